This design comes from an exercise in tuning for small area and a short achievable clock period on the open sky130 flow, not from production work.
Where RTL was checked, it was by simulation tests only, not by an equivalence proof against the original.
The runs stand in the order in which they began. Some may have run side by side, so a run need not build on the results above it, and the first need not be the original design.
The series may have gaps, and a smaller design here may also do less where the tests do not look.
For runs 2 to 11, 13, 15, 17, 19 to 22, 25, 26, 28 to 31, 33, 42, 43, 46, 47 and 50 to 52, only the layout was checked, not whether the RTL still works.
Power figures rest on the tool's default switching activity, not on a simulated workload.

File: flow/config.mk
export PLATFORM = sky130hd
export DESIGN_NAME = MAC
export DESIGN_NICKNAME = MAC
export VERILOG_FILES = /design/flow/design.v
export SDC_FILE = /design/flow/constraint.sdc
export NUM_CORES = 4
export LEC_CHECK = 0
export CAP_MARGIN = 20
export CORE_MARGIN = 2
export CORE_UTILIZATION = 40
export SLEW_MARGIN = 20
File: flow/constraint.sdc
create_clock -name core_clock -period 5.5 [get_ports {clk}]
set_input_delay 1.1000 -clock core_clock [delete_from_list [all_inputs] [get_ports {clk}]]
set_output_delay 1.1000 -clock core_clock [all_outputs]
set_load 0.01 [all_outputs]
File: flow/design.v
module halfAdder ( a ,b ,sum ,carry );
output sum ;
output carry ;
input a ;
input b ;
assign  sum = a ^ b ;  
assign  carry = a & b;
endmodule
module fullAdder (input a ,b ,cin ,
output sum ,carry );
assign  sum = a ^ b ^ cin;  
assign  carry = (a&b) | (b&cin) | (cin&a);
endmodule
module adder4( a ,b ,cin, sum ,carry );
output [3:0] sum ;
output carry ;
input [3:0] a ;
input [3:0] b ;
input cin;
wire [2:0]s;
fullAdder u0 (a[0],b[0],1'b0,sum[0],s[0]);
fullAdder u1 (a[1],b[1],s[0],sum[1],s[1]);
fullAdder u2 (a[2],b[2],s[1],sum[2],s[2]);
fullAdder u3 (a[3],b[3],s[2],sum[3],carry);
endmodule
module alpha_adder16(a,b,cin,sum,carry );
output [15:0] sum ;
output carry ;
input [15:0] a ;
input [15:0] b ;
input cin;
wire [2:0]c;
adder4 a0 (a[3:0],b[3:0],0,sum[3:0],c[0]);
adder4 a1 (a[7:4],b[7:4],c[0],sum[7:4],c[1]);
adder4 a2 (a[11:8],b[11:8],c[1],sum[11:8],c[2]);
adder4 a3 (a[15:12],b[15:12],c[2],sum[15:12],carry);
endmodule
`timescale 1ns / 1ps
module reg_in(clk,in,out);
input clk;
input [7:0]in;
output reg [7:0]out;
always@(posedge clk)
begin
	out<=in;
end
endmodule
module PPG(X,Y,p00,p01,p02,p03,p04,p05,p06,p07,p10,p11,p12,p13,p14,p15,p16,p17,p20,p21,p22,p23,p24,p25,
          p26,p27,p30,p31,p32,p33,p34,p35,p36,p37,p40,p41,p42,p43,p44,p45,p46,p47,p50,p51,p52,p53,
          p54,p55,p56,p57,p60,p61,p62,p63,p64,p65,p66,p67,p70,p71,p72,p73,p74,p75,p76,p77);
      input [7:0] X;
      input [7:0] Y;
		output p00,p01,p02,p03,p04,p05,p06,p07,p10,p11,p12,p13,p14,p15,p16,p17,p20,p21,p22,p23,p24,p25,
           p26,p27,p30,p31,p32,p33,p34,p35,p36,p37,p40,p41,p42,p43,p44,p45,p46,p47,p50,p51,p52,p53,
           p54,p55,p56,p57,p60,p61,p62,p63,p64,p65,p66,p67,p70,p71,p72,p73,p74,p75,p76,p77;
	 assign     p10 = X[1] & Y[0];
    assign     p20 = X[2] & Y[0];
    assign     p30 = X[3] & Y[0];
    assign     p40 = X[4] & Y[0];
    assign     p50 = X[5] & Y[0];
    assign     p60 = X[6] & Y[0];
    assign     p70 = X[7] & Y[0];
    assign     p01 = X[0] & Y[1];
    assign     p11 = X[1] & Y[1];
    assign     p21 = X[2] & Y[1];
    assign     p31 = X[3] & Y[1];
    assign     p41 = X[4] & Y[1];
    assign     p51 = X[5] & Y[1];
    assign     p61 = X[6] & Y[1];
    assign     p71 = X[7] & Y[1];
    assign     p00 = X[0] & Y[0];
    assign     p02 = X[0] & Y[2];
    assign     p12 = X[1] & Y[2];
    assign     p22 = X[2] & Y[2];
    assign     p32 = X[3] & Y[2];
    assign     p42 = X[4] & Y[2];
    assign     p52 = X[5] & Y[2];
    assign     p62 = X[6] & Y[2];
    assign     p72 = X[7] & Y[2];
    assign     p03 = X[0] & Y[3];
    assign     p13 = X[1] & Y[3];
    assign     p23 = X[2] & Y[3];
    assign     p33 = X[3] & Y[3];
    assign     p43 = X[4] & Y[3];
    assign     p53 = X[5] & Y[3];
    assign     p63 = X[6] & Y[3];
    assign     p73 = X[7] & Y[3];
    assign     p04 = X[0] & Y[4];
    assign     p14 = X[1] & Y[4];
    assign     p24 = X[2] & Y[4];
    assign     p34 = X[3] & Y[4];
    assign     p44 = X[4] & Y[4];
    assign     p54 = X[5] & Y[4];
    assign     p64 = X[6] & Y[4];
    assign     p74 = X[7] & Y[4];
    assign     p05 = X[0] & Y[5];
    assign     p15 = X[1] & Y[5];
    assign     p25 = X[2] & Y[5];
    assign     p35 = X[3] & Y[5];
    assign     p45 = X[4] & Y[5];
    assign     p55 = X[5] & Y[5];
    assign     p65 = X[6] & Y[5];
    assign     p75 = X[7] & Y[5];
    assign     p06 = X[0] & Y[6];
    assign     p16 = X[1] & Y[6];
    assign     p26 = X[2] & Y[6];
    assign     p36 = X[3] & Y[6];
    assign     p46 = X[4] & Y[6];
    assign     p56 = X[5] & Y[6];
    assign     p66 = X[6] & Y[6];
    assign     p76 = X[7] & Y[6];
    assign     p07 = X[0] & Y[7];
    assign     p17 = X[1] & Y[7];
    assign     p27 = X[2] & Y[7];
    assign     p37 = X[3] & Y[7];
    assign     p47 = X[4] & Y[7];
    assign     p57 = X[5] & Y[7];
    assign     p67 = X[6] & Y[7];
    assign     p77 = X[7] & Y[7];
endmodule
module PPR(p00,p01,p02,p03,p04,p05,p06,p07,p10,p11,p12,p13,p14,p15,p16,p17,p20,p21,p22,p23,p24,p25,
          p26,p27,p30,p31,p32,p33,p34,p35,p36,p37,p40,p41,p42,p43,p44,p45,p46,p47,p50,p51,p52,p53,
          p54,p55,p56,p57,p60,p61,p62,p63,p64,p65,p66,p67,p70,p71,p72,p73,p74,p75,p76,p77,row1,row2);
input     p00,p01,p02,p03,p04,p05,p06,p07,p10,p11,p12,p13,p14,p15,p16,p17,p20,p21,p22,p23,p24,p25,
          p26,p27,p30,p31,p32,p33,p34,p35,p36,p37,p40,p41,p42,p43,p44,p45,p46,p47,p50,p51,p52,p53,
          p54,p55,p56,p57,p60,p61,p62,p63,p64,p65,p66,p67,p70,p71,p72,p73,p74,p75,p76,p77;
	 output [15:0] row1;
    output [15:0] row2;	 
     wire  [42:1] s;
     wire  [42:1] c;
 	  halfAdder  h1(p60,p51,s[1],c[1]);
     fullAdder  h2(p70,p61,p52,s[2],c[2]);
     halfAdder  h3(p43,p34,s[3],c[3]);
     fullAdder  h4(p62,p53,p44,s[4],c[4]);
     halfAdder  h5(p26,p35,s[5],c[5]);
     fullAdder  h6(p36,p45,p54,s[6],c[6]);
    halfAdder  h7(p31,p40,s[7],c[7]);
    halfAdder  h8(p14,p23,s[8],c[8]);
    fullAdder  h9(p32,p50,p41,s[9],c[9]);
    fullAdder  h10(p06,p15,p24,s[10],c[10]);
    fullAdder  h11(p33,p42,s[1],s[11],c[11]);
    fullAdder  h12(p07,p16,p25,s[12],c[12]);    
    fullAdder  h13(s[2],s[3],c[1],s[13],c[13]);
    fullAdder  h14(p71,p17,s[5],s[14],c[14]);
    fullAdder  h15(c[2],s[4],c[3],s[15],c[15]);
    fullAdder  h16(p63,p27,p72 ,s[16],c[16]);
    fullAdder  h17(s[6],c[4], c[5],s[17],c[17]);
    fullAdder  h18(p55,p64,p73,s[18],c[18]);
    fullAdder  h19(p37,p46,c[6],s[19],c[19]);
    fullAdder  h20(p56,p65,p74,s[20],c[20]);
    halfAdder  h21(p21,p30,s[21],c[21]);
    fullAdder  h22(p13,p22,s[7],s[22],c[22]);
    fullAdder  h23(s[8],s[9],c[7],s[23],c[23]);
    fullAdder  h24(s[11],c[8],c[9],s[24],c[24]);
    fullAdder  h25(s[13],c[10],c[11],s[25],c[25]);
    fullAdder  h26(s[15],c[12],c[13],s[26],c[26]);
    fullAdder  h27(s[17],c[14],c[15],s[27],c[27]);
    fullAdder  h28(s[19],c[16],c[17],s[28],c[28]);
    fullAdder  h29(c[18],c[19],p47,s[29],c[29]);
    fullAdder  h30(p66,p75,c[20],s[30],c[30]);
    halfAdder  h31(p11,p20,s[31],c[31]);
    fullAdder  h32(p03,p12,s[21],s[32],c[32]);
    fullAdder  h33(p04,c[21],s[22],s[33],c[33]);
    fullAdder  h34(p05,s[23],c[22],s[34],c[34]);
    fullAdder  h35(s[10],s[24],c[23],s[35],c[35]);
    fullAdder  h36(s[12],s[25],c[24],s[36],c[36]);
    fullAdder  h37(s[14],s[26],c[25],s[37],c[37]);
    fullAdder  h38(s[16],s[27],c[26],s[38],c[38]);
    fullAdder  h40(s[18],s[28],c[27],s[39],c[39]);
    fullAdder  h41(s[20],s[29],c[28],s[40],c[40]);
    fullAdder  h42(p57,s[30],c[29],s[41],c[41]);
    fullAdder  h43(p67,p76,c[30],s[42],c[42]);
    assign row1[0] = p00;
    assign row1[1] = p01;
    assign row1[2] = p02;
    assign row1[3] = s[32];
    assign row1[4] = s[33];
    assign row1[5] = s[34];
    assign row1[6] = s[35];
    assign row1[7] = s[36];
    assign row1[8] = s[37];
    assign row1[9] = s[38];
    assign row1[10]= s[39];
    assign row1[11]= s[40];
    assign row1[12]= s[41];
    assign row1[13]= s[42];
    assign row1[14]= p77;
    assign row1[15]= 0;
    assign row2[0] = 0;
    assign row2[1] = p10;
    assign row2[2] = s[31];
    assign row2[3] = c[31];
    assign row2[4] = c[32];
    assign row2[5] = c[33];
    assign row2[6] = c[34];
    assign row2[7] = c[35];
    assign row2[8] = c[36];
    assign row2[9] = c[37];
    assign row2[10]= c[38];
    assign row2[11]= c[39];
    assign row2[12]= c[40];
    assign row2[13]= c[41];
    assign row2[14]= c[42];
    assign row2[15]= 0;
endmodule
`timescale 1ns / 1ps
module MAC( clk,reset,X,Y,reg_Pro );
        input clk,reset;
		  input [7:0] X;
        input [7:0] Y;
  wire [7:0] reg_X;
  wire [7:0] reg_Y;
  wire [15:0] row1;
  wire [15:0] row2;
  wire [15:0] Pro;
  output reg  [15:0] reg_Pro;
  reg_in R1(clk,X,reg_X);
  reg_in R2(clk,Y,reg_Y);
  PPG PP1(reg_X,reg_Y,p00,p01,p02,p03,p04,p05,p06,p07,p10,p11,p12,p13,p14,p15,p16,p17,p20,p21,p22,p23,p24,p25,
          p26,p27,p30,p31,p32,p33,p34,p35,p36,p37,p40,p41,p42,p43,p44,p45,p46,p47,p50,p51,p52,p53,
          p54,p55,p56,p57,p60,p61,p62,p63,p64,p65,p66,p67,p70,p71,p72,p73,p74,p75,p76,p77);
  PPR PP2(p00,p01,p02,p03,p04,p05,p06,p07,p10,p11,p12,p13,p14,p15,p16,p17,p20,p21,p22,p23,p24,p25,
          p26,p27,p30,p31,p32,p33,p34,p35,p36,p37,p40,p41,p42,p43,p44,p45,p46,p47,p50,p51,p52,p53,
          p54,p55,p56,p57,p60,p61,p62,p63,p64,p65,p66,p67,p70,p71,p72,p73,p74,p75,p76,p77,row1,row2);
  alpha_adder16 a(row1,row2,1'b0,Pro,carry);
always@(posedge clk)
begin
if (reset)
	reg_Pro<=0;
else
	reg_Pro<=Pro+reg_Pro;
end
endmodule
File: flow/run.sh
#!/bin/bash
# synth_recipe.tcl (not shown) runs the flow's synth.tcl, then flattens the netlist and writes it again
# the make line also repeats each setting of config.mk as NAME=value (left out here)
make -C /OpenROAD-flow-scripts/flow DESIGN_CONFIG=/design/flow/config.mk WORK_HOME=/design/flow/orfs CLKGATE_MAP_FILE= SYNTH_SCRIPT=/design/flow/synth_recipe.tcl finish
==> results of run 1 <==
==> registers in the layout, summed over array words and instances, names as in the netlist <==
signal,flops
R1.out,8
reg_Pro,16
R2.out,8
==> metrics by stage <==
step	hold WS [ps]	total power, uW	cell area (sq um)	util
after floorplan	629	1260	2990	-
after global routing	676	2020	3650	0.503
after CTS	613	1820	3620	0.499
after detailed placement	593	1560	3500	0.482
final	605	1830	3650	0.503
after global placement	593	1550	3500	0.482
==> where the power goes <==
group | switching [uW] | internal (uW) | total (uW)
combinational | 652 | 598 | 1250
clock | 92.7 | 160 | 253
sequential | 37.8 | 290 | 328
total | 783 | 1050 | 1830
==> cell usage in the layout, fill, tap and decap left out, drive strengths merged <==
master         instances
and4                   2
mux2                   2
a221oi                 1
bufinv                 1
nor2                  15
o21ai                  6
a21oi                 12
a211oi                 3
fa                    43
ha                    26
nand2                 34
o211ai                 2
o211a                  1
o22ai                  1
buf                    8
xnor2                 11
clkbuf                 7
nor2b                  6
and2                  40
inv                   56
nand3                  2
dfxtp                 32
a31oi                  2
o21bai                 2
clkdlybuf4s50         33
a21o                   4
nand4                  1
xor2                   8
==> final cells by class <==
cell class / instances / area, sq um / share of cell area
Multi-Input combinational cell: 224 / 2150 / 0.588
Sequential cell: 32 / 651 / 0.178
Clock buffer: 7 / 96.3 / 0.0264
Timing Repair Buffer: 41 / 390 / 0.107
Clock inverter: 1 / 30.0 / 0.00823
Tap cell: 99 / 124 / 0.0340
Inverter: 56 / 210 / 0.0576
==> worst register-to-register path: cells and delay by family (launching register included) <==
family	cells	cell delay (ps)
DFF	1	390
adders and majority gates	8	3440
muxes	1	320
and+or+nand+nor	3	380
buffers and inverters	3	140
AOI/OAI and AO/OA	3	470
==> routing by layer <==
| metal | up-vias | track usage |
|---|---|---|
| met1 | 1030 | 0.211 |
| met4 | 0 | 0.0321 |
| met3 | 8 | 0.0426 |
| met5 | - | 0 |
| met2 | 43 | 0.249 |
| li1 | 1063 | - |
==> final timing paths <==
check        startpoint          end  slack (ps)  depth (start not counted)
min          reg_Pro[0]   reg_Pro[0]         610                          2
max           R2.out[2]  reg_Pro[14]         260                         18
min reg2reg  reg_Pro[0]   reg_Pro[0]         610                          2
max reg2reg   R2.out[2]  reg_Pro[14]         260                         18
==> cells by family (layout without fill, tap and decap cells) <==
family / after synthesis / after routing / share of synthesized area
muxes: 2 / 2 / 0.00879
buffers and inverters: 58 / 105 / 0.0728
DFF: 32 / 32 / 0.214
adders and majority gates: 69 / 69 / 0.397
xor gates and xnor gates: 19 / 19 / 0.0557
AOI/OAI and AO/OA: 34 / 34 / 0.0825
and+or+nand+nor: 100 / 100 / 0.169
==> timing repair <==
action | CTS | global route
buffers inserted | 0 | 0
resized for setup | 0 | 9
hold buffers | 0 | 0
endpoints found under the setup margin | 0 | 4
==> impl_metrics.json, run 1 <==
{
  "p_leak_uw": 0.00173,
  "coreArea_sq_mm": 0.00725,
  "fillers": 700,
  "placedCellCount": 452,
  "worstSetupPathType": "flop to flop",
  "ys_ff_latch": 32,
  "worst_slack_ps": 263,
  "die_y_um": 90.4,
  "critical-path-top-delay-family": "adder cells",
  "synth.avg_cell_area_sq_um": 9.52,
  "finalSetupTns_ps": 0,
  "area.growth.synth_to_final_pct": 22.1,
  "top_layer": "met4",
  "vias": 2144,
  "ys_top_cells_by_count": "inv_1, fa_1, and2_1, nand2_1, dfxtp_1",
  "pre_cts_ws_ps": 55.9,
  "met2_length_um": 2700,
  "wire_per_inst_um": 12.7,
  "path_buf_inv": 3,
  "finalHoldViolations": 0,
  "grt_max_degree": 19,
  "setup.worst_path.end_class": "flop",
  "critPathMaxFanout": 8,
  "cp-start-kind": "flop",
  "syn_inst": 314,
  "worstMarginPinSlew_ps": 665,
  "relSlewSlack": 0.555,
  "wl_met3_um": 248,
  "synthFlopType": "dfxtp_1",
  "vias_per_cell": 4.66,
  "fin_crit_ps": 5240,
  "ys_types": 32,
  "grt_pass1_wl_um": 10200,
  "status": "timing/DRC/antenna clean",
  "cts_buffers": 5,
  "start_util": 0.412,
  "synthArstFlopShare": 0,
  "dieArea_sq_mm": 0.00818,
  "netlist_area_sq_mm": 0.00299,
  "clkTransAtPathRegs_ps": 80,
  "h-tree-depth": 2,
  "overflow": 0,
  "pin_count": 34,
  "num-nets-final": 447,
  "cp_slowest_cell": "fa_1",
  "synth.area.top_cells": "fa_1, dfxtp_1, ha_1, and2_1, inv_1",
  "drtIter0Drc": 73,
  "ys_seq_area_frac": 0.214,
  "hold_class": "flop to flop",
  "cp.arrival_ps": 5420,
  "antenna_left": 0,
  "rsz0062_at_grt": "false",
  "fp.dieW_um": 90.4,
  "max_freq_ghz": 0.191,
  "grt_antenna_before_repair": 0,
  "finalSetupViolCount": 0,
  "synth_top_area_share": 0.288,
  "cts.sink_count": 32,
  "yosysTopAreaCell": "fa_1",
  "routabilityCongestion": 0.790,
  "worstPathCellList": "nand2_1, fa_1, inv_1, fa_1, fa_1, inv_1, fa_1, inv_1, ha_1, fa_1, fa_1, ha_4, and4_1, o211a_1, nand2_1, a21oi_2, a31oi_1, mux2_1",
  "finalNonFillerCells": 460,
  "cpMostUsedCell": "fa_1",
  "drive_gt1_frac": 0.0803,
  "io_buffer_count": 33,
  "slew_violations": 0,
  "routed_wl_um": 5840,
  "post-route-period-util": 0.952,
  "yosysMostFrequentCell": "inv_1",
  "drcViolationCount": 0,
  "cts_max_path_buffers": 2,
  "maxCapViolations": 0,
  "wl_met1_um": 2800,
  "required_ps": 5680,
  "cts_tree": "built",
  "fin_worst_skew_ps": 11.8,
  "max-vdd-ir-drop_mv": 0.285,
  "yosysWarnings": 68,
  "powerDensity_mw_per_mm2": 502,
  "track_usage": 0.155,
  "cpPeakStageDelay_ps": 540,
  "grt_pass1_vias": 2246,
  "antenna_cells": 0,
  "synth_edf_count": 0,
  "num_rows": 31,
  "drt-pass1-iter-count": 4,
  "root_buffer": "clkbuf_8",
  "clk_latency_ps": 290,
  "dp_hpwl_um": 4750
}
==> run 2, diff against run 1 <==
--- a/flow/design.v
+++ b/flow/design.v
@@ -206,15 +206,13 @@
 `timescale 1ns / 1ps
 module MAC( clk,reset,X,Y,reg_Pro );
-        input clk,reset;
-		  input [7:0] X;
-        input [7:0] Y;
-  wire [7:0] reg_X;
-  wire [7:0] reg_Y;
+  input clk,reset;
+  input [7:0] X;
+  input [7:0] Y;
+  output reg [15:0] reg_Pro;
   wire [15:0] row1;
   wire [15:0] row2;
   wire [15:0] Pro;
-  output reg  [15:0] reg_Pro;
-  reg_in R1(clk,X,reg_X);
-  reg_in R2(clk,Y,reg_Y);
+  wire [7:0] reg_X = X;
+  wire [7:0] reg_Y = Y;
   PPG PP1(reg_X,reg_Y,p00,p01,p02,p03,p04,p05,p06,p07,p10,p11,p12,p13,p14,p15,p16,p17,p20,p21,p22,p23,p24,p25,
           p26,p27,p30,p31,p32,p33,p34,p35,p36,p37,p40,p41,p42,p43,p44,p45,p46,p47,p50,p51,p52,p53,
@@ -224,10 +222,9 @@
           p54,p55,p56,p57,p60,p61,p62,p63,p64,p65,p66,p67,p70,p71,p72,p73,p74,p75,p76,p77,row1,row2);
   alpha_adder16 a(row1,row2,1'b0,Pro,carry);
-always@(posedge clk)
-begin
-if (reset)
-	reg_Pro<=0;
-else
-	reg_Pro<=Pro+reg_Pro;
-end
-endmodule
+  reg [15:0] reg_A;
+  always @(posedge clk) begin
+    reg_A <= Pro;
+    if (reset) reg_Pro <= 0;
+    else reg_Pro <= reg_Pro + reg_A;
+  end
+endmodule
==> run 2 against run 1 <==
  * Synthesized area increased by 0.88%
  * Global-route usage fell by 0.24 points
  * Non-clock buffer count down 2
  * Worst hold slack got worse by 47 ps
  * Register-to-register slack improved by 2900 ps
  * Die area rose by 0.84%
  * Synthesized cell count rose by 1.3%
  * Largest cell class unchanged
==> impl_metrics.json, run 2 <==
{
  "hold_class": "flop to flop",
  "final-seq-area_sq_um": 641,
  "io_buffer_count": 33,
  "cts_max_path_buffers": 2,
  "routed_wl_um": 5780,
  "synth.avg_cell_area_sq_um": 9.48,
  "fin_total_pwr_uw": 1460,
  "switchingPower_uw": 623,
  "ys_types": 41,
  "routabilityCongestion": 0.822,
  "fillers": 738,
  "h-tree-depth": 2,
  "grt_pass1_wl_um": 10300,
  "p_leak_uw": 0.00167,
  "die_y_um": 90.8,
  "reg2reg_to": "reg_Pro[12]",
  "fin_worst_skew_ps": 2.90,
  "critPathMaxFanout": 8,
  "cts.sink_count": 32,
  "final_area_sq_mm": 0.00357,
  "status": "timing/DRC/antenna clean",
  "worst_slack_ps": 669,
  "worstSetupPathType": "input pin to flop",
  "max_freq_ghz": 0.207,
  "max-vdd-ir-drop_mv": 0.141,
  "overflow": 0,
  "powerDensity_mw_per_mm2": 410,
  "ys_ff_latch": 32,
  "pre_cts_ws_ps": 320,
  "yosysMostFrequentCell": "inv_1",
  "clk_latency_ps": 280,
  "cts_buffers": 5,
  "num_rows": 31,
  "syn_inst": 318,
  "cp-start-kind": "input pin",
  "dpl_cell_area_sq_mm": 0.00349,
  "cp_slowest_cell": "fa_1",
  "placedCellCount": 451,
  "worstPathCellList": "clkdlybuf4s50_1, and2_1, fa_1, inv_1, fa_1, fa_1, fa_1, inv_1, ha_1, inv_1, fa_1, inv_1, fa_1",
  "synthFlopType": "dfxtp_1",
  "mostFrequentLayoutCells": "inv_1, fa_1, and2_1",
  "start_util": 0.414,
  "yosysTopAreaCell": "fa_1",
  "cts_hold_buf": 0,
  "yosysWarnings": 67,
  "critical-path-top-delay-family": "adder cells",
  "hold_end": "reg_Pro[0]",
  "rsz0062_at_grt": "false",
  "synth.area.top_cells": "fa_1, dfxtp_1, ha_1, and2_1, inv_1",
  "drive_gt1_frac": 0.0362,
  "hp-start": "reg_A[0]",
  "cp.arrival_ps": 4990,
  "grt_max_degree": 22,
  "r2r_slack_ps": 3160,
  "coreArea_sq_mm": 0.00729,
  "r2r_start": "reg_Pro[0]",
  "multi_input_area_sq_mm": 0.00217,
  "whs_path_depth": 2,
  "setup.worst_path.end_class": "flop",
  "vias_per_cell": 4.76,
  "reg2regPathDepth": 8,
  "cts_tree": "built",
  "finalSetupTns_ps": 0,
  "pwr-share-clk": 0.114,
  "combPwrFrac": 0.633,
  "netlist_area_sq_mm": 0.00302,
  "swShare": 0.426,
  "dieArea_sq_mm": 0.00825,
  "fp.dieW_um": 90.8,
  "maxCapViolations": 0,
  "track_usage": 0.153,
  "vias": 2178,
  "area.growth.synth_to_final_pct": 18.4,
  "cts_resized": 0,
  "cts_setup_buffers": 0,
  "layout_commonest_cell": "inv_1",
  "required_ps": 5660,
  "num-nets-final": 446,
  "cpPeakStageDelay_ps": 580,
  "slew_violations": 0,
  "largestRegisters": "reg_A (16), reg_Pro (16)",
  "antenna_left": 0,
  "cpMostUsedCell": "fa_1",
  "internal-power_uw": 841,
  "grt_pass1_vias": 2240,
  "ys_seq_area_frac": 0.212,
  "synth_edf_count": 0,
  "grt_antenna_before_repair": 0,
  "relSlewSlack": 0.491,
  "dp_hpwl_um": 4860,
  "synthArstFlopShare": 0,
  "post-route-period-util": 0.878,
  "root_buffer": "clkbuf_8",
  "wire_per_inst_um": 12.6,
  "finalHoldViolations": 0,
  "pin_count": 34,
  "clkTransAtPathRegs_ps": 60,
  "ys_top_cells_by_count": "inv_1, fa_1, and2_1, nand2_1, dfxtp_1",
  "antenna_cells": 0,
  "drtIter0Drc": 61,
  "pwr-share-seq": 0.253,
  "path_buf_inv": 5,
  "fin_crit_ps": 4830,
  "drt-pass1-iter-count": 5,
  "finalSetupViolCount": 0,
  "synth_top_area_share": 0.285,
  "finalNonFillerCells": 458,
  "drcViolationCount": 0,
  "worstMarginPinSlew_ps": 761
}
run 2: cell types whose count changed after synthesis, moves of 3 or more:
cell	delta
xnor2_1	-4
o21ai_1	-3
xor2_1	-3
nor3_1	+6
o21ai_0	+3
buf_2	+3
o21a_1	+3
inv_1	-8
run 2: stage by stage:
stage          utilization  hold slack [ps]
2_1_floorplan            -              524
3_5_place_dp         0.479              549
3_3_place_gp         0.479              541
5_1_grt              0.490              628
4_1_cts              0.490              566
6_report             0.490              558
run 2: worst max-delay path by stage:
stage	startpoint	to	slack, ps	depth (start not counted)
after global routing	Y[2]	reg_A[10]	480	13
after floorplan	X[6]	reg_A[10]	1070	12
after global placement	X[6]	reg_A[10]	400	13
after detailed placement	X[6]	reg_A[10]	320	13
final	X[6]	reg_A[10]	670	13
after CTS	X[6]	reg_A[10]	640	13
run 2: logic make-up (layout without fill, tap and decap cells):
logic type	count (synthesis)	in the layout	synth area share
xor+xnor	12	12	0.0349
flops	32	32	0.212
fa+ha+maj	69	69	0.393
simple gates	108	108	0.183
compound gates	41	41	0.0983
buf+inv	53	94	0.0672
mux	3	3	0.0112
run 2: layer usage:
| metal | GRT usage | share of wire | wire length (um) |
|---|---|---|---|
| met5 | 0 | 0 | 0 |
| met4 | 0.0505 | 0.015 | 84 |
| met3 | 0.0192 | 0.040 | 233 |
| met2 | 0.249 | 0.45 | 2610 |
| met1 | 0.211 | 0.49 | 2850 |
run 2: final cells by class:
type | count | share of cell area
multi-input cells | 233 | 0.608
clock buffers | 6 | 0.0203
clock inverters | 1 | 0.00140
inverters | 48 | 0.0505
well taps | 99 | 0.0347
repair buffers | 39 | 0.105
flip-flops and latches | 32 | 0.179
run 2: power groups by stage:
stage / Sequential [uW] / Combinational [uW] / Clock (uW)
floorplan: 385 / 666 / 0
CTS: 371 / 931 / 173
global route: 380 / 1060 / 184
global placement: 375 / 910 / 0
detailed placement: 376 / 924 / 0
finish: 370 / 927 / 167
run 2: worst reg2reg max path: stages (launching register included):
cell,delay [ps]
dfxtp_1,330
ha_1,190
inv_1,60
fa_1,370
and2b_1,240
o2111ai_1,170
a21oi_1,380
a31oi_1,150
mux2_1,330
==> run 3, diff against run 2 <==
--- a/flow/design.v
+++ b/flow/design.v
@@ -213,4 +213,5 @@
   wire [15:0] row2;
   wire [15:0] Pro;
+  wire [15:0] t1, t2;
   wire [7:0] reg_X = X;
   wire [7:0] reg_Y = Y;
@@ -220,11 +221,14 @@
   PPR PP2(p00,p01,p02,p03,p04,p05,p06,p07,p10,p11,p12,p13,p14,p15,p16,p17,p20,p21,p22,p23,p24,p25,
           p26,p27,p30,p31,p32,p33,p34,p35,p36,p37,p40,p41,p42,p43,p44,p45,p46,p47,p50,p51,p52,p53,
-          p54,p55,p56,p57,p60,p61,p62,p63,p64,p65,p66,p67,p70,p71,p72,p73,p74,p75,p76,p77,row1,row2);
+          p54,p55,p56,p57,p60,p61,p62,p63,p64,p65,p66,p67,p70,p71,p72,p73,p74,p75,p76,p77,t1,t2);
+  reg [15:0] reg_r1, reg_r2;
+  assign row1 = reg_r1;
+  assign row2 = reg_r2;
   alpha_adder16 a(row1,row2,1'b0,Pro,carry);
-  reg [15:0] reg_A;
   always @(posedge clk) begin
-    reg_A <= Pro;
+    reg_r1 <= t1;
+    reg_r2 <= t2;
     if (reset) reg_Pro <= 0;
-    else reg_Pro <= reg_Pro + reg_A;
+    else reg_Pro <= reg_Pro + Pro;
   end
 endmodule
==> run 3 against run 2 <==
  * Still clean
  * Sequential cell count is 13 higher
  * Combinational power is 26% higher
  * Count of clock-buffer cells in the layout is 1 lower
  * Die area is 11% higher
  * Synthesized area is 11% higher
  * Via count is 4.6% higher
  * Non-clock buffer count is 6 lower
  * Sequential power is 28% higher
  * Global-route usage is 0.74 points lower
  * Fmax is 26% higher
  * Critical endpoint is now reg_r1[9]
  * Highest routed layer unchanged
==> impl_metrics.json, run 3 <==
{
  "switchingPower_uw": 792,
  "cts_hold_buf": 0,
  "hold_class": "flop to flop",
  "largestRegisters": "reg_Pro (16), reg_r1 (15)",
  "grt_antenna_before_repair": 0,
  "yosysWarnings": 67,
  "clk_latency_ps": 300,
  "dieArea_sq_mm": 0.00914,
  "root_buffer": "clkbuf_8",
  "synth_edf_count": 0,
  "cts_resized": 0,
  "dp_hpwl_um": 4900,
  "synthFlopType": "dfxtp_1",
  "pwr-share-clk": 0.137,
  "drive_gt1_frac": 0.0395,
  "synthArstFlopShare": 0,
  "required_ps": 5680,
  "r2r_start": "a.a1.b[0]",
  "ys_types": 40,
  "internal-power_uw": 1110,
  "num-nets-final": 467,
  "max-vdd-ir-drop_mv": 0.158,
  "reg2reg_to": "reg_Pro[12]",
  "finalSetupTns_ps": 0,
  "h-tree-depth": 2,
  "r2r_slack_ps": 2290,
  "pwr-share-seq": 0.249,
  "cts_max_path_buffers": 2,
  "timing.hold.ws_ps": 566,
  "critPathCapture": "reg_r1[9]",
  "grt_pass1_vias": 2264,
  "largest_reg_flops": 16,
  "die_y_um": 95.6,
  "worst_slack_ps": 1670,
  "post-route-period-util": 0.697,
  "drtIter0Drc": 48,
  "netlist_area_sq_mm": 0.00336,
  "pin_count": 34,
  "worstSetupPathType": "input pin to flop",
  "yosysMostFrequentCell": "inv_1",
  "layout_commonest_cell": "inv_1",
  "rsz0062_at_grt": "false",
  "ys_seq_area_frac": 0.268,
  "vias_per_cell": 4.70,
  "track_usage": 0.145,
  "reg2regPathDepth": 11,
  "finalSetupViolCount": 0,
  "fin_crit_ps": 3830,
  "fp.dieW_um": 95.6,
  "grt_max_degree": 19,
  "critPathMaxFanout": 8,
  "crit_start": "Y[5]",
  "cts_tree": "built",
  "pre_cts_ws_ps": 1330,
  "cp-start-kind": "input pin",
  "ys_ff_latch": 45,
  "wire_per_inst_um": 12.1,
  "yosysTopAreaCell": "dfxtp_1",
  "powerDensity_mw_per_mm2": 487,
  "drt-pass1-iter-count": 4,
  "swShare": 0.417,
  "grt_pass1_wl_um": 10400,
  "largest_register": "reg_Pro",
  "cp.arrival_ps": 4010,
  "slew_violations": 0,
  "status": "timing/DRC/antenna clean",
  "worstMarginPinSlew_ps": 721,
  "antenna_cells": 0,
  "vias": 2278,
  "routed_wl_um": 5890,
  "finalHoldViolations": 0,
  "clkTransAtPathRegs_ps": 90,
  "drcViolationCount": 0,
  "num_rows": 33,
  "cts.sink_count": 45,
  "overflow": 0,
  "cts_setup_buffers": 0,
  "setup.worst_path.end_class": "flop",
  "ys_top_cells_by_count": "inv_1, dfxtp_1, fa_1, and2_1, nand2_1",
  "area.growth.synth_to_final_pct": 16.2,
  "io_buffer_count": 33,
  "antenna_left": 0,
  "synth.avg_cell_area_sq_um": 9.82,
  "synth_top_area_share": 0.268,
  "p_leak_uw": 0.00177,
  "combPwrFrac": 0.614,
  "routabilityCongestion": 0.837,
  "relSlewSlack": 0.518,
  "cts_buffers": 5,
  "mostFrequentLayoutCells": "inv_1, dfxtp_1, fa_1",
  "start_util": 0.411,
  "maxCapViolations": 0,
  "synth.area.top_cells": "dfxtp_1, fa_1, ha_1, and2_1, inv_1",
  "final_util": 0.477,
  "max_freq_ghz": 0.261,
  "fin_worst_skew_ps": 5.54,
  "coreArea_sq_mm": 0.00818,
  "syn_inst": 342
}
==> run 3: worst min path at each step <==
stage / cells past startpoint / start / end / slack (ps)
after global placement: 2 / reg_r1[0] / reg_Pro[0] / 540
after CTS: 2 / reg_r1[0] / reg_Pro[0] / 570
after floorplan: 2 / reg_r1[0] / reg_Pro[0] / 520
final: 2 / reg_r1[0] / reg_Pro[0] / 570
after detailed placement: 2 / reg_r1[0] / reg_Pro[0] / 550
after global routing: 2 / reg_r1[0] / reg_Pro[0] / 620
==> run 3: power groups by stage <==
stage / combinational [uW] / sequential (uW) / clock (uW)
floorplan: 876 / 496 / 0
global placement: 1150 / 481 / 0
detailed placement: 1170 / 482 / 0
CTS: 1170 / 474 / 269
global route: 1320 / 483 / 281
finish: 1170 / 472 / 260
==> run 3: metal layers <==
layer	global-route usage	up-vias	wire, um
met5	0	-	0
met4	0.0429	0	63
met3	0.0166	4	174
met2	0.237	37	2730
met1	0.204	1081	2930
li1	-	1156	-
==> run 3: worst max-delay path: stages <==
cell and delay, ps:
clkdlybuf4s50_1 560, and2_1 250, fa_1 480, fa_1 540, inv_1 50, fa_1 520
inv_1 50, fa_1 450
==> run 3: final cells by class <==
cell class / count / area, sq um
Clock buffer: 5 / 68.8
Clock inverter: 3 / 47.5
Fill cell: 796 / 4270
Inverter: 60 / 225
Multi-Input combinational cell: 234 / 2200
Sequential cell: 45 / 901
Tap cell: 105 / 131
Timing Repair Buffer: 33 / 330
==> run 3: cells by family (layout without fill, tap and decap cells) <==
group	Yosys count	after routing	share of synthesized area
AO/OA/AOI/OAI	40	40	0.0876
multiplexers	2	2	0.00671
XOR/XNOR	15	15	0.0391
AND/OR/NAND/NOR	107	107	0.164
adder cells (fa/ha/maj)	70	70	0.357
flip-flops	45	45	0.268
buffers and inverters	63	101	0.0772
==> run 3: metrics by stage <==
stage	power, uW	instances	cell area (sq um)
floorplan	1370	342	3360
global placement	1630	477	3780
detailed placement	1650	477	3780
CTS	1910	485	3900
global route	2090	485	3900
finish	1900	485	3900
==> run 4, diff against run 3 <==
--- a/flow/config.mk
+++ b/flow/config.mk
@@ -9,3 +9,4 @@
 export CORE_MARGIN = 2
 export CORE_UTILIZATION = 40
+export SETUP_SLACK_MARGIN = 2.0
 export SLEW_MARGIN = 20
==> run 4 against run 3 <==
  * Clock skew rose by 2.3 ps
  * Worst setup slack improved by 400 ps
  * Die area did not move
  * Core utilization fell by 0.34 points
  * Wire length rose by 0.87%
  * First-iteration DRC count fell by 6.3%
  * Cell area fell by 0.71%
  * Critical endpoint is now reg_r1[7]
  * Cell count did not move
  * Largest power group unchanged
  * Largest cell class unchanged
  * Critical path depth did not move
  * Worst hold slack improved by 0.59 ps
  * Sequential cell count did not move
  * Global-route usage barely moved
  * Still clean
==> impl_metrics.json, run 4 <==
{
  "status": "timing/DRC/antenna clean",
  "relSlewSlack": 0.519,
  "yosysTopAreaCell": "dfxtp_1",
  "fin_worst_skew_ps": 7.87,
  "synth_top_area_share": 0.268,
  "synth.avg_cell_area_sq_um": 9.82,
  "synthArstFlopShare": 0,
  "yosysMostFrequentCell": "inv_1",
  "placedCellCount": 477,
  "cp_slowest_cell": "fa_1",
  "cts.sink_count": 45,
  "worstMarginPinSlew_ps": 720,
  "clkTransAtPathRegs_ps": 90,
  "cp.arrival_ps": 3620,
  "synthFlopType": "dfxtp_1",
  "drcViolationCount": 0,
  "vias_per_cell": 4.71,
  "powerDensity_mw_per_mm2": 490,
  "h-tree-depth": 2,
  "vias": 2286,
  "fp.dieW_um": 95.6,
  "maxCapViolations": 0,
  "num-nets-final": 467,
  "clk_latency_ps": 300,
  "reg2regPathDepth": 11,
  "dieArea_sq_mm": 0.00914,
  "io_buffer_count": 33,
  "coreArea_sq_mm": 0.00818,
  "die_y_um": 95.6,
  "routabilityCongestion": 0.837,
  "p_leak_uw": 0.00179,
  "max-vdd-ir-drop_mv": 0.157,
  "area.growth.synth_to_final_pct": 15.4,
  "worst_slack_ps": 2070,
  "grt_antenna_before_repair": 0,
  "cts_max_path_buffers": 2,
  "cts_tree": "built",
  "grt_max_degree": 19,
  "whs_path_depth": 2,
  "finalSetupViolCount": 0,
  "timing.hold.ws_ps": 567,
  "largest_reg_flops": 16,
  "wire_per_inst_um": 12.3,
  "pin_count": 34,
  "hold_class": "flop to flop",
  "drive_gt1_frac": 0.0763,
  "layout_commonest_cell": "inv_1",
  "largest_register": "reg_Pro",
  "grt_pass1_wl_um": 10400,
  "start_util": 0.411,
  "worstPathCellList": "clkdlybuf4s15_2, and2_4, fa_1, fa_1, inv_1, fa_1, inv_1, fa_1",
  "root_buffer": "clkbuf_8",
  "antenna_cells": 0,
  "cp-start-kind": "input pin",
  "cts_hold_buf": 0,
  "ys_types": 40,
  "cts_buffers": 5,
  "ys_top_cells_by_count": "inv_1, dfxtp_1, fa_1, and2_1, nand2_1",
  "num_rows": 33,
  "finalNonFillerCells": 485,
  "synth_edf_count": 0,
  "fin_crit_ps": 3430,
  "slew_violations": 0,
  "setup.worst_path.end_class": "flop",
  "grt_pass1_vias": 2257,
  "mostFrequentLayoutCells": "inv_1, dfxtp_1, fa_1",
  "syn_inst": 342,
  "worstSetupPathType": "input pin to flop",
  "synth.area.top_cells": "dfxtp_1, fa_1, ha_1, and2_1, inv_1",
  "drtIter0Drc": 45,
  "yosysWarnings": 67,
  "max_freq_ghz": 0.292,
  "largestRegisters": "reg_Pro (16), reg_r1 (15)",
  "cts_setup_buffers": 0,
  "finalSetupTns_ps": 0,
  "dp_hpwl_um": 4900,
  "cpMostUsedCell": "fa_1",
  "pre_cts_ws_ps": 1330,
  "overflow": 0,
  "netlist_area_sq_mm": 0.00336,
  "critPathMaxFanout": 8,
  "required_ps": 5690,
  "cpPeakStageDelay_ps": 540,
  "fin_total_pwr_uw": 1900,
  "post-route-period-util": 0.624,
  "routed_wl_um": 5940,
  "track_usage": 0.146,
  "ys_seq_area_frac": 0.268,
  "drt-pass1-iter-count": 4,
  "ys_ff_latch": 45,
  "finalHoldViolations": 0,
  "rsz0062_at_grt": "false",
  "antenna_left": 0
}
[run 4: cell type report]
class / count / area, sq um
clock inverter: 3 / 47.5
clock buffer: 5 / 68.8
inverter: 60 / 225
tap: 105 / 131
multi-input combinational: 234 / 2200
fill: 801 / 4300
timing repair buffer: 33 / 298
sequential: 45 / 901
[run 4: path summary, 6_finish.rpt]
kind	end	slack, ps	startpoint
worst max-delay path	reg_r1[7]	2070	Y[2]
worst min-delay path	reg_Pro[0]	570	reg_r1[0]
worst max register to register	reg_Pro[12]	2290	a.a1.b[0]
worst min register to register	reg_Pro[0]	570	reg_r1[0]
[run 4: where the power goes]
group	leakage (uW)	switching [uW]	internal, uW
sequential	0.000376	42.3	430
clock	0.0000591	123	139
combinational	0.00135	629	535
total	0.00179	794	1100
[run 4: what timing repair did]
| item | CTS | global route |
|---|---|---|
| pin swaps | 0 | 2 |
| endpoints found under the setup margin | 10 | 7 |
| resized for setup | 30 | 17 |
[run 4: kinds of logic after synthesis]
kind of cell	count (synthesis)	synth area share
AOI/OAI and AO/OA	40	0.0876
and+or+nand+nor	107	0.164
adders and majority gates	70	0.357
xor gates and xnor gates	15	0.0391
buffers and inverters	63	0.0772
muxes	2	0.00671
DFF	45	0.268
[run 4: through the flow]
stage               cell area [sq um]   util
CTS                              3910  0.478
floorplan                        3360      -
global placement                 3780  0.463
detailed placement               3780  0.463
finish                           3870  0.474
global route                     3870  0.474
[run 4: worst max-delay path: cells and delay by family]
kind | cells | cell delay (ps)
adder cells (fa/ha/maj) | 4 | 2000
AND/OR/NAND/NOR | 1 | 160
buffers and inverters | 3 | 350
[run 4: routing by layer]
layer  GRT usage  wire length, um
met1       0.204             2990
met3      0.0166              153
met5           0                0
met2       0.237             2740
met4      0.0429               60
==> run 5, diff against run 4 <==
--- a/flow/config.mk
+++ b/flow/config.mk
@@ -6,7 +6,8 @@
 export NUM_CORES = 4
 export LEC_CHECK = 0
+export ABC_CLOCK_PERIOD_IN_PS = 3000
 export CAP_MARGIN = 20
 export CORE_MARGIN = 2
 export CORE_UTILIZATION = 40
-export SETUP_SLACK_MARGIN = 2.0
+export SETUP_SLACK_MARGIN = 2.5
 export SLEW_MARGIN = 20
==> run 5 against run 4 <==
  * Via count grew 3.0%
  * Core utilization grew 4.1 points
  * Clock skew shrank 0.71 ps
  * Cell count grew 3.3%
  * First-iteration DRC count grew 22%
  * Sequential cell count is the same
  * Synthesized cell count is the same
  * Fmax grew 8.8%
  * Wire length grew 11%
  * Critical path depth is the same
  * Critical endpoint is now reg_r1[9]
==> impl_metrics.json, run 5 <==
{
  "status": "timing/DRC/antenna clean",
  "maxCapViolations": 0,
  "num-nets-final": 483,
  "fp.dieW_um": 95.6,
  "io_buffer_count": 33,
  "grt_pass1_wl_um": 11300,
  "reg2regPathDepth": 11,
  "h-tree-depth": 2,
  "yosysWarnings": 67,
  "crit_start": "Y[6]",
  "finalSetupViolCount": 0,
  "netlist_area_sq_mm": 0.00336,
  "worstPathCellList": "buf_4, and2_4, fa_2, fa_1, inv_1, fa_1, inv_1, fa_2",
  "wl_met3_um": 195,
  "powerDensity_mw_per_mm2": 517,
  "vias_per_cell": 4.70,
  "clkTransAtPathRegs_ps": 80,
  "synth.avg_cell_area_sq_um": 9.82,
  "cp.arrival_ps": 3400,
  "yosysTopAreaCell": "dfxtp_1",
  "worstMarginPinSlew_ps": 734,
  "ys_ff_latch": 45,
  "cts_max_path_buffers": 2,
  "vias": 2355,
  "largest_reg_flops": 16,
  "max-vdd-ir-drop_mv": 0.185,
  "drive_gt1_frac": 0.215,
  "cts_buffers": 5,
  "pin_count": 34,
  "start_util": 0.411,
  "ys_types": 40,
  "grt_antenna_before_repair": 0,
  "max_freq_ghz": 0.317,
  "largestRegisters": "reg_Pro (16), reg_r1 (15)",
  "antenna_cells": 0,
  "top_layer": "met4",
  "synth.area.top_cells": "dfxtp_1, fa_1, ha_1, and2_1, inv_1",
  "r2r_start": "a.a1.b[0]",
  "rsz0062_at_grt": "true",
  "dp_hpwl_um": 5020,
  "critPathMaxFanout": 8,
  "cts.sink_count": 45,
  "synthFlopType": "dfxtp_1",
  "grt_max_degree": 19,
  "track_usage": 0.160,
  "overflow": 0,
  "grt_pass1_vias": 2426,
  "ys_top_cells_by_count": "inv_1, dfxtp_1, fa_1, and2_1, nand2_1",
  "fin_total_pwr_uw": 2180,
  "fin_crit_ps": 3150,
  "antenna_left": 0,
  "layout_commonest_cell": "inv_1",
  "finalHoldViolations": 0,
  "post-route-period-util": 0.573,
  "whs_path_depth": 2,
  "syn_inst": 342,
  "required_ps": 5750,
  "clk_latency_ps": 300,
  "drtIter0Drc": 55,
  "fin_worst_skew_ps": 7.16,
  "largest_register": "reg_Pro",
  "relSlewSlack": 0.509,
  "synthArstFlopShare": 0,
  "dieArea_sq_mm": 0.00914,
  "synth_edf_count": 0,
  "worstSetupPathType": "input pin to flop",
  "finalSetupTns_ps": 0,
  "routabilityCongestion": 0.818,
  "wl_met1_um": 3100,
  "cts_hold_buf": 0,
  "num_rows": 33,
  "root_buffer": "clkbuf_8",
  "area.growth.synth_to_final_pct": 25.4,
  "cp_slowest_cell": "fa_2",
  "cts_tree": "built",
  "ys_seq_area_frac": 0.268,
  "cpPeakStageDelay_ps": 500,
  "coreArea_sq_mm": 0.00818,
  "met2_length_um": 3190,
  "slew_violations": 0,
  "multi_input_area_sq_mm": 0.00235,
  "setup.worst_path.end_class": "flop",
  "synth_top_area_share": 0.268,
  "hold_class": "flop to flop",
  "drcViolationCount": 0,
  "cp-start-kind": "input pin",
  "fillers": 751,
  "drt-pass1-iter-count": 4,
  "yosysMostFrequentCell": "inv_1",
  "mostFrequentLayoutCells": "inv_1, dfxtp_1, nand2_1",
  "final-seq-area_sq_um": 902,
  "die_y_um": 95.6,
  "hp-start": "reg_r1[0]",
  "wire_per_inst_um": 13.1,
  "routed_wl_um": 6570,
  "p_leak_uw": 0.00190
}
-- run 5: cell types whose count changed in the layout (fill, tap and decap cells not counted), sizes merged, moves of 2 or more --
cell,change
clkdlybuf4s15,-3
buf,+24
clkdlybuf4s50,-3
clkbuf,-3
inv,-2
-- run 5: critical path: cells and delay by family --
kind | cells | cell delay, ps
adders and majority gates | 4 | 1880
and+or+nand+nor | 1 | 160
buffers and inverters | 3 | 250
-- run 5: power by group --
group	leakage, uW	internal (uW)	switching, uW	total (uW)
sequential	0.000376	430	44.8	475
clock	0.0000554	136	117	253
combinational	0.00147	705	745	1450
-- run 5: final timing paths --
check           endpoint  slack (ps)
max reg2reg  reg_Pro[12]        2630
min reg2reg   reg_Pro[0]         570
max            reg_r1[9]        2350
min           reg_Pro[0]         570
-- run 5: logic make-up after synthesis --
group,Yosys count,synth area share
compound gates,40,0.0876
simple gates,107,0.164
buf+inv,63,0.0772
flops,45,0.268
mux,2,0.00671
xor+xnor,15,0.0391
fa+ha+maj,70,0.357
-- run 5: final cells by class --
| cell class | count | share of cell area |
|---|---|---|
| tap | 105 | 0.0312 |
| timing repair buffer | 49 | 0.116 |
| multi-input combinational | 234 | 0.559 |
| clock inverter | 2 | 0.00922 |
| clock buffer | 6 | 0.0172 |
| sequential | 45 | 0.214 |
| inverter | 60 | 0.0535 |
-- run 5: metrics by stage --
stage           util  cells  hold slack [ps]  worst slack, ps  instance area, sq um
3_3_place_gp   0.466    477              541             1510                  3810
5_1_grt        0.515    501              588             2290                  4210
6_report       0.515    501              571             2350                  4210
4_1_cts        0.501    495              580             2350                  4090
2_1_floorplan      -    342              524             2210                  3380
3_5_place_dp   0.466    477              553             1450                  3810
-- run 5: routing by layer --
metal | track usage | vias up
met5 | 0 | -
met4 | 0.0524 | 0
met3 | 0.0229 | 6
met2 | 0.277 | 42
met1 | 0.205 | 1124
li1 | - | 1183
-- run 5: what timing repair did --
action / CTS / global route
gates cloned: 0 / 0
setup buffers: 10 / 6
endpoints found under the setup margin: 20 / 14
gates resized for setup: 102 / 24
pin swaps: 15 / 19
==> run 6, diff against run 5 <==
==> flow/flow/run.sh (new file) <==
#!/bin/bash
# Standard ORFS layout, but synthesis keeps full adders as plain gates
# (no mapping to the library's fa/ha cells), so abc can map them for speed.
set -euo pipefail
bash standard.sh ADDER_MAP_FILE= finish > flow_make.log 2>&1
==> flow/standard.sh (new file) <==
#!/bin/bash
# synth_recipe.tcl (not shown) runs the flow's synth.tcl, then flattens the netlist and writes it again
# the make line also repeats each setting of config.mk as NAME=value (left out here)
make -C /OpenROAD-flow-scripts/flow DESIGN_CONFIG=/design/flow/config.mk WORK_HOME=/design/flow/orfs CLKGATE_MAP_FILE= SYNTH_SCRIPT=/design/flow/synth_recipe.tcl "${@:-finish}"
--- a/flow/config.mk
+++ b/flow/config.mk
@@ -6,8 +6,7 @@
 export NUM_CORES = 4
 export LEC_CHECK = 0
-export ABC_CLOCK_PERIOD_IN_PS = 3000
 export CAP_MARGIN = 20
 export CORE_MARGIN = 2
 export CORE_UTILIZATION = 40
-export SETUP_SLACK_MARGIN = 2.5
+export SETUP_SLACK_MARGIN = 2.0
 export SLEW_MARGIN = 20
removed: flow/run.sh
==> run 6 against run 5 <==
  * Core utilization is 5.6 points lower
  * Synthesized area is 27% higher
  * Fmax is 3.6% lower
  * Cell area is 13% higher
  * Cell count is 44% higher
  * Worst setup slack worse by 120 ps
  * Combinational power is 13% lower
  * Critical path type unchanged
==> impl_metrics.json, run 6 <==
{
  "synth_top_area_share": 0.212,
  "antenna_cells": 0,
  "critical-path-top-delay-family": "buffers and inverters",
  "required_ps": 5680,
  "p_leak_uw": 0.00177,
  "finalSetupTns_ps": 0,
  "fin_total_pwr_uw": 2080,
  "coreArea_sq_mm": 0.0103,
  "worst_slack_ps": 2230,
  "drtIter0Drc": 92,
  "cts_setup_buffers": 0,
  "synth.area.top_cells": "dfxtp_1, xnor2_1, xor2_1, nand2_1, maj3_1",
  "powerDensity_mw_per_mm2": 439,
  "max-vdd-ir-drop_mv": 0.158,
  "setup.worst_path.end_class": "flop",
  "netlist_area_sq_mm": 0.00425,
  "cts_resized": 2,
  "path_buf_inv": 1,
  "fp.dieW_um": 107,
  "num_rows": 37,
  "drive_gt1_frac": 0.0513,
  "area.growth.synth_to_final_pct": 11.5,
  "mostFrequentLayoutCells": "nand2_1, xnor2_1, nor2_1",
  "layout_commonest_cell": "nand2_1",
  "start_util": 0.411,
  "cts_buffers": 5,
  "yosysTopAreaCell": "dfxtp_1",
  "syn_inst": 579,
  "synth_edf_count": 0,
  "cts_max_path_buffers": 2,
  "ys_seq_area_frac": 0.212,
  "die_y_um": 107,
  "synth.avg_cell_area_sq_um": 7.33,
  "vias_per_cell": 5.20,
  "cpMostUsedCell": "nor2_1",
  "final_util": 0.459,
  "ys_types": 62,
  "grt_antenna_before_repair": 0,
  "worstPathCellList": "clkdlybuf4s50_1, a21oi_1, nor2_1, xnor3_1, nor2_1, nand2b_1, xnor2_1, maj3_1",
  "slew_violations": 0,
  "wire_per_inst_um": 12.2,
  "h-tree-depth": 2,
  "ys_ff_latch": 45,
  "cts_hold_buf": 0,
  "placedCellCount": 713,
  "dieArea_sq_mm": 0.0115,
  "max_freq_ghz": 0.306,
  "status": "timing/DRC/antenna clean",
  "relSlewSlack": 0.543,
  "fin_worst_skew_ps": 13.2,
  "root_buffer": "clkbuf_8",
  "routed_wl_um": 8830,
  "synthFlopType": "dfxtp_1",
  "grt_pass1_vias": 3453,
  "ys_top_cells_by_count": "nand2_1, xnor2_1, nor2_1, dfxtp_1, xor2_1",
  "pre_cts_ws_ps": 1570,
  "yosysWarnings": 67,
  "cp-start-kind": "input pin",
  "synthArstFlopShare": 0,
  "clk_latency_ps": 300,
  "io_buffer_count": 33,
  "hold_class": "flop to flop",
  "cts.sink_count": 45,
  "largest_reg_flops": 16,
  "fin_crit_ps": 3270,
  "worstSetupPathType": "input pin to flop",
  "overflow": 0,
  "dp_hpwl_um": 6620,
  "drcViolationCount": 0,
  "clkTransAtPathRegs_ps": 80,
  "cp.arrival_ps": 3450,
  "cts_tree": "built",
  "rsz0062_at_grt": "false",
  "largestRegisters": "reg_Pro (16), reg_r1 (15)",
  "critPathMaxFanout": 16,
  "num-nets-final": 602,
  "finalNonFillerCells": 721,
  "post-route-period-util": 0.594,
  "yosysMostFrequentCell": "nand2_1",
  "routabilityCongestion": 0.817,
  "grt_max_degree": 21,
  "worstMarginPinSlew_ps": 684,
  "maxCapViolations": 0,
  "track_usage": 0.159,
  "vias": 3748,
  "finalHoldViolations": 0,
  "fillers": 1042,
  "finalSetupViolCount": 0,
  "pin_count": 34,
  "grt_pass1_wl_um": 15200,
  "drt-pass1-iter-count": 4,
  "cpPeakStageDelay_ps": 880,
  "cp_slowest_cell": "clkdlybuf4s50_1",
  "largest_register": "reg_Pro",
  "antenna_left": 0
}
[run 6: area by class of cell]
type	instances	area, sq um	share of cell area
timing repair buffer	33	344	0.0727
tap	136	170	0.0359
inverter	13	48.8	0.0103
sequential	45	901	0.190
clock buffer	6	82.6	0.0174
multi-input combinational	486	3150	0.666
clock inverter	2	37.5	0.00793
[run 6: routing by layer]
metal	GRT usage	wire [um]	vias up	share of wire
met1	0.218	4510	1716	0.51
li1	-	-	1974	-
met5	0	0	-	0
met2	0.261	3970	52	0.45
met3	0.0195	244	6	0.028
met4	0.0482	97	0	0.011
[run 6: cell families after synthesis]
| group | after synthesis | share of synthesized area |
|---|---|---|
| flip-flops | 45 | 0.212 |
| XOR/XNOR | 120 | 0.253 |
| multiplexers | 3 | 0.00825 |
| AO/OA/AOI/OAI | 124 | 0.186 |
| adder cells (fa/ha/maj) | 26 | 0.0625 |
| AND/OR/NAND/NOR | 213 | 0.233 |
| buffers and inverters | 48 | 0.0457 |
[run 6: worst reg2reg max path: cells and delay by family, from the launching register on]
| kind | cells | cell delay [ps] |
|---|---|---|
| mux | 1 | 290 |
| fa+ha+maj | 1 | 250 |
| xor+xnor | 1 | 520 |
| compound gates | 4 | 830 |
| flops | 1 | 400 |
| simple gates | 3 | 680 |
[run 6: final timing paths]
kind / start / end / slack, ps / cells past startpoint
hold / removal: reg_Pro[0] / reg_Pro[0] / 600 / 2
setup / recovery: X[7] / a.a2.b[1] / 2230 / 8
hold reg to reg: reg_Pro[0] / reg_Pro[0] / 600 / 2
setup reg to reg: a.a1.b[1] / reg_Pro[15] / 2420 / 10
[run 6: power by group]
part | internal, uW | switching, uW | total [uW]
Combinational | 618 | 642 | 1260
Clock | 148 | 113 | 260
Sequential | 427 | 133 | 560
Total | 1190 | 888 | 2080
[run 6: through the flow]
| stage | instance area (sq um) | hold slack (ps) |
|---|---|---|
| global route | 4740 | 692 |
| global placement | 4600 | 587 |
| finish | 4740 | 601 |
| CTS | 4720 | 608 |
| detailed placement | 4600 | 595 |
| floorplan | 4250 | 554 |
==> run 7: too many edits to list; what changed since run 6 <==
flow/design.v: 234 -> 435 lines; modules unchanged: 7
  MAC: edited, 28 -> 229 lines, not shown
removed: flow/flow/run.sh
removed: flow/standard.sh
==> flow/run.sh (new file) <==
#!/bin/bash
# synth_recipe.tcl (not shown) runs the flow's synth.tcl, then flattens the netlist and writes it again
# the make line also repeats each setting of config.mk as NAME=value (left out here)
make -C /OpenROAD-flow-scripts/flow DESIGN_CONFIG=/design/flow/config.mk WORK_HOME=/design/flow/orfs CLKGATE_MAP_FILE= SYNTH_SCRIPT=/design/flow/synth_recipe.tcl finish
--- a/flow/config.mk
+++ b/flow/config.mk
@@ -9,4 +9,4 @@
 export CORE_MARGIN = 2
 export CORE_UTILIZATION = 40
-export SETUP_SLACK_MARGIN = 2.0
+export SETUP_SLACK_MARGIN = 2.5
 export SLEW_MARGIN = 20
==> run 7 against run 6 <==
  * Register-to-register slack improved by 90 ps
  * First-iteration DRC count fell by 64%
  * Synthesized cell count fell by 39%
  * Non-clock buffer count rose by 10
  * Clock power fell by 12%
  * Clock skew fell by 4.2 ps
  * Wire length fell by 26%
  * Die area fell by 16%
  * Synthesized area fell by 17%
  * Global-route usage fell by 1.4 points
  * Via count fell by 36%
  * Largest cell class unchanged
  * Highest routed layer unchanged
==> impl_metrics.json, run 7 <==
{
  "status": "timing/DRC/antenna clean",
  "ys_ff_latch": 49,
  "top_layer": "met4",
  "drive_gt1_frac": 0.172,
  "timing.hold.ws_ps": 572,
  "synth_edf_count": 0,
  "largestRegisters": "reg_Pro (16), a0_q (4)",
  "cts.sink_count": 49,
  "routed_wl_um": 6500,
  "whs_path_depth": 2,
  "fin_crit_ps": 2990,
  "pre_cts_ws_ps": 1830,
  "finalHoldViolations": 0,
  "cts_max_path_buffers": 2,
  "grt_pass1_wl_um": 11500,
  "synthFlopType": "dfxtp_1",
  "grt_pass1_vias": 2502,
  "routabilityCongestion": 0.856,
  "wire_per_inst_um": 12.8,
  "num-nets-final": 490,
  "synth.area.top_cells": "dfxtp_1, fa_1, ha_1, and2_1, inv_1",
  "yosysWarnings": 1,
  "antenna_left": 0,
  "mostFrequentLayoutCells": "and2_1, inv_1, dfxtp_1",
  "dieArea_sq_mm": 0.00959,
  "fin_worst_skew_ps": 9.03,
  "finalSetupTns_ps": 0,
  "wl_met1_um": 3280,
  "p_leak_uw": 0.00198,
  "slew_violations": 0,
  "relSlewSlack": 0.418,
  "hold_end": "reg_Pro[0]",
  "pin_count": 34,
  "layout_commonest_cell": "and2_1",
  "reg2reg_to": "reg_Pro[15]",
  "synth_top_area_share": 0.278,
  "synthArstFlopShare": 0,
  "rsz0062_at_grt": "true",
  "required_ps": 5700,
  "finalSetupViolCount": 0,
  "area.growth.synth_to_final_pct": 20.6,
  "num_rows": 34,
  "vias_per_cell": 4.73,
  "drtIter0Drc": 33,
  "clk_latency_ps": 300,
  "worstMarginPinSlew_ps": 870,
  "fp.dieW_um": 97.9,
  "cts_buffers": 5,
  "largest_reg_flops": 16,
  "r2r_start": "c29_q",
  "yosysMostFrequentCell": "and2_1",
  "cts_hold_buf": 0,
  "setup.worst_path.end_class": "flop",
  "vias": 2407,
  "hp-start": "a0_q[0]",
  "start_util": 0.409,
  "reg2regPathDepth": 11,
  "cp-start-kind": "flop",
  "hold_class": "flop to flop",
  "worstSetupPathType": "flop to flop",
  "largest_register": "reg_Pro",
  "die_y_um": 97.9,
  "synth.avg_cell_area_sq_um": 10.0,
  "clkTransAtPathRegs_ps": 100,
  "fillers": 820,
  "maxCapViolations": 0,
  "root_buffer": "clkbuf_8",
  "ys_seq_area_frac": 0.278,
  "powerDensity_mw_per_mm2": 533,
  "overflow": 0,
  "r2r_slack_ps": 2510,
  "post-route-period-util": 0.544,
  "netlist_area_sq_mm": 0.00353,
  "ys_types": 39,
  "coreArea_sq_mm": 0.00864,
  "cp.arrival_ps": 3200,
  "ys_top_cells_by_count": "and2_1, inv_1, dfxtp_1, fa_1, ha_1",
  "grt_antenna_before_repair": 0,
  "max_freq_ghz": 0.334,
  "wl_met3_um": 189,
  "io_buffer_count": 33,
  "grt_max_degree": 23,
  "critPathMaxFanout": 2,
  "met2_length_um": 2940,
  "yosysTopAreaCell": "dfxtp_1",
  "h-tree-depth": 2,
  "worst_slack_ps": 2510,
  "dp_hpwl_um": 5170,
  "track_usage": 0.145,
  "drt-pass1-iter-count": 4,
  "fin_total_pwr_uw": 2270,
  "syn_inst": 353,
  "cts_tree": "built",
  "drcViolationCount": 0,
  "max-vdd-ir-drop_mv": 0.198,
  "antenna_cells": 0
}
## run 7: area by class of cell
| type | instances | area, sq um | area share |
|---|---|---|---|
| clock inverter | 2 | 17.5 | 0.00412 |
| timing repair buffer | 43 | 382 | 0.0897 |
| multi-input combinational | 250 | 2460 | 0.578 |
| tap | 108 | 135 | 0.0317 |
| inverter | 51 | 191 | 0.0450 |
| sequential | 49 | 986 | 0.232 |
| clock buffer | 6 | 82.6 | 0.0194 |
## run 7: worst max-delay path by stage
stage / start / slack, ps / end / cells after the start
after detailed placement: X[7] / 1830 / s25_q / 7
after CTS: c29_q / 2480 / reg_Pro[15] / 11
final: c29_q / 2510 / reg_Pro[15] / 11
after global routing: c29_q / 2350 / reg_Pro[15] / 11
after global placement: Y[5] / 1870 / s27_q / 7
after floorplan: c26_q / 2500 / reg_Pro[15] / 11
## run 7: logic make-up (layout without fill, tap and decap cells)
| family | Yosys count | in the layout | synth area share |
|---|---|---|---|
| AO/OA/AOI/OAI | 53 | 53 | 0.106 |
| buffers and inverters | 54 | 102 | 0.0578 |
| adder cells (fa/ha/maj) | 72 | 72 | 0.340 |
| XOR/XNOR | 13 | 13 | 0.0323 |
| flip-flops | 49 | 49 | 0.278 |
| AND/OR/NAND/NOR | 106 | 106 | 0.166 |
| multiplexers | 6 | 6 | 0.0202 |
## run 7: power by group
group / internal (uW) / switching [uW]
logic: 765 / 779
registers: 450 / 47.2
clock network: 105 / 124
## run 7: per-layer routing
metal,GRT usage,vias to the layer above
met5,0,-
li1,-,1226
met3,0.0215,7
met1,0.194,1135
met2,0.244,39
met4,0.0459,0
## run 7: timing repair
item | in CTS | in global routing
setup endpoints to repair | 14 | 12
gates resized for setup | 47 | 30
pin swaps | 8 | 14
buffers inserted | 8 | 2
## run 7: stage by stage
stage,std cells,instance area (sq um),util
global placement,491,3980,0.461
global route,509,4260,0.493
CTS,507,4210,0.487
finish,509,4260,0.493
floorplan,353,3530,-
detailed placement,491,3980,0.461
## run 7: worst max-delay path: stages (launching register included)
cell     delay, ps
dfxtp_2        330
fa_1           540
ha_2           170
inv_1           50
fa_2           350
xnor2_2        150
ha_1           300
a21o_1         160
a31oi_1        120
a21bo_2        240
a41oi_2        180
mux2_4         320
==> run 8, diff against run 7 <==
--- a/flow/design.v
+++ b/flow/design.v
@@ -342,8 +342,22 @@
   wire s34_d = p05_d ^ s23_d ^ c22_d;
   wire c34_d = (p05_d & s23_d) | (s23_d & c22_d) | (c22_d & p05_d);
+  wire s35_d = s10_d ^ s24_d ^ c23_d;
+  wire c35_d = (s10_d & s24_d) | (s24_d & c23_d) | (c23_d & s10_d);
+  wire s36_d = s12_d ^ s25_d ^ c24_d;
+  wire c36_d = (s12_d & s25_d) | (s25_d & c24_d) | (c24_d & s12_d);
+  wire s37_d = s14_d ^ s26_d ^ c25_d;
+  wire c37_d = (s14_d & s26_d) | (s26_d & c25_d) | (c25_d & s14_d);
+  wire s38_d = s16_d ^ s27_d ^ c26_d;
+  wire c38_d = (s16_d & s27_d) | (s27_d & c26_d) | (c26_d & s16_d);
+  wire s39_d = s18_d ^ s28_d ^ c27_d;
+  wire c39_d = (s18_d & s28_d) | (s28_d & c27_d) | (c27_d & s18_d);
+  wire s40_d = s20_d ^ s29_d ^ c28_d;
+  wire c40_d = (s20_d & s29_d) | (s29_d & c28_d) | (c28_d & s20_d);
+  wire s41_d = p57_d ^ s30_d ^ c29_d;
+  wire c41_d = (p57_d & s30_d) | (s30_d & c29_d) | (c29_d & p57_d);
   wire s42_d = p67_d ^ p76_d ^ c30_d;
   wire c42_d = (p67_d & p76_d) | (p76_d & c30_d) | (c30_d & p67_d);
   wire [3:0] a0_d = {s32_d,p02_d,p01_d,p00_d} + {c31_d,s31_d,p10_d,1'b0};
-  reg c32_q, s33_q, c33_q, s34_q, c23_q, c34_q, s10_q, s24_q, c24_q, s12_q, s25_q, c25_q, s14_q, s26_q, c26_q, s16_q, s27_q, c27_q, s18_q, s28_q, c28_q, s20_q, s29_q, c29_q, p57_q, s30_q, s42_q, c42_q, p77_q;
+  reg c32_q, s33_q, c33_q, s34_q, c34_q, s35_q, c35_q, s36_q, c36_q, s37_q, c37_q, s38_q, c38_q, s39_q, c39_q, s40_q, c40_q, s41_q, c41_q, s42_q, c42_q, p77_q;
   reg [3:0] a0_q;
   always @(posedge clk) begin
@@ -352,26 +366,19 @@
     c33_q <= c33_d;
     s34_q <= s34_d;
-    c23_q <= c23_d;
     c34_q <= c34_d;
-    s10_q <= s10_d;
-    s24_q <= s24_d;
-    c24_q <= c24_d;
-    s12_q <= s12_d;
-    s25_q <= s25_d;
-    c25_q <= c25_d;
-    s14_q <= s14_d;
-    s26_q <= s26_d;
-    c26_q <= c26_d;
-    s16_q <= s16_d;
-    s27_q <= s27_d;
-    c27_q <= c27_d;
-    s18_q <= s18_d;
-    s28_q <= s28_d;
-    c28_q <= c28_d;
-    s20_q <= s20_d;
-    s29_q <= s29_d;
-    c29_q <= c29_d;
-    p57_q <= p57_d;
-    s30_q <= s30_d;
+    s35_q <= s35_d;
+    c35_q <= c35_d;
+    s36_q <= s36_d;
+    c36_q <= c36_d;
+    s37_q <= s37_d;
+    c37_q <= c37_d;
+    s38_q <= s38_d;
+    c38_q <= c38_d;
+    s39_q <= s39_d;
+    c39_q <= c39_d;
+    s40_q <= s40_d;
+    c40_q <= c40_d;
+    s41_q <= s41_d;
+    c41_q <= c41_d;
     s42_q <= s42_d;
     c42_q <= c42_d;
@@ -383,43 +390,22 @@
   wire c33 = c33_q;
   wire s34 = s34_q;
-  wire c23 = c23_q;
   wire c34 = c34_q;
-  wire s10 = s10_q;
-  wire s24 = s24_q;
-  wire c24 = c24_q;
-  wire s12 = s12_q;
-  wire s25 = s25_q;
-  wire c25 = c25_q;
-  wire s14 = s14_q;
-  wire s26 = s26_q;
-  wire c26 = c26_q;
-  wire s16 = s16_q;
-  wire s27 = s27_q;
-  wire c27 = c27_q;
-  wire s18 = s18_q;
-  wire s28 = s28_q;
-  wire c28 = c28_q;
-  wire s20 = s20_q;
-  wire s29 = s29_q;
-  wire c29 = c29_q;
-  wire p57 = p57_q;
-  wire s30 = s30_q;
+  wire s35 = s35_q;
+  wire c35 = c35_q;
+  wire s36 = s36_q;
+  wire c36 = c36_q;
+  wire s37 = s37_q;
+  wire c37 = c37_q;
+  wire s38 = s38_q;
+  wire c38 = c38_q;
+  wire s39 = s39_q;
+  wire c39 = c39_q;
+  wire s40 = s40_q;
+  wire c40 = c40_q;
+  wire s41 = s41_q;
+  wire c41 = c41_q;
   wire s42 = s42_q;
   wire c42 = c42_q;
   wire p77 = p77_q;
-  wire s35 = s10 ^ s24 ^ c23;
-  wire c35 = (s10 & s24) | (s24 & c23) | (c23 & s10);
-  wire s36 = s12 ^ s25 ^ c24;
-  wire c36 = (s12 & s25) | (s25 & c24) | (c24 & s12);
-  wire s37 = s14 ^ s26 ^ c25;
-  wire c37 = (s14 & s26) | (s26 & c25) | (c25 & s14);
-  wire s38 = s16 ^ s27 ^ c26;
-  wire c38 = (s16 & s27) | (s27 & c26) | (c26 & s16);
-  wire s39 = s18 ^ s28 ^ c27;
-  wire c39 = (s18 & s28) | (s28 & c27) | (c27 & s18);
-  wire s40 = s20 ^ s29 ^ c28;
-  wire c40 = (s20 & s29) | (s29 & c28) | (c28 & s20);
-  wire s41 = p57 ^ s30 ^ c29;
-  wire c41 = (p57 & s30) | (s30 & c29) | (c29 & p57);
   wire [15:4] row1 = {1'b0,p77,s42,s41,s40,s39,s38,s37,s36,s35,s34,s33};
   wire [15:4] row2 = {1'b0,c42,c41,c40,c39,c38,c37,c36,c35,c34,c33,c32};
==> run 8 against run 7 <==
  * Cell area fell by 7.7%
  * Sequential power fell by 8.2%
  * Fmax fell by 5.0%
  * Critical endpoint is now s36_q
  * Cell count fell by 6.1%
  * Critical path depth fell by 3
  * Clock power rose by 4%
==> impl_metrics.json, run 8 <==
{
  "fp.dieW_um": 94.2,
  "h-tree-depth": 2,
  "fillers": 750,
  "num_rows": 32,
  "synthArstFlopShare": 0,
  "final_util": 0.503,
  "drtIter0Drc": 46,
  "synth.avg_cell_area_sq_um": 9.80,
  "start_util": 0.417,
  "io_buffer_count": 33,
  "fin_crit_ps": 3150,
  "largest_register": "reg_Pro",
  "finalHoldViolations": 0,
  "p_leak_uw": 0.00184,
  "grt_pass1_wl_um": 10600,
  "layout_commonest_cell": "dfxtp_1",
  "synth_edf_count": 0,
  "grt_antenna_before_repair": 0,
  "root_buffer": "clkbuf_8",
  "ys_seq_area_frac": 0.258,
  "area.growth.synth_to_final_pct": 20.7,
  "clkTransAtPathRegs_ps": 80,
  "hold_class": "flop to flop",
  "wire_per_inst_um": 12.6,
  "worstMarginPinSlew_ps": 865,
  "ys_types": 36,
  "drt-pass1-iter-count": 4,
  "drcViolationCount": 0,
  "cts.sink_count": 42,
  "rsz0062_at_grt": "true",
  "vias": 2260,
  "dieArea_sq_mm": 0.00887,
  "cp.arrival_ps": 3390,
  "cts_tree": "built",
  "mostFrequentLayoutCells": "dfxtp_1, inv_1, nand2_1",
  "overflow": 0,
  "dp_hpwl_um": 4980,
  "ys_ff_latch": 42,
  "clk_latency_ps": 290,
  "synthFlopType": "dfxtp_1",
  "netlist_area_sq_mm": 0.00325,
  "routed_wl_um": 6040,
  "status": "timing/DRC/antenna clean",
  "critPathMaxFanout": 6,
  "antenna_cells": 0,
  "dpl_cell_area_sq_mm": 0.00374,
  "worstSetupPathType": "input pin to flop",
  "yosysTopAreaCell": "dfxtp_1",
  "setup.worst_path.end_class": "flop",
  "max_freq_ghz": 0.317,
  "die_y_um": 94.2,
  "relSlewSlack": 0.422,
  "vias_per_cell": 4.73,
  "grt_max_degree": 24,
  "pin_count": 34,
  "finalSetupTns_ps": 0,
  "largestRegisters": "reg_Pro (16), a0_q (4)",
  "fin_worst_skew_ps": 6.10,
  "cp-start-kind": "input pin",
  "maxCapViolations": 0,
  "largest_reg_flops": 16,
  "post-route-period-util": 0.573,
  "final_area_sq_mm": 0.00393,
  "num-nets-final": 465,
  "synth.area.top_cells": "dfxtp_1, fa_1, ha_1, and2_1, inv_1",
  "syn_inst": 332,
  "synth_top_area_share": 0.258,
  "grt_pass1_vias": 2297,
  "routabilityCongestion": 0.815,
  "antenna_left": 0,
  "yosysMostFrequentCell": "dfxtp_1",
  "max-vdd-ir-drop_mv": 0.175,
  "track_usage": 0.152,
  "powerDensity_mw_per_mm2": 450,
  "ys_top_cells_by_count": "dfxtp_1, and2_1, fa_1, inv_1, nand2_1",
  "slew_violations": 0,
  "cts_buffers": 5,
  "yosysWarnings": 1,
  "finalSetupViolCount": 0,
  "drive_gt1_frac": 0.146,
  "cts_max_path_buffers": 2,
  "fin_total_pwr_uw": 1770,
  "required_ps": 5740,
  "coreArea_sq_mm": 0.00781
}
run 8: changes by cell type after synthesis, moves of 3 or more:
cell,delta
o21a_1,-5
and2_1,-15
nand2_1,+20
o211ai_1,-3
dfxtp_1,-7
nor3_1,-5
inv_1,-11
run 8: path summary, 6_finish.rpt:
path / depth (start not counted) / slack [ps] / start / endpoint
max: 8 / 2350 / Y[2] / s36_q
min: 2 / 570 / a0_q[0] / reg_Pro[0]
max reg2reg: 10 / 2730 / c33_q / reg_Pro[13]
min reg2reg: 2 / 570 / a0_q[0] / reg_Pro[0]
run 8: area by class of cell:
cell class / instances / area [sq um] / share of cell area
Clock buffer: 6 / 72.6 / 0.0185
Clock inverter: 2 / 37.5 / 0.00955
Inverter: 40 / 150 / 0.0382
Multi-Input combinational cell: 248 / 2310 / 0.588
Sequential cell: 42 / 841 / 0.214
Tap cell: 102 / 128 / 0.0325
Timing Repair Buffer: 38 / 392 / 0.0997
run 8: power by group:
part,internal (uW),switching [uW]
Clock,135,104
Combinational,512,558
Sequential,407,50.5
Total,1050,712
run 8: worst max-delay path, stage by stage:
cell	delay, ps
buf_12	110
and2_4	150
fa_2	470
fa_1	490
inv_1	50
fa_1	470
inv_1	50
fa_2	500
run 8: logic make-up after synthesis:
kind of cell,synth area share
buffers and inverters,0.0484
adder cells (fa/ha/maj),0.369
AND/OR/NAND/NOR,0.181
AO/OA/AOI/OAI,0.0823
XOR/XNOR,0.0350
multiplexers,0.0254
flip-flops,0.258
run 8: stage by stage:
step                      hold WS [ps]  std cells  setup slack (ps)
after floorplan                    524        332              2210
after global placement             544        465              1470
after detailed placement           557        465              1450
final                              567        478              2350
after global routing               597        478              2290
after CTS                          579        475              2360
run 8: routing by layer:
| layer | global-route usage | share of wire | up-vias |
|---|---|---|---|
| met5 | 0 | 0 | - |
| met4 | 0.0507 | 0.013 | 0 |
| met3 | 0.0193 | 0.033 | 6 |
| met1 | 0.212 | 0.50 | 1058 |
| li1 | - | - | 1150 |
| met2 | 0.246 | 0.45 | 46 |
run 8: timing repair:
item                       in CTS  in global routing
hold buffers                    0                  0
setup endpoints to repair      17                  9
buffers inserted                2                  3
pin swaps                       4                  2
resized for setup              90                  8
gates cloned                    0                  0
==> run 9, diff against run 8 <==
--- a/flow/design.v
+++ b/flow/design.v
@@ -410,12 +410,20 @@
   wire [15:4] row1 = {1'b0,p77,s42,s41,s40,s39,s38,s37,s36,s35,s34,s33};
   wire [15:4] row2 = {1'b0,c42,c41,c40,c39,c38,c37,c36,c35,c34,c33,c32};
-  wire [3:0] a3 = row1[15:12] + row2[15:12];
-  wire [3:0] a2 = row1[11:8] + row2[11:8];
-  wire [3:0] a1 = row1[7:4] + row2[7:4];
-  wire [3:0] a0 = a0_q;
-  wire [15:0] approx = {a3, a2, a1, a0};
+  wire [15:4] cs_s = reg_Pro[15:4] ^ row1[15:4] ^ row2[15:4];
+  wire [15:4] cs_c = (reg_Pro[15:4] & row1[15:4]) | (row1[15:4] & row2[15:4]) | (row2[15:4] & reg_Pro[15:4]);
+  wire [4:0] n0 = {1'b0, reg_Pro[3:0]} + {1'b0, a0_q};
+  wire d1 = ({1'b0, row1[7:4]} + {1'b0, row2[7:4]}) > 5'd15;
+  wire ci1 = n0[4];
+  wire [4:0] n1 = {1'b0, cs_s[7:4]} + {1'b0, cs_c[6:4], 1'b0} + {4'd0, ci1};
+  wire d2 = ({1'b0, row1[11:8]} + {1'b0, row2[11:8]}) > 5'd15;
+  wire ci2 = (cs_c[7] & ~d1) | ((cs_c[7] | ~d1) & n1[4]);
+  wire [4:0] n2 = {1'b0, cs_s[11:8]} + {1'b0, cs_c[10:8], 1'b0} + {4'd0, ci2};
+  wire d3 = ({1'b0, row1[15:12]} + {1'b0, row2[15:12]}) > 5'd15;
+  wire ci3 = (cs_c[11] & ~d2) | ((cs_c[11] | ~d2) & n2[4]);
+  wire [4:0] n3 = {1'b0, cs_s[15:12]} + {1'b0, cs_c[14:12], 1'b0} + {4'd0, ci3};
+  wire [15:0] nxt = {n3[3:0], n2[3:0], n1[3:0], n0[3:0]};
   always @(posedge clk) begin
     if (reset) reg_Pro <= 16'd0;
-    else reg_Pro <= reg_Pro + approx;
+    else reg_Pro <= nxt;
   end
 endmodule
==> run 9 against run 8 <==
  * Cell count decreased by 7.9%
  * Combinational power decreased by 6%
  * Cell area increased by 1.1%
  * Worst setup slack got worse by 730 ps
  * Sequential power increased by 6.3%
  * Clock power increased by 26%
  * Count of clock-buffer cells in the layout unchanged
  * Critical path type is now flop to flop
  * Wire length decreased by 7.7%
  * Worst hold slack improved by 30 ps
==> impl_metrics.json, run 9 <==
{
  "ys_ff_latch": 42,
  "ys_seq_area_frac": 0.269,
  "synth.area.top_cells": "fa_1, dfxtp_1, ha_1, and2_1, inv_1",
  "clk_latency_ps": 290,
  "max-vdd-ir-drop_mv": 0.189,
  "layout_commonest_cell": "dfxtp_1",
  "status": "timing/DRC/antenna clean",
  "overflow": 0,
  "slew_violations": 0,
  "placedCellCount": 420,
  "cts.sink_count": 42,
  "grt_pass1_wl_um": 10200,
  "antenna_cells": 0,
  "whs_path_depth": 2,
  "pwr-share-clk": 0.167,
  "coreArea_sq_mm": 0.00765,
  "routed_wl_um": 5570,
  "grt_busiest_layer": "met2",
  "internal-power_uw": 1150,
  "synthArstFlopShare": 0,
  "synthAdderAreaFrac": 0.463,
  "yosysTopAreaCell": "fa_1",
  "finalNonFillerCells": 440,
  "post-route-period-util": 0.706,
  "grt_max_degree": 21,
  "reg2regPathDepth": 20,
  "finalSetupTns_ps": 0,
  "vias": 2008,
  "cts_max_path_buffers": 2,
  "synth_edf_count": 0,
  "rsz0062_at_grt": "true",
  "relSlewSlack": 0.456,
  "final_util": 0.519,
  "setup.worst_path.end_class": "flop",
  "synth.avg_cell_area_sq_um": 10.9,
  "synth_compound_area_frac": 0.0373,
  "powerDensity_mw_per_mm2": 452,
  "hp-start": "a0_q[0]",
  "yosysMostFrequentCell": "fa_1",
  "routabilityCongestion": 0.805,
  "dieArea_sq_mm": 0.00852,
  "hold_class": "flop to flop",
  "fin_worst_skew_ps": 12.0,
  "synthMuxAreaShare": 0.0108,
  "antenna_left": 0,
  "combPwrFrac": 0.562,
  "drtIter0Drc": 23,
  "ys_top_cells_by_count": "fa_1, dfxtp_1, inv_1, and2_1, ha_1",
  "fin_crit_ps": 3880,
  "die_y_um": 92.3,
  "cts_buffers": 5,
  "max_freq_ghz": 0.257,
  "fp.dieW_um": 92.3,
  "worstPathCellList": "ha_4, fa_2, a21o_1, a21o_1, ha_2, inv_2, fa_2, nand2b_4, a21oi_2, maj3_2, ha_4, inv_2, fa_2, nand2b_4, a21oi_2, maj3_2, ha_4, a21o_1, a2111o_1, o21ai_1",
  "switchingPower_uw": 644,
  "drt-pass1-iter-count": 4,
  "drive_gt1_frac": 0.234,
  "pwr-share-seq": 0.271,
  "netlist_area_sq_mm": 0.00312,
  "drcViolationCount": 0,
  "synth_xor_area_frac": 0.0196,
  "cts_tree": "built",
  "grt_pass1_vias": 2218,
  "use_met2": 0.248,
  "met1_usage": 0.208,
  "synthFlopType": "dfxtp_1",
  "worstSetupPathType": "flop to flop",
  "area.growth.synth_to_final_pct": 27.2,
  "p_leak_uw": 0.00187,
  "finalHoldViolations": 0,
  "ys_types": 18,
  "r2r_slack_ps": 1620,
  "num_rows": 32,
  "synth_top_family_by_area": "adder cells",
  "cp.arrival_ps": 4100,
  "dp_hpwl_um": 4480,
  "cp-start-kind": "flop",
  "root_buffer": "clkbuf_8",
  "vias_per_cell": 4.56,
  "clkTransAtPathRegs_ps": 80,
  "maxCapViolations": 0,
  "pin_count": 34,
  "largestRegisters": "reg_Pro (16), a0_q (4)",
  "track_usage": 0.151,
  "num-nets-final": 437,
  "yosys.area_share.simple": 0.146,
  "hold_end": "reg_Pro[0]",
  "largest_reg_flops": 16,
  "largest_register": "reg_Pro",
  "critPathMaxFanout": 2,
  "critical-path-top-delay-family": "adder cells",
  "cpPeakStageDelay_ps": 360,
  "grt_util_met3": 0.0212,
  "start_util": 0.408,
  "swShare": 0.359,
  "r2r_start": "reg_Pro[0]",
  "syn_inst": 287,
  "yosysWarnings": 1,
  "cp_slowest_cell": "a2111o_1",
  "h-tree-depth": 2,
  "worstMarginPinSlew_ps": 814,
  "finalSetupViolCount": 0,
  "io_buffer_count": 33,
  "path_buf_inv": 2,
  "synth_top_area_share": 0.340,
  "grt_antenna_before_repair": 0,
  "mostFrequentLayoutCells": "dfxtp_1, fa_1, inv_1",
  "reg2reg_to": "reg_Pro[15]",
  "required_ps": 5720,
  "wire_per_inst_um": 12.7
}
run 9: changes by cell type after synthesis, sizes merged, moves of 3 or more:
cell | previous run | this run
fa | 40 | 53
nand2 | 36 | 26
a21oi | 15 | 8
o21ai | 8 | 1
a211oi | 4 | 0
mux2 | 7 | 3
nand3 | 4 | 0
xnor2 | 8 | 4
ha | 32 | 29
nor3 | 3 | 0
run 9: cell type report:
type | instances | area (sq um)
Sequential cell | 42 | 843
Inverter | 42 | 158
Timing Repair Buffer | 45 | 452
Clock inverter | 2 | 60.1
Fill cell | 692 | 3680
Clock buffer | 6 | 82.6
Multi-Input combinational cell | 201 | 2250
Tap cell | 102 | 128
run 9: power by group through the flow:
| stage | clock network [uW] | registers (uW) | logic, uW |
|---|---|---|---|
| 6_report | 300 | 486 | 1010 |
| 4_1_cts | 312 | 488 | 999 |
| 2_1_floorplan | 0 | 500 | 674 |
| 5_1_grt | 320 | 504 | 1180 |
| 3_3_place_gp | 0 | 494 | 911 |
| 3_5_place_dp | 0 | 494 | 942 |
run 9: through the flow:
| step | power (uW) | hold slack, ps | area, sq um | setup WS (ps) |
|---|---|---|---|---|
| detailed placement | 1440 | 593 | 3660 | 1430 |
| global route | 2000 | 638 | 3970 | 1400 |
| global placement | 1410 | 586 | 3660 | 1440 |
| floorplan | 1170 | 592 | 3220 | 1740 |
| CTS | 1800 | 607 | 3930 | 1600 |
| finish | 1790 | 597 | 3970 | 1620 |
run 9: worst max-delay path by stage:
| stage | from | to | slack (ps) | cells after the start |
|---|---|---|---|---|
| after floorplan | reg_Pro[0] | reg_Pro[15] | 1740 | 20 |
| after global placement | Y[4] | s38_q | 1440 | 8 |
| after detailed placement | Y[3] | s37_q | 1430 | 8 |
| after CTS | reg_Pro[0] | reg_Pro[13] | 1600 | 20 |
| after global routing | reg_Pro[0] | reg_Pro[15] | 1400 | 20 |
| final | reg_Pro[0] | reg_Pro[15] | 1620 | 20 |
run 9: timing repair:
item | in CTS | in global routing
resized for setup | 94 | 8
hold buffers | 0 | 0
setup buffers | 10 | 2
pin swaps | 13 | 4
endpoints found under the setup margin | 23 | 17
run 9: layer usage:
layer / part of all wire / wire length (um)
met3: 0.025 / 141
met2: 0.47 / 2610
met5: 0 / 0
met1: 0.49 / 2750
met4: 0.011 / 64
==> run 10, diff against run 9 <==
--- a/flow/design.v
+++ b/flow/design.v
@@ -342,22 +342,8 @@
   wire s34_d = p05_d ^ s23_d ^ c22_d;
   wire c34_d = (p05_d & s23_d) | (s23_d & c22_d) | (c22_d & p05_d);
-  wire s35_d = s10_d ^ s24_d ^ c23_d;
-  wire c35_d = (s10_d & s24_d) | (s24_d & c23_d) | (c23_d & s10_d);
-  wire s36_d = s12_d ^ s25_d ^ c24_d;
-  wire c36_d = (s12_d & s25_d) | (s25_d & c24_d) | (c24_d & s12_d);
-  wire s37_d = s14_d ^ s26_d ^ c25_d;
-  wire c37_d = (s14_d & s26_d) | (s26_d & c25_d) | (c25_d & s14_d);
-  wire s38_d = s16_d ^ s27_d ^ c26_d;
-  wire c38_d = (s16_d & s27_d) | (s27_d & c26_d) | (c26_d & s16_d);
-  wire s39_d = s18_d ^ s28_d ^ c27_d;
-  wire c39_d = (s18_d & s28_d) | (s28_d & c27_d) | (c27_d & s18_d);
-  wire s40_d = s20_d ^ s29_d ^ c28_d;
-  wire c40_d = (s20_d & s29_d) | (s29_d & c28_d) | (c28_d & s20_d);
-  wire s41_d = p57_d ^ s30_d ^ c29_d;
-  wire c41_d = (p57_d & s30_d) | (s30_d & c29_d) | (c29_d & p57_d);
   wire s42_d = p67_d ^ p76_d ^ c30_d;
   wire c42_d = (p67_d & p76_d) | (p76_d & c30_d) | (c30_d & p67_d);
   wire [3:0] a0_d = {s32_d,p02_d,p01_d,p00_d} + {c31_d,s31_d,p10_d,1'b0};
-  reg c32_q, s33_q, c33_q, s34_q, c34_q, s35_q, c35_q, s36_q, c36_q, s37_q, c37_q, s38_q, c38_q, s39_q, c39_q, s40_q, c40_q, s41_q, c41_q, s42_q, c42_q, p77_q;
+  reg c32_q, s33_q, c33_q, s34_q, c23_q, c34_q, s10_q, s24_q, c24_q, s12_q, s25_q, c25_q, s14_q, s26_q, c26_q, s16_q, s27_q, c27_q, s18_q, s28_q, c28_q, s20_q, s29_q, c29_q, p57_q, s30_q, s42_q, c42_q, p77_q;
   reg [3:0] a0_q;
   always @(posedge clk) begin
@@ -366,19 +352,26 @@
     c33_q <= c33_d;
     s34_q <= s34_d;
+    c23_q <= c23_d;
     c34_q <= c34_d;
-    s35_q <= s35_d;
-    c35_q <= c35_d;
-    s36_q <= s36_d;
-    c36_q <= c36_d;
-    s37_q <= s37_d;
-    c37_q <= c37_d;
-    s38_q <= s38_d;
-    c38_q <= c38_d;
-    s39_q <= s39_d;
-    c39_q <= c39_d;
-    s40_q <= s40_d;
-    c40_q <= c40_d;
-    s41_q <= s41_d;
-    c41_q <= c41_d;
+    s10_q <= s10_d;
+    s24_q <= s24_d;
+    c24_q <= c24_d;
+    s12_q <= s12_d;
+    s25_q <= s25_d;
+    c25_q <= c25_d;
+    s14_q <= s14_d;
+    s26_q <= s26_d;
+    c26_q <= c26_d;
+    s16_q <= s16_d;
+    s27_q <= s27_d;
+    c27_q <= c27_d;
+    s18_q <= s18_d;
+    s28_q <= s28_d;
+    c28_q <= c28_d;
+    s20_q <= s20_d;
+    s29_q <= s29_d;
+    c29_q <= c29_d;
+    p57_q <= p57_d;
+    s30_q <= s30_d;
     s42_q <= s42_d;
     c42_q <= c42_d;
@@ -390,22 +383,43 @@
   wire c33 = c33_q;
   wire s34 = s34_q;
+  wire c23 = c23_q;
   wire c34 = c34_q;
-  wire s35 = s35_q;
-  wire c35 = c35_q;
-  wire s36 = s36_q;
-  wire c36 = c36_q;
-  wire s37 = s37_q;
-  wire c37 = c37_q;
-  wire s38 = s38_q;
-  wire c38 = c38_q;
-  wire s39 = s39_q;
-  wire c39 = c39_q;
-  wire s40 = s40_q;
-  wire c40 = c40_q;
-  wire s41 = s41_q;
-  wire c41 = c41_q;
+  wire s10 = s10_q;
+  wire s24 = s24_q;
+  wire c24 = c24_q;
+  wire s12 = s12_q;
+  wire s25 = s25_q;
+  wire c25 = c25_q;
+  wire s14 = s14_q;
+  wire s26 = s26_q;
+  wire c26 = c26_q;
+  wire s16 = s16_q;
+  wire s27 = s27_q;
+  wire c27 = c27_q;
+  wire s18 = s18_q;
+  wire s28 = s28_q;
+  wire c28 = c28_q;
+  wire s20 = s20_q;
+  wire s29 = s29_q;
+  wire c29 = c29_q;
+  wire p57 = p57_q;
+  wire s30 = s30_q;
   wire s42 = s42_q;
   wire c42 = c42_q;
   wire p77 = p77_q;
+  wire s35 = s10 ^ s24 ^ c23;
+  wire c35 = (s10 & s24) | (s24 & c23) | (c23 & s10);
+  wire s36 = s12 ^ s25 ^ c24;
+  wire c36 = (s12 & s25) | (s25 & c24) | (c24 & s12);
+  wire s37 = s14 ^ s26 ^ c25;
+  wire c37 = (s14 & s26) | (s26 & c25) | (c25 & s14);
+  wire s38 = s16 ^ s27 ^ c26;
+  wire c38 = (s16 & s27) | (s27 & c26) | (c26 & s16);
+  wire s39 = s18 ^ s28 ^ c27;
+  wire c39 = (s18 & s28) | (s28 & c27) | (c27 & s18);
+  wire s40 = s20 ^ s29 ^ c28;
+  wire c40 = (s20 & s29) | (s29 & c28) | (c28 & s20);
+  wire s41 = p57 ^ s30 ^ c29;
+  wire c41 = (p57 & s30) | (s30 & c29) | (c29 & p57);
   wire [15:4] row1 = {1'b0,p77,s42,s41,s40,s39,s38,s37,s36,s35,s34,s33};
   wire [15:4] row2 = {1'b0,c42,c41,c40,c39,c38,c37,c36,c35,c34,c33,c32};
==> run 10 against run 9 <==
  * Clock power grew 1%
  * Sequential cell count rose by 7
  * Sequential power up 5.1%
  * Clock skew decreased by 6.9 ps
  * Combinational power rose by 12%
  * Global-route usage about the same
  * Sequential share of layout area increased by 3.2 points
  * Die area is 6.0% higher
  * Critical path type unchanged
  * Critical endpoint is now reg_Pro[13]
  * Largest power group unchanged
  * Highest routed layer unchanged
==> impl_metrics.json, run 10 <==
{
  "rsz0062_at_grt": "true",
  "drcViolationCount": 0,
  "synth.avg_cell_area_sq_um": 11.1,
  "worstMarginPinSlew_ps": 728,
  "post-route-period-util": 0.718,
  "ys_ff_latch": 49,
  "die_y_um": 95.0,
  "powerDensity_mw_per_mm2": 484,
  "fp.dieW_um": 95.0,
  "layout_commonest_cell": "and2_1",
  "cts.sink_count": 49,
  "synth_edf_count": 0,
  "fillers": 770,
  "finalHoldViolations": 0,
  "drtIter0Drc": 38,
  "clk_latency_ps": 300,
  "cp.arrival_ps": 4120,
  "cts_max_path_buffers": 2,
  "synthFlopType": "dfxtp_1",
  "largestRegisters": "reg_Pro (16), a0_q (4)",
  "pin_count": 34,
  "h-tree-depth": 2,
  "final_area_sq_mm": 0.00402,
  "root_buffer": "clkbuf_8",
  "largest_reg_flops": 16,
  "drive_gt1_frac": 0.158,
  "num-nets-final": 441,
  "timing.hold.ws_ps": 597,
  "grt_max_degree": 21,
  "synth.area.top_cells": "fa_1, dfxtp_1, ha_1, and2_1, inv_1",
  "coreArea_sq_mm": 0.00813,
  "grt_pass1_wl_um": 10400,
  "track_usage": 0.150,
  "antenna_cells": 0,
  "fin_worst_skew_ps": 5.14,
  "p_leak_uw": 0.00190,
  "setup.worst_path.end_class": "flop",
  "ys_top_cells_by_count": "and2_1, fa_1, dfxtp_1, inv_1, ha_1",
  "worst_slack_ps": 1550,
  "yosysTopAreaCell": "fa_1",
  "synth_top_area_share": 0.320,
  "routed_wl_um": 5900,
  "dp_hpwl_um": 4780,
  "antenna_left": 0,
  "finalNonFillerCells": 447,
  "status": "timing/DRC/antenna clean",
  "vias": 1984,
  "dieArea_sq_mm": 0.00903,
  "grt_pass1_vias": 2230,
  "drt-pass1-iter-count": 3,
  "cts_tree": "built",
  "max-vdd-ir-drop_mv": 0.202,
  "num_rows": 33,
  "area.growth.synth_to_final_pct": 21.3,
  "worstSetupPathType": "flop to flop",
  "maxCapViolations": 0,
  "grt_antenna_before_repair": 0,
  "ys_types": 18,
  "finalSetupTns_ps": 0,
  "slew_violations": 0,
  "fin_total_pwr_uw": 1950,
  "hold_class": "flop to flop",
  "fin_crit_ps": 3950,
  "netlist_area_sq_mm": 0.00332,
  "routabilityCongestion": 0.763,
  "dpl_cell_area_sq_mm": 0.00383,
  "io_buffer_count": 33,
  "wire_per_inst_um": 13.2,
  "critPathMaxFanout": 2,
  "mostFrequentLayoutCells": "and2_1, fa_1, dfxtp_1",
  "max_freq_ghz": 0.253,
  "largest_register": "reg_Pro",
  "placedCellCount": 434,
  "finalSetupViolCount": 0,
  "final_util": 0.495,
  "synthArstFlopShare": 0,
  "pre_cts_ws_ps": 1490,
  "yosysMostFrequentCell": "and2_1",
  "required_ps": 5670,
  "overflow": 0,
  "vias_per_cell": 4.44,
  "cts_buffers": 5,
  "cp-start-kind": "flop",
  "yosysWarnings": 1,
  "clkTransAtPathRegs_ps": 90,
  "start_util": 0.408,
  "syn_inst": 298,
  "relSlewSlack": 0.513,
  "ys_seq_area_frac": 0.296
}
## run 10: cell count changes after synthesis, sizes merged
cell	delta
and2	+16
dfxtp	+7
nand2	-16
inv	+4
## run 10: per-layer routing
metal	up-vias	global-route usage	wire (um)	part of all wire
met2	31	0.241	2630	0.44
li1	984	-	-	-
met3	6	0.0221	154	0.026
met1	963	0.214	3060	0.52
met4	0	0.0399	68	0.012
met5	-	0	0	0
## run 10: power by group
group | internal [uW] | switching (uW)
clock network | 183 | 121
registers | 451 | 59.9
logic | 607 | 527
total | 1240 | 708
## run 10: logic make-up after synthesis
| kind of cell | Yosys count | synth area share |
|---|---|---|
| and+or+nand+nor | 89 | 0.150 |
| adders and majority gates | 84 | 0.435 |
| DFF | 49 | 0.296 |
| buffers and inverters | 48 | 0.0551 |
| AOI/OAI and AO/OA | 18 | 0.0351 |
| xor gates and xnor gates | 7 | 0.0185 |
| muxes | 3 | 0.0102 |
## run 10: final timing paths
| kind | from | to | slack (ps) | depth (start not counted) |
|---|---|---|---|---|
| hold / removal | a0_q[0] | reg_Pro[0] | 600 | 2 |
| setup reg to reg | c23_q | reg_Pro[13] | 1550 | 18 |
| hold reg to reg | a0_q[0] | reg_Pro[0] | 600 | 2 |
| setup / recovery | c23_q | reg_Pro[13] | 1550 | 18 |
## run 10: cell type report
type / count / area [sq um] / share of cell area
clock inverters: 3 / 68.8 / 0.0171
repair buffers: 38 / 324 / 0.0806
flip-flops and latches: 49 / 985 / 0.245
inverters: 46 / 173 / 0.0429
clock buffers: 5 / 68.8 / 0.0171
multi-input cells: 201 / 2270 / 0.565
well taps: 105 / 131 / 0.0327
## run 10: worst max-delay path, stage by stage, from the launching register on
cell and delay (ps):
dfxtp_2 330, fa_1 550, inv_1 50, fa_1 500, inv_2 50, ha_4 280, nand2b_4 60, a21oi_4 110
maj3_2 220, ha_4 130, inv_2 30, fa_2 340, nand2b_4 150, a21oi_2 120, maj3_2 210, ha_4 130
inv_2 30, fa_2 510, nor2_1 40
## run 10: what timing repair did
item                                    4_1_cts  5_1_grt
endpoints found under the setup margin       21       11
buffers inserted                              4        1
hold buffers                                  0        0
gates resized for setup                      48       21
pin swaps                                    10        3
==> run 11, diff against run 10 <==
--- a/flow/design.v
+++ b/flow/design.v
@@ -426,18 +426,73 @@
   wire [15:4] cs_s = reg_Pro[15:4] ^ row1[15:4] ^ row2[15:4];
   wire [15:4] cs_c = (reg_Pro[15:4] & row1[15:4]) | (row1[15:4] & row2[15:4]) | (row2[15:4] & reg_Pro[15:4]);
-  wire [4:0] n0 = {1'b0, reg_Pro[3:0]} + {1'b0, a0_q};
-  wire d1 = ({1'b0, row1[7:4]} + {1'b0, row2[7:4]}) > 5'd15;
-  wire ci1 = n0[4];
-  wire [4:0] n1 = {1'b0, cs_s[7:4]} + {1'b0, cs_c[6:4], 1'b0} + {4'd0, ci1};
-  wire d2 = ({1'b0, row1[11:8]} + {1'b0, row2[11:8]}) > 5'd15;
-  wire ci2 = (cs_c[7] & ~d1) | ((cs_c[7] | ~d1) & n1[4]);
-  wire [4:0] n2 = {1'b0, cs_s[11:8]} + {1'b0, cs_c[10:8], 1'b0} + {4'd0, ci2};
-  wire d3 = ({1'b0, row1[15:12]} + {1'b0, row2[15:12]}) > 5'd15;
-  wire ci3 = (cs_c[11] & ~d2) | ((cs_c[11] | ~d2) & n2[4]);
-  wire [4:0] n3 = {1'b0, cs_s[15:12]} + {1'b0, cs_c[14:12], 1'b0} + {4'd0, ci3};
-  wire [15:0] nxt = {n3[3:0], n2[3:0], n1[3:0], n0[3:0]};
+  wire [15:0] opa = {cs_s[15:4], reg_Pro[3:0]};
+  wire [15:0] opb = {cs_c[14:12], 1'b0, cs_c[10:8], 1'b0, cs_c[6:4], 1'b0, a0_q};
+  wire [15:0] g = opa & opb;
+  wire [15:0] p = opa ^ opb;
+  wire [3:0] dg1 = row1[7:4] & row2[7:4];
+  wire [3:0] dp1 = row1[7:4] | row2[7:4];
+  wire d1 = dg1[3] | (dp1[3] & dg1[2]) | (dp1[3] & dp1[2] & dg1[1]) | (dp1[3] & dp1[2] & dp1[1] & dg1[0]);
+  wire [3:0] dg2 = row1[11:8] & row2[11:8];
+  wire [3:0] dp2 = row1[11:8] | row2[11:8];
+  wire d2 = dg2[3] | (dp2[3] & dg2[2]) | (dp2[3] & dp2[2] & dg2[1]) | (dp2[3] & dp2[2] & dp2[1] & dg2[0]);
+  wire [3:0] dg3 = row1[15:12] & row2[15:12];
+  wire [3:0] dp3 = row1[15:12] | row2[15:12];
+  wire d3 = dg3[3] | (dp3[3] & dg3[2]) | (dp3[3] & dp3[2] & dg3[1]) | (dp3[3] & dp3[2] & dp3[1] & dg3[0]);
+  wire G0_1 = g[1] | (p[1] & g[0]);
+  wire P0_1 = p[1] & p[0];
+  wire G0_2 = g[2] | (p[2] & G0_1);
+  wire P0_2 = p[2] & P0_1;
+  wire G0_3 = g[3] | (p[3] & g[2]) | (p[3] & p[2] & G0_1);
+  wire P0_3 = p[3] & p[2] & P0_1;
+  wire G1_1 = g[5] | (p[5] & g[4]);
+  wire P1_1 = p[5] & p[4];
+  wire G1_2 = g[6] | (p[6] & G1_1);
+  wire P1_2 = p[6] & P1_1;
+  wire G1_3 = g[7] | (p[7] & g[6]) | (p[7] & p[6] & G1_1);
+  wire P1_3 = p[7] & p[6] & P1_1;
+  wire G2_1 = g[9] | (p[9] & g[8]);
+  wire P2_1 = p[9] & p[8];
+  wire G2_2 = g[10] | (p[10] & G2_1);
+  wire P2_2 = p[10] & P2_1;
+  wire G2_3 = g[11] | (p[11] & g[10]) | (p[11] & p[10] & G2_1);
+  wire P2_3 = p[11] & p[10] & P2_1;
+  wire G3_1 = g[13] | (p[13] & g[12]);
+  wire P3_1 = p[13] & p[12];
+  wire G3_2 = g[14] | (p[14] & G3_1);
+  wire P3_2 = p[14] & P3_1;
+  wire G3_3 = g[15] | (p[15] & g[14]) | (p[15] & p[14] & G3_1);
+  wire P3_3 = p[15] & p[14] & P3_1;
+  wire k1 = cs_c[7] | ~d1;
+  wire Gm1 = (cs_c[7] & ~d1) | (k1 & G1_3);
+  wire Pm1 = k1 & P1_3;
+  wire k2 = cs_c[11] | ~d2;
+  wire Gm2 = (cs_c[11] & ~d2) | (k2 & G2_3);
+  wire Pm2 = k2 & P2_3;
+  wire k3 = cs_c[15] | ~d3;
+  wire Gm3 = (cs_c[15] & ~d3) | (k3 & G3_3);
+  wire Pm3 = k3 & P3_3;
+  wire ci1 = G0_3;
+  wire ci2 = Gm1 | (Pm1 & G0_3);
+  wire ci3 = Gm2 | (Pm2 & Gm1) | (Pm2 & Pm1 & G0_3);
+  wire [15:0] cy;
+  assign cy[0] = 1'b0;
+  assign cy[1] = g[0] | (p[0] & 1'b0);
+  assign cy[2] = G0_1 | (P0_1 & 1'b0);
+  assign cy[3] = G0_2 | (P0_2 & 1'b0);
+  assign cy[4] = ci1;
+  assign cy[5] = g[4] | (p[4] & ci1);
+  assign cy[6] = G1_1 | (P1_1 & ci1);
+  assign cy[7] = G1_2 | (P1_2 & ci1);
+  assign cy[8] = ci2;
+  assign cy[9] = g[8] | (p[8] & ci2);
+  assign cy[10] = G2_1 | (P2_1 & ci2);
+  assign cy[11] = G2_2 | (P2_2 & ci2);
+  assign cy[12] = ci3;
+  assign cy[13] = g[12] | (p[12] & ci3);
+  assign cy[14] = G3_1 | (P3_1 & ci3);
+  assign cy[15] = G3_2 | (P3_2 & ci3);
+  wire [15:0] nxt = p ^ cy;
   always @(posedge clk) begin
-    if (reset) reg_Pro <= 16'd0;
-    else reg_Pro <= nxt;
+    reg_Pro <= nxt & {16{~reset}};
   end
 endmodule
==> run 11 against run 10 <==
  * Global-route usage is 0.55 points lower
  * Clock power is 24% lower
  * First-iteration DRC count is 37% higher
  * Largest cell class unchanged
==> impl_metrics.json, run 11 <==
{
  "netlist_area_sq_mm": 0.00345,
  "internal-power_uw": 1340,
  "cts.sink_count": 49,
  "worst_slack_ps": 2340,
  "mostFrequentLayoutCells": "and2_1, inv_1, dfxtp_1",
  "synth.avg_cell_area_sq_um": 10.4,
  "coreArea_sq_mm": 0.00830,
  "routed_wl_um": 6440,
  "swShare": 0.412,
  "cpPeakStageDelay_ps": 570,
  "syn_inst": 332,
  "drcViolationCount": 0,
  "rsz0062_at_grt": "true",
  "num_rows": 33,
  "yosysTopAreaCell": "dfxtp_1",
  "cp-start-kind": "flop",
  "worstMarginPinSlew_ps": 407,
  "grt_antenna_before_repair": 0,
  "finalSetupViolCount": 0,
  "finalSetupTns_ps": 0,
  "root_buffer": "clkbuf_8",
  "clk_latency_ps": 300,
  "cts_max_path_buffers": 2,
  "fp.dieW_um": 96.9,
  "largest_register": "reg_Pro",
  "die_y_um": 96.9,
  "yosysWarnings": 1,
  "vias": 2279,
  "layout_commonest_cell": "and2_1",
  "final_util": 0.503,
  "drtIter0Drc": 52,
  "yosysMostFrequentCell": "and2_1",
  "post-route-period-util": 0.575,
  "h-tree-depth": 2,
  "powerDensity_mw_per_mm2": 545,
  "ys_top_cells_by_count": "and2_1, inv_1, dfxtp_1, fa_1, ha_1",
  "critPathMaxFanout": 3,
  "drt-pass1-iter-count": 4,
  "finalNonFillerCells": 489,
  "synth.area.top_cells": "dfxtp_1, fa_1, and2_1, ha_1, inv_1",
  "area.growth.synth_to_final_pct": 21.1,
  "required_ps": 5690,
  "largest_reg_flops": 16,
  "dieArea_sq_mm": 0.00938,
  "clkTransAtPathRegs_ps": 100,
  "worstPathCellList": "fa_1, inv_2, fa_1, inv_2, ha_4, o21a_1, nor2_4, o41ai_4, a31oi_4, a21bo_2, a21oi_2, ha_1, nor2b_1",
  "switchingPower_uw": 938,
  "fin_crit_ps": 3160,
  "placedCellCount": 470,
  "setup.worst_path.end_class": "flop",
  "vias_per_cell": 4.66,
  "combPwrFrac": 0.675,
  "slew_violations": 0,
  "dpl_cell_area_sq_mm": 0.00394,
  "pwr-share-clk": 0.102,
  "cp_slowest_cell": "fa_1",
  "ys_seq_area_frac": 0.284,
  "synthFlopType": "dfxtp_1",
  "synth_top_area_share": 0.284,
  "pin_count": 34,
  "final-seq-area_sq_um": 982,
  "drive_gt1_frac": 0.159,
  "hold_class": "flop to flop",
  "max_freq_ghz": 0.316,
  "finalHoldViolations": 0,
  "antenna_cells": 0,
  "fillers": 787,
  "grt_pass1_wl_um": 11300,
  "fin_worst_skew_ps": 11.6,
  "dp_hpwl_um": 5020,
  "wire_per_inst_um": 13.2,
  "grt_pass1_vias": 2361,
  "pwr-share-seq": 0.224,
  "worstSetupPathType": "flop to flop",
  "cts_buffers": 5,
  "ys_ff_latch": 49,
  "multi_input_area_sq_mm": 0.00240,
  "start_util": 0.415,
  "max-vdd-ir-drop_mv": 0.204,
  "cts_tree": "built",
  "final_area_sq_mm": 0.00418,
  "largestRegisters": "reg_Pro (16), a0_q (4)",
  "p_leak_uw": 0.00190,
  "antenna_left": 0,
  "num-nets-final": 472,
  "relSlewSlack": 0.727,
  "routabilityCongestion": 0.816,
  "io_buffer_count": 33,
  "track_usage": 0.145,
  "synthArstFlopShare": 0,
  "ys_types": 43,
  "synth_edf_count": 0,
  "maxCapViolations": 0,
  "status": "timing/DRC/antenna clean",
  "pre_cts_ws_ps": 1880,
  "cp.arrival_ps": 3360,
  "overflow": 0,
  "grt_max_degree": 19
}
[run 11: cell types whose count changed after synthesis, moves of 5 or more]
cell | previous run | this run
ha_1 | 29 | 23
nand2_1 | 10 | 17
nand3_1 | 0 | 6
fa_1 | 53 | 48
inv_1 | 46 | 51
a21o_1 | 8 | 3
[run 11: power by group through the flow]
stage	sequential, uW	clock [uW]	combinational (uW)
floorplan	527	0	913
global placement	516	0	1190
detailed placement	518	0	1210
CTS	510	241	1330
global route	524	256	1720
finish	510	232	1540
[run 11: cell type report]
class	count	area share
Clock inverter	2	0.00419
Tap cell	105	0.0315
Sequential cell	49	0.235
Timing Repair Buffer	45	0.0893
Clock buffer	6	0.0198
Inverter	51	0.0458
Multi-Input combinational cell	231	0.574
[run 11: through the flow]
step / hold WS (ps) / total power [uW]
after floorplan: 524 / 1440
after global placement: 538 / 1710
after detailed placement: 546 / 1730
after CTS: 570 / 2080
after global routing: 582 / 2500
final: 557 / 2280
[run 11: metal layers]
layer  up-vias  track usage  share of wire
li1       1156            -              -
met3         7       0.0130          0.017
met2        28        0.228           0.45
met1      1088        0.214           0.52
met5         -            0              0
met4         0       0.0412          0.011
[run 11: worst paths after layout]
check / slack [ps] / cells past startpoint / startpoint / to
setup / recovery: 2340 / 13 / s24_q / reg_Pro[12]
hold / removal: 560 / 2 / a0_q[0] / reg_Pro[0]
setup reg to reg: 2340 / 13 / s24_q / reg_Pro[12]
hold reg to reg: 560 / 2 / a0_q[0] / reg_Pro[0]
[run 11: critical path, delay by kind of cell (launching register included)]
family                     cells  cell delay, ps
buffers and inverters          2             100
AOI/OAI and AO/OA              5             880
adders and majority gates      4            1550
and+or+nand+nor                2             200
DFF                            1             330
[run 11: cell families after synthesis]
kind of cell / count (synthesis) / synth area share
muxes: 1 / 0.00435
AOI/OAI and AO/OA: 41 / 0.0940
buffers and inverters: 52 / 0.0566
DFF: 49 / 0.284
adders and majority gates: 72 / 0.365
xor gates and xnor gates: 10 / 0.0254
and+or+nand+nor: 107 / 0.170
[run 11: repair_timing]
item / in CTS / in global routing
endpoints found under the setup margin: 14 / 14
buffers inserted: 4 / 7
pin swaps: 1 / 11
resized for setup: 29 / 35
hold buffers: 0 / 0
==> run 12, diff against run 11 <==
--- a/flow/design.v
+++ b/flow/design.v
@@ -342,8 +342,22 @@
   wire s34_d = p05_d ^ s23_d ^ c22_d;
   wire c34_d = (p05_d & s23_d) | (s23_d & c22_d) | (c22_d & p05_d);
+  wire s35_d = s10_d ^ s24_d ^ c23_d;
+  wire c35_d = (s10_d & s24_d) | (s24_d & c23_d) | (c23_d & s10_d);
+  wire s36_d = s12_d ^ s25_d ^ c24_d;
+  wire c36_d = (s12_d & s25_d) | (s25_d & c24_d) | (c24_d & s12_d);
+  wire s37_d = s14_d ^ s26_d ^ c25_d;
+  wire c37_d = (s14_d & s26_d) | (s26_d & c25_d) | (c25_d & s14_d);
+  wire s38_d = s16_d ^ s27_d ^ c26_d;
+  wire c38_d = (s16_d & s27_d) | (s27_d & c26_d) | (c26_d & s16_d);
+  wire s39_d = s18_d ^ s28_d ^ c27_d;
+  wire c39_d = (s18_d & s28_d) | (s28_d & c27_d) | (c27_d & s18_d);
+  wire s40_d = s20_d ^ s29_d ^ c28_d;
+  wire c40_d = (s20_d & s29_d) | (s29_d & c28_d) | (c28_d & s20_d);
+  wire s41_d = p57_d ^ s30_d ^ c29_d;
+  wire c41_d = (p57_d & s30_d) | (s30_d & c29_d) | (c29_d & p57_d);
   wire s42_d = p67_d ^ p76_d ^ c30_d;
   wire c42_d = (p67_d & p76_d) | (p76_d & c30_d) | (c30_d & p67_d);
   wire [3:0] a0_d = {s32_d,p02_d,p01_d,p00_d} + {c31_d,s31_d,p10_d,1'b0};
-  reg c32_q, s33_q, c33_q, s34_q, c23_q, c34_q, s10_q, s24_q, c24_q, s12_q, s25_q, c25_q, s14_q, s26_q, c26_q, s16_q, s27_q, c27_q, s18_q, s28_q, c28_q, s20_q, s29_q, c29_q, p57_q, s30_q, s42_q, c42_q, p77_q;
+  reg c32_q, s33_q, c33_q, s34_q, c34_q, s35_q, c35_q, s36_q, c36_q, s37_q, c37_q, s38_q, c38_q, s39_q, c39_q, s40_q, c40_q, s41_q, c41_q, s42_q, c42_q, p77_q;
   reg [3:0] a0_q;
   always @(posedge clk) begin
@@ -352,26 +366,19 @@
     c33_q <= c33_d;
     s34_q <= s34_d;
-    c23_q <= c23_d;
     c34_q <= c34_d;
-    s10_q <= s10_d;
-    s24_q <= s24_d;
-    c24_q <= c24_d;
-    s12_q <= s12_d;
-    s25_q <= s25_d;
-    c25_q <= c25_d;
-    s14_q <= s14_d;
-    s26_q <= s26_d;
-    c26_q <= c26_d;
-    s16_q <= s16_d;
-    s27_q <= s27_d;
-    c27_q <= c27_d;
-    s18_q <= s18_d;
-    s28_q <= s28_d;
-    c28_q <= c28_d;
-    s20_q <= s20_d;
-    s29_q <= s29_d;
-    c29_q <= c29_d;
-    p57_q <= p57_d;
-    s30_q <= s30_d;
+    s35_q <= s35_d;
+    c35_q <= c35_d;
+    s36_q <= s36_d;
+    c36_q <= c36_d;
+    s37_q <= s37_d;
+    c37_q <= c37_d;
+    s38_q <= s38_d;
+    c38_q <= c38_d;
+    s39_q <= s39_d;
+    c39_q <= c39_d;
+    s40_q <= s40_d;
+    c40_q <= c40_d;
+    s41_q <= s41_d;
+    c41_q <= c41_d;
     s42_q <= s42_d;
     c42_q <= c42_d;
@@ -383,43 +390,22 @@
   wire c33 = c33_q;
   wire s34 = s34_q;
-  wire c23 = c23_q;
   wire c34 = c34_q;
-  wire s10 = s10_q;
-  wire s24 = s24_q;
-  wire c24 = c24_q;
-  wire s12 = s12_q;
-  wire s25 = s25_q;
-  wire c25 = c25_q;
-  wire s14 = s14_q;
-  wire s26 = s26_q;
-  wire c26 = c26_q;
-  wire s16 = s16_q;
-  wire s27 = s27_q;
-  wire c27 = c27_q;
-  wire s18 = s18_q;
-  wire s28 = s28_q;
-  wire c28 = c28_q;
-  wire s20 = s20_q;
-  wire s29 = s29_q;
-  wire c29 = c29_q;
-  wire p57 = p57_q;
-  wire s30 = s30_q;
+  wire s35 = s35_q;
+  wire c35 = c35_q;
+  wire s36 = s36_q;
+  wire c36 = c36_q;
+  wire s37 = s37_q;
+  wire c37 = c37_q;
+  wire s38 = s38_q;
+  wire c38 = c38_q;
+  wire s39 = s39_q;
+  wire c39 = c39_q;
+  wire s40 = s40_q;
+  wire c40 = c40_q;
+  wire s41 = s41_q;
+  wire c41 = c41_q;
   wire s42 = s42_q;
   wire c42 = c42_q;
   wire p77 = p77_q;
-  wire s35 = s10 ^ s24 ^ c23;
-  wire c35 = (s10 & s24) | (s24 & c23) | (c23 & s10);
-  wire s36 = s12 ^ s25 ^ c24;
-  wire c36 = (s12 & s25) | (s25 & c24) | (c24 & s12);
-  wire s37 = s14 ^ s26 ^ c25;
-  wire c37 = (s14 & s26) | (s26 & c25) | (c25 & s14);
-  wire s38 = s16 ^ s27 ^ c26;
-  wire c38 = (s16 & s27) | (s27 & c26) | (c26 & s16);
-  wire s39 = s18 ^ s28 ^ c27;
-  wire c39 = (s18 & s28) | (s28 & c27) | (c27 & s18);
-  wire s40 = s20 ^ s29 ^ c28;
-  wire c40 = (s20 & s29) | (s29 & c28) | (c28 & s20);
-  wire s41 = p57 ^ s30 ^ c29;
-  wire c41 = (p57 & s30) | (s30 & c29) | (c29 & p57);
   wire [15:4] row1 = {1'b0,p77,s42,s41,s40,s39,s38,s37,s36,s35,s34,s33};
   wire [15:4] row2 = {1'b0,c42,c41,c40,c39,c38,c37,c36,c35,c34,c33,c32};
--- a/flow/config.mk
+++ b/flow/config.mk
@@ -9,4 +9,4 @@
 export CORE_MARGIN = 2
 export CORE_UTILIZATION = 40
-export SETUP_SLACK_MARGIN = 2.5
+export SETUP_SLACK_MARGIN = 3.2
 export SLEW_MARGIN = 20
==> run 12 against run 11 <==
  * Cell count decreased by 6.3%
  * Cell area shrank 0.84%
  * Combinational power is 22% lower
  * Power decreased by 18%
  * Register-to-register slack improved by 510 ps
  * Synthesized cell count decreased by 8.7%
  * Clock skew decreased by 6.0 ps
  * Critical path depth is 5 lower
  * Synthesized area down 9.7%
  * First-iteration DRC count decreased by 58%
  * Wire length shrank 13%
  * Die area is 9.3% lower
==> impl_metrics.json, run 12 <==
{
  "synth_top_family_by_area": "adder cells",
  "rsz0062_at_grt": "true",
  "fillers": 673,
  "max_freq_ghz": 0.312,
  "finalSetupTns_ps": 0,
  "finalNonFillerCells": 458,
  "coreArea_sq_mm": 0.00765,
  "dieArea_sq_mm": 0.00851,
  "synthMuxAreaShare": 0,
  "powerDensity_mw_per_mm2": 453,
  "largestRegisters": "reg_Pro (16), a0_q (4)",
  "drcViolationCount": 0,
  "crit_start": "X[4]",
  "fin_crit_ps": 3200,
  "routabilityCongestion": 0.783,
  "synth.avg_cell_area_sq_um": 10.3,
  "hold_class": "flop to flop",
  "drtIter0Drc": 22,
  "antenna_left": 0,
  "synthArstFlopShare": 0,
  "vias_per_cell": 4.55,
  "finalSetupViolCount": 0,
  "num-nets-final": 445,
  "largest_register": "reg_Pro",
  "cts.sink_count": 42,
  "cp-start-kind": "input pin",
  "critical-path-top-delay-family": "adder cells",
  "layout_commonest_cell": "dfxtp_1",
  "area.growth.synth_to_final_pct": 33.0,
  "root_buffer": "clkbuf_8",
  "cp.arrival_ps": 3370,
  "clkTransAtPathRegs_ps": 80,
  "vias": 2084,
  "overflow": 0,
  "p_leak_uw": 0.00197,
  "yosysMostFrequentCell": "fa_1",
  "yosys.area_share.simple": 0.155,
  "pre_cts_ws_ps": 1380,
  "num_rows": 32,
  "synth_compound_area_frac": 0.0747,
  "fp.dieW_um": 92.2,
  "cts_max_path_buffers": 2,
  "io_buffer_count": 33,
  "reg2reg_to": "reg_Pro[13]",
  "cts_tree": "built",
  "antenna_cells": 0,
  "worstMarginPinSlew_ps": 650,
  "synth_xor_area_frac": 0.0337,
  "placedCellCount": 435,
  "timing.hold.ws_ps": 566,
  "critPathMaxFanout": 5,
  "ys_types": 37,
  "max-vdd-ir-drop_mv": 0.173,
  "synthFlopType": "dfxtp_1",
  "largest_reg_flops": 16,
  "wire_per_inst_um": 12.2,
  "grt_pass1_vias": 2220,
  "cts_hold_buf": 0,
  "r2r_slack_ps": 2850,
  "synthAdderAreaFrac": 0.407,
  "synth_edf_count": 0,
  "synth_top_area_share": 0.315,
  "finalHoldViolations": 0,
  "cpMostUsedCell": "fa_2",
  "drt-pass1-iter-count": 4,
  "yosysWarnings": 1,
  "r2r_start": "s34_q",
  "cp_slowest_cell": "fa_2",
  "relSlewSlack": 0.565,
  "synth.area.top_cells": "fa_1, dfxtp_1, ha_1, and2_1, inv_1",
  "maxCapViolations": 0,
  "drive_gt1_frac": 0.301,
  "pin_count": 34,
  "reg2regPathDepth": 11,
  "yosysTopAreaCell": "fa_1",
  "crit_cells": 8,
  "ys_top_cells_by_count": "fa_1, inv_1, dfxtp_1, nand2_1, and2_1",
  "worstSetupPathType": "input pin to flop",
  "post-route-period-util": 0.582,
  "cpPeakStageDelay_ps": 560,
  "slew_violations": 0,
  "netlist_area_sq_mm": 0.00311,
  "die_y_um": 92.2,
  "grt_pass1_wl_um": 10400,
  "mostFrequentLayoutCells": "dfxtp_1, inv_1, fa_1",
  "ys_seq_area_frac": 0.270,
  "setup.worst_path.end_class": "flop",
  "status": "timing/DRC/antenna clean",
  "grt_antenna_before_repair": 0,
  "fin_total_pwr_uw": 1870,
  "ys_ff_latch": 42,
  "critPathCapture": "s37_q",
  "syn_inst": 303,
  "cts_buffers": 5,
  "track_usage": 0.151,
  "fin_worst_skew_ps": 5.61,
  "worstPathCellList": "buf_12, and2_4, fa_2, inv_2, fa_2, fa_1, inv_1, fa_2",
  "worst_slack_ps": 2300,
  "grt_max_degree": 19,
  "required_ps": 5670,
  "start_util": 0.407,
  "clk_latency_ps": 290,
  "path_buf_inv": 3,
  "dp_hpwl_um": 4500,
  "routed_wl_um": 5600,
  "h-tree-depth": 2
}
## run 12: cell count changes after synthesis, moves of 3 or more
cell,change
and2_1,-22
dfxtp_1,-7
nand2_1,+19
nand2b_1,-3
nand3_1,-5
inv_1,-5
o22ai_1,-3
## run 12: kinds of logic (layout without fill, tap and decap cells)
kind of cell,after synthesis,in the layout
AO/OA/AOI/OAI,30,30
XOR/XNOR,12,12
adder cells (fa/ha/maj),72,72
buffers and inverters,49,102
flip-flops,42,42
AND/OR/NAND/NOR,98,98
## run 12: area by class of cell
type                       count  area [sq um]  area share
multi-input combinational    212          2340       0.566
sequential                    42           843       0.204
inverter                      46           173      0.0417
clock buffer                   5          68.8      0.0166
tap                          102           128      0.0308
clock inverter                 2          15.0     0.00363
timing repair buffer          49           572       0.138
## run 12: worst min path at each step
stage          cells after the start  slack, ps    endpoint     from
2_1_floorplan                      2        520  reg_Pro[0]  a0_q[0]
3_3_place_gp                       2        550  reg_Pro[0]  a0_q[0]
3_5_place_dp                       2        560  reg_Pro[0]  a0_q[0]
4_1_cts                            2        570  reg_Pro[0]  a0_q[0]
5_1_grt                            2        610  reg_Pro[0]  a0_q[0]
6_report                           2        570  reg_Pro[0]  a0_q[0]
## run 12: worst register-to-register path, cell delays in order (launching register included)
cell and delay [ps]:
dfxtp_2 340, fa_1 570, ha_4 210, o211a_1 110, o21a_1 130, a311oi_2 320
o211ai_2 150, a311oi_2 230, a21oi_1 70, ha_2 180, xnor2_1 140, nor2_1 60
## run 12: repair_timing
action,in CTS,in global routing
pin swaps,26,12
buffers inserted,10,6
resized for setup,147,27
endpoints found under the setup margin,41,33
endpoints found under the hold margin,0,0
## run 12: through the flow
stage / cell area [sq um] / util
after detailed placement: 3690 / 0.483
after global routing: 4140 / 0.542
after floorplan: 3270 / -
after CTS: 4030 / 0.527
after global placement: 3690 / 0.483
final: 4140 / 0.542
## run 12: layer usage
layer	wire (um)	track usage	up-vias
li1	-	-	1051
met1	2860	0.221	994
met2	2500	0.232	31
met3	136	0.0197	8
met4	99	0.0498	0
met5	0	0	-
## run 12: power breakdown
| group | switching [uW] | total [uW] | internal, uW |
|---|---|---|---|
| combinational | 566 | 1200 | 634 |
| sequential | 76.2 | 487 | 410 |
| clock | 103 | 189 | 86.6 |
| total | 744 | 1870 | 1130 |
--- run 13: outline of the changes from run 12 ---
flow/design.v: 484 -> 516 lines; modules unchanged: 7
  MAC: edited, 278 -> 310 lines, not shown
--- a/flow/config.mk
+++ b/flow/config.mk
@@ -9,4 +9,4 @@
 export CORE_MARGIN = 2
 export CORE_UTILIZATION = 40
-export SETUP_SLACK_MARGIN = 3.2
+export SETUP_SLACK_MARGIN = 3.0
 export SLEW_MARGIN = 20
==> run 13 against run 12 <==
  * Cell area grew 7.6%
  * Power grew 35%
  * Still clean
  * Critical path depth grew 5
  * Non-clock buffer count shrank 3
  * Worst hold slack lost 2.2 ps
  * Core utilization shrank 2.8 points
  * Combinational power grew 27%
  * Synthesized cell count grew 13%
  * Highest routed layer unchanged
  * Sequential cell count grew 16
==> impl_metrics.json, run 13 <==
{
  "slew_violations": 0,
  "ys_seq_area_frac": 0.325,
  "finalNonFillerCells": 510,
  "grt_busiest_layer": "met2",
  "dpl_cell_area_sq_mm": 0.00408,
  "cts.sink_count": 58,
  "num_rows": 34,
  "swShare": 0.369,
  "pwr-share-clk": 0.176,
  "fin_worst_skew_ps": 13.8,
  "num-nets-final": 486,
  "cp-start-kind": "flop",
  "grt_antenna_before_repair": 0,
  "mostFrequentLayoutCells": "inv_1, dfxtp_1, fa_1",
  "synthArstFlopShare": 0,
  "required_ps": 5730,
  "cts_max_path_buffers": 2,
  "clkTransAtPathRegs_ps": 80,
  "cts_buffers": 9,
  "worstMarginPinSlew_ps": 462,
  "antenna_cells": 0,
  "area.growth.synth_to_final_pct": 24.7,
  "drive_gt1_frac": 0.152,
  "fin_crit_ps": 3580,
  "synth.avg_cell_area_sq_um": 10.5,
  "whs_path_depth": 2,
  "vias": 2334,
  "pwr-share-seq": 0.221,
  "grt_max_degree": 19,
  "synth.area.top_cells": "dfxtp_1, fa_1, ha_1, inv_1, and2_1",
  "vias_per_cell": 4.58,
  "worst_slack_ps": 1920,
  "cp_slowest_cell": "fa_1",
  "met1_usage": 0.220,
  "antenna_left": 0,
  "synth_edf_count": 0,
  "track_usage": 0.153,
  "root_buffer": "clkbuf_8",
  "largest_reg_flops": 16,
  "powerDensity_mw_per_mm2": 567,
  "cts_tree": "built",
  "synth_top_area_share": 0.325,
  "fp.dieW_um": 98.5,
  "placedCellCount": 482,
  "h-tree-depth": 3,
  "die_y_um": 98.5,
  "grt_pass1_vias": 2495,
  "netlist_area_sq_mm": 0.00357,
  "finalSetupViolCount": 0,
  "pre_cts_ws_ps": 1790,
  "routed_wl_um": 6600,
  "max_freq_ghz": 0.279,
  "met2_length_um": 2890,
  "start_util": 0.412,
  "cp.arrival_ps": 3810,
  "worstSetupPathType": "flop to flop",
  "dp_hpwl_um": 5160,
  "routabilityCongestion": 0.787,
  "grt_util_met3": 0.0277,
  "wl_met3_um": 209,
  "combPwrFrac": 0.603,
  "wl_met1_um": 3360,
  "setup.worst_path.end_class": "flop",
  "maxCapViolations": 0,
  "p_leak_uw": 0.00210,
  "final_area_sq_mm": 0.00446,
  "worstPathCellList": "inv_1, fa_1, fa_1, inv_2, fa_1, ha_4, and3_2, nand2_1, o31a_1, a31oi_4, and2_4, ha_4, nor2b_1",
  "hold_class": "flop to flop",
  "use_met2": 0.230,
  "yosysWarnings": 1,
  "coreArea_sq_mm": 0.00868,
  "drcViolationCount": 0,
  "final_util": 0.514,
  "syn_inst": 341,
  "finalSetupTns_ps": 0,
  "post-route-period-util": 0.651,
  "yosysMostFrequentCell": "inv_1",
  "largestRegisters": "reg_Pro (16), a0_q (4)",
  "dieArea_sq_mm": 0.00971,
  "io_buffer_count": 33,
  "relSlewSlack": 0.692,
  "drt-pass1-iter-count": 4,
  "status": "timing/DRC/antenna clean",
  "pin_count": 34,
  "internal-power_uw": 1600,
  "largest_register": "reg_Pro",
  "synthFlopType": "dfxtp_1",
  "drtIter0Drc": 40,
  "ys_ff_latch": 58,
  "layout_commonest_cell": "inv_1",
  "reg2regPathDepth": 13,
  "top_layer": "met4",
  "clk_latency_ps": 340,
  "cpPeakStageDelay_ps": 540,
  "rsz0062_at_grt": "true",
  "grt_pass1_wl_um": 11800,
  "yosysTopAreaCell": "dfxtp_1",
  "finalHoldViolations": 0,
  "ys_top_cells_by_count": "inv_1, dfxtp_1, fa_1, and2_1, nand2_1",
  "overflow": 0,
  "switchingPower_uw": 933,
  "cpMostUsedCell": "fa_1",
  "critPathMaxFanout": 3,
  "wire_per_inst_um": 12.9,
  "max-vdd-ir-drop_mv": 0.190,
  "ys_types": 39
}
==> run 13: cell count changes after synthesis, moves of 3 or more <==
| cell | delta |
|---|---|
| and2_1 | +5 |
| or2_2 | +3 |
| inv_1 | +16 |
| dfxtp_1 | +16 |
| nor2_1 | -3 |
==> run 13: what timing repair did <==
action / 4_1_cts / 5_1_grt
pin swaps: 10 / 1
buffers inserted: 8 / 4
setup endpoints to repair: 22 / 15
hold buffers: 0 / 0
gates resized for setup: 24 / 12
==> run 13: final timing paths <==
kind / from / to / slack, ps
max reg2reg: c14_q / reg_Pro[12] / 1920
max: c14_q / reg_Pro[12] / 1920
min reg2reg: a0_q[0] / reg_Pro[0] / 560
min: a0_q[0] / reg_Pro[0] / 560
==> run 13: layout make-up <==
class / count / area (sq um)
clock buffer: 10 / 138
clock inverter: 6 / 90.1
fill: 823 / 4220
inverter: 62 / 233
multi-input combinational: 220 / 2290
sequential: 58 / 1160
tap: 108 / 135
timing repair buffer: 46 / 410
==> run 13: worst max-delay path, delay by kind of cell, from the launching register on <==
| kind | cells | cell delay [ps] |
|---|---|---|
| compound gates | 2 | 510 |
| fa+ha+maj | 5 | 2010 |
| buf+inv | 2 | 100 |
| flops | 1 | 310 |
| simple gates | 4 | 540 |
==> run 13: power groups by stage <==
stage | sequential, uW | combinational (uW) | clock (uW)
after floorplan | 581 | 936 | 0
after global placement | 570 | 1200 | 0
after detailed placement | 571 | 1230 | 0
after CTS | 563 | 1440 | 458
after global routing | 575 | 1720 | 477
final | 559 | 1520 | 445
==> run 13: cell families (layout without fill, tap and decap cells) <==
group | count (synthesis) | in the layout | synth area share
XOR/XNOR | 11 | 11 | 0.0270
buffers and inverters | 63 | 124 | 0.0662
adder cells (fa/ha/maj) | 71 | 71 | 0.351
AND/OR/NAND/NOR | 107 | 107 | 0.155
multiplexers | 1 | 1 | 0.00280
flip-flops | 58 | 58 | 0.325
AO/OA/AOI/OAI | 30 | 30 | 0.0728
==> run 13: metrics by stage <==
step           hold WS, ps  power, uW
6_report               564       2530
3_3_place_gp           542       1770
4_1_cts                582       2470
2_1_floorplan          524       1520
5_1_grt                610       2770
3_5_place_dp           563       1800
==> run 14, diff against run 13 <==
==> flow/design.v: back to that of run 12 <==
--- a/flow/config.mk
+++ b/flow/config.mk
@@ -9,4 +9,4 @@
 export CORE_MARGIN = 2
 export CORE_UTILIZATION = 40
-export SETUP_SLACK_MARGIN = 3.0
+export SETUP_SLACK_MARGIN = 2.5
 export SLEW_MARGIN = 20
==> run 14 against run 13 <==
  * Combinational power is 33% lower
  * Global-route usage is 0.24 points higher
  * Sequential cell count shrank 16
  * Register-to-register slack better by 770 ps
  * Worst hold slack lost 1.0 ps
  * Largest cell class unchanged
  * Largest power group unchanged
  * Highest routed layer unchanged
==> impl_metrics.json, run 14 <==
{
  "finalHoldViolations": 0,
  "synth_edf_count": 0,
  "status": "timing/DRC/antenna clean",
  "worstMarginPinSlew_ps": 669,
  "vias_per_cell": 4.65,
  "overflow": 0,
  "fin_worst_skew_ps": 6.20,
  "fin_crit_ps": 3190,
  "antenna_cells": 0,
  "largest_register": "reg_Pro",
  "drcViolationCount": 0,
  "worstSetupPathType": "input pin to flop",
  "yosysTopAreaCell": "fa_1",
  "max-vdd-ir-drop_mv": 0.152,
  "h-tree-depth": 2,
  "drt-pass1-iter-count": 6,
  "yosysMostFrequentCell": "fa_1",
  "pwr-share-seq": 0.279,
  "slew_violations": 0,
  "wire_per_inst_um": 12.7,
  "finalSetupTns_ps": 0,
  "synth.area.top_cells": "fa_1, dfxtp_1, ha_1, and2_1, inv_1",
  "syn_inst": 303,
  "antenna_left": 0,
  "coreArea_sq_mm": 0.00765,
  "cts_tree": "built",
  "ys_ff_latch": 42,
  "mostFrequentLayoutCells": "fa_1, dfxtp_1, inv_1",
  "cts_max_path_buffers": 2,
  "dp_hpwl_um": 4650,
  "num-nets-final": 437,
  "grt_pass1_vias": 2241,
  "relSlewSlack": 0.553,
  "finalNonFillerCells": 451,
  "internal-power_uw": 1080,
  "dieArea_sq_mm": 0.00851,
  "start_util": 0.407,
  "yosysWarnings": 1,
  "area.growth.synth_to_final_pct": 24.9,
  "io_buffer_count": 33,
  "track_usage": 0.155,
  "cts_hold_buf": 0,
  "rsz0062_at_grt": "true",
  "largestRegisters": "reg_Pro (16), a0_q (4)",
  "routabilityCongestion": 0.817,
  "netlist_area_sq_mm": 0.00311,
  "vias": 2096,
  "cp-start-kind": "input pin",
  "combPwrFrac": 0.582,
  "clkTransAtPathRegs_ps": 80,
  "grt_max_degree": 19,
  "cts.sink_count": 42,
  "p_leak_uw": 0.00178,
  "synthFlopType": "dfxtp_1",
  "max_freq_ghz": 0.314,
  "ys_types": 37,
  "powerDensity_mw_per_mm2": 451,
  "drtIter0Drc": 31,
  "synth.avg_cell_area_sq_um": 10.3,
  "required_ps": 5680,
  "largest_reg_flops": 16,
  "post-route-period-util": 0.580,
  "synth_top_area_share": 0.315,
  "pin_count": 34,
  "cp.arrival_ps": 3370,
  "drive_gt1_frac": 0.175,
  "grt_antenna_before_repair": 0,
  "timing.hold.ws_ps": 563,
  "hold_class": "flop to flop",
  "placedCellCount": 435,
  "fp.dieW_um": 92.2,
  "die_y_um": 92.2,
  "routed_wl_um": 5750,
  "ys_top_cells_by_count": "fa_1, inv_1, dfxtp_1, nand2_1, and2_1",
  "ys_seq_area_frac": 0.270,
  "synthArstFlopShare": 0,
  "clk_latency_ps": 300,
  "root_buffer": "clkbuf_8",
  "critPathMaxFanout": 4,
  "grt_pass1_wl_um": 10400,
  "swShare": 0.386,
  "setup.worst_path.end_class": "flop",
  "num_rows": 32,
  "finalSetupViolCount": 0,
  "maxCapViolations": 0,
  "switchingPower_uw": 677,
  "cts_buffers": 5,
  "pwr-share-clk": 0.138
}
[run 14: power groups by stage]
stage	logic (uW)	registers, uW	clock network [uW]
floorplan	722	500	0
global placement	958	495	0
detailed placement	979	497	0
CTS	999	490	252
global route	1170	507	262
finish	1020	489	243
[run 14: repair_timing]
action | in CTS | in global routing
setup buffers | 5 | 3
resized for setup | 109 | 8
pin swaps | 6 | 6
setup endpoints to repair | 19 | 10
[run 14: per-stage QoR]
| step | power, uW | worst slack [ps] | utilization | area, sq um |
|---|---|---|---|---|
| finish | 1750 | 2310 | 0.509 | 3890 |
| global route | 1940 | 2260 | 0.509 | 3890 |
| CTS | 1740 | 2320 | 0.504 | 3850 |
| detailed placement | 1480 | 1370 | 0.472 | 3610 |
| global placement | 1450 | 1440 | 0.472 | 3610 |
| floorplan | 1220 | 2150 | - | 3180 |
[run 14: routing by layer]
layer / vias up / global-route usage / wire (um)
li1: 1035 / - / -
met1: 1010 / 0.216 / 2850
met2: 39 / 0.241 / 2590
met3: 12 / 0.0255 / 161
met4: 0 / 0.0634 / 147
met5: - / 0 / 0
[run 14: kinds of logic after synthesis]
kind of cell,synth area share
XOR/XNOR,0.0337
buffers and inverters,0.0591
flip-flops,0.270
adder cells (fa/ha/maj),0.407
AND/OR/NAND/NOR,0.155
AO/OA/AOI/OAI,0.0747
[run 14: area by class of cell]
type	instances	area, sq um
tap	102	128
timing repair buffer	41	468
fill	710	3760
sequential	42	841
clock inverter	2	37.5
multi-input combinational	212	2170
clock buffer	6	72.6
inverter	46	173
[run 14: path summary, 6_finish.rpt]
kind         startpoint           to  slack (ps)  depth (start not counted)
max                Y[4]        s37_q        2310                          8
max reg2reg       c33_q  reg_Pro[13]        2690                         11
min reg2reg     a0_q[0]   reg_Pro[0]         560                          2
min             a0_q[0]   reg_Pro[0]         560                          2
[run 14: critical path, cell delays in order]
cell and delay (ps):
buf_8 100, and2_4 150, fa_2 560, inv_2 40, fa_2 520, fa_1 400, inv_1 80, fa_2 420
==> run 15, diff against run 14 <==
==> flow/design.v: back to that of run 11 <==
--- a/flow/config.mk
+++ b/flow/config.mk
@@ -6,7 +6,8 @@
 export NUM_CORES = 4
 export LEC_CHECK = 0
+export ABC_CLOCK_PERIOD_IN_PS = 2000
 export CAP_MARGIN = 20
 export CORE_MARGIN = 2
 export CORE_UTILIZATION = 40
-export SETUP_SLACK_MARGIN = 2.5
+export SETUP_SLACK_MARGIN = 2.9
 export SLEW_MARGIN = 20
==> run 15 against run 14 <==
  * Fmax rose by 1.6%
  * Register-to-register slack lost 330 ps
  * Largest cell class unchanged
  * Count of clock-buffer cells in the layout unchanged
  * Worst setup slack gained 51 ps
  * Power increased by 31%
  * Non-clock buffer count increased by 9
  * Via count rose by 9.3%
==> impl_metrics.json, run 15 <==
{
  "status": "timing/DRC/antenna clean",
  "final-seq-area_sq_um": 983,
  "layout_commonest_cell": "dfxtp_1",
  "largest_register": "reg_Pro",
  "synth.avg_cell_area_sq_um": 10.4,
  "setup.worst_path.end_class": "flop",
  "pin_count": 34,
  "fin_worst_skew_ps": 9.10,
  "synth.area.top_cells": "dfxtp_1, fa_1, and2_1, ha_1, inv_1",
  "hold_class": "flop to flop",
  "drive_gt1_frac": 0.249,
  "fp.dieW_um": 96.9,
  "critPathMaxFanout": 5,
  "crit_start": "s24_q",
  "clkTransAtPathRegs_ps": 90,
  "finalNonFillerCells": 494,
  "max-vdd-ir-drop_mv": 0.213,
  "synth_top_area_share": 0.284,
  "io_buffer_count": 33,
  "post-route-period-util": 0.570,
  "num-nets-final": 477,
  "grt_pass1_vias": 2310,
  "cp.arrival_ps": 3330,
  "clk_latency_ps": 300,
  "wire_per_inst_um": 12.6,
  "finalHoldViolations": 0,
  "yosysTopAreaCell": "dfxtp_1",
  "die_y_um": 96.9,
  "rsz0062_at_grt": "true",
  "worstMarginPinSlew_ps": 368,
  "ys_ff_latch": 49,
  "drtIter0Drc": 69,
  "netlist_area_sq_mm": 0.00345,
  "relSlewSlack": 0.755,
  "dieArea_sq_mm": 0.00938,
  "num_rows": 33,
  "grt_max_degree": 19,
  "max_freq_ghz": 0.319,
  "h-tree-depth": 2,
  "area.growth.synth_to_final_pct": 26.5,
  "cts_tree": "built",
  "slew_violations": 0,
  "hold_end": "reg_Pro[0]",
  "powerDensity_mw_per_mm2": 527,
  "start_util": 0.415,
  "fin_crit_ps": 3140,
  "maxCapViolations": 0,
  "dp_hpwl_um": 5050,
  "drt-pass1-iter-count": 4,
  "synthArstFlopShare": 0,
  "worstSetupPathType": "flop to flop",
  "ys_top_cells_by_count": "and2_1, inv_1, dfxtp_1, fa_1, ha_1",
  "vias_per_cell": 4.64,
  "p_leak_uw": 0.00195,
  "ys_types": 43,
  "track_usage": 0.141,
  "vias": 2290,
  "placedCellCount": 470,
  "r2r_slack_ps": 2360,
  "final_util": 0.525,
  "ys_seq_area_frac": 0.284,
  "yosysWarnings": 1,
  "largestRegisters": "reg_Pro (16), a0_q (4)",
  "routed_wl_um": 6250,
  "multi_input_area_sq_mm": 0.00247,
  "cts.sink_count": 49,
  "whs_path_depth": 2,
  "finalSetupViolCount": 0,
  "largest_reg_flops": 16,
  "required_ps": 5700,
  "drcViolationCount": 0,
  "fillers": 750,
  "grt_antenna_before_repair": 0,
  "cts_buffers": 5,
  "cp-start-kind": "flop",
  "reg2regPathDepth": 13,
  "root_buffer": "clkbuf_8",
  "hp-start": "a0_q[0]",
  "syn_inst": 332,
  "overflow": 0,
  "antenna_left": 0,
  "reg2reg_to": "reg_Pro[14]",
  "cts_max_path_buffers": 2,
  "synth_edf_count": 0,
  "mostFrequentLayoutCells": "dfxtp_1, and2_1, inv_1",
  "grt_pass1_wl_um": 11000,
  "synthFlopType": "dfxtp_1",
  "yosysMostFrequentCell": "and2_1",
  "cts_hold_buf": 0,
  "finalSetupTns_ps": 0,
  "routabilityCongestion": 0.839,
  "antenna_cells": 0,
  "r2r_start": "s24_q",
  "coreArea_sq_mm": 0.00830
}
## run 15: layout make-up
class / instances / area share
inverters: 51 / 0.0439
clock buffers: 6 / 0.0189
flip-flops and latches: 49 / 0.226
clock inverters: 2 / 0.00402
multi-input cells: 231 / 0.566
well taps: 105 / 0.0301
repair buffers: 50 / 0.112
## run 15: kinds of logic (layout without fill, tap and decap cells)
family | Yosys count | in the layout | synth area share
xor gates and xnor gates | 10 | 10 | 0.0254
adders and majority gates | 72 | 72 | 0.365
DFF | 49 | 49 | 0.284
AOI/OAI and AO/OA | 41 | 41 | 0.0940
and+or+nand+nor | 107 | 107 | 0.170
buffers and inverters | 52 | 109 | 0.0566
muxes | 1 | 1 | 0.00435
## run 15: layer usage
layer | GRT usage | wire length (um) | vias up
met5 | 0 | 0 | -
met4 | 0.0390 | 71 | 0
met3 | 0.0173 | 124 | 5
met2 | 0.220 | 2830 | 31
met1 | 0.207 | 3220 | 1090
li1 | - | - | 1164
## run 15: critical path: stages (launching register included)
cell	delay, ps
dfxtp_2	330
fa_1	570
inv_2	50
fa_1	520
inv_2	50
ha_4	260
o21a_1	160
nor2_4	60
o41ai_4	250
a31oi_4	60
buf_4	160
buf_6	120
o21ai_4	140
mux2_4	310
## run 15: worst max path at each step
| stage | cells past startpoint | slack [ps] | end |
|---|---|---|---|
| 3_5_place_dp | 7 | 1930 | s25_q |
| 3_3_place_gp | 7 | 1970 | s27_q |
| 6_report | 13 | 2360 | reg_Pro[14] |
| 2_1_floorplan | 13 | 2460 | reg_Pro[12] |
| 4_1_cts | 13 | 2320 | reg_Pro[12] |
| 5_1_grt | 14 | 2250 | reg_Pro[13] |
## run 15: repair_timing
action / in CTS / in global routing
pin swaps: 7 / 26
setup buffers: 7 / 9
resized for setup: 88 / 30
setup endpoints to repair: 27 / 17
## run 15: where the power goes
group,internal [uW],leakage [uW],switching (uW)
clock network,105,0.0000518,124
registers,451,0.000409,59.2
logic,822,0.00148,737
## run 15: stage by stage
step	power, uW	hold slack [ps]	area (sq um)	setup slack, ps
2_1_floorplan	1450	524	3510	2460
3_3_place_gp	1720	537	3980	1970
3_5_place_dp	1740	549	3980	1930
4_1_cts	2060	570	4160	2320
5_1_grt	2510	604	4360	2250
6_report	2300	559	4360	2360
==> run 16, diff against run 15 <==
==> flow/design.v: back to that of run 12 <==
--- a/flow/config.mk
+++ b/flow/config.mk
@@ -6,8 +6,7 @@
 export NUM_CORES = 4
 export LEC_CHECK = 0
-export ABC_CLOCK_PERIOD_IN_PS = 2000
 export CAP_MARGIN = 20
 export CORE_MARGIN = 2
 export CORE_UTILIZATION = 40
-export SETUP_SLACK_MARGIN = 2.9
+export SETUP_SLACK_MARGIN = 2.2
 export SLEW_MARGIN = 20
==> run 16 against run 15 <==
  * First-iteration DRC count fell by 54%
  * Sequential cell count fell by 7
  * Register-to-register slack better by 260 ps
  * Cell count is 10% lower
  * Critical path depth shrank 5
  * Via count down 13%
  * Critical path type is now input pin to flop
  * Sequential power shrank 4.5%
  * Power down 27%
  * Fmax down 2.5%
  * Cell area is 17% lower
==> impl_metrics.json, run 16 <==
{
  "cts_buffers": 5,
  "cts_setup_buffers": 0,
  "critPathMaxFanout": 8,
  "status": "timing/DRC/antenna clean",
  "num_rows": 32,
  "netlist_area_sq_mm": 0.00311,
  "rsz0062_at_grt": "true",
  "num-nets-final": 429,
  "cts_tree": "built",
  "largestRegisters": "reg_Pro (16), a0_q (4)",
  "synth.avg_cell_area_sq_um": 10.3,
  "start_util": 0.407,
  "reg2regPathDepth": 10,
  "fin_worst_skew_ps": 5.76,
  "io_buffer_count": 33,
  "relSlewSlack": 0.544,
  "ys_ff_latch": 42,
  "vias_per_cell": 4.51,
  "synthArstFlopShare": 0,
  "drive_gt1_frac": 0.0880,
  "syn_inst": 303,
  "synthFlopType": "dfxtp_1",
  "post-route-period-util": 0.585,
  "dieArea_sq_mm": 0.00851,
  "finalSetupViolCount": 0,
  "wire_per_inst_um": 11.9,
  "p_leak_uw": 0.00171,
  "r2r_slack_ps": 2620,
  "whs_path_depth": 2,
  "dp_hpwl_um": 4390,
  "h-tree-depth": 2,
  "powerDensity_mw_per_mm2": 463,
  "timing.hold.ws_ps": 555,
  "antenna_cells": 0,
  "synth_top_area_share": 0.315,
  "die_y_um": 92.2,
  "fin_crit_ps": 3220,
  "cts_max_path_buffers": 2,
  "clkTransAtPathRegs_ps": 80,
  "slew_violations": 0,
  "clk_latency_ps": 290,
  "mostFrequentLayoutCells": "fa_1, inv_1, dfxtp_1",
  "grt_pass1_wl_um": 9440,
  "cp.arrival_ps": 3390,
  "yosysWarnings": 1,
  "ys_seq_area_frac": 0.270,
  "ys_top_cells_by_count": "fa_1, inv_1, dfxtp_1, nand2_1, and2_1",
  "cts.sink_count": 42,
  "synth_edf_count": 0,
  "dpl_cell_area_sq_mm": 0.00357,
  "yosysMostFrequentCell": "fa_1",
  "largest_reg_flops": 16,
  "coreArea_sq_mm": 0.00765,
  "maxCapViolations": 0,
  "layout_commonest_cell": "fa_1",
  "antenna_left": 0,
  "final_area_sq_mm": 0.00364,
  "grt_antenna_before_repair": 0,
  "cp-start-kind": "input pin",
  "worstSetupPathType": "input pin to flop",
  "area.growth.synth_to_final_pct": 16.9,
  "yosysTopAreaCell": "fa_1",
  "pin_count": 34,
  "ys_types": 37,
  "worstMarginPinSlew_ps": 681,
  "drcViolationCount": 0,
  "drtIter0Drc": 32,
  "routed_wl_um": 5250,
  "hold_class": "flop to flop",
  "root_buffer": "clkbuf_8",
  "finalHoldViolations": 0,
  "routabilityCongestion": 0.800,
  "setup.worst_path.end_class": "flop",
  "max-vdd-ir-drop_mv": 0.144,
  "finalSetupTns_ps": 0,
  "max_freq_ghz": 0.311,
  "overflow": 0,
  "synth.area.top_cells": "fa_1, dfxtp_1, ha_1, and2_1, inv_1",
  "track_usage": 0.140,
  "required_ps": 5670,
  "largest_register": "reg_Pro",
  "fp.dieW_um": 92.2,
  "grt_max_degree": 19,
  "vias": 1999,
  "drt-pass1-iter-count": 4,
  "grt_pass1_vias": 1993
}
run 16: cell count changes after synthesis, sizes merged, moves of 4 or more:
cell,previous run,this run
dfxtp,49,42
inv,51,46
nand2,17,36
o21ai,6,2
and2,54,33
nand3,6,1
run 16: cell type report:
| class | count | area (sq um) |
|---|---|---|
| fillers | 722 | 4010 |
| multi-input cells | 212 | 2100 |
| flip-flops and latches | 42 | 841 |
| repair buffers | 33 | 284 |
| inverters | 46 | 173 |
| well taps | 102 | 128 |
| clock buffers | 6 | 72.6 |
| clock inverters | 2 | 37.5 |
run 16: per-layer routing:
metal | GRT usage | part of all wire | up-vias | wire, um
li1 | - | - | 1020 | -
met1 | 0.208 | 0.54 | 941 | 2820
met2 | 0.210 | 0.42 | 30 | 2220
met3 | 0.0214 | 0.023 | 8 | 123
met4 | 0.0435 | 0.017 | 0 | 87
met5 | 0 | 0 | - | 0
run 16: report_power, final:
group          internal, uW  switching (uW)
registers               409            78.3
clock network           135             107
logic                   495             460
total                  1040             645
run 16: what timing repair did:
action / 4_1_cts / 5_1_grt
hold buffers: 0 / 0
endpoints found under the setup margin: 12 / 7
resized for setup: 49 / 19
run 16: per-stage QoR:
stage / worst slack, ps / cells / total power, uW / utilization
after floorplan: 2150 / 303 / 1220 / -
after global placement: 1470 / 435 / 1450 / 0.467
after detailed placement: 1430 / 435 / 1460 / 0.467
after CTS: 2200 / 443 / 1710 / 0.478
after global routing: 2170 / 443 / 1870 / 0.476
final: 2280 / 443 / 1680 / 0.476
run 16: critical path, cell delays in order:
cell	delay [ps]
clkbuf_4	150
and2_4	160
fa_1	520
inv_1	50
fa_1	450
fa_1	490
inv_1	50
fa_1	430
run 16: worst paths after layout:
path | startpoint | to
min reg2reg | a0_q[0] | reg_Pro[0]
max reg2reg | c33_q | reg_Pro[12]
min | a0_q[0] | reg_Pro[0]
max | X[4] | s37_q
run 16: logic make-up (layout without fill, tap and decap cells):
group | Yosys count | count (layout) | synth area share
simple gates | 98 | 98 | 0.155
fa+ha+maj | 72 | 72 | 0.407
buf+inv | 49 | 87 | 0.0591
flops | 42 | 42 | 0.270
compound gates | 30 | 30 | 0.0747
xor+xnor | 12 | 12 | 0.0337
==> run 17: too many edits to list; what changed since run 16 <==
flow/design.v: 484 -> 495 lines; modules unchanged: 7
  MAC: edited, 278 -> 289 lines, not shown
--- a/flow/config.mk
+++ b/flow/config.mk
@@ -9,4 +9,6 @@
 export CORE_MARGIN = 2
 export CORE_UTILIZATION = 40
-export SETUP_SLACK_MARGIN = 2.2
+export SETUP_SLACK_MARGIN = 2.5
 export SLEW_MARGIN = 20
+export SYNTH_HIERARCHICAL = 1
+export SYNTH_MINIMUM_KEEP_SIZE = 0
==> run 17 against run 16 <==
  * Critical path depth is 2 lower
  * Cell area increased by 3.9%
  * Non-clock buffer count grew 3
  * Critical path type unchanged
  * Global-route usage rose by 1.1 points
  * Core utilization is 1.8 points higher
  * Still clean on timing, DRC and antenna
  * Largest cell class unchanged
  * First-iteration DRC count up 9.4%
  * Register-to-register slack gained 30 ps
  * Worst setup slack improved by 75 ps
  * Clock skew rose by 0.89 ps
==> impl_metrics.json, run 17 <==
{
  "relSlewSlack": 0.531,
  "required_ps": 5670,
  "post-route-period-util": 0.572,
  "pin_count": 34,
  "synth_top_area_share": 0.320,
  "largest_reg_flops": 16,
  "cp.arrival_ps": 3310,
  "num-nets-final": 412,
  "worstMarginPinSlew_ps": 701,
  "slew_violations": 0,
  "hold_class": "flop to flop",
  "finalSetupViolCount": 0,
  "setup.worst_path.end_class": "flop",
  "yosysTopAreaCell": "fa_1",
  "status": "timing/DRC/antenna clean",
  "root_buffer": "clkbuf_8",
  "powerDensity_mw_per_mm2": 461,
  "max-vdd-ir-drop_mv": 0.179,
  "coreArea_sq_mm": 0.00765,
  "fin_worst_skew_ps": 6.64,
  "finalSetupTns_ps": 0,
  "die_y_um": 92.4,
  "overflow": 0,
  "layout_commonest_cell": "and2_1",
  "largestRegisters": "reg_Pro (16), a0_q (4)",
  "rsz0062_at_grt": "true",
  "dieArea_sq_mm": 0.00854,
  "cp-start-kind": "input pin",
  "antenna_cells": 0,
  "clk_latency_ps": 290,
  "drcViolationCount": 0,
  "ys_ff_latch": 42,
  "final_util": 0.494,
  "cts_max_path_buffers": 2,
  "grt_pass1_wl_um": 10300,
  "wire_per_inst_um": 13.4,
  "synth.avg_cell_area_sq_um": 11.2,
  "yosysMostFrequentCell": "and2_1",
  "synth.area.top_cells": "fa_1, dfxtp_1, and2_1, ha_1, nor2_1",
  "synthArstFlopShare": 0,
  "worst_slack_ps": 2360,
  "drt-pass1-iter-count": 4,
  "ys_seq_area_frac": 0.269,
  "h-tree-depth": 2,
  "fin_crit_ps": 3140,
  "finalHoldViolations": 0,
  "pre_cts_ws_ps": 1560,
  "routed_wl_um": 5710,
  "fin_total_pwr_uw": 1740,
  "synthFlopType": "dfxtp_1",
  "grt_max_degree": 20,
  "cts_tree": "built",
  "cts.sink_count": 42,
  "grt_antenna_before_repair": 0,
  "netlist_area_sq_mm": 0.00313,
  "fp.dieW_um": 92.4,
  "p_leak_uw": 0.00164,
  "ys_types": 42,
  "drive_gt1_frac": 0.155,
  "mostFrequentLayoutCells": "and2_1, dfxtp_1, fa_1",
  "routabilityCongestion": 0.794,
  "maxCapViolations": 0,
  "antenna_left": 0,
  "ys_top_cells_by_count": "and2_1, fa_1, dfxtp_1, ha_1, nor2_1",
  "num_rows": 32,
  "track_usage": 0.151,
  "max_freq_ghz": 0.318,
  "drtIter0Drc": 35,
  "worstSetupPathType": "input pin to flop",
  "io_buffer_count": 33,
  "timing.hold.ws_ps": 567,
  "syn_inst": 280,
  "cts_buffers": 5,
  "critPathMaxFanout": 8,
  "dp_hpwl_um": 4700,
  "area.growth.synth_to_final_pct": 20.8,
  "yosysWarnings": 7,
  "clkTransAtPathRegs_ps": 80,
  "grt_pass1_vias": 2175,
  "start_util": 0.409,
  "vias_per_cell": 4.70,
  "vias": 1997,
  "synth_edf_count": 0,
  "largest_register": "reg_Pro"
}
## run 17: changes by cell type after synthesis, moves of 4 or more
cell,change
nand3_1,+4
and2_1,+32
inv_1,-35
nand2b_1,+4
nand2_1,-28
## run 17: layout make-up
cell class,instances,area [sq um]
inverters,12,45.0
clock inverters,2,16.3
flip-flops and latches,42,841
well taps,102,128
clock buffers,6,82.6
repair buffers,36,358
fillers,690,3870
multi-input cells,225,2310
## run 17: critical path, cell delays in order
cell and delay (ps):
buf_8 110, and2_4 150, fa_2 570, fa_2 450, fa_1 510, fa_2 420
## run 17: per-layer routing
| metal | routed length, um | up-vias | track usage | share of wire |
|---|---|---|---|---|
| met1 | 2920 | 961 | 0.221 | 0.51 |
| met2 | 2630 | 31 | 0.245 | 0.46 |
| met5 | 0 | - | 0 | 0 |
| li1 | - | 1003 | - | - |
| met3 | 120 | 2 | 0.0146 | 0.021 |
| met4 | 36 | 0 | 0.0336 | 0.0063 |
## run 17: report_power, final
part,total [uW],switching (uW),internal [uW]
registers,500,87.6,412
clock network,214,110,103
logic,1030,503,527
total,1740,700,1040
## run 17: modules after synthesis, one instance, submodules excluded
module / copies in the design / cells inside
fullAdder: 47 / 1
halfAdder: 7 / 1
MAC: 1 / 226
## run 17: per-stage QoR
| step | cells | cell area, sq um |
|---|---|---|
| final | 425 | 3780 |
| after global routing | 425 | 3780 |
| after CTS | 424 | 3720 |
| after detailed placement | 414 | 3610 |
| after global placement | 414 | 3610 |
| after floorplan | 281 | 3160 |
## run 17: path summary, 6_finish.rpt
kind	cells after the start	start	slack, ps	end
setup reg to reg	9	reg_Pro[7]	2650	reg_Pro[12]
hold / removal	2	a0_q[0]	570	reg_Pro[0]
setup / recovery	6	X[4]	2360	s37_q
hold reg to reg	2	a0_q[0]	570	reg_Pro[0]
## run 17: cells by family after synthesis
kind of cell | Yosys count | share of synthesized area
adder cells (fa/ha/maj) | 74 | 0.416
AND/OR/NAND/NOR | 111 | 0.204
XOR/XNOR | 9 | 0.0252
other | 1 | 0.00120
buffers and inverters | 14 | 0.0168
AO/OA/AOI/OAI | 28 | 0.0644
multiplexers | 1 | 0.00360
flip-flops | 42 | 0.269
## run 17: timing repair
action                     4_1_cts  5_1_grt
setup endpoints to repair       16       10
pin swaps                        3        2
resized for setup               75       25
hold buffers                     0        0
buffers inserted                 2        1
==> run 18, diff against run 17 <==
==> flow/design.v: back to that of run 12 <==
--- a/flow/config.mk
+++ b/flow/config.mk
@@ -9,6 +9,4 @@
 export CORE_MARGIN = 2
 export CORE_UTILIZATION = 40
-export SETUP_SLACK_MARGIN = 2.5
+export SETUP_SLACK_MARGIN = 2.0
 export SLEW_MARGIN = 20
-export SYNTH_HIERARCHICAL = 1
-export SYNTH_MINIMUM_KEEP_SIZE = 0
==> run 18 against run 17 <==
  * Still clean
  * Global-route usage is 0.83 points lower
  * Sequential cell count unchanged
  * Worst setup slack worse by 280 ps
  * Core utilization fell by 1.9 points
  * Synthesized cell count increased by 8.2%
  * Count of clock-buffer cells in the layout unchanged
  * Worst hold slack got worse by 15 ps
  * Critical path type unchanged
  * Critical endpoint is now s38_q
  * Highest routed layer unchanged
==> impl_metrics.json, run 18 <==
{
  "status": "timing/DRC/antenna clean",
  "slew_violations": 0,
  "required_ps": 5680,
  "cts.sink_count": 42,
  "drt-pass1-iter-count": 4,
  "io_buffer_count": 33,
  "root_buffer": "clkbuf_8",
  "fin_worst_skew_ps": 6.43,
  "wire_per_inst_um": 12.1,
  "cp_slowest_cell": "fa_1",
  "cts_resized": 24,
  "rsz0062_at_grt": "true",
  "powerDensity_mw_per_mm2": 465,
  "netlist_area_sq_mm": 0.00311,
  "ys_types": 37,
  "fillers": 723,
  "grt_max_degree": 19,
  "pre_cts_ws_ps": 1340,
  "mostFrequentLayoutCells": "fa_1, inv_1, dfxtp_1",
  "setup.worst_path.end_class": "flop",
  "finalSetupViolCount": 0,
  "cpMostUsedCell": "fa_1",
  "reg2regPathDepth": 10,
  "overflow": 0,
  "grt_antenna_before_repair": 0,
  "maxCapViolations": 0,
  "r2r_start": "c34_q",
  "coreArea_sq_mm": 0.00765,
  "die_y_um": 92.2,
  "vias": 2038,
  "relSlewSlack": 0.566,
  "cp.arrival_ps": 3600,
  "cts_buffers": 5,
  "critPathMaxFanout": 8,
  "largest_reg_flops": 16,
  "num-nets-final": 429,
  "layout_commonest_cell": "fa_1",
  "pin_count": 34,
  "hp-start": "a0_q[0]",
  "whs_path_depth": 2,
  "finalHoldViolations": 0,
  "max_freq_ghz": 0.292,
  "antenna_left": 0,
  "max-vdd-ir-drop_mv": 0.183,
  "grt_pass1_vias": 2148,
  "ys_ff_latch": 42,
  "worstSetupPathType": "input pin to flop",
  "synth_edf_count": 0,
  "clkTransAtPathRegs_ps": 80,
  "r2r_slack_ps": 2610,
  "synth.area.top_cells": "fa_1, dfxtp_1, ha_1, and2_1, inv_1",
  "track_usage": 0.143,
  "finalNonFillerCells": 443,
  "synthFlopType": "dfxtp_1",
  "synth.avg_cell_area_sq_um": 10.3,
  "ys_seq_area_frac": 0.270,
  "cp-start-kind": "input pin",
  "h-tree-depth": 2,
  "syn_inst": 303,
  "antenna_cells": 0,
  "yosysTopAreaCell": "fa_1",
  "worstMarginPinSlew_ps": 650,
  "placedCellCount": 435,
  "cpPeakStageDelay_ps": 530,
  "num_rows": 32,
  "area.growth.synth_to_final_pct": 16.6,
  "p_leak_uw": 0.00170,
  "largestRegisters": "reg_Pro (16), a0_q (4)",
  "vias_per_cell": 4.60,
  "yosysMostFrequentCell": "fa_1",
  "routabilityCongestion": 0.813,
  "dp_hpwl_um": 4450,
  "cts_hold_buf": 0,
  "grt_pass1_wl_um": 9760,
  "routed_wl_um": 5350,
  "ys_top_cells_by_count": "fa_1, inv_1, dfxtp_1, nand2_1, and2_1",
  "synth_top_area_share": 0.315,
  "start_util": 0.407,
  "cts_setup_buffers": 0,
  "worst_slack_ps": 2080,
  "largest_register": "reg_Pro",
  "drtIter0Drc": 46,
  "clk_latency_ps": 290,
  "hold_end": "reg_Pro[0]",
  "synthArstFlopShare": 0,
  "reg2reg_to": "reg_Pro[12]",
  "drive_gt1_frac": 0.0792,
  "drcViolationCount": 0,
  "hold_class": "flop to flop",
  "finalSetupTns_ps": 0,
  "cts_max_path_buffers": 2,
  "worstPathCellList": "clkdlybuf4s15_2, nand2_4, fa_1, inv_1, fa_1, inv_1, fa_1, inv_1, fa_1",
  "yosysWarnings": 1,
  "cts_tree": "built",
  "fp.dieW_um": 92.2,
  "post-route-period-util": 0.623,
  "fin_crit_ps": 3420,
  "dieArea_sq_mm": 0.00851
}
run 18: cell count changes after synthesis, moves of 2 or more:
cell	previous run	this run
nor2b_1	6	8
nand2_1	8	36
nor3_1	0	2
and4_1	2	0
xor2_1	3	5
nand3_1	5	1
o211a_1	0	2
inv_1	11	46
o2111ai_1	4	2
and3_1	2	0
and2_1	64	32
clkbuf_1	1	3
nand2b_1	4	0
run 18: per-stage QoR:
step | util | hold WS [ps] | cell area (sq um) | total power, uW
floorplan | - | 524 | 3140 | 1220
global placement | 0.467 | 534 | 3570 | 1450
detailed placement | 0.467 | 544 | 3570 | 1460
CTS | 0.481 | 565 | 3680 | 1710
global route | 0.475 | 572 | 3630 | 1880
finish | 0.475 | 553 | 3630 | 1690
run 18: per-layer routing:
layer,GRT usage,vias to the layer above,wire [um]
met3,0.0230,9,190
li1,-,1016,-
met1,0.202,972,2780
met4,0.0510,0,104
met2,0.222,41,2280
met5,0,-,0
run 18: worst max-delay path by stage:
stage | to | slack (ps) | startpoint
6_report | s38_q | 2080 | Y[6]
5_1_grt | s38_q | 2000 | Y[5]
4_1_cts | s37_q | 1990 | Y[3]
3_5_place_dp | s38_q | 1340 | Y[6]
3_3_place_gp | s38_q | 1380 | Y[5]
2_1_floorplan | s38_q | 2010 | Y[6]
run 18: layout make-up:
type / instances / area [sq um] / share of cell area
clock inverter: 2 / 37.5 / 0.0103
multi-input combinational: 212 / 2100 / 0.578
inverter: 46 / 173 / 0.0476
clock buffer: 6 / 72.6 / 0.0200
timing repair buffer: 33 / 283 / 0.0779
sequential: 42 / 841 / 0.232
tap: 102 / 128 / 0.0351
run 18: cells by family (layout without fill, tap and decap cells):
logic type | Yosys count | count (layout) | synth area share
adder cells (fa/ha/maj) | 72 | 72 | 0.407
buffers and inverters | 49 | 87 | 0.0591
AND/OR/NAND/NOR | 98 | 98 | 0.155
XOR/XNOR | 12 | 12 | 0.0337
flip-flops | 42 | 42 | 0.270
AO/OA/AOI/OAI | 30 | 30 | 0.0747
run 18: critical path, delay by kind of cell:
kind / cells / cell delay, ps
adders and majority gates: 4 / 1990
buffers and inverters: 4 / 440
and+or+nand+nor: 1 / 70
run 18: power by group:
group          switching (uW)  internal (uW)  total (uW)
Clock                     107            135         242
Sequential               79.1            409         488
Combinational             462            495         957
Total                     647           1040        1690
==> run 19, diff against run 18 <==
==> flow/design.v: back to that of run 17 <==
--- a/flow/config.mk
+++ b/flow/config.mk
@@ -9,4 +9,6 @@
 export CORE_MARGIN = 2
 export CORE_UTILIZATION = 40
-export SETUP_SLACK_MARGIN = 2.0
+export SETUP_SLACK_MARGIN = 2.2
 export SLEW_MARGIN = 20
+export SYNTH_HIERARCHICAL = 1
+export SYNTH_MINIMUM_KEEP_SIZE = 0
==> run 19 against run 18 <==
  * Power decreased by 1.1%
  * Wire length grew 6.7%
  * Still clean on timing, DRC and antenna
  * Core utilization increased by 0.13 points
==> impl_metrics.json, run 19 <==
{
  "pin_count": 34,
  "cts_max_path_buffers": 2,
  "reg2reg_to": "reg_Pro[12]",
  "antenna_left": 0,
  "finalSetupTns_ps": 0,
  "placedCellCount": 414,
  "synth_top_area_share": 0.320,
  "status": "timing/DRC/antenna clean",
  "mostFrequentLayoutCells": "and2_1, fa_1, dfxtp_1",
  "timing.hold.ws_ps": 552,
  "yosys.area_share.simple": 0.204,
  "finalHoldViolations": 0,
  "maxCapViolations": 0,
  "layout_commonest_cell": "and2_1",
  "synth.area.top_cells": "fa_1, dfxtp_1, and2_1, ha_1, nor2_1",
  "crit_start": "Y[2]",
  "syn_inst": 280,
  "cts_tree": "built",
  "setup.worst_path.end_class": "flop",
  "routed_wl_um": 5710,
  "r2r_start": "s34_q",
  "drtIter0Drc": 66,
  "critPathMaxFanout": 8,
  "worstMarginPinSlew_ps": 710,
  "clk_latency_ps": 290,
  "cp-start-kind": "input pin",
  "cp_slowest_cell": "fa_1",
  "grt_pass1_wl_um": 9960,
  "vias_per_cell": 4.73,
  "slew_violations": 0,
  "h-tree-depth": 2,
  "powerDensity_mw_per_mm2": 458,
  "fin_crit_ps": 3250,
  "synthAdderAreaFrac": 0.416,
  "area.growth.synth_to_final_pct": 16.4,
  "grt_antenna_before_repair": 0,
  "max_freq_ghz": 0.308,
  "fillers": 712,
  "dp_hpwl_um": 4700,
  "coreArea_sq_mm": 0.00765,
  "io_buffer_count": 33,
  "dieArea_sq_mm": 0.00854,
  "start_util": 0.409,
  "synth.avg_cell_area_sq_um": 11.2,
  "yosysMostFrequentCell": "and2_1",
  "ys_top_cells_by_count": "and2_1, fa_1, dfxtp_1, ha_1, nor2_1",
  "ys_types": 42,
  "ys_seq_area_frac": 0.269,
  "finalSetupViolCount": 0,
  "overflow": 0,
  "yosysTopAreaCell": "fa_1",
  "r2r_slack_ps": 2630,
  "relSlewSlack": 0.525,
  "grt_pass1_vias": 2092,
  "synthMuxAreaShare": 0.00360,
  "drt-pass1-iter-count": 4,
  "drive_gt1_frac": 0.0972,
  "yosysWarnings": 7,
  "track_usage": 0.147,
  "cts.sink_count": 42,
  "antenna_cells": 0,
  "grt_max_degree": 20,
  "post-route-period-util": 0.591,
  "vias": 1990,
  "dpl_cell_area_sq_mm": 0.00358,
  "largest_register": "reg_Pro",
  "synth_xor_area_frac": 0.0252,
  "required_ps": 5670,
  "hold_class": "flop to flop",
  "p_leak_uw": 0.00159,
  "synthFlopType": "dfxtp_1",
  "max-vdd-ir-drop_mv": 0.159,
  "synth_edf_count": 0,
  "synthArstFlopShare": 0,
  "drcViolationCount": 0,
  "fin_worst_skew_ps": 5.71,
  "largest_reg_flops": 16,
  "clkTransAtPathRegs_ps": 80,
  "root_buffer": "clkbuf_8",
  "cpMostUsedCell": "fa_1",
  "final_area_sq_mm": 0.00364,
  "reg2regPathDepth": 10,
  "fp.dieW_um": 92.4,
  "rsz0062_at_grt": "false",
  "num_rows": 32,
  "netlist_area_sq_mm": 0.00313,
  "cp.arrival_ps": 3420,
  "largestRegisters": "reg_Pro (16), a0_q (4)",
  "routabilityCongestion": 0.846,
  "synth_top_family_by_area": "adder cells",
  "synth_compound_area_frac": 0.0644,
  "worstPathCellList": "clkdlybuf4s15_2, and2_4, fa_1, fa_2, fa_1, fa_1",
  "finalNonFillerCells": 421,
  "worstSetupPathType": "input pin to flop",
  "cpPeakStageDelay_ps": 550,
  "ys_ff_latch": 42,
  "wire_per_inst_um": 13.6,
  "critPathCapture": "s37_q",
  "die_y_um": 92.4,
  "cts_buffers": 5,
  "num-nets-final": 409
}
## run 19: cell type report
type	instances	area [sq um]	share of cell area
multi-input cells	225	2260	0.620
flip-flops and latches	42	841	0.231
repair buffers	33	288	0.0790
well taps	102	128	0.0351
clock buffers	5	68.8	0.0189
inverters	12	45.0	0.0124
clock inverters	2	15.0	0.00412
## run 19: metrics by stage
step	utilization	total power [uW]	worst slack (ps)
floorplan	-	1220	2240
global placement	0.468	1470	1590
detailed placement	0.468	1490	1550
CTS	0.482	1690	2210
global route	0.476	1840	2210
finish	0.476	1670	2250
## run 19: Yosys stat by module (local to each module, per instance)
module / flops+latches / area [sq um] / cells inside / times used
MAC: 42 / 2100 / 226 / 1
fullAdder: 0 / 20.0 / 1 / 47
halfAdder: 0 / 12.5 / 1 / 7
## run 19: how the worst min path moves through the flow
stage	cells past startpoint	slack (ps)	endpoint	from
2_1_floorplan	2	520	reg_Pro[0]	a0_q[0]
3_3_place_gp	2	530	reg_Pro[0]	a0_q[0]
3_5_place_dp	2	550	reg_Pro[0]	a0_q[0]
4_1_cts	2	570	reg_Pro[0]	a0_q[0]
5_1_grt	2	580	reg_Pro[0]	a0_q[0]
6_report	2	550	reg_Pro[0]	a0_q[0]
## run 19: power breakdown
part	internal, uW	total [uW]	switching [uW]
Sequential	412	500	87.6
Clock	86.7	192	105
Combinational	499	976	477
## run 19: worst max-delay path, delay by kind of cell
| family | cells | cell delay [ps] |
|---|---|---|
| adders and majority gates | 4 | 1910 |
| and+or+nand+nor | 1 | 160 |
| buffers and inverters | 1 | 240 |
## run 19: logic make-up (layout without fill, tap and decap cells)
| family | Yosys count | in the layout |
|---|---|---|
| multiplexers | 1 | 1 |
| AO/OA/AOI/OAI | 28 | 28 |
| XOR/XNOR | 9 | 9 |
| flip-flops | 42 | 42 |
| AND/OR/NAND/NOR | 111 | 111 |
| buffers and inverters | 14 | 52 |
| adder cells (fa/ha/maj) | 74 | 74 |
| other | 1 | 2 |
## run 19: what timing repair did
action,CTS,global route
gates resized for setup,38,24
pin swaps,0,1
endpoints found under the setup margin,14,5
hold buffers,0,0
setup buffers,0,0
## run 19: layer usage
metal,up-vias,share of wire,track usage
met5,-,0,0
met3,4,0.030,0.0195
met1,951,0.51,0.216
met4,0,0.011,0.0485
met2,38,0.45,0.226
li1,997,-,-
==> run 20, diff against run 19 <==
--- a/flow/config.mk
+++ b/flow/config.mk
@@ -9,5 +9,5 @@
 export CORE_MARGIN = 2
 export CORE_UTILIZATION = 40
-export SETUP_SLACK_MARGIN = 2.2
+export SETUP_SLACK_MARGIN = 2.35
 export SLEW_MARGIN = 20
 export SYNTH_HIERARCHICAL = 1
==> run 20 against run 19 <==
  * Still clean on timing, DRC and antenna
  * Worst setup slack improved by 120 ps
  * Core utilization rose by 0.97 points
  * Wire length fell by 2.5%
  * Critical endpoint unchanged
  * Largest power group unchanged
==> impl_metrics.json, run 20 <==
{
  "hp-start": "a0_q[0]",
  "critPathMaxFanout": 4,
  "ys_types": 42,
  "powerDensity_mw_per_mm2": 462,
  "ys_top_cells_by_count": "and2_1, fa_1, dfxtp_1, ha_1, nor2_1",
  "antenna_left": 0,
  "worstMarginPinSlew_ps": 737,
  "largest_register": "reg_Pro",
  "clkTransAtPathRegs_ps": 80,
  "critical-path-top-delay-family": "adder cells",
  "dieArea_sq_mm": 0.00854,
  "start_util": 0.409,
  "drcViolationCount": 0,
  "reg2reg_to": "reg_Pro[12]",
  "ys_ff_latch": 42,
  "finalSetupTns_ps": 0,
  "drt-pass1-iter-count": 4,
  "fillers": 711,
  "worst_slack_ps": 2370,
  "cpMostUsedCell": "fa_1",
  "combPwrFrac": 0.568,
  "fin_crit_ps": 3130,
  "h-tree-depth": 2,
  "placedCellCount": 414,
  "wire_per_inst_um": 13.2,
  "grt_pass1_wl_um": 9690,
  "hold_end": "reg_Pro[0]",
  "overflow": 0,
  "yosysWarnings": 7,
  "fin_total_pwr_uw": 1720,
  "synth.avg_cell_area_sq_um": 11.2,
  "reg2regPathDepth": 9,
  "finalSetupViolCount": 0,
  "r2r_slack_ps": 2650,
  "switchingPower_uw": 668,
  "cts_tree": "built",
  "multi_input_area_sq_mm": 0.00226,
  "mostFrequentLayoutCells": "and2_1, fa_1, dfxtp_1",
  "swShare": 0.389,
  "routed_wl_um": 5570,
  "r2r_start": "reg_Pro[7]",
  "track_usage": 0.144,
  "cts_buffers": 5,
  "drive_gt1_frac": 0.103,
  "worstSetupPathType": "input pin to flop",
  "finalHoldViolations": 0,
  "yosysMostFrequentCell": "and2_1",
  "hold_class": "flop to flop",
  "antenna_cells": 0,
  "relSlewSlack": 0.507,
  "cpPeakStageDelay_ps": 560,
  "routabilityCongestion": 0.826,
  "layout_commonest_cell": "and2_1",
  "pin_count": 34,
  "synth_edf_count": 0,
  "setup.worst_path.end_class": "flop",
  "synth.area.top_cells": "fa_1, dfxtp_1, and2_1, ha_1, nor2_1",
  "cp.arrival_ps": 3300,
  "area.growth.synth_to_final_pct": 18.8,
  "ys_seq_area_frac": 0.269,
  "dp_hpwl_um": 4580,
  "yosysTopAreaCell": "fa_1",
  "crit_cells": 6,
  "die_y_um": 92.4,
  "syn_inst": 280,
  "whs_path_depth": 2,
  "maxCapViolations": 0,
  "slew_violations": 0,
  "max-vdd-ir-drop_mv": 0.151,
  "required_ps": 5670,
  "grt_antenna_before_repair": 0,
  "coreArea_sq_mm": 0.00765,
  "vias": 2010,
  "largest_reg_flops": 16,
  "status": "timing/DRC/antenna clean",
  "largestRegisters": "reg_Pro (16), a0_q (4)",
  "synth_top_area_share": 0.320,
  "netlist_area_sq_mm": 0.00313,
  "cts.sink_count": 42,
  "drtIter0Drc": 54,
  "path_buf_inv": 1,
  "pre_cts_ws_ps": 1560,
  "synthArstFlopShare": 0,
  "cp-start-kind": "input pin",
  "clk_latency_ps": 290,
  "fin_worst_skew_ps": 8.39,
  "root_buffer": "clkbuf_8",
  "grt_pass1_vias": 2021,
  "post-route-period-util": 0.569,
  "max_freq_ghz": 0.320,
  "finalNonFillerCells": 423,
  "synthFlopType": "dfxtp_1",
  "num-nets-final": 410,
  "pwr-share-seq": 0.291,
  "cts_max_path_buffers": 2,
  "cp_slowest_cell": "fa_1",
  "internal-power_uw": 1050,
  "num_rows": 32,
  "grt_max_degree": 20,
  "p_leak_uw": 0.00165,
  "pwr-share-clk": 0.141,
  "final-seq-area_sq_um": 841,
  "worstPathCellList": "buf_8, and2_4, fa_1, fa_1, fa_1, fa_1",
  "cts_hold_buf": 0,
  "io_buffer_count": 33,
  "rsz0062_at_grt": "true",
  "fp.dieW_um": 92.4,
  "vias_per_cell": 4.75
}
## run 20: cell counts after synthesis
No cell type changed its count.
## run 20: power by group through the flow
stage / combinational (uW) / clock, uW / sequential [uW]
finish: 975 / 242 / 500
global route: 1120 / 262 / 518
CTS: 978 / 251 / 503
detailed placement: 974 / 0 / 510
global placement: 964 / 0 / 508
floorplan: 705 / 0 / 513
## run 20: modules after synthesis (local to each module, per instance)
module / times used / cells / cell area (sq um)
MAC: 1 / 226 / 2100
fullAdder: 47 / 1 / 20.0
halfAdder: 7 / 1 / 12.5
## run 20: area by class of cell
| cell class | instances | share of cell area |
|---|---|---|
| multi-input combinational | 225 | 0.608 |
| sequential | 42 | 0.226 |
| timing repair buffer | 34 | 0.0896 |
| tap | 102 | 0.0344 |
| clock buffer | 6 | 0.0195 |
| inverter | 12 | 0.0121 |
| clock inverter | 2 | 0.0101 |
## run 20: worst reg2reg max path, stage by stage (launching register included)
cell and delay, ps:
dfxtp_1 340, fa_1 480, ha_1 220, or3_1 380, o22ai_2 180, maj3_4 250
o21ai_0 90, maj3_1 380, ha_1 270, nor2b_1 120
## run 20: cell families after synthesis
family / share of synthesized area
buffers and inverters: 0.0168
xor gates and xnor gates: 0.0252
and+or+nand+nor: 0.204
AOI/OAI and AO/OA: 0.0644
other: 0.00120
DFF: 0.269
adders and majority gates: 0.416
muxes: 0.00360
## run 20: routing by layer
layer	up-vias	global-route usage	routed length [um]
met3	4	0.0195	130
met4	0	0.0498	62
met5	-	0	0
met2	32	0.220	2480
met1	970	0.211	2900
li1	1004	-	-
## run 20: timing repair
item,in CTS,in global routing
gates resized for setup,51,33
buffers inserted,0,1
pin swaps,0,6
endpoints found under the setup margin,16,6
## run 20: worst max-delay path by stage
stage / start / end
after floorplan: X[5] / s38_q
after global placement: Y[5] / s39_q
after detailed placement: Y[5] / s39_q
after CTS: Y[7] / s39_q
after global routing: Y[2] / s36_q
final: Y[2] / s37_q
## run 20: per-stage QoR
step	hold WS (ps)	cell area, sq um	utilization
after floorplan	524	3140	-
after global placement	536	3590	0.469
after detailed placement	546	3590	0.469
after CTS	566	3650	0.477
after global routing	577	3710	0.486
final	554	3710	0.486
==> run 21, diff against run 20 <==
--- a/flow/design.v
+++ b/flow/design.v
@@ -342,22 +342,8 @@
   wire s34_d, c34_d;
   fullAdder u_s34_d(p05_d, s23_d, c22_d, s34_d, c34_d);
-  wire s35_d, c35_d;
-  fullAdder u_s35_d(s10_d, s24_d, c23_d, s35_d, c35_d);
-  wire s36_d, c36_d;
-  fullAdder u_s36_d(s12_d, s25_d, c24_d, s36_d, c36_d);
-  wire s37_d, c37_d;
-  fullAdder u_s37_d(s14_d, s26_d, c25_d, s37_d, c37_d);
-  wire s38_d, c38_d;
-  fullAdder u_s38_d(s16_d, s27_d, c26_d, s38_d, c38_d);
-  wire s39_d, c39_d;
-  fullAdder u_s39_d(s18_d, s28_d, c27_d, s39_d, c39_d);
-  wire s40_d, c40_d;
-  fullAdder u_s40_d(s20_d, s29_d, c28_d, s40_d, c40_d);
-  wire s41_d, c41_d;
-  fullAdder u_s41_d(p57_d, s30_d, c29_d, s41_d, c41_d);
   wire s42_d, c42_d;
   fullAdder u_s42_d(p67_d, p76_d, c30_d, s42_d, c42_d);
   wire [3:0] a0_d = {s32_d,p02_d,p01_d,p00_d} + {c31_d,s31_d,p10_d,1'b0};
-  reg c32_q, s33_q, c33_q, s34_q, c34_q, s35_q, c35_q, s36_q, c36_q, s37_q, c37_q, s38_q, c38_q, s39_q, c39_q, s40_q, c40_q, s41_q, c41_q, s42_q, c42_q, p77_q;
+  reg c32_q, s33_q, c33_q, s34_q, c23_q, c34_q, s10_q, s24_q, c24_q, s12_q, s25_q, c25_q, s14_q, s26_q, c26_q, s16_q, s27_q, c27_q, s18_q, s28_q, c28_q, s20_q, s29_q, c29_q, p57_q, s30_q, s42_q, c42_q, p77_q;
   reg [3:0] a0_q;
   always @(posedge clk) begin
@@ -366,19 +352,26 @@
     c33_q <= c33_d;
     s34_q <= s34_d;
+    c23_q <= c23_d;
     c34_q <= c34_d;
-    s35_q <= s35_d;
-    c35_q <= c35_d;
-    s36_q <= s36_d;
-    c36_q <= c36_d;
-    s37_q <= s37_d;
-    c37_q <= c37_d;
-    s38_q <= s38_d;
-    c38_q <= c38_d;
-    s39_q <= s39_d;
-    c39_q <= c39_d;
-    s40_q <= s40_d;
-    c40_q <= c40_d;
-    s41_q <= s41_d;
-    c41_q <= c41_d;
+    s10_q <= s10_d;
+    s24_q <= s24_d;
+    c24_q <= c24_d;
+    s12_q <= s12_d;
+    s25_q <= s25_d;
+    c25_q <= c25_d;
+    s14_q <= s14_d;
+    s26_q <= s26_d;
+    c26_q <= c26_d;
+    s16_q <= s16_d;
+    s27_q <= s27_d;
+    c27_q <= c27_d;
+    s18_q <= s18_d;
+    s28_q <= s28_d;
+    c28_q <= c28_d;
+    s20_q <= s20_d;
+    s29_q <= s29_d;
+    c29_q <= c29_d;
+    p57_q <= p57_d;
+    s30_q <= s30_d;
     s42_q <= s42_d;
     c42_q <= c42_d;
@@ -390,22 +383,43 @@
   wire c33 = c33_q;
   wire s34 = s34_q;
+  wire c23 = c23_q;
   wire c34 = c34_q;
-  wire s35 = s35_q;
-  wire c35 = c35_q;
-  wire s36 = s36_q;
-  wire c36 = c36_q;
-  wire s37 = s37_q;
-  wire c37 = c37_q;
-  wire s38 = s38_q;
-  wire c38 = c38_q;
-  wire s39 = s39_q;
-  wire c39 = c39_q;
-  wire s40 = s40_q;
-  wire c40 = c40_q;
-  wire s41 = s41_q;
-  wire c41 = c41_q;
+  wire s10 = s10_q;
+  wire s24 = s24_q;
+  wire c24 = c24_q;
+  wire s12 = s12_q;
+  wire s25 = s25_q;
+  wire c25 = c25_q;
+  wire s14 = s14_q;
+  wire s26 = s26_q;
+  wire c26 = c26_q;
+  wire s16 = s16_q;
+  wire s27 = s27_q;
+  wire c27 = c27_q;
+  wire s18 = s18_q;
+  wire s28 = s28_q;
+  wire c28 = c28_q;
+  wire s20 = s20_q;
+  wire s29 = s29_q;
+  wire c29 = c29_q;
+  wire p57 = p57_q;
+  wire s30 = s30_q;
   wire s42 = s42_q;
   wire c42 = c42_q;
   wire p77 = p77_q;
+  wire s35, c35;
+  fullAdder u_s35(s10, s24, c23, s35, c35);
+  wire s36, c36;
+  fullAdder u_s36(s12, s25, c24, s36, c36);
+  wire s37, c37;
+  fullAdder u_s37(s14, s26, c25, s37, c37);
+  wire s38, c38;
+  fullAdder u_s38(s16, s27, c26, s38, c38);
+  wire s39, c39;
+  fullAdder u_s39(s18, s28, c27, s39, c39);
+  wire s40, c40;
+  fullAdder u_s40(s20, s29, c28, s40, c40);
+  wire s41, c41;
+  fullAdder u_s41(p57, s30, c29, s41, c41);
   wire [15:4] row1 = {1'b0,p77,s42,s41,s40,s39,s38,s37,s36,s35,s34,s33};
   wire [15:4] row2 = {1'b0,c42,c41,c40,c39,c38,c37,c36,c35,c34,c33,c32};
@@ -422,5 +436,6 @@
   fullAdder u_cs13(reg_Pro[13], row1[13], row2[13], cs_s[13], cs_c[13]);
   fullAdder u_cs14(reg_Pro[14], row1[14], row2[14], cs_s[14], cs_c[14]);
-  fullAdder u_cs15(reg_Pro[15], row1[15], row2[15], cs_s[15], cs_c[15]);
+  assign cs_s[15] = reg_Pro[15];
+  assign cs_c[15] = 1'b0;
   wire [15:0] opa = {cs_s[15:4], reg_Pro[3:0]};
   wire [15:0] opb = {cs_c[14:12], 1'b0, cs_c[10:8], 1'b0, cs_c[6:4], 1'b0, a0_q};
--- a/flow/config.mk
+++ b/flow/config.mk
@@ -9,5 +9,5 @@
 export CORE_MARGIN = 2
 export CORE_UTILIZATION = 40
-export SETUP_SLACK_MARGIN = 2.35
+export SETUP_SLACK_MARGIN = 2.5
 export SLEW_MARGIN = 20
 export SYNTH_HIERARCHICAL = 1
==> run 21 against run 20 <==
  * Clock power fell by 5%
  * Non-clock buffer count increased by 9
  * Cell count rose by 3.1%
  * First-iteration DRC count shrank 50%
  * Via count grew 3.6%
  * Fmax shrank 0.12%
  * Power is 21% higher
  * Combinational power grew 36%
  * Critical path type is now flop to flop
  * Critical endpoint is now reg_Pro[13]
==> impl_metrics.json, run 21 <==
{
  "yosysWarnings": 7,
  "ys_top_cells_by_count": "and2_1, dfxtp_1, fa_1, ha_1, nor2_1",
  "dpl_cell_area_sq_mm": 0.00371,
  "p_leak_uw": 0.00171,
  "overflow": 0,
  "area.growth.synth_to_final_pct": 21.7,
  "netlist_area_sq_mm": 0.00325,
  "coreArea_sq_mm": 0.00781,
  "yosysTopAreaCell": "dfxtp_1",
  "routed_wl_um": 5900,
  "cpPeakStageDelay_ps": 590,
  "layout_commonest_cell": "and2_1",
  "die_y_um": 94.2,
  "dp_hpwl_um": 4660,
  "num_rows": 32,
  "timing.hold.ws_ps": 567,
  "cp_slowest_cell": "fa_1",
  "slew_violations": 0,
  "finalSetupViolCount": 0,
  "required_ps": 5670,
  "vias": 2083,
  "critical-path-top-delay-family": "adder cells",
  "start_util": 0.417,
  "dieArea_sq_mm": 0.00887,
  "fin_crit_ps": 3130,
  "ys_types": 42,
  "crit_start": "c23_q",
  "pwr-share-clk": 0.110,
  "max-vdd-ir-drop_mv": 0.187,
  "drive_gt1_frac": 0.108,
  "drtIter0Drc": 27,
  "drt-pass1-iter-count": 4,
  "largestRegisters": "reg_Pro (16), a0_q (4)",
  "synthArstFlopShare": 0,
  "fin_total_pwr_uw": 2080,
  "synth.area.top_cells": "dfxtp_1, fa_1, and2_1, ha_1, nor2_1",
  "pre_cts_ws_ps": 1990,
  "path_buf_inv": 0,
  "syn_inst": 286,
  "vias_per_cell": 4.78,
  "synth_edf_count": 0,
  "r2r_slack_ps": 2370,
  "hp-start": "a0_q[0]",
  "cts_buffers": 5,
  "wire_per_inst_um": 13.5,
  "largest_reg_flops": 16,
  "num-nets-final": 422,
  "ys_ff_latch": 49,
  "max_freq_ghz": 0.319,
  "grt_max_degree": 20,
  "grt_pass1_wl_um": 10100,
  "rsz0062_at_grt": "true",
  "status": "timing/DRC/antenna clean",
  "routabilityCongestion": 0.815,
  "fp.dieW_um": 94.2,
  "root_buffer": "clkbuf_8",
  "track_usage": 0.144,
  "cts_tree": "built",
  "worst_slack_ps": 2370,
  "cts_hold_buf": 0,
  "final_util": 0.507,
  "r2r_start": "c23_q",
  "setup.worst_path.end_class": "flop",
  "cp-start-kind": "flop",
  "combPwrFrac": 0.641,
  "synth_top_area_share": 0.302,
  "antenna_cells": 0,
  "finalSetupTns_ps": 0,
  "critPathMaxFanout": 3,
  "worstSetupPathType": "flop to flop",
  "worstMarginPinSlew_ps": 703,
  "swShare": 0.393,
  "pin_count": 34,
  "io_buffer_count": 33,
  "grt_antenna_before_repair": 0,
  "powerDensity_mw_per_mm2": 526,
  "h-tree-depth": 2,
  "ys_seq_area_frac": 0.302,
  "synth.avg_cell_area_sq_um": 11.4,
  "cp.arrival_ps": 3300,
  "mostFrequentLayoutCells": "and2_1, fa_1, dfxtp_1",
  "fillers": 703,
  "post-route-period-util": 0.569,
  "cts_max_path_buffers": 2,
  "switchingPower_uw": 818,
  "hold_class": "flop to flop",
  "maxCapViolations": 0,
  "worstPathCellList": "fa_1, fa_1, ha_4, or3_4, o22ai_4, maj3_4, o21ai_2, maj3_2, ha_4, xnor2_1, nor2_1",
  "synthFlopType": "dfxtp_1",
  "placedCellCount": 418,
  "drcViolationCount": 0,
  "cts.sink_count": 49,
  "yosysMostFrequentCell": "and2_1",
  "clkTransAtPathRegs_ps": 100,
  "relSlewSlack": 0.530,
  "finalHoldViolations": 0,
  "fin_worst_skew_ps": 11.9,
  "antenna_left": 0,
  "internal-power_uw": 1260,
  "largest_register": "reg_Pro",
  "grt_pass1_vias": 2068,
  "final_area_sq_mm": 0.00396,
  "clk_latency_ps": 310,
  "pwr-share-seq": 0.249,
  "finalNonFillerCells": 436
}
[run 21: changes by cell type after synthesis]
cell	previous run	this run
dfxtp_1	42	49
fa_1	50	49
buf_4	0	1
conb_1	1	0
[run 21: repair_timing]
action                                  in CTS  in global routing
resized for setup                           20                 12
pin swaps                                    8                  6
setup buffers                                6                  4
endpoints found under the setup margin      15                  9
[run 21: power by group through the flow]
stage	registers (uW)	clock network, uW	logic, uW
after detailed placement	529	0	1070
after global placement	530	0	1060
after global routing	535	252	1500
after floorplan	536	0	790
final	519	229	1330
after CTS	522	237	1200
[run 21: path summary, 6_finish.rpt]
check / cells past startpoint / endpoint
worst max-delay path: 11 / reg_Pro[13]
worst min-delay path: 2 / reg_Pro[0]
worst max register to register: 11 / reg_Pro[13]
worst min register to register: 2 / reg_Pro[0]
[run 21: per-module statistics from Yosys, one instance, submodules excluded]
module	cells	flops+latches	copies in the design	cell area, sq um
MAC	233	49	1	2240
halfAdder	1	0	7	12.5
fullAdder	1	0	46	20.0
[run 21: final cells by class]
cell class	instances	area, sq um	area share
multi-input combinational	222	2300	0.580
clock buffer	6	82.6	0.0209
sequential	49	985	0.249
tap	102	128	0.0322
timing repair buffer	43	395	0.0999
inverter	12	52.6	0.0133
clock inverter	2	17.5	0.00443
[run 21: worst reg2reg max path, cell delays in order, from the launching register on]
cell and delay, ps:
dfxtp_2 330, fa_1 590, fa_1 470, ha_4 190
or3_4 370, o22ai_4 130, maj3_4 210, o21ai_2 50
maj3_2 320, ha_4 160, xnor2_1 120, nor2_1 60
[run 21: cell families after synthesis]
kind of cell / count (synthesis) / synth area share
buffers and inverters: 15 / 0.0185
AND/OR/NAND/NOR: 111 / 0.197
AO/OA/AOI/OAI: 28 / 0.0619
multiplexers: 1 / 0.00346
flip-flops: 49 / 0.302
XOR/XNOR: 9 / 0.0242
adder cells (fa/ha/maj): 73 / 0.394
[run 21: layer usage]
layer | global-route usage | wire length (um) | vias to the layer above
met5 | 0 | 0 | -
met4 | 0.0435 | 63 | 0
met3 | 0.0209 | 128 | 4
met2 | 0.217 | 2540 | 32
met1 | 0.215 | 3160 | 1011
li1 | - | - | 1036
==> run 22, diff against run 21 <==
--- a/flow/design.v
+++ b/flow/design.v
@@ -342,8 +342,10 @@
   wire s34_d, c34_d;
   fullAdder u_s34_d(p05_d, s23_d, c22_d, s34_d, c34_d);
+  wire s35_d, c35_d;
+  fullAdder u_s35_d(s10_d, s24_d, c23_d, s35_d, c35_d);
   wire s42_d, c42_d;
   fullAdder u_s42_d(p67_d, p76_d, c30_d, s42_d, c42_d);
   wire [3:0] a0_d = {s32_d,p02_d,p01_d,p00_d} + {c31_d,s31_d,p10_d,1'b0};
-  reg c32_q, s33_q, c33_q, s34_q, c23_q, c34_q, s10_q, s24_q, c24_q, s12_q, s25_q, c25_q, s14_q, s26_q, c26_q, s16_q, s27_q, c27_q, s18_q, s28_q, c28_q, s20_q, s29_q, c29_q, p57_q, s30_q, s42_q, c42_q, p77_q;
+  reg c32_q, s33_q, c33_q, s34_q, c34_q, s35_q, c24_q, c35_q, s12_q, s25_q, c25_q, s14_q, s26_q, c26_q, s16_q, s27_q, c27_q, s18_q, s28_q, c28_q, s20_q, s29_q, c29_q, p57_q, s30_q, s42_q, c42_q, p77_q;
   reg [3:0] a0_q;
   always @(posedge clk) begin
@@ -352,9 +354,8 @@
     c33_q <= c33_d;
     s34_q <= s34_d;
-    c23_q <= c23_d;
     c34_q <= c34_d;
-    s10_q <= s10_d;
-    s24_q <= s24_d;
+    s35_q <= s35_d;
     c24_q <= c24_d;
+    c35_q <= c35_d;
     s12_q <= s12_d;
     s25_q <= s25_d;
@@ -383,9 +384,8 @@
   wire c33 = c33_q;
   wire s34 = s34_q;
-  wire c23 = c23_q;
   wire c34 = c34_q;
-  wire s10 = s10_q;
-  wire s24 = s24_q;
+  wire s35 = s35_q;
   wire c24 = c24_q;
+  wire c35 = c35_q;
   wire s12 = s12_q;
   wire s25 = s25_q;
@@ -408,6 +408,4 @@
   wire c42 = c42_q;
   wire p77 = p77_q;
-  wire s35, c35;
-  fullAdder u_s35(s10, s24, c23, s35, c35);
   wire s36, c36;
   fullAdder u_s36(s12, s25, c24, s36, c36);
==> run 22 against run 21 <==
  * Cell count decreased by 1.6%
  * Worst setup slack better by 38 ps
  * Worst hold slack lost 13 ps
  * Combinational power is 11% lower
  * Synthesized area is 0.62% lower
  * Core utilization shrank 1.2 points
  * Critical path depth unchanged
  * Global-route usage is 0.37 points higher
  * Synthesized cell count down 0.35%
  * Critical endpoint unchanged
  * Sequential cell count down 1
==> impl_metrics.json, run 22 <==
{
  "status": "timing/DRC/antenna clean",
  "synth.area.top_cells": "fa_1, dfxtp_1, and2_1, ha_1, nor2_1",
  "relSlewSlack": 0.538,
  "vias": 2053,
  "routabilityCongestion": 0.799,
  "yosysWarnings": 7,
  "cts_tree": "built",
  "syn_inst": 285,
  "cp.arrival_ps": 3270,
  "pre_cts_ws_ps": 1880,
  "ys_types": 42,
  "max_freq_ghz": 0.323,
  "met2_length_um": 2430,
  "num-nets-final": 415,
  "grt_pass1_vias": 2118,
  "cts_resized": 14,
  "cts_buffers": 5,
  "cts_setup_buffers": 3,
  "drive_gt1_frac": 0.110,
  "largest_register": "reg_Pro",
  "dieArea_sq_mm": 0.00881,
  "top_layer": "met4",
  "powerDensity_mw_per_mm2": 504,
  "finalSetupTns_ps": 0,
  "clk_latency_ps": 310,
  "fin_crit_ps": 3090,
  "ys_seq_area_frac": 0.297,
  "rsz0062_at_grt": "true",
  "wl_met3_um": 196,
  "grt_pass1_wl_um": 10100,
  "post-route-period-util": 0.562,
  "routed_wl_um": 5720,
  "cts_hold_buf": 0,
  "grt_antenna_before_repair": 0,
  "antenna_left": 0,
  "finalHoldViolations": 0,
  "worstMarginPinSlew_ps": 691,
  "fp.dieW_um": 93.9,
  "vias_per_cell": 4.79,
  "required_ps": 5670,
  "synthFlopType": "dfxtp_1",
  "root_buffer": "clkbuf_8",
  "cp-start-kind": "flop",
  "track_usage": 0.148,
  "overflow": 0,
  "dp_hpwl_um": 4710,
  "cpPeakStageDelay_ps": 590,
  "synth_top_area_share": 0.304,
  "setup.worst_path.end_class": "flop",
  "worst_slack_ps": 2410,
  "cts_max_path_buffers": 2,
  "fillers": 710,
  "hold_class": "flop to flop",
  "synthArstFlopShare": 0,
  "fin_worst_skew_ps": 5.91,
  "h-tree-depth": 2,
  "cp_slowest_cell": "fa_2",
  "grt_max_degree": 20,
  "drt-pass1-iter-count": 4,
  "cts.sink_count": 48,
  "wl_met1_um": 3010,
  "yosysMostFrequentCell": "and2_1",
  "coreArea_sq_mm": 0.00777,
  "num_rows": 32,
  "largest_reg_flops": 16,
  "ys_top_cells_by_count": "and2_1, fa_1, dfxtp_1, ha_1, nor2_1",
  "maxCapViolations": 0,
  "slew_violations": 0,
  "finalSetupViolCount": 0,
  "p_leak_uw": 0.00168,
  "die_y_um": 93.9,
  "pin_count": 34,
  "mostFrequentLayoutCells": "and2_1, fa_1, dfxtp_1",
  "ys_ff_latch": 48,
  "worstSetupPathType": "flop to flop",
  "netlist_area_sq_mm": 0.00323,
  "worstPathCellList": "fa_2, fa_1, ha_2, or3_4, o22ai_4, maj3_4, o21ai_2, maj3_2, ha_4, xnor2_2, nor2_1",
  "largestRegisters": "reg_Pro (16), a0_q (4)",
  "clkTransAtPathRegs_ps": 90,
  "critPathMaxFanout": 3,
  "synth_edf_count": 0,
  "wire_per_inst_um": 13.3,
  "max-vdd-ir-drop_mv": 0.205,
  "start_util": 0.416,
  "area.growth.synth_to_final_pct": 18.9,
  "antenna_cells": 0,
  "yosysTopAreaCell": "fa_1",
  "synth.avg_cell_area_sq_um": 11.3,
  "drtIter0Drc": 44,
  "layout_commonest_cell": "and2_1",
  "io_buffer_count": 33,
  "drcViolationCount": 0
}
-- run 22: report_power, final --
group          internal (uW)  switching (uW)
clock network            105             128
registers                448            69.4
logic                    615             572
-- run 22: layer usage --
layer | vias to the layer above | global-route usage
met5 | - | 0
met3 | 4 | 0.0217
met2 | 42 | 0.226
li1 | 1021 | -
met1 | 986 | 0.214
met4 | 0 | 0.0543
-- run 22: through the flow --
step           std cells  cell area (sq um)  power [uW]   util  hold slack, ps
6_report             429               3840        1940  0.495             554
5_1_grt              429               3840        2140  0.495             580
4_1_cts              428               3820        1870  0.491             565
3_5_place_dp         417               3700        1590  0.476             542
3_3_place_gp         417               3700        1570  0.476             538
2_1_floorplan        285               3250        1310      -             524
-- run 22: area by class of cell --
type / instances / area, sq um / share of cell area
multi-input cells: 222 / 2280 / 0.593
flip-flops and latches: 48 / 962 / 0.250
repair buffers: 37 / 328 / 0.0853
well taps: 102 / 128 / 0.0332
clock buffers: 6 / 82.6 / 0.0215
inverters: 12 / 45.0 / 0.0117
clock inverters: 2 / 17.5 / 0.00456
-- run 22: cells by family (layout without fill, tap and decap cells) --
kind of cell | after synthesis | count (layout) | share of synthesized area
and+or+nand+nor | 111 | 111 | 0.198
adders and majority gates | 73 | 73 | 0.396
DFF | 48 | 48 | 0.297
AOI/OAI and AO/OA | 28 | 28 | 0.0623
buffers and inverters | 15 | 57 | 0.0186
xor gates and xnor gates | 9 | 9 | 0.0244
muxes | 1 | 1 | 0.00348
-- run 22: Yosys stat by module (local to each module, per instance) --
module | cell area [sq um] | cells | flops+latches
MAC | 2220 | 232 | 48
fullAdder | 20.0 | 1 | 0
halfAdder | 12.5 | 1 | 0
-- run 22: worst max-delay path, delay by kind of cell (launching register included) --
kind,cells,cell delay [ps]
AO/OA/AOI/OAI,2,210
XOR/XNOR,1,110
adder cells (fa/ha/maj),6,1900
flip-flops,1,330
AND/OR/NAND/NOR,2,390
-- run 22: path summary, 6_finish.rpt --
kind                            slack (ps)    start           to  cells past startpoint
worst max-delay path                  2410    c24_q  reg_Pro[13]                     11
worst min-delay path                   550  a0_q[0]   reg_Pro[0]                      2
worst max register to register        2410    c24_q  reg_Pro[13]                     11
worst min register to register         550  a0_q[0]   reg_Pro[0]                      2
==> run 23, diff against run 22 <==
--- a/flow/design.v
+++ b/flow/design.v
@@ -344,8 +344,20 @@
   wire s35_d, c35_d;
   fullAdder u_s35_d(s10_d, s24_d, c23_d, s35_d, c35_d);
+  wire s36_d, c36_d;
+  fullAdder u_s36_d(s12_d, s25_d, c24_d, s36_d, c36_d);
+  wire s37_d, c37_d;
+  fullAdder u_s37_d(s14_d, s26_d, c25_d, s37_d, c37_d);
+  wire s38_d, c38_d;
+  fullAdder u_s38_d(s16_d, s27_d, c26_d, s38_d, c38_d);
+  wire s39_d, c39_d;
+  fullAdder u_s39_d(s18_d, s28_d, c27_d, s39_d, c39_d);
+  wire s40_d, c40_d;
+  fullAdder u_s40_d(s20_d, s29_d, c28_d, s40_d, c40_d);
+  wire s41_d, c41_d;
+  fullAdder u_s41_d(p57_d, s30_d, c29_d, s41_d, c41_d);
   wire s42_d, c42_d;
   fullAdder u_s42_d(p67_d, p76_d, c30_d, s42_d, c42_d);
   wire [3:0] a0_d = {s32_d,p02_d,p01_d,p00_d} + {c31_d,s31_d,p10_d,1'b0};
-  reg c32_q, s33_q, c33_q, s34_q, c34_q, s35_q, c24_q, c35_q, s12_q, s25_q, c25_q, s14_q, s26_q, c26_q, s16_q, s27_q, c27_q, s18_q, s28_q, c28_q, s20_q, s29_q, c29_q, p57_q, s30_q, s42_q, c42_q, p77_q;
+  reg c32_q, s33_q, c33_q, s34_q, c34_q, s35_q, c35_q, s36_q, c36_q, s37_q, c37_q, s38_q, c38_q, s39_q, c39_q, s40_q, c40_q, s41_q, c41_q, s42_q, c42_q, p77_q;
   reg [3:0] a0_q;
   always @(posedge clk) begin
@@ -356,23 +368,17 @@
     c34_q <= c34_d;
     s35_q <= s35_d;
-    c24_q <= c24_d;
     c35_q <= c35_d;
-    s12_q <= s12_d;
-    s25_q <= s25_d;
-    c25_q <= c25_d;
-    s14_q <= s14_d;
-    s26_q <= s26_d;
-    c26_q <= c26_d;
-    s16_q <= s16_d;
-    s27_q <= s27_d;
-    c27_q <= c27_d;
-    s18_q <= s18_d;
-    s28_q <= s28_d;
-    c28_q <= c28_d;
-    s20_q <= s20_d;
-    s29_q <= s29_d;
-    c29_q <= c29_d;
-    p57_q <= p57_d;
-    s30_q <= s30_d;
+    s36_q <= s36_d;
+    c36_q <= c36_d;
+    s37_q <= s37_d;
+    c37_q <= c37_d;
+    s38_q <= s38_d;
+    c38_q <= c38_d;
+    s39_q <= s39_d;
+    c39_q <= c39_d;
+    s40_q <= s40_d;
+    c40_q <= c40_d;
+    s41_q <= s41_d;
+    c41_q <= c41_d;
     s42_q <= s42_d;
     c42_q <= c42_d;
@@ -386,38 +392,20 @@
   wire c34 = c34_q;
   wire s35 = s35_q;
-  wire c24 = c24_q;
   wire c35 = c35_q;
-  wire s12 = s12_q;
-  wire s25 = s25_q;
-  wire c25 = c25_q;
-  wire s14 = s14_q;
-  wire s26 = s26_q;
-  wire c26 = c26_q;
-  wire s16 = s16_q;
-  wire s27 = s27_q;
-  wire c27 = c27_q;
-  wire s18 = s18_q;
-  wire s28 = s28_q;
-  wire c28 = c28_q;
-  wire s20 = s20_q;
-  wire s29 = s29_q;
-  wire c29 = c29_q;
-  wire p57 = p57_q;
-  wire s30 = s30_q;
+  wire s36 = s36_q;
+  wire c36 = c36_q;
+  wire s37 = s37_q;
+  wire c37 = c37_q;
+  wire s38 = s38_q;
+  wire c38 = c38_q;
+  wire s39 = s39_q;
+  wire c39 = c39_q;
+  wire s40 = s40_q;
+  wire c40 = c40_q;
+  wire s41 = s41_q;
+  wire c41 = c41_q;
   wire s42 = s42_q;
   wire c42 = c42_q;
   wire p77 = p77_q;
-  wire s36, c36;
-  fullAdder u_s36(s12, s25, c24, s36, c36);
-  wire s37, c37;
-  fullAdder u_s37(s14, s26, c25, s37, c37);
-  wire s38, c38;
-  fullAdder u_s38(s16, s27, c26, s38, c38);
-  wire s39, c39;
-  fullAdder u_s39(s18, s28, c27, s39, c39);
-  wire s40, c40;
-  fullAdder u_s40(s20, s29, c28, s40, c40);
-  wire s41, c41;
-  fullAdder u_s41(p57, s30, c29, s41, c41);
   wire [15:4] row1 = {1'b0,p77,s42,s41,s40,s39,s38,s37,s36,s35,s34,s33};
   wire [15:4] row2 = {1'b0,c42,c41,c40,c39,c38,c37,c36,c35,c34,c33,c32};
--- a/flow/config.mk
+++ b/flow/config.mk
@@ -9,5 +9,5 @@
 export CORE_MARGIN = 2
 export CORE_UTILIZATION = 40
-export SETUP_SLACK_MARGIN = 2.5
+export SETUP_SLACK_MARGIN = 2.35
 export SLEW_MARGIN = 20
 export SYNTH_HIERARCHICAL = 1
==> run 23 against run 22 <==
  * Still clean
  * Critical path depth is 5 lower
  * Wire length decreased by 2.1%
  * Sequential share of layout area decreased by 2.2 points
  * Fmax is 2.0% lower
  * Core utilization is 1.3 points lower
  * Count of clock-buffer cells in the layout unchanged
  * Sequential cell count decreased by 6
  * Die area fell by 3.6%
  * Sequential power decreased by 3.9%
  * Global-route usage about the same
  * First-iteration DRC count decreased by 2.3%
==> impl_metrics.json, run 23 <==
{
  "ys_ff_latch": 42,
  "root_buffer": "clkbuf_8",
  "power_clock_uw": 243,
  "grt_max_degree": 20,
  "synth.avg_cell_area_sq_um": 11.2,
  "dp_hpwl_um": 4610,
  "max_freq_ghz": 0.317,
  "worstSetupPathType": "input pin to flop",
  "powerDensity_mw_per_mm2": 465,
  "layout_commonest_cell": "and2_1",
  "start_util": 0.407,
  "swShare": 0.390,
  "pwr-share-clk": 0.142,
  "track_usage": 0.148,
  "clk_latency_ps": 300,
  "switchingPower_uw": 669,
  "cp.arrival_ps": 3330,
  "internal-power_uw": 1050,
  "fin_crit_ps": 3150,
  "antenna_cells": 0,
  "r2r_slack_ps": 2610,
  "die_y_um": 92.2,
  "finalSetupViolCount": 0,
  "pin_count": 34,
  "ys_seq_area_frac": 0.270,
  "setup.worst_path.end_class": "flop",
  "drive_gt1_frac": 0.107,
  "cts_max_path_buffers": 2,
  "largest_register": "reg_Pro",
  "fin_worst_skew_ps": 4.69,
  "relSlewSlack": 0.523,
  "ys_types": 42,
  "finalSetupTns_ps": 0,
  "cp-start-kind": "input pin",
  "synth.area.top_cells": "fa_1, dfxtp_1, and2_1, ha_1, nor2_1",
  "routed_wl_um": 5600,
  "pwr-share-seq": 0.291,
  "finalHoldViolations": 0,
  "maxCapViolations": 0,
  "vias_per_cell": 4.75,
  "synth_top_area_share": 0.315,
  "powerSeq_uw": 498,
  "post-route-period-util": 0.574,
  "cts.sink_count": 42,
  "cts_tree": "built",
  "antenna_left": 0,
  "combPwrFrac": 0.568,
  "area.growth.synth_to_final_pct": 18.4,
  "synth_edf_count": 0,
  "ys_top_cells_by_count": "and2_1, fa_1, dfxtp_1, ha_1, nor2_1",
  "netlist_area_sq_mm": 0.00311,
  "grt_antenna_before_repair": 0,
  "clkTransAtPathRegs_ps": 80,
  "syn_inst": 279,
  "fillers": 712,
  "wire_per_inst_um": 13.3,
  "io_buffer_count": 33,
  "rsz0062_at_grt": "true",
  "largest_reg_flops": 16,
  "critPathMaxFanout": 8,
  "p_leak_uw": 0.00161,
  "synthArstFlopShare": 0,
  "coreArea_sq_mm": 0.00765,
  "h-tree-depth": 2,
  "yosysTopAreaCell": "fa_1",
  "max-vdd-ir-drop_mv": 0.175,
  "hold_class": "flop to flop",
  "dieArea_sq_mm": 0.00850,
  "drtIter0Drc": 43,
  "yosysMostFrequentCell": "and2_1",
  "routabilityCongestion": 0.788,
  "vias": 1998,
  "yosysWarnings": 7,
  "num_rows": 32,
  "fp.dieW_um": 92.2,
  "worstMarginPinSlew_ps": 713,
  "pg_comb_uw": 973,
  "status": "timing/DRC/antenna clean",
  "synthFlopType": "dfxtp_1",
  "top_power_group": "combinational logic",
  "cts_buffers": 5,
  "drcViolationCount": 0,
  "slew_violations": 0,
  "largestRegisters": "reg_Pro (16), a0_q (4)",
  "grt_pass1_wl_um": 9870,
  "final_util": 0.482,
  "num-nets-final": 407,
  "grt_pass1_vias": 1988,
  "required_ps": 5680,
  "mostFrequentLayoutCells": "and2_1, fa_1, dfxtp_1",
  "overflow": 0,
  "drt-pass1-iter-count": 4
}
[run 23: kinds of logic after synthesis]
family	Yosys count	share of synthesized area
DFF	42	0.270
adders and majority gates	73	0.411
buffers and inverters	15	0.0193
and+or+nand+nor	111	0.205
muxes	1	0.00362
AOI/OAI and AO/OA	28	0.0647
xor gates and xnor gates	9	0.0253
[run 23: per-layer routing]
layer / share of wire / wire, um / up-vias / GRT usage
met5: 0 / 0 / - / 0
li1: - / - / 997 / -
met1: 0.50 / 2810 / 962 / 0.216
met3: 0.030 / 168 / 6 / 0.0222
met4: 0.014 / 78 / 0 / 0.0485
met2: 0.45 / 2540 / 33 / 0.229
[run 23: layout make-up]
type / count / area [sq um] / share of cell area
Clock buffer: 6 / 72.6 / 0.0197
Clock inverter: 2 / 37.5 / 0.0102
Inverter: 12 / 45.0 / 0.0122
Multi-Input combinational cell: 222 / 2230 / 0.605
Sequential cell: 42 / 841 / 0.228
Tap cell: 102 / 128 / 0.0346
Timing Repair Buffer: 35 / 330 / 0.0896
[run 23: metrics by stage]
stage / worst slack, ps / cells / instance area, sq um / total power (uW) / hold slack, ps
global route: 2310 / 421 / 3680 / 1900 / 575
CTS: 2350 / 419 / 3640 / 1730 / 567
finish: 2350 / 421 / 3680 / 1710 / 555
detailed placement: 1560 / 411 / 3560 / 1480 / 545
global placement: 1610 / 411 / 3560 / 1460 / 534
floorplan: 2280 / 279 / 3120 / 1210 / 524
[run 23: per-module statistics from Yosys, one instance, submodules excluded]
module	cells inside	copies in the design	flops+latches
MAC	226	1	42
fullAdder	1	46	0
halfAdder	1	7	0
[run 23: path summary, 6_finish.rpt]
| path | to | depth (start not counted) | start |
|---|---|---|---|
| max | s38_q | 6 | X[3] |
| min | reg_Pro[0] | 2 | a0_q[0] |
| max reg2reg | reg_Pro[12] | 9 | reg_Pro[7] |
| min reg2reg | reg_Pro[0] | 2 | a0_q[0] |
[run 23: worst max-delay path, cell delays in order]
cell and delay (ps):
buf_2 140, and2_1 170, fa_1 540, fa_2 450
fa_1 500, fa_1 420
[run 23: what timing repair did]
item,4_1_cts,5_1_grt
hold buffers,0,0
gates resized for setup,63,10
buffers inserted,0,2
pin swaps,9,6
setup endpoints to repair,15,4
==> run 24: too many edits to list; what changed since run 23 <==
flow/design.v: 496 -> 637 lines; modules unchanged: 7
  MAC: edited, 290 -> 410 lines, not shown
  g_inv: new, 3 lines
  g_nand2: new, 3 lines, not shown
  g_nor2: new, 3 lines
  g_xor2: new, 3 lines
  g_xnor2: new, 3 lines, not shown
  g_a21oi: new, 3 lines, not shown
  g_o21ai: new, 3 lines, not shown
==> module g_inv as of run 24 <==
module g_inv (input a, output y);
  assign y = ~a;
endmodule
==> module g_nor2 as of run 24 <==
module g_nor2 (input a, b, output y);
  assign y = ~(a | b);
endmodule
==> module g_xor2 as of run 24 <==
module g_xor2 (input a, b, output y);
  assign y = a ^ b;
endmodule
--- a/flow/config.mk
+++ b/flow/config.mk
@@ -9,5 +9,5 @@
 export CORE_MARGIN = 2
 export CORE_UTILIZATION = 40
-export SETUP_SLACK_MARGIN = 2.35
+export SETUP_SLACK_MARGIN = 2.6
 export SLEW_MARGIN = 20
 export SYNTH_HIERARCHICAL = 1
==> run 24 against run 23 <==
  * Core utilization up 0.85 points
  * Non-clock buffer count down 2
  * Wire length up 0.89%
  * Global-route usage down 0.76 points
  * Worst setup slack better by 330 ps
  * Via count down 1.9%
  * Largest power group unchanged
  * Synthesized area up 3.9%
  * Fmax up 12%
  * Largest cell class unchanged
  * Critical path depth down 1
  * Register-to-register slack better by 70 ps
  * Clock power down 6%
  * Synthesized cell count up 1.1%
==> impl_metrics.json, run 24 <==
{
  "met2_length_um": 2450,
  "fin_worst_skew_ps": 7.86,
  "setup.worst_path.end_class": "flop",
  "layout_commonest_cell": "and2_1",
  "largestRegisters": "reg_Pro (16), a0_q (4)",
  "slew_violations": 0,
  "yosysMostFrequentCell": "and2_1",
  "drcViolationCount": 0,
  "cpMostUsedCell": "fa_1",
  "fin_crit_ps": 2830,
  "ys_types": 16,
  "cts_buffers": 5,
  "finalHoldViolations": 0,
  "coreArea_sq_mm": 0.00777,
  "synth_xor_area_frac": 0.0461,
  "synth_top_family_by_area": "adder cells",
  "switchingPower_uw": 785,
  "critical-path-top-delay-family": "adder cells",
  "dp_hpwl_um": 4610,
  "pwr-share-seq": 0.267,
  "grt_pass1_wl_um": 9580,
  "ys_top_cells_by_count": "and2_1, dfxtp_1, fa_1, ha_1, nor2_1",
  "antenna_cells": 0,
  "fp.dieW_um": 93.9,
  "cts_tree": "built",
  "final_area_sq_mm": 0.00381,
  "cp_slowest_cell": "fa_1",
  "path_buf_inv": 1,
  "hold_class": "flop to flop",
  "pwr-share-clk": 0.119,
  "ys_ff_latch": 49,
  "required_ps": 5680,
  "yosysWarnings": 7,
  "reg2reg_to": "reg_Pro[14]",
  "reg2regPathDepth": 12,
  "internal-power_uw": 1130,
  "clk_latency_ps": 310,
  "maxCapViolations": 0,
  "fin_total_pwr_uw": 1920,
  "swShare": 0.409,
  "r2r_slack_ps": 2680,
  "h-tree-depth": 2,
  "routed_wl_um": 5650,
  "largest_reg_flops": 16,
  "fillers": 742,
  "use_met2": 0.214,
  "r2r_start": "c24_q",
  "synthMuxAreaShare": 0,
  "powerDensity_mw_per_mm2": 504,
  "cts_setup_buffers": 0,
  "top_layer": "met4",
  "rsz0062_at_grt": "true",
  "finalSetupViolCount": 0,
  "drt-pass1-iter-count": 4,
  "synthFlopType": "dfxtp_1",
  "worstPathCellList": "clkdlybuf4s15_2, and2_1, fa_1, fa_1, fa_1",
  "wl_met3_um": 177,
  "worstMarginPinSlew_ps": 595,
  "yosysTopAreaCell": "dfxtp_1",
  "status": "timing/DRC/antenna clean",
  "max_freq_ghz": 0.353,
  "cts_max_path_buffers": 2,
  "synth_edf_count": 0,
  "relSlewSlack": 0.602,
  "syn_inst": 282,
  "worstSetupPathType": "input pin to flop",
  "p_leak_uw": 0.00167,
  "pin_count": 34,
  "multi_input_area_sq_mm": 0.00224,
  "routabilityCongestion": 0.863,
  "wl_met1_um": 2930,
  "final-seq-area_sq_um": 982,
  "grt_max_degree": 17,
  "die_y_um": 93.9,
  "mostFrequentLayoutCells": "and2_1, fa_1, dfxtp_1",
  "cp.arrival_ps": 3010,
  "largest_register": "reg_Pro",
  "cts.sink_count": 49,
  "combPwrFrac": 0.614,
  "max-vdd-ir-drop_mv": 0.161,
  "num-nets-final": 415,
  "vias_per_cell": 4.62,
  "synthAdderAreaFrac": 0.408,
  "netlist_area_sq_mm": 0.00323,
  "met1_usage": 0.206,
  "synth.area.top_cells": "dfxtp_1, fa_1, and2_1, ha_1, a21oi_2",
  "whs_path_depth": 3,
  "drtIter0Drc": 31,
  "critPathMaxFanout": 8,
  "hp-start": "a0_q[0]",
  "cp-start-kind": "input pin",
  "root_buffer": "clkbuf_8",
  "drive_gt1_frac": 0.134,
  "cpPeakStageDelay_ps": 560,
  "clkTransAtPathRegs_ps": 90,
  "cts_hold_buf": 0,
  "grt_pass1_vias": 1995,
  "vias": 1960,
  "grt_busiest_layer": "met2",
  "dieArea_sq_mm": 0.00881,
  "antenna_left": 0,
  "finalSetupTns_ps": 0
}
run 24: changes by cell type after synthesis, sizes merged, moves of 4 or more:
cell     change
a21oi        +9
dfxtp        +7
nand2        +6
nor2b        -6
ha           +5
nor2         +5
o21ai        +5
nand2b       -4
o2111ai      -4
xnor2        +4
xor2         +4
run 24: worst max-delay path by stage:
stage           from  cells past startpoint          end
2_1_floorplan   X[3]                      4        s27_q
3_3_place_gp    Y[1]                      5        s25_q
3_5_place_dp    Y[1]                      5        s25_q
4_1_cts         X[6]                      5        s25_q
5_1_grt        c24_q                     12  reg_Pro[14]
6_report        Y[2]                      5        s34_q
run 24: cell type report:
| class | count | area share |
|---|---|---|
| Clock buffer | 6 | 0.0217 |
| Clock inverter | 2 | 0.00460 |
| Inverter | 14 | 0.0138 |
| Multi-Input combinational cell | 218 | 0.588 |
| Sequential cell | 49 | 0.258 |
| Tap cell | 102 | 0.0335 |
| Timing Repair Buffer | 33 | 0.0802 |
run 24: stage by stage:
stage | utilization | setup slack [ps] | hold WS [ps] | cells
after CTS | 0.487 | 2600 | 565 | 424
after floorplan | - | 2640 | 519 | 282
after detailed placement | 0.474 | 1950 | 541 | 416
after global routing | 0.490 | 2520 | 630 | 424
after global placement | 0.474 | 1950 | 528 | 416
final | 0.490 | 2670 | 560 | 424
run 24: logic make-up after synthesis:
logic type	Yosys count
adder cells (fa/ha/maj)	76
XOR/XNOR	17
AO/OA/AOI/OAI	25
flip-flops	49
AND/OR/NAND/NOR	100
buffers and inverters	15
run 24: timing repair:
item                                    CTS  global route
resized for setup                        26            21
endpoints found under the setup margin   17            14
pin swaps                                 1             9
run 24: per-module statistics from Yosys, one instance, submodules excluded, a selection:
| module | times used | flops+latches | cells |
|---|---|---|---|
| g_nor2 | 19 | 0 | 1 |
| g_nand2 | 13 | 0 | 1 |
| g_a21oi | 14 | 0 | 1 |
| g_xor2 | 6 | 0 | 1 |
| fullAdder | 46 | 0 | 1 |
| g_inv | 11 | 0 | 1 |
| halfAdder | 20 | 0 | 1 |
| MAC | 1 | 49 | 137 |
| g_o21ai | 7 | 0 | 1 |
run 24: power groups by stage:
stage	clock network, uW	logic, uW	registers (uW)
6_report	228	1180	512
5_1_grt	250	1340	525
3_3_place_gp	0	1090	522
4_1_cts	237	1110	516
3_5_place_dp	0	1100	524
2_1_floorplan	0	834	532
==> run 25, diff against run 24 <==
--- a/flow/design.v
+++ b/flow/design.v
@@ -342,8 +342,22 @@
   wire s34_d, c34_d;
   fullAdder u_s34(p05_d, s23_d, c22_d, s34_d, c34_d);
+  wire s35_d, c35_d;
+  fullAdder u_s35(s10_d, s24_d, c23_d, s35_d, c35_d);
+  wire s36_d, c36_d;
+  fullAdder u_s36(s12_d, s25_d, c24_d, s36_d, c36_d);
+  wire s37_d, c37_d;
+  fullAdder u_s37(s14_d, s26_d, c25_d, s37_d, c37_d);
+  wire s38_d, c38_d;
+  fullAdder u_s38(s16_d, s27_d, c26_d, s38_d, c38_d);
+  wire s39_d, c39_d;
+  fullAdder u_s39(s18_d, s28_d, c27_d, s39_d, c39_d);
+  wire s40_d, c40_d;
+  fullAdder u_s40(s20_d, s29_d, c28_d, s40_d, c40_d);
+  wire s41_d, c41_d;
+  fullAdder u_s41(p57_d, s30_d, c29_d, s41_d, c41_d);
   wire s42_d, c42_d;
   fullAdder u_s42(p67_d, p76_d, c30_d, s42_d, c42_d);
   wire [3:0] a0_d = {s32_d,p02_d,p01_d,p00_d} + {c31_d,s31_d,p10_d,1'b0};
-  reg c32_q, s33_q, c33_q, s34_q, c23_q, c34_q, s10_q, s24_q, c24_q, s12_q, s25_q, c25_q, s14_q, s26_q, c26_q, s16_q, s27_q, c27_q, s18_q, s28_q, c28_q, s20_q, s29_q, c29_q, p57_q, s30_q, s42_q, c42_q, p77_q;
+  reg c32_q, s33_q, c33_q, s34_q, c34_q, s35_q, c35_q, s36_q, c36_q, s37_q, c37_q, s38_q, c38_q, s39_q, c39_q, s40_q, c40_q, s41_q, c41_q, s42_q, c42_q, p77_q;
   reg [3:0] a0_q;
   always @(posedge clk) begin
@@ -352,26 +366,19 @@
     c33_q <= c33_d;
     s34_q <= s34_d;
-    c23_q <= c23_d;
     c34_q <= c34_d;
-    s10_q <= s10_d;
-    s24_q <= s24_d;
-    c24_q <= c24_d;
-    s12_q <= s12_d;
-    s25_q <= s25_d;
-    c25_q <= c25_d;
-    s14_q <= s14_d;
-    s26_q <= s26_d;
-    c26_q <= c26_d;
-    s16_q <= s16_d;
-    s27_q <= s27_d;
-    c27_q <= c27_d;
-    s18_q <= s18_d;
-    s28_q <= s28_d;
-    c28_q <= c28_d;
-    s20_q <= s20_d;
-    s29_q <= s29_d;
-    c29_q <= c29_d;
-    p57_q <= p57_d;
-    s30_q <= s30_d;
+    s35_q <= s35_d;
+    c35_q <= c35_d;
+    s36_q <= s36_d;
+    c36_q <= c36_d;
+    s37_q <= s37_d;
+    c37_q <= c37_d;
+    s38_q <= s38_d;
+    c38_q <= c38_d;
+    s39_q <= s39_d;
+    c39_q <= c39_d;
+    s40_q <= s40_d;
+    c40_q <= c40_d;
+    s41_q <= s41_d;
+    c41_q <= c41_d;
     s42_q <= s42_d;
     c42_q <= c42_d;
@@ -383,43 +390,22 @@
   wire c33 = c33_q;
   wire s34 = s34_q;
-  wire c23 = c23_q;
   wire c34 = c34_q;
-  wire s10 = s10_q;
-  wire s24 = s24_q;
-  wire c24 = c24_q;
-  wire s12 = s12_q;
-  wire s25 = s25_q;
-  wire c25 = c25_q;
-  wire s14 = s14_q;
-  wire s26 = s26_q;
-  wire c26 = c26_q;
-  wire s16 = s16_q;
-  wire s27 = s27_q;
-  wire c27 = c27_q;
-  wire s18 = s18_q;
-  wire s28 = s28_q;
-  wire c28 = c28_q;
-  wire s20 = s20_q;
-  wire s29 = s29_q;
-  wire c29 = c29_q;
-  wire p57 = p57_q;
-  wire s30 = s30_q;
+  wire s35 = s35_q;
+  wire c35 = c35_q;
+  wire s36 = s36_q;
+  wire c36 = c36_q;
+  wire s37 = s37_q;
+  wire c37 = c37_q;
+  wire s38 = s38_q;
+  wire c38 = c38_q;
+  wire s39 = s39_q;
+  wire c39 = c39_q;
+  wire s40 = s40_q;
+  wire c40 = c40_q;
+  wire s41 = s41_q;
+  wire c41 = c41_q;
   wire s42 = s42_q;
   wire c42 = c42_q;
   wire p77 = p77_q;
-  wire s35, c35;
-  fullAdder u_s35(s10, s24, c23, s35, c35);
-  wire s36, c36;
-  fullAdder u_s36(s12, s25, c24, s36, c36);
-  wire s37, c37;
-  fullAdder u_s37(s14, s26, c25, s37, c37);
-  wire s38, c38;
-  fullAdder u_s38(s16, s27, c26, s38, c38);
-  wire s39, c39;
-  fullAdder u_s39(s18, s28, c27, s39, c39);
-  wire s40, c40;
-  fullAdder u_s40(s20, s29, c28, s40, c40);
-  wire s41, c41;
-  fullAdder u_s41(p57, s30, c29, s41, c41);
   wire [15:4] row1 = {1'b0,p77,s42,s41,s40,s39,s38,s37,s36,s35,s34,s33};
   wire [15:4] row2 = {1'b0,c42,c41,c40,c39,c38,c37,c36,c35,c34,c33,c32};
==> run 25 against run 24 <==
  * Power down 11%
  * Fmax down 9.6%
  * Clock power down 14%
  * Via count down 0.51%
  * Sequential cell count down 7
  * Clock skew down 1.8 ps
  * Cell area down 1.4%
  * Count of clock-buffer cells in the layout unchanged
  * Non-clock buffer count up 4
  * Worst setup slack worse by 300 ps
  * Die area down 4.2%
  * Cell count down 0.71%
==> impl_metrics.json, run 25 <==
{
  "status": "timing/DRC/antenna clean",
  "pwr-share-seq": 0.283,
  "powerDensity_mw_per_mm2": 456,
  "max_freq_ghz": 0.320,
  "wire_per_inst_um": 13.4,
  "cts.sink_count": 42,
  "antenna_left": 0,
  "fp.dieW_um": 91.9,
  "rsz0062_at_grt": "true",
  "vias": 1950,
  "drt-pass1-iter-count": 4,
  "fin_crit_ps": 3130,
  "synth.avg_cell_area_sq_um": 11.2,
  "drcViolationCount": 0,
  "start_util": 0.406,
  "cp-start-kind": "input pin",
  "placedCellCount": 409,
  "required_ps": 5670,
  "fin_worst_skew_ps": 6.07,
  "crit_start": "Y[4]",
  "max-vdd-ir-drop_mv": 0.144,
  "synthFlopType": "dfxtp_1",
  "pin_count": 34,
  "dpl_cell_area_sq_mm": 0.00357,
  "largestRegisters": "reg_Pro (16), a0_q (4)",
  "finalSetupTns_ps": 0,
  "vias_per_cell": 4.63,
  "syn_inst": 275,
  "critPathMaxFanout": 6,
  "routabilityCongestion": 0.776,
  "worstSetupPathType": "input pin to flop",
  "yosysWarnings": 7,
  "cp.arrival_ps": 3300,
  "synth_edf_count": 0,
  "power_clock_uw": 195,
  "top_power_group": "combinational logic",
  "finalSetupViolCount": 0,
  "yosysTopAreaCell": "fa_1",
  "track_usage": 0.150,
  "cts_buffers": 5,
  "final_util": 0.494,
  "io_buffer_count": 33,
  "hp-start": "a0_q[0]",
  "netlist_area_sq_mm": 0.00309,
  "synth.area.top_cells": "fa_1, dfxtp_1, and2_1, ha_1, a21oi_2",
  "largest_reg_flops": 16,
  "ys_types": 16,
  "num_rows": 32,
  "timing.hold.ws_ps": 550,
  "ys_top_cells_by_count": "and2_1, fa_1, dfxtp_1, ha_1, nor2_1",
  "pwr-share-clk": 0.114,
  "ys_seq_area_frac": 0.272,
  "mostFrequentLayoutCells": "and2_1, dfxtp_1, fa_1",
  "hold_class": "flop to flop",
  "powerSeq_uw": 486,
  "drive_gt1_frac": 0.191,
  "clkTransAtPathRegs_ps": 80,
  "grt_antenna_before_repair": 0,
  "antenna_cells": 0,
  "synth_top_area_share": 0.317,
  "grt_max_degree": 17,
  "fin_total_pwr_uw": 1710,
  "synthArstFlopShare": 0,
  "setup.worst_path.end_class": "flop",
  "maxCapViolations": 0,
  "worstMarginPinSlew_ps": 623,
  "pg_comb_uw": 1030,
  "pre_cts_ws_ps": 1530,
  "worst_slack_ps": 2370,
  "relSlewSlack": 0.583,
  "post-route-period-util": 0.569,
  "slew_violations": 0,
  "switchingPower_uw": 714,
  "num-nets-final": 412,
  "drtIter0Drc": 38,
  "p_leak_uw": 0.00166,
  "h-tree-depth": 2,
  "ys_ff_latch": 42,
  "layout_commonest_cell": "and2_1",
  "dp_hpwl_um": 4770,
  "combPwrFrac": 0.603,
  "cts_max_path_buffers": 2,
  "grt_pass1_wl_um": 10000,
  "final_area_sq_mm": 0.00376,
  "yosysMostFrequentCell": "and2_1",
  "root_buffer": "clkbuf_8",
  "largest_register": "reg_Pro",
  "clk_latency_ps": 290,
  "finalNonFillerCells": 421,
  "dieArea_sq_mm": 0.00845,
  "swShare": 0.416,
  "r2r_start": "reg_Pro[6]",
  "finalHoldViolations": 0,
  "cts_tree": "built",
  "die_y_um": 91.9,
  "area.growth.synth_to_final_pct": 21.5,
  "coreArea_sq_mm": 0.00761,
  "routed_wl_um": 5630,
  "internal-power_uw": 1000,
  "overflow": 0,
  "grt_pass1_vias": 2140
}
==> run 25: worst max-delay path, cell delays in order <==
cell    delay (ps)
buf_12         110
and2_4         150
fa_1           550
fa_2           440
fa_1           520
fa_2           430
==> run 25: what timing repair did <==
action	in CTS	in global routing
endpoints found under the setup margin	18	12
hold buffers	0	0
setup buffers	4	0
pin swaps	7	9
resized for setup	88	14
gates cloned	0	0
==> run 25: final timing paths <==
| check | slack (ps) | endpoint | depth (start not counted) |
|---|---|---|---|
| worst max register to register | 3120 | reg_Pro[11] | 10 |
| worst min-delay path | 550 | reg_Pro[0] | 3 |
| worst max-delay path | 2370 | s37_q | 6 |
| worst min register to register | 550 | reg_Pro[0] | 3 |
==> run 25: logic make-up after synthesis <==
family / synth area share
and+or+nand+nor: 0.175
adders and majority gates: 0.427
DFF: 0.272
AOI/OAI and AO/OA: 0.0591
xor gates and xnor gates: 0.0482
buffers and inverters: 0.0194
==> run 25: routing by layer <==
metal | wire length (um) | share of wire | up-vias | track usage
met3 | 127 | 0.023 | 4 | 0.0173
met1 | 2720 | 0.48 | 964 | 0.206
li1 | - | - | 953 | -
met2 | 2730 | 0.48 | 29 | 0.253
met4 | 53 | 0.0094 | 0 | 0.0373
met5 | 0 | 0 | - | 0
==> run 25: Yosys stat by module (local to each module, per instance) <==
module | area (sq um) | times used | cells
g_xor2 | 8.76 | 6 | 1
g_o21ai | 5.00 | 7 | 1
fullAdder | 20.0 | 46 | 1
MAC | 1470 | 1 | 130
g_inv | 3.75 | 11 | 1
g_a21oi | 8.76 | 14 | 1
g_nand2 | 3.75 | 13 | 1
halfAdder | 12.5 | 20 | 1
g_xnor2 | 8.76 | 9 | 1
g_nor2 | 3.75 | 19 | 1
==> run 25: cell type report <==
| cell class | count | area, sq um |
|---|---|---|
| Fill cell | 720 | 3850 |
| Multi-Input combinational cell | 218 | 2260 |
| Sequential cell | 42 | 841 |
| Timing Repair Buffer | 37 | 390 |
| Tap cell | 102 | 128 |
| Clock buffer | 6 | 72.6 |
| Inverter | 14 | 52.6 |
| Clock inverter | 2 | 13.8 |
==> run 26, diff against run 25 <==
--- a/flow/design.v
+++ b/flow/design.v
@@ -344,20 +344,8 @@
   wire s35_d, c35_d;
   fullAdder u_s35(s10_d, s24_d, c23_d, s35_d, c35_d);
-  wire s36_d, c36_d;
-  fullAdder u_s36(s12_d, s25_d, c24_d, s36_d, c36_d);
-  wire s37_d, c37_d;
-  fullAdder u_s37(s14_d, s26_d, c25_d, s37_d, c37_d);
-  wire s38_d, c38_d;
-  fullAdder u_s38(s16_d, s27_d, c26_d, s38_d, c38_d);
-  wire s39_d, c39_d;
-  fullAdder u_s39(s18_d, s28_d, c27_d, s39_d, c39_d);
-  wire s40_d, c40_d;
-  fullAdder u_s40(s20_d, s29_d, c28_d, s40_d, c40_d);
-  wire s41_d, c41_d;
-  fullAdder u_s41(p57_d, s30_d, c29_d, s41_d, c41_d);
   wire s42_d, c42_d;
   fullAdder u_s42(p67_d, p76_d, c30_d, s42_d, c42_d);
   wire [3:0] a0_d = {s32_d,p02_d,p01_d,p00_d} + {c31_d,s31_d,p10_d,1'b0};
-  reg c32_q, s33_q, c33_q, s34_q, c34_q, s35_q, c35_q, s36_q, c36_q, s37_q, c37_q, s38_q, c38_q, s39_q, c39_q, s40_q, c40_q, s41_q, c41_q, s42_q, c42_q, p77_q;
+  reg c32_q, s33_q, c33_q, s34_q, c34_q, s35_q, c24_q, c35_q, s12_q, s25_q, c25_q, s14_q, s26_q, c26_q, s16_q, s27_q, c27_q, s18_q, s28_q, c28_q, s20_q, s29_q, c29_q, p57_q, s30_q, s42_q, c42_q, p77_q;
   reg [3:0] a0_q;
   always @(posedge clk) begin
@@ -368,17 +356,23 @@
     c34_q <= c34_d;
     s35_q <= s35_d;
+    c24_q <= c24_d;
     c35_q <= c35_d;
-    s36_q <= s36_d;
-    c36_q <= c36_d;
-    s37_q <= s37_d;
-    c37_q <= c37_d;
-    s38_q <= s38_d;
-    c38_q <= c38_d;
-    s39_q <= s39_d;
-    c39_q <= c39_d;
-    s40_q <= s40_d;
-    c40_q <= c40_d;
-    s41_q <= s41_d;
-    c41_q <= c41_d;
+    s12_q <= s12_d;
+    s25_q <= s25_d;
+    c25_q <= c25_d;
+    s14_q <= s14_d;
+    s26_q <= s26_d;
+    c26_q <= c26_d;
+    s16_q <= s16_d;
+    s27_q <= s27_d;
+    c27_q <= c27_d;
+    s18_q <= s18_d;
+    s28_q <= s28_d;
+    c28_q <= c28_d;
+    s20_q <= s20_d;
+    s29_q <= s29_d;
+    c29_q <= c29_d;
+    p57_q <= p57_d;
+    s30_q <= s30_d;
     s42_q <= s42_d;
     c42_q <= c42_d;
@@ -392,20 +386,38 @@
   wire c34 = c34_q;
   wire s35 = s35_q;
+  wire c24 = c24_q;
   wire c35 = c35_q;
-  wire s36 = s36_q;
-  wire c36 = c36_q;
-  wire s37 = s37_q;
-  wire c37 = c37_q;
-  wire s38 = s38_q;
-  wire c38 = c38_q;
-  wire s39 = s39_q;
-  wire c39 = c39_q;
-  wire s40 = s40_q;
-  wire c40 = c40_q;
-  wire s41 = s41_q;
-  wire c41 = c41_q;
+  wire s12 = s12_q;
+  wire s25 = s25_q;
+  wire c25 = c25_q;
+  wire s14 = s14_q;
+  wire s26 = s26_q;
+  wire c26 = c26_q;
+  wire s16 = s16_q;
+  wire s27 = s27_q;
+  wire c27 = c27_q;
+  wire s18 = s18_q;
+  wire s28 = s28_q;
+  wire c28 = c28_q;
+  wire s20 = s20_q;
+  wire s29 = s29_q;
+  wire c29 = c29_q;
+  wire p57 = p57_q;
+  wire s30 = s30_q;
   wire s42 = s42_q;
   wire c42 = c42_q;
   wire p77 = p77_q;
+  wire s36, c36;
+  fullAdder u_s36(s12, s25, c24, s36, c36);
+  wire s37, c37;
+  fullAdder u_s37(s14, s26, c25, s37, c37);
+  wire s38, c38;
+  fullAdder u_s38(s16, s27, c26, s38, c38);
+  wire s39, c39;
+  fullAdder u_s39(s18, s28, c27, s39, c39);
+  wire s40, c40;
+  fullAdder u_s40(s20, s29, c28, s40, c40);
+  wire s41, c41;
+  fullAdder u_s41(p57, s30, c29, s41, c41);
   wire [15:4] row1 = {1'b0,p77,s42,s41,s40,s39,s38,s37,s36,s35,s34,s33};
   wire [15:4] row2 = {1'b0,c42,c41,c40,c39,c38,c37,c36,c35,c34,c33,c32};
--- a/flow/config.mk
+++ b/flow/config.mk
@@ -9,5 +9,5 @@
 export CORE_MARGIN = 2
 export CORE_UTILIZATION = 40
-export SETUP_SLACK_MARGIN = 2.6
+export SETUP_SLACK_MARGIN = 2.7
 export SLEW_MARGIN = 20
 export SYNTH_HIERARCHICAL = 1
==> run 26 against run 25 <==
  * Clock power is 31% higher
  * Fmax is 10% higher
  * Core utilization is 0.96 points higher
  * Cell area is 4.1% higher
  * Largest cell class unchanged
  * Critical path type is now flop to flop
  * Count of clock-buffer cells in the layout is 1 lower
  * Wire length is 5.4% higher
==> impl_metrics.json, run 26 <==
{
  "status": "timing/DRC/antenna clean",
  "finalHoldViolations": 0,
  "synthArstFlopShare": 0,
  "start_util": 0.413,
  "ys_types": 16,
  "drive_gt1_frac": 0.193,
  "synth.avg_cell_area_sq_um": 11.4,
  "required_ps": 5670,
  "h-tree-depth": 2,
  "r2r_slack_ps": 2660,
  "ys_seq_area_frac": 0.299,
  "finalSetupTns_ps": 0,
  "setup.worst_path.end_class": "flop",
  "fp.dieW_um": 93.6,
  "cp.arrival_ps": 3020,
  "whs_path_depth": 3,
  "finalSetupViolCount": 0,
  "p_leak_uw": 0.00170,
  "antenna_left": 0,
  "grt_pass1_vias": 2140,
  "root_buffer": "clkbuf_8",
  "synth_top_area_share": 0.305,
  "drtIter0Drc": 35,
  "drt-pass1-iter-count": 4,
  "largestRegisters": "reg_Pro (16), a0_q (4)",
  "cts_tree": "built",
  "yosysTopAreaCell": "fa_1",
  "clkTransAtPathRegs_ps": 100,
  "grt_pass1_wl_um": 10200,
  "cts_buffers": 5,
  "synthFlopType": "dfxtp_1",
  "worstMarginPinSlew_ps": 701,
  "worst_slack_ps": 2660,
  "yosysMostFrequentCell": "and2_1",
  "critPathMaxFanout": 3,
  "grt_antenna_before_repair": 0,
  "largest_register": "reg_Pro",
  "antenna_cells": 0,
  "critical-path-top-delay-family": "adder cells",
  "wire_per_inst_um": 13.9,
  "path_buf_inv": 1,
  "post-route-period-util": 0.517,
  "crit_cells": 12,
  "r2r_start": "c28_q",
  "cts_max_path_buffers": 2,
  "cpMostUsedCell": "a21oi_2",
  "num-nets-final": 419,
  "timing.hold.ws_ps": 574,
  "ys_ff_latch": 48,
  "ys_top_cells_by_count": "and2_1, fa_1, dfxtp_1, ha_1, nor2_1",
  "cp_slowest_cell": "fa_2",
  "hold_class": "flop to flop",
  "layout_commonest_cell": "and2_1",
  "area.growth.synth_to_final_pct": 21.7,
  "clk_latency_ps": 300,
  "hold_end": "reg_Pro[0]",
  "crit_start": "c28_q",
  "vias": 1971,
  "overflow": 0,
  "cts_hold_buf": 0,
  "vias_per_cell": 4.61,
  "fin_worst_skew_ps": 10.7,
  "pin_count": 34,
  "max-vdd-ir-drop_mv": 0.209,
  "powerDensity_mw_per_mm2": 522,
  "netlist_area_sq_mm": 0.00321,
  "cp-start-kind": "flop",
  "reg2reg_to": "reg_Pro[14]",
  "routed_wl_um": 5930,
  "synth_edf_count": 0,
  "grt_max_degree": 17,
  "worstPathCellList": "fa_2, fa_1, ha_4, a21oi_2, o21ai_1, a21oi_2, o21ai_2, a21oi_2, inv_2, a21oi_2, xor2_1, nor2_1",
  "routabilityCongestion": 0.769,
  "yosysWarnings": 7,
  "cpPeakStageDelay_ps": 600,
  "reg2regPathDepth": 12,
  "syn_inst": 281,
  "max_freq_ghz": 0.352,
  "pre_cts_ws_ps": 1890,
  "hp-start": "a0_q[0]",
  "io_buffer_count": 33,
  "drcViolationCount": 0,
  "synth.area.top_cells": "fa_1, dfxtp_1, and2_1, ha_1, a21oi_2",
  "worstSetupPathType": "flop to flop",
  "largest_reg_flops": 16,
  "mostFrequentLayoutCells": "and2_1, dfxtp_1, fa_1",
  "die_y_um": 93.6,
  "relSlewSlack": 0.531,
  "fin_crit_ps": 2840,
  "maxCapViolations": 0,
  "rsz0062_at_grt": "true",
  "coreArea_sq_mm": 0.00777,
  "dieArea_sq_mm": 0.00876,
  "dp_hpwl_um": 4800,
  "slew_violations": 0,
  "num_rows": 32,
  "track_usage": 0.153,
  "cts.sink_count": 48
}
[run 26: changes by cell type after synthesis]
| cell | change |
|---|---|
| dfxtp_1 | +6 |
[run 26: worst reg2reg max path: stages (launching register included)]
cell	delay, ps
dfxtp_2	340
fa_2	600
fa_1	460
ha_4	240
a21oi_2	100
o21ai_1	80
a21oi_2	190
o21ai_2	80
a21oi_2	190
inv_2	80
a21oi_2	140
xor2_1	150
nor2_1	60
[run 26: worst max path at each step]
stage and to:
2_1_floorplan s35_q, 3_5_place_dp s35_q, 3_3_place_gp s35_q, 4_1_cts reg_Pro[14], 5_1_grt reg_Pro[14], 6_report reg_Pro[14]
[run 26: routing by layer]
layer  track usage  routed length (um)  vias up
met1         0.202                2700      961
met5             0                   0        -
met2         0.256                2970       31
met3        0.0330                 196        6
met4        0.0362                  64        0
li1              -                   -      973
[run 26: where the power goes]
group	switching (uW)	internal (uW)	total [uW]
clock	121	135	256
combinational	641	633	1270
sequential	63.7	446	510
total	826	1210	2040
[run 26: per-stage QoR]
stage | cells | cell area, sq um | total power (uW) | utilization
after global placement | 415 | 3680 | 1610 | 0.474
after floorplan | 281 | 3230 | 1350 | -
after global routing | 428 | 3910 | 2250 | 0.503
after detailed placement | 415 | 3680 | 1640 | 0.474
after CTS | 425 | 3840 | 2030 | 0.494
final | 428 | 3910 | 2040 | 0.503
[run 26: logic make-up after synthesis]
kind of cell    count (synthesis)  share of synthesized area
simple gates                  100                      0.168
xor+xnor                       17                     0.0464
flops                          48                      0.299
buf+inv                        15                     0.0187
compound gates                 25                     0.0569
fa+ha+maj                      76                      0.411
[run 26: repair_timing]
action,4_1_cts,5_1_grt
buffers inserted,2,3
resized for setup,51,28
endpoints found under the setup margin,22,13
pin swaps,12,17
[run 26: per-module statistics from Yosys (local to each module, per instance), excerpt]
module | copies in the design | cell area [sq um]
MAC | 1 | 1590
g_a21oi | 14 | 8.76
g_inv | 11 | 3.75
g_nand2 | 13 | 3.75
g_nor2 | 19 | 3.75
g_xnor2 | 9 | 8.76
halfAdder | 20 | 12.5
[run 26: cell type report]
cell class                 instances  area, sq um
clock buffer                       5         68.8
timing repair buffer              38          365
sequential                        48          963
multi-input combinational        218         2290
tap                              102          128
inverter                          14         52.6
clock inverter                     3         42.5
fill                             744         3860
==> run 27, diff against run 26 <==
--- a/flow/design.v
+++ b/flow/design.v
@@ -342,10 +342,8 @@
   wire s34_d, c34_d;
   fullAdder u_s34(p05_d, s23_d, c22_d, s34_d, c34_d);
-  wire s35_d, c35_d;
-  fullAdder u_s35(s10_d, s24_d, c23_d, s35_d, c35_d);
   wire s42_d, c42_d;
   fullAdder u_s42(p67_d, p76_d, c30_d, s42_d, c42_d);
   wire [3:0] a0_d = {s32_d,p02_d,p01_d,p00_d} + {c31_d,s31_d,p10_d,1'b0};
-  reg c32_q, s33_q, c33_q, s34_q, c34_q, s35_q, c24_q, c35_q, s12_q, s25_q, c25_q, s14_q, s26_q, c26_q, s16_q, s27_q, c27_q, s18_q, s28_q, c28_q, s20_q, s29_q, c29_q, p57_q, s30_q, s42_q, c42_q, p77_q;
+  reg c32_q, s33_q, c33_q, s34_q, c23_q, c34_q, s10_q, s24_q, c24_q, s12_q, s25_q, c25_q, s14_q, s26_q, c26_q, s16_q, s27_q, c27_q, s18_q, s28_q, c28_q, s20_q, s29_q, c29_q, p57_q, s30_q, s42_q, c42_q, p77_q;
   reg [3:0] a0_q;
   always @(posedge clk) begin
@@ -354,8 +352,9 @@
     c33_q <= c33_d;
     s34_q <= s34_d;
+    c23_q <= c23_d;
     c34_q <= c34_d;
-    s35_q <= s35_d;
+    s10_q <= s10_d;
+    s24_q <= s24_d;
     c24_q <= c24_d;
-    c35_q <= c35_d;
     s12_q <= s12_d;
     s25_q <= s25_d;
@@ -384,8 +383,9 @@
   wire c33 = c33_q;
   wire s34 = s34_q;
+  wire c23 = c23_q;
   wire c34 = c34_q;
-  wire s35 = s35_q;
+  wire s10 = s10_q;
+  wire s24 = s24_q;
   wire c24 = c24_q;
-  wire c35 = c35_q;
   wire s12 = s12_q;
   wire s25 = s25_q;
@@ -408,4 +408,6 @@
   wire c42 = c42_q;
   wire p77 = p77_q;
+  wire s35, c35;
+  fullAdder u_s35(s10, s24, c23, s35, c35);
   wire s36, c36;
   fullAdder u_s36(s12, s25, c24, s36, c36);
--- a/flow/config.mk
+++ b/flow/config.mk
@@ -9,5 +9,5 @@
 export CORE_MARGIN = 2
 export CORE_UTILIZATION = 40
-export SETUP_SLACK_MARGIN = 2.7
+export SETUP_SLACK_MARGIN = 2.85
 export SLEW_MARGIN = 20
 export SYNTH_HIERARCHICAL = 1
==> run 27 against run 26 <==
  * Global-route usage grew 0.20 points
  * Critical endpoint is now reg_Pro[15]
  * Sequential power is essentially flat
  * Via count grew 1.5%
  * Fmax shrank 1.8%
  * Synthesized area grew 0.62%
  * First-iteration DRC count shrank 5.7%
  * Highest routed layer unchanged
  * Die area grew 0.60%
  * Clock power grew 17%
  * Sequential share of layout area shrank 0.22 points
  * Still clean
  * Wire length shrank 0.37%
==> impl_metrics.json, run 27 <==
{
  "finalHoldViolations": 0,
  "rsz0062_at_grt": "true",
  "r2r_start": "s12_q",
  "required_ps": 5670,
  "slew_violations": 0,
  "routed_wl_um": 5910,
  "vias": 2000,
  "fin_worst_skew_ps": 5.95,
  "max-vdd-ir-drop_mv": 0.277,
  "worstMarginPinSlew_ps": 692,
  "hold_class": "flop to flop",
  "start_util": 0.416,
  "fin_crit_ps": 2900,
  "routabilityCongestion": 0.830,
  "netlist_area_sq_mm": 0.00323,
  "worst_slack_ps": 2600,
  "synth.avg_cell_area_sq_um": 11.5,
  "synthArstFlopShare": 0,
  "dp_hpwl_um": 4730,
  "ys_seq_area_frac": 0.304,
  "synth_top_area_share": 0.304,
  "wire_per_inst_um": 13.6,
  "whs_path_depth": 3,
  "clkTransAtPathRegs_ps": 90,
  "track_usage": 0.155,
  "dpl_cell_area_sq_mm": 0.00369,
  "h-tree-depth": 2,
  "yosysMostFrequentCell": "and2_1",
  "maxCapViolations": 0,
  "critPathMaxFanout": 3,
  "cts.sink_count": 49,
  "area.growth.synth_to_final_pct": 25.1,
  "status": "timing/DRC/antenna clean",
  "layout_commonest_cell": "and2_1",
  "max_freq_ghz": 0.345,
  "synth.area.top_cells": "dfxtp_1, fa_1, and2_1, ha_1, a21oi_2",
  "cts_tree": "built",
  "pin_count": 34,
  "finalSetupViolCount": 0,
  "syn_inst": 282,
  "num_rows": 32,
  "fillers": 721,
  "synth_edf_count": 0,
  "critPathCapture": "reg_Pro[15]",
  "grt_pass1_wl_um": 10400,
  "powerDensity_mw_per_mm2": 584,
  "drcViolationCount": 0,
  "num-nets-final": 425,
  "cts_max_path_buffers": 2,
  "clk_latency_ps": 300,
  "largest_register": "reg_Pro",
  "fp.dieW_um": 93.9,
  "finalSetupTns_ps": 0,
  "reg2regPathDepth": 13,
  "drt-pass1-iter-count": 4,
  "root_buffer": "clkbuf_8",
  "dieArea_sq_mm": 0.00881,
  "hp-start": "a0_q[0]",
  "antenna_left": 0,
  "cts_buffers": 5,
  "worstSetupPathType": "flop to flop",
  "ys_types": 16,
  "setup.worst_path.end_class": "flop",
  "antenna_cells": 0,
  "ys_ff_latch": 49,
  "vias_per_cell": 4.61,
  "grt_antenna_before_repair": 0,
  "overflow": 0,
  "cp.arrival_ps": 3070,
  "yosysTopAreaCell": "dfxtp_1",
  "coreArea_sq_mm": 0.00777,
  "hold_end": "reg_Pro[0]",
  "drive_gt1_frac": 0.250,
  "io_buffer_count": 33,
  "reg2reg_to": "reg_Pro[15]",
  "grt_max_degree": 17,
  "post-route-period-util": 0.527,
  "largestRegisters": "reg_Pro (16), a0_q (4)",
  "grt_pass1_vias": 2228,
  "relSlewSlack": 0.537,
  "cp-start-kind": "flop",
  "synthFlopType": "dfxtp_1",
  "yosysWarnings": 7,
  "drtIter0Drc": 33,
  "r2r_slack_ps": 2600,
  "final_area_sq_mm": 0.00404,
  "mostFrequentLayoutCells": "and2_1, fa_1, dfxtp_1",
  "ys_top_cells_by_count": "and2_1, dfxtp_1, fa_1, ha_1, nor2_1",
  "largest_reg_flops": 16,
  "crit_start": "s12_q",
  "pre_cts_ws_ps": 2070,
  "die_y_um": 93.9,
  "p_leak_uw": 0.00179,
  "final_util": 0.520
}
[run 27: cell count changes after synthesis]
cell | previous run | this run
dfxtp_1 | 48 | 49
[run 27: cell families after synthesis]
| group | count (synthesis) | share of synthesized area |
|---|---|---|
| DFF | 49 | 0.304 |
| xor gates and xnor gates | 17 | 0.0461 |
| adders and majority gates | 76 | 0.408 |
| and+or+nand+nor | 100 | 0.167 |
| buffers and inverters | 15 | 0.0186 |
| AOI/OAI and AO/OA | 25 | 0.0565 |
[run 27: per-module statistics from Yosys (local to each module, per instance)]
module     flops+latches  cell area, sq um  times used
MAC                   49              1610           1
fullAdder              0              20.0          46
halfAdder              0              12.5          20
g_a21oi                0              8.76          14
g_xnor2                0              8.76           9
g_xor2                 0              8.76           6
g_o21ai                0              5.00           7
g_inv                  0              3.75          11
g_nand2                0              3.75          13
g_nor2                 0              3.75          19
[run 27: power breakdown]
group          switching (uW)  internal (uW)  total (uW)  leakage, uW
Sequential               58.2            452         511     0.000410
Clock                     120            181         300    0.0000681
Combinational             763            786        1550      0.00131
[run 27: timing repair]
action,4_1_cts,5_1_grt
pin swaps,11,20
setup endpoints to repair,27,15
setup buffers,4,6
hold buffers,0,0
gates resized for setup,75,42
[run 27: worst max-delay path, cell delays in order, from the launching register on]
cell and delay, ps:
dfxtp_2 330, fa_1 580, fa_1 460, ha_4 320, nand2_4 50, o21ai_2 140
a21oi_2 80, o21ai_2 150, a21oi_2 50, buf_6 140, buf_4 140, o21ai_4 140
xnor2_1 130, nor2_1 50
[run 27: through the flow]
step	instances	total power, uW	hold slack [ps]
final	434	2360	567
after global routing	434	2580	619
after CTS	428	2150	577
after floorplan	282	1360	519
after global placement	416	1620	538
after detailed placement	416	1640	559
[run 27: final cells by class]
type | instances | area, sq um | area share
repair buffers | 43 | 377 | 0.0932
flip-flops and latches | 49 | 987 | 0.244
inverters | 14 | 57.6 | 0.0142
well taps | 102 | 128 | 0.0316
clock buffers | 5 | 68.8 | 0.0170
clock inverters | 3 | 65.1 | 0.0161
multi-input cells | 218 | 2360 | 0.584
[run 27: metal layers]
metal,routed length [um],vias to the layer above,share of wire,track usage
met2,2960,36,0.50,0.257
met1,2660,969,0.45,0.201
met3,181,12,0.031,0.0337
met5,0,-,0,0
met4,112,0,0.019,0.0507
li1,-,983,-,-
--- run 28: outline of the changes from run 27 ---
flow/design.v: 637 -> 650 lines; modules unchanged: 14
  fullAdderF: new, 7 lines
  MAC: edited, 410 -> 410 lines, not shown
  g_or2: new, 3 lines
  g_maj3: new, 3 lines
==> module fullAdderF as of run 28 <==
module fullAdderF (input a ,b ,cin ,
output sum ,carry );
wire t;
g_xor2 x0 (a, b, t);
g_xor2 x1 (t, cin, sum);
g_maj3 m0 (a, b, cin, carry);
endmodule
==> module g_or2 as of run 28 <==
module g_or2 (input a, b, output y);
  assign y = a | b;
endmodule
==> module g_maj3 as of run 28 <==
module g_maj3 (input a, b, c, output y);
  assign y = (a & b) | (b & c) | (c & a);
endmodule
--- a/flow/config.mk
+++ b/flow/config.mk
@@ -9,5 +9,5 @@
 export CORE_MARGIN = 2
 export CORE_UTILIZATION = 40
-export SETUP_SLACK_MARGIN = 2.85
+export SETUP_SLACK_MARGIN = 2.8
 export SLEW_MARGIN = 20
 export SYNTH_HIERARCHICAL = 1
==> run 28 against run 27 <==
  * Fmax up 11%
  * Combinational power shrank 15%
  * Worst setup slack better by 280 ps
  * Die area rose by 12%
  * Cell count up 21%
  * Power is 11% lower
  * Synthesized area up 12%
  * Count of clock-buffer cells in the layout grew 2
  * Core utilization fell by 2.6 points
  * Non-clock buffer count shrank 5
  * Synthesized cell count grew 33%
  * Via count is 25% higher
  * Critical path type unchanged
  * Largest cell class unchanged
  * Largest power group unchanged
==> impl_metrics.json, run 28 <==
{
  "pwr-share-clk": 0.126,
  "finalHoldViolations": 0,
  "pwr-share-seq": 0.251,
  "cp_slowest_cell": "dfxtp_2",
  "cts.sink_count": 49,
  "routabilityCongestion": 0.790,
  "overflow": 0,
  "combPwrFrac": 0.623,
  "synthFlopType": "dfxtp_1",
  "area.growth.synth_to_final_pct": 19.1,
  "die_y_um": 99.3,
  "grt_pass1_wl_um": 11200,
  "relSlewSlack": 0.562,
  "wire_per_inst_um": 12.3,
  "worstMarginPinSlew_ps": 654,
  "io_buffer_count": 33,
  "grt_antenna_before_repair": 0,
  "max_freq_ghz": 0.382,
  "yosysMostFrequentCell": "xor2_1",
  "cp-start-kind": "flop",
  "fp.dieW_um": 99.3,
  "finalNonFillerCells": 527,
  "critPathMaxFanout": 3,
  "fin_worst_skew_ps": 9.57,
  "swShare": 0.412,
  "cpMostUsedCell": "a21oi_2",
  "drt-pass1-iter-count": 4,
  "netlist_area_sq_mm": 0.00363,
  "setup.worst_path.end_class": "flop",
  "cts_buffers": 5,
  "clk_latency_ps": 300,
  "grt_busiest_layer": "met2",
  "synth_edf_count": 0,
  "worst_slack_ps": 2880,
  "largestRegisters": "reg_Pro (16), a0_q (4)",
  "largest_reg_flops": 16,
  "vias_per_cell": 4.74,
  "root_buffer": "clkbuf_8",
  "internal-power_uw": 1240,
  "whs_path_depth": 3,
  "top_layer": "met4",
  "cpPeakStageDelay_ps": 340,
  "maxCapViolations": 0,
  "wl_met1_um": 3170,
  "mostFrequentLayoutCells": "xor2_1, and2_1, maj3_2",
  "p_leak_uw": 0.00209,
  "yosysTopAreaCell": "dfxtp_1",
  "pin_count": 34,
  "synthArstFlopShare": 0,
  "largest_register": "reg_Pro",
  "track_usage": 0.141,
  "finalSetupViolCount": 0,
  "num_rows": 34,
  "cts_tree": "built",
  "final-seq-area_sq_um": 986,
  "met2_length_um": 3030,
  "drcViolationCount": 0,
  "dp_hpwl_um": 5220,
  "cp.arrival_ps": 2790,
  "switchingPower_uw": 869,
  "vias": 2500,
  "h-tree-depth": 2,
  "reg2regPathDepth": 14,
  "worstSetupPathType": "flop to flop",
  "syn_inst": 374,
  "placedCellCount": 514,
  "antenna_left": 0,
  "fillers": 845,
  "synth_top_area_share": 0.270,
  "ys_types": 17,
  "post-route-period-util": 0.476,
  "final_util": 0.494,
  "layout_commonest_cell": "xor2_1",
  "required_ps": 5670,
  "finalSetupTns_ps": 0,
  "rsz0062_at_grt": "true",
  "ys_ff_latch": 49,
  "fin_crit_ps": 2620,
  "ys_seq_area_frac": 0.270,
  "drive_gt1_frac": 0.212,
  "cts_hold_buf": 0,
  "use_met2": 0.241,
  "synth.area.top_cells": "dfxtp_1, xor2_1, maj3_2, and2_1, ha_1",
  "multi_input_area_sq_mm": 0.00267,
  "drtIter0Drc": 35,
  "powerDensity_mw_per_mm2": 487,
  "dieArea_sq_mm": 0.00987,
  "start_util": 0.415,
  "met1_usage": 0.184,
  "grt_util_met3": 0.0197,
  "num-nets-final": 466,
  "fin_total_pwr_uw": 2110,
  "antenna_cells": 0,
  "slew_violations": 0,
  "r2r_slack_ps": 2880,
  "status": "timing/DRC/antenna clean",
  "routed_wl_um": 6470,
  "worstPathCellList": "xor2_2, xor2_2, xor2_1, xor2_1, ha_1, a21oi_2, o21ai_2, a21oi_2, o21ai_2, a21oi_2, inv_2, a21oi_2, xor2_1, nor2_1",
  "synth.avg_cell_area_sq_um": 9.72,
  "max-vdd-ir-drop_mv": 0.140,
  "yosysWarnings": 7,
  "grt_max_degree": 17,
  "cts_max_path_buffers": 2,
  "coreArea_sq_mm": 0.00876,
  "grt_pass1_vias": 2441,
  "clkTransAtPathRegs_ps": 90,
  "ys_top_cells_by_count": "xor2_1, and2_1, dfxtp_1, maj3_2, ha_1",
  "hold_class": "flop to flop",
  "wl_met3_um": 179,
  "pre_cts_ws_ps": 2400
}
==> run 28: path summary, 6_finish.rpt <==
path              startpoint     endpoint
hold reg to reg      a0_q[0]   reg_Pro[0]
setup / recovery       s20_q  reg_Pro[14]
hold / removal       a0_q[0]   reg_Pro[0]
setup reg to reg       s20_q  reg_Pro[14]
==> run 28: kinds of logic after synthesis <==
kind of cell               after synthesis  share of synthesized area
xor gates and xnor gates               109                      0.263
buffers and inverters                   15                     0.0165
AOI/OAI and AO/OA                       25                     0.0503
DFF                                     49                      0.270
adders and majority gates               76                      0.252
and+or+nand+nor                        100                      0.149
==> run 28: per-stage QoR <==
step | hold WS [ps] | cell area (sq um)
4_1_cts | 579 | 4210
5_1_grt | 621 | 4330
3_3_place_gp | 543 | 4090
2_1_floorplan | 519 | 3630
3_5_place_dp | 557 | 4090
6_report | 560 | 4330
==> run 28: power by group through the flow <==
| stage | combinational [uW] | sequential [uW] | clock [uW] |
|---|---|---|---|
| finish | 1320 | 529 | 265 |
| global placement | 1190 | 530 | 0 |
| global route | 1470 | 546 | 291 |
| detailed placement | 1210 | 535 | 0 |
| floorplan | 945 | 540 | 0 |
| CTS | 1210 | 527 | 278 |
==> run 28: layout make-up <==
type / count / area share
clock buffers: 7 / 0.0199
clock inverters: 1 / 0.00693
inverters: 14 / 0.0121
multi-input cells: 310 / 0.616
flip-flops and latches: 49 / 0.228
well taps: 108 / 0.0312
repair buffers: 38 / 0.0861
==> run 28: per-module statistics from Yosys, one instance, submodules excluded, excerpt <==
module / cells / cell area, sq um / flip-flops and latches
g_maj3: 1 / 11.3 / 0
MAC: 137 / 1610 / 49
g_nand2: 1 / 3.75 / 0
g_inv: 1 / 3.75 / 0
g_xnor2: 1 / 8.76 / 0
g_o21ai: 1 / 5.00 / 0
halfAdder: 1 / 12.5 / 0
g_xor2: 1 / 8.76 / 0
g_nor2: 1 / 3.75 / 0
g_a21oi: 1 / 8.76 / 0
==> run 28: timing repair <==
item / CTS / global route
setup buffers: 1 / 4
endpoints found under the setup margin: 6 / 16
pin swaps: 0 / 17
resized for setup: 9 / 22
==> run 28: worst max-delay path: cells and delay by family (launching register included) <==
kind,cells,cell delay [ps]
xor+xnor,5,940
buf+inv,1,70
simple gates,1,50
compound gates,6,790
fa+ha+maj,1,290
flops,1,340
==> run 29, diff against run 28 <==
--- a/flow/design.v
+++ b/flow/design.v
@@ -349,8 +349,22 @@
   wire s34_d, c34_d;
   fullAdderF u_s34(p05_d, c22_d, s23_d, s34_d, c34_d);
+  wire s35_d, c35_d;
+  fullAdderF u_s35(s10_d, c23_d, s24_d, s35_d, c35_d);
+  wire s36_d, c36_d;
+  fullAdderF u_s36(s12_d, c24_d, s25_d, s36_d, c36_d);
+  wire s37_d, c37_d;
+  fullAdderF u_s37(s14_d, c25_d, s26_d, s37_d, c37_d);
+  wire s38_d, c38_d;
+  fullAdderF u_s38(s16_d, c26_d, s27_d, s38_d, c38_d);
+  wire s39_d, c39_d;
+  fullAdderF u_s39(s18_d, c27_d, s28_d, s39_d, c39_d);
+  wire s40_d, c40_d;
+  fullAdderF u_s40(s20_d, s29_d, c28_d, s40_d, c40_d);
+  wire s41_d, c41_d;
+  fullAdderF u_s41(p57_d, s30_d, c29_d, s41_d, c41_d);
   wire s42_d, c42_d;
   fullAdderF u_s42(p67_d, p76_d, c30_d, s42_d, c42_d);
   wire [3:0] a0_d = {s32_d,p02_d,p01_d,p00_d} + {c31_d,s31_d,p10_d,1'b0};
-  reg c32_q, s33_q, c33_q, s34_q, c23_q, c34_q, s10_q, s24_q, c24_q, s12_q, s25_q, c25_q, s14_q, s26_q, c26_q, s16_q, s27_q, c27_q, s18_q, s28_q, c28_q, s20_q, s29_q, c29_q, p57_q, s30_q, s42_q, c42_q, p77_q;
+  reg c32_q, s33_q, c33_q, s34_q, c34_q, s35_q, c35_q, s36_q, c36_q, s37_q, c37_q, s38_q, c38_q, s39_q, c39_q, s40_q, c40_q, s41_q, c41_q, s42_q, c42_q, p77_q;
   reg [3:0] a0_q;
   always @(posedge clk) begin
@@ -359,26 +373,19 @@
     c33_q <= c33_d;
     s34_q <= s34_d;
-    c23_q <= c23_d;
     c34_q <= c34_d;
-    s10_q <= s10_d;
-    s24_q <= s24_d;
-    c24_q <= c24_d;
-    s12_q <= s12_d;
-    s25_q <= s25_d;
-    c25_q <= c25_d;
-    s14_q <= s14_d;
-    s26_q <= s26_d;
-    c26_q <= c26_d;
-    s16_q <= s16_d;
-    s27_q <= s27_d;
-    c27_q <= c27_d;
-    s18_q <= s18_d;
-    s28_q <= s28_d;
-    c28_q <= c28_d;
-    s20_q <= s20_d;
-    s29_q <= s29_d;
-    c29_q <= c29_d;
-    p57_q <= p57_d;
-    s30_q <= s30_d;
+    s35_q <= s35_d;
+    c35_q <= c35_d;
+    s36_q <= s36_d;
+    c36_q <= c36_d;
+    s37_q <= s37_d;
+    c37_q <= c37_d;
+    s38_q <= s38_d;
+    c38_q <= c38_d;
+    s39_q <= s39_d;
+    c39_q <= c39_d;
+    s40_q <= s40_d;
+    c40_q <= c40_d;
+    s41_q <= s41_d;
+    c41_q <= c41_d;
     s42_q <= s42_d;
     c42_q <= c42_d;
@@ -390,43 +397,22 @@
   wire c33 = c33_q;
   wire s34 = s34_q;
-  wire c23 = c23_q;
   wire c34 = c34_q;
-  wire s10 = s10_q;
-  wire s24 = s24_q;
-  wire c24 = c24_q;
-  wire s12 = s12_q;
-  wire s25 = s25_q;
-  wire c25 = c25_q;
-  wire s14 = s14_q;
-  wire s26 = s26_q;
-  wire c26 = c26_q;
-  wire s16 = s16_q;
-  wire s27 = s27_q;
-  wire c27 = c27_q;
-  wire s18 = s18_q;
-  wire s28 = s28_q;
-  wire c28 = c28_q;
-  wire s20 = s20_q;
-  wire s29 = s29_q;
-  wire c29 = c29_q;
-  wire p57 = p57_q;
-  wire s30 = s30_q;
+  wire s35 = s35_q;
+  wire c35 = c35_q;
+  wire s36 = s36_q;
+  wire c36 = c36_q;
+  wire s37 = s37_q;
+  wire c37 = c37_q;
+  wire s38 = s38_q;
+  wire c38 = c38_q;
+  wire s39 = s39_q;
+  wire c39 = c39_q;
+  wire s40 = s40_q;
+  wire c40 = c40_q;
+  wire s41 = s41_q;
+  wire c41 = c41_q;
   wire s42 = s42_q;
   wire c42 = c42_q;
   wire p77 = p77_q;
-  wire s35, c35;
-  fullAdderF u_s35(s10, c23, s24, s35, c35);
-  wire s36, c36;
-  fullAdderF u_s36(s12, c24, s25, s36, c36);
-  wire s37, c37;
-  fullAdderF u_s37(s14, c25, s26, s37, c37);
-  wire s38, c38;
-  fullAdderF u_s38(s16, c26, s27, s38, c38);
-  wire s39, c39;
-  fullAdderF u_s39(s18, c27, s28, s39, c39);
-  wire s40, c40;
-  fullAdderF u_s40(s20, s29, c28, s40, c40);
-  wire s41, c41;
-  fullAdderF u_s41(p57, s30, c29, s41, c41);
   wire [15:4] row1 = {1'b0,p77,s42,s41,s40,s39,s38,s37,s36,s35,s34,s33};
   wire [15:4] row2 = {1'b0,c42,c41,c40,c39,c38,c37,c36,c35,c34,c33,c32};
==> run 29 against run 28 <==
  * Sequential cell count fell by 7
  * Cell count fell by 2.1%
  * Combinational power fell by 14%
  * Die area fell by 3.7%
  * Wire length fell by 4.8%
  * Clock power fell by 8.3%
  * Largest cell class unchanged
  * Highest routed layer unchanged
  * Still clean on timing, DRC and antenna
  * Largest power group unchanged
  * First-iteration DRC count fell by 2.9%
  * Count of clock-buffer cells in the layout fell by 1
  * Critical path depth fell by 7
  * Critical path type is now input pin to flop
  * Non-clock buffer count fell by 4
==> impl_metrics.json, run 29 <==
{
  "drive_gt1_frac": 0.216,
  "final_util": 0.471,
  "yosysMostFrequentCell": "xor2_1",
  "yosysWarnings": 7,
  "vias": 2403,
  "syn_inst": 367,
  "cts_buffers": 5,
  "critPathMaxFanout": 8,
  "met2_length_um": 2810,
  "final-seq-area_sq_um": 841,
  "maxCapViolations": 0,
  "relSlewSlack": 0.606,
  "pwr-share-seq": 0.268,
  "dieArea_sq_mm": 0.00950,
  "synthArstFlopShare": 0,
  "synth_edf_count": 0,
  "fp.dieW_um": 97.5,
  "fillers": 838,
  "fin_crit_ps": 2630,
  "multi_input_area_sq_mm": 0.00262,
  "reg2reg_to": "reg_Pro[14]",
  "combPwrFrac": 0.603,
  "slew_violations": 0,
  "track_usage": 0.139,
  "fin_worst_skew_ps": 5.26,
  "grt_busiest_layer": "met2",
  "top_layer": "met4",
  "powerDensity_mw_per_mm2": 463,
  "cpPeakStageDelay_ps": 340,
  "grt_pass1_vias": 2376,
  "antenna_left": 0,
  "wl_met3_um": 140,
  "mostFrequentLayoutCells": "xor2_1, and2_1, maj3_2",
  "largest_register": "reg_Pro",
  "grt_max_degree": 17,
  "routabilityCongestion": 0.782,
  "synth.avg_cell_area_sq_um": 9.52,
  "routed_wl_um": 6160,
  "h-tree-depth": 2,
  "netlist_area_sq_mm": 0.00349,
  "use_met2": 0.229,
  "grt_util_met3": 0.0180,
  "hold_end": "reg_Pro[0]",
  "cts_max_path_buffers": 2,
  "coreArea_sq_mm": 0.00859,
  "hp-start": "a0_q[0]",
  "clkTransAtPathRegs_ps": 80,
  "whs_path_depth": 3,
  "grt_antenna_before_repair": 0,
  "overflow": 0,
  "cts_hold_buf": 0,
  "ys_seq_area_frac": 0.241,
  "ys_top_cells_by_count": "xor2_1, and2_1, maj3_2, dfxtp_1, ha_1",
  "yosysTopAreaCell": "xor2_1",
  "finalHoldViolations": 0,
  "wire_per_inst_um": 11.9,
  "worstPathCellList": "clkdlybuf4s15_2, and2_1, ha_1, maj3_2, maj3_2, xor2_1, xor2_1",
  "worst_slack_ps": 2870,
  "grt_pass1_wl_um": 11000,
  "drt-pass1-iter-count": 4,
  "finalNonFillerCells": 516,
  "synthFlopType": "dfxtp_1",
  "post-route-period-util": 0.479,
  "placedCellCount": 507,
  "pwr-share-clk": 0.130,
  "switchingPower_uw": 783,
  "ys_ff_latch": 42,
  "cts.sink_count": 42,
  "num_rows": 34,
  "drcViolationCount": 0,
  "reg2regPathDepth": 12,
  "finalSetupTns_ps": 0,
  "layout_commonest_cell": "xor2_1",
  "finalSetupViolCount": 0,
  "worstSetupPathType": "input pin to flop",
  "r2r_start": "reg_Pro[7]",
  "num-nets-final": 455,
  "worstMarginPinSlew_ps": 589,
  "largest_reg_flops": 16,
  "drtIter0Drc": 34,
  "synth.area.top_cells": "xor2_1, dfxtp_1, maj3_2, and2_1, ha_1",
  "start_util": 0.407,
  "p_leak_uw": 0.00195,
  "dp_hpwl_um": 5020,
  "cp_slowest_cell": "maj3_2",
  "max-vdd-ir-drop_mv": 0.171,
  "io_buffer_count": 33,
  "timing.hold.ws_ps": 553,
  "hold_class": "flop to flop",
  "required_ps": 5680,
  "synth_top_area_share": 0.248,
  "max_freq_ghz": 0.380,
  "met1_usage": 0.190,
  "rsz0062_at_grt": "false",
  "swShare": 0.418,
  "cts_tree": "built",
  "wl_met1_um": 3140,
  "pre_cts_ws_ps": 2080,
  "pin_count": 34,
  "r2r_slack_ps": 3250,
  "status": "timing/DRC/antenna clean",
  "die_y_um": 97.5,
  "root_buffer": "clkbuf_8",
  "cp-start-kind": "input pin",
  "area.growth.synth_to_final_pct": 15.7,
  "cp.arrival_ps": 2810,
  "vias_per_cell": 4.66,
  "ys_types": 17,
  "internal-power_uw": 1090,
  "setup.worst_path.end_class": "flop",
  "largestRegisters": "reg_Pro (16), a0_q (4)",
  "clk_latency_ps": 300,
  "antenna_cells": 0
}
[run 29: cell count changes after synthesis]
cell and delta:
dfxtp_1 -7
[run 29: cells by family (layout without fill, tap and decap cells)]
kind of cell | Yosys count | after routing | share of synthesized area
compound gates | 25 | 25 | 0.0523
xor+xnor | 109 | 109 | 0.273
fa+ha+maj | 76 | 76 | 0.262
buf+inv | 15 | 56 | 0.0172
flops | 42 | 42 | 0.241
simple gates | 100 | 100 | 0.155
[run 29: critical path: cells and delay by family]
kind,cells,cell delay (ps)
buffers and inverters,1,240
and+or+nand+nor,1,160
adders and majority gates,3,980
xor gates and xnor gates,2,330
[run 29: modules after synthesis, one instance, submodules excluded, a selection]
module     flip-flops and latches  cells  cell area (sq um)
MAC                            42    130               1470
halfAdder                       0      1               12.5
g_maj3                          0      1               11.3
g_a21oi                         0      1               8.76
g_xnor2                         0      1               8.76
g_xor2                          0      1               8.76
g_o21ai                         0      1               5.00
g_inv                           0      1               3.75
g_nand2                         0      1               3.75
g_nor2                          0      1               3.75
[run 29: cell type report]
class                           instances  share of cell area
Timing Repair Buffer                   34              0.0702
Clock inverter                          2             0.00928
Multi-Input combinational cell        310               0.648
Sequential cell                        42               0.208
Tap cell                              108              0.0334
Clock buffer                            6              0.0179
Inverter                               14              0.0130
[run 29: worst max-delay path by stage]
stage          start    end  slack [ps]
6_report        Y[6]  s39_q        2870
5_1_grt         Y[6]  c40_q        2800
4_1_cts         Y[4]  s39_q        2800
3_5_place_dp    X[6]  c37_q        2080
3_3_place_gp    X[7]  c37_q        2080
2_1_floorplan   X[5]  s38_q        2820
[run 29: through the flow]
step	total power (uW)	cell area, sq um
2_1_floorplan	1400	3490
3_3_place_gp	1620	3950
5_1_grt	2060	4040
3_5_place_dp	1640	3950
6_report	1870	4040
4_1_cts	1890	4060
[run 29: what timing repair did]
item	CTS	global route
resized for setup	55	20
pin swaps	2	8
setup buffers	0	1
cloned	0	0
endpoints found under the setup margin	17	10
[run 29: power groups by stage]
stage / clock network [uW] / registers (uW) / logic [uW]
2_1_floorplan: 0 / 512 / 884
3_3_place_gp: 0 / 508 / 1110
3_5_place_dp: 0 / 512 / 1130
4_1_cts: 252 / 504 / 1140
5_1_grt: 263 / 523 / 1280
6_report: 243 / 501 / 1130
--- run 30: outline of the changes from run 29 ---
flow/design.v: 636 -> 636 lines; modules unchanged: 17
  MAC: edited, 396 -> 396 lines, not shown
removed: flow/run.sh
==> flow/flow/run.sh (new file) <==
#!/bin/bash
# The standard layout (standard.sh), with the port buffers that placement inserts
# made the smallest buffer; repair_timing upsizes those on critical paths.
set -euo pipefail
bash standard.sh "BUFFER_PORTS_ARGS=-buffer_cell sky130_fd_sc_hd__buf_1" finish > standard_flow.log 2>&1
==> flow/standard.sh (new file) <==
#!/bin/bash
# synth_recipe.tcl (not shown) runs the flow's synth.tcl, then flattens the netlist and writes it again
# the make line also repeats each setting of config.mk as NAME=value (left out here)
make -C /OpenROAD-flow-scripts/flow DESIGN_CONFIG=/design/flow/config.mk WORK_HOME=/design/flow/orfs CLKGATE_MAP_FILE= SYNTH_SCRIPT=/design/flow/synth_recipe.tcl "${@:-finish}"
--- a/flow/config.mk
+++ b/flow/config.mk
@@ -9,5 +9,5 @@
 export CORE_MARGIN = 2
 export CORE_UTILIZATION = 40
-export SETUP_SLACK_MARGIN = 2.8
+export SETUP_SLACK_MARGIN = 2.85
 export SLEW_MARGIN = 20
 export SYNTH_HIERARCHICAL = 1
==> run 30 against run 29 <==
  * Still clean
  * Synthesized area is 5.5% lower
  * Combinational power is 9% lower
  * Sequential power is 4% lower
  * Count of clock-buffer cells in the layout stayed put
==> impl_metrics.json, run 30 <==
{
  "cp_slowest_cell": "maj3_2",
  "slew_violations": 0,
  "h-tree-depth": 2,
  "required_ps": 5680,
  "finalSetupViolCount": 0,
  "yosysMostFrequentCell": "and2_1",
  "r2r_slack_ps": 3120,
  "coreArea_sq_mm": 0.00809,
  "num-nets-final": 435,
  "critical-path-top-delay-family": "adder cells",
  "largest_register": "reg_Pro",
  "max_freq_ghz": 0.384,
  "track_usage": 0.144,
  "vias": 2155,
  "grt_pass1_wl_um": 10100,
  "ys_ff_latch": 42,
  "reg2reg_to": "reg_Pro[14]",
  "cts_max_path_buffers": 2,
  "path_buf_inv": 1,
  "cp.arrival_ps": 2790,
  "wire_per_inst_um": 12.6,
  "grt_pass1_vias": 2161,
  "p_leak_uw": 0.00174,
  "vias_per_cell": 4.58,
  "io_buffer_count": 33,
  "layout_commonest_cell": "and2_1",
  "critPathMaxFanout": 8,
  "whs_path_depth": 3,
  "start_util": 0.408,
  "final_area_sq_mm": 0.00372,
  "synthArstFlopShare": 0,
  "fp.dieW_um": 94.9,
  "pin_count": 34,
  "drcViolationCount": 0,
  "setup.worst_path.end_class": "flop",
  "drt-pass1-iter-count": 4,
  "antenna_left": 0,
  "ys_top_cells_by_count": "and2_1, xor2_1, dfxtp_1, ha_1, fa_1",
  "cts_buffers": 5,
  "antenna_cells": 0,
  "fin_crit_ps": 2610,
  "maxCapViolations": 0,
  "cpPeakStageDelay_ps": 350,
  "hp-start": "a0_q[0]",
  "largest_reg_flops": 16,
  "overflow": 0,
  "cts.sink_count": 42,
  "hold_end": "reg_Pro[0]",
  "grt_max_degree": 17,
  "area.growth.synth_to_final_pct": 12.8,
  "post-route-period-util": 0.474,
  "worstSetupPathType": "input pin to flop",
  "synth_edf_count": 0,
  "drive_gt1_frac": 0.180,
  "synth.area.top_cells": "dfxtp_1, fa_1, xor2_1, and2_1, ha_1",
  "worstPathCellList": "buf_2, and2_1, ha_1, maj3_2, xor2_2, xor2_2, maj3_2",
  "relSlewSlack": 0.515,
  "yosysWarnings": 7,
  "max-vdd-ir-drop_mv": 0.141,
  "die_y_um": 94.9,
  "r2r_start": "reg_Pro[7]",
  "drtIter0Drc": 35,
  "mostFrequentLayoutCells": "and2_1, xor2_1, dfxtp_1",
  "root_buffer": "clkbuf_8",
  "fin_worst_skew_ps": 2.76,
  "yosysTopAreaCell": "dfxtp_1",
  "clkTransAtPathRegs_ps": 80,
  "finalHoldViolations": 0,
  "grt_antenna_before_repair": 0,
  "ys_seq_area_frac": 0.255,
  "synth_top_area_share": 0.255,
  "dp_hpwl_um": 5000,
  "rsz0062_at_grt": "true",
  "powerDensity_mw_per_mm2": 470,
  "synth.avg_cell_area_sq_um": 10.2,
  "synthFlopType": "dfxtp_1",
  "netlist_area_sq_mm": 0.00330,
  "reg2regPathDepth": 11,
  "dpl_cell_area_sq_mm": 0.00355,
  "cp-start-kind": "input pin",
  "cts_tree": "built",
  "dieArea_sq_mm": 0.00900,
  "num_rows": 33,
  "routabilityCongestion": 0.801,
  "ys_types": 17,
  "status": "timing/DRC/antenna clean",
  "routed_wl_um": 5910,
  "clk_latency_ps": 290,
  "largestRegisters": "reg_Pro (16), a0_q (4)",
  "syn_inst": 323,
  "worstMarginPinSlew_ps": 728,
  "hold_class": "flop to flop",
  "finalSetupTns_ps": 0
}
[run 30: cell families (layout without fill, tap and decap cells)]
kind of cell	count (synthesis)	after routing	synth area share
simple gates	100	100	0.164
fa+ha+maj	76	76	0.336
xor+xnor	65	65	0.172
flops	42	42	0.255
compound gates	25	25	0.0553
buf+inv	15	58	0.0182
[run 30: worst max-delay path by stage]
stage | startpoint | to | slack, ps | cells past startpoint
after floorplan | X[4] | c34_q | 2850 | 4
final | X[5] | c36_q | 2890 | 7
after global placement | X[6] | c38_q | 2460 | 8
after global routing | X[7] | c37_q | 2820 | 8
after CTS | Y[1] | c38_q | 2850 | 7
after detailed placement | X[6] | c38_q | 2420 | 8
[run 30: layout make-up]
| class | count | area (sq um) |
|---|---|---|
| multi-input combinational | 266 | 2420 |
| clock buffer | 6 | 72.6 |
| fill | 827 | 4370 |
| inverter | 14 | 52.6 |
| tap | 105 | 131 |
| sequential | 42 | 841 |
| timing repair buffer | 36 | 165 |
| clock inverter | 2 | 37.5 |
[run 30: layer usage]
| layer | vias up | part of all wire | global-route usage |
|---|---|---|---|
| li1 | 1119 | - | - |
| met1 | 996 | 0.49 | 0.194 |
| met2 | 34 | 0.47 | 0.239 |
| met3 | 6 | 0.026 | 0.0160 |
| met4 | 0 | 0.012 | 0.0495 |
| met5 | - | 0 | 0 |
[run 30: where the power goes]
| part | leakage, uW | internal [uW] | switching, uW |
|---|---|---|---|
| clock | 0.0000514 | 135 | 103 |
| sequential | 0.000351 | 410 | 73.6 |
| combinational | 0.00134 | 467 | 563 |
| total | 0.00174 | 1010 | 739 |
[run 30: what timing repair did]
item	CTS	global route
pin swaps	0	8
buffers inserted	0	3
endpoints found under the hold margin	0	0
endpoints found under the setup margin	9	13
gates resized for setup	7	11
hold buffers	0	0
[run 30: per-stage QoR]
step           total power, uW  worst slack (ps)  cells   util  hold slack [ps]
5_1_grt                   1940              2820    471  0.460              645
4_1_cts                   1760              2850    468  0.454              564
2_1_floorplan             1320              2850    323      -              519
3_5_place_dp              1510              2420    460  0.439              546
3_3_place_gp              1490              2460    460  0.439              539
6_report                  1750              2890    471  0.460              552
==> run 31, diff against run 30 <==
--- a/flow/design.v
+++ b/flow/design.v
@@ -284,13 +284,13 @@
   halfAdder u_s1(p60_d, p51_d, s1_d, c1_d);
   wire s2_d, c2_d;
-  fullAdderF h2(p70_d, p61_d, p52_d, s2_d, c2_d);
+  fullAdder h2(p70_d, p61_d, p52_d, s2_d, c2_d);
   wire s3_d, c3_d;
   halfAdder u_s3(p43_d, p34_d, s3_d, c3_d);
   wire s4_d, c4_d;
-  fullAdderF h4(p62_d, p53_d, p44_d, s4_d, c4_d);
+  fullAdder h4(p62_d, p53_d, p44_d, s4_d, c4_d);
   wire s5_d, c5_d;
   halfAdder u_s5(p26_d, p35_d, s5_d, c5_d);
   wire s6_d, c6_d;
-  fullAdderF h6(p36_d, p45_d, p54_d, s6_d, c6_d);
+  fullAdder h6(p36_d, p45_d, p54_d, s6_d, c6_d);
   wire s7_d, c7_d;
   halfAdder u_s7(p31_d, p40_d, s7_d, c7_d);
@@ -302,5 +302,5 @@
   fullAdder h10(p06_d, p15_d, p24_d, s10_d, c10_d);
   wire s11_d, c11_d;
-  fullAdderF h11(p33_d, p42_d, s1_d, s11_d, c11_d);
+  fullAdder h11(p33_d, p42_d, s1_d, s11_d, c11_d);
   wire s12_d, c12_d;
   fullAdder h12(p07_d, p16_d, p25_d, s12_d, c12_d);
@@ -308,5 +308,5 @@
   fullAdderF h13(c1_d, s3_d, s2_d, s13_d, c13_d);
   wire s14_d, c14_d;
-  fullAdderF h14(p71_d, p17_d, s5_d, s14_d, c14_d);
+  fullAdder h14(p71_d, p17_d, s5_d, s14_d, c14_d);
   wire s15_d, c15_d;
   fullAdderF h15(c3_d, c2_d, s4_d, s15_d, c15_d);
@@ -348,5 +348,5 @@
   fullAdder h33(p04_d, c21_d, s22_d, s33_d, c33_d);
   wire s34_d, c34_d;
-  fullAdderF h34(p05_d, c22_d, s23_d, s34_d, c34_d);
+  fullAdder h34(p05_d, s23_d, c22_d, s34_d, c34_d);
   wire s35_d, c35_d;
   fullAdderF h35(s10_d, c23_d, s24_d, s35_d, c35_d);
@@ -364,5 +364,5 @@
   fullAdderF h42(p57_d, s30_d, c29_d, s41_d, c41_d);
   wire s42_d, c42_d;
-  fullAdderF h43(p67_d, p76_d, c30_d, s42_d, c42_d);
+  fullAdder h43(p67_d, p76_d, c30_d, s42_d, c42_d);
   wire [3:0] a0_d = {s32_d,p02_d,p01_d,p00_d} + {c31_d,s31_d,p10_d,1'b0};
   reg c32_q, s33_q, c33_q, s34_q, c34_q, s35_q, c35_q, s36_q, c36_q, s37_q, c37_q, s38_q, c38_q, s39_q, c39_q, s40_q, c40_q, s41_q, c41_q, s42_q, c42_q, p77_q;
==> run 31 against run 30 <==
  * Critical endpoint is now s34_q
  * Clock power hardly changed
  * Count of clock-buffer cells in the layout unchanged
  * Still clean on timing, DRC and antenna
  * Combinational power about the same
  * Via count down 3.9%
  * Cell area increased by 3.1%
  * Non-clock buffer count grew 4
==> impl_metrics.json, run 31 <==
{
  "vias_per_cell": 4.52,
  "cpPeakStageDelay_ps": 560,
  "die_y_um": 94.0,
  "nNonClkBuffers": 40,
  "max-vdd-ir-drop_mv": 0.161,
  "ys_types": 17,
  "final-seq-area_sq_um": 841,
  "nClkBuffers": 6,
  "start_util": 0.415,
  "finalSetupViolCount": 0,
  "max_freq_ghz": 0.375,
  "cts_buffers": 5,
  "fp.dieW_um": 94.0,
  "worst_slack_ps": 2840,
  "wire_per_inst_um": 12.6,
  "top_layer": "met4",
  "status": "timing/DRC/antenna clean",
  "buffer_area_frac": 0.0701,
  "worstSetupPathType": "input pin to flop",
  "timing.hold.ws_ps": 563,
  "seq_share": 0.219,
  "cts_max_path_buffers": 2,
  "post-route-period-util": 0.484,
  "swShare": 0.418,
  "wl_met1_um": 2870,
  "pwr-share-seq": 0.277,
  "largest_reg_flops": 16,
  "vias": 2071,
  "root_buffer": "clkbuf_8",
  "largest_class": "multi-input gates",
  "mostFrequentLayoutCells": "and2_1, dfxtp_1, xor2_1",
  "finalSetupTns_ps": 0,
  "coreArea_sq_mm": 0.00781,
  "drtIter0Drc": 38,
  "io_buffer_count": 33,
  "ys_seq_area_frac": 0.259,
  "ys_top_cells_by_count": "and2_1, dfxtp_1, xor2_1, fa_1, ha_1",
  "cp-start-kind": "input pin",
  "cts_hold_buf": 0,
  "drcViolationCount": 0,
  "fin_worst_skew_ps": 4.27,
  "path_buf_inv": 1,
  "grt_pass1_vias": 2168,
  "dp_hpwl_um": 4820,
  "required_ps": 5730,
  "drive_gt1_frac": 0.228,
  "antenna_left": 0,
  "antenna_cells": 0,
  "synth_top_area_share": 0.259,
  "slew_violations": 0,
  "yosysWarnings": 7,
  "multi_input_area_share": 0.635,
  "num_tap_cells": 102,
  "grt_antenna_before_repair": 0,
  "inv_count": 14,
  "netlist_area_sq_mm": 0.00324,
  "setup.worst_path.end_class": "flop",
  "pre_cts_ws_ps": 2330,
  "rsz0062_at_grt": "true",
  "wl_met3_um": 140,
  "powerDensity_mw_per_mm2": 457,
  "multi_input_area_sq_mm": 0.00244,
  "routed_wl_um": 5780,
  "num_rows": 32,
  "area.growth.synth_to_final_pct": 18.4,
  "worstMarginPinSlew_ps": 683,
  "layout_commonest_cell": "and2_1",
  "synth.area.top_cells": "dfxtp_1, fa_1, and2_1, xor2_1, ha_1",
  "track_usage": 0.148,
  "largestRegisters": "reg_Pro (16), a0_q (4)",
  "final_util": 0.492,
  "fin_total_pwr_uw": 1750,
  "synth.avg_cell_area_sq_um": 10.5,
  "hold_class": "flop to flop",
  "synth_edf_count": 0,
  "num-multi-input-gates": 252,
  "grt_max_degree": 17,
  "grt_pass1_wl_um": 10100,
  "ys_ff_latch": 42,
  "met2_length_um": 2710,
  "cp.arrival_ps": 2900,
  "cts_tree": "built",
  "pwr-share-clk": 0.136,
  "cp_slowest_cell": "fa_1",
  "combPwrFrac": 0.587,
  "syn_inst": 309,
  "critical-path-top-delay-family": "adder cells",
  "h-tree-depth": 2,
  "maxCapViolations": 0,
  "overflow": 0,
  "p_leak_uw": 0.00175,
  "largest_register": "reg_Pro",
  "yosysMostFrequentCell": "and2_1",
  "yosysTopAreaCell": "dfxtp_1",
  "cts.sink_count": 42,
  "synthFlopType": "dfxtp_1",
  "seq_cells": 42,
  "num-nets-final": 432,
  "critPathMaxFanout": 6,
  "pin_count": 34,
  "relSlewSlack": 0.544,
  "fin_crit_ps": 2660,
  "cpMostUsedCell": "fa_1",
  "clkTransAtPathRegs_ps": 80,
  "dieArea_sq_mm": 0.00884,
  "worstPathCellList": "buf_8, and2_4, fa_1, fa_1, fa_2",
  "finalHoldViolations": 0,
  "synthArstFlopShare": 0,
  "clock_cell_area_share": 0.0287,
  "internal-power_uw": 1020,
  "drt-pass1-iter-count": 4,
  "clk_latency_ps": 290,
  "switchingPower_uw": 732,
  "routabilityCongestion": 0.810,
  "fillers": 745
}
[run 31: cell count changes after synthesis, sizes merged]
cell,before,now
fa,25,32
maj3,24,17
xor2,55,41
[run 31: per-layer routing]
metal | vias up | track usage
met5 | - | 0
met4 | 0 | 0.0399
met3 | 4 | 0.0177
met2 | 33 | 0.243
met1 | 964 | 0.205
li1 | 1070 | -
[run 31: worst min-delay path, delay by kind of cell (launching register included)]
kind | cells | cell delay (ps)
DFF | 1 | 320
adders and majority gates | 1 | 120
buffers and inverters | 1 | 30
and+or+nand+nor | 1 | 60
[run 31: timing repair]
item | CTS | global route
setup buffers | 5 | 2
resized for setup | 39 | 13
pin swaps | 9 | 8
endpoints found under the setup margin | 15 | 9
[run 31: logic make-up after synthesis]
| kind of cell | synth area share |
|---|---|
| DFF | 0.259 |
| buffers and inverters | 0.0185 |
| AOI/OAI and AO/OA | 0.0564 |
| adders and majority gates | 0.361 |
| and+or+nand+nor | 0.167 |
| xor gates and xnor gates | 0.138 |
[run 31: path summary, 6_finish.rpt]
check | end | cells after the start | start | slack (ps)
max | s34_q | 5 | X[4] | 2840
min | reg_Pro[0] | 3 | a0_q[0] | 560
max reg2reg | reg_Pro[14] | 11 | reg_Pro[7] | 3110
min reg2reg | reg_Pro[0] | 3 | a0_q[0] | 560
[run 31: Yosys stat by module, one instance, submodules excluded, a selection]
module,copies in the design,cells
g_xor2,40,1
g_nor2,19,1
g_inv,11,1
halfAdder,20,1
g_nand2,13,1
MAC,1,130
g_o21ai,7,1
g_xnor2,9,1
g_maj3,17,1
fullAdder,29,1
g_a21oi,14,1
[run 31: stage by stage]
| stage | cell area (sq um) | instances |
|---|---|---|
| after CTS | 3760 | 456 |
| after global routing | 3840 | 458 |
| after detailed placement | 3520 | 443 |
| final | 3840 | 458 |
| after floorplan | 3270 | 309 |
| after global placement | 3520 | 443 |
[run 31: power groups by stage]
stage / Clock [uW] / Sequential (uW) / Combinational [uW]
after global routing: 261 / 503 / 1180
after CTS: 250 / 490 / 1030
final: 238 / 486 / 1030
after detailed placement: 0 / 497 / 1000
after floorplan: 0 / 499 / 815
after global placement: 0 / 494 / 991
==> run 32, diff against run 31 <==
==> flow/design.v: back to that of run 24 <==
--- a/flow/config.mk
+++ b/flow/config.mk
@@ -9,5 +9,5 @@
 export CORE_MARGIN = 2
 export CORE_UTILIZATION = 40
-export SETUP_SLACK_MARGIN = 2.85
+export SETUP_SLACK_MARGIN = 2.6
 export SLEW_MARGIN = 20
 export SYNTH_HIERARCHICAL = 1
==> run 32 against run 31 <==
  * Still clean on timing, DRC and antenna
  * Sequential power up 5.3%
  * Sequential share of layout area up 4.9 points
  * Non-clock buffer count down 7
  * Wire length increased by 0.92%
  * Register-to-register slack got worse by 420 ps
  * Synthesized area shrank 0.27%
  * Global-route usage grew 0.057 points
  * Worst hold slack got worse by 10 ps
  * Synthesized cell count is 8.7% lower
  * Count of clock-buffer cells in the layout increased by 1
  * Critical path depth is the same
  * Largest cell class unchanged
  * Largest power group unchanged
==> impl_metrics.json, run 32 <==
{
  "swShare": 0.410,
  "wire_per_inst_um": 13.8,
  "synth_top_area_share": 0.304,
  "synthFlopType": "dfxtp_1",
  "vias": 1925,
  "p_leak_uw": 0.00160,
  "synth.avg_cell_area_sq_um": 11.5,
  "start_util": 0.416,
  "final_util": 0.471,
  "grt_max_degree": 17,
  "largest_reg_flops": 16,
  "ys_seq_area_frac": 0.304,
  "finalNonFillerCells": 424,
  "fp.dieW_um": 93.9,
  "vias_per_cell": 4.54,
  "fin_total_pwr_uw": 1940,
  "mostFrequentLayoutCells": "and2_1, fa_1, dfxtp_1",
  "largestRegisters": "reg_Pro (16), a0_q (4)",
  "max_freq_ghz": 0.353,
  "yosysWarnings": 7,
  "dpl_cell_area_sq_mm": 0.00348,
  "clkTransAtPathRegs_ps": 90,
  "antenna_cells": 0,
  "root_buffer": "clkbuf_8",
  "hold_end": "reg_Pro[0]",
  "rsz0062_at_grt": "true",
  "antenna_left": 0,
  "hold_class": "flop to flop",
  "worstMarginPinSlew_ps": 718,
  "status": "timing/DRC/antenna clean",
  "cp-start-kind": "input pin",
  "cts_buffers": 5,
  "worstSetupPathType": "input pin to flop",
  "coreArea_sq_mm": 0.00777,
  "pwr-share-clk": 0.136,
  "grt_pass1_vias": 2015,
  "pin_count": 34,
  "ys_ff_latch": 49,
  "critPathMaxFanout": 8,
  "timing.hold.ws_ps": 553,
  "overflow": 0,
  "layout_commonest_cell": "and2_1",
  "relSlewSlack": 0.521,
  "maxCapViolations": 0,
  "area.growth.synth_to_final_pct": 13.2,
  "synth_edf_count": 0,
  "cts_tree": "built",
  "clk_latency_ps": 290,
  "netlist_area_sq_mm": 0.00323,
  "drtIter0Drc": 26,
  "fin_crit_ps": 2830,
  "max-vdd-ir-drop_mv": 0.147,
  "synthArstFlopShare": 0,
  "final_area_sq_mm": 0.00366,
  "r2r_start": "c24_q",
  "fin_worst_skew_ps": 9.75,
  "slew_violations": 0,
  "pwr-share-seq": 0.264,
  "finalSetupTns_ps": 0,
  "reg2regPathDepth": 12,
  "die_y_um": 93.9,
  "finalHoldViolations": 0,
  "pre_cts_ws_ps": 2310,
  "synth.area.top_cells": "dfxtp_1, fa_1, and2_1, ha_1, a21oi_2",
  "powerDensity_mw_per_mm2": 531,
  "cts.sink_count": 49,
  "switchingPower_uw": 796,
  "post-route-period-util": 0.515,
  "reg2reg_to": "reg_Pro[14]",
  "track_usage": 0.148,
  "finalSetupViolCount": 0,
  "largest_register": "reg_Pro",
  "ys_types": 16,
  "whs_path_depth": 3,
  "num-nets-final": 415,
  "io_buffer_count": 33,
  "placedCellCount": 416,
  "yosysTopAreaCell": "dfxtp_1",
  "dieArea_sq_mm": 0.00881,
  "worst_slack_ps": 2670,
  "yosysMostFrequentCell": "and2_1",
  "setup.worst_path.end_class": "flop",
  "routabilityCongestion": 0.792,
  "r2r_slack_ps": 2690,
  "cts_max_path_buffers": 2,
  "internal-power_uw": 1150,
  "required_ps": 5670,
  "drive_gt1_frac": 0.115,
  "grt_antenna_before_repair": 0,
  "cp.arrival_ps": 3000,
  "drcViolationCount": 0,
  "routed_wl_um": 5830,
  "drt-pass1-iter-count": 4,
  "hp-start": "a0_q[0]",
  "combPwrFrac": 0.600,
  "ys_top_cells_by_count": "and2_1, dfxtp_1, fa_1, ha_1, nor2_1",
  "syn_inst": 282,
  "cts_setup_buffers": 0,
  "grt_pass1_wl_um": 9900,
  "num_rows": 32,
  "h-tree-depth": 2,
  "dp_hpwl_um": 4740
}
run 32: changes by cell type in the layout (fill, tap and decap cells not counted), moves of 4 or more:
| cell | delta |
|---|---|
| buf_1 | +5 |
| fa_1 | +21 |
| buf_4 | -10 |
| clkbuf_2 | +8 |
| buf_6 | -5 |
| and2_1 | +11 |
| xor2_1 | -28 |
| and2_4 | -11 |
| xor2_2 | -6 |
| fa_2 | -4 |
| dfxtp_1 | +6 |
| maj3_2 | -17 |
run 32: cells by family (layout without fill, tap and decap cells):
family                   count (synthesis)  in the layout  share of synthesized area
adder cells (fa/ha/maj)                 76             76                      0.408
flip-flops                              49             49                      0.304
AND/OR/NAND/NOR                        100            100                      0.167
XOR/XNOR                                17             17                     0.0461
AO/OA/AOI/OAI                           25             25                     0.0565
buffers and inverters                   15             55                     0.0186
run 32: critical path, cell delays in order:
cell and delay [ps]:
buf_1 250, and2_1 210, fa_1 430, fa_1 520, fa_1 490
run 32: routing by layer:
metal	routed length (um)	vias to the layer above	share of wire	global-route usage
met5	0	-	0	0
met2	2520	30	0.43	0.222
met4	92	0	0.016	0.0543
met3	177	5	0.030	0.0209
met1	3040	928	0.52	0.218
li1	-	962	-	-
run 32: power by group through the flow:
stage / Sequential [uW] / Combinational (uW) / Clock (uW)
global placement: 524 / 1030 / 0
global route: 528 / 1320 / 288
CTS: 515 / 1110 / 274
floorplan: 532 / 834 / 0
finish: 512 / 1170 / 264
detailed placement: 524 / 1050 / 0
run 32: how the worst max path moves through the flow:
stage / start / endpoint / slack [ps] / cells after the start
2_1_floorplan: X[3] / s27_q / 2640 / 4
3_3_place_gp: Y[1] / s25_q / 2330 / 5
3_5_place_dp: Y[1] / s25_q / 2310 / 5
4_1_cts: s10_q / reg_Pro[14] / 2620 / 12
5_1_grt: s10_q / reg_Pro[11] / 2530 / 11
6_report: Y[0] / s25_q / 2670 / 5
run 32: repair_timing:
action,4_1_cts,5_1_grt
pin swaps,0,7
resized for setup,2,14
setup endpoints to repair,1,8
hold buffers,0,0
run 32: area by class of cell:
class / instances / area [sq um]
tap: 102 / 128
inverter: 14 / 52.6
clock inverter: 1 / 30.0
timing repair buffer: 33 / 134
fill: 767 / 4110
multi-input combinational: 218 / 2250
sequential: 49 / 982
clock buffer: 7 / 86.3
--- run 33: outline of the changes from run 32 ---
flow/design.v: 637 -> 640 lines; modules unchanged: 14
  fullAdderF: new, 7 lines
  MAC: edited, 410 -> 400 lines, not shown
  g_or2: new, 3 lines
  g_maj3: new, 3 lines
==> module fullAdderF as of run 33 <==
module fullAdderF (input a ,b ,cin ,
output sum ,carry );
wire t;
g_xor2 x0 (a, b, t);
g_xor2 x1 (t, cin, sum);
g_maj3 m0 (a, b, cin, carry);
endmodule
==> module g_or2 as of run 33 <==
module g_or2 (input a, b, output y);
  assign y = a | b;
endmodule
==> module g_maj3 as of run 33 <==
module g_maj3 (input a, b, c, output y);
  assign y = (a & b) | (b & c) | (c & a);
endmodule
--- a/flow/config.mk
+++ b/flow/config.mk
@@ -9,5 +9,5 @@
 export CORE_MARGIN = 2
 export CORE_UTILIZATION = 40
-export SETUP_SLACK_MARGIN = 2.6
+export SETUP_SLACK_MARGIN = 2.85
 export SLEW_MARGIN = 20
 export SYNTH_HIERARCHICAL = 1
==> run 33 against run 32 <==
  * Still clean on timing, DRC and antenna
  * Synthesized cell count grew 17%
  * Synthesized area grew 2.2%
  * Register-to-register slack gained 330 ps
  * Global-route usage grew 0.27 points
  * Clock power shrank 6%
  * Via count grew 16%
  * Fmax grew 9.8%
  * Highest routed layer unchanged
==> impl_metrics.json, run 33 <==
{
  "cp-start-kind": "input pin",
  "ys_top_cells_by_count": "and2_1, xor2_1, dfxtp_1, maj3_2, fa_1",
  "ys_ff_latch": 42,
  "hp-start": "a0_q[0]",
  "cts_max_path_buffers": 2,
  "root_buffer": "clkbuf_8",
  "whs_path_depth": 3,
  "dp_hpwl_um": 5060,
  "ys_seq_area_frac": 0.255,
  "drtIter0Drc": 45,
  "fillers": 860,
  "dieArea_sq_mm": 0.00900,
  "finalSetupTns_ps": 0,
  "timing.hold.ws_ps": 549,
  "mostFrequentLayoutCells": "and2_1, xor2_1, dfxtp_1",
  "dpl_cell_area_sq_mm": 0.00356,
  "powerDensity_mw_per_mm2": 479,
  "hold_end": "reg_Pro[0]",
  "die_y_um": 94.9,
  "track_usage": 0.151,
  "worstPathCellList": "buf_2, and2_1, maj3_2, maj3_2, maj3_2, maj3_2",
  "reg2reg_to": "reg_Pro[11]",
  "post-route-period-util": 0.469,
  "max-vdd-ir-drop_mv": 0.141,
  "num-nets-final": 432,
  "worstSetupPathType": "input pin to flop",
  "num_rows": 33,
  "cts_buffers": 5,
  "syn_inst": 329,
  "finalHoldViolations": 0,
  "synthFlopType": "dfxtp_1",
  "setup.worst_path.end_class": "flop",
  "cts_tree": "built",
  "netlist_area_sq_mm": 0.00330,
  "cpMostUsedCell": "maj3_2",
  "final_util": 0.458,
  "antenna_cells": 0,
  "cp_slowest_cell": "maj3_2",
  "cts.sink_count": 42,
  "routed_wl_um": 6080,
  "clk_latency_ps": 300,
  "critPathMaxFanout": 8,
  "grt_pass1_vias": 2271,
  "worstMarginPinSlew_ps": 699,
  "grt_antenna_before_repair": 0,
  "synth_edf_count": 0,
  "largestRegisters": "reg_Pro (16), a0_q (4)",
  "fin_worst_skew_ps": 11.6,
  "maxCapViolations": 0,
  "hold_class": "flop to flop",
  "vias": 2233,
  "overflow": 0,
  "rsz0062_at_grt": "false",
  "io_buffer_count": 33,
  "synth.area.top_cells": "dfxtp_1, xor2_1, fa_1, and2_1, maj3_2",
  "routabilityCongestion": 0.770,
  "largest_reg_flops": 16,
  "drive_gt1_frac": 0.194,
  "area.growth.synth_to_final_pct": 12.3,
  "yosysMostFrequentCell": "and2_1",
  "clkTransAtPathRegs_ps": 80,
  "layout_commonest_cell": "and2_1",
  "yosysWarnings": 7,
  "slew_violations": 0,
  "drcViolationCount": 0,
  "reg2regPathDepth": 10,
  "fp.dieW_um": 94.9,
  "grt_max_degree": 17,
  "relSlewSlack": 0.534,
  "grt_pass1_wl_um": 10600,
  "coreArea_sq_mm": 0.00809,
  "cpPeakStageDelay_ps": 350,
  "status": "timing/DRC/antenna clean",
  "ys_types": 27,
  "synth_top_area_share": 0.255,
  "antenna_left": 0,
  "wire_per_inst_um": 12.8,
  "yosysTopAreaCell": "dfxtp_1",
  "r2r_slack_ps": 3020,
  "final_area_sq_mm": 0.00371,
  "vias_per_cell": 4.69,
  "h-tree-depth": 2,
  "p_leak_uw": 0.00169,
  "synthArstFlopShare": 0,
  "synth.avg_cell_area_sq_um": 10.0,
  "pin_count": 34,
  "max_freq_ghz": 0.388,
  "cp.arrival_ps": 2770,
  "required_ps": 5690,
  "fin_crit_ps": 2580,
  "start_util": 0.408,
  "r2r_start": "c34_q",
  "drt-pass1-iter-count": 4,
  "finalSetupViolCount": 0,
  "largest_register": "reg_Pro"
}
[run 33: critical path, delay by kind of cell]
family	cells	cell delay (ps)
fa+ha+maj	4	1320
simple gates	1	200
buf+inv	1	150
[run 33: per-module statistics from Yosys, one instance, submodules excluded, excerpt]
module | flops+latches | copies in the design
g_maj3 | 0 | 24
g_nor2 | 0 | 19
g_inv | 0 | 11
g_xor2 | 0 | 54
g_nand2 | 0 | 13
fullAdder | 0 | 22
g_xnor2 | 0 | 9
halfAdder | 0 | 20
g_a21oi | 0 | 14
MAC | 42 | 1
g_o21ai | 0 | 7
[run 33: logic make-up after synthesis]
group                      Yosys count  share of synthesized area
and+or+nand+nor                    103                      0.172
buffers and inverters               16                     0.0193
AOI/OAI and AO/OA                   34                     0.0773
xor gates and xnor gates            65                      0.172
adders and majority gates           69                      0.304
DFF                                 42                      0.255
[run 33: repair_timing]
item	CTS	global route
gates resized for setup	8	9
hold buffers	0	0
cloned	0	0
setup buffers	0	2
endpoints found under the setup margin	7	13
pin swaps	0	5
[run 33: how the worst max path moves through the flow]
stage          startpoint  endpoint  slack, ps
4_1_cts              Y[3]     s39_q       2860
6_report             X[5]     c41_q       2920
2_1_floorplan        X[4]     c34_q       2850
3_3_place_gp         Y[5]     c40_q       2430
3_5_place_dp         Y[5]     c40_q       2420
5_1_grt              Y[4]     s37_q       2830
[run 33: power by group]
part	total (uW)	internal, uW	switching [uW]
combinational	1030	467	567
clock	247	135	112
sequential	496	410	86.4
[run 33: area by class of cell]
class | count | area (sq um) | area share
clock buffer | 5 | 68.8 | 0.0185
clock inverter | 3 | 45.0 | 0.0121
inverter | 15 | 56.3 | 0.0152
multi-input combinational | 271 | 2410 | 0.651
sequential | 42 | 841 | 0.227
tap | 105 | 131 | 0.0354
timing repair buffer | 35 | 154 | 0.0415
[run 33: routing by layer]
layer	track usage	share of wire	vias to the layer above
li1	-	-	1152
met1	0.199	0.48	1049
met2	0.257	0.48	27
met3	0.0215	0.028	5
met4	0.0435	0.013	0
met5	0	0	-
[run 33: metrics by stage]
step / power, uW / instances / setup slack [ps]
after global placement: 1510 / 466 / 2430
final: 1780 / 476 / 2920
after detailed placement: 1540 / 466 / 2420
after CTS: 1800 / 474 / 2860
after floorplan: 1340 / 329 / 2850
after global routing: 1970 / 476 / 2830
## Run 34: large edit since run 33, in outline
flow/design.v: 640 -> 698 lines; modules unchanged: 17
  halfAdderN: new, 8 lines
  MAC: edited, 400 -> 450 lines, not shown
==> module halfAdderN as of run 34 <==
module halfAdderN ( a ,b ,sum ,carry );
output sum ;
output carry ;
input a ;
input b ;
g_xnor2 x0 (a, b, sum);
g_or2 o0 (a, b, carry);
endmodule
==> run 34 against run 33 <==
  * Largest power group unchanged
  * Sequential power fell by 2%
  * Synthesized cell count is 12% higher
  * First-iteration DRC count fell by 6.7%
  * Global-route usage fell by 0.14 points
  * Worst setup slack better by 14 ps
  * Sequential share of layout area grew 0.42 points
  * Worst hold slack better by 22 ps
  * Power shrank 0.74%
  * Critical path depth is 1 higher
==> impl_metrics.json, run 34 <==
{
  "cts.sink_count": 42,
  "dp_hpwl_um": 4830,
  "drtIter0Drc": 42,
  "io_buffer_count": 33,
  "largestRegisters": "reg_Pro (16), a0_q (4)",
  "ys_top_cells_by_count": "nand2_1, xor2_1, dfxtp_1, nor2_1, inv_1",
  "synth.avg_cell_area_sq_um": 8.81,
  "setup.worst_path.end_class": "flop",
  "dieArea_sq_mm": 0.00881,
  "path_buf_inv": 1,
  "max-vdd-ir-drop_mv": 0.150,
  "final_area_sq_mm": 0.00364,
  "placedCellCount": 491,
  "pin_count": 34,
  "start_util": 0.416,
  "relSlewSlack": 0.514,
  "vias": 2319,
  "largest_register": "reg_Pro",
  "required_ps": 5680,
  "num_rows": 32,
  "grt_pass1_wl_um": 10600,
  "yosysTopAreaCell": "dfxtp_1",
  "ys_types": 26,
  "syn_inst": 367,
  "post-route-period-util": 0.467,
  "critical-path-top-delay-family": "adder cells",
  "fillers": 777,
  "cp.arrival_ps": 2740,
  "synthArstFlopShare": 0,
  "cts_max_path_buffers": 2,
  "drive_gt1_frac": 0.186,
  "routed_wl_um": 5770,
  "status": "timing/DRC/antenna clean",
  "powerDensity_mw_per_mm2": 484,
  "grt_pass1_vias": 2383,
  "final_util": 0.469,
  "worstSetupPathType": "input pin to flop",
  "worstMarginPinSlew_ps": 728,
  "clk_latency_ps": 290,
  "track_usage": 0.149,
  "largest_reg_flops": 16,
  "worst_slack_ps": 2930,
  "yosysMostFrequentCell": "nand2_1",
  "wire_per_inst_um": 11.5,
  "finalSetupViolCount": 0,
  "h-tree-depth": 2,
  "finalSetupTns_ps": 0,
  "cp-start-kind": "input pin",
  "slew_violations": 0,
  "fp.dieW_um": 93.9,
  "mostFrequentLayoutCells": "nand2_1, xor2_1, dfxtp_1",
  "pre_cts_ws_ps": 2360,
  "maxCapViolations": 0,
  "yosysWarnings": 7,
  "worstPathCellList": "buf_2, nand2_2, maj3_2, maj3_2, maj3_2, xor2_1, xor2_1",
  "dpl_cell_area_sq_mm": 0.00350,
  "ys_seq_area_frac": 0.260,
  "fin_worst_skew_ps": 7.21,
  "die_y_um": 93.9,
  "synth_top_area_share": 0.260,
  "coreArea_sq_mm": 0.00777,
  "multi_input_area_sq_mm": 0.00232,
  "finalNonFillerCells": 500,
  "antenna_cells": 0,
  "grt_max_degree": 17,
  "fin_crit_ps": 2570,
  "area.growth.synth_to_final_pct": 12.7,
  "clkTransAtPathRegs_ps": 80,
  "cpPeakStageDelay_ps": 350,
  "fin_total_pwr_uw": 1760,
  "synth.area.top_cells": "dfxtp_1, xor2_1, fa_1, nand2_1, maj3_2",
  "p_leak_uw": 0.00140,
  "rsz0062_at_grt": "true",
  "max_freq_ghz": 0.390,
  "grt_antenna_before_repair": 0,
  "cts_buffers": 5,
  "finalHoldViolations": 0,
  "drt-pass1-iter-count": 4,
  "cts_tree": "built",
  "ys_ff_latch": 42,
  "hold_class": "flop to flop",
  "synth_edf_count": 0,
  "netlist_area_sq_mm": 0.00323,
  "root_buffer": "clkbuf_8",
  "timing.hold.ws_ps": 571,
  "r2r_slack_ps": 3060,
  "num-nets-final": 443,
  "overflow": 0,
  "routabilityCongestion": 0.854,
  "final-seq-area_sq_um": 841,
  "vias_per_cell": 4.64,
  "cpMostUsedCell": "maj3_2",
  "critPathMaxFanout": 8,
  "cp_slowest_cell": "maj3_2",
  "drcViolationCount": 0,
  "antenna_left": 0,
  "synthFlopType": "dfxtp_1"
}
-- run 34: cell types whose count changed in the layout (fill, tap and decap cells not counted), sizes merged, moves of 3 or more --
cell / change
o21a: +3
nand2: +57
or2: +7
nor2: +11
ha: -16
and2: -60
inv: +13
xnor2: +9
xor2: +7
-- run 34: cells by family after synthesis --
kind of cell,count (synthesis),synth area share
XOR/XNOR,81,0.220
adder cells (fa/ha/maj),52,0.245
flip-flops,42,0.260
AND/OR/NAND/NOR,118,0.151
buffers and inverters,38,0.0441
AO/OA/AOI/OAI,36,0.0801
-- run 34: what timing repair did --
action / 4_1_cts / 5_1_grt
buffers inserted: 0 / 1
pin swaps: 0 / 0
hold buffers: 0 / 0
gates resized for setup: 13 / 4
endpoints found under the setup margin: 16 / 7
-- run 34: where the power goes --
group	switching, uW	internal (uW)	total (uW)	leakage [uW]
sequential	78.2	409	487	0.000351
combinational	606	459	1070	0.00101
clock	108	103	211	0.0000478
-- run 34: cell type report --
class | count | area share
Clock buffer | 6 | 0.0227
Clock inverter | 2 | 0.00447
Inverter | 27 | 0.0278
Multi-Input combinational cell | 287 | 0.637
Sequential cell | 42 | 0.231
Tap cell | 102 | 0.0350
Timing Repair Buffer | 34 | 0.0419
-- run 34: metal layers --
layer | GRT usage | vias up | share of wire
li1 | - | 1212 | -
met1 | 0.196 | 1075 | 0.50
met2 | 0.258 | 28 | 0.47
met3 | 0.0201 | 4 | 0.023
met4 | 0.0399 | 0 | 0.012
met5 | 0 | - | 0
-- run 34: final timing paths --
| check | startpoint | to | cells after the start |
|---|---|---|---|
| max reg2reg | reg_Pro[7] | reg_Pro[11] | 11 |
| max | X[5] | s39_q | 7 |
| min | a0_q[0] | reg_Pro[0] | 3 |
| min reg2reg | a0_q[0] | reg_Pro[0] | 3 |
-- run 34: Yosys stat by module, one instance, submodules excluded, excerpt --
| module | times used | flip-flops and latches |
|---|---|---|
| g_maj3 | 24 | 0 |
| g_inv | 14 | 0 |
| g_xnor2 | 17 | 0 |
| g_nor2 | 28 | 0 |
| g_o21ai | 7 | 0 |
| g_a21oi | 14 | 0 |
| g_or2 | 7 | 0 |
| fullAdder | 22 | 0 |
| g_nand2 | 12 | 0 |
| MAC | 1 | 42 |
| halfAdder | 4 | 0 |
| g_xor2 | 62 | 0 |
==> run 35, diff against run 34 <==
==> flow/flow/run.sh (replaced) <==
#!/bin/bash
# The standard layout (standard.sh) with two changes:
#  - the port buffers that placement inserts start as the smallest buffer;
#  - after the standard synthesis, combinational cells that abc sized up are set back to
#    drive strength 1 (same function and pins), before floorplan; the flow's repair steps
#    size up again the ones that need it. Registers are not touched.
set -euo pipefail
RES=$PWD/orfs/results/$FLOW_PLATFORM/MAC/base
ARGS=("BUFFER_PORTS_ARGS=-buffer_cell sky130_fd_sc_hd__buf_1")
bash standard.sh "${ARGS[@]}" $RES/1_2_yosys.v > synth.log 2>&1
python3 flow/downsize.py $RES/1_2_yosys.v > downsize.log 2>&1
bash standard.sh "${ARGS[@]}" finish > layout.log 2>&1
==> flow/flow/downsize.py (new file) <==
# Set abc-upsized combinational cells of the synthesized netlist back to drive strength 1.
import re,sys,collections
path=sys.argv[1]
lib=open('/OpenROAD-flow-scripts/flow/platforms/sky130hd/lib/sky130_fd_sc_hd__tt_025C_1v80.lib').read()
cells=set(re.findall(r'cell \("(sky130_fd_sc_hd__\w+)"\)',lib))
KEEP=('df','dl','sdf','edf','conb','clk','tap','fill','decap','diode','buf','inv','lpflow','probe','ebuf','einv','mux2i')
v=open(path).read()
cnt=collections.Counter()
def sub(m):
    name,base,size=m.group(0),m.group(1),m.group(2)
    short=base.replace('sky130_fd_sc_hd__','')
    if size=='1' or any(short.startswith(k) for k in KEEP): return name
    new='%s_1'%base
    if new not in cells: return name
    cnt[name+' -> '+new]+=1
    return new
v2=re.sub(r'\b(sky130_fd_sc_hd__[a-z0-9]+)_(\d+)\b(?=\s+\S+\s*\()',sub,v)
open(path,'w').write(v2)
for k,n in sorted(cnt.items()): print(n,k)
--- a/flow/config.mk
+++ b/flow/config.mk
@@ -9,4 +9,6 @@
 export CORE_MARGIN = 2
 export CORE_UTILIZATION = 40
+export CTS_CLUSTER_DIAMETER = 300
+export CTS_CLUSTER_SIZE = 50
 export SETUP_SLACK_MARGIN = 2.85
 export SLEW_MARGIN = 20
==> run 35 against run 34 <==
  * Largest power group unchanged
  * Core utilization shrank 0.62 points
  * Still clean
  * Cell area decreased by 2.3%
  * Non-clock buffer count fell by 1
  * Critical path type unchanged
  * Synthesized area down 2.7%
  * Sequential power is essentially flat
==> impl_metrics.json, run 35 <==
{
  "cts_max_path_buffers": 2,
  "start_util": 0.409,
  "critical-path-top-delay-family": "XOR/XNOR gates",
  "grt_pass1_wl_um": 10300,
  "max_freq_ghz": 0.393,
  "drive_gt1_frac": 0.126,
  "synth.avg_cell_area_sq_um": 8.56,
  "r2r_start": "reg_Pro[6]",
  "die_y_um": 92.6,
  "finalNonFillerCells": 498,
  "worstPathCellList": "buf_2, nand2_4, xor2_1, xor2_1, maj3_2, xor2_1, xor2_1, maj3_2",
  "cpMostUsedCell": "xor2_1",
  "p_leak_uw": 0.00139,
  "vias": 2320,
  "max-vdd-ir-drop_mv": 0.142,
  "num_rows": 32,
  "dpl_cell_area_sq_mm": 0.00344,
  "grt_antenna_before_repair": 0,
  "pin_count": 34,
  "drtIter0Drc": 53,
  "rsz0062_at_grt": "true",
  "cts_setup_buffers": 0,
  "worst_slack_ps": 2950,
  "hold_class": "flop to flop",
  "largestRegisters": "reg_Pro (16), a0_q (4)",
  "routabilityCongestion": 0.811,
  "dp_hpwl_um": 4830,
  "critPathMaxFanout": 8,
  "finalHoldViolations": 0,
  "cts.sink_count": 42,
  "io_buffer_count": 33,
  "grt_max_degree": 17,
  "setup.worst_path.end_class": "flop",
  "grt_pass1_vias": 2210,
  "cp-start-kind": "input pin",
  "num-nets-final": 442,
  "placedCellCount": 491,
  "clkTransAtPathRegs_ps": 80,
  "reg2reg_to": "reg_Pro[11]",
  "cts_buffers": 5,
  "drt-pass1-iter-count": 4,
  "post-route-period-util": 0.463,
  "reg2regPathDepth": 11,
  "largest_reg_flops": 16,
  "cts_tree": "built",
  "h-tree-depth": 2,
  "dieArea_sq_mm": 0.00858,
  "final_area_sq_mm": 0.00356,
  "yosysWarnings": 7,
  "pre_cts_ws_ps": 2350,
  "largest_register": "reg_Pro",
  "wire_per_inst_um": 11.6,
  "cp_slowest_cell": "maj3_2",
  "fp.dieW_um": 92.6,
  "maxCapViolations": 0,
  "drcViolationCount": 0,
  "worstMarginPinSlew_ps": 671,
  "r2r_slack_ps": 3090,
  "finalSetupViolCount": 0,
  "crit_cells": 8,
  "slew_violations": 0,
  "antenna_cells": 0,
  "powerDensity_mw_per_mm2": 467,
  "required_ps": 5680,
  "hp-start": "a0_q[0]",
  "overflow": 0,
  "vias_per_cell": 4.66,
  "fin_worst_skew_ps": 8.36,
  "netlist_area_sq_mm": 0.00314,
  "area.growth.synth_to_final_pct": 13.2,
  "cpPeakStageDelay_ps": 320,
  "routed_wl_um": 5750,
  "finalSetupTns_ps": 0,
  "final_util": 0.463,
  "worstSetupPathType": "input pin to flop",
  "cp.arrival_ps": 2730,
  "hold_end": "reg_Pro[0]",
  "cts_hold_buf": 0,
  "root_buffer": "clkbuf_8",
  "antenna_left": 0,
  "clk_latency_ps": 290,
  "layout_commonest_cell": "xor2_1",
  "path_buf_inv": 1,
  "track_usage": 0.149,
  "coreArea_sq_mm": 0.00769,
  "mostFrequentLayoutCells": "xor2_1, nand2_1, dfxtp_1",
  "relSlewSlack": 0.552,
  "whs_path_depth": 3,
  "fin_crit_ps": 2550,
  "status": "timing/DRC/antenna clean",
  "syn_inst": 367
}
-- run 35: worst max-delay path by stage --
stage / to / start
global placement: s41_q / X[5]
floorplan: c38_q / X[6]
CTS: c38_q / X[2]
finish: c37_q / Y[1]
detailed placement: c36_q / X[5]
global route: reg_Pro[14] / reg_Pro[7]
-- run 35: cell type report --
cell class	count	area, sq um
Clock buffer	5	68.8
Clock inverter	2	10.0
Fill cell	783	4130
Inverter	27	101
Multi-Input combinational cell	287	2250
Sequential cell	42	841
Tap cell	102	128
Timing Repair Buffer	33	155
-- run 35: layer usage --
layer | global-route usage | routed length (um) | up-vias
met5 | 0 | 0 | -
met1 | 0.203 | 2820 | 1067
met4 | 0.0502 | 79 | 0
met2 | 0.246 | 2690 | 36
li1 | - | - | 1213
met3 | 0.0195 | 158 | 4
-- run 35: stage by stage --
stage / hold slack [ps] / total power (uW)
CTS: 583 / 1680
global placement: 534 / 1470
floorplan: 519 / 1320
detailed placement: 556 / 1490
finish: 575 / 1660
global route: 616 / 1860
-- run 35: report_power, final --
group / total [uW] / switching (uW) / internal (uW) / leakage [uW]
clock network: 182 / 96.7 / 85.1 / 0.0000438
registers: 486 / 76.2 / 409 / 0.000351
logic: 994 / 562 / 432 / 0.000991
-- run 35: worst register-to-register path, cell delays in order (launching register included) --
cell and delay [ps]:
dfxtp_1 330, inv_1 60, fa_1 560, xor2_1 300
nand2_1 110, nor2_1 100, nand2_1 70, o21ai_1 320
inv_1 80, o21ai_1 160, xnor2_1 130, nor2_1 50
-- run 35: repair_timing --
action / in CTS / in global routing
pin swaps: 0 / 1
setup endpoints to repair: 17 / 9
gates resized for setup: 12 / 8
==> run 36, diff against run 35 <==
--- a/flow/config.mk
+++ b/flow/config.mk
@@ -9,4 +9,5 @@
 export CORE_MARGIN = 2
 export CORE_UTILIZATION = 40
+export CTS_BUF_LIST = sky130_fd_sc_hd__clkbuf_16
 export CTS_CLUSTER_DIAMETER = 300
 export CTS_CLUSTER_SIZE = 50
==> run 36 against run 35 <==
  * Clock power grew 47%
  * Still clean
  * Global-route usage down 0.052 points
  * Clock skew decreased by 2.0 ps
  * Highest routed layer unchanged
  * First-iteration DRC count decreased by 5.7%
==> impl_metrics.json, run 36 <==
{
  "cts_hold_buf": 0,
  "antenna_left": 0,
  "vias": 2335,
  "pre_cts_ws_ps": 2350,
  "antenna_cells": 0,
  "r2r_slack_ps": 3100,
  "clk_latency_ps": 280,
  "area.growth.synth_to_final_pct": 15.2,
  "netlist_area_sq_mm": 0.00314,
  "fin_worst_skew_ps": 6.39,
  "critPathCapture": "s39_q",
  "reg2reg_to": "reg_Pro[11]",
  "track_usage": 0.149,
  "p_leak_uw": 0.00142,
  "io_buffer_count": 33,
  "worstSetupPathType": "input pin to flop",
  "fp.dieW_um": 92.6,
  "cts_max_path_buffers": 2,
  "max_freq_ghz": 0.388,
  "num-nets-final": 443,
  "r2r_start": "reg_Pro[6]",
  "grt_antenna_before_repair": 0,
  "die_y_um": 92.6,
  "relSlewSlack": 0.552,
  "maxCapViolations": 0,
  "hold_class": "flop to flop",
  "status": "timing/DRC/antenna clean",
  "required_ps": 5660,
  "root_buffer": "clkbuf_16",
  "largestRegisters": "reg_Pro (16), a0_q (4)",
  "cts_buffers": 5,
  "cts_tree": "built",
  "dp_hpwl_um": 4830,
  "layout_commonest_cell": "xor2_1",
  "finalSetupTns_ps": 0,
  "crit_start": "X[4]",
  "worstMarginPinSlew_ps": 671,
  "num_rows": 32,
  "grt_max_degree": 17,
  "largest_reg_flops": 16,
  "finalSetupViolCount": 0,
  "yosysWarnings": 7,
  "grt_pass1_wl_um": 10300,
  "fin_crit_ps": 2570,
  "cp.arrival_ps": 2730,
  "overflow": 0,
  "final_util": 0.471,
  "slew_violations": 0,
  "drt-pass1-iter-count": 4,
  "cts.sink_count": 42,
  "worst_slack_ps": 2930,
  "critPathMaxFanout": 8,
  "clkTransAtPathRegs_ps": 60,
  "reg2regPathDepth": 11,
  "finalHoldViolations": 0,
  "max-vdd-ir-drop_mv": 0.153,
  "routed_wl_um": 5800,
  "setup.worst_path.end_class": "flop",
  "mostFrequentLayoutCells": "xor2_1, nand2_1, dfxtp_1",
  "drive_gt1_frac": 0.134,
  "rsz0062_at_grt": "true",
  "h-tree-depth": 2,
  "dieArea_sq_mm": 0.00858,
  "synth.avg_cell_area_sq_um": 8.56,
  "wire_per_inst_um": 11.6,
  "routabilityCongestion": 0.811,
  "drtIter0Drc": 50,
  "pin_count": 34,
  "largest_register": "reg_Pro",
  "syn_inst": 367,
  "cp-start-kind": "input pin",
  "start_util": 0.409,
  "post-route-period-util": 0.468,
  "vias_per_cell": 4.68,
  "drcViolationCount": 0,
  "grt_pass1_vias": 2217,
  "powerDensity_mw_per_mm2": 483,
  "coreArea_sq_mm": 0.00769
}
==> run 36: stage by stage <==
step                      instance area (sq um)  power (uW)  instances  hold slack [ps]
after floorplan                            3390        1320        367              519
after global placement                     3440        1470        491              534
after detailed placement                   3440        1490        491              556
after CTS                                  3590        1770        498              578
after global routing                       3620        1950        499              617
final                                      3620        1750        499              572
==> run 36: report_power, final <==
| part | total (uW) | internal, uW | switching (uW) | leakage (uW) |
|---|---|---|---|---|
| Clock | 268 | 163 | 105 | 0.0000694 |
| Sequential | 486 | 410 | 76.2 | 0.000351 |
| Combinational | 995 | 433 | 563 | 0.00100 |
| Total | 1750 | 1010 | 743 | 0.00142 |
==> run 36: how the worst min path moves through the flow <==
stage / from / end / slack, ps / depth (start not counted)
after global routing: a0_q[0] / reg_Pro[0] / 620 / 3
after global placement: a0_q[0] / reg_Pro[0] / 530 / 3
after detailed placement: a0_q[0] / reg_Pro[0] / 560 / 3
final: a0_q[0] / reg_Pro[0] / 570 / 3
after CTS: a0_q[0] / reg_Pro[0] / 580 / 3
after floorplan: a0_q[0] / reg_Pro[0] / 520 / 3
==> run 36: critical path, stage by stage <==
cell	delay [ps]
buf_2	220
nand2_2	100
maj3_2	330
xor2_1	180
xor2_1	170
maj3_2	340
xor2_1	150
xor2_1	130
==> run 36: layout make-up <==
cell class | instances | area, sq um
timing repair buffer | 34 | 156
sequential | 42 | 841
fill | 775 | 4070
clock buffer | 5 | 125
tap | 102 | 128
inverter | 27 | 101
clock inverter | 2 | 10.0
multi-input combinational | 287 | 2260
==> run 36: timing repair <==
item | 4_1_cts | 5_1_grt
buffers inserted | 0 | 1
resized for setup | 12 | 7
pin swaps | 0 | 2
endpoints found under the setup margin | 18 | 11
==> run 36: routing by layer <==
layer	vias to the layer above	global-route usage	part of all wire	wire length (um)
li1	1211	-	-	-
met1	1075	0.203	0.48	2800
met2	45	0.247	0.48	2760
met3	4	0.0171	0.030	173
met4	0	0.0466	0.010	60
met5	-	0	0	0
==> run 37, diff against run 36 <==
--- a/flow/config.mk
+++ b/flow/config.mk
@@ -9,8 +9,5 @@
 export CORE_MARGIN = 2
 export CORE_UTILIZATION = 40
-export CTS_BUF_LIST = sky130_fd_sc_hd__clkbuf_16
-export CTS_CLUSTER_DIAMETER = 300
-export CTS_CLUSTER_SIZE = 50
-export SETUP_SLACK_MARGIN = 2.85
+export SETUP_SLACK_MARGIN = 2.7
 export SLEW_MARGIN = 20
 export SYNTH_HIERARCHICAL = 1
==> run 37 against run 36 <==
  * Still clean on timing, DRC and antenna
  * Combinational power decreased by 0.4%
  * Cell count decreased by 0.20%
  * Clock power decreased by 29%
  * Critical endpoint is now c41_q
==> impl_metrics.json, run 37 <==
{
  "status": "timing/DRC/antenna clean",
  "antenna_cells": 0,
  "overflow": 0,
  "max-vdd-ir-drop_mv": 0.139,
  "num_rows": 32,
  "pin_count": 34,
  "wire_per_inst_um": 11.8,
  "powerDensity_mw_per_mm2": 480,
  "yosysWarnings": 7,
  "finalHoldViolations": 0,
  "largest_register": "reg_Pro",
  "pwr-share-clk": 0.114,
  "switchingPower_uw": 742,
  "cts_hold_buf": 0,
  "cp.arrival_ps": 2850,
  "hold_class": "flop to flop",
  "vias": 2339,
  "setup.worst_path.end_class": "flop",
  "num-nets-final": 442,
  "dp_hpwl_um": 5010,
  "hold_end": "reg_Pro[0]",
  "finalSetupTns_ps": 0,
  "maxCapViolations": 0,
  "drtIter0Drc": 48,
  "relSlewSlack": 0.557,
  "drive_gt1_frac": 0.0783,
  "grt_busiest_layer": "met2",
  "coreArea_sq_mm": 0.00769,
  "finalSetupViolCount": 0,
  "die_y_um": 92.6,
  "fp.dieW_um": 92.6,
  "clk_latency_ps": 290,
  "reg2regPathDepth": 12,
  "whs_path_depth": 3,
  "r2r_slack_ps": 3100,
  "fillers": 796,
  "clkTransAtPathRegs_ps": 80,
  "largestRegisters": "reg_Pro (16), a0_q (4)",
  "h-tree-depth": 2,
  "grt_antenna_before_repair": 0,
  "internal-power_uw": 923,
  "p_leak_uw": 0.00133,
  "max_freq_ghz": 0.373,
  "mostFrequentLayoutCells": "nand2_1, xor2_1, dfxtp_1",
  "rsz0062_at_grt": "false",
  "cpPeakStageDelay_ps": 400,
  "r2r_start": "reg_Pro[7]",
  "cp-start-kind": "input pin",
  "worstMarginPinSlew_ps": 665,
  "area.growth.synth_to_final_pct": 10.4,
  "cts_buffers": 5,
  "post-route-period-util": 0.487,
  "dieArea_sq_mm": 0.00858,
  "track_usage": 0.153,
  "syn_inst": 367,
  "swShare": 0.445,
  "worstPathCellList": "buf_2, nand2_1, maj3_2, maj3_2, maj3_1, maj3_1",
  "cts_max_path_buffers": 2,
  "start_util": 0.409,
  "critPathMaxFanout": 8,
  "synth.avg_cell_area_sq_um": 8.56,
  "drt-pass1-iter-count": 4,
  "fin_worst_skew_ps": 6.25,
  "fin_total_pwr_uw": 1670,
  "cp_slowest_cell": "maj3_1",
  "vias_per_cell": 4.70,
  "grt_pass1_vias": 2390,
  "pwr-share-seq": 0.292,
  "met1_usage": 0.192,
  "largest_reg_flops": 16,
  "cts_tree": "built",
  "reg2reg_to": "reg_Pro[14]",
  "grt_pass1_wl_um": 10600,
  "layout_commonest_cell": "nand2_1",
  "cts.sink_count": 42,
  "drcViolationCount": 0,
  "slew_violations": 0,
  "grt_util_met3": 0.0260,
  "routed_wl_um": 5890,
  "cts_setup_buffers": 0,
  "io_buffer_count": 33,
  "routabilityCongestion": 0.863,
  "worstSetupPathType": "input pin to flop",
  "root_buffer": "clkbuf_8",
  "grt_max_degree": 17,
  "hp-start": "a0_q[0]",
  "netlist_area_sq_mm": 0.00314,
  "use_met2": 0.267,
  "antenna_left": 0,
  "combPwrFrac": 0.595,
  "required_ps": 5670,
  "fin_crit_ps": 2680,
  "timing.hold.ws_ps": 596
}
-- run 37: worst max path at each step --
stage	startpoint	endpoint	slack, ps	cells past startpoint
2_1_floorplan	Y[4]	c41_q	2660	6
5_1_grt	X[5]	c38_q	2760	8
4_1_cts	X[4]	c41_q	2700	6
3_3_place_gp	Y[5]	c41_q	2320	6
6_report	Y[5]	c41_q	2820	6
3_5_place_dp	Y[5]	c41_q	2310	6
-- run 37: critical path: cells and delay by family --
family,cells,cell delay (ps)
adders and majority gates,4,1450
buffers and inverters,1,180
and+or+nand+nor,1,120
-- run 37: power groups by stage --
stage	logic, uW	clock network [uW]	registers (uW)
6_report	991	189	485
5_1_grt	1160	205	499
4_1_cts	999	196	488
3_5_place_dp	992	0	495
3_3_place_gp	971	0	492
2_1_floorplan	806	0	499
-- run 37: final cells by class --
cell class                 instances  area, sq um  share of cell area
sequential                        42          841               0.242
clock buffer                       5         68.8              0.0198
timing repair buffer              33          140              0.0404
tap                              102          128              0.0368
multi-input combinational        287         2180               0.627
clock inverter                     2         15.0             0.00433
inverter                          27          101              0.0292
-- run 37: metrics by stage --
stage / worst slack, ps / area [sq um] / utilization / cells
global placement: 2320 / 3370 / 0.438 / 491
finish: 2820 / 3470 / 0.451 / 498
CTS: 2700 / 3460 / 0.450 / 498
detailed placement: 2310 / 3370 / 0.438 / 491
floorplan: 2660 / 3180 / - / 367
global route: 2760 / 3470 / 0.451 / 498
-- run 37: what timing repair did --
action                     4_1_cts  5_1_grt
gates resized for setup          5        9
cloned                           0        0
setup endpoints to repair        4       10
-- run 37: layer usage --
metal,share of wire,vias up,wire (um)
li1,-,1213,-
met4,0.016,0,95
met5,0,-,0
met3,0.041,8,239
met1,0.48,1076,2810
met2,0.47,42,2750
==> run 38, diff against run 37 <==
--- a/flow/config.mk
+++ b/flow/config.mk
@@ -9,5 +9,5 @@
 export CORE_MARGIN = 2
 export CORE_UTILIZATION = 40
-export SETUP_SLACK_MARGIN = 2.7
+export SETUP_SLACK_MARGIN = 3.05
 export SLEW_MARGIN = 20
 export SYNTH_HIERARCHICAL = 1
==> run 38 against run 37 <==
  * Still clean
  * Fmax is 9.5% higher
  * Combinational power is 14% higher
  * Sequential power grew 0.8%
  * Synthesized area stayed put
  * Count of clock-buffer cells in the layout is 1 higher
==> impl_metrics.json, run 38 <==
{
  "setup.worst_path.end_class": "flop",
  "antenna_cells": 0,
  "grt_antenna_before_repair": 0,
  "slew_violations": 0,
  "cts_max_path_buffers": 2,
  "layout_commonest_cell": "nand2_1",
  "routed_wl_um": 5860,
  "clkTransAtPathRegs_ps": 90,
  "powerDensity_mw_per_mm2": 464,
  "finalHoldViolations": 0,
  "cts_buffers": 5,
  "critPathMaxFanout": 7,
  "status": "timing/DRC/antenna clean",
  "wire_per_inst_um": 11.6,
  "drcViolationCount": 0,
  "grt_pass1_wl_um": 10100,
  "rsz0062_at_grt": "true",
  "reg2reg_to": "reg_Pro[14]",
  "syn_inst": 367,
  "required_ps": 5680,
  "p_leak_uw": 0.00153,
  "drt-pass1-iter-count": 4,
  "pre_cts_ws_ps": 2370,
  "root_buffer": "clkbuf_8",
  "area.growth.synth_to_final_pct": 25.4,
  "max-vdd-ir-drop_mv": 0.159,
  "largest_reg_flops": 16,
  "overflow": 0,
  "cts.sink_count": 42,
  "r2r_slack_ps": 3140,
  "cts_tree": "built",
  "cpPeakStageDelay_ps": 350,
  "dp_hpwl_um": 4710,
  "worstMarginPinSlew_ps": 711,
  "h-tree-depth": 2,
  "hp-start": "a0_q[0]",
  "finalSetupTns_ps": 0,
  "clk_latency_ps": 300,
  "routabilityCongestion": 0.853,
  "fp.dieW_um": 92.6,
  "r2r_start": "reg_Pro[7]",
  "cp.arrival_ps": 2620,
  "vias": 2298,
  "maxCapViolations": 0,
  "track_usage": 0.146,
  "worstSetupPathType": "input pin to flop",
  "fin_total_pwr_uw": 1830,
  "hold_class": "flop to flop",
  "pin_count": 34,
  "largestRegisters": "reg_Pro (16), a0_q (4)",
  "grt_pass1_vias": 2229,
  "num_rows": 32,
  "mostFrequentLayoutCells": "nand2_1, xor2_1, dfxtp_1",
  "synth.avg_cell_area_sq_um": 8.56,
  "post-route-period-util": 0.445,
  "worstPathCellList": "buf_12, nand2_8, xor2_4, xor2_2, maj3_2, xor2_2, xor2_1, maj3_2",
  "dpl_cell_area_sq_mm": 0.00345,
  "hold_end": "reg_Pro[0]",
  "netlist_area_sq_mm": 0.00314,
  "fin_worst_skew_ps": 13.0,
  "num-nets-final": 450,
  "cp-start-kind": "input pin",
  "worst_slack_ps": 3050,
  "relSlewSlack": 0.526,
  "drtIter0Drc": 51,
  "reg2regPathDepth": 12,
  "antenna_left": 0,
  "dieArea_sq_mm": 0.00858,
  "final_area_sq_mm": 0.00394,
  "timing.hold.ws_ps": 566,
  "fin_crit_ps": 2450,
  "finalSetupViolCount": 0,
  "largest_register": "reg_Pro",
  "io_buffer_count": 33,
  "yosysWarnings": 7,
  "vias_per_cell": 4.53,
  "grt_max_degree": 17,
  "max_freq_ghz": 0.409,
  "drive_gt1_frac": 0.227,
  "start_util": 0.409,
  "whs_path_depth": 3,
  "cp_slowest_cell": "maj3_2",
  "die_y_um": 92.6,
  "cts_hold_buf": 0,
  "coreArea_sq_mm": 0.00769
}
run 38: worst max path at each step:
stage / start / endpoint / slack [ps] / cells after the start
after global routing: reg_Pro[6] / reg_Pro[14] / 2990 / 12
after floorplan: X[6] / c37_q / 2830 / 8
final: X[7] / c37_q / 3050 / 8
after detailed placement: Y[4] / s38_q / 2370 / 8
after CTS: Y[0] / s38_q / 3050 / 8
after global placement: Y[4] / s37_q / 2380 / 8
run 38: timing repair:
action	CTS	global route
resized for setup	37	57
buffers inserted	0	8
setup endpoints to repair	20	18
pin swaps	2	26
run 38: critical path, delay by kind of cell:
kind                     cells  cell delay (ps)
buffers and inverters        1              100
XOR/XNOR                     4              690
AND/OR/NAND/NOR              1               60
adder cells (fa/ha/maj)      2              660
run 38: layer usage:
| metal | vias to the layer above | GRT usage | share of wire |
|---|---|---|---|
| li1 | 1221 | - | - |
| met1 | 1038 | 0.200 | 0.49 |
| met2 | 34 | 0.236 | 0.47 |
| met3 | 5 | 0.0228 | 0.028 |
| met4 | 0 | 0.0453 | 0.011 |
| met5 | - | 0 | 0 |
run 38: where the power goes:
part           internal [uW]  switching (uW)
logic                    511             623
registers                412            77.0
clock network            101             104
total                   1020             804
run 38: per-stage QoR:
step                 util  std cells
finish              0.513        507
floorplan               -        367
global placement    0.449        491
detailed placement  0.449        491
global route        0.513        507
CTS                 0.473        499
run 38: cell type report:
class	count	area, sq um
fill	753	3750
sequential	42	846
multi-input combinational	287	2390
tap	102	128
inverter	27	101
timing repair buffer	41	380
clock inverter	2	12.5
clock buffer	6	82.6
==> run 39, diff against run 38 <==
--- a/flow/config.mk
+++ b/flow/config.mk
@@ -9,5 +9,5 @@
 export CORE_MARGIN = 2
 export CORE_UTILIZATION = 40
-export SETUP_SLACK_MARGIN = 3.05
+export SETUP_SLACK_MARGIN = 2.85
 export SLEW_MARGIN = 20
 export SYNTH_HIERARCHICAL = 1
==> run 39 against run 38 <==
  * Global-route usage up 0.36 points
  * Clock skew shrank 4.6 ps
  * Core utilization decreased by 5.0 points
  * Fmax shrank 3.9%
  * Sequential share of layout area grew 2.2 points
  * Synthesized area stayed put
  * Critical path depth stayed put
  * Highest routed layer unchanged
  * Power fell by 9.1%
==> impl_metrics.json, run 39 <==
{
  "status": "timing/DRC/antenna clean",
  "hold_end": "reg_Pro[0]",
  "mostFrequentLayoutCells": "xor2_1, nand2_1, dfxtp_1",
  "relSlewSlack": 0.552,
  "drtIter0Drc": 53,
  "combPwrFrac": 0.598,
  "rsz0062_at_grt": "true",
  "fillers": 783,
  "internal-power_uw": 926,
  "cp.arrival_ps": 2730,
  "pin_count": 34,
  "post-route-period-util": 0.463,
  "coreArea_sq_mm": 0.00769,
  "reg2regPathDepth": 11,
  "drt-pass1-iter-count": 4,
  "timing.hold.ws_ps": 575,
  "largestRegisters": "reg_Pro (16), a0_q (4)",
  "drive_gt1_frac": 0.126,
  "die_y_um": 92.6,
  "largest_register": "reg_Pro",
  "max_freq_ghz": 0.393,
  "area.growth.synth_to_final_pct": 13.2,
  "track_usage": 0.149,
  "max-vdd-ir-drop_mv": 0.142,
  "fp.dieW_um": 92.6,
  "hp-start": "a0_q[0]",
  "r2r_start": "reg_Pro[6]",
  "cts_buffers": 5,
  "whs_path_depth": 3,
  "routabilityCongestion": 0.811,
  "layout_commonest_cell": "xor2_1",
  "yosysWarnings": 7,
  "cts.sink_count": 42,
  "antenna_left": 0,
  "num-nets-final": 442,
  "finalSetupViolCount": 0,
  "synth.avg_cell_area_sq_um": 8.56,
  "worstSetupPathType": "input pin to flop",
  "fin_crit_ps": 2550,
  "wire_per_inst_um": 11.6,
  "worstMarginPinSlew_ps": 671,
  "fin_worst_skew_ps": 8.36,
  "cp-start-kind": "input pin",
  "swShare": 0.442,
  "largest_reg_flops": 16,
  "pwr-share-clk": 0.109,
  "grt_max_degree": 17,
  "root_buffer": "clkbuf_8",
  "syn_inst": 367,
  "start_util": 0.409,
  "io_buffer_count": 33,
  "finalSetupTns_ps": 0,
  "required_ps": 5680,
  "num_rows": 32,
  "clk_latency_ps": 290,
  "r2r_slack_ps": 3090,
  "powerDensity_mw_per_mm2": 467,
  "switchingPower_uw": 735,
  "netlist_area_sq_mm": 0.00314,
  "p_leak_uw": 0.00139,
  "drcViolationCount": 0,
  "hold_class": "flop to flop",
  "cts_tree": "built",
  "cts_hold_buf": 0,
  "vias_per_cell": 4.66,
  "grt_pass1_vias": 2210,
  "maxCapViolations": 0,
  "vias": 2320,
  "dp_hpwl_um": 4830,
  "slew_violations": 0,
  "grt_pass1_wl_um": 10300,
  "routed_wl_um": 5750,
  "reg2reg_to": "reg_Pro[11]",
  "finalHoldViolations": 0,
  "cts_max_path_buffers": 2,
  "critPathMaxFanout": 8,
  "antenna_cells": 0,
  "overflow": 0,
  "grt_antenna_before_repair": 0,
  "pwr-share-seq": 0.292,
  "h-tree-depth": 2,
  "clkTransAtPathRegs_ps": 80,
  "setup.worst_path.end_class": "flop",
  "dieArea_sq_mm": 0.00858
}
[run 39: worst max path at each step]
stage | start | endpoint | cells past startpoint | slack (ps)
2_1_floorplan | X[6] | c38_q | 8 | 2830
3_3_place_gp | X[5] | s41_q | 6 | 2400
3_5_place_dp | X[5] | c36_q | 7 | 2350
4_1_cts | X[2] | c38_q | 7 | 2890
5_1_grt | reg_Pro[7] | reg_Pro[14] | 12 | 2850
6_report | Y[1] | c37_q | 8 | 2950
[run 39: layout make-up]
cell class,instances,area [sq um],area share
multi-input cells,287,2250,0.633
flip-flops and latches,42,841,0.236
repair buffers,33,155,0.0436
well taps,102,128,0.0359
inverters,27,101,0.0285
clock buffers,5,68.8,0.0193
clock inverters,2,10.0,0.00281
[run 39: per-layer routing]
layer / wire length (um) / vias up / GRT usage
met5: 0 / - / 0
met4: 79 / 0 / 0.0502
met3: 158 / 4 / 0.0195
met2: 2690 / 36 / 0.246
met1: 2820 / 1067 / 0.203
li1: - / 1213 / -
[run 39: critical path, cell delays in order]
cell     delay, ps
buf_2          200
nand2_4         80
xor2_1         200
xor2_1         260
maj3_2         260
xor2_1         180
xor2_1         130
maj3_2         320
[run 39: through the flow]
stage	util	power [uW]	instance area [sq um]	instances	setup slack, ps
final	0.463	1660	3560	498	2950
after global routing	0.463	1860	3560	498	2850
after CTS	0.460	1680	3540	498	2890
after detailed placement	0.448	1490	3440	491	2350
after global placement	0.448	1470	3440	491	2400
after floorplan	-	1320	3390	367	2830
[run 39: timing repair]
| item | 4_1_cts | 5_1_grt |
|---|---|---|
| gates resized for setup | 12 | 8 |
| buffers inserted | 0 | 0 |
| endpoints found under the setup margin | 17 | 9 |
| pin swaps | 0 | 1 |
[run 39: power groups by stage]
stage	Clock, uW	Sequential (uW)	Combinational [uW]
2_1_floorplan	0	499	823
3_3_place_gp	0	490	981
3_5_place_dp	0	495	1000
4_1_cts	191	488	1000
5_1_grt	203	502	1150
6_report	182	486	994
==> run 40, diff against run 39 <==
--- a/flow/config.mk
+++ b/flow/config.mk
@@ -9,5 +9,5 @@
 export CORE_MARGIN = 2
 export CORE_UTILIZATION = 40
-export SETUP_SLACK_MARGIN = 2.85
+export SETUP_SLACK_MARGIN = 2.95
 export SLEW_MARGIN = 20
 export SYNTH_HIERARCHICAL = 1
==> run 40 against run 39 <==
  * Via count increased by 0.47%
  * Largest power group unchanged
  * Largest cell class unchanged
  * Clock power grew 34%
  * Critical path depth decreased by 1
  * Still clean
  * Power up 8.3%
==> impl_metrics.json, run 40 <==
{
  "largestRegisters": "reg_Pro (16), a0_q (4)",
  "grt_antenna_before_repair": 0,
  "num_rows": 32,
  "pwr-share-seq": 0.272,
  "finalSetupViolCount": 0,
  "grt_pass1_vias": 2314,
  "status": "timing/DRC/antenna clean",
  "maxCapViolations": 0,
  "yosysWarnings": 7,
  "netlist_area_sq_mm": 0.00314,
  "placedCellCount": 491,
  "max-vdd-ir-drop_mv": 0.144,
  "vias_per_cell": 4.66,
  "cts_tree": "built",
  "root_buffer": "clkbuf_8",
  "pwr-share-clk": 0.135,
  "die_y_um": 92.6,
  "critPathMaxFanout": 8,
  "combPwrFrac": 0.593,
  "required_ps": 5670,
  "grt_max_degree": 17,
  "overflow": 0,
  "track_usage": 0.148,
  "worstSetupPathType": "input pin to flop",
  "fp.dieW_um": 92.6,
  "h-tree-depth": 2,
  "fin_total_pwr_uw": 1800,
  "max_freq_ghz": 0.394,
  "relSlewSlack": 0.539,
  "dieArea_sq_mm": 0.00858,
  "synth.avg_cell_area_sq_um": 8.56,
  "post-route-period-util": 0.461,
  "cts_max_path_buffers": 2,
  "slew_violations": 0,
  "mostFrequentLayoutCells": "nand2_1, xor2_1, dfxtp_1",
  "hold_class": "flop to flop",
  "drive_gt1_frac": 0.198,
  "cp-start-kind": "input pin",
  "clkTransAtPathRegs_ps": 80,
  "finalNonFillerCells": 500,
  "antenna_left": 0,
  "start_util": 0.409,
  "cts_hold_buf": 0,
  "cp.arrival_ps": 2700,
  "powerDensity_mw_per_mm2": 481,
  "num-nets-final": 444,
  "cts_buffers": 5,
  "grt_pass1_wl_um": 10300,
  "routed_wl_um": 5960,
  "rsz0062_at_grt": "true",
  "cts.sink_count": 42,
  "largest_register": "reg_Pro",
  "clk_latency_ps": 290,
  "fin_worst_skew_ps": 11.5,
  "layout_commonest_cell": "nand2_1",
  "area.growth.synth_to_final_pct": 18.9,
  "syn_inst": 367,
  "final_util": 0.486,
  "internal-power_uw": 1020,
  "coreArea_sq_mm": 0.00769,
  "swShare": 0.432,
  "drcViolationCount": 0,
  "antenna_cells": 0,
  "finalSetupTns_ps": 0,
  "switchingPower_uw": 777,
  "setup.worst_path.end_class": "flop",
  "wire_per_inst_um": 11.9,
  "largest_reg_flops": 16,
  "fin_crit_ps": 2530,
  "drtIter0Drc": 66,
  "dp_hpwl_um": 4910,
  "p_leak_uw": 0.00145,
  "io_buffer_count": 33,
  "pin_count": 34,
  "vias": 2331,
  "worstMarginPinSlew_ps": 692,
  "finalHoldViolations": 0,
  "drt-pass1-iter-count": 4,
  "routabilityCongestion": 0.868
}
## run 40: critical path, cell delays in order
cell and delay (ps):
buf_4 150, nand2_2 90, xor2_2 190, xor2_2 160, maj3_2 350, maj3_2 350, maj3_2 310
## run 40: final cells by class
type                       instances  area, sq um
sequential                        42          843
fill                             765         3950
inverter                          27          101
timing repair buffer              35          201
multi-input combinational        287         2350
tap                              102          128
clock inverter                     1         30.0
clock buffer                       6         82.6
## run 40: per-layer routing
metal  global-route usage  vias up  share of wire
li1                     -     1204              -
met1                0.203     1083           0.49
met2                0.245       37           0.47
met3               0.0203        7          0.030
met4               0.0441        0          0.014
met5                    0        -              0
## run 40: path summary, 6_finish.rpt
| kind | startpoint | end | slack, ps | cells after the start |
|---|---|---|---|---|
| setup / recovery | X[6] | c38_q | 2970 | 7 |
| hold / removal | a0_q[0] | reg_Pro[0] | 580 | 3 |
| setup reg to reg | c34_q | reg_Pro[11] | 3130 | 11 |
| hold reg to reg | a0_q[0] | reg_Pro[0] | 580 | 3 |
## run 40: through the flow
| step | setup WS, ps | cell area [sq um] | hold WS (ps) |
|---|---|---|---|
| 5_1_grt | 2880 | 3740 | 624 |
| 6_report | 2970 | 3740 | 579 |
| 4_1_cts | 2960 | 3600 | 585 |
| 3_5_place_dp | 2360 | 3450 | 580 |
| 2_1_floorplan | 2830 | 3420 | 519 |
| 3_3_place_gp | 2390 | 3450 | 559 |
## run 40: what timing repair did
item | CTS | global route
pin swaps | 1 | 20
resized for setup | 18 | 36
endpoints found under the setup margin | 18 | 16
buffers inserted | 1 | 1
## run 40: power by group through the flow
stage,Combinational (uW),Clock [uW],Sequential [uW]
after floorplan,826,0,499
after global placement,984,0,491
after detailed placement,1000,0,496
after CTS,1010,250,489
after global routing,1220,265,505
final,1070,243,489
==> run 41, diff against run 40 <==
--- a/flow/config.mk
+++ b/flow/config.mk
@@ -9,5 +9,5 @@
 export CORE_MARGIN = 2
 export CORE_UTILIZATION = 40
-export SETUP_SLACK_MARGIN = 2.95
+export SETUP_SLACK_MARGIN = 2.8
 export SLEW_MARGIN = 20
 export SYNTH_HIERARCHICAL = 1
==> run 41 against run 40 <==
  * Still clean
  * Fmax is 2.4% lower
  * Sequential power about the same
  * Wire length down 3.3%
  * First-iteration DRC count rose by 89%
  * Global-route usage is essentially flat
  * Worst setup slack got worse by 63 ps
  * Sequential share of layout area is 1.5 points higher
  * Cell count shrank 0.40%
  * Non-clock buffer count decreased by 2
  * Cell area shrank 6.4%
  * Largest power group unchanged
==> impl_metrics.json, run 41 <==
{
  "post-route-period-util": 0.472,
  "r2r_start": "reg_Pro[7]",
  "critical-path-top-delay-family": "adder cells",
  "drtIter0Drc": 125,
  "internal-power_uw": 928,
  "p_leak_uw": 0.00134,
  "hold_end": "reg_Pro[0]",
  "synth.avg_cell_area_sq_um": 8.56,
  "io_buffer_count": 33,
  "r2r_slack_ps": 3040,
  "grt_antenna_before_repair": 0,
  "coreArea_sq_mm": 0.00769,
  "die_y_um": 92.6,
  "cts.sink_count": 42,
  "vias_per_cell": 4.59,
  "antenna_left": 0,
  "worstMarginPinSlew_ps": 706,
  "required_ps": 5660,
  "pwr-share-seq": 0.292,
  "use_met2": 0.244,
  "grt_pass1_vias": 2271,
  "whs_path_depth": 3,
  "rsz0062_at_grt": "false",
  "antenna_cells": 0,
  "grt_busiest_layer": "met2",
  "cts_max_path_buffers": 2,
  "reg2reg_to": "reg_Pro[14]",
  "pin_count": 34,
  "max_freq_ghz": 0.385,
  "start_util": 0.409,
  "num_rows": 32,
  "finalSetupTns_ps": 0,
  "max-vdd-ir-drop_mv": 0.147,
  "fin_worst_skew_ps": 10.1,
  "switchingPower_uw": 746,
  "fin_total_pwr_uw": 1670,
  "powerDensity_mw_per_mm2": 478,
  "timing.hold.ws_ps": 578,
  "finalNonFillerCells": 498,
  "relSlewSlack": 0.529,
  "drive_gt1_frac": 0.114,
  "netlist_area_sq_mm": 0.00314,
  "root_buffer": "clkbuf_8",
  "grt_pass1_wl_um": 10400,
  "drt-pass1-iter-count": 4,
  "grt_max_degree": 17,
  "drcViolationCount": 0,
  "placedCellCount": 491,
  "num-nets-final": 442,
  "wire_per_inst_um": 11.6,
  "hold_class": "flop to flop",
  "routabilityCongestion": 0.808,
  "status": "timing/DRC/antenna clean",
  "dieArea_sq_mm": 0.00858,
  "yosysWarnings": 7,
  "routed_wl_um": 5760,
  "area.growth.synth_to_final_pct": 11.3,
  "syn_inst": 367,
  "dp_hpwl_um": 4750,
  "cp-start-kind": "input pin",
  "met1_usage": 0.203,
  "critPathMaxFanout": 8,
  "largestRegisters": "reg_Pro (16), a0_q (4)",
  "cts_setup_buffers": 0,
  "cp.arrival_ps": 2760,
  "layout_commonest_cell": "nand2_1",
  "maxCapViolations": 0,
  "fillers": 771,
  "fp.dieW_um": 92.6,
  "clkTransAtPathRegs_ps": 80,
  "cp_slowest_cell": "maj3_2",
  "finalHoldViolations": 0,
  "final_util": 0.455,
  "cts_hold_buf": 0,
  "finalSetupViolCount": 0,
  "hp-start": "a0_q[0]",
  "cpMostUsedCell": "xor2_1",
  "path_buf_inv": 1,
  "track_usage": 0.149,
  "mostFrequentLayoutCells": "nand2_1, xor2_1, dfxtp_1",
  "pwr-share-clk": 0.111,
  "vias": 2286,
  "fin_crit_ps": 2600,
  "overflow": 0,
  "cpPeakStageDelay_ps": 350,
  "h-tree-depth": 2,
  "grt_util_met3": 0.0212,
  "largest_register": "reg_Pro",
  "worstSetupPathType": "input pin to flop",
  "largest_reg_flops": 16,
  "cts_tree": "built",
  "swShare": 0.445,
  "setup.worst_path.end_class": "flop",
  "clk_latency_ps": 290,
  "combPwrFrac": 0.597,
  "cts_buffers": 5,
  "worstPathCellList": "buf_2, nand2_1, maj3_2, xor2_1, xor2_1, maj3_2, xor2_1, xor2_1",
  "reg2regPathDepth": 12,
  "slew_violations": 0
}
[run 41: timing repair]
| action | CTS | global route |
|---|---|---|
| pin swaps | 0 | 0 |
| endpoints found under the setup margin | 12 | 13 |
| resized for setup | 10 | 4 |
[run 41: tightest hold or removal path, stage by stage, from the launching register on]
cell and delay, ps:
dfxtp_1 340, ha_1 120, inv_1 30, nor2_1 70
[run 41: final cells by class]
cell class | count | area (sq um) | share of cell area
Sequential cell | 42 | 841 | 0.240
Clock buffer | 6 | 72.6 | 0.0207
Inverter | 27 | 101 | 0.0290
Multi-Input combinational cell | 287 | 2210 | 0.631
Tap cell | 102 | 128 | 0.0365
Clock inverter | 1 | 7.51 | 0.00215
Timing Repair Buffer | 33 | 140 | 0.0400
[run 41: how the worst max path moves through the flow]
stage / start / end / slack, ps / depth (start not counted)
3_3_place_gp: Y[4] / c41_q / 2410 / 6
3_5_place_dp: X[5] / s38_q / 2390 / 8
5_1_grt: Y[7] / c37_q / 2800 / 6
4_1_cts: Y[1] / s38_q / 2800 / 8
6_report: X[5] / s38_q / 2900 / 8
2_1_floorplan: X[5] / c41_q / 2790 / 6
[run 41: through the flow]
stage / instance area [sq um] / setup WS (ps)
after global routing: 3500 / 2800
final: 3500 / 2900
after CTS: 3490 / 2800
after detailed placement: 3400 / 2390
after floorplan: 3310 / 2790
after global placement: 3400 / 2410
[run 41: power groups by stage]
stage / sequential, uW / combinational, uW / clock (uW)
2_1_floorplan: 499 / 818 / 0
3_3_place_gp: 493 / 977 / 0
3_5_place_dp: 497 / 998 / 0
4_1_cts: 490 / 1010 / 193
5_1_grt: 503 / 1160 / 204
6_report: 489 / 999 / 185
[run 41: per-layer routing]
layer / vias up / wire length (um) / share of wire
met4: 0 / 72 / 0.012
met5: - / 0 / 0
li1: 1208 / - / -
met1: 1041 / 2920 / 0.51
met3: 5 / 152 / 0.026
met2: 32 / 2620 / 0.46
==> run 42, diff against run 41 <==
--- a/flow/design.v
+++ b/flow/design.v
@@ -27,4 +27,14 @@
 g_maj3 m0 (a, b, cin, carry);
 endmodule
+module fullAdderFN (input a ,b ,cin ,
+output sum ,carry );
+wire t, n0, n1, n2;
+g_xor2 x0 (a, b, t);
+g_xor2 x1 (t, cin, sum);
+g_nand2 m0 (a, b, n0);
+g_nand2 m1 (b, cin, n1);
+g_nand2 m2 (a, cin, n2);
+g_nand3 m3 (n0, n1, n2, carry);
+endmodule
 module adder4( a ,b ,cin, sum ,carry );
 output [3:0] sum ;
@@ -356,21 +366,21 @@
   fullAdder h33(p04_d, c21_d, s22_d, s33_d, c33_d);
   wire s34_d, c34_d;
-  fullAdderF h34(p05_d, c22_d, s23_d, s34_d, c34_d);
+  fullAdderFN h34(p05_d, c22_d, s23_d, s34_d, c34_d);
   wire s35_d, c35_d;
-  fullAdderF h35(s10_d, c23_d, s24_d, s35_d, c35_d);
+  fullAdderFN h35(s10_d, c23_d, s24_d, s35_d, c35_d);
   wire s36_d, c36_d;
-  fullAdderF h36(s12_d, c24_d, s25_d, s36_d, c36_d);
+  fullAdderFN h36(s12_d, c24_d, s25_d, s36_d, c36_d);
   wire s37_d, c37_d;
-  fullAdderF h37(s14_d, c25_d, s26_d, s37_d, c37_d);
+  fullAdderFN h37(s14_d, c25_d, s26_d, s37_d, c37_d);
   wire s38_d, c38_d;
-  fullAdderF h38(s16_d, c26_d, s27_d, s38_d, c38_d);
+  fullAdderFN h38(s16_d, c26_d, s27_d, s38_d, c38_d);
   wire s39_d, c39_d;
-  fullAdderF h40(s18_d, c27_d, s28_d, s39_d, c39_d);
+  fullAdderFN h40(s18_d, c27_d, s28_d, s39_d, c39_d);
   wire s40_d, c40_d;
-  fullAdderF h41(s20_d, s29_d, c28_d, s40_d, c40_d);
+  fullAdderFN h41(s20_d, s29_d, c28_d, s40_d, c40_d);
   wire s41_d, c41_d;
-  fullAdderF h42(p57_d, s30_d, c29_d, s41_d, c41_d);
+  fullAdderFN h42(p57_d, s30_d, c29_d, s41_d, c41_d);
   wire s42_d, c42_d;
-  fullAdderF h43(p67_d, p76_d, c30_d, s42_d, c42_d);
+  fullAdderFN h43(p67_d, p76_d, c30_d, s42_d, c42_d);
   wire [3:0] a0_d = {~s32_d,~p02_d,~p01_d,~p00_d} + {~c31_d,~s31_d,~p10_d,1'b0};
   reg c32_q, s33_q, c33_q, s34_q, c34_q, s35_q, c35_q, s36_q, c36_q, s37_q, c37_q, s38_q, c38_q, s39_q, c39_q, s40_q, c40_q, s41_q, c41_q, s42_q, c42_q, p77_q;
@@ -697,2 +707,14 @@
   assign y = (a & b) | (b & c) | (c & a);
 endmodule
+module g_a21boi (input a1, a2, b1n, output y);
+  assign y = ~((a1 & a2) | ~b1n);
+endmodule
+module g_o21bai (input a1, a2, b1n, output y);
+  assign y = ~((a1 | a2) & ~b1n);
+endmodule
+module g_nor2b (input a, bn, output y);
+  assign y = ~(a | ~bn);
+endmodule
+module g_nand3 (input a, b, c, output y);
+  assign y = ~(a & b & c);
+endmodule
--- a/flow/config.mk
+++ b/flow/config.mk
@@ -9,5 +9,5 @@
 export CORE_MARGIN = 2
 export CORE_UTILIZATION = 40
-export SETUP_SLACK_MARGIN = 2.8
+export SETUP_SLACK_MARGIN = 2.85
 export SLEW_MARGIN = 20
 export SYNTH_HIERARCHICAL = 1
==> run 42 against run 41 <==
  * Still clean on timing, DRC and antenna
  * First-iteration DRC count shrank 56%
  * Core utilization grew 1.1 points
  * Global-route usage grew 1.0 points
  * Worst hold slack lost 12 ps
  * Via count grew 7.6%
  * Clock skew shrank 3.5 ps
  * Wire length grew 4.4%
  * Sequential share of layout area shrank 0.67 points
  * Count of clock-buffer cells in the layout is the same
  * Sequential cell count is the same
  * Largest cell class unchanged
  * Highest routed layer unchanged
==> impl_metrics.json, run 42 <==
{
  "status": "timing/DRC/antenna clean",
  "powerDensity_mw_per_mm2": 485,
  "worstSetupPathType": "input pin to flop",
  "routabilityCongestion": 0.822,
  "setup.worst_path.end_class": "flop",
  "p_leak_uw": 0.00146,
  "track_usage": 0.159,
  "overflow": 0,
  "die_y_um": 93.4,
  "worstMarginPinSlew_ps": 678,
  "mostFrequentLayoutCells": "nand2_1, xor2_1, dfxtp_1",
  "h-tree-depth": 2,
  "cts_tree": "built",
  "coreArea_sq_mm": 0.00773,
  "dp_hpwl_um": 5030,
  "cp_slowest_cell": "maj3_2",
  "post-route-period-util": 0.468,
  "placedCellCount": 518,
  "drtIter0Drc": 55,
  "num-nets-final": 470,
  "syn_inst": 394,
  "clk_latency_ps": 290,
  "antenna_cells": 0,
  "cts.sink_count": 42,
  "routed_wl_um": 6020,
  "num_rows": 32,
  "required_ps": 5670,
  "max-vdd-ir-drop_mv": 0.154,
  "slew_violations": 0,
  "antenna_left": 0,
  "netlist_area_sq_mm": 0.00320,
  "fp.dieW_um": 93.4,
  "dieArea_sq_mm": 0.00873,
  "worstPathCellList": "buf_2, nand2_1, maj3_2, xor2_1, xor2_1, maj3_2, xor2_1, xor2_1",
  "largest_reg_flops": 16,
  "reg2regPathDepth": 12,
  "relSlewSlack": 0.548,
  "grt_pass1_wl_um": 11300,
  "wire_per_inst_um": 11.4,
  "hold_class": "flop to flop",
  "clkTransAtPathRegs_ps": 80,
  "area.growth.synth_to_final_pct": 12.5,
  "final-seq-area_sq_um": 841,
  "finalSetupViolCount": 0,
  "synth.avg_cell_area_sq_um": 8.12,
  "final_util": 0.466,
  "cts_max_path_buffers": 2,
  "cts_buffers": 5,
  "multi_input_area_sq_mm": 0.00227,
  "drcViolationCount": 0,
  "io_buffer_count": 33,
  "grt_max_degree": 17,
  "finalSetupTns_ps": 0,
  "rsz0062_at_grt": "true",
  "layout_commonest_cell": "nand2_1",
  "cpPeakStageDelay_ps": 350,
  "vias": 2460,
  "fin_crit_ps": 2570,
  "vias_per_cell": 4.68,
  "largestRegisters": "reg_Pro (16), a0_q (4)",
  "start_util": 0.414,
  "pin_count": 34,
  "finalHoldViolations": 0,
  "grt_antenna_before_repair": 0,
  "cp-start-kind": "input pin",
  "largest_register": "reg_Pro",
  "fin_worst_skew_ps": 6.56,
  "maxCapViolations": 0,
  "critPathMaxFanout": 8,
  "cpMostUsedCell": "xor2_1",
  "max_freq_ghz": 0.389,
  "grt_pass1_vias": 2472,
  "finalNonFillerCells": 526,
  "root_buffer": "clkbuf_8",
  "drive_gt1_frac": 0.104,
  "cp.arrival_ps": 2740,
  "fillers": 765,
  "whs_path_depth": 3,
  "drt-pass1-iter-count": 4,
  "yosysWarnings": 7
}
-- run 42: final timing paths --
check             startpoint     endpoint  slack, ps
setup / recovery        Y[2]        s38_q       2930
setup reg to reg  reg_Pro[7]  reg_Pro[14]       3120
hold reg to reg      a0_q[0]   reg_Pro[0]        570
hold / removal       a0_q[0]   reg_Pro[0]        570
-- run 42: area by class of cell --
type / count / area share
multi-input cells: 314 / 0.630
flip-flops and latches: 42 / 0.234
repair buffers: 34 / 0.0414
well taps: 102 / 0.0355
inverters: 27 / 0.0282
clock buffers: 6 / 0.0229
clock inverters: 1 / 0.00834
-- run 42: through the flow --
stage | worst slack (ps) | hold slack, ps | area [sq um] | total power (uW)
finish | 2930 | 566 | 3600 | 1750
global route | 2800 | 622 | 3600 | 1960
CTS | 2860 | 583 | 3570 | 1750
detailed placement | 2380 | 555 | 3450 | 1500
global placement | 2440 | 533 | 3450 | 1470
floorplan | 2800 | 519 | 3310 | 1320
-- run 42: metal layers --
metal  global-route usage  routed length, um
met5                    0                  0
met4               0.0490                 61
met3               0.0226                288
met2                0.266               2820
met1                0.212               2850
-- run 42: repair_timing --
action / CTS / global route
endpoints found under the setup margin: 7 / 13
gates resized for setup: 11 / 6
hold buffers: 0 / 0
setup buffers: 0 / 1
pin swaps: 0 / 2
-- run 42: where the power goes --
group / internal, uW / switching [uW] / leakage, uW / total [uW]
clock: 145 / 97.7 / 0.0000573 / 243
sequential: 410 / 79.0 / 0.000351 / 489
combinational: 434 / 581 / 0.00105 / 1020
-- run 42: critical path: cells and delay by family --
| family | cells | cell delay, ps |
|---|---|---|
| and+or+nand+nor | 1 | 110 |
| adders and majority gates | 2 | 680 |
| xor gates and xnor gates | 4 | 660 |
| buffers and inverters | 1 | 180 |
==> run 43, diff against run 42 <==
--- a/flow/design.v
+++ b/flow/design.v
@@ -302,13 +302,13 @@
   halfAdderN u_s1(p60_d, p51_d, s1_d, c1_d);
   wire s2_d, c2_d;
-  fullAdderF h2(p70_d, p61_d, p52_d, s2_d, c2_d);
+  fullAdderFN h2(p70_d, p61_d, p52_d, s2_d, c2_d);
   wire s3_d, c3_d;
   halfAdderN u_s3(p43_d, p34_d, s3_d, c3_d);
   wire s4_d, c4_d;
-  fullAdderF h4(p62_d, p53_d, p44_d, s4_d, c4_d);
+  fullAdderFN h4(p62_d, p53_d, p44_d, s4_d, c4_d);
   wire s5_d, c5_d;
   halfAdderN u_s5(p26_d, p35_d, s5_d, c5_d);
   wire s6_d, c6_d;
-  fullAdderF h6(p36_d, p45_d, p54_d, s6_d, c6_d);
+  fullAdderFN h6(p36_d, p45_d, p54_d, s6_d, c6_d);
   wire s7_d, c7_d;
   halfAdderN u_s7(p31_d, p40_d, s7_d, c7_d);
@@ -320,21 +320,21 @@
   fullAdder h10(p06_d, p15_d, p24_d, s10_d, c10_d);
   wire s11_d, c11_d;
-  fullAdderF h11(p33_d, p42_d, s1_d, s11_d, c11_d);
+  fullAdderFN h11(p33_d, p42_d, s1_d, s11_d, c11_d);
   wire s12_d, c12_d;
   fullAdder h12(p07_d, p16_d, p25_d, s12_d, c12_d);
   wire s13_d, c13_d;
-  fullAdderF h13(c1_d, s3_d, s2_d, s13_d, c13_d);
+  fullAdderFN h13(c1_d, s3_d, s2_d, s13_d, c13_d);
   wire s14_d, c14_d;
-  fullAdderF h14(p71_d, p17_d, s5_d, s14_d, c14_d);
+  fullAdderFN h14(p71_d, p17_d, s5_d, s14_d, c14_d);
   wire s15_d, c15_d;
-  fullAdderF h15(c3_d, c2_d, s4_d, s15_d, c15_d);
+  fullAdderFN h15(c3_d, c2_d, s4_d, s15_d, c15_d);
   wire s16_d, c16_d;
   fullAdder h16(p63_d, p27_d, p72_d, s16_d, c16_d);
   wire s17_d, c17_d;
-  fullAdderF h17(c5_d, c4_d, s6_d, s17_d, c17_d);
+  fullAdderFN h17(c5_d, c4_d, s6_d, s17_d, c17_d);
   wire s18_d, c18_d;
   fullAdder h18(p55_d, p64_d, p73_d, s18_d, c18_d);
   wire s19_d, c19_d;
-  fullAdderF h19(p37_d, p46_d, c6_d, s19_d, c19_d);
+  fullAdderFN h19(p37_d, p46_d, c6_d, s19_d, c19_d);
   wire s20_d, c20_d;
   fullAdder h20(p56_d, p65_d, p74_d, s20_d, c20_d);
@@ -346,15 +346,15 @@
   fullAdder h23(s8_d, s9_d, c7_d, s23_d, c23_d);
   wire s24_d, c24_d;
-  fullAdderF h24(c8_d, c9_d, s11_d, s24_d, c24_d);
+  fullAdderFN h24(c8_d, c9_d, s11_d, s24_d, c24_d);
   wire s25_d, c25_d;
-  fullAdderF h25(c10_d, c11_d, s13_d, s25_d, c25_d);
+  fullAdderFN h25(c10_d, c11_d, s13_d, s25_d, c25_d);
   wire s26_d, c26_d;
-  fullAdderF h26(c12_d, c13_d, s15_d, s26_d, c26_d);
+  fullAdderFN h26(c12_d, c13_d, s15_d, s26_d, c26_d);
   wire s27_d, c27_d;
-  fullAdderF h27(c14_d, c15_d, s17_d, s27_d, c27_d);
+  fullAdderFN h27(c14_d, c15_d, s17_d, s27_d, c27_d);
   wire s28_d, c28_d;
-  fullAdderF h28(c16_d, s19_d, c17_d, s28_d, c28_d);
+  fullAdderFN h28(c16_d, s19_d, c17_d, s28_d, c28_d);
   wire s29_d, c29_d;
-  fullAdderF h29(p47_d, c18_d, c19_d, s29_d, c29_d);
+  fullAdderFN h29(p47_d, c18_d, c19_d, s29_d, c29_d);
   wire s30_d, c30_d;
   fullAdder h30(p66_d, p75_d, c20_d, s30_d, c30_d);
==> run 43 against run 42 <==
  * Still clean on timing, DRC and antenna
  * Cell count is 9.1% higher
  * Sequential share of layout area is 0.80 points lower
  * Sequential cell count stayed put
  * Worst setup slack better by 48 ps
  * Worst hold slack better by 1.7 ps
  * Non-clock buffer count is 1 lower
  * Cell area is 3.5% higher
  * Core utilization is 0.53 points lower
  * Clock power is 3% lower
  * Global-route usage is 0.51 points lower
  * Wire length is 6.8% higher
  * Register-to-register slack worse by 80 ps
  * Largest cell class unchanged
==> impl_metrics.json, run 43 <==
{
  "status": "timing/DRC/antenna clean",
  "routabilityCongestion": 0.814,
  "netlist_area_sq_mm": 0.00329,
  "met2_length_um": 3050,
  "finalNonFillerCells": 574,
  "fillers": 825,
  "post-route-period-util": 0.459,
  "finalHoldViolations": 0,
  "cp.arrival_ps": 2740,
  "swShare": 0.438,
  "cts_setup_buffers": 0,
  "root_buffer": "clkbuf_8",
  "vias_per_cell": 4.70,
  "largestRegisters": "reg_Pro (16), a0_q (4)",
  "grt_pass1_wl_um": 11000,
  "coreArea_sq_mm": 0.00809,
  "internal-power_uw": 948,
  "dieArea_sq_mm": 0.00897,
  "worstMarginPinSlew_ps": 669,
  "area.growth.synth_to_final_pct": 13.2,
  "worst_slack_ps": 2980,
  "overflow": 0,
  "drive_gt1_frac": 0.0768,
  "syn_inst": 439,
  "relSlewSlack": 0.554,
  "fin_worst_skew_ps": 2.30,
  "pwr-share-clk": 0.140,
  "critPathMaxFanout": 8,
  "wire_per_inst_um": 11.2,
  "multi_input_area_sq_mm": 0.00241,
  "rsz0062_at_grt": "true",
  "slew_violations": 0,
  "h-tree-depth": 2,
  "placedCellCount": 566,
  "largest_reg_flops": 16,
  "drcViolationCount": 0,
  "antenna_left": 0,
  "grt_pass1_vias": 2530,
  "num_rows": 33,
  "setup.worst_path.end_class": "flop",
  "cts.sink_count": 42,
  "wl_met3_um": 254,
  "die_y_um": 94.7,
  "worstSetupPathType": "input pin to flop",
  "pin_count": 34,
  "clk_latency_ps": 290,
  "pwr-share-seq": 0.283,
  "track_usage": 0.154,
  "max_freq_ghz": 0.396,
  "vias": 2697,
  "fin_total_pwr_uw": 1690,
  "antenna_cells": 0,
  "fin_crit_ps": 2520,
  "wl_met1_um": 3100,
  "yosysWarnings": 7,
  "top_layer": "met4",
  "cts_buffers": 5,
  "drt-pass1-iter-count": 4,
  "switchingPower_uw": 739,
  "layout_commonest_cell": "nand2_1",
  "cts_tree": "built",
  "pre_cts_ws_ps": 2370,
  "combPwrFrac": 0.578,
  "required_ps": 5720,
  "finalSetupViolCount": 0,
  "final-seq-area_sq_um": 841,
  "mostFrequentLayoutCells": "nand2_1, xor2_1, dfxtp_1",
  "grt_antenna_before_repair": 0,
  "maxCapViolations": 0,
  "largest_register": "reg_Pro",
  "grt_max_degree": 17,
  "drtIter0Drc": 118,
  "cp-start-kind": "input pin",
  "max-vdd-ir-drop_mv": 0.150,
  "finalSetupTns_ps": 0,
  "dp_hpwl_um": 5330,
  "cts_max_path_buffers": 2,
  "p_leak_uw": 0.00166,
  "hold_class": "flop to flop",
  "num-nets-final": 514,
  "powerDensity_mw_per_mm2": 453,
  "routed_wl_um": 6430,
  "start_util": 0.407,
  "clkTransAtPathRegs_ps": 80,
  "io_buffer_count": 33,
  "fp.dieW_um": 94.7,
  "synth.avg_cell_area_sq_um": 7.50,
  "timing.hold.ws_ps": 568
}
-- run 43: metrics by stage --
step	utilization	instance area, sq um
3_5_place_dp	0.434	3510
6_report	0.461	3730
4_1_cts	0.448	3630
2_1_floorplan	-	3330
3_3_place_gp	0.434	3510
5_1_grt	0.461	3730
-- run 43: area by class of cell --
type | instances | share of cell area
Multi-Input combinational cell | 359 | 0.646
Clock buffer | 7 | 0.0205
Inverter | 27 | 0.0272
Tap cell | 105 | 0.0352
Sequential cell | 42 | 0.226
Timing Repair Buffer | 33 | 0.0379
Clock inverter | 1 | 0.00806
-- run 43: per-layer routing --
metal,up-vias,track usage
met3,2,0.0200
met4,0,0.0399
met5,-,0
li1,1420,-
met1,1216,0.207
met2,59,0.261
-- run 43: power groups by stage --
stage               Clock, uW  Combinational [uW]  Sequential [uW]
floorplan                   0                 780              491
global placement            0                 944              483
detailed placement          0                 963              486
finish                    236                 975              477
global route              259                1120              494
CTS                       245                 967              479
-- run 43: what timing repair did --
action / in CTS / in global routing
resized for setup: 8 / 20
gates cloned: 0 / 0
pin swaps: 0 / 5
hold buffers: 0 / 0
endpoints found under the setup margin: 7 / 12
-- run 43: final timing paths --
path	start	end	slack [ps]	cells after the start
setup reg to reg	reg_Pro[6]	reg_Pro[11]	3040	11
hold reg to reg	a0_q[0]	reg_Pro[0]	570	3
setup / recovery	Y[3]	s39_q	2980	10
hold / removal	a0_q[0]	reg_Pro[0]	570	3
-- run 43: critical path, stage by stage --
cell and delay, ps:
buf_2 190, nand2_1 150, nand2_1 90, nand3_1 170, xor2_2 260, xor2_2 250
nand2_1 70, nand3_1 140, xor2_1 180, xor2_1 150
==> run 44, diff against run 43 <==
==> flow/design.v: back to that of run 34 <==
--- a/flow/config.mk
+++ b/flow/config.mk
@@ -8,5 +8,5 @@
 export CAP_MARGIN = 20
 export CORE_MARGIN = 2
-export CORE_UTILIZATION = 40
+export CORE_UTILIZATION = 60
 export SETUP_SLACK_MARGIN = 2.85
 export SLEW_MARGIN = 20
==> run 44 against run 43 <==
  * Synthesized area decreased by 4.6%
  * Clock power shrank 16%
  * Register-to-register slack lost 60 ps
  * Critical endpoint is now c38_q
  * Combinational power increased by 4%
  * Cell count is 18% lower
  * Sequential power rose by 2%
  * Global-route usage rose by 5.5 points
  * Still clean
  * Highest routed layer unchanged
  * Power grew 0.45%
  * Count of clock-buffer cells in the layout is the same
  * Worst hold slack gained 8.1 ps
  * Fmax fell by 0.69%
==> impl_metrics.json, run 44 <==
{
  "antenna_cells": 0,
  "cp.arrival_ps": 2720,
  "yosysWarnings": 7,
  "worstPathCellList": "buf_2, nand2_4, maj3_2, maj3_2, xor2_1, xor2_1, maj3_2",
  "slew_violations": 0,
  "vias": 2330,
  "layout_commonest_cell": "xor2_1",
  "fin_crit_ps": 2540,
  "drcViolationCount": 0,
  "cts_tree": "built",
  "finalSetupTns_ps": 0,
  "cts_buffers": 5,
  "coreArea_sq_mm": 0.00507,
  "cpMostUsedCell": "maj3_2",
  "required_ps": 5680,
  "grt_max_degree": 17,
  "cts_max_path_buffers": 2,
  "synth.avg_cell_area_sq_um": 8.56,
  "area.growth.synth_to_final_pct": 13.1,
  "combPwrFrac": 0.596,
  "antenna_left": 0,
  "finalNonFillerCells": 469,
  "relSlewSlack": 0.544,
  "routabilityCongestion": 0.834,
  "io_buffer_count": 33,
  "netlist_area_sq_mm": 0.00314,
  "drtIter0Drc": 48,
  "drt-pass1-iter-count": 4,
  "maxCapViolations": 0,
  "swShare": 0.440,
  "rsz0062_at_grt": "true",
  "setup.worst_path.end_class": "flop",
  "status": "timing/DRC/antenna clean",
  "h-tree-depth": 2,
  "dieArea_sq_mm": 0.00583,
  "track_usage": 0.209,
  "placedCellCount": 459,
  "post-route-period-util": 0.462,
  "largest_reg_flops": 16,
  "pwr-share-clk": 0.117,
  "reg2regPathDepth": 12,
  "fin_total_pwr_uw": 1690,
  "finalSetupViolCount": 0,
  "wire_per_inst_um": 11.8,
  "die_y_um": 76.4,
  "cts.sink_count": 42,
  "hold_class": "flop to flop",
  "internal-power_uw": 950,
  "timing.hold.ws_ps": 576,
  "finalHoldViolations": 0,
  "cp_slowest_cell": "maj3_2",
  "p_leak_uw": 0.00141,
  "powerDensity_mw_per_mm2": 477,
  "pin_count": 34,
  "fin_worst_skew_ps": 3.44,
  "root_buffer": "clkbuf_8",
  "num-nets-final": 444,
  "mostFrequentLayoutCells": "xor2_1, nand2_1, dfxtp_1",
  "clkTransAtPathRegs_ps": 80,
  "vias_per_cell": 4.97,
  "fillers": 424,
  "grt_antenna_before_repair": 0,
  "whs_path_depth": 3,
  "grt_pass1_vias": 2284,
  "cp-start-kind": "input pin",
  "final_util": 0.701,
  "critPathMaxFanout": 8,
  "fp.dieW_um": 76.4,
  "clk_latency_ps": 290,
  "routed_wl_um": 5550,
  "switchingPower_uw": 745,
  "syn_inst": 367,
  "cpPeakStageDelay_ps": 340,
  "start_util": 0.619,
  "grt_pass1_wl_um": 9930,
  "largestRegisters": "reg_Pro (16), a0_q (4)",
  "max_freq_ghz": 0.394,
  "dp_hpwl_um": 4590,
  "drive_gt1_frac": 0.135,
  "overflow": 0,
  "largest_register": "reg_Pro",
  "pwr-share-seq": 0.287,
  "max-vdd-ir-drop_mv": 0.194,
  "num_rows": 26,
  "worstSetupPathType": "input pin to flop",
  "worstMarginPinSlew_ps": 684
}
==> run 44: power groups by stage <==
| stage | clock network, uW | registers [uW] | logic [uW] |
|---|---|---|---|
| floorplan | 0 | 499 | 823 |
| global placement | 0 | 491 | 973 |
| detailed placement | 0 | 494 | 999 |
| CTS | 207 | 487 | 1000 |
| global route | 220 | 501 | 1150 |
| finish | 198 | 486 | 1010 |
==> run 44: final timing paths <==
path | from | endpoint | slack, ps
worst max-delay path | X[7] | c38_q | 2960
worst min-delay path | a0_q[0] | reg_Pro[0] | 580
worst max register to register | reg_Pro[7] | reg_Pro[14] | 2980
worst min register to register | a0_q[0] | reg_Pro[0] | 580
==> run 44: routing by layer <==
| metal | GRT usage | share of wire | up-vias | wire length (um) |
|---|---|---|---|---|
| li1 | - | - | 1211 | - |
| met4 | 0.0545 | 0.0097 | 0 | 54 |
| met2 | 0.368 | 0.47 | 49 | 2600 |
| met3 | 0.0249 | 0.034 | 4 | 187 |
| met1 | 0.272 | 0.49 | 1066 | 2720 |
| met5 | 0 | 0 | - | 0 |
==> run 44: layout make-up <==
class                   count  area (sq um)  share of cell area
clock buffers               7          86.3              0.0243
clock inverters             1          5.00             0.00141
inverters                  27           101              0.0285
multi-input cells         287          2260               0.637
flip-flops and latches     42           841               0.236
well taps                  70          87.6              0.0246
repair buffers             35           170              0.0479
==> run 44: timing repair <==
action                                 CTS  global route
endpoints found under the hold margin    0             0
setup endpoints to repair               16             7
gates resized for setup                 12            10
setup buffers                            0             2
pin swaps                                0             4
hold buffers                             0             0
==> run 44: worst max-delay path, delay by kind of cell <==
family	cells	cell delay [ps]
buffers and inverters	1	210
AND/OR/NAND/NOR	1	70
adder cells (fa/ha/maj)	3	980
XOR/XNOR	2	340
==> run 44: metrics by stage <==
| stage | setup slack [ps] | cell area (sq um) |
|---|---|---|
| after floorplan | 2830 | 3390 |
| after global placement | 2400 | 3400 |
| after detailed placement | 2350 | 3400 |
| after CTS | 2910 | 3510 |
| after global routing | 2800 | 3560 |
| final | 2960 | 3560 |
==> run 45, diff against run 44 <==
--- a/flow/config.mk
+++ b/flow/config.mk
@@ -8,5 +8,5 @@
 export CAP_MARGIN = 20
 export CORE_MARGIN = 2
-export CORE_UTILIZATION = 60
+export CORE_UTILIZATION = 75
 export SETUP_SLACK_MARGIN = 2.85
 export SLEW_MARGIN = 20
==> run 45 against run 44 <==
  * Synthesized cell count is the same
  * Global-route usage grew 8.5 points
  * Clock power grew 21%
  * Register-to-register slack gained 20 ps
  * Sequential share of layout area grew 0.12 points
  * Fmax shrank 1.1%
  * Synthesized area is the same
  * Combinational power grew 4%
  * Sequential cell count is the same
  * Largest cell class unchanged
==> impl_metrics.json, run 45 <==
{
  "rsz0062_at_grt": "true",
  "path_buf_inv": 1,
  "fin_worst_skew_ps": 5.68,
  "netlist_area_sq_mm": 0.00314,
  "maxCapViolations": 0,
  "routabilityCongestion": 0.921,
  "r2r_slack_ps": 3000,
  "start_util": 0.780,
  "largestRegisters": "reg_Pro (16), a0_q (4)",
  "track_usage": 0.294,
  "status": "timing/DRC/antenna clean",
  "critPathCapture": "c38_q",
  "grt_antenna_before_repair": 0,
  "required_ps": 5740,
  "antenna_cells": 0,
  "vias": 2462,
  "finalSetupViolCount": 0,
  "wire_per_inst_um": 13.8,
  "cp-start-kind": "input pin",
  "root_buffer": "clkbuf_8",
  "p_leak_uw": 0.00140,
  "cts_max_path_buffers": 2,
  "syn_inst": 367,
  "setup.worst_path.end_class": "flop",
  "worstPathCellList": "clkbuf_4, nand2_4, xor2_1, xor2_1, maj3_2, xor2_1, xor2_1, maj3_2",
  "slew_violations": 0,
  "mostFrequentLayoutCells": "nand2_1, xor2_1, dfxtp_1",
  "largest_register": "reg_Pro",
  "relSlewSlack": 0.564,
  "drcViolationCount": 0,
  "yosysWarnings": 7,
  "finalHoldViolations": 0,
  "fp.dieW_um": 68.7,
  "crit_start": "X[5]",
  "fin_crit_ps": 2570,
  "r2r_start": "reg_Pro[7]",
  "drive_gt1_frac": 0.136,
  "num_rows": 23,
  "clkTransAtPathRegs_ps": 80,
  "overflow": 0,
  "dieArea_sq_mm": 0.00472,
  "coreArea_sq_mm": 0.00403,
  "powerDensity_mw_per_mm2": 503,
  "crit_cells": 8,
  "cts.sink_count": 42,
  "area.growth.synth_to_final_pct": 12.6,
  "hold_class": "flop to flop",
  "max-vdd-ir-drop_mv": 0.250,
  "drtIter0Drc": 137,
  "fillers": 214,
  "dp_hpwl_um": 4830,
  "cp.arrival_ps": 2810,
  "routed_wl_um": 6180,
  "finalNonFillerCells": 448,
  "grt_max_degree": 17,
  "io_buffer_count": 33,
  "critPathMaxFanout": 8,
  "reg2reg_to": "reg_Pro[14]",
  "synth.avg_cell_area_sq_um": 8.56,
  "num-nets-final": 443,
  "hp-start": "a0_q[0]",
  "pin_count": 34,
  "cts_tree": "built",
  "cpPeakStageDelay_ps": 290,
  "placedCellCount": 439,
  "largest_reg_flops": 16,
  "h-tree-depth": 2,
  "reg2regPathDepth": 12,
  "cts_buffers": 5,
  "max_freq_ghz": 0.389,
  "critical-path-top-delay-family": "XOR/XNOR gates",
  "grt_pass1_vias": 2353,
  "drt-pass1-iter-count": 4,
  "vias_per_cell": 5.50,
  "finalSetupTns_ps": 0,
  "clk_latency_ps": 300,
  "worstSetupPathType": "input pin to flop",
  "grt_pass1_wl_um": 10200,
  "antenna_left": 0,
  "worstMarginPinSlew_ps": 654,
  "cpMostUsedCell": "xor2_1",
  "cts_hold_buf": 0,
  "die_y_um": 68.7,
  "cp_slowest_cell": "xor2_1",
  "post-route-period-util": 0.467
}
==> run 45: area by class of cell <==
cell class	instances	area [sq um]	share of cell area
Inverter	27	101	0.0286
Clock inverter	3	45.0	0.0127
Timing Repair Buffer	34	155	0.0438
Clock buffer	5	68.8	0.0194
Multi-Input combinational cell	287	2260	0.640
Tap cell	50	62.6	0.0177
Sequential cell	42	841	0.238
==> run 45: per-layer routing <==
metal,vias up,part of all wire,track usage
li1,1212,-,-
met1,1157,0.41,0.351
met3,8,0.052,0.0471
met4,0,0.013,0.127
met5,-,0,0
met2,85,0.53,0.520
==> run 45: worst register-to-register path, stage by stage, from the launching register on <==
cell	delay (ps)
dfxtp_1	340
inv_1	60
fa_1	510
xor2_1	200
a21oi_1	160
o21ai_1	80
a21oi_1	230
o21ai_1	130
a21oi_2	190
inv_1	110
a21oi_1	160
xor2_1	150
nor2_1	50
==> run 45: power by group <==
part	leakage [uW]	internal (uW)	switching, uW
Clock	0.0000504	135	105
Sequential	0.000351	409	79.3
Combinational	0.000997	438	614
Total	0.00140	982	798
==> run 45: timing repair <==
item | CTS | global route
endpoints found under the setup margin | 16 | 6
gates cloned | 0 | 0
gates resized for setup | 12 | 7
setup buffers | 0 | 1
pin swaps | 0 | 1
==> run 45: per-stage QoR <==
step                power (uW)  instance area, sq um  hold WS [ps]  setup WS (ps)   util
floorplan                 1320                  3390           519           2830      -
global placement          1450                  3380           537           2390  0.839
detailed placement        1510                  3380           565           2340  0.839
CTS                       1770                  3510           582           2870  0.870
global route              1950                  3540           589           2820  0.878
finish                    1780                  3540           573           2930  0.878
==> run 45: how the worst min path moves through the flow <==
stage,to,cells after the start
after floorplan,reg_Pro[0],3
after global placement,reg_Pro[0],3
after detailed placement,reg_Pro[0],3
after CTS,reg_Pro[0],3
after global routing,reg_Pro[0],3
final,reg_Pro[0],3
==> run 46, diff against run 45 <==
--- a/flow/design.v
+++ b/flow/design.v
@@ -27,4 +27,14 @@
 g_maj3 m0 (a, b, cin, carry);
 endmodule
+module fullAdderFN (input a ,b ,cin ,
+output sum ,carry );
+wire t, n0, n1, n2;
+g_xor2 x0 (a, b, t);
+g_xor2 x1 (t, cin, sum);
+g_nand2 m0 (a, b, n0);
+g_nand2 m1 (b, cin, n1);
+g_nand2 m2 (a, cin, n2);
+g_nand3 m3 (n0, n1, n2, carry);
+endmodule
 module adder4( a ,b ,cin, sum ,carry );
 output [3:0] sum ;
@@ -697,2 +707,14 @@
   assign y = (a & b) | (b & c) | (c & a);
 endmodule
+module g_a21boi (input a1, a2, b1n, output y);
+  assign y = ~((a1 & a2) | ~b1n);
+endmodule
+module g_o21bai (input a1, a2, b1n, output y);
+  assign y = ~((a1 | a2) & ~b1n);
+endmodule
+module g_nor2b (input a, bn, output y);
+  assign y = ~(a | ~bn);
+endmodule
+module g_nand3 (input a, b, c, output y);
+  assign y = ~(a & b & c);
+endmodule
--- a/flow/config.mk
+++ b/flow/config.mk
@@ -8,5 +8,5 @@
 export CAP_MARGIN = 20
 export CORE_MARGIN = 2
-export CORE_UTILIZATION = 75
+export CORE_UTILIZATION = 40
 export SETUP_SLACK_MARGIN = 2.85
 export SLEW_MARGIN = 20
==> run 46 against run 45 <==
  * Register-to-register slack improved by 90 ps
  * Worst hold slack better by 2.4 ps
  * Power down 6.7%
  * Core utilization fell by 42 points
  * First-iteration DRC count decreased by 61%
==> impl_metrics.json, run 46 <==
{
  "cp_slowest_cell": "maj3_2",
  "overflow": 0,
  "clkTransAtPathRegs_ps": 80,
  "cts_max_path_buffers": 2,
  "drtIter0Drc": 53,
  "synth.avg_cell_area_sq_um": 8.56,
  "netlist_area_sq_mm": 0.00314,
  "post-route-period-util": 0.463,
  "cpMostUsedCell": "xor2_1",
  "vias_per_cell": 4.66,
  "worstMarginPinSlew_ps": 671,
  "finalSetupViolCount": 0,
  "maxCapViolations": 0,
  "r2r_slack_ps": 3090,
  "finalHoldViolations": 0,
  "largest_reg_flops": 16,
  "layout_commonest_cell": "xor2_1",
  "fp.dieW_um": 92.6,
  "drcViolationCount": 0,
  "pin_count": 34,
  "pwr-share-seq": 0.292,
  "start_util": 0.409,
  "root_buffer": "clkbuf_8",
  "cts_hold_buf": 0,
  "max_freq_ghz": 0.393,
  "fin_total_pwr_uw": 1660,
  "dp_hpwl_um": 4830,
  "die_y_um": 92.6,
  "p_leak_uw": 0.00139,
  "internal-power_uw": 926,
  "rsz0062_at_grt": "true",
  "drive_gt1_frac": 0.126,
  "fin_worst_skew_ps": 8.36,
  "max-vdd-ir-drop_mv": 0.142,
  "routabilityCongestion": 0.811,
  "antenna_cells": 0,
  "wire_per_inst_um": 11.6,
  "h-tree-depth": 2,
  "cp-start-kind": "input pin",
  "swShare": 0.442,
  "placedCellCount": 491,
  "powerDensity_mw_per_mm2": 467,
  "dpl_cell_area_sq_mm": 0.00344,
  "path_buf_inv": 1,
  "setup.worst_path.end_class": "flop",
  "grt_max_degree": 17,
  "switchingPower_uw": 735,
  "worstPathCellList": "buf_2, nand2_4, xor2_1, xor2_1, maj3_2, xor2_1, xor2_1, maj3_2",
  "grt_pass1_vias": 2210,
  "vias": 2320,
  "largestRegisters": "reg_Pro (16), a0_q (4)",
  "slew_violations": 0,
  "cp.arrival_ps": 2730,
  "drt-pass1-iter-count": 4,
  "num_rows": 32,
  "mostFrequentLayoutCells": "xor2_1, nand2_1, dfxtp_1",
  "finalSetupTns_ps": 0,
  "combPwrFrac": 0.598,
  "grt_pass1_wl_um": 10300,
  "coreArea_sq_mm": 0.00769,
  "track_usage": 0.149,
  "io_buffer_count": 33,
  "routed_wl_um": 5750,
  "syn_inst": 367,
  "dieArea_sq_mm": 0.00858,
  "largest_register": "reg_Pro",
  "cts_buffers": 5,
  "status": "timing/DRC/antenna clean",
  "hold_class": "flop to flop",
  "critPathMaxFanout": 8,
  "yosysWarnings": 7,
  "final_area_sq_mm": 0.00356,
  "clk_latency_ps": 290,
  "relSlewSlack": 0.552,
  "cpPeakStageDelay_ps": 320,
  "required_ps": 5680,
  "pwr-share-clk": 0.109,
  "fin_crit_ps": 2550,
  "critical-path-top-delay-family": "XOR/XNOR gates",
  "antenna_left": 0,
  "area.growth.synth_to_final_pct": 13.2,
  "num-nets-final": 442,
  "finalNonFillerCells": 498,
  "worstSetupPathType": "input pin to flop",
  "cts.sink_count": 42,
  "grt_antenna_before_repair": 0,
  "cts_tree": "built"
}
[run 46: power by group through the flow]
stage / registers [uW] / clock network (uW) / logic, uW
3_3_place_gp: 490 / 0 / 981
2_1_floorplan: 499 / 0 / 823
6_report: 486 / 182 / 994
4_1_cts: 488 / 191 / 1000
5_1_grt: 502 / 203 / 1150
3_5_place_dp: 495 / 0 / 1000
[run 46: path summary, 6_finish.rpt]
kind | startpoint | end | cells after the start
setup / recovery | Y[1] | c37_q | 8
hold / removal | a0_q[0] | reg_Pro[0] | 3
setup reg to reg | reg_Pro[6] | reg_Pro[11] | 11
hold reg to reg | a0_q[0] | reg_Pro[0] | 3
[run 46: tightest hold or removal path: cells and delay by family, from the launching register on]
kind | cells | cell delay, ps
simple gates | 1 | 60
buf+inv | 1 | 30
fa+ha+maj | 1 | 120
flops | 1 | 330
[run 46: timing repair]
action                                  in CTS  in global routing
pin swaps                                    0                  1
hold endpoints to repair                     0                  0
buffers inserted                             0                  0
resized for setup                           12                  8
endpoints found under the setup margin      17                  9
cloned                                       0                  0
[run 46: routing by layer]
| metal | vias to the layer above | wire length [um] | track usage |
|---|---|---|---|
| met2 | 36 | 2690 | 0.246 |
| met1 | 1067 | 2820 | 0.203 |
| met4 | 0 | 79 | 0.0502 |
| li1 | 1213 | - | - |
| met5 | - | 0 | 0 |
| met3 | 4 | 158 | 0.0195 |
[run 46: final cells by class]
cell class / instances / area (sq um)
Fill cell: 783 / 4130
Multi-Input combinational cell: 287 / 2250
Sequential cell: 42 / 841
Timing Repair Buffer: 33 / 155
Tap cell: 102 / 128
Inverter: 27 / 101
Clock buffer: 5 / 68.8
Clock inverter: 2 / 10.0
[run 46: metrics by stage]
step	util	hold slack, ps	worst slack, ps
2_1_floorplan	-	519	2830
3_3_place_gp	0.448	534	2400
3_5_place_dp	0.448	556	2350
4_1_cts	0.460	583	2890
5_1_grt	0.463	616	2850
6_report	0.463	575	2950
==> run 47, diff against run 46 <==
--- a/flow/design.v
+++ b/flow/design.v
@@ -443,45 +443,45 @@
   wire [15:4] cs_s, cs_c;
   wire cs_sn4, cs_cn4;
-  fullAdder u_cs4(~reg_Pro[4], s33, c32, cs_sn4, cs_cn4);
+  fullAdderF u_cs4(s33, c32, ~reg_Pro[4], cs_sn4, cs_cn4);
   assign cs_s[4] = ~cs_sn4;
   assign cs_c[4] = ~cs_cn4;
   wire cs_sn5, cs_cn5;
-  fullAdder u_cs5(~reg_Pro[5], s34, c33, cs_sn5, cs_cn5);
+  fullAdderF u_cs5(s34, c33, ~reg_Pro[5], cs_sn5, cs_cn5);
   assign cs_s[5] = ~cs_sn5;
   assign cs_c[5] = ~cs_cn5;
   wire cs_sn6, cs_cn6;
-  fullAdder u_cs6(~reg_Pro[6], s35, c34, cs_sn6, cs_cn6);
+  fullAdderF u_cs6(s35, c34, ~reg_Pro[6], cs_sn6, cs_cn6);
   assign cs_s[6] = ~cs_sn6;
   assign cs_c[6] = ~cs_cn6;
   wire cs_sn7, cs_cn7;
-  fullAdder u_cs7(~reg_Pro[7], s36, c35, cs_sn7, cs_cn7);
+  fullAdderF u_cs7(s36, c35, ~reg_Pro[7], cs_sn7, cs_cn7);
   assign cs_s[7] = ~cs_sn7;
   assign cs_c[7] = ~cs_cn7;
   wire cs_sn8, cs_cn8;
-  fullAdder u_cs8(~reg_Pro[8], s37, c36, cs_sn8, cs_cn8);
+  fullAdderF u_cs8(s37, c36, ~reg_Pro[8], cs_sn8, cs_cn8);
   assign cs_s[8] = ~cs_sn8;
   assign cs_c[8] = ~cs_cn8;
   wire cs_sn9, cs_cn9;
-  fullAdder u_cs9(~reg_Pro[9], s38, c37, cs_sn9, cs_cn9);
+  fullAdderF u_cs9(s38, c37, ~reg_Pro[9], cs_sn9, cs_cn9);
   assign cs_s[9] = ~cs_sn9;
   assign cs_c[9] = ~cs_cn9;
   wire cs_sn10, cs_cn10;
-  fullAdder u_cs10(~reg_Pro[10], s39, c38, cs_sn10, cs_cn10);
+  fullAdderF u_cs10(s39, c38, ~reg_Pro[10], cs_sn10, cs_cn10);
   assign cs_s[10] = ~cs_sn10;
   assign cs_c[10] = ~cs_cn10;
   wire cs_sn11, cs_cn11;
-  fullAdder u_cs11(~reg_Pro[11], s40, c39, cs_sn11, cs_cn11);
+  fullAdderF u_cs11(s40, c39, ~reg_Pro[11], cs_sn11, cs_cn11);
   assign cs_s[11] = ~cs_sn11;
   assign cs_c[11] = ~cs_cn11;
   wire cs_sn12, cs_cn12;
-  fullAdder u_cs12(~reg_Pro[12], s41, c40, cs_sn12, cs_cn12);
+  fullAdderF u_cs12(s41, c40, ~reg_Pro[12], cs_sn12, cs_cn12);
   assign cs_s[12] = ~cs_sn12;
   assign cs_c[12] = ~cs_cn12;
   wire cs_sn13, cs_cn13;
-  fullAdder u_cs13(~reg_Pro[13], s42, c41, cs_sn13, cs_cn13);
+  fullAdderF u_cs13(s42, c41, ~reg_Pro[13], cs_sn13, cs_cn13);
   assign cs_s[13] = ~cs_sn13;
   assign cs_c[13] = ~cs_cn13;
   wire cs_sn14, cs_cn14;
-  fullAdder u_cs14(~reg_Pro[14], p77, c42, cs_sn14, cs_cn14);
+  fullAdderF u_cs14(p77, c42, ~reg_Pro[14], cs_sn14, cs_cn14);
   assign cs_s[14] = ~cs_sn14;
   assign cs_c[14] = ~cs_cn14;
==> run 47 against run 46 <==
  * Wire length rose by 3.6%
  * Power rose by 2.4%
  * First-iteration DRC count fell by 1.9%
  * Sequential power rose by 1%
  * Die area rose by 2.5%
  * Clock skew barely moved
  * Global-route usage fell by 0.18 points
  * Worst hold slack improved by 0.84 ps
==> impl_metrics.json, run 47 <==
{
  "max_freq_ghz": 0.392,
  "cpMostUsedCell": "xor2_1",
  "final-seq-area_sq_um": 841,
  "use_met2": 0.247,
  "synth.avg_cell_area_sq_um": 8.29,
  "whs_path_depth": 3,
  "drcViolationCount": 0,
  "critPathMaxFanout": 8,
  "cts_buffers": 5,
  "coreArea_sq_mm": 0.00777,
  "grt_max_degree": 17,
  "reg2regPathDepth": 12,
  "rsz0062_at_grt": "true",
  "hold_class": "flop to flop",
  "start_util": 0.415,
  "syn_inst": 389,
  "netlist_area_sq_mm": 0.00323,
  "required_ps": 5670,
  "finalNonFillerCells": 521,
  "track_usage": 0.147,
  "finalHoldViolations": 0,
  "largestRegisters": "reg_Pro (16), a0_q (4)",
  "clk_latency_ps": 290,
  "drtIter0Drc": 52,
  "status": "timing/DRC/antenna clean",
  "routabilityCongestion": 0.798,
  "fin_worst_skew_ps": 7.98,
  "worstMarginPinSlew_ps": 692,
  "finalSetupViolCount": 0,
  "yosysWarnings": 7,
  "multi_input_area_sq_mm": 0.00234,
  "fp.dieW_um": 93.8,
  "h-tree-depth": 2,
  "p_leak_uw": 0.00141,
  "cts.sink_count": 42,
  "placedCellCount": 513,
  "cp.arrival_ps": 2720,
  "area.growth.synth_to_final_pct": 13.0,
  "cpPeakStageDelay_ps": 350,
  "grt_antenna_before_repair": 0,
  "largest_reg_flops": 16,
  "pin_count": 34,
  "clkTransAtPathRegs_ps": 80,
  "largest_register": "reg_Pro",
  "critical-path-top-delay-family": "XOR/XNOR gates",
  "cts_hold_buf": 0,
  "met1_usage": 0.197,
  "setup.worst_path.end_class": "flop",
  "grt_pass1_vias": 2266,
  "num_rows": 32,
  "die_y_um": 93.8,
  "antenna_cells": 0,
  "reg2reg_to": "reg_Pro[14]",
  "wire_per_inst_um": 11.4,
  "slew_violations": 0,
  "overflow": 0,
  "layout_commonest_cell": "xor2_1",
  "cts_setup_buffers": 0,
  "worstSetupPathType": "input pin to flop",
  "num-nets-final": 453,
  "mostFrequentLayoutCells": "xor2_1, nand2_1, dfxtp_1",
  "routed_wl_um": 5960,
  "cp_slowest_cell": "maj3_2",
  "cp-start-kind": "input pin",
  "hold_end": "reg_Pro[0]",
  "fillers": 799,
  "dp_hpwl_um": 4900,
  "final_util": 0.469,
  "relSlewSlack": 0.538,
  "drive_gt1_frac": 0.119,
  "fin_crit_ps": 2550,
  "root_buffer": "clkbuf_8",
  "path_buf_inv": 1,
  "hp-start": "a0_q[0]",
  "dieArea_sq_mm": 0.00880,
  "drt-pass1-iter-count": 4,
  "worstPathCellList": "buf_2, nand2_1, or2_1, xor2_1, xor2_1, maj3_2, xor2_1, xor2_1",
  "io_buffer_count": 33,
  "grt_pass1_wl_um": 10400,
  "r2r_start": "reg_Pro[6]",
  "r2r_slack_ps": 3120,
  "cts_max_path_buffers": 2,
  "grt_util_met3": 0.0233,
  "finalSetupTns_ps": 0,
  "grt_busiest_layer": "met2",
  "max-vdd-ir-drop_mv": 0.139,
  "cts_tree": "built",
  "vias": 2428,
  "antenna_left": 0,
  "post-route-period-util": 0.463,
  "vias_per_cell": 4.66,
  "powerDensity_mw_per_mm2": 467,
  "maxCapViolations": 0
}
==> run 47: per-stage QoR <==
stage          hold WS, ps  power (uW)  instance area [sq um]  worst slack (ps)
6_report               576        1700                   3650              2950
3_5_place_dp           563        1530                   3530              2350
2_1_floorplan          519        1360                   3470              2830
4_1_cts                584        1720                   3630              2910
5_1_grt                652        1880                   3650              2840
3_3_place_gp           563        1510                   3530              2390
==> run 47: area by class of cell <==
class,instances,area share
Clock buffer,6,0.0199
Multi-Input combinational cell,309,0.642
Tap cell,102,0.0350
Timing Repair Buffer,33,0.0412
Inverter,27,0.0278
Clock inverter,2,0.00377
Sequential cell,42,0.231
==> run 47: layer usage <==
metal / wire length [um] / part of all wire
met2: 2760 / 0.46
met5: 0 / 0
met1: 2970 / 0.50
met3: 152 / 0.026
met4: 82 / 0.014
==> run 47: worst max path at each step <==
stage               slack, ps  cells after the start    end  start
global placement         2390                      6  s41_q   X[5]
global route             2840                      8  c38_q   Y[2]
CTS                      2910                      8  s39_q   X[6]
floorplan                2830                      8  c38_q   X[6]
finish                   2950                      8  s38_q   Y[3]
detailed placement       2350                      8  s37_q   X[5]
==> run 47: repair_timing <==
| item | in CTS | in global routing |
|---|---|---|
| gates resized for setup | 13 | 5 |
| setup endpoints to repair | 18 | 6 |
| pin swaps | 0 | 1 |
| endpoints found under the hold margin | 0 | 0 |
==> run 47: where the power goes <==
part           switching (uW)  internal (uW)  total [uW]
clock network             100           89.5         190
logic                     580            439        1020
registers                82.8            409         492
total                     763            938        1700
==> run 47: worst min-delay path: cells and delay by family (launching register included) <==
| family | cells | cell delay, ps |
|---|---|---|
| buf+inv | 1 | 30 |
| fa+ha+maj | 1 | 120 |
| simple gates | 1 | 60 |
| flops | 1 | 330 |
==> run 48, diff against run 47 <==
==> flow/design.v: back to that of run 34 <==
--- a/flow/config.mk
+++ b/flow/config.mk
@@ -9,4 +9,5 @@
 export CORE_MARGIN = 2
 export CORE_UTILIZATION = 40
+export PLACE_DENSITY = 0.8
 export SETUP_SLACK_MARGIN = 2.85
 export SLEW_MARGIN = 20
==> run 48 against run 47 <==
  * Combinational power hardly changed
  * Via count grew 0.33%
  * Power rose by 0.42%
  * Global-route usage increased by 0.41 points
  * Cell area is 2.2% lower
  * Core utilization decreased by 0.55 points
  * Critical endpoint is now c37_q
==> impl_metrics.json, run 48 <==
{
  "pre_cts_ws_ps": 2360,
  "p_leak_uw": 0.00139,
  "antenna_cells": 0,
  "relSlewSlack": 0.533,
  "setup.worst_path.end_class": "flop",
  "largestRegisters": "reg_Pro (16), a0_q (4)",
  "wire_per_inst_um": 12.4,
  "cp.arrival_ps": 2810,
  "layout_commonest_cell": "xor2_1",
  "post-route-period-util": 0.469,
  "cts_buffers": 5,
  "num_rows": 32,
  "fp.dieW_um": 92.6,
  "final_area_sq_mm": 0.00357,
  "rsz0062_at_grt": "true",
  "finalSetupTns_ps": 0,
  "vias_per_cell": 4.88,
  "cp-start-kind": "input pin",
  "dieArea_sq_mm": 0.00858,
  "cts_tree": "built",
  "pin_count": 34,
  "coreArea_sq_mm": 0.00769,
  "grt_antenna_before_repair": 0,
  "slew_violations": 0,
  "cpMostUsedCell": "xor2_1",
  "antenna_left": 0,
  "largest_register": "reg_Pro",
  "netlist_area_sq_mm": 0.00314,
  "placedCellCount": 491,
  "required_ps": 5730,
  "cts.sink_count": 42,
  "critPathMaxFanout": 8,
  "h-tree-depth": 2,
  "die_y_um": 92.6,
  "finalNonFillerCells": 499,
  "worst_slack_ps": 2920,
  "start_util": 0.409,
  "maxCapViolations": 0,
  "grt_max_degree": 17,
  "io_buffer_count": 33,
  "fin_crit_ps": 2580,
  "status": "timing/DRC/antenna clean",
  "finalHoldViolations": 0,
  "drive_gt1_frac": 0.131,
  "cts_max_path_buffers": 2,
  "root_buffer": "clkbuf_8",
  "mostFrequentLayoutCells": "xor2_1, nand2_1, dfxtp_1",
  "worstMarginPinSlew_ps": 701,
  "dpl_cell_area_sq_mm": 0.00344,
  "dp_hpwl_um": 5110,
  "routabilityCongestion": 0.865,
  "max_freq_ghz": 0.388,
  "path_buf_inv": 1,
  "powerDensity_mw_per_mm2": 479,
  "drtIter0Drc": 56,
  "critical-path-top-delay-family": "XOR/XNOR gates",
  "worstSetupPathType": "input pin to flop",
  "clkTransAtPathRegs_ps": 80,
  "cp_slowest_cell": "xor2_1",
  "yosysWarnings": 7,
  "finalSetupViolCount": 0,
  "largest_reg_flops": 16,
  "cpPeakStageDelay_ps": 290,
  "routed_wl_um": 6170,
  "syn_inst": 367,
  "worstPathCellList": "buf_2, nand2_4, xor2_1, xor2_1, maj3_2, xor2_1, xor2_1, maj3_2",
  "grt_pass1_vias": 2388,
  "max-vdd-ir-drop_mv": 0.136,
  "track_usage": 0.151,
  "cts_hold_buf": 0,
  "hold_class": "flop to flop",
  "area.growth.synth_to_final_pct": 13.5,
  "grt_pass1_wl_um": 10500,
  "vias": 2436,
  "overflow": 0,
  "drcViolationCount": 0,
  "fin_worst_skew_ps": 7.38,
  "drt-pass1-iter-count": 4,
  "clk_latency_ps": 290,
  "num-nets-final": 443,
  "synth.avg_cell_area_sq_um": 8.56
}
[run 48: cell count changes in the layout (fill, tap and decap cells not counted), moves of 3 or more]
| cell | before | now |
|---|---|---|
| xor2_1 | 84 | 62 |
| fa_1 | 12 | 23 |
| maj3_1 | 17 | 6 |
| a21oi_1 | 16 | 13 |
| a21oi_2 | 0 | 3 |
[run 48: worst paths after layout]
check	startpoint	endpoint	slack [ps]	cells past startpoint
worst max-delay path	Y[1]	c37_q	2920	8
worst min-delay path	a0_q[0]	reg_Pro[0]	580	3
worst max register to register	reg_Pro[7]	reg_Pro[14]	3030	12
worst min register to register	a0_q[0]	reg_Pro[0]	580	3
[run 48: through the flow]
stage	hold WS [ps]	utilization	power [uW]
after CTS	575	0.460	1700
after floorplan	519	-	1320
after global placement	552	0.448	1450
after detailed placement	562	0.448	1510
after global routing	590	0.464	1880
final	579	0.464	1710
[run 48: layer usage]
metal  share of wire  vias up  track usage
li1                -     1211            -
met1            0.44     1150        0.185
met2            0.49       66        0.270
met3           0.051        9       0.0252
met4           0.017        0       0.0527
met5               0        -            0
[run 48: where the power goes]
| part | switching (uW) | internal (uW) | total [uW] |
|---|---|---|---|
| clock network | 96.0 | 87.4 | 183 |
| logic | 596 | 442 | 1040 |
| registers | 78.0 | 409 | 487 |
| total | 770 | 938 | 1710 |
[run 48: cell type report]
cell class	instances	area (sq um)
flip-flops and latches	42	841
well taps	102	128
fillers	750	4120
multi-input cells	287	2260
repair buffers	34	155
clock buffers	7	76.3
inverters	27	101
[run 48: timing repair]
item                                    4_1_cts  5_1_grt
resized for setup                            12        8
endpoints found under the setup margin       17        8
cloned                                        0        0
endpoints found under the hold margin         0        0
setup buffers                                 0        1
[run 48: tightest hold or removal path: stages (launching register included)]
cell and delay, ps:
dfxtp_1 330, ha_1 120, inv_1 30, nor2_1 70
==> run 49, diff against run 48 <==
--- a/flow/config.mk
+++ b/flow/config.mk
@@ -7,4 +7,6 @@
 export LEC_CHECK = 0
 export CAP_MARGIN = 20
+export CELL_PAD_IN_SITES_DETAIL_PLACEMENT = 0
+export CELL_PAD_IN_SITES_GLOBAL_PLACEMENT = 0
 export CORE_MARGIN = 2
 export CORE_UTILIZATION = 40
==> run 49 against run 48 <==
  * Clock skew unchanged
  * Cell count unchanged
  * Sequential power about the same
  * First-iteration DRC count unchanged
  * Cell area unchanged
  * Clock power about the same
  * Power unchanged
  * Sequential cell count unchanged
  * Worst hold slack unchanged
  * Still clean
  * Highest routed layer unchanged
  * Synthesized area unchanged
  * Synthesized cell count unchanged
  * Non-clock buffer count unchanged
  * Largest cell class unchanged
  * Largest power group unchanged
==> impl_metrics.json, run 49 <==
{
  "status": "timing/DRC/antenna clean",
  "cpPeakStageDelay_ps": 290,
  "antenna_cells": 0,
  "fin_crit_ps": 2580,
  "netlist_area_sq_mm": 0.00314,
  "h-tree-depth": 2,
  "synth.avg_cell_area_sq_um": 8.56,
  "p_leak_uw": 0.00139,
  "pin_count": 34,
  "internal-power_uw": 938,
  "grt_pass1_wl_um": 10500,
  "drt-pass1-iter-count": 4,
  "num_rows": 32,
  "required_ps": 5730,
  "path_buf_inv": 1,
  "worstSetupPathType": "input pin to flop",
  "max_freq_ghz": 0.388,
  "maxCapViolations": 0,
  "cts_buffers": 5,
  "setup.worst_path.end_class": "flop",
  "dpl_cell_area_sq_mm": 0.00344,
  "vias": 2436,
  "combPwrFrac": 0.607,
  "worstMarginPinSlew_ps": 701,
  "slew_violations": 0,
  "largestRegisters": "reg_Pro (16), a0_q (4)",
  "wire_per_inst_um": 12.4,
  "cp_slowest_cell": "xor2_1",
  "io_buffer_count": 33,
  "dieArea_sq_mm": 0.00858,
  "clk_latency_ps": 290,
  "die_y_um": 92.6,
  "grt_pass1_vias": 2388,
  "clkTransAtPathRegs_ps": 80,
  "rsz0062_at_grt": "true",
  "cts.sink_count": 42,
  "mostFrequentLayoutCells": "xor2_1, nand2_1, dfxtp_1",
  "yosysWarnings": 7,
  "worst_slack_ps": 2920,
  "hold_class": "flop to flop",
  "relSlewSlack": 0.533,
  "final_area_sq_mm": 0.00357,
  "switchingPower_uw": 770,
  "placedCellCount": 491,
  "drtIter0Drc": 56,
  "routed_wl_um": 6170,
  "fillers": 750,
  "finalSetupViolCount": 0,
  "layout_commonest_cell": "xor2_1",
  "root_buffer": "clkbuf_8",
  "max-vdd-ir-drop_mv": 0.136,
  "cts_max_path_buffers": 2,
  "worstPathCellList": "buf_2, nand2_4, xor2_1, xor2_1, maj3_2, xor2_1, xor2_1, maj3_2",
  "drcViolationCount": 0,
  "pwr-share-seq": 0.285,
  "area.growth.synth_to_final_pct": 13.5,
  "pre_cts_ws_ps": 2360,
  "post-route-period-util": 0.469,
  "cts_tree": "built",
  "num-nets-final": 443,
  "cts_hold_buf": 0,
  "pwr-share-clk": 0.107,
  "start_util": 0.409,
  "cp-start-kind": "input pin",
  "cpMostUsedCell": "xor2_1",
  "finalSetupTns_ps": 0,
  "vias_per_cell": 4.88,
  "final_util": 0.464,
  "multi_input_area_sq_mm": 0.00226,
  "cp.arrival_ps": 2810,
  "grt_max_degree": 17,
  "final-seq-area_sq_um": 841,
  "swShare": 0.451,
  "largest_reg_flops": 16,
  "finalNonFillerCells": 499,
  "finalHoldViolations": 0,
  "track_usage": 0.151,
  "drive_gt1_frac": 0.131,
  "fin_worst_skew_ps": 7.38,
  "fp.dieW_um": 92.6,
  "critPathMaxFanout": 8,
  "grt_antenna_before_repair": 0,
  "powerDensity_mw_per_mm2": 479,
  "critical-path-top-delay-family": "XOR/XNOR gates",
  "syn_inst": 367,
  "antenna_left": 0,
  "dp_hpwl_um": 5110,
  "overflow": 0,
  "largest_register": "reg_Pro",
  "coreArea_sq_mm": 0.00769,
  "routabilityCongestion": 0.865
}
==> run 49: what timing repair did <==
item,CTS,global route
pin swaps,0,0
gates resized for setup,12,8
endpoints found under the setup margin,17,8
buffers inserted,0,1
==> run 49: path summary, 6_finish.rpt <==
path         startpoint          end  slack [ps]  depth (start not counted)
max reg2reg  reg_Pro[7]  reg_Pro[14]        3030                         12
max                Y[1]        c37_q        2920                          8
min             a0_q[0]   reg_Pro[0]         580                          3
min reg2reg     a0_q[0]   reg_Pro[0]         580                          3
==> run 49: layer usage <==
layer | global-route usage | share of wire
met5 | 0 | 0
met4 | 0.0527 | 0.017
met3 | 0.0252 | 0.051
met2 | 0.270 | 0.49
met1 | 0.185 | 0.44
==> run 49: per-stage QoR <==
stage                     hold WS [ps]  power (uW)
after global placement             552        1450
after floorplan                    519        1320
after detailed placement           562        1510
final                              579        1710
after CTS                          575        1700
after global routing               590        1880
==> run 49: layout make-up <==
cell class                      instances  area share
Multi-Input combinational cell        287       0.635
Sequential cell                        42       0.236
Timing Repair Buffer                   34      0.0435
Tap cell                              102      0.0358
Inverter                               27      0.0284
Clock buffer                            7      0.0214
==> run 49: worst register-to-register path: cells and delay by family, from the launching register on <==
kind / cells / cell delay (ps)
buffers and inverters: 2 / 180
AO/OA/AOI/OAI: 6 / 900
adder cells (fa/ha/maj): 1 / 510
AND/OR/NAND/NOR: 1 / 50
XOR/XNOR: 2 / 360
flip-flops: 1 / 340
==> run 49: power groups by stage <==
stage          registers, uW  clock network (uW)  logic (uW)
2_1_floorplan            499                   0         823
3_3_place_gp             491                   0         963
3_5_place_dp             496                   0        1010
4_1_cts                  488                 192        1020
5_1_grt                  502                 202        1180
6_report                 487                 183        1040
--- run 50: outline of the changes from run 49 ---
flow/design.v: 698 -> 713 lines; modules unchanged: 18
  fullAdderFN: new, 10 lines, not shown
  MAC: edited, 450 -> 443 lines, not shown
  g_a21boi: new, 3 lines, not shown
  g_o21bai: new, 3 lines, not shown
  g_nor2b: new, 3 lines
  g_nand3: new, 3 lines
==> module g_nor2b as of run 50 <==
module g_nor2b (input a, bn, output y);
  assign y = ~(a | ~bn);
endmodule
==> module g_nand3 as of run 50 <==
module g_nand3 (input a, b, c, output y);
  assign y = ~(a & b & c);
endmodule
--- a/flow/config.mk
+++ b/flow/config.mk
@@ -7,9 +7,6 @@
 export LEC_CHECK = 0
 export CAP_MARGIN = 20
-export CELL_PAD_IN_SITES_DETAIL_PLACEMENT = 0
-export CELL_PAD_IN_SITES_GLOBAL_PLACEMENT = 0
 export CORE_MARGIN = 2
 export CORE_UTILIZATION = 40
-export PLACE_DENSITY = 0.8
 export SETUP_SLACK_MARGIN = 2.85
 export SLEW_MARGIN = 20
==> run 50 against run 49 <==
  * Still clean
  * Cell area is 0.88% higher
  * Clock power is 29% higher
  * Count of clock-buffer cells in the layout is 1 lower
  * Synthesized cell count is 0.54% lower
  * Worst hold slack worse by 41 ps
  * First-iteration DRC count is 21% lower
  * Power is 1.4% higher
  * Global-route usage is 0.56 points lower
  * Cell count is 0.20% lower
  * Clock skew is 1.7 ps higher
  * Worst setup slack better by 4.3 ps
  * Largest cell class unchanged
==> impl_metrics.json, run 50 <==
{
  "dp_hpwl_um": 4870,
  "final_area_sq_mm": 0.00360,
  "max_freq_ghz": 0.388,
  "fp.dieW_um": 92.4,
  "num_rows": 32,
  "track_usage": 0.146,
  "worstMarginPinSlew_ps": 633,
  "finalSetupTns_ps": 0,
  "antenna_cells": 0,
  "r2r_slack_ps": 3070,
  "yosysWarnings": 7,
  "clk_latency_ps": 290,
  "routed_wl_um": 5840,
  "hold_class": "flop to flop",
  "worst_slack_ps": 2930,
  "dieArea_sq_mm": 0.00853,
  "drtIter0Drc": 44,
  "finalSetupViolCount": 0,
  "grt_max_degree": 17,
  "cts_tree": "built",
  "placedCellCount": 489,
  "root_buffer": "clkbuf_8",
  "max-vdd-ir-drop_mv": 0.164,
  "finalNonFillerCells": 498,
  "slew_violations": 0,
  "required_ps": 5680,
  "cts_hold_buf": 0,
  "maxCapViolations": 0,
  "pre_cts_ws_ps": 2320,
  "relSlewSlack": 0.578,
  "cp.arrival_ps": 2750,
  "fin_crit_ps": 2570,
  "grt_pass1_vias": 2165,
  "vias": 2306,
  "worstSetupPathType": "input pin to flop",
  "io_buffer_count": 33,
  "status": "timing/DRC/antenna clean",
  "h-tree-depth": 2,
  "dpl_cell_area_sq_mm": 0.00342,
  "post-route-period-util": 0.468,
  "routabilityCongestion": 0.801,
  "setup.worst_path.end_class": "flop",
  "largest_register": "reg_Pro",
  "cts.sink_count": 42,
  "num-nets-final": 438,
  "largest_reg_flops": 16,
  "grt_antenna_before_repair": 0,
  "overflow": 0,
  "die_y_um": 92.4,
  "powerDensity_mw_per_mm2": 481,
  "clkTransAtPathRegs_ps": 80,
  "coreArea_sq_mm": 0.00765,
  "largestRegisters": "reg_Pro (16), a0_q (4)",
  "wire_per_inst_um": 11.7,
  "p_leak_uw": 0.00137,
  "fin_worst_skew_ps": 9.05,
  "area.growth.synth_to_final_pct": 15.1,
  "cp-start-kind": "input pin",
  "drive_gt1_frac": 0.139,
  "grt_pass1_wl_um": 10100,
  "finalHoldViolations": 0,
  "critPathMaxFanout": 8,
  "vias_per_cell": 4.63,
  "final_util": 0.470,
  "netlist_area_sq_mm": 0.00312,
  "antenna_left": 0,
  "fillers": 760,
  "drcViolationCount": 0,
  "cts_max_path_buffers": 2,
  "layout_commonest_cell": "nand2_1",
  "syn_inst": 365,
  "cts_buffers": 5,
  "synth.avg_cell_area_sq_um": 8.56,
  "drt-pass1-iter-count": 4,
  "start_util": 0.409,
  "rsz0062_at_grt": "true",
  "mostFrequentLayoutCells": "nand2_1, xor2_1, dfxtp_1",
  "pin_count": 34
}
run 50: path summary, 6_finish.rpt:
kind                                    end  cells after the start  startpoint
worst max-delay path                  c38_q                      7        Y[4]
worst min register to register   reg_Pro[0]                      2     a0_q[0]
worst min-delay path             reg_Pro[0]                      2     a0_q[0]
worst max register to register  reg_Pro[11]                     13  reg_Pro[6]
run 50: through the flow:
stage,hold WS [ps],total power [uW]
CTS,547,1730
floorplan,484,1320
global placement,514,1470
global route,570,1910
detailed placement,528,1500
finish,539,1730
run 50: routing by layer:
| layer | part of all wire | vias up | wire, um | global-route usage |
|---|---|---|---|---|
| met5 | 0 | - | 0 | 0 |
| met4 | 0.014 | 0 | 80 | 0.0410 |
| met3 | 0.034 | 6 | 196 | 0.0195 |
| met2 | 0.46 | 41 | 2660 | 0.235 |
| met1 | 0.50 | 1053 | 2900 | 0.206 |
| li1 | - | 1206 | - | - |
run 50: timing repair:
action | in CTS | in global routing
endpoints found under the setup margin | 17 | 11
resized for setup | 12 | 8
pin swaps | 0 | 1
buffers inserted | 0 | 1
run 50: final cells by class:
type	instances	area [sq um]	area share
multi-input combinational	290	2280	0.635
sequential	42	841	0.234
timing repair buffer	34	153	0.0424
tap	102	128	0.0355
inverter	22	82.6	0.0230
clock buffer	6	72.6	0.0202
clock inverter	2	37.5	0.0104
run 50: worst max-delay path: stages:
cell	delay, ps
buf_2	230
nand2_1	150
or2_1	280
maj3_2	350
xor2_1	160
xor2_1	170
maj3_2	310
run 50: report_power, final:
group | switching (uW) | internal [uW] | leakage [uW]
Clock | 101 | 135 | 0.0000514
Sequential | 81.2 | 409 | 0.000351
Combinational | 568 | 437 | 0.000963
==> run 51, diff against run 50 <==
--- a/flow/config.mk
+++ b/flow/config.mk
@@ -9,5 +9,5 @@
 export CORE_MARGIN = 2
 export CORE_UTILIZATION = 40
-export SETUP_SLACK_MARGIN = 2.85
+export SETUP_SLACK_MARGIN = 2.8
 export SLEW_MARGIN = 20
 export SYNTH_HIERARCHICAL = 1
==> run 51 against run 50 <==
  * Combinational power about the same
  * Highest routed layer unchanged
  * Critical path depth unchanged
  * Sequential power about the same
==> impl_metrics.json, run 51 <==
{
  "fin_crit_ps": 2590,
  "hp-start": "a0_q[0]",
  "drtIter0Drc": 45,
  "critPathMaxFanout": 8,
  "r2r_start": "reg_Pro[7]",
  "cts_setup_buffers": 0,
  "finalHoldViolations": 0,
  "maxCapViolations": 0,
  "dieArea_sq_mm": 0.00853,
  "cts_tree": "built",
  "cts_buffers": 5,
  "top_layer": "met4",
  "worstMarginPinSlew_ps": 673,
  "clk_latency_ps": 280,
  "netlist_area_sq_mm": 0.00312,
  "pin_count": 34,
  "cp.arrival_ps": 2770,
  "fin_worst_skew_ps": 5.90,
  "vias_per_cell": 4.63,
  "setup.worst_path.end_class": "flop",
  "syn_inst": 365,
  "powerDensity_mw_per_mm2": 480,
  "slew_violations": 0,
  "dp_hpwl_um": 4790,
  "met2_length_um": 2660,
  "required_ps": 5670,
  "max-vdd-ir-drop_mv": 0.171,
  "overflow": 0,
  "fin_total_pwr_uw": 1690,
  "area.growth.synth_to_final_pct": 12.6,
  "largest_register": "reg_Pro",
  "cp-start-kind": "input pin",
  "relSlewSlack": 0.551,
  "max_freq_ghz": 0.385,
  "cts_hold_buf": 0,
  "wire_per_inst_um": 11.4,
  "drcViolationCount": 0,
  "finalNonFillerCells": 497,
  "clkTransAtPathRegs_ps": 80,
  "antenna_cells": 0,
  "coreArea_sq_mm": 0.00765,
  "layout_commonest_cell": "nand2_1",
  "final_util": 0.460,
  "die_y_um": 92.4,
  "start_util": 0.409,
  "fp.dieW_um": 92.4,
  "num-nets-final": 437,
  "finalSetupTns_ps": 0,
  "drive_gt1_frac": 0.127,
  "timing.hold.ws_ps": 541,
  "grt_pass1_vias": 2243,
  "root_buffer": "clkbuf_8",
  "io_buffer_count": 33,
  "crit_start": "X[6]",
  "p_leak_uw": 0.00132,
  "routed_wl_um": 5680,
  "worstSetupPathType": "input pin to flop",
  "finalSetupViolCount": 0,
  "status": "timing/DRC/antenna clean",
  "largestRegisters": "reg_Pro (16), a0_q (4)",
  "grt_max_degree": 17,
  "mostFrequentLayoutCells": "nand2_1, xor2_1, dfxtp_1",
  "num_rows": 32,
  "placedCellCount": 489,
  "synth.avg_cell_area_sq_um": 8.56,
  "wl_met3_um": 154,
  "cts_max_path_buffers": 2,
  "vias": 2303,
  "drt-pass1-iter-count": 4,
  "antenna_left": 0,
  "h-tree-depth": 2,
  "rsz0062_at_grt": "true",
  "routabilityCongestion": 0.812,
  "yosysWarnings": 7,
  "wl_met1_um": 2820,
  "grt_antenna_before_repair": 0,
  "largest_reg_flops": 16,
  "track_usage": 0.148,
  "grt_pass1_wl_um": 10300,
  "cts.sink_count": 42,
  "post-route-period-util": 0.472,
  "hold_class": "flop to flop"
}
-- run 51: power by group --
| part | internal, uW | leakage, uW | total (uW) | switching, uW |
|---|---|---|---|---|
| logic | 432 | 0.000922 | 1000 | 572 |
| clock network | 101 | 0.0000482 | 196 | 94.5 |
| registers | 410 | 0.000351 | 489 | 79.1 |
-- run 51: critical path: stages --
cell and delay, ps:
buf_2 190, nand2_1 140, maj3_2 340, xor2_1 170, xor2_1 170, maj3_2 350
maj3_2 310
-- run 51: layout make-up --
type,count,area [sq um]
Clock buffer,7,86.3
Multi-Input combinational cell,290,2230
Timing Repair Buffer,33,143
Sequential cell,42,841
Tap cell,102,128
Inverter,22,82.6
Fill cell,784,4130
Clock inverter,1,5.00
-- run 51: through the flow --
step / setup slack, ps / cell area (sq um)
after global routing: 2770 / 3520
after detailed placement: 2390 / 3380
after floorplan: 2790 / 3300
after CTS: 2820 / 3490
after global placement: 2410 / 3380
final: 2910 / 3520
-- run 51: layer usage --
metal / global-route usage / vias to the layer above
met5: 0 / -
met4: 0.0410 / 0
met3: 0.0260 / 2
met2: 0.244 / 28
met1: 0.201 / 1065
li1: - / 1208
-- run 51: worst paths after layout --
path / slack, ps / depth (start not counted) / endpoint
min: 540 / 2 / reg_Pro[0]
min reg2reg: 540 / 2 / reg_Pro[0]
max reg2reg: 3090 / 12 / reg_Pro[14]
max: 2910 / 7 / c39_q
-- run 51: timing repair --
action                     4_1_cts  5_1_grt
pin swaps                        0        2
gates resized for setup         11        8
setup endpoints to repair       11       10
--- run 52: outline of the changes from run 51 ---
flow/design.v: 713 -> 705 lines; modules unchanged: 23
  MAC: edited, 443 -> 435 lines, not shown
--- a/flow/config.mk
+++ b/flow/config.mk
@@ -9,5 +9,5 @@
 export CORE_MARGIN = 2
 export CORE_UTILIZATION = 40
-export SETUP_SLACK_MARGIN = 2.8
+export SETUP_SLACK_MARGIN = 2.85
 export SLEW_MARGIN = 20
 export SYNTH_HIERARCHICAL = 1
==> run 52 against run 51 <==
  * Sequential cell count did not move
  * Combinational power barely moved
  * Still clean on timing, DRC and antenna
  * Highest routed layer unchanged
  * Core utilization is 0.62 points higher
  * Largest cell class unchanged
  * First-iteration DRC count fell by 29%
  * Non-clock buffer count rose by 1
==> impl_metrics.json, run 52 <==
{
  "status": "timing/DRC/antenna clean",
  "dp_hpwl_um": 4820,
  "antenna_left": 0,
  "mostFrequentLayoutCells": "xor2_1, nand2_1, dfxtp_1",
  "clk_latency_ps": 290,
  "max_freq_ghz": 0.388,
  "drcViolationCount": 0,
  "dieArea_sq_mm": 0.00852,
  "cts_hold_buf": 0,
  "path_buf_inv": 2,
  "post-route-period-util": 0.469,
  "p_leak_uw": 0.00133,
  "netlist_area_sq_mm": 0.00312,
  "num_rows": 32,
  "largestRegisters": "reg_Pro (16), a0_q (4)",
  "layout_commonest_cell": "xor2_1",
  "cts_max_path_buffers": 2,
  "syn_inst": 361,
  "finalHoldViolations": 0,
  "setup.worst_path.end_class": "flop",
  "fin_worst_skew_ps": 11.8,
  "antenna_cells": 0,
  "slew_violations": 0,
  "critPathMaxFanout": 8,
  "vias_per_cell": 4.64,
  "area.growth.synth_to_final_pct": 14.3,
  "yosysWarnings": 7,
  "num-nets-final": 434,
  "critical-path-top-delay-family": "XOR/XNOR gates",
  "cpPeakStageDelay_ps": 320,
  "finalSetupViolCount": 0,
  "final_util": 0.466,
  "timing.hold.ws_ps": 533,
  "fillers": 763,
  "cts_tree": "built",
  "fp.dieW_um": 92.3,
  "grt_antenna_before_repair": 0,
  "h-tree-depth": 2,
  "required_ps": 5670,
  "cp.arrival_ps": 2750,
  "die_y_um": 92.3,
  "cpMostUsedCell": "xor2_1",
  "cp-start-kind": "input pin",
  "rsz0062_at_grt": "true",
  "wire_per_inst_um": 11.8,
  "grt_pass1_vias": 2307,
  "powerDensity_mw_per_mm2": 476,
  "finalSetupTns_ps": 0,
  "root_buffer": "clkbuf_8",
  "cts_buffers": 5,
  "io_buffer_count": 33,
  "worstSetupPathType": "input pin to flop",
  "largest_reg_flops": 16,
  "clkTransAtPathRegs_ps": 80,
  "drive_gt1_frac": 0.140,
  "drtIter0Drc": 32,
  "largest_register": "reg_Pro",
  "grt_pass1_wl_um": 10200,
  "coreArea_sq_mm": 0.00765,
  "fin_crit_ps": 2580,
  "track_usage": 0.148,
  "vias": 2292,
  "cts.sink_count": 42,
  "maxCapViolations": 0,
  "overflow": 0,
  "grt_max_degree": 17,
  "worstPathCellList": "buf_2, nand2_1, or2_1, xor2_1, xor2_1, buf_4, xor2_1, maj3_2",
  "hold_class": "flop to flop",
  "drt-pass1-iter-count": 4,
  "pin_count": 34,
  "cp_slowest_cell": "maj3_2",
  "worstMarginPinSlew_ps": 685,
  "routabilityCongestion": 0.806,
  "max-vdd-ir-drop_mv": 0.164,
  "synth.avg_cell_area_sq_um": 8.64,
  "start_util": 0.408,
  "relSlewSlack": 0.543,
  "routed_wl_um": 5830
}
==> run 52: stage by stage <==
step | area [sq um] | power (uW) | setup WS [ps] | std cells
final | 3560 | 1700 | 2920 | 494
after global routing | 3560 | 1880 | 2830 | 494
after CTS | 3530 | 1700 | 2880 | 493
after detailed placement | 3420 | 1490 | 2330 | 485
after global placement | 3420 | 1470 | 2370 | 485
after floorplan | 3370 | 1320 | 2830 | 361
==> run 52: cell type report <==
class / instances / area (sq um) / area share
Clock inverter: 2 / 12.5 / 0.00351
Sequential cell: 42 / 841 / 0.236
Clock buffer: 6 / 82.6 / 0.0232
Tap cell: 102 / 128 / 0.0358
Timing Repair Buffer: 34 / 155 / 0.0435
Inverter: 18 / 67.6 / 0.0190
Multi-Input combinational cell: 290 / 2280 / 0.639
==> run 52: power by group <==
part	switching, uW	total [uW]	leakage (uW)	internal (uW)
sequential	83.0	492	0.000351	409
clock	101	202	0.0000472	101
combinational	557	1000	0.000934	445
total	741	1700	0.00133	955
==> run 52: worst reg2reg max path, stage by stage, from the launching register on <==
cell and delay [ps]:
dfxtp_1 350, inv_1 70, fa_1 560, xor2_1 210, nor2b_1 240, nor2b_1 170
nand2_1 80, nor2_1 140, a21oi_2 100, inv_1 110, a21oi_1 80, xor2_1 150
nor2_1 50
==> run 52: final timing paths <==
check | start | endpoint | slack (ps) | cells past startpoint
max | Y[4] | c37_q | 2920 | 8
min | a0_q[0] | reg_Pro[0] | 530 | 2
max reg2reg | reg_Pro[9] | reg_Pro[14] | 3060 | 12
min reg2reg | a0_q[0] | reg_Pro[0] | 530 | 2
==> run 52: layer usage <==
| layer | wire [um] | global-route usage | vias to the layer above |
|---|---|---|---|
| li1 | - | - | 1207 |
| met1 | 2980 | 0.196 | 1050 |
| met2 | 2660 | 0.254 | 33 |
| met3 | 137 | 0.0220 | 2 |
| met4 | 49 | 0.0336 | 0 |
| met5 | 0 | 0 | - |
==> run 52: repair_timing <==
item,in CTS,in global routing
pin swaps,0,1
buffers inserted,0,1
gates cloned,0,0
setup endpoints to repair,17,9
gates resized for setup,12,8
==> run 53, diff against run 52 <==
==> flow/design.v: back to that of run 34 <==
--- a/flow/flow/downsize.py
+++ b/flow/flow/downsize.py
@@ -1,6 +1,7 @@
 # Set abc-upsized combinational cells of the synthesized netlist back to drive strength 1.
-import re,sys,collections
+import os,re,sys,collections
 path=sys.argv[1]
-lib=open('/OpenROAD-flow-scripts/flow/platforms/sky130hd/lib/sky130_fd_sc_hd__tt_025C_1v80.lib').read()
+flow_home=os.environ.get('FLOW_HOME','/OpenROAD-flow-scripts/flow')
+lib=open(flow_home+'/platforms/sky130hd/lib/sky130_fd_sc_hd__tt_025C_1v80.lib').read()
 cells=set(re.findall(r'cell \("(sky130_fd_sc_hd__\w+)"\)',lib))
 KEEP=('df','dl','sdf','edf','conb','clk','tap','fill','decap','diode','buf','inv','lpflow','probe','ebuf','einv','mux2i')
==> run 53 against run 52 <==
  * Still clean on timing, DRC and antenna
  * Synthesized area grew 0.76%
  * Register-to-register slack better by 30 ps
  * Worst hold slack better by 43 ps
  * Synthesized cell count increased by 1.7%
  * Sequential power down 1%
  * Core utilization fell by 0.34 points
  * First-iteration DRC count rose by 66%
  * Clock skew decreased by 3.4 ps
  * Clock power down 9.9%
  * Critical path type unchanged
  * Largest cell class unchanged
  * Highest routed layer unchanged
==> impl_metrics.json, run 53 <==
{
  "timing.hold.ws_ps": 575,
  "drt-pass1-iter-count": 4,
  "finalHoldViolations": 0,
  "largest_register": "reg_Pro",
  "drtIter0Drc": 53,
  "pwr-share-seq": 0.292,
  "hold_end": "reg_Pro[0]",
  "largest_reg_flops": 16,
  "status": "timing/DRC/antenna clean",
  "vias_per_cell": 4.66,
  "dp_hpwl_um": 4830,
  "powerDensity_mw_per_mm2": 467,
  "swShare": 0.442,
  "drive_gt1_frac": 0.126,
  "fin_total_pwr_uw": 1660,
  "critPathMaxFanout": 8,
  "root_buffer": "clkbuf_8",
  "reg2reg_to": "reg_Pro[11]",
  "slew_violations": 0,
  "antenna_cells": 0,
  "r2r_slack_ps": 3090,
  "pin_count": 34,
  "io_buffer_count": 33,
  "pwr-share-clk": 0.109,
  "rsz0062_at_grt": "true",
  "setup.worst_path.end_class": "flop",
  "internal-power_uw": 926,
  "cts_setup_buffers": 0,
  "grt_pass1_vias": 2210,
  "combPwrFrac": 0.598,
  "track_usage": 0.149,
  "reg2regPathDepth": 11,
  "required_ps": 5680,
  "cts_hold_buf": 0,
  "cp.arrival_ps": 2730,
  "worst_slack_ps": 2950,
  "mostFrequentLayoutCells": "xor2_1, nand2_1, dfxtp_1",
  "vias": 2320,
  "switchingPower_uw": 735,
  "clk_latency_ps": 290,
  "num-nets-final": 442,
  "die_y_um": 92.6,
  "r2r_start": "reg_Pro[6]",
  "overflow": 0,
  "layout_commonest_cell": "xor2_1",
  "routed_wl_um": 5750,
  "netlist_area_sq_mm": 0.00314,
  "cts_max_path_buffers": 2,
  "hold_class": "flop to flop",
  "grt_max_degree": 17,
  "hp-start": "a0_q[0]",
  "whs_path_depth": 3,
  "area.growth.synth_to_final_pct": 13.2,
  "grt_antenna_before_repair": 0,
  "antenna_left": 0,
  "max-vdd-ir-drop_mv": 0.142,
  "cp-start-kind": "input pin",
  "drcViolationCount": 0,
  "routabilityCongestion": 0.811,
  "worstMarginPinSlew_ps": 671,
  "max_freq_ghz": 0.393,
  "p_leak_uw": 0.00139,
  "relSlewSlack": 0.552,
  "grt_pass1_wl_um": 10300,
  "start_util": 0.409,
  "worstSetupPathType": "input pin to flop",
  "dieArea_sq_mm": 0.00858,
  "fp.dieW_um": 92.6,
  "cts_tree": "built",
  "coreArea_sq_mm": 0.00769,
  "yosysWarnings": 7,
  "syn_inst": 367,
  "largestRegisters": "reg_Pro (16), a0_q (4)",
  "clkTransAtPathRegs_ps": 80,
  "h-tree-depth": 2,
  "maxCapViolations": 0,
  "num_rows": 32,
  "synth.avg_cell_area_sq_um": 8.56,
  "fin_crit_ps": 2550,
  "finalSetupTns_ps": 0,
  "final_util": 0.463,
  "fin_worst_skew_ps": 8.36,
  "post-route-period-util": 0.463,
  "wire_per_inst_um": 11.6,
  "cts.sink_count": 42,
  "cts_buffers": 5,
  "finalSetupViolCount": 0,
  "pre_cts_ws_ps": 2350
}
run 53: worst max path at each step:
stage                    start          end  cells after the start
floorplan                 X[6]        c38_q                      8
global placement          X[5]        s41_q                      6
detailed placement        X[5]        c36_q                      7
CTS                       X[2]        c38_q                      7
global route        reg_Pro[7]  reg_Pro[14]                     12
finish                    Y[1]        c37_q                      8
run 53: final cells by class:
| cell class | instances | area (sq um) |
|---|---|---|
| fillers | 783 | 4130 |
| multi-input cells | 287 | 2250 |
| flip-flops and latches | 42 | 841 |
| repair buffers | 33 | 155 |
| well taps | 102 | 128 |
| inverters | 27 | 101 |
| clock buffers | 5 | 68.8 |
| clock inverters | 2 | 10.0 |
run 53: power by group through the flow:
| stage | Sequential [uW] | Combinational, uW | Clock (uW) |
|---|---|---|---|
| 2_1_floorplan | 499 | 823 | 0 |
| 3_3_place_gp | 490 | 981 | 0 |
| 3_5_place_dp | 495 | 1000 | 0 |
| 4_1_cts | 488 | 1000 | 191 |
| 5_1_grt | 502 | 1150 | 203 |
| 6_report | 486 | 994 | 182 |
run 53: what timing repair did:
item                       4_1_cts  5_1_grt
setup endpoints to repair       17        9
resized for setup               12        8
pin swaps                        0        1
run 53: stage by stage:
| stage | area, sq um | std cells |
|---|---|---|
| after global placement | 3440 | 491 |
| after floorplan | 3390 | 367 |
| final | 3560 | 498 |
| after global routing | 3560 | 498 |
| after CTS | 3540 | 498 |
| after detailed placement | 3440 | 491 |
run 53: critical path: stages:
cell     delay (ps)
buf_2           200
nand2_4          80
xor2_1          200
xor2_1          260
maj3_2          260
xor2_1          180
xor2_1          130
maj3_2          320
run 53: layer usage:
| layer | routed length (um) | GRT usage | vias to the layer above |
|---|---|---|---|
| met5 | 0 | 0 | - |
| met4 | 79 | 0.0502 | 0 |
| met3 | 158 | 0.0195 | 4 |
| met2 | 2690 | 0.246 | 36 |
| met1 | 2820 | 0.203 | 1067 |
| li1 | - | - | 1213 |
==> run 54, diff against run 53 <==
--- a/flow/flow/downsize.py
+++ b/flow/flow/downsize.py
@@ -1,7 +1,6 @@
 # Set abc-upsized combinational cells of the synthesized netlist back to drive strength 1.
-import os,re,sys,collections
+import re,sys,collections
 path=sys.argv[1]
-flow_home=os.environ.get('FLOW_HOME','/OpenROAD-flow-scripts/flow')
-lib=open(flow_home+'/platforms/sky130hd/lib/sky130_fd_sc_hd__tt_025C_1v80.lib').read()
+lib=open('/OpenROAD-flow-scripts/flow/platforms/sky130hd/lib/sky130_fd_sc_hd__tt_025C_1v80.lib').read()
 cells=set(re.findall(r'cell \("(sky130_fd_sc_hd__\w+)"\)',lib))
 KEEP=('df','dl','sdf','edf','conb','clk','tap','fill','decap','diode','buf','inv','lpflow','probe','ebuf','einv','mux2i')
--- a/flow/config.mk
+++ b/flow/config.mk
@@ -13,2 +13,3 @@
 export SYNTH_HIERARCHICAL = 1
 export SYNTH_MINIMUM_KEEP_SIZE = 0
+export TNS_END_PERCENT = 10
==> run 54 against run 53 <==
  * Synthesized cell count unchanged
  * Register-to-register slack worse by 50 ps
  * Wire length down 3.8%
  * Fmax down 1.8%
  * Core utilization down 0.49 points
  * Non-clock buffer count unchanged
  * Global-route usage down 0.85 points
  * Largest cell class unchanged
  * Die area unchanged
  * Clock power up 2%
  * Via count down 0.22%
  * Critical path type unchanged
  * Worst hold slack worse by 7.3 ps
  * Critical endpoint is now c38_q
  * Largest power group unchanged
==> impl_metrics.json, run 54 <==
{
  "status": "timing/DRC/antenna clean",
  "vias": 2315,
  "placedCellCount": 491,
  "worstPathCellList": "buf_1, nand2_1, xnor2_1, maj3_1, xor2_1, xor2_1, maj3_2",
  "track_usage": 0.141,
  "rsz0062_at_grt": "true",
  "maxCapViolations": 0,
  "cts_hold_buf": 0,
  "reg2regPathDepth": 12,
  "max_freq_ghz": 0.386,
  "clk_latency_ps": 290,
  "r2r_start": "reg_Pro[7]",
  "cts_tree": "built",
  "cts_resized": 8,
  "drcViolationCount": 0,
  "hold_end": "reg_Pro[0]",
  "routabilityCongestion": 0.773,
  "critical-path-top-delay-family": "adder cells",
  "num_rows": 32,
  "wire_per_inst_um": 11.1,
  "overflow": 0,
  "cp.arrival_ps": 2770,
  "grt_max_degree": 17,
  "netlist_area_sq_mm": 0.00314,
  "worstSetupPathType": "input pin to flop",
  "cp-start-kind": "input pin",
  "syn_inst": 367,
  "cp_slowest_cell": "maj3_1",
  "hold_class": "flop to flop",
  "antenna_left": 0,
  "largest_register": "reg_Pro",
  "finalSetupTns_ps": 0,
  "grt_pass1_wl_um": 9740,
  "drive_gt1_frac": 0.119,
  "fp.dieW_um": 92.6,
  "dp_hpwl_um": 4680,
  "root_buffer": "clkbuf_8",
  "finalHoldViolations": 0,
  "required_ps": 5680,
  "grt_antenna_before_repair": 0,
  "h-tree-depth": 2,
  "largest_reg_flops": 16,
  "yosysWarnings": 7,
  "hp-start": "a0_q[0]",
  "vias_per_cell": 4.65,
  "routed_wl_um": 5540,
  "cpPeakStageDelay_ps": 400,
  "synth.avg_cell_area_sq_um": 8.56,
  "post-route-period-util": 0.471,
  "fin_crit_ps": 2590,
  "start_util": 0.409,
  "worstMarginPinSlew_ps": 690,
  "cts_max_path_buffers": 2,
  "critPathMaxFanout": 8,
  "powerDensity_mw_per_mm2": 469,
  "r2r_slack_ps": 3040,
  "p_leak_uw": 0.00135,
  "dieArea_sq_mm": 0.00858,
  "finalNonFillerCells": 498,
  "drt-pass1-iter-count": 4,
  "cts.sink_count": 42,
  "coreArea_sq_mm": 0.00769,
  "slew_violations": 0,
  "reg2reg_to": "reg_Pro[14]",
  "setup.worst_path.end_class": "flop",
  "area.growth.synth_to_final_pct": 12.0,
  "antenna_cells": 0,
  "cts_buffers": 5,
  "num-nets-final": 442,
  "max-vdd-ir-drop_mv": 0.139,
  "largestRegisters": "reg_Pro (16), a0_q (4)",
  "relSlewSlack": 0.540,
  "finalSetupViolCount": 0,
  "clkTransAtPathRegs_ps": 80,
  "pin_count": 34,
  "drtIter0Drc": 42,
  "path_buf_inv": 1,
  "cpMostUsedCell": "xor2_1",
  "grt_pass1_vias": 2190,
  "cts_setup_buffers": 0,
  "whs_path_depth": 3,
  "io_buffer_count": 33,
  "die_y_um": 92.6,
  "fin_worst_skew_ps": 4.73,
  "mostFrequentLayoutCells": "nand2_1, xor2_1, dfxtp_1"
}
## run 54: worst max-delay path by stage
stage,startpoint,endpoint,slack [ps],cells past startpoint
2_1_floorplan,Y[4],s39_q,2830,8
6_report,X[2],c38_q,2910,7
3_5_place_dp,X[6],c37_q,2370,8
5_1_grt,reg_Pro[7],reg_Pro[14],2750,12
4_1_cts,X[7],c37_q,2790,8
3_3_place_gp,X[6],c37_q,2390,8
## run 54: layout make-up
type                       count  area [sq um]
fill                         777          4170
clock buffer                   5          68.8
multi-input combinational    287          2230
sequential                    42           841
tap                          102           128
timing repair buffer          33           139
clock inverter                 2          15.0
inverter                      27           101
## run 54: power breakdown
| group | switching (uW) | internal [uW] |
|---|---|---|
| clock | 99.7 | 86.5 |
| sequential | 75.5 | 409 |
| combinational | 552 | 428 |
| total | 728 | 924 |
## run 54: through the flow
| step | util | area, sq um | hold slack (ps) | total power, uW | worst slack [ps] |
|---|---|---|---|---|---|
| floorplan | - | 3370 | 519 | 1320 | 2830 |
| global placement | 0.445 | 3420 | 534 | 1470 | 2390 |
| detailed placement | 0.445 | 3420 | 558 | 1490 | 2370 |
| CTS | 0.457 | 3510 | 577 | 1680 | 2790 |
| global route | 0.458 | 3520 | 616 | 1850 | 2750 |
| finish | 0.458 | 3520 | 568 | 1650 | 2910 |
## run 54: tightest hold or removal path: stages (launching register included)
cell and delay (ps):
dfxtp_1 320, ha_1 110, inv_1 30, nor2_1 70
## run 54: per-layer routing
layer  global-route usage  routed length, um
met1                0.187               2730
met2                0.231               2540
met3               0.0212                176
met4               0.0539                 89
met5                    0                  0
==> run 55, diff against run 54 <==
--- a/flow/config.mk
+++ b/flow/config.mk
@@ -13,3 +13,3 @@
 export SYNTH_HIERARCHICAL = 1
 export SYNTH_MINIMUM_KEEP_SIZE = 0
-export TNS_END_PERCENT = 10
+export TNS_END_PERCENT = 40
==> run 55 against run 54 <==
  * Via count decreased by 0.22%
  * Clock power is 25% higher
  * Combinational power is 2% higher
  * Cell area is 1.5% higher
  * Worst hold slack improved by 0.64 ps
  * Synthesized area did not move
  * Worst setup slack better by 21 ps
  * Sequential cell count stayed put
  * Clock skew rose by 6.2 ps
  * Wire length is 3.6% higher
  * First-iteration DRC count is 36% higher
==> impl_metrics.json, run 55 <==
{
  "status": "timing/DRC/antenna clean",
  "coreArea_sq_mm": 0.00769,
  "grt_pass1_wl_um": 10100,
  "routabilityCongestion": 0.819,
  "whs_path_depth": 3,
  "drt-pass1-iter-count": 4,
  "finalSetupViolCount": 0,
  "cp-start-kind": "input pin",
  "worstMarginPinSlew_ps": 668,
  "cts_max_path_buffers": 2,
  "grt_antenna_before_repair": 0,
  "worstSetupPathType": "input pin to flop",
  "cts_setup_buffers": 0,
  "antenna_left": 0,
  "fin_crit_ps": 2570,
  "drive_gt1_frac": 0.126,
  "maxCapViolations": 0,
  "worst_slack_ps": 2930,
  "fp.dieW_um": 92.6,
  "dp_hpwl_um": 4880,
  "rsz0062_at_grt": "true",
  "hold_class": "flop to flop",
  "max_freq_ghz": 0.389,
  "vias": 2310,
  "dieArea_sq_mm": 0.00858,
  "powerDensity_mw_per_mm2": 480,
  "p_leak_uw": 0.00139,
  "cts_tree": "built",
  "root_buffer": "clkbuf_8",
  "required_ps": 5710,
  "num_rows": 32,
  "largest_register": "reg_Pro",
  "finalSetupTns_ps": 0,
  "setup.worst_path.end_class": "flop",
  "die_y_um": 92.6,
  "grt_max_degree": 17,
  "clk_latency_ps": 290,
  "pre_cts_ws_ps": 2370,
  "grt_pass1_vias": 2215,
  "cts.sink_count": 42,
  "clkTransAtPathRegs_ps": 80,
  "drcViolationCount": 0,
  "pin_count": 34,
  "synth.avg_cell_area_sq_um": 8.56,
  "netlist_area_sq_mm": 0.00314,
  "post-route-period-util": 0.468,
  "critPathMaxFanout": 8,
  "fin_worst_skew_ps": 11.0,
  "drtIter0Drc": 57,
  "wire_per_inst_um": 11.5,
  "largest_reg_flops": 16,
  "max-vdd-ir-drop_mv": 0.138,
  "relSlewSlack": 0.555,
  "largestRegisters": "reg_Pro (16), a0_q (4)",
  "cp.arrival_ps": 2790,
  "vias_per_cell": 4.63,
  "mostFrequentLayoutCells": "nand2_1, xor2_1, dfxtp_1",
  "syn_inst": 367,
  "track_usage": 0.148,
  "reg2regPathDepth": 12,
  "fin_total_pwr_uw": 1720,
  "finalHoldViolations": 0,
  "start_util": 0.409,
  "antenna_cells": 0,
  "area.growth.synth_to_final_pct": 13.6,
  "cts_buffers": 5,
  "yosysWarnings": 7,
  "num-nets-final": 442,
  "routed_wl_um": 5730,
  "h-tree-depth": 2,
  "io_buffer_count": 33,
  "slew_violations": 0,
  "overflow": 0
}
==> run 55: path summary, 6_finish.rpt <==
| kind | endpoint | slack, ps | start |
|---|---|---|---|
| min reg2reg | reg_Pro[0] | 570 | a0_q[0] |
| min | reg_Pro[0] | 570 | a0_q[0] |
| max reg2reg | reg_Pro[14] | 3020 | reg_Pro[7] |
| max | s38_q | 2930 | Y[4] |
==> run 55: timing repair <==
action	4_1_cts	5_1_grt
hold buffers	0	0
resized for setup	12	5
setup endpoints to repair	17	11
==> run 55: final cells by class <==
type,count,area [sq um]
Timing Repair Buffer,33,143
Tap cell,102,128
Clock buffer,7,76.3
Inverter,27,101
Clock inverter,1,30.0
Multi-Input combinational cell,287,2250
Fill cell,801,4120
Sequential cell,42,841
==> run 55: critical path, stage by stage <==
cell and delay (ps):
buf_2 210, nand2_1 130, or2_1 290, xor2_1 200, xor2_1 260, maj3_2 260
xor2_1 170, xor2_1 150
==> run 55: routing by layer <==
layer / global-route usage / vias to the layer above / wire length (um)
li1: - / 1217 / -
met1: 0.206 / 1050 / 2830
met2: 0.239 / 38 / 2630
met3: 0.0220 / 5 / 202
met4: 0.0441 / 0 / 74
met5: 0 / - / 0
==> run 55: power by group <==
part | internal [uW] | switching, uW | total, uW
Combinational | 433 | 562 | 995
Sequential | 409 | 78.3 | 488
Clock | 136 | 97.1 | 233
==> run 55: stage by stage <==
step	std cells	cell area (sq um)	hold slack [ps]	util
after floorplan	367	3380	519	-
after global placement	491	3430	541	0.446
after detailed placement	491	3430	550	0.446
after CTS	499	3550	569	0.462
after global routing	499	3570	615	0.465
final	499	3570	569	0.465

what the ideal ports hide:
How much do the figures lean on ideal ports? The routed layouts below were timed once more, with nothing changed but the port constraints. Step 1 (the two cells are an assumption about what drives the block):
set clk [get_ports {clk}]
set_driving_cell -lib_cell sky130_fd_sc_hd__clkbuf_16 $clk
set_driving_cell -lib_cell sky130_fd_sc_hd__buf_2 [delete_from_list [all_inputs] $clk]
Step 2 also shifts input and output timing later by t, the mid clock arrival at the registers, as if the neighbouring blocks saw the same clock. Three values: no drivers, after step 1, after step 2; two values: the first two.
run	t, ns	setup slack, ns	hold WS [ns]	worst setup path after step 2	latest minus earliest clock arrival (ns)
run 1	0.311	0.263 / 0.263 / 0.263	0.605 / 0.605 / 0.605	register to register	0.012 / 0.012
run 2	0.308	0.669 / 0.673 / 0.364	0.558 / 0.558 / 0.558	input to register	0.003 / 0.003
run 3	0.319	1.667 / 1.668 / 1.349	0.566 / 0.566 / 0.566	input to register	0.006 / 0.006
run 4	0.320	2.070 / 2.075 / 1.755	0.567 / 0.567 / 0.567	input to register	0.008 / 0.008
run 5	0.330	2.348 / 2.343 / 2.013	0.571 / 0.571 / 0.571	input to register	0.007 / 0.008
run 6	0.326	2.231 / 2.236 / 1.910	0.601 / 0.601 / 0.601	input to register	0.014 / 0.014
run 7	0.330	2.506 / 2.506 / 2.220	0.572 / 0.572 / 0.572	input to register	0.009 / 0.009
run 8	0.313	2.348 / 2.330 / 2.017	0.567 / 0.567 / 0.567	input to register	0.006 / 0.006
run 9	0.315	1.615 / 1.615 / 1.615	0.597 / 0.597 / 0.597	register to register	0.012 / 0.013
run 10	0.322	1.552 / 1.553 / 1.553	0.597 / 0.597 / 0.597	register to register	0.006 / 0.006
run 11	0.321	2.339 / 2.339 / 2.240	0.557 / 0.557 / 0.557	input to register	0.012 / 0.012
run 12	0.314	2.299 / 2.283 / 1.970	0.566 / 0.566 / 0.566	input to register	0.006 / 0.007
run 13	0.361	1.920 / 1.920 / 1.920	0.564 / 0.564 / 0.564	register to register	0.014 / 0.014
run 14	0.323	2.311 / 2.283 / 1.960	0.563 / 0.563 / 0.563	input to register	0.007 / 0.006
run 15	0.321	2.363 / 2.363 / 2.363	0.559 / 0.559 / 0.559	register to register	0.009 / 0.009
run 16	0.314	2.281 / 2.287 / 1.973	0.555 / 0.555 / 0.555	input to register	0.006 / 0.006
run 17	0.311	2.356 / 2.344 / 2.032	0.567 / 0.567 / 0.567	input to register	0.008 / 0.007
run 18	0.320	2.076 / 2.079 / 1.759	0.553 / 0.553 / 0.553	input to register	0.007 / 0.006
run 19	0.314	2.250 / 2.258 / 1.944	0.552 / 0.552 / 0.552	input to register	0.006 / 0.006
run 20	0.315	2.372 / 2.363 / 2.048	0.554 / 0.554 / 0.554	input to register	0.008 / 0.008
run 21	0.326	2.368 / 2.369 / 2.254	0.567 / 0.567 / 0.567	input to register	0.012 / 0.012
run 22	0.334	2.407 / 2.407 / 2.261	0.554 / 0.554 / 0.554	input to register	0.008 / 0.007
run 23	0.322	2.345 / 2.356 / 2.034	0.555 / 0.555 / 0.555	input to register	0.004 / 0.004
run 24	0.330	2.671 / 2.677 / 2.347	0.560 / 0.560 / 0.560	input to register	0.008 / 0.008
run 25	0.316	2.371 / 2.352 / 2.036	0.550 / 0.550 / 0.550	input to register	0.006 / 0.007
run 26	0.332	2.656 / 2.656 / 2.324	0.574 / 0.574 / 0.574	input to register	0.011 / 0.011
run 27	0.330	2.602 / 2.603 / 2.530	0.567 / 0.567 / 0.567	input to register	0.007 / 0.007
run 28	0.324	2.881 / 2.881 / 2.621	0.560 / 0.560 / 0.560	input to register	0.010 / 0.010
run 29	0.322	2.868 / 2.875 / 2.553	0.553 / 0.553 / 0.553	input to register	0.005 / 0.006
run 30	0.315	2.894 / 2.903 / 2.589	0.552 / 0.552 / 0.552	input to register	0.003 / 0.003
run 31	0.309	2.836 / 2.824 / 2.515	0.563 / 0.563 / 0.563	input to register	0.005 / 0.004
run 32	0.320	2.668 / 2.674 / 2.354	0.553 / 0.553 / 0.553	input to register	0.010 / 0.010
run 33	0.323	2.919 / 2.926 / 2.603	0.549 / 0.549 / 0.549	input to register	0.012 / 0.011
run 34	0.312	2.934 / 2.939 / 2.627	0.571 / 0.571 / 0.571	input to register	0.007 / 0.007
run 35	0.314	2.954 / 2.962 / 2.648	0.575 / 0.575 / 0.575	input to register	0.008 / 0.008
run 36	0.305	2.926 / 2.939 / 2.634	0.572 / 0.572 / 0.572	input to register	0.006 / 0.006
run 37	0.314	2.821 / 2.828 / 2.514	0.596 / 0.596 / 0.596	input to register	0.006 / 0.006
run 38	0.316	3.053 / 3.018 / 2.703	0.566 / 0.566 / 0.566	input to register	0.014 / 0.013
run 39	0.314	2.954 / 2.962 / 2.648	0.575 / 0.575 / 0.575	input to register	0.008 / 0.008
run 40	0.309	2.965 / 2.969 / 2.660	0.579 / 0.579 / 0.579	input to register	0.012 / 0.012
run 41	0.312	2.902 / 2.911 / 2.599	0.578 / 0.578 / 0.578	input to register	0.014 / 0.014
run 42	0.312	2.928 / 2.933 / 2.621	0.566 / 0.566 / 0.566	input to register	0.007 / 0.006
run 43	0.310	2.976 / 2.982 / 2.671	0.568 / 0.568 / 0.568	input to register	0.003 / 0.003
run 44	0.308	2.959 / 2.962 / 2.654	0.576 / 0.576 / 0.576	input to register	0.006 / 0.006
run 45	0.320	2.931 / 2.938 / 2.618	0.573 / 0.573 / 0.573	input to register	0.005 / 0.005
run 46	0.314	2.954 / 2.962 / 2.648	0.575 / 0.575 / 0.575	input to register	0.008 / 0.008
run 47	0.308	2.951 / 2.957 / 2.649	0.576 / 0.576 / 0.576	input to register	0.010 / 0.009
run 48	0.315	2.921 / 2.921 / 2.606	0.579 / 0.579 / 0.579	input to register	0.009 / 0.010
run 49	0.315	2.921 / 2.921 / 2.606	0.579 / 0.579 / 0.579	input to register	0.009 / 0.010
run 50	0.312	2.926 / 2.931 / 2.618	0.539 / 0.539 / 0.539	input to register	0.009 / 0.009
run 51	0.309	2.905 / 2.913 / 2.604	0.541 / 0.541 / 0.541	input to register	0.006 / 0.006
run 52	0.308	2.921 / 2.928 / 2.620	0.533 / 0.533 / 0.533	input to register	0.012 / 0.011
run 53	0.314	2.954 / 2.962 / 2.648	0.575 / 0.575 / 0.575	input to register	0.008 / 0.008
run 54	0.314	2.907 / 2.912 / 2.599	0.568 / 0.568 / 0.568	input to register	0.007 / 0.007
run 55	0.311	2.928 / 2.936 / 2.625	0.569 / 0.569 / 0.569	input to register	0.011 / 0.011
After both steps every run listed still meets setup and hold. The setup slack of run 14, which loses most, moves by -0.028 ns with the drivers and by -0.351 ns with both steps.
